This design comes from an exercise in tuning for small area and a short achievable clock period on the open sky130 flow, not from production work. RTL that was checked went through simulation tests only; none was proved equivalent to the original. Order is by start time. A run may have started before the one above it ended, and the first run may already hold edits. Not every run is shown, and edits may drop behaviour that the tests do not exercise. The RTL of runs 2 to 14, 20, 21, 25, 31 to 33 and 36 was laid out without a check of its function. The clock cells of runs 20 to 39 come from the design's own scripts or RTL, not from TritonCTS. The clock port is modelled as an ideal driver, which makes a skipped or thinned clock tree look cheaper than it is; a real chip needs a root buffer or a tree. Power and IR drop assume default switching activity.

==> design.v <==
module registers (
    input logic rst,
    input logic clk,
    input logic [31:0] reg_addr,
    input logic [31:0] reg_wr_data,
    input logic reg_wr,
    output logic [1:0] op_type
);
    logic [31:0] reg_op_ctrl;
    logic [31:0] reg_op_ctrl_d;
    assign op_type = reg_op_ctrl[1:0];
    assign reg_op_ctrl_d = (reg_addr == 32'd10 & reg_wr) ? reg_wr_data : reg_op_ctrl; 
    always_ff @(posedge clk)
    begin
        if (rst) begin
            reg_op_ctrl <= 0;
        end
        else begin
            reg_op_ctrl <= reg_op_ctrl_d;
        end
    end
endmodule
module calculate (
    input logic rst,
    input logic clk,
    input logic [31:0] a,
    input logic [31:0] b,
    input logic [31:0] c,
    input logic [1:0] op_type,
    output logic [63:0] z
);
    always_ff @(posedge clk)
    begin
        if (rst) begin
            z <= 0;
        end
        else begin
            if (op_type == 2'h1) begin
                z <= a + b - c;
            end
            else if (op_type == 2'h2) begin
                z <= a - b - c;
            end
            else begin
                z <= a + b + c;
            end
        end
    end
endmodule
module operator (
    input logic rst,
    input logic clk,
    input logic [31:0] reg_addr,
    input logic [31:0] reg_wr_data,
    input logic reg_wr,
    input logic [31:0] a,
    input logic [31:0] b,
    input logic [31:0] c,
    output logic [63:0] z
);
    logic [1:0] op_type;
    logic [31:0] reg_addr_d;
    logic [31:0] reg_wr_data_d;
    logic reg_wr_d;
    logic [31:0] a_d;
    logic [31:0] b_d;
    logic [31:0] c_d;
    logic [63:0] z_d;
    always_ff @(posedge clk)
    begin
        if (rst) begin
            a_d <= 0;
            b_d <= 0;
            c_d <= 0;
            reg_addr_d <= 0;
            reg_wr_data_d <= 0;
            reg_wr_d <= 0;
            z <= 0;
        end
        else begin
            a_d <= a;
            b_d <= b;
            c_d <= c;
            reg_addr_d <= reg_addr;
            reg_wr_data_d <= reg_wr_data;
            reg_wr_d <= reg_wr;
            z <= z_d;
        end
    end
    calculate ical(
        .clk(clk),
        .rst(rst),
        .a(a_d),
        .b(b_d),
        .c(c_d),
        .z(z_d),
        .op_type(op_type));
    registers ireg(
        .clk(clk),
        .rst(rst),
        .reg_addr(reg_addr_d),
        .reg_wr_data(reg_wr_data_d),
        .reg_wr(reg_wr_d),
        .op_type(op_type));
endmodule
==> run.sh <==
#!/bin/bash
# synth_recipe.tcl (not shown) runs the flow's synth.tcl, then flattens the netlist and writes it again
# the make line also repeats each setting of config.mk as NAME=value (left out here)
make -C /OpenROAD-flow-scripts/flow DESIGN_CONFIG=/design/flow/config.mk WORK_HOME=/design/flow/orfs CLKGATE_MAP_FILE= SYNTH_SCRIPT=/design/flow/synth_recipe.tcl finish
==> config.mk <==
export PLATFORM = sky130hd
export DESIGN_NAME = operator
export DESIGN_NICKNAME = operator
export VERILOG_FILES = /design/flow/design.v
export SDC_FILE = /design/flow/constraint.sdc
export NUM_CORES = 4
export LEC_CHECK = 0
export CAP_MARGIN = 20
export CORE_MARGIN = 2
export CORE_UTILIZATION = 40
export SLEW_MARGIN = 20
==> constraint.sdc <==
create_clock -name core_clock -period 6.0 [get_ports {clk}]
set_input_delay 1.2000 -clock core_clock [delete_from_list [all_inputs] [get_ports {clk}]]
set_output_delay 1.2000 -clock core_clock [all_outputs]
set_load 0.01 [all_outputs]
==> metrics.cfg, run 1 <==
[drt]
viasPerCell=5.245
drc=0
postRouteAntennaNets=0
vias=13780
drt_iter0_markers=913
wire_per_inst_um=17.03
drtPass1Iterations=6
routed_wirelength_um=44760

[global_route]
grt_pass1_vias=13290
grt_pass1_wl_um=70290
grt_max_degree=129
grt_util_all_layers_pct=20.77
overflow=0
antenna_found_initial=0

[sta]
slew-limit-headroom_pct=45.13
finalSetupViolCount=0
setup_tns_ps=0
finalMaxSlewViolations=0
hold_viol_final=0
period_minus_slack_ps=5621
finalCritPeriodShare_pct=93.69
worst_slew_pin_slew_ps=823.0
fmax_mhz=177.9
rsz0062_at_grt=false
fin_skew_ps=8.771
setup_ws_ps=378.9
hold_ws_ps=431.7

[yosys]
synth_seq_cells=261
ys_seq_area_share_pct=32.05
ys_async_sr_fraction_pct=0
ys_types=99
syn_inst=1922
yosys_warnings=3
synth_top_area_share_pct=32.05
syn_avg_cell_area_um2=8.482
synth_area_leaders=dfxtp_1, ha_1, nor2b_1
ys_dominant_reg_cell=dfxtp_1
synth_edf_count=0
syn_area_um2=16300
synth_most_common_cell=dfxtp_1
synth_commonest_cells=dfxtp_1, nor2b_1, a21oi_1, ha_1, nor2_1
post-synth-top-area-cell=dfxtp_1

[clock_network]
htreeDepth=1
insertion_delay_ps=560
cts_num_sinks=261
cts_max_path_buffers=3
clk_pin_slew_ps=60
cts_buffers=27
cts_hold_buffers=0
cts_tree=done
cts_root_buffer=clkbuf_16

[worst_setup_path]
r2r_start=b_d[0]$_SDFF_PP0_
critPathKind=flip-flop to flip-flop
cp-start-kind=flip-flop
critPathRequiredTime_ps=6410
critPathMaxFanout=15
ff2ff_setup_slack_ps=380
r2r_cells=23
rr_endpoint=ical.z[61]$_SDFF_PP0_
arrival_ps=6030
end_kind=flip-flop
cp-startpoint=b_d[0]$_SDFF_PP0_

[power_and_ir_drop]
peakVddDrop_mv=0.2072
power_w=0.005618
power.leakage_nw=8.066
p_per_area_nw_per_um2=285.8

[hold_path]
whs_path_depth=1
min_path_type=flip-flop to flip-flop
worstHoldEndpoint=z[11]$_SDFF_PP0_
min_from=ical.z[11]$_SDFF_PP0_

[floorplanning]
die_y_um=205.9
die_w_um=205.9
initial_core_util_pct=40.75
rows=73
core_area_um2=40010
num_io_pins=227
die_area_um2=42390

[cells_and_area]
nets=2413
drive_above_1_share_pct=5.991
area_growth_pct=20.57
diodes=0

[placed_design]
gp_congestion=0.9134
place_ws_ps=412.1
hpwl_um=35220
port_buffers=196

[outcome]
outcome=complete, no violations

[job]
drv_cap=0

-- worst max-delay path by stage --
stage / cells past startpoint / endpoint
after floorplan: 23 / ical.z[55]$_SDFF_PP0_
after global placement: 22 / ical.z[59]$_SDFF_PP0_
after detailed placement: 21 / ical.z[32]$_SDFF_PP0_
after CTS: 22 / ical.z[61]$_SDFF_PP0_
after global routing: 22 / ical.z[51]$_SDFF_PP0_
final: 23 / ical.z[61]$_SDFF_PP0_
-- final cells by class --
type | count | area [um^2]
fill | 3890 | 20350
clock inverter | 7 | 71.32
tap | 525 | 656.9
inverter | 148 | 555.5
timing repair buffer | 224 | 2188
clock buffer | 41 | 808.3
sequential | 261 | 5225
multi-input combinational | 1422 | 10150
-- power breakdown --
group          switching, W  leakage (nW)  internal, W  total [W]
Sequential        0.0000407          2.15      0.00185    0.00189
Combinational       0.00119          5.48     0.000890    0.00208
Clock              0.000680         0.436     0.000967    0.00165
-- layout by cell type, fill, tap and decap left out, types with 20 or more instances in the layout --
cell type	n
a21oi_1	167
clkdlybuf4s50_1	195
a211oi_1	33
o21bai_1	22
xor2_1	31
buf_4	27
nand2b_1	34
inv_1	146
xnor2_1	90
clkbuf_16	27
nor2_1	152
dfxtp_1	261
nor3_1	32
nor2b_1	216
nand2_1	62
o21ai_0	58
o211ai_1	23
ha_1	161
o21a_1	20
a31oi_1	20
a21o_1	22
-- sequential cells by signal, indices dropped and copies added, names as in the netlist --
signal,cells
ical.z,64
c_d,32
z,64
ireg.reg_op_ctrl,2
reg_wr_data_d,2
a_d,32
b_d,32
reg_wr_d,1
reg_addr_d,32
-- metrics by stage --
stage	area [um^2]	instances	utilization, %
floorplan	16300	1922	-
global placement	18740	2580	46.85
finish	19660	2628	49.13
CTS	19620	2628	49.05
detailed placement	18740	2580	46.85
global route	19660	2628	49.13
-- critical path, cell delays in order (launching register included) --
cell	delay, ps
dfxtp_1	340
ha_1	180
inv_1	60
fa_1	410
nor2_1	160
o211ai_1	190
a211oi_1	380
buf_4	200
o21ai_0	160
a41oi_1	310
o21ai_0	130
a211oi_1	290
o22ai_1	130
xor2_1	190
ha_1	330
nand4bb_1	210
or4_4	540
o211a_1	230
o21a_2	150
o31ai_4	220
nand2b_2	120
a221oi_4	310
buf_12	180
nor2_1	60
-- kinds of logic after synthesis --
logic type               count (synthesis)  synth area share [%]
AO/OA/AOI/OAI                          509                 21.37
buffers and inverters                  239                 5.902
AND/OR/NAND/NOR                        616                 20.59
flip-flops                             261                 32.05
XOR/XNOR                               121                 6.500
adder cells (fa/ha/maj)                166                 12.97
multiplexers                            10                0.6140
-- metal layers --
| metal | vias to the layer above | part of all wire [%] | GRT usage (%) |
|---|---|---|---|
| li1 | 6990 | - | - |
| met1 | 6308 | 50 | 30.21 |
| met2 | 433 | 41 | 32.08 |
| met3 | 52 | 7.0 | 3.295 |
| met4 | 0 | 1.8 | 4.796 |
| met5 | - | 0 | 0 |
-- what timing repair did --
| action | CTS | global route |
|---|---|---|
| buffers inserted | 0 | 0 |
| setup endpoints to repair | 0 | 22 |
| gates resized for setup | 0 | 5 |
==> inputs of run 2 (changes only) <==
==> design.v (replaced) <==
module registers (
    input logic rst,
    input logic clk,
    input logic [31:0] reg_addr,
    input logic [31:0] reg_wr_data,
    input logic reg_wr,
    output logic neg_b,
    output logic neg_c
);
    logic wr_hit;
    assign wr_hit = reg_wr & (reg_addr == 32'd10);
    always_ff @(posedge clk)
    begin
        if (rst) begin
            neg_b <= 1'b0;
            neg_c <= 1'b0;
        end
        else if (wr_hit) begin
            neg_b <= (reg_wr_data[1:0] == 2'h2);
            neg_c <= (reg_wr_data[1:0] == 2'h1) | (reg_wr_data[1:0] == 2'h2);
        end
    end
endmodule
module calculate (
    input logic rst,
    input logic clk,
    input logic [31:0] a,
    input logic [31:0] b,
    input logic [31:0] c,
    input logic neg_b,
    input logic neg_c,
    output logic [63:0] z
);
    logic [31:0] bx, cx;
    logic [31:0] s1, cy1;
    logic nb1, nc1;
    logic [34:0] sum2;
    logic [34:0] x2;
    logic [34:0] z3;
    logic rst1, rst2;
    assign bx = b ^ {32{neg_b}};
    assign cx = c ^ {32{neg_c}};
    always_ff @(posedge clk)
    begin
        s1  <= a ^ bx ^ cx;
        cy1 <= (a & bx) | (a & cx) | (bx & cx);
        nb1 <= neg_b;
        nc1 <= neg_c;
    end
    assign sum2 = {{3{nb1 ^ nc1}}, s1} + {{2{nb1 & nc1}}, cy1, nc1} + {34'b0, nb1};
    always_ff @(posedge clk)
    begin
        x2 <= sum2;
        rst1 <= rst;
        rst2 <= rst1;
        if (rst | rst1 | rst2)
            z3 <= 35'b0;
        else
            z3 <= x2;
    end
    assign z = {{29{z3[34]}}, z3};
endmodule
module operator (
    input logic rst,
    input logic clk,
    input logic [31:0] reg_addr,
    input logic [31:0] reg_wr_data,
    input logic reg_wr,
    input logic [31:0] a,
    input logic [31:0] b,
    input logic [31:0] c,
    output logic [63:0] z
);
    logic neg_b;
    logic neg_c;
    registers ireg(
        .clk(clk),
        .rst(rst),
        .reg_addr(reg_addr),
        .reg_wr_data(reg_wr_data),
        .reg_wr(reg_wr),
        .neg_b(neg_b),
        .neg_c(neg_c));
    calculate ical(
        .clk(clk),
        .rst(rst),
        .a(a),
        .b(b),
        .c(c),
        .neg_b(neg_b),
        .neg_c(neg_c),
        .z(z));
endmodule
==> run 2 against run 1 <==
Effect of this change:
- clock skew fell by 0.65 ps
- combinational power fell by 66%
- final cell count fell by 62%
- area after synthesis fell by 60%
- wire length fell by 68%
- critical endpoint is now z[54]
==> metrics.cfg, run 2 <==
[yosys]
ys_async_sr_fraction_pct=0  ; unchanged
ys_types=56  ; -43%
syn_avg_cell_area_um2=10.97  ; +29%
synth_edf_count=0  ; unchanged
synth_seq_cells=140  ; -46%
syn_area_um2=6574  ; -60%
synth_top_area_share_pct=42.63  ; +11 points
synth_most_common_cell=dfxtp_1
syn_inst=599  ; -69%
post-synth-top-area-cell=dfxtp_1
ys_dominant_reg_cell=dfxtp_1
yosys_warnings=2  ; -1
ys_seq_area_share_pct=42.63  ; +11 points
synth_commonest_cells=dfxtp_1, xor2_1, and2_1, ha_1, fa_1
synth_area_leaders=dfxtp_1, fa_1, xor2_1

[sta]
setup_tns_ps=0  ; unchanged
finalCritPeriodShare_pct=51.93  ; -42 points
hold_viol_final=0  ; unchanged
worst_slew_pin_slew_ps=1059  ; +236.0 ps
finalMaxSlewViolations=0  ; unchanged
slew-limit-headroom_pct=29.40  ; -16 points
finalSetupViolCount=0  ; unchanged
fin_skew_ps=8.126  ; -0.6457 ps
period_minus_slack_ps=3116  ; -2505 ps
fmax_mhz=320.9  ; +80%
rsz0062_at_grt=false

[worst_setup_path]
cp-startpoint=ical.z3[34]$_SDFF_PP0_
r2r_start=ical.nc1$_DFF_P_
slowest_stage=dfxtp_1
ff2ff_setup_slack_ps=3220  ; +2840 ps
critPathMaxFanout=30  ; +15
end_kind=output port
critPathRequiredTime_ps=4800  ; -1610 ps
critPathMaxStageDelay_ps=820  ; +280 ps
crit_chain=clkdlybuf4s50_1
path_delay_family=flip-flops
path_buf_inv=1  ; -2
arrival_ps=1920  ; -4110 ps
cp-start-kind=flip-flop
critPathKind=flip-flop to output port

[hold_path]
min_path_type=flip-flop to flip-flop
min_from=ical.rst1$_DFF_P_

[floorplanning]
die_w_um=132.2  ; -36%
die_area_um2=17480  ; -59%
num_io_pins=227  ; unchanged
core_area_um2=16000  ; -60%
die_y_um=132.2  ; -36%
initial_core_util_pct=41.09  ; +0.33 points
rows=46  ; -37%

[clock_network]
cts_tree=done
post-cts-setup-buffers=0  ; unchanged
cts_root_buffer=clkbuf_16
cts_hold_buffers=0  ; unchanged
clk_pin_slew_ps=60  ; about the same
insertion_delay_ps=410  ; -150 ps
htreeDepth=4  ; +3
cts_num_sinks=140  ; -46%
post_cts_resized=0  ; unchanged
cts_buffers=17  ; -37%
cts_max_path_buffers=2  ; -1

[global_route]
overflow=0  ; unchanged
grt_pass1_wl_um=23980  ; -66%
grt_util_all_layers_pct=17.25  ; -3.5 points
grt_pass1_vias=4867  ; -63%
grt_max_degree=35  ; -73%
antenna_found_initial=0  ; unchanged

[placed_design]
port_buffers=196  ; unchanged
gp_congestion=0.8244  ; -9.7%
hpwl_um=11400  ; -68%

[cells_and_area]
top_regs=ical.x2 x35, ical.z3 x35
drive_above_1_share_pct=6.186  ; +0.19 points
n_fill_cell=1391  ; -64%
nets=996  ; -59%
regArea_um2=2805  ; -46%
multi_input_area_um2=3383  ; -67%
diodes=0  ; unchanged
final_cell_mix=clkdlybuf4s50_1, dfxtp_1, xor2_1
area_growth_pct=38.54
layout_commonest_cell=clkdlybuf4s50_1

[power_and_ir_drop]
p_clk_share_pct=36.1  ; +6.8 points
power.leakage_nw=3.842  ; -52%
power.switching_w=0.0008043  ; -58%
peakVddDrop_mv=0.2049  ; -1.1%
p_sw_share_pct=27.68  ; -6.4 points
seq_power_share_pct=39.7  ; +6.1 points
intPower_w=0.002101  ; -43%
power_w=0.002906  ; -48%
combPwrFrac_pct=24.2  ; -13 points
p_per_area_nw_per_um2=319.0  ; +12%

[outcome]
outcome=complete, no violations

[drt]
routed_wirelength_um=14420  ; -68%
drt_iter0_markers=196  ; -79%
drtPass1Iterations=6  ; unchanged
drc=0  ; unchanged
viasPerCell=4.775  ; -9.0%
vias=4737  ; -66%
wire_per_inst_um=14.53  ; -15%
postRouteAntennaNets=0  ; unchanged

[job]
drv_cap=0  ; unchanged

-- run 2: cell type report --
type	instances	area share (%)
multi-input cells	392	37.15
flip-flops and latches	140	30.80
repair buffers	198	21.93
clock buffers	17	4.671
well taps	216	2.967
clock inverters	14	1.868
inverters	15	0.6182
-- run 2: cells by family after synthesis --
group	synth area share, %
simple gates	10.47
flops	42.63
fa+ha+maj	17.02
compound gates	11.10
buf+inv	5.976
xor+xnor	12.66
mux	0.1523
-- run 2: metal layers --
| layer | share of wire [%] | track usage (%) | wire, um |
|---|---|---|---|
| met3 | 6.1 | 4.037 | 884 |
| met4 | 2.0 | 7.407 | 282 |
| met2 | 47 | 28.41 | 6823 |
| met5 | 0 | 0 | 0 |
| met1 | 45 | 21.72 | 6428 |
-- run 2: final timing paths --
kind                          to  depth (start not counted)
max                        z[54]                          1
min            ical.rst2$_DFF_P_                          0
max reg2reg  ical.x2[34]$_DFF_P_                         10
min reg2reg    ical.rst2$_DFF_P_                          0
-- run 2: power groups by stage --
stage	clock (W)	sequential [W]	combinational [W]
after detailed placement	0	0.00118	0.000701
after global placement	0	0.00117	0.000697
after floorplan	0	0.00117	0.000445
after CTS	0.00107	0.00116	0.000707
after global routing	0.00112	0.00117	0.000781
final	0.00105	0.00115	0.000704
-- run 2: per-stage QoR --
stage	instance area (um^2)	cells	utilization [%]	hold slack [ps]	worst slack, ps
6_report	9107	992	56.92	363.5	2884
5_1_grt	9107	992	56.92	372.2	2670
4_1_cts	9080	991	56.75	364.2	2808
3_5_place_dp	8484	960	53.03	356.0	2884
3_3_place_gp	8484	960	53.03	353.3	2935
2_1_floorplan	6574	599	-	329.0	3555
==> inputs of run 3 (changes only) <==
--- a/config.mk
+++ b/config.mk
@@ -8,4 +8,5 @@
 export CAP_MARGIN = 20
 export CORE_MARGIN = 2
 export CORE_UTILIZATION = 40
+export SETUP_SLACK_MARGIN = 4.0
 export SLEW_MARGIN = 20
==> run 3 against run 2 <==
Effect of this change:
- sequential share of layout area fell by 3.0 points
- critical path depth rose by 2
- design area rose by 12%
- combinational power rose by 22%
- sequential power barely moved
- sequential cell count did not move
- register-to-register slack improved by 410 ps
- global-route usage rose by 0.83 points
- maximum frequency rose by 30%
==> metrics.cfg, run 3 <==
[outcome]
outcome=complete, no violations

[sta]
fmax_mhz=417.4  ; +30%
period_minus_slack_ps=2396  ; -719.9 ps
finalSetupViolCount=0  ; unchanged
slew-limit-headroom_pct=38.19  ; +8.8 points
finalCritPeriodShare_pct=39.93  ; -12 points
rsz0062_at_grt=true
hold_viol_final=0  ; unchanged
worst_slew_pin_slew_ps=927.2  ; -131.8 ps
setup_tns_ps=0  ; unchanged
fin_skew_ps=4.979  ; -3.147 ps
finalMaxSlewViolations=0  ; unchanged

[yosys]
synth_edf_count=0  ; unchanged
synthAdderAreaFrac_pct=17.02  ; unchanged
synth_area_leaders=dfxtp_1, fa_1, xor2_1
synth_compound_area_share_pct=11.10  ; unchanged
synth_commonest_cells=dfxtp_1, xor2_1, and2_1, ha_1, fa_1
synth_seq_cells=140  ; unchanged
syn_avg_cell_area_um2=10.97  ; unchanged
ys_types=56  ; unchanged
syn_inst=599  ; unchanged
yosys.area_share.simple_pct=10.47  ; unchanged
yosys_warnings=2  ; unchanged
ys_seq_area_share_pct=42.63  ; unchanged
synth_most_common_cell=dfxtp_1
ys_async_sr_fraction_pct=0  ; unchanged
muxShareOfSynthArea_pct=0.1523  ; unchanged
syn_area_um2=6574  ; unchanged
synth_top_family_by_area=adder cells
ys_dominant_reg_cell=dfxtp_1
synth_top_area_share_pct=42.63  ; unchanged
synthXorXnorAreaFrac_pct=12.66  ; unchanged
post-synth-top-area-cell=dfxtp_1

[clock_network]
clk_pin_slew_ps=60  ; about the same
cts_tree=done
cts_root_buffer=clkbuf_16
htreeDepth=4  ; unchanged
cts_max_path_buffers=2  ; unchanged
cts_num_sinks=140  ; unchanged
insertion_delay_ps=410  ; about the same
cts_hold_buffers=0  ; unchanged
cts_buffers=17  ; unchanged

[floorplanning]
die_y_um=132.2  ; unchanged
num_io_pins=227  ; unchanged
core_area_um2=16000  ; unchanged
rows=46  ; unchanged
die_w_um=132.2  ; unchanged
die_area_um2=17480  ; unchanged
initial_core_util_pct=41.09  ; unchanged

[drt]
routed_wirelength_um=16250  ; +13%
vias=4911  ; +3.7%
drtPass1Iterations=4  ; -2
drt_iter0_markers=149  ; -24%
wire_per_inst_um=15.92  ; +9.5%
drc=0  ; unchanged
postRouteAntennaNets=0  ; unchanged
viasPerCell=4.810  ; +0.73%

[cells_and_area]
diodes=0  ; unchanged
final_area_um2=10220  ; +12%
nets=1024  ; +2.8%
final_cell_mix=dfxtp_1, buf_6, clkdlybuf4s50_1
drive_above_1_share_pct=34.66  ; +28 points
area_growth_pct=55.52
layout_commonest_cell=dfxtp_1
top_regs=ical.x2 x35, ical.z3 x35
n_fill_cell=1282  ; -7.8%

[placed_design]
hpwl_um=11340  ; -0.56%
port_buffers=196  ; unchanged
placed_cell_area_um2=8516  ; +0.37%
gp_congestion=0.7916  ; -4.0%

[worst_setup_path]
critPathMaxFanout=6  ; -80%
cp-startpoint=ical.z3[34]$_SDFF_PP0_
slowest_stage=dfxtp_4
critPathMaxStageDelay_ps=380  ; -440 ps
critPathRequiredTime_ps=4800  ; about the same
crit_chain=clkbuf_16 -> buf_12 -> buf_6
end_kind=output port
critPathKind=flip-flop to output port
arrival_ps=1200  ; -720 ps
cp-start-kind=flip-flop
r2r_start=ical.nb1$_DFF_P_

[power_and_ir_drop]
p_per_area_nw_per_um2=302.3  ; -5.2%
power.leakage_nw=4.668  ; +21%
peakVddDrop_mv=0.2118  ; +3.4%

[global_route]
grt_pass1_wl_um=25350  ; +5.7%
grt_util_all_layers_pct=18.08  ; +0.83 points
antenna_found_initial=0  ; unchanged
overflow=0  ; unchanged
grt_pass1_vias=5160  ; +6.0%
grt_max_degree=36  ; +2.9%

[hold_path]
min_from=ical.rst1$_DFF_P_
min_path_type=flip-flop to flip-flop

[job]
drv_cap=0  ; unchanged

run 3: cell counts after synthesis:
No cell type changed its count.
run 3: repair_timing:
item / in CTS / in global routing
setup endpoints to repair: 119 / 148
buffers inserted: 15 / 11
gates cloned: 0 / 3
gates resized for setup: 393 / 195
pin swaps: 54 / 53
run 3: logic make-up after synthesis:
kind of cell	after synthesis
AO/OA/AOI/OAI	102
AND/OR/NAND/NOR	125
XOR/XNOR	95
buffers and inverters	67
adder cells (fa/ha/maj)	69
flip-flops	140
multiplexers	1
run 3: report_power, final:
group / total, W / internal [W] / switching [W]
logic: 0.000862 / 0.000427 / 0.000435
clock network: 0.00106 / 0.000666 / 0.000396
registers: 0.00117 / 0.00111 / 0.0000545
run 3: final timing paths:
check / depth (start not counted) / end / slack (ps)
worst max-delay path: 3 / z[35] / 3600
worst max register to register: 10 / ical.x2[22]$_DFF_P_ / 3630
worst min register to register: 0 / ical.rst2$_DFF_P_ / 380
worst min-delay path: 0 / ical.rst2$_DFF_P_ / 380
run 3: cell type report:
type | count | area (um^2) | share of cell area (%)
clock buffer | 19 | 442.9 | 4.332
clock inverter | 13 | 165.2 | 1.615
inverter | 15 | 56.30 | 0.5507
multi-input combinational | 392 | 4136 | 40.46
sequential | 140 | 2843 | 27.81
tap | 216 | 270.3 | 2.643
timing repair buffer | 226 | 2310 | 22.59
run 3: metal layers:
layer  part of all wire [%]  track usage [%]  up-vias
met4                    1.1            6.511        0
met2                     51            30.90      171
met3                    5.3            4.075       16
li1                       -                -     2369
met5                      0                0        -
met1                     43            22.48     2355
run 3: stage by stage:
step,utilization (%),instances,hold WS (ps),setup WS [ps],total power [W]
after detailed placement,53.22,960,355.4,2879,0.001883
final,63.90,1021,383.2,3604,0.003091
after CTS,59.31,1007,361.5,3632,0.003055
after global routing,63.90,1021,386.4,3560,0.003263
after floorplan,-,599,328.9,3569,0.001620
after global placement,53.22,960,351.1,2906,0.001873
run 3: worst max-delay path, delay by kind of cell, from the launching register on:
| family | cells | cell delay [ps] |
|---|---|---|
| buffers and inverters | 3 | 400 |
| flip-flops | 1 | 380 |
==> inputs of run 4 (changes only) <==
--- a/config.mk
+++ b/config.mk
@@ -5,8 +5,9 @@
 export SDC_FILE = /design/flow/constraint.sdc
 export NUM_CORES = 4
 export LEC_CHECK = 0
+export ABC_CLOCK_PERIOD_IN_PS = 2000
 export CAP_MARGIN = 20
 export CORE_MARGIN = 2
-export CORE_UTILIZATION = 40
-export SETUP_SLACK_MARGIN = 4.0
+export CORE_UTILIZATION = 60
+export SETUP_SLACK_MARGIN = 3.6
 export SLEW_MARGIN = 20
==> run 4 against run 3 <==
Effect of this change:
- still clean on timing, DRC and antenna
- combinational power is 11% lower
- clock-buffer cell count is 1 higher
- worst setup slack worse by 50 ps
- clock power is 4% higher
- largest power group unchanged
- highest routed layer unchanged
==> metrics.cfg, run 4 <==
[cells_and_area]
regArea_um2=2815  ; -0.97%
multi_input_area_um2=3553  ; -14%
drive_above_1_share_pct=15.21  ; -19 points
nets=1008  ; -1.6%
layout_commonest_cell=dfxtp_1
diodes=0  ; unchanged
final_cell_mix=dfxtp_1, clkdlybuf4s50_1, xor2_1
n_fill_cell=538  ; -58%
top_regs=ical.x2 x35, ical.z3 x35
finalNonFillerCells=929  ; -9.0%
area_growth_pct=39.57

[clock_network]
insertion_delay_ps=520  ; +110 ps
cts_buffers=17  ; unchanged
cts_tree=done
clk_pin_slew_ps=60  ; about the same
cts_max_path_buffers=2  ; unchanged
cts_hold_buffers=0  ; unchanged
cts_root_buffer=clkbuf_8
cts_num_sinks=140  ; unchanged
htreeDepth=4  ; unchanged

[global_route]
antenna_found_initial=0  ; unchanged
grt_util_all_layers_pct=31.13  ; +13 points
overflow=0  ; unchanged
grt_pass1_vias=5408  ; +4.8%
grt_max_degree=36  ; unchanged
grt_pass1_wl_um=27480  ; +8.4%

[yosys]
synth_area_leaders=dfxtp_1, fa_1, xor2_1
syn_avg_cell_area_um2=10.97  ; unchanged
post-synth-top-area-cell=dfxtp_1
syn_inst=599  ; unchanged
synth_commonest_cells=dfxtp_1, xor2_1, and2_1, ha_1, fa_1
synth_seq_cells=140  ; unchanged
ys_types=56  ; unchanged
ys_dominant_reg_cell=dfxtp_1
synth_edf_count=0  ; unchanged
ys_seq_area_share_pct=42.63  ; unchanged
synth_top_area_share_pct=42.63  ; unchanged
syn_area_um2=6574  ; unchanged
yosys_warnings=2  ; unchanged
synth_most_common_cell=dfxtp_1
ys_async_sr_fraction_pct=0  ; unchanged

[floorplanning]
core_area_um2=10750  ; -33%
die_y_um=108.7  ; -18%
rows=38  ; -17%
initial_core_util_pct=61.18  ; +20 points
num_io_pins=227  ; unchanged
die_w_um=108.7  ; -18%
die_area_um2=11810  ; -32%

[drt]
drc=0  ; unchanged
wire_per_inst_um=19.18  ; +21%
routed_wirelength_um=17820  ; +9.6%
drt_iter0_markers=276  ; +85%
drtPass1Iterations=5  ; +1
viasPerCell=5.531  ; +15%
postRouteAntennaNets=0  ; unchanged
vias=5138  ; +4.6%

[power_and_ir_drop]
p_per_area_nw_per_um2=329.6  ; +9.0%
power_w=0.003024  ; -2.1%
p_clk_share_pct=36.2  ; +1.8 points
power.leakage_nw=4.210  ; -9.8%
peakVddDrop_mv=0.2239  ; +5.7%
power.switching_w=0.0008742  ; -1.4%
seq_power_share_pct=38.5  ; +0.8 points
combPwrFrac_pct=25.2  ; -2.7 points
p_sw_share_pct=28.90  ; +0.23 points
intPower_w=0.002150  ; -2.5%

[hold_path]
worstHoldEndpoint=ical.rst2$_DFF_P_
whs_path_depth=0  ; unchanged
min_from=ical.rst1$_DFF_P_
min_path_type=flip-flop to flip-flop

[outcome]
outcome=complete, no violations

[placed_design]
gp_congestion=0.8037  ; +1.5%
hpwl_um=11960  ; +5.5%
placed_cells=884  ; -7.9%
port_buffers=196  ; unchanged

[sta]
fin_skew_ps=7.542  ; +2.563 ps
period_minus_slack_ps=2446  ; +49.55 ps
finalSetupViolCount=0  ; unchanged
finalCritPeriodShare_pct=40.76  ; +0.83 points
hold_viol_final=0  ; unchanged
setup_tns_ps=0  ; unchanged
finalMaxSlewViolations=0  ; unchanged
slew-limit-headroom_pct=24.50  ; -14 points
worst_slew_pin_slew_ps=1132  ; +205.3 ps
rsz0062_at_grt=true
fmax_mhz=408.9  ; -2.0%

[worst_setup_path]
ff2ff_setup_slack_ps=3620  ; about the same
r2r_cells=7  ; -3
critPathRequiredTime_ps=4800  ; about the same
r2r_start=ical.cy1[21]$_DFF_P_
cp-start-kind=flip-flop
end_kind=output port
rr_endpoint=ical.x2[29]$_DFF_P_
arrival_ps=1250  ; +50 ps
critPathMaxFanout=4  ; -2
critPathKind=flip-flop to output port

[job]
drv_cap=0  ; unchanged

-- run 4: changes by cell type in the layout (fill, tap and decap cells not counted), sizes merged, moves of 2 or more --
cell	delta
clkdlybuf4s50	+59
buf	-53
dlymetal6s2s	-36
dlygate4sd2	+25
clkbuf	-10
clkinvlp	-2
-- run 4: power by group through the flow --
| stage | logic (W) | clock network [W] | registers (W) |
|---|---|---|---|
| after floorplan | 0.000445 | 0 | 0.00117 |
| after global placement | 0.000670 | 0 | 0.00117 |
| after detailed placement | 0.000697 | 0 | 0.00118 |
| after CTS | 0.000735 | 0.00110 | 0.00116 |
| after global routing | 0.000824 | 0.00115 | 0.00118 |
| final | 0.000764 | 0.00110 | 0.00116 |
-- run 4: cell families (layout without fill, tap and decap cells) --
group / count (synthesis) / count (layout) / synth area share [%]
compound gates: 102 / 102 / 11.10
mux: 1 / 1 / 0.1523
flops: 140 / 140 / 42.63
xor+xnor: 95 / 95 / 12.66
buf+inv: 67 / 257 / 5.976
simple gates: 125 / 125 / 10.47
fa+ha+maj: 69 / 69 / 17.02
-- run 4: stage by stage --
stage	hold slack, ps	setup WS, ps	util [%]	instance area (um^2)
2_1_floorplan	329.0	3568	-	6574
3_3_place_gp	352.9	2442	78.07	8389
3_5_place_dp	371.8	2278	78.07	8389
4_1_cts	381.8	3472	84.30	9059
5_1_grt	395.4	3530	85.39	9175
6_report	386.3	3554	85.39	9175
-- run 4: metal layers --
layer	global-route usage, %	vias up	routed length, um
li1	-	2366	-
met4	12.00	0	480
met5	0	-	0
met2	56.88	290	9375
met1	34.98	2429	6695
met3	7.352	53	1266
-- run 4: cell type report --
class	count	share of cell area [%]
clock buffer	20	4.746
multi-input combinational	392	38.73
clock inverter	12	2.046
tap	140	1.909
sequential	140	30.68
timing repair buffer	210	21.27
inverter	15	0.6137
-- run 4: worst max-delay path by stage --
stage                                   end  depth (start not counted)  slack, ps              startpoint
finish                                z[46]                          3       3550  ical.z3[34]$_SDFF_PP0_
global route                          z[46]                          3       3530  ical.z3[34]$_SDFF_PP0_
CTS                                   z[57]                          2       3470  ical.z3[34]$_SDFF_PP0_
detailed placement  ireg.neg_b$_SDFFE_PP0P_                          7       2280             reg_addr[4]
global placement    ireg.neg_b$_SDFFE_PP0P_                          7       2440             reg_addr[4]
floorplan           ireg.neg_b$_SDFFE_PP0P_                          5       3570             reg_addr[6]
-- run 4: repair_timing --
item / CTS / global route
gates resized for setup: 204 / 38
cloned: 1 / 0
buffers inserted: 12 / 0
pin swaps: 17 / 14
setup endpoints to repair: 76 / 37
-- run 4: worst max-delay path: stages (launching register included) --
cell	delay (ps)
dfxtp_4	370
buf_6	130
buf_12	120
buf_6	110
==> inputs of run 5 (changes only) <==
==> flow/run.sh (new file) <==
#!/bin/bash
# Standard ORFS layout, except that the port buffers are small plain buffers
# (buffer_ports otherwise picks a large delay cell for every port).
set -euo pipefail
W=$(pwd)
bash standard.sh synth > "$W/make_synth.log" 2>&1
export DONT_BUFFER_PORTS=1
export PRE_GLOBAL_PLACE_TCL="$W/flow/port_buffers.tcl"
bash standard.sh > "$W/make_layout.log" 2>&1
==> flow/port_buffers.tcl (new file) <==
# Buffer every input and output port, as the standard flow does, with plain buffers.
puts "Perform port buffering with plain buffers..."
buffer_ports -inputs -buffer_cell sky130_fd_sc_hd__buf_1
buffer_ports -outputs -buffer_cell sky130_fd_sc_hd__buf_2
==> standard.sh (new file) <==
#!/bin/bash
# synth_recipe.tcl (not shown) runs the flow's synth.tcl, then flattens the netlist and writes it again
# the make line also repeats each setting of config.mk as NAME=value (left out here)
make -C /OpenROAD-flow-scripts/flow DESIGN_CONFIG=/design/flow/config.mk WORK_HOME=/design/flow/orfs CLKGATE_MAP_FILE= SYNTH_SCRIPT=/design/flow/synth_recipe.tcl "${@:-finish}"
removed: run.sh
==> run 5 against run 4 <==
Effect of this change:
- sequential power is essentially flat
- utilization shrank 17 points
- clock power is essentially flat
- synthesized cell count is the same
- design area shrank 20%
- worst setup slack lost 230 ps
- clock skew grew 1.6 ps
- sequential cell count is the same
- area after synthesis is the same
- die area is the same
- worst hold slack lost 22 ps
- power shrank 3.3%
==> metrics.cfg, run 5 <==
[cells_and_area]
nets=807  ; -20%
final_cell_mix=dfxtp_1, xor2_1, and2_1
multi_input_area_um2=3563  ; +0.28%
drive_above_1_share_pct=14.63  ; -0.58 points
layout_commonest_cell=dfxtp_1
regArea_um2=2813  ; about the same
n_fill_cell=818  ; +52%
area_growth_pct=11.34
top_regs=ical.x2 x35, ical.z3 x35

[power_and_ir_drop]
power.leakage_nw=3.184  ; -24%
intPower_w=0.002100  ; -2.3%
p_clk_share_pct=38.6  ; +2.4 points
seq_power_share_pct=39.9  ; +1.4 points
combPwrFrac_pct=21.5  ; -3.7 points
p_per_area_nw_per_um2=399.7  ; +21%
power.switching_w=0.0008252  ; -5.6%
peakVddDrop_mv=0.2469  ; +10%
p_sw_share_pct=28.21  ; -0.69 points

[placed_design]
port_buffers=196  ; unchanged
gp_congestion=0.8574  ; +6.7%
hpwl_um=9883  ; -17%

[yosys]
yosys_warnings=2  ; unchanged
ys_seq_area_share_pct=42.63  ; unchanged
synth_edf_count=0  ; unchanged
syn_avg_cell_area_um2=10.97  ; unchanged
synth_top_area_share_pct=42.63  ; unchanged
synth_most_common_cell=dfxtp_1
syn_inst=599  ; unchanged
ys_async_sr_fraction_pct=0  ; unchanged
synth_area_leaders=dfxtp_1, fa_1, xor2_1
ys_dominant_reg_cell=dfxtp_1
syn_area_um2=6574  ; unchanged
post-synth-top-area-cell=dfxtp_1
synth_seq_cells=140  ; unchanged
synth_commonest_cells=dfxtp_1, xor2_1, and2_1, ha_1, fa_1
ys_types=56  ; unchanged

[drt]
wire_per_inst_um=19.01  ; -0.87%
routed_wirelength_um=13880  ; -22%
drtPass1Iterations=4  ; -1
drt_iter0_markers=160  ; -42%
vias=4098  ; -20%
drc=0  ; unchanged
postRouteAntennaNets=0  ; unchanged
viasPerCell=5.614  ; +1.5%

[sta]
fmax_mhz=374.2  ; -8.5%
hold_viol_final=0  ; unchanged
hold_ws_ps=364.3  ; -22.06 ps
finalCritPeriodShare_pct=44.54  ; +3.8 points
worst_slew_pin_slew_ps=1099  ; -33.27 ps
finalMaxSlewViolations=0  ; unchanged
rsz0062_at_grt=true
fin_skew_ps=9.166  ; +1.623 ps
period_minus_slack_ps=2672  ; +226.9 ps
finalSetupViolCount=0  ; unchanged
setup_tns_ps=0  ; unchanged
slew-limit-headroom_pct=26.72  ; +2.2 points

[clock_network]
cts_hold_buffers=0  ; unchanged
cts_max_path_buffers=2  ; unchanged
insertion_delay_ps=530  ; about the same
htreeDepth=4  ; unchanged
cts_tree=done
cts_root_buffer=clkbuf_8
clk_pin_slew_ps=60  ; about the same
cts_buffers=17  ; unchanged
cts_num_sinks=140  ; unchanged

[hold_path]
whs_path_depth=0  ; unchanged
min_from=ical.rst1$_DFF_P_
min_path_type=flip-flop to flip-flop
worstHoldEndpoint=ical.rst2$_DFF_P_

[worst_setup_path]
ff2ff_setup_slack_ps=3610  ; about the same
worst-path-stages=0  ; -3
rr_endpoint=ical.x2[34]$_DFF_P_
critPathMaxFanout=30  ; +26
r2r_cells=10  ; +3
cp-start-kind=flip-flop
critPathKind=flip-flop to output port
critPathRequiredTime_ps=4800  ; about the same
arrival_ps=1470  ; +220 ps
r2r_start=ical.nb1$_DFF_P_
end_kind=output port

[floorplanning]
core_area_um2=10750  ; unchanged
die_area_um2=11810  ; unchanged
die_y_um=108.7  ; unchanged
die_w_um=108.7  ; unchanged
rows=38  ; unchanged
initial_core_util_pct=61.18  ; unchanged
num_io_pins=227  ; unchanged

[global_route]
overflow=0  ; unchanged
grt_util_all_layers_pct=24.25  ; -6.9 points
grt_pass1_wl_um=20960  ; -24%
grt_pass1_vias=4028  ; -26%
grt_max_degree=36  ; unchanged
antenna_found_initial=2  ; +2

[outcome]
outcome=complete, no violations

[job]
drv_cap=0  ; unchanged

-- run 5: cell counts after synthesis --
Identical to the previous run, type by type.
-- run 5: cell type report --
| class | count | area share [%] |
|---|---|---|
| Sequential cell | 140 | 38.43 |
| Timing Repair Buffer | 9 | 0.9744 |
| Inverter | 15 | 0.7692 |
| Tap cell | 140 | 2.393 |
| Clock buffer | 19 | 5.761 |
| Multi-Input combinational cell | 392 | 48.68 |
| Antenna cell | 2 | 0.06838 |
| Clock inverter | 13 | 2.923 |
-- run 5: worst max-delay path by stage --
| stage | startpoint | endpoint |
|---|---|---|
| 5_1_grt | ical.z3[34]$_SDFF_PP0_ | z[49] |
| 6_report | ical.z3[34]$_SDFF_PP0_ | z[54] |
| 2_1_floorplan | reg_addr[6] | ireg.neg_b$_SDFFE_PP0P_ |
| 4_1_cts | ical.z3[34]$_SDFF_PP0_ | z[54] |
| 3_5_place_dp | reg_addr[2] | ireg.neg_b$_SDFFE_PP0P_ |
| 3_3_place_gp | reg_addr[2] | ireg.neg_b$_SDFFE_PP0P_ |
-- run 5: timing repair --
item	4_1_cts	5_1_grt
setup buffers	6	2
resized for setup	12	29
endpoints found under the setup margin	42	44
pin swaps	7	8
-- run 5: power groups by stage --
stage,combinational [W],sequential (W),clock [W]
5_1_grt,0.000696,0.00119,0.00119
4_1_cts,0.000583,0.00117,0.00114
3_3_place_gp,0.000545,0.00118,0
6_report,0.000630,0.00117,0.00113
3_5_place_dp,0.000553,0.00119,0
2_1_floorplan,0.000445,0.00117,0
-- run 5: cells by family (layout without fill, tap and decap cells) --
group           Yosys count  in the layout  synth area share [%]
flops                   140            140                 42.63
simple gates            125            125                 10.47
compound gates          102            102                 11.10
xor+xnor                 95             95                 12.66
fa+ha+maj                69             69                 17.02
buf+inv                  67             56                 5.976
mux                       1              1                0.1523
other cells               0              2                     0
-- run 5: stage by stage --
step | instances | setup WS, ps | power (W) | instance area (um^2) | utilization (%)
after floorplan | 599 | 3568 | 0.001613 | 6574 | -
after detailed placement | 688 | 2924 | 0.001740 | 6431 | 59.85
final | 730 | 3328 | 0.002925 | 7320 | 68.12
after global placement | 688 | 2970 | 0.001726 | 6431 | 59.85
after global routing | 730 | 3195 | 0.003068 | 7320 | 68.12
after CTS | 726 | 3320 | 0.002890 | 7167 | 66.70
-- run 5: per-layer routing --
metal	vias to the layer above	global-route usage (%)	share of wire, %
met5	-	0	0
met4	0	10.99	2.9
met3	26	6.695	6.5
met2	184	39.73	49
met1	1925	29.88	42
li1	1963	-	-
==> inputs of run 6 (changes only) <==
--- a/flow/run.sh
+++ b/flow/run.sh
@@ -4,6 +4,5 @@
 set -euo pipefail
 W=$(pwd)
 bash standard.sh synth > "$W/make_synth.log" 2>&1
-export DONT_BUFFER_PORTS=1
-export PRE_GLOBAL_PLACE_TCL="$W/flow/port_buffers.tcl"
+export BUFFER_PORTS_ARGS="-buffer_cell sky130_fd_sc_hd__buf_1"
 bash standard.sh > "$W/make_layout.log" 2>&1
removed: flow/port_buffers.tcl
==> run 6 against run 5 <==
Effect of this change:
- synthesized cell count unchanged
- sequential power about the same
- maximum frequency increased by 10%
- design area increased by 15%
- register-to-register slack got worse by 20 ps
- largest power group is now clock
- critical path depth increased by 2
- worst setup slack improved by 240 ps
- die area unchanged
- clock-buffer cell count increased by 1
- critical path type unchanged
==> metrics.cfg, run 6 <==
[worst_setup_path]
critPathMaxStageDelay_ps=410
r2r_cells=10  ; unchanged
critPathRequiredTime_ps=4800  ; about the same
critPathMaxFanout=7  ; -77%
r2r_start=ical.nb1$_DFF_P_
rr_endpoint=ical.x2[26]$_DFF_P_
crit_chain=clkbuf_16 -> buf_2
end_kind=output port
ff2ff_setup_slack_ps=3590  ; -20 ps
critPathKind=flip-flop to output port
cp-startpoint=ical.z3[34]$_SDFF_PP0_
slowest_stage=dfxtp_4
crit_path_end=z[39]
cp-start-kind=flip-flop
arrival_ps=1230  ; -240 ps

[cells_and_area]
n_fill_cell=656  ; -20%
diodes=0  ; -2
final_cell_mix=buf_1, dfxtp_1, xor2_1
area_growth_pct=27.90
layout_commonest_cell=buf_1
final_area_um2=8408  ; +15%
nets=1010  ; +25%
final_core_util_pct=78.25  ; +10 points
drive_above_1_share_pct=15.68  ; +1.1 points
top_regs=ical.x2 x35, ical.z3 x35

[drt]
drtPass1Iterations=7  ; +3
viasPerCell=5.411  ; -3.6%
wire_per_inst_um=18.41  ; -3.2%
drc=0  ; unchanged
drt_iter0_markers=302  ; +89%
vias=5038  ; +23%
postRouteAntennaNets=0  ; unchanged
routed_wirelength_um=17140  ; +23%

[clock_network]
htreeDepth=4  ; unchanged
clk_pin_slew_ps=60  ; about the same
insertion_delay_ps=520  ; about the same
cts_hold_buffers=0  ; unchanged
cts_buffers=17  ; unchanged
cts_tree=done
cts_max_path_buffers=2  ; unchanged
cts_root_buffer=clkbuf_8
cts_num_sinks=140  ; unchanged

[sta]
period_minus_slack_ps=2429  ; -243.4 ps
hold_viol_final=0  ; unchanged
worst_slew_pin_slew_ps=1127  ; +28.22 ps
rsz0062_at_grt=true
finalSetupViolCount=0  ; unchanged
fin_skew_ps=6.051  ; -3.114 ps
setup_ws_ps=3571  ; +243.4 ps
fmax_mhz=411.7  ; +10%
hold_ws_ps=374.9  ; +10.61 ps
finalCritPeriodShare_pct=40.48  ; -4.1 points
setup_tns_ps=0  ; unchanged
finalMaxSlewViolations=0  ; unchanged
slew-limit-headroom_pct=24.84  ; -1.9 points

[power_and_ir_drop]
p_per_area_nw_per_um2=367.6  ; -8.0%
peakVddDrop_mv=0.2166  ; -12%
power.leakage_nw=3.642  ; +14%

[yosys]
ys_seq_area_share_pct=42.63  ; unchanged
ys_types=56  ; unchanged
syn_inst=599  ; unchanged
synth_most_common_cell=dfxtp_1
synth_edf_count=0  ; unchanged
synth_seq_cells=140  ; unchanged
yosys_warnings=2  ; unchanged
ys_dominant_reg_cell=dfxtp_1
syn_avg_cell_area_um2=10.97  ; unchanged
post-synth-top-area-cell=dfxtp_1
ys_async_sr_fraction_pct=0  ; unchanged
synth_area_leaders=dfxtp_1, fa_1, xor2_1
syn_area_um2=6574  ; unchanged
synth_top_area_share_pct=42.63  ; unchanged
synth_commonest_cells=dfxtp_1, xor2_1, and2_1, ha_1, fa_1

[outcome]
outcome=complete, no violations

[global_route]
grt_pass1_vias=4724  ; +17%
grt_util_all_layers_pct=26.35  ; +2.1 points
grt_util_met1_pct=32.05  ; +2.2 points
overflow=0  ; unchanged
grt_max_degree=36  ; unchanged
grt_pass1_wl_um=23370  ; +11%
antenna_found_initial=0  ; -2
grt_use_met2_pct=47.86  ; +8.1 points
gr-usage-met3_pct=4.483  ; -2.2 points
grt-busiest-layer=met2

[placed_design]
hpwl_um=10850  ; +9.7%
gp_congestion=0.7993  ; -6.8%
place_ws_ps=2797  ; -127.0 ps
port_buffers=196  ; unchanged
placed_cell_area_um2=7163  ; +11%

[floorplanning]
core_area_um2=10750  ; unchanged
initial_core_util_pct=61.18  ; unchanged
rows=38  ; unchanged
die_area_um2=11810  ; unchanged
die_w_um=108.7  ; unchanged
die_y_um=108.7  ; unchanged
num_io_pins=227  ; unchanged

[hold_path]
min_from=ical.rst1$_DFF_P_
min_path_type=flip-flop to flip-flop

[job]
drv_cap=0  ; unchanged

==> run 6: area by class of cell <==
cell class              instances  area (um^2)  area share, %
clock buffers                  20        435.4          5.179
clock inverters                12        234.0          2.783
inverters                      15        56.30         0.6696
multi-input cells             392         3583          42.62
flip-flops and latches        140         2814          33.47
well taps                     140        175.2          2.083
repair buffers                212         1110          13.20
==> run 6: metal layers <==
metal	vias up	part of all wire (%)	wire length, um
li1	2367	-	-
met4	0	2.2	385
met2	261	52	8866
met1	2371	40	6804
met5	-	0	0
met3	39	6.3	1084
==> run 6: what timing repair did <==
item                                    4_1_cts  5_1_grt
gates cloned                                  0        2
resized for setup                            21      116
buffers inserted                              9        4
pin swaps                                    10        7
endpoints found under the setup margin       41       44
==> run 6: worst min path at each step <==
stage	endpoint	slack, ps	cells after the start
6_report	ical.rst2$_DFF_P_	370	0
3_5_place_dp	ical.rst2$_DFF_P_	350	0
4_1_cts	ical.rst2$_DFF_P_	360	0
3_3_place_gp	ical.rst2$_DFF_P_	350	0
5_1_grt	ical.rst2$_DFF_P_	380	0
2_1_floorplan	ical.nb1$_DFF_P_	330	0
==> run 6: worst max-delay path: cells and delay by family (launching register included) <==
family	cells	cell delay, ps
flops	1	410
buf+inv	2	300
==> run 6: stage by stage <==
stage	std cells	total power [W]
after floorplan	599	0.001613
after global placement	884	0.001769
after detailed placement	884	0.001794
after CTS	925	0.003012
after global routing	931	0.003206
final	931	0.003091
==> run 6: logic make-up (layout without fill, tap and decap cells) <==
group	after synthesis	after routing	synth area share (%)
AO/OA/AOI/OAI	102	102	11.10
XOR/XNOR	95	95	12.66
adder cells (fa/ha/maj)	69	69	17.02
buffers and inverters	67	259	5.976
flip-flops	140	140	42.63
multiplexers	1	1	0.1523
AND/OR/NAND/NOR	125	125	10.47
==> run 6: report_power, final <==
group / leakage [nW] / switching, W / internal, W / total, W
Combinational: 2.15 / 0.000426 / 0.000305 / 0.000731
Clock: 0.322 / 0.000416 / 0.000778 / 0.00119
Sequential: 1.17 / 0.0000560 / 0.00111 / 0.00117
Total: 3.64 / 0.000898 / 0.00219 / 0.00309
==> inputs of run 7 (changes only) <==
--- a/design.v
+++ b/design.v
@@ -31,12 +31,13 @@
     input logic neg_c,
     output logic [63:0] z
 );
+    localparam int W = 38;
     logic [31:0] bx, cx;
     logic [31:0] s1, cy1;
     logic nb1, nc1;
-    logic [34:0] sum2;
-    logic [34:0] x2;
-    logic [34:0] z3;
+    logic [W-1:0] sum2;
+    logic [W-1:0] x2;
+    logic [W-1:0] z3;
     logic rst1, rst2;
     assign bx = b ^ {32{neg_b}};
     assign cx = c ^ {32{neg_c}};
@@ -47,18 +48,25 @@
         nb1 <= neg_b;
         nc1 <= neg_c;
     end
-    assign sum2 = {{3{nb1 ^ nc1}}, s1} + {{2{nb1 & nc1}}, cy1, nc1} + {34'b0, nb1};
+    assign sum2 = {{(W-32){nb1 ^ nc1}}, s1}
+                + {{(W-33){nb1 & nc1}}, cy1, nc1}
+                + {{(W-1){1'b0}}, nb1};
     always_ff @(posedge clk)
     begin
         x2 <= sum2;
         rst1 <= rst;
         rst2 <= rst1;
         if (rst | rst1 | rst2)
-            z3 <= 35'b0;
+            z3 <= '0;
         else
             z3 <= x2;
     end
-    assign z = {{29{z3[34]}}, z3};
+    always_comb
+    begin
+        z[W-1:0] = z3;
+        for (int i = W; i < 64; i++)
+            z[i] = z3[34 + (i % (W-34))];
+    end
 endmodule
 module operator (
     input logic rst,
==> run 7 against run 6 <==
Effect of this change:
- still clean on timing, DRC and antenna
- clock-buffer cell count did not move
- maximum frequency fell by 27%
- power rose by 13%
- sequential cell count rose by 6
- die area rose by 19%
- utilization fell by 2.5 points
- first-iteration DRC count rose by 4.3%
==> metrics.cfg, run 7 <==
[yosys]
synth_edf_count=0  ; unchanged
yosys_warnings=2  ; unchanged
ys_dominant_reg_cell=dfxtp_1
syn_avg_cell_area_um2=9.932  ; -9.5%
ys_types=79  ; +41%
synth_seq_cells=146  ; +4.3%
synth_most_common_cell=dfxtp_1
synth_commonest_cells=dfxtp_1, xor2_1, nand2_1, and2_1
post-synth-top-area-cell=dfxtp_1
ys_seq_area_share_pct=37.20  ; -5.4 points
syn_inst=791  ; +32%
syn_area_um2=7856  ; +20%
synth_top_area_share_pct=37.20  ; -5.4 points
ys_async_sr_fraction_pct=0  ; unchanged
synth_area_leaders=dfxtp_1, xor2_1, fa_1

[floorplanning]
die_area_um2=14030  ; +19%
die_y_um=118.4  ; +9.0%
initial_core_util_pct=61.75  ; +0.57 points
rows=41  ; +7.9%
num_io_pins=227  ; unchanged
core_area_um2=12720  ; +18%
die_w_um=118.4  ; +9.0%

[global_route]
grt_pass1_wl_um=29980  ; +28%
grt_pass1_vias=6225  ; +32%
antenna_found_initial=0  ; unchanged
grt_util_all_layers_pct=26.74  ; +0.39 points
overflow=0  ; unchanged
grt_max_degree=39  ; +8.3%

[worst_setup_path]
arrival_ps=3620  ; +2390 ps
cp-start-kind=flip-flop
critPathMaxFanout=6  ; -1
critPathRequiredTime_ps=6280  ; +1480 ps
critPathKind=flip-flop to flip-flop
r2r_cells=12  ; +2
end_kind=flip-flop

[cells_and_area]
area_growth_pct=22.74
final_core_util_pct=75.80  ; -2.5 points
top_regs=ical.x2 x38, ical.z3 x38
multi_input_area_um2=4886  ; +36%
finalNonFillerCells=1159  ; +24%
n_fill_cell=836  ; +27%
drive_above_1_share_pct=13.27  ; -2.4 points
nets=1208  ; +20%
final_area_um2=9643  ; +15%
diodes=0  ; unchanged
final_cell_mix=buf_1, dfxtp_1, xor2_1
layout_commonest_cell=buf_1
regArea_um2=2929  ; +4.1%

[placed_design]
gp_congestion=0.8636  ; +8.0%
placed_cells=1103  ; +25%
hpwl_um=13700  ; +26%
placed_cell_area_um2=8558  ; +19%
port_buffers=196  ; unchanged

[sta]
worst_slew_pin_slew_ps=1001  ; -126.7 ps
finalSetupViolCount=0  ; unchanged
period_minus_slack_ps=3336  ; +906.8 ps
finalMaxSlewViolations=0  ; unchanged
fmax_mhz=299.8  ; -27%
hold_viol_final=0  ; unchanged
fin_skew_ps=11.53  ; +5.481 ps
finalCritPeriodShare_pct=55.60  ; +15 points
hold_ws_ps=376.4  ; +1.546 ps
rsz0062_at_grt=true
slew-limit-headroom_pct=33.28  ; +8.4 points
setup_tns_ps=0  ; unchanged

[outcome]
outcome=complete, no violations

[clock_network]
cts_max_path_buffers=2  ; unchanged
cts_tree=done
cts_buffers=17  ; unchanged
cts_root_buffer=clkbuf_16
insertion_delay_ps=420  ; -100 ps
cts_num_sinks=146  ; +4.3%
cts_hold_buffers=0  ; unchanged
htreeDepth=4  ; unchanged
clk_pin_slew_ps=70  ; about the same

[drt]
drtPass1Iterations=5  ; -2
wire_per_inst_um=16.46  ; -11%
vias=6459  ; +28%
routed_wirelength_um=19080  ; +11%
drt_iter0_markers=315  ; +4.3%
drc=0  ; unchanged
postRouteAntennaNets=0  ; unchanged
viasPerCell=5.573  ; +3.0%

[power_and_ir_drop]
p_per_area_nw_per_um2=362.5  ; -1.4%
peakVddDrop_mv=0.1903  ; -12%
power.leakage_nw=3.940  ; +8.2%

[job]
drv_cap=0  ; unchanged

[hold_path]
min_path_type=flip-flop to flip-flop
whs_path_depth=0  ; unchanged

[run 7: cell count changes after synthesis, moves of 7 or more]
cell and delta:
a21oi_1 +11, and2_1 +10, xor2_1 +9, xnor2_1 +10, o21ai_1 +8, nor4_1 +7
nor2_1 +23, nand3_1 +8, nor3_1 +8, nand2_1 +27
[run 7: layout make-up]
| type | count | area share (%) |
|---|---|---|
| multi-input combinational | 578 | 50.67 |
| sequential | 146 | 30.37 |
| timing repair buffer | 221 | 9.848 |
| clock buffer | 20 | 4.736 |
| tap | 172 | 2.232 |
| clock inverter | 12 | 1.752 |
| inverter | 10 | 0.3893 |
[run 7: final timing paths]
check,start,to,slack [ps]
worst max register to register,ical.cy1[3]$_DFF_P_,ical.x2[34]$_DFF_P_,2660
worst max-delay path,ical.cy1[3]$_DFF_P_,ical.x2[34]$_DFF_P_,2660
worst min-delay path,ical.rst1$_DFF_P_,ical.rst2$_DFF_P_,380
worst min register to register,ical.rst1$_DFF_P_,ical.rst2$_DFF_P_,380
[run 7: what timing repair did]
action	4_1_cts	5_1_grt
setup buffers	17	7
endpoints found under the setup margin	30	31
resized for setup	37	19
pin swaps	10	11
[run 7: report_power, final]
part	leakage (nW)	switching, W	internal (W)
clock network	0.301	0.000421	0.000687
registers	1.22	0.0000514	0.00114
logic	2.42	0.000710	0.000482
total	3.94	0.00118	0.00231
[run 7: cells by family after synthesis]
logic type	after synthesis	share of synthesized area, %
compound gates	149	13.33
xor+xnor	114	12.71
fa+ha+maj	71	14.46
buf+inv	67	4.635
flops	146	37.20
mux	6	0.8122
simple gates	238	16.85
[run 7: critical path: stages (launching register included)]
cell and delay, ps:
dfxtp_1 310, ha_1 400, o211ai_1 120, buf_4 170
o21ai_2 220, xor2_1 480, nand3_2 230, nor4_4 330
nand2_2 180, nor4_4 270, buf_4 180, nand4_1 140
xor2_1 180
[run 7: stage by stage]
step                      total power [W]  setup slack [ps]
final                            0.003495              2664
after global routing             0.003661              2497
after CTS                        0.003408              2712
after detailed placement         0.002189              2308
after floorplan                  0.001932              2936
after global placement           0.002149              2396
[run 7: routing by layer]
metal | global-route usage (%) | wire length (um) | vias to the layer above
met1 | 34.24 | 8486 | 3027
met5 | 0 | 0 | -
li1 | - | - | 3115
met3 | 4.344 | 1012 | 30
met2 | 45.70 | 9185 | 287
met4 | 9.598 | 398 | 0
==> inputs of run 8 (changes only) <==
--- a/design.v
+++ b/design.v
@@ -31,13 +31,12 @@
     input logic neg_c,
     output logic [63:0] z
 );
-    localparam int W = 38;
     logic [31:0] bx, cx;
     logic [31:0] s1, cy1;
     logic nb1, nc1;
-    logic [W-1:0] sum2;
-    logic [W-1:0] x2;
-    logic [W-1:0] z3;
+    logic [34:0] sum2;
+    logic [34:0] x2;
+    logic [34:0] z3;
     logic rst1, rst2;
     assign bx = b ^ {32{neg_b}};
     assign cx = c ^ {32{neg_c}};
@@ -48,25 +47,18 @@
         nb1 <= neg_b;
         nc1 <= neg_c;
     end
-    assign sum2 = {{(W-32){nb1 ^ nc1}}, s1}
-                + {{(W-33){nb1 & nc1}}, cy1, nc1}
-                + {{(W-1){1'b0}}, nb1};
+    assign sum2 = {{3{nb1 ^ nc1}}, s1} + {{2{nb1 & nc1}}, cy1, nc1} + {34'b0, nb1};
     always_ff @(posedge clk)
     begin
         x2 <= sum2;
         rst1 <= rst;
         rst2 <= rst1;
         if (rst | rst1 | rst2)
-            z3 <= '0;
+            z3 <= 35'b0;
         else
             z3 <= x2;
     end
-    always_comb
-    begin
-        z[W-1:0] = z3;
-        for (int i = W; i < 64; i++)
-            z[i] = z3[34 + (i % (W-34))];
-    end
+    assign z = {{29{z3[34]}}, z3};
 endmodule
 module operator (
     input logic rst,
--- a/config.mk
+++ b/config.mk
@@ -9,5 +9,8 @@
 export CAP_MARGIN = 20
 export CORE_MARGIN = 2
 export CORE_UTILIZATION = 60
+export CTS_BUF_LIST = sky130_fd_sc_hd__clkbuf_4 sky130_fd_sc_hd__clkbuf_8
+export CTS_CLUSTER_DIAMETER = 60
+export CTS_CLUSTER_SIZE = 30
 export SETUP_SLACK_MARGIN = 3.6
 export SLEW_MARGIN = 20
==> run 8 against run 7 <==
Effect of this change:
- non-clock buffer count down 12
- utilization shrank 1.7 points
- area after synthesis decreased by 16%
- largest cell class unchanged
==> metrics.cfg, run 8 <==
[worst_setup_path]
slowest_stage=fa_2
critPathKind=flip-flop to flip-flop
crit_chain=fa_2 -> inv_2 -> fa_2 -> nor2b_4 -> o2111ai_4 -> a21o_1 -> a31oi_4 -> a41o_4 -> a31oi_4 -> xnor2_2
critPathMaxFanout=3  ; -3
cp-start-kind=flip-flop
critPathMaxStageDelay_ps=360  ; -120 ps
path_buf_inv=1  ; -1
critPathRequiredTime_ps=6330  ; +50 ps
path_delay_family=compound AO/OA/AOI/OAI gates
arrival_ps=2710  ; -910 ps
end_kind=flip-flop

[sta]
finalSetupViolCount=0  ; unchanged
rsz0062_at_grt=true
hold_ws_ps=364.2  ; -12.24 ps
fmax_mhz=418.8  ; +40%
slew-limit-headroom_pct=26.74  ; -6.5 points
worst_slew_pin_slew_ps=1099  ; +98.23 ps
period_minus_slack_ps=2388  ; -948.0 ps
finalMaxSlewViolations=0  ; unchanged
finalCritPeriodShare_pct=39.80  ; -16 points
setup_tns_ps=0  ; unchanged
fin_skew_ps=11.53  ; -0.007300 ps
hold_viol_final=0  ; unchanged

[drt]
drtPass1Iterations=4  ; -1
routed_wirelength_um=14840  ; -22%
vias=4852  ; -25%
wire_per_inst_um=15.99  ; -2.9%
drc=0  ; unchanged
viasPerCell=5.228  ; -6.2%
drt_iter0_markers=218  ; -31%
postRouteAntennaNets=0  ; unchanged

[global_route]
overflow=0  ; unchanged
grt-busiest-layer=met2
antenna_found_initial=0  ; unchanged
grt_use_met2_pct=45.18  ; -0.52 points
gr-usage-met3_pct=4.662  ; +0.32 points
grt_pass1_wl_um=22360  ; -25%
grt_pass1_vias=4626  ; -26%
grt_util_all_layers_pct=25.22  ; -1.5 points
grt_util_met1_pct=30.57  ; -3.7 points
grt_max_degree=36  ; -7.7%

[yosys]
synth_top_area_share_pct=42.63  ; +5.4 points
synth_commonest_cells=dfxtp_1, xor2_1, and2_1, ha_1, fa_1
post-synth-top-area-cell=dfxtp_1
ys_seq_area_share_pct=42.63  ; +5.4 points
yosys_warnings=2  ; unchanged
synth_edf_count=0  ; unchanged
syn_area_um2=6574  ; -16%
syn_avg_cell_area_um2=10.97  ; +10%
synth_seq_cells=140  ; -4.1%
synth_most_common_cell=dfxtp_1
syn_inst=599  ; -24%
ys_async_sr_fraction_pct=0  ; unchanged
ys_types=56  ; -29%
synth_area_leaders=dfxtp_1, fa_1, xor2_1
ys_dominant_reg_cell=dfxtp_1

[floorplanning]
num_io_pins=227  ; unchanged
rows=38  ; -7.3%
initial_core_util_pct=61.18  ; -0.57 points
core_area_um2=10750  ; -16%
die_w_um=108.7  ; -8.2%
die_y_um=108.7  ; -8.2%
die_area_um2=11810  ; -16%

[clock_network]
insertion_delay_ps=440  ; +20 ps
cts_num_sinks=140  ; -4.1%
cts_buffers=17  ; unchanged
cts_tree=done
cts_max_path_buffers=2  ; unchanged
htreeDepth=4  ; unchanged
clk_pin_slew_ps=80  ; about the same
cts_root_buffer=clkbuf_8
cts_hold_buffers=0  ; unchanged

[cells_and_area]
nets=1007  ; -17%
area_growth_pct=21.13
drive_above_1_share_pct=11.55  ; -1.7 points
layout_commonest_cell=buf_1
final_cell_mix=buf_1, dfxtp_1, xor2_1
top_regs=ical.x2 x35, ical.z3 x35
diodes=0  ; unchanged

[power_and_ir_drop]
p_per_area_nw_per_um2=349.2  ; -3.7%
power.switching_w=0.0008135  ; -31%
seq_power_share_pct=41.5  ; +7.3 points
combPwrFrac_pct=25.0  ; -9.1 points
power.leakage_nw=3.394  ; -14%
p_clk_share_pct=33.6  ; +1.9 points
peakVddDrop_mv=0.1846  ; -3.0%
p_sw_share_pct=29.26  ; -4.6 points
intPower_w=0.001967  ; -15%

[outcome]
outcome=complete, no violations

[job]
drv_cap=0  ; unchanged

[hold_path]
min_path_type=flip-flop to flip-flop

[placed_design]
gp_congestion=0.7993  ; -7.4%
port_buffers=196  ; unchanged
hpwl_um=10850  ; -21%

## run 8: changes by cell type in the layout (fill, tap and decap cells not counted), sizes merged, moves of 8 or more
| cell | previous run | this run |
|---|---|---|
| nand2 | 48 | 21 |
| nor2 | 38 | 15 |
| buf | 221 | 209 |
| a21oi | 40 | 30 |
| nor4 | 15 | 5 |
| xnor2 | 31 | 21 |
| and2 | 46 | 37 |
| nor3 | 17 | 8 |
| o21ai | 26 | 17 |
| xor2 | 83 | 74 |
| nand3 | 19 | 11 |
## run 8: power by group through the flow
stage          Sequential, W  Clock [W]  Combinational [W]
2_1_floorplan        0.00117          0           0.000445
3_3_place_gp         0.00117          0           0.000601
3_5_place_dp         0.00118          0           0.000618
4_1_cts              0.00116   0.000944           0.000650
5_1_grt              0.00117   0.000981           0.000760
6_report             0.00115   0.000933           0.000694
## run 8: cells by family after synthesis
family	after synthesis	synth area share, %
flops	140	42.63
simple gates	125	10.47
compound gates	102	11.10
xor+xnor	95	12.66
fa+ha+maj	69	17.02
buf+inv	67	5.976
mux	1	0.1523
## run 8: area by class of cell
cell class                 instances  area (um^2)
clock buffer                      20        262.8
timing repair buffer             209        853.3
fill                             753         2783
inverter                          15        56.30
sequential                       140         2813
multi-input combinational        392         3568
tap                              140        175.2
clock inverter                    12        234.0
## run 8: through the flow
stage | util [%] | instance area (um^2) | setup slack (ps) | total power, W | std cells
finish | 74.10 | 7963 | 3612 | 0.002781 | 928
global route | 74.10 | 7963 | 3523 | 0.002910 | 928
CTS | 72.39 | 7779 | 3590 | 0.002750 | 923
floorplan | - | 6574 | 3568 | 0.001613 | 599
global placement | 66.66 | 7163 | 2790 | 0.001769 | 884
detailed placement | 66.66 | 7163 | 2797 | 0.001794 | 884
## run 8: worst register-to-register path, delay by kind of cell (launching register included)
family                     cells  cell delay (ps)
DFF                            1              350
xor gates and xnor gates       1              150
buffers and inverters          1               40
and+or+nand+nor                1              160
AOI/OAI and AO/OA              5              990
adders and majority gates      2              580
## run 8: repair_timing
| item | 4_1_cts | 5_1_grt |
|---|---|---|
| endpoints found under the setup margin | 40 | 45 |
| endpoints found under the hold margin | 0 | 0 |
| resized for setup | 16 | 25 |
| cloned | 0 | 0 |
| pin swaps | 8 | 4 |
| setup buffers | 7 | 5 |
## run 8: layer usage
layer	vias up	share of wire, %	routed length (um)
met1	2276	42	6168
met5	-	0	0
li1	2355	-	-
met3	18	5.4	795
met4	0	1.4	205
met2	203	52	7671
## run 8: final timing paths
path	startpoint	to	slack, ps	cells past startpoint
max	ical.nc1$_DFF_P_	ical.x2[30]$_DFF_P_	3610	10
max reg2reg	ical.nc1$_DFF_P_	ical.x2[30]$_DFF_P_	3610	10
min	ical.rst1$_DFF_P_	ical.rst2$_DFF_P_	360	0
min reg2reg	ical.rst1$_DFF_P_	ical.rst2$_DFF_P_	360	0
==> inputs of run 9 (changes only) <==
--- a/config.mk
+++ b/config.mk
@@ -12,5 +12,5 @@
 export CTS_BUF_LIST = sky130_fd_sc_hd__clkbuf_4 sky130_fd_sc_hd__clkbuf_8
 export CTS_CLUSTER_DIAMETER = 60
 export CTS_CLUSTER_SIZE = 30
-export SETUP_SLACK_MARGIN = 3.6
+export SETUP_SLACK_MARGIN = 4.0
 export SLEW_MARGIN = 20
==> run 9 against run 8 <==
Effect of this change:
- global-route usage is 0.11 points lower
- worst hold slack better by 28 ps
- sequential power hardly changed
- first-iteration DRC count is 46% higher
==> metrics.cfg, run 9 <==
[outcome]
outcome=complete, no violations

[clock_network]
insertion_delay_ps=450  ; about the same
clk_pin_slew_ps=90  ; about the same
htreeDepth=4  ; unchanged
cts_num_sinks=140  ; unchanged
cts_tree=done
cts_buffers=17  ; unchanged
cts_root_buffer=clkbuf_8
cts_max_path_buffers=2  ; unchanged

[sta]
worst_slew_pin_slew_ps=620.6  ; -478.4 ps
setup_tns_ps=0  ; unchanged
rsz0062_at_grt=true
finalMaxSlewViolations=0  ; unchanged
hold_viol_final=0  ; unchanged
finalSetupViolCount=0  ; unchanged
fin_skew_ps=16.05  ; +4.520 ps
slew-limit-headroom_pct=58.63  ; +32 points
finalCritPeriodShare_pct=41.25  ; +1.5 points
fmax_mhz=404.0  ; -3.5%
period_minus_slack_ps=2475  ; +87.24 ps

[worst_setup_path]
critPathRequiredTime_ps=6330  ; about the same
crit_chain=fa_2 -> inv_2 -> fa_2 -> nor2b_4 -> o2111ai_2 -> a21o_1 -> a31oi_4 -> a41o_4 -> a21oi_2 -> a31o_1
cp-startpoint=ical.nb1$_DFF_P_
slowest_stage=fa_2
critPathMaxStageDelay_ps=380  ; +20 ps
end_kind=flip-flop
critPathKind=flip-flop to flip-flop
cp_common_cell=fa_2
path_buf_inv=1  ; unchanged
worst-path-stages=10  ; unchanged
ff2ff_setup_slack_ps=3530  ; -90 ps
crit_path_end=ical.x2[34]$_DFF_P_
r2r_start=ical.nb1$_DFF_P_
rr_endpoint=ical.x2[34]$_DFF_P_
r2r_cells=10  ; unchanged
cp-start-kind=flip-flop
arrival_ps=2800  ; +90 ps
critPathMaxFanout=3  ; unchanged
path_delay_family=compound AO/OA/AOI/OAI gates

[global_route]
grt_use_met2_pct=43.75  ; -1.4 points
gr-usage-met3_pct=5.678  ; +1.0 points
grt_pass1_wl_um=22580  ; +0.98%
overflow=0  ; unchanged
antenna_found_initial=0  ; unchanged
grt-busiest-layer=met2
grt_util_all_layers_pct=25.11  ; -0.11 points
grt_util_met1_pct=30.57  ; about the same
grt_max_degree=36  ; unchanged
grt_pass1_vias=4660  ; +0.73%

[cells_and_area]
final_area_um2=8577  ; +7.7%
diodes=0  ; unchanged
drive_above_1_share_pct=25.16  ; +14 points
area_growth_pct=30.47
nets=1015  ; +0.79%
final_cell_mix=buf_1, dfxtp_1, xor2_1
top_regs=ical.x2 x35, ical.z3 x35
layout_commonest_cell=buf_1

[drt]
viasPerCell=5.474  ; +4.7%
drtPass1Iterations=5  ; +1
postRouteAntennaNets=0  ; unchanged
drc=0  ; unchanged
wire_per_inst_um=18.76  ; +17%
vias=5118  ; +5.5%
drt_iter0_markers=319  ; +46%
routed_wirelength_um=17540  ; +18%

[power_and_ir_drop]
power.leakage_nw=3.746  ; +10%
p_clk_share_pct=30.3  ; -3.3 points
power_w=0.002820  ; +1.4%
power.switching_w=0.0008570  ; +5.3%
combPwrFrac_pct=28.3  ; +3.3 points
p_per_area_nw_per_um2=328.8  ; -5.8%
seq_power_share_pct=41.5  ; about the same
peakVddDrop_mv=0.1881  ; +1.9%
intPower_w=0.001963  ; -0.21%
p_sw_share_pct=30.39  ; +1.1 points

[yosys]
syn_inst=599  ; unchanged
synth_top_area_share_pct=42.63  ; unchanged
syn_area_um2=6574  ; unchanged
synth_seq_cells=140  ; unchanged
yosys_warnings=2  ; unchanged
synth_most_common_cell=dfxtp_1
synth_edf_count=0  ; unchanged
syn_avg_cell_area_um2=10.97  ; unchanged
ys_types=56  ; unchanged
post-synth-top-area-cell=dfxtp_1
synth_commonest_cells=dfxtp_1, xor2_1, and2_1, ha_1, fa_1
ys_async_sr_fraction_pct=0  ; unchanged
ys_dominant_reg_cell=dfxtp_1
ys_seq_area_share_pct=42.63  ; unchanged
synth_area_leaders=dfxtp_1, fa_1, xor2_1

[floorplanning]
rows=38  ; unchanged
core_area_um2=10750  ; unchanged
die_w_um=108.7  ; unchanged
die_y_um=108.7  ; unchanged
die_area_um2=11810  ; unchanged
initial_core_util_pct=61.18  ; unchanged
num_io_pins=227  ; unchanged

[placed_design]
hpwl_um=10390  ; -4.2%
placed_cell_area_um2=7194  ; +0.44%
gp_congestion=0.8460  ; +5.8%
port_buffers=196  ; unchanged

[hold_path]
min_from=ical.rst1$_DFF_P_
min_path_type=flip-flop to flip-flop

[job]
drv_cap=0  ; unchanged

==> run 9: changes by cell type in the layout (fill, tap and decap cells not counted), sizes merged <==
| cell | delta |
|---|---|
| bufinv | -2 |
| clkbuf | +4 |
| clkinvlp | +1 |
| buf | +6 |
| inv | -1 |
| clkinv | -1 |
==> run 9: worst register-to-register path, cell delays in order (launching register included) <==
cell and delay [ps]:
dfxtp_2 350, fa_2 220, inv_2 40, fa_2 380, nor2b_4 170, o2111ai_2 150
a21o_1 260, a31oi_4 240, a41o_4 280, a21oi_2 70, a31o_1 190
==> run 9: repair_timing <==
action	CTS	global route
cloned	0	2
resized for setup	141	64
setup endpoints to repair	91	96
setup buffers	13	5
pin swaps	18	9
hold buffers	0	0
==> run 9: final cells by class <==
type / count / area (um^2)
Multi-Input combinational cell: 392 / 3759
Clock buffer: 22 / 290.3
Inverter: 15 / 56.30
Timing Repair Buffer: 217 / 1305
Fill cell: 637 / 2168
Clock inverter: 9 / 157.7
Tap cell: 140 / 175.2
Sequential cell: 140 / 2834
==> run 9: logic make-up (layout without fill, tap and decap cells) <==
logic type | count (synthesis) | in the layout | share of synthesized area, %
multiplexers | 1 | 1 | 0.1523
buffers and inverters | 67 | 263 | 5.976
flip-flops | 140 | 140 | 42.63
XOR/XNOR | 95 | 95 | 12.66
AND/OR/NAND/NOR | 125 | 125 | 10.47
AO/OA/AOI/OAI | 102 | 102 | 11.10
adder cells (fa/ha/maj) | 69 | 69 | 17.02
==> run 9: power by group through the flow <==
stage,Sequential [W],Combinational [W],Clock [W]
4_1_cts,0.00116,0.000726,0.000852
3_5_place_dp,0.00117,0.000620,0
5_1_grt,0.00118,0.000863,0.000900
3_3_place_gp,0.00117,0.000606,0
6_report,0.00117,0.000797,0.000854
2_1_floorplan,0.00117,0.000452,0
==> run 9: worst min path at each step <==
stage | endpoint | slack, ps | depth (start not counted)
after global routing | ical.rst2$_DFF_P_ | 400 | 0
after detailed placement | ical.rst2$_DFF_P_ | 360 | 0
after floorplan | ical.nb1$_DFF_P_ | 330 | 0
after CTS | ical.rst2$_DFF_P_ | 370 | 0
after global placement | ical.rst2$_DFF_P_ | 350 | 0
final | ical.rst2$_DFF_P_ | 390 | 0
==> run 9: per-layer routing <==
layer  wire [um]  up-vias
met3        1151       59
met1        6762     2444
li1            -     2371
met5           0        -
met2        8858      244
met4         768        0
==> run 9: per-stage QoR <==
step           std cells  utilization (%)  setup slack [ps]  hold slack (ps)
3_5_place_dp         884            66.95              3169            358.2
4_1_cts              928            76.14              3622            368.9
2_1_floorplan        599                -              3569            328.9
5_1_grt              935            79.82              3476            399.8
6_report             935            79.82              3525            391.8
3_3_place_gp         884            66.95              3195            350.4
==> inputs of run 10 (changes only) <==
--- a/design.v
+++ b/design.v
@@ -31,12 +31,14 @@
     input logic neg_c,
     output logic [63:0] z
 );
+    localparam int W = 38;
     logic [31:0] bx, cx;
     logic [31:0] s1, cy1;
     logic nb1, nc1;
-    logic [34:0] sum2;
-    logic [34:0] x2;
-    logic [34:0] z3;
+    logic [W-1:0] opa, opb;
+    logic [W-1:0] sum2;
+    logic [W-1:0] x2n;
+    logic [W-1:0] z3;
     logic rst1, rst2;
     assign bx = b ^ {32{neg_b}};
     assign cx = c ^ {32{neg_c}};
@@ -47,18 +49,54 @@
         nb1 <= neg_b;
         nc1 <= neg_c;
     end
-    assign sum2 = {{3{nb1 ^ nc1}}, s1} + {{2{nb1 & nc1}}, cy1, nc1} + {34'b0, nb1};
+    assign opa = {{(W-32){nb1 ^ nc1}}, s1};
+    assign opb = {{(W-33){nb1 & nc1}}, cy1, nc1};
+    prefix_adder #(.W(W)) iadd(.x(opa), .y(opb), .cin(nb1), .s(sum2));
     always_ff @(posedge clk)
     begin
-        x2 <= sum2;
+        x2n <= ~sum2;
         rst1 <= rst;
         rst2 <= rst1;
         if (rst | rst1 | rst2)
-            z3 <= 35'b0;
+            z3 <= '0;
         else
-            z3 <= x2;
+            z3 <= ~x2n;
     end
-    assign z = {{29{z3[34]}}, z3};
+    always_comb
+    begin
+        z[W-1:0] = z3;
+        for (int i = W; i < 64; i++)
+            z[i] = z3[34 + (i % (W-34))];
+    end
+endmodule
+module prefix_adder #(
+    parameter int W = 38
+) (
+    input logic [W-1:0] x,
+    input logic [W-1:0] y,
+    input logic cin,
+    output logic [W-1:0] s
+);
+    localparam int L = $clog2(W);
+    logic [W-1:0] p;
+    logic [W-1:0] g0;
+    assign p = x ^ y;
+    assign g0 = {x[W-1:1] & y[W-1:1], (x[0] & y[0]) | (x[0] & cin) | (y[0] & cin)};
+    for (genvar l = 0; l <= L; l++) begin : level
+        logic [W-1:0] g;
+        logic [W-1:0] t;
+        if (l == 0) begin : first
+            assign g = g0;
+            assign t = p;
+        end
+        else begin : next
+            localparam int D = 1 << (l - 1);
+            assign g = {level[l-1].g[W-1:D] | (level[l-1].t[W-1:D] & level[l-1].g[W-1-D:0]),
+                        level[l-1].g[D-1:0]};
+            assign t = {level[l-1].t[W-1:D] & level[l-1].t[W-1-D:0], level[l-1].t[D-1:0]};
+        end
+    end
+    assign s = p ^ {level[L].g[W-2:0], cin};
 endmodule
 module operator (
     input logic rst,
--- a/config.mk
+++ b/config.mk
@@ -12,5 +12,5 @@
 export CTS_BUF_LIST = sky130_fd_sc_hd__clkbuf_4 sky130_fd_sc_hd__clkbuf_8
 export CTS_CLUSTER_DIAMETER = 60
 export CTS_CLUSTER_SIZE = 30
-export SETUP_SLACK_MARGIN = 4.0
+export SETUP_SLACK_MARGIN = 3.6
 export SLEW_MARGIN = 20
==> run 10 against run 9 <==
Effect of this change:
- register-to-register slack got worse by 180 ps
- die area decreased by 2.0%
- first-iteration DRC count decreased by 52%
- sequential power increased by 3%
- largest cell class unchanged
- utilization decreased by 3.1 points
- power decreased by 7.5%
- largest power group unchanged
==> metrics.cfg, run 10 <==
[placed_design]
hpwl_um=9557  ; -8.1%
gp_congestion=0.8776  ; +3.7%
port_buffers=196  ; unchanged

[floorplanning]
die_area_um2=11580  ; -2.0%
die_w_um=107.6  ; -0.99%
rows=37  ; -2.6%
initial_core_util_pct=62.09  ; +0.91 points
num_io_pins=227  ; unchanged
core_area_um2=10370  ; -3.5%
die_y_um=107.6  ; -0.99%

[yosys]
synth_area_leaders=dfxtp_1, xor2_1, fa_1
synthAdderAreaFrac_pct=17.37  ; +0.36 points
synth_seq_cells=146  ; +4.3%
synth_top_area_share_pct=45.39  ; +2.8 points
synth_most_common_cell=dfxtp_1
ys_types=57  ; +1.8%
ys_dominant_reg_cell=dfxtp_1
yosys_warnings=2  ; unchanged
ys_async_sr_fraction_pct=0  ; unchanged
synth_commonest_cells=dfxtp_1, xor2_1, nor2_1, a21oi_1, ha_1
synth_compound_area_share_pct=10.71  ; -0.39 points
ys_seq_area_share_pct=45.39  ; +2.8 points
syn_area_um2=6439  ; -2.1%
muxShareOfSynthArea_pct=0.3109  ; +0.16 points
synth_edf_count=0  ; unchanged
post-synth-top-area-cell=dfxtp_1
synth_top_family_by_area=adder cells
synthXorXnorAreaFrac_pct=12.65  ; about the same
yosys.area_share.simple_pct=8.784  ; -1.7 points
syn_inst=586  ; -2.2%
syn_avg_cell_area_um2=10.99  ; +0.12%

[worst_setup_path]
critPathMaxStageDelay_ps=430  ; +50 ps
cp-start-kind=flip-flop
ff2ff_setup_slack_ps=3350  ; -180 ps
end_kind=flip-flop
rr_endpoint=ical.x2n[31]$_DFF_P_
r2r_start=ical.nc1$_DFF_P_
critPathMaxFanout=4  ; +1
path_buf_inv=1  ; unchanged
path_delay_family=compound AO/OA/AOI/OAI gates
crit_chain=fa_2 -> a211oi_2 -> o211ai_1 -> or3b_4 -> a21oi_4 -> a211o_4 -> a41o_4 -> buf_6 -> a41o_1 -> nor2_1
worst-path-stages=10  ; unchanged
r2r_cells=10  ; unchanged
critPathRequiredTime_ps=6370  ; +40 ps
critPathKind=flip-flop to flip-flop
slowest_stage=fa_2
arrival_ps=3020  ; +220 ps

[sta]
hold_viol_final=0  ; unchanged
worst_slew_pin_slew_ps=1082  ; +461.6 ps
finalMaxSlewViolations=0  ; unchanged
setup_tns_ps=0  ; unchanged
fmax_mhz=377.3  ; -6.6%
slew-limit-headroom_pct=27.85  ; -31 points
period_minus_slack_ps=2650  ; +175.3 ps
finalSetupViolCount=0  ; unchanged
finalCritPeriodShare_pct=44.17  ; +2.9 points
fin_skew_ps=7.275  ; -8.771 ps
rsz0062_at_grt=true

[power_and_ir_drop]
p_per_area_nw_per_um2=327.9  ; -0.28%
power.leakage_nw=3.411  ; -8.9%
peakVddDrop_mv=0.1967  ; +4.6%

[hold_path]
min_path_type=flip-flop to flip-flop
whs_path_depth=0  ; unchanged
min_from=ical.rst1$_DFF_P_
worstHoldEndpoint=ical.rst2$_DFF_P_

[cells_and_area]
drive_above_1_share_pct=13.51  ; -12 points
final_cell_mix=buf_1, dfxtp_1, xor2_1
final_core_util_pct=76.76  ; -3.1 points
nets=1013  ; -0.20%
top_regs=ical.x2n x38, ical.z3 x38
diodes=0  ; unchanged
n_fill_cell=711  ; +12%
multi_input_area_um2=3518  ; -6.4%
regArea_um2=2928  ; +3.3%
layout_commonest_cell=buf_1
area_growth_pct=23.63

[clock_network]
cts_num_sinks=146  ; +4.3%
cts_buffers=17  ; unchanged
cts_root_buffer=clkbuf_8
clk_pin_slew_ps=70  ; -20 ps
htreeDepth=4  ; unchanged
insertion_delay_ps=440  ; about the same
cts_hold_buffers=0  ; unchanged
cts_tree=done
cts_max_path_buffers=2  ; unchanged

[global_route]
grt_pass1_vias=4831  ; +3.7%
overflow=0  ; unchanged
grt_pass1_wl_um=21260  ; -5.8%
antenna_found_initial=0  ; unchanged
grt_max_degree=35  ; -2.8%
grt_util_all_layers_pct=24.21  ; -0.89 points

[job]
drv_cap=0  ; unchanged

[drt]
drt_iter0_markers=154  ; -52%
drc=0  ; unchanged
vias=4734  ; -7.5%
drtPass1Iterations=4  ; -1
postRouteAntennaNets=0  ; unchanged
routed_wirelength_um=13440  ; -23%
viasPerCell=5.101  ; -6.8%
wire_per_inst_um=14.49  ; -23%

[outcome]
outcome=complete, no violations

-- run 10: cell count changes after synthesis, sizes merged, moves of 9 or more --
cell | previous run | this run
xnor2 | 21 | 12
nor2 | 15 | 62
buf | 42 | 32
and2 | 37 | 2
-- run 10: timing repair --
action	4_1_cts	5_1_grt
resized for setup	36	15
pin swaps	29	24
setup endpoints to repair	20	23
buffers inserted	13	6
cloned	0	0
-- run 10: worst max-delay path by stage --
stage               slack (ps)          startpoint              endpoint
finish                    3350    ical.nc1$_DFF_P_  ical.x2n[31]$_DFF_P_
global route              3270    ical.nc1$_DFF_P_  ical.x2n[18]$_DFF_P_
CTS                       3340    ical.nb1$_DFF_P_  ical.x2n[31]$_DFF_P_
detailed placement        3210  ical.s1[0]$_DFF_P_  ical.x2n[30]$_DFF_P_
global placement          3220  ical.s1[0]$_DFF_P_  ical.x2n[30]$_DFF_P_
floorplan                 3570  ical.s1[0]$_DFF_P_  ical.x2n[31]$_DFF_P_
-- run 10: stage by stage --
stage               std cells  total power [W]  hold slack [ps]  area [um^2]  setup WS, ps
finish                    928         0.002610            350.1         7960          3350
global route              928         0.002750            359.4         7960          3267
CTS                       921         0.002581            353.6         7833          3341
detailed placement        878         0.001777            339.2         7144          3213
global placement          878         0.001757            330.2         7144          3220
floorplan                 586         0.001620            324.6         6487          3567
-- run 10: per-layer routing --
layer	global-route usage [%]	part of all wire, %	up-vias
met3	5.508	6.7	26
met2	44.79	51	196
met5	0	0	-
li1	-	-	2333
met1	26.19	39	2179
met4	10.62	2.7	0
-- run 10: cells by family after synthesis --
logic type      count (synthesis)
buf+inv                        55
mux                             2
compound gates                100
flops                         146
fa+ha+maj                      69
xor+xnor                       93
simple gates                  121
-- run 10: cell type report --
type	count	share of cell area, %
clock buffer	25	4.165
clock inverter	5	0.6287
inverter	14	0.6602
multi-input combinational	385	44.20
sequential	146	36.78
tap	136	2.138
timing repair buffer	217	11.43
-- run 10: power breakdown --
part | internal, W | switching, W
logic | 0.000318 | 0.000361
registers | 0.00115 | 0.0000590
clock network | 0.000396 | 0.000326
==> inputs of run 11 (changes only) <==
--- a/config.mk
+++ b/config.mk
@@ -5,7 +5,7 @@
 export SDC_FILE = /design/flow/constraint.sdc
 export NUM_CORES = 4
 export LEC_CHECK = 0
-export ABC_CLOCK_PERIOD_IN_PS = 2000
+export ABC_CLOCK_PERIOD_IN_PS = 1000
 export CAP_MARGIN = 20
 export CORE_MARGIN = 2
 export CORE_UTILIZATION = 60
==> run 11 against run 10 <==
Effect of this change:
- still clean
- register-to-register slack about the same
- global-route usage unchanged
- worst setup slack did not move
- clock power hardly changed
- maximum frequency did not move
- critical endpoint unchanged
- highest routed layer unchanged
==> metrics.cfg, run 11 <==
[sta]
fmax_mhz=377.3  ; unchanged
setup_tns_ps=0  ; unchanged
hold_viol_final=0  ; unchanged
finalMaxSlewViolations=0  ; unchanged
period_minus_slack_ps=2650  ; unchanged
slew-limit-headroom_pct=27.85  ; unchanged
finalSetupViolCount=0  ; unchanged
rsz0062_at_grt=true
finalCritPeriodShare_pct=44.17  ; unchanged
worst_slew_pin_slew_ps=1082  ; unchanged
fin_skew_ps=7.275  ; unchanged

[floorplanning]
die_w_um=107.6  ; unchanged
num_io_pins=227  ; unchanged
rows=37  ; unchanged
die_y_um=107.6  ; unchanged
initial_core_util_pct=62.09  ; unchanged
core_area_um2=10370  ; unchanged
die_area_um2=11580  ; unchanged

[drt]
drc=0  ; unchanged
wire_per_inst_um=14.49  ; unchanged
routed_wirelength_um=13440  ; unchanged
viasPerCell=5.101  ; unchanged
vias=4734  ; unchanged
postRouteAntennaNets=0  ; unchanged
drtPass1Iterations=4  ; unchanged
drt_iter0_markers=154  ; unchanged

[worst_setup_path]
arrival_ps=3020  ; about the same
r2r_cells=10  ; unchanged
critPathMaxFanout=4  ; unchanged
end_kind=flip-flop
critPathKind=flip-flop to flip-flop
cp-start-kind=flip-flop
critPathRequiredTime_ps=6370  ; about the same
critPathMaxStageDelay_ps=430  ; about the same
slowest_stage=fa_2
crit_chain=fa_2 -> a211oi_2 -> o211ai_1 -> or3b_4 -> a21oi_4 -> a211o_4 -> a41o_4 -> buf_6 -> a41o_1 -> nor2_1

[clock_network]
htreeDepth=4  ; unchanged
cts_max_path_buffers=2  ; unchanged
cts_root_buffer=clkbuf_8
cts_tree=done
insertion_delay_ps=440  ; about the same
cts_num_sinks=146  ; unchanged
cts_buffers=17  ; unchanged
clk_pin_slew_ps=70  ; about the same

[placed_design]
hpwl_um=9557  ; unchanged
gp_congestion=0.8776  ; unchanged
port_buffers=196  ; unchanged
placed_cells=878  ; unchanged

[cells_and_area]
drive_above_1_share_pct=13.51  ; unchanged
diodes=0  ; unchanged
final_core_util_pct=76.76  ; unchanged
nets=1013  ; unchanged
n_fill_cell=711  ; unchanged
finalNonFillerCells=928  ; unchanged
area_growth_pct=23.63  ; unchanged
final_cell_mix=buf_1, dfxtp_1, xor2_1
top_regs=ical.x2n x38, ical.z3 x38
layout_commonest_cell=buf_1

[power_and_ir_drop]
combPwrFrac_pct=26.0  ; about the same
power.leakage_nw=3.411  ; unchanged
power.switching_w=0.0007463  ; unchanged
p_per_area_nw_per_um2=327.9  ; unchanged
p_sw_share_pct=28.60  ; unchanged
peakVddDrop_mv=0.1967  ; unchanged
seq_power_share_pct=46.3  ; about the same
intPower_w=0.001864  ; unchanged
p_clk_share_pct=27.7  ; about the same

[global_route]
overflow=0  ; unchanged
grt-busiest-layer=met2
grt_pass1_vias=4831  ; unchanged
grt_max_degree=35  ; unchanged
antenna_found_initial=0  ; unchanged
grt_use_met2_pct=44.79  ; unchanged
gr-usage-met3_pct=5.508  ; unchanged
grt_pass1_wl_um=21260  ; unchanged
grt_util_all_layers_pct=24.21  ; unchanged
grt_util_met1_pct=26.19  ; unchanged

[yosys]
synth_top_area_share_pct=45.39  ; unchanged
ys_async_sr_fraction_pct=0  ; unchanged
syn_area_um2=6439  ; unchanged
ys_dominant_reg_cell=dfxtp_1
post-synth-top-area-cell=dfxtp_1
ys_types=57  ; unchanged
ys_seq_area_share_pct=45.39  ; unchanged
synth_seq_cells=146  ; unchanged
synth_commonest_cells=dfxtp_1, xor2_1, nor2_1, a21oi_1, ha_1
yosys_warnings=2  ; unchanged
synth_edf_count=0  ; unchanged
synth_most_common_cell=dfxtp_1
syn_avg_cell_area_um2=10.99  ; unchanged
synth_area_leaders=dfxtp_1, xor2_1, fa_1
syn_inst=586  ; unchanged

[hold_path]
min_path_type=flip-flop to flip-flop
whs_path_depth=0  ; unchanged

[job]
drv_cap=0  ; unchanged

[outcome]
outcome=complete, no violations

run 11: cell counts in the layout (fill, tap and decap cells not counted):
Identical to the previous run, type by type.
run 11: power by group through the flow:
stage | sequential [W] | combinational [W] | clock (W)
2_1_floorplan | 0.00122 | 0.000401 | 0
3_3_place_gp | 0.00122 | 0.000536 | 0
3_5_place_dp | 0.00122 | 0.000553 | 0
4_1_cts | 0.00121 | 0.000639 | 0.000732
5_1_grt | 0.00122 | 0.000753 | 0.000774
6_report | 0.00121 | 0.000679 | 0.000722
run 11: logic make-up after synthesis:
group	share of synthesized area, %
adders and majority gates	17.37
AOI/OAI and AO/OA	10.71
xor gates and xnor gates	12.65
muxes	0.3109
DFF	45.39
buffers and inverters	4.780
and+or+nand+nor	8.784
run 11: critical path, delay by kind of cell (launching register included):
| family | cells | cell delay (ps) |
|---|---|---|
| DFF | 1 | 340 |
| buffers and inverters | 1 | 120 |
| adders and majority gates | 1 | 430 |
| AOI/OAI and AO/OA | 6 | 1270 |
| and+or+nand+nor | 2 | 400 |
run 11: final timing paths:
| kind | slack [ps] | to | startpoint |
|---|---|---|---|
| max | 3350 | ical.x2n[31]$_DFF_P_ | ical.nc1$_DFF_P_ |
| min | 350 | ical.rst2$_DFF_P_ | ical.rst1$_DFF_P_ |
| max reg2reg | 3350 | ical.x2n[31]$_DFF_P_ | ical.nc1$_DFF_P_ |
| min reg2reg | 350 | ical.rst2$_DFF_P_ | ical.rst1$_DFF_P_ |
run 11: cell type report:
cell class                      count  area [um^2]  share of cell area (%)
Clock buffer                       25        331.6                   4.165
Clock inverter                      5        50.05                  0.6287
Multi-Input combinational cell    385         3518                   44.20
Tap cell                          136        170.2                   2.138
Timing Repair Buffer              217        909.6                   11.43
Inverter                           14        52.55                  0.6602
Sequential cell                   146         2928                   36.78
run 11: repair_timing:
action,CTS,global route
gates resized for setup,36,15
setup endpoints to repair,20,23
buffers inserted,13,6
pin swaps,29,24
hold buffers,0,0
run 11: through the flow:
| stage | cell area (um^2) | hold WS, ps | power (W) | worst slack (ps) |
|---|---|---|---|---|
| final | 7960 | 350.1 | 0.002610 | 3350 |
| after global routing | 7960 | 359.4 | 0.002750 | 3267 |
| after floorplan | 6487 | 324.6 | 0.001620 | 3567 |
| after global placement | 7144 | 330.2 | 0.001757 | 3220 |
| after detailed placement | 7144 | 339.2 | 0.001777 | 3213 |
| after CTS | 7833 | 353.6 | 0.002581 | 3341 |
run 11: routing by layer:
metal | vias up | part of all wire [%]
li1 | 2333 | -
met1 | 2179 | 39
met2 | 196 | 51
met3 | 26 | 6.7
met4 | 0 | 2.7
met5 | - | 0
==> inputs of run 12 (changes only) <==
--- a/config.mk
+++ b/config.mk
@@ -12,5 +12,5 @@
 export CTS_BUF_LIST = sky130_fd_sc_hd__clkbuf_4 sky130_fd_sc_hd__clkbuf_8
 export CTS_CLUSTER_DIAMETER = 60
 export CTS_CLUSTER_SIZE = 30
-export SETUP_SLACK_MARGIN = 3.6
+export SETUP_SLACK_MARGIN = 3.8
 export SLEW_MARGIN = 20
==> run 12 against run 11 <==
Effect of this change:
- clock skew grew 3.3 ps
- final cell count grew 0.75%
- combinational power grew 9.3%
- synthesized cell count is the same
- largest power group unchanged
==> metrics.cfg, run 12 <==
[power_and_ir_drop]
power.switching_w=0.0008111  ; +8.7%
power.leakage_nw=3.612  ; +5.9%
power_w=0.002869  ; +9.9%
combPwrFrac_pct=25.9  ; about the same
intPower_w=0.002058  ; +10%
p_sw_share_pct=28.27  ; -0.32 points
p_clk_share_pct=31.9  ; +4.2 points
seq_power_share_pct=42.2  ; -4.1 points
p_per_area_nw_per_um2=347.1  ; +5.9%
peakVddDrop_mv=0.1870  ; -4.9%

[worst_setup_path]
critPathMaxFanout=5  ; +1
end_kind=flip-flop
r2r_cells=9  ; -1
r2r_start=ical.s1[0]$_DFF_P_
cp-startpoint=ical.s1[0]$_DFF_P_
crit_path_end=ical.x2n[31]$_DFF_P_
ff2ff_setup_slack_ps=3340  ; about the same
critPathKind=flip-flop to flip-flop
cp-start-kind=flip-flop
rr_endpoint=ical.x2n[31]$_DFF_P_
critPathRequiredTime_ps=6320  ; -50 ps
arrival_ps=2990  ; -30 ps

[outcome]
outcome=complete, no violations

[drt]
drtPass1Iterations=5  ; +1
viasPerCell=5.099  ; about the same
drc=0  ; unchanged
drt_iter0_markers=141  ; -8.4%
postRouteAntennaNets=0  ; unchanged
wire_per_inst_um=14.85  ; +2.5%
vias=4768  ; +0.72%
routed_wirelength_um=13890  ; +3.3%

[cells_and_area]
nets=1019  ; +0.59%
multi_input_area_um2=3603  ; +2.4%
diodes=0  ; unchanged
area_growth_pct=28.35
regArea_um2=2937  ; +0.30%
n_fill_cell=661  ; -7.0%
finalNonFillerCells=935  ; +0.75%
layout_commonest_cell=buf_1
top_regs=ical.x2n x38, ical.z3 x38
drive_above_1_share_pct=20.40  ; +6.9 points
final_cell_mix=buf_1, dfxtp_1, xor2_1

[clock_network]
cts_max_path_buffers=2  ; unchanged
insertion_delay_ps=440  ; about the same
cts_hold_buffers=0  ; unchanged
cts_buffers=17  ; unchanged
clk_pin_slew_ps=80  ; about the same
cts_tree=done
htreeDepth=4  ; unchanged
cts_root_buffer=clkbuf_8
cts_num_sinks=146  ; unchanged

[floorplanning]
rows=37  ; unchanged
die_y_um=107.6  ; unchanged
num_io_pins=227  ; unchanged
die_w_um=107.6  ; unchanged
die_area_um2=11580  ; unchanged
initial_core_util_pct=62.09  ; unchanged
core_area_um2=10370  ; unchanged

[global_route]
overflow=0  ; unchanged
grt_max_degree=39  ; +11%
antenna_found_initial=0  ; unchanged
grt_pass1_vias=4714  ; -2.4%
grt_util_all_layers_pct=23.72  ; -0.49 points
grt_pass1_wl_um=21190  ; -0.32%

[placed_design]
port_buffers=196  ; unchanged
hpwl_um=9361  ; -2.0%
gp_congestion=0.8837  ; +0.70%
placed_cells=878  ; unchanged

[yosys]
synth_commonest_cells=dfxtp_1, xor2_1, nor2_1, a21oi_1, ha_1
synth_top_area_share_pct=45.39  ; unchanged
ys_seq_area_share_pct=45.39  ; unchanged
yosys_warnings=2  ; unchanged
syn_avg_cell_area_um2=10.99  ; unchanged
post-synth-top-area-cell=dfxtp_1
ys_async_sr_fraction_pct=0  ; unchanged
syn_inst=586  ; unchanged
syn_area_um2=6439  ; unchanged
synth_seq_cells=146  ; unchanged
synth_area_leaders=dfxtp_1, xor2_1, fa_1
synth_most_common_cell=dfxtp_1
synth_edf_count=0  ; unchanged
ys_dominant_reg_cell=dfxtp_1
ys_types=57  ; unchanged

[sta]
finalCritPeriodShare_pct=44.37  ; +0.20 points
hold_viol_final=0  ; unchanged
slew-limit-headroom_pct=27.96  ; +0.10 points
rsz0062_at_grt=true
setup_tns_ps=0  ; unchanged
finalMaxSlewViolations=0  ; unchanged
finalSetupViolCount=0  ; unchanged
fin_skew_ps=10.54  ; +3.267 ps
worst_slew_pin_slew_ps=1081  ; -1.540 ps
period_minus_slack_ps=2662  ; +12.13 ps
hold_ws_ps=359.6  ; +9.451 ps
fmax_mhz=375.6  ; -0.46%

[job]
drv_cap=0  ; unchanged

[hold_path]
min_path_type=flip-flop to flip-flop

-- run 12: cell types whose count changed in the layout (fill, tap and decap cells not counted), sizes merged --
cell | before | now
clkinv | 4 | 3
bufinv | 1 | 6
clkinvlp | 0 | 2
clkbuf | 25 | 51
buf | 217 | 191
inv | 14 | 15
-- run 12: area by class of cell --
cell class | instances | share of cell area, %
clock inverter | 12 | 2.786
tap | 136 | 2.059
multi-input combinational | 385 | 43.60
sequential | 146 | 35.53
inverter | 14 | 0.6359
timing repair buffer | 223 | 12.29
clock buffer | 19 | 3.089
-- run 12: power by group through the flow --
stage          clock network [W]  logic (W)  registers (W)
2_1_floorplan                  0   0.000410        0.00122
3_3_place_gp                   0   0.000546        0.00122
3_5_place_dp                   0   0.000562        0.00122
4_1_cts                 0.000921   0.000670        0.00121
5_1_grt                 0.000966   0.000813        0.00122
6_report                0.000916   0.000742        0.00121
-- run 12: cells by family (layout without fill, tap and decap cells) --
kind of cell / after synthesis / in the layout / share of synthesized area, %
DFF: 146 / 146 / 45.39
muxes: 2 / 2 / 0.3109
buffers and inverters: 55 / 268 / 4.780
xor gates and xnor gates: 93 / 93 / 12.65
and+or+nand+nor: 121 / 121 / 8.784
adders and majority gates: 69 / 69 / 17.37
AOI/OAI and AO/OA: 100 / 100 / 10.71
-- run 12: worst min path at each step --
stage | startpoint | endpoint | slack [ps] | cells after the start
after floorplan | ical.rst1$_DFF_P_ | ical.rst2$_DFF_P_ | 320 | 0
after detailed placement | ical.rst1$_DFF_P_ | ical.rst2$_DFF_P_ | 340 | 0
after global routing | ical.rst1$_DFF_P_ | ical.rst2$_DFF_P_ | 370 | 0
after CTS | ical.rst1$_DFF_P_ | ical.rst2$_DFF_P_ | 360 | 0
after global placement | ical.rst1$_DFF_P_ | ical.rst2$_DFF_P_ | 330 | 0
final | ical.rst1$_DFF_P_ | ical.rst2$_DFF_P_ | 360 | 0
-- run 12: metal layers --
metal / vias to the layer above / track usage, % / wire [um]
met3: 20 / 6.477 / 969
li1: 2341 / - / -
met5: - / 0 / 0
met1: 2220 / 25.84 / 5408
met2: 187 / 44.34 / 7305
met4: 0 / 7.418 / 206
-- run 12: critical path: stages (launching register included) --
cell and delay (ps):
dfxtp_2 330, fa_2 420, a211oi_2 280, o211ai_1 150, or3b_4 280, a21oi_4 60
a211o_4 350, a41o_4 290, a2111oi_4 300, nor2_1 70
-- run 12: per-stage QoR --
step,cell area [um^2],setup slack (ps),utilization [%]
after CTS,8026,3358,77.40
after detailed placement,7179,3237,69.23
after global placement,7179,3218,69.23
after global routing,8264,3275,79.69
after floorplan,6523,3569,-
final,8264,3338,79.69
-- run 12: what timing repair did --
action / CTS / global route
gates resized for setup: 46 / 64
setup buffers: 17 / 9
pin swaps: 30 / 31
gates cloned: 0 / 0
endpoints found under the setup margin: 57 / 62
==> inputs of run 13 (changes only) <==
==> design.v (replaced) <==
module registers (
    input logic rst,
    input logic clk,
    input logic [31:0] reg_addr,
    input logic [31:0] reg_wr_data,
    input logic reg_wr,
    output logic neg_b,
    output logic neg_c
);
    logic wr_hit, wr_nb, wr_nc;
    logic nb_r, nc_r;
    always_ff @(posedge clk)
    begin
        wr_hit <= ~rst & reg_wr & (reg_addr == 32'd10);
        wr_nb <= (reg_wr_data[1:0] == 2'h2);
        wr_nc <= (reg_wr_data[1:0] == 2'h1) | (reg_wr_data[1:0] == 2'h2);
    end
    assign neg_b = wr_hit ? wr_nb : nb_r;
    assign neg_c = wr_hit ? wr_nc : nc_r;
    always_ff @(posedge clk)
    begin
        if (rst) begin
            nb_r <= 1'b0;
            nc_r <= 1'b0;
        end
        else begin
            nb_r <= neg_b;
            nc_r <= neg_c;
        end
    end
endmodule
module calculate (
    input logic rst,
    input logic clk,
    input logic [31:0] a,
    input logic [31:0] b,
    input logic [31:0] c,
    input logic neg_b,
    input logic neg_c,
    output logic [63:0] z
);
    localparam int W = 38;
    logic [31:0] bx, cx;
    logic [31:0] s0, cy0;
    logic [W-1:0] ra, rb;
    logic [W-1:0] p1, g1;
    logic nb1;
    logic [W-1:0] sum2;
    logic [W-1:0] x2n;
    logic [W-1:0] z3;
    logic rst1, rst2;
    assign bx = b ^ {32{neg_b}};
    assign cx = c ^ {32{neg_c}};
    assign s0  = a ^ bx ^ cx;
    assign cy0 = (a & bx) | (a & cx) | (bx & cx);
    assign ra = {{(W-32){neg_b ^ neg_c}}, s0};
    assign rb = {{(W-33){neg_b & neg_c}}, cy0, neg_c};
    always_ff @(posedge clk)
    begin
        p1 <= ra ^ rb;
        g1 <= {ra[W-1:1] & rb[W-1:1], (ra[0] & rb[0]) | (ra[0] & neg_b) | (rb[0] & neg_b)};
        nb1 <= neg_b;
    end
    prefix_carry #(.W(W)) iadd(.p(p1), .g(g1), .cin(nb1), .s(sum2));
    always_ff @(posedge clk)
    begin
        x2n <= ~sum2;
        rst1 <= rst;
        rst2 <= rst1;
        if (rst | rst1 | rst2)
            z3 <= '0;
        else
            z3 <= ~x2n;
    end
    always_comb
    begin
        z[W-1:0] = z3;
        for (int i = W; i < 64; i++)
            z[i] = z3[34 + (i % (W-34))];
    end
endmodule
module prefix_carry #(
    parameter int W = 38
) (
    input logic [W-1:0] p,
    input logic [W-1:0] g,
    input logic cin,
    output logic [W-1:0] s
);
    localparam int L = $clog2(W);
    for (genvar l = 0; l <= L; l++) begin : level
        logic [W-1:0] gg;
        logic [W-1:0] tt;
        if (l == 0) begin : first
            assign gg = g;
            assign tt = p;
        end
        else begin : next
            localparam int D = 1 << (l - 1);
            assign gg = {level[l-1].gg[W-1:D] | (level[l-1].tt[W-1:D] & level[l-1].gg[W-1-D:0]),
                         level[l-1].gg[D-1:0]};
            assign tt = {level[l-1].tt[W-1:D] & level[l-1].tt[W-1-D:0], level[l-1].tt[D-1:0]};
        end
    end
    assign s = p ^ {level[L].gg[W-2:0], cin};
endmodule
module operator (
    input logic rst,
    input logic clk,
    input logic [31:0] reg_addr,
    input logic [31:0] reg_wr_data,
    input logic reg_wr,
    input logic [31:0] a,
    input logic [31:0] b,
    input logic [31:0] c,
    output logic [63:0] z
);
    logic neg_b;
    logic neg_c;
    registers ireg(
        .clk(clk),
        .rst(rst),
        .reg_addr(reg_addr),
        .reg_wr_data(reg_wr_data),
        .reg_wr(reg_wr),
        .neg_b(neg_b),
        .neg_c(neg_c));
    calculate ical(
        .clk(clk),
        .rst(rst),
        .a(a),
        .b(b),
        .c(c),
        .neg_b(neg_b),
        .neg_c(neg_c),
        .z(z));
endmodule
--- a/config.mk
+++ b/config.mk
@@ -12,5 +12,5 @@
 export CTS_BUF_LIST = sky130_fd_sc_hd__clkbuf_4 sky130_fd_sc_hd__clkbuf_8
 export CTS_CLUSTER_DIAMETER = 60
 export CTS_CLUSTER_SIZE = 30
-export SETUP_SLACK_MARGIN = 3.8
+export SETUP_SLACK_MARGIN = 3.6
 export SLEW_MARGIN = 20
==> run 13 against run 12 <==
Effect of this change:
- sequential power increased by 13%
- critical path depth unchanged
- highest routed layer unchanged
- synthesized cell count is 4.6% higher
- wire length decreased by 1.0%
- maximum frequency up 14%
- non-clock buffer count down 20
- worst setup slack improved by 330 ps
- global-route usage grew 0.95 points
- worst hold slack worse by 12 ps
- largest cell class unchanged
- power shrank 9.4%
==> metrics.cfg, run 13 <==
[clock_network]
cts_hold_buffers=0  ; unchanged
cts_buffers=17  ; unchanged
clk_pin_slew_ps=90  ; about the same
cts_tree=done
cts_root_buffer=clkbuf_8
cts_max_path_buffers=2  ; unchanged
insertion_delay_ps=440  ; about the same
cts_num_sinks=152  ; +4.1%
htreeDepth=4  ; unchanged

[power_and_ir_drop]
p_clk_share_pct=28.0  ; -3.9 points
power.leakage_nw=3.168  ; -12%
intPower_w=0.001829  ; -11%
power_w=0.002598  ; -9.4%
p_sw_share_pct=29.59  ; +1.3 points
p_per_area_nw_per_um2=329.9  ; -5.0%
seq_power_share_pct=52.7  ; +10 points
peakVddDrop_mv=0.2258  ; +21%
power.switching_w=0.0007689  ; -5.2%
combPwrFrac_pct=19.3  ; -6.6 points

[worst_setup_path]
end_kind=flip-flop
critPathMaxFanout=5  ; unchanged
arrival_ps=2660  ; -330 ps
critPathKind=flip-flop to flip-flop
cp-start-kind=flip-flop
critPathRequiredTime_ps=6320  ; about the same
r2r_start=ical.p1[1]$_DFF_P_
cp-startpoint=ical.p1[1]$_DFF_P_

[sta]
finalMaxSlewViolations=0  ; unchanged
finalCritPeriodShare_pct=38.94  ; -5.4 points
hold_viol_final=0  ; unchanged
setup_ws_ps=3664  ; +326.3 ps
setup_tns_ps=0  ; unchanged
finalSetupViolCount=0  ; unchanged
worst_slew_pin_slew_ps=521.8  ; -558.9 ps
period_minus_slack_ps=2336  ; -326.3 ps
fin_skew_ps=12.54  ; +1.994 ps
slew-limit-headroom_pct=64.92  ; +37 points
rsz0062_at_grt=true
fmax_mhz=428.1  ; +14%

[drt]
viasPerCell=5.124  ; +0.49%
routed_wirelength_um=13750  ; -1.0%
vias=4827  ; +1.2%
dr_wl_met3_um=814  ; -16%
drc=0  ; unchanged
postRouteAntennaNets=0  ; unchanged
top_layer_used=met4
drt_iter0_markers=157  ; +11%
wire_per_inst_um=14.59  ; -1.8%
drtPass1Iterations=7  ; +2
route.met2.wl_um=6838  ; -6.4%
wl_met1_um=5790  ; +7.1%

[yosys]
syn_inst=613  ; +4.6%
post-synth-top-area-cell=dfxtp_1
synth_commonest_cells=dfxtp_1, xnor2_1, nor2_1, ha_1, a21oi_1
synth_top_area_share_pct=45.20  ; -0.19 points
synth_seq_cells=152  ; +4.1%
yosys_warnings=2  ; unchanged
synth_most_common_cell=dfxtp_1
syn_avg_cell_area_um2=10.98  ; about the same
synth_edf_count=0  ; unchanged
ys_seq_area_share_pct=45.20  ; -0.19 points
ys_dominant_reg_cell=dfxtp_1
ys_types=58  ; +1.8%
syn_area_um2=6731  ; +4.5%
synth_area_leaders=dfxtp_1, xnor2_1, fa_1
ys_async_sr_fraction_pct=0  ; unchanged

[floorplanning]
core_area_um2=10890  ; +5.0%
die_area_um2=12080  ; +4.4%
die_w_um=109.9  ; +2.2%
rows=38  ; +2.7%
num_io_pins=227  ; unchanged
initial_core_util_pct=61.82  ; -0.26 points
die_y_um=109.9  ; +2.2%

[placed_design]
port_buffers=196  ; unchanged
place_ws_ps=3272  ; +35.43 ps
hpwl_um=10770  ; +15%
gp_congestion=0.8356  ; -5.4%

[outcome]
outcome=complete, no violations

[global_route]
grt_max_degree=39  ; unchanged
grt_pass1_wl_um=22160  ; +4.6%
grt_pass1_vias=4698  ; -0.34%
grt_util_all_layers_pct=24.67  ; +0.95 points
overflow=0  ; unchanged
antenna_found_initial=0  ; unchanged

[cells_and_area]
top_regs=ical.x2n x38, ical.z3 x38
nets=1021  ; +0.20%
layout_commonest_cell=buf_1
diodes=0  ; unchanged
drive_above_1_share_pct=7.855  ; -13 points
final_cell_mix=buf_1, dfxtp_1, xnor2_1
area_growth_pct=17.01

[job]
drv_cap=0  ; unchanged

[hold_path]
min_from=ical.rst1$_DFF_P_
min_path_type=flip-flop to flip-flop

## run 13: logic make-up after synthesis
family / Yosys count / share of synthesized area (%)
AOI/OAI and AO/OA: 108 / 11.54
xor gates and xnor gates: 95 / 12.36
adders and majority gates: 69 / 16.39
buffers and inverters: 62 / 5.037
DFF: 152 / 45.20
muxes: 3 / 0.4461
and+or+nand+nor: 124 / 9.015
## run 13: critical path, stage by stage (launching register included)
cell and delay (ps):
dfxtp_2 340, ha_4 160, o211ai_1 280, a21oi_2 140, o31ai_4 330, a211oi_2 140, o211ai_2 360, nor2b_1 260
o21ai_1 100, xnor2_1 130
## run 13: worst paths after layout
check                                       endpoint  slack [ps]  cells after the start
worst min-delay path               ical.rst2$_DFF_P_         350                      0
worst max-delay path            ical.x2n[22]$_DFF_P_        3660                      9
worst max register to register  ical.x2n[22]$_DFF_P_        3660                      9
worst min register to register     ical.rst2$_DFF_P_         350                      0
## run 13: area by class of cell
| cell class | count | area (um^2) |
|---|---|---|
| inverter | 16 | 60.06 |
| fill | 827 | 3012 |
| multi-input combinational | 399 | 3407 |
| clock inverter | 11 | 97.59 |
| clock buffer | 21 | 282.8 |
| sequential | 152 | 3045 |
| timing repair buffer | 203 | 808.3 |
| tap | 140 | 175.2 |
## run 13: per-layer routing
metal	up-vias	global-route usage, %
li1	2407	-
met1	2214	29.24
met2	184	42.77
met3	22	5.631
met4	0	10.49
met5	-	0
## run 13: stage by stage
step                      cell area [um^2]  hold WS, ps  utilization, %  cells
after floorplan                       6733        324.6               -    613
after global placement                7411        329.2           68.06    906
after detailed placement              7411        336.1           68.06    906
after CTS                             7826        349.1           71.88    940
after global routing                  7876        356.9           72.34    942
final                                 7876        348.0           72.34    942
## run 13: what timing repair did
action / 4_1_cts / 5_1_grt
setup endpoints to repair: 55 / 5
pin swaps: 0 / 8
resized for setup: 4 / 8
buffers inserted: 2 / 2
## run 13: power by group through the flow
| stage | clock network (W) | registers, W | logic, W |
|---|---|---|---|
| after global placement | 0 | 0.00138 | 0.000481 |
| after detailed placement | 0 | 0.00139 | 0.000493 |
| after global routing | 0.000790 | 0.00139 | 0.000575 |
| final | 0.000727 | 0.00137 | 0.000502 |
| after floorplan | 0 | 0.00134 | 0.000375 |
| after CTS | 0.000747 | 0.00136 | 0.000500 |
==> inputs of run 14 (changes only) <==
--- a/design.v
+++ b/design.v
@@ -40,13 +40,18 @@
     output logic [63:0] z
 );
     localparam int W = 38;
+    localparam int K = 17;
     logic [31:0] bx, cx;
     logic [31:0] s0, cy0;
     logic [W-1:0] ra, rb;
     logic [W-1:0] p1, g1;
     logic nb1;
-    logic [W-1:0] sum2;
+    logic [K-1:0] lo2;
+    logic lo2_c;
+    logic [W-K-1:0] hi2;
     logic [W-1:0] x2n;
+    logic x2n_c;
+    logic [W-K-1:0] hi3;
     logic [W-1:0] z3;
     logic rst1, rst2;
     assign bx = b ^ {32{neg_b}};
@@ -61,16 +66,22 @@
         g1 <= {ra[W-1:1] & rb[W-1:1], (ra[0] & rb[0]) | (ra[0] & neg_b) | (rb[0] & neg_b)};
         nb1 <= neg_b;
     end
-    prefix_carry #(.W(W)) iadd(.p(p1), .g(g1), .cin(nb1), .s(sum2));
+    prefix_carry #(.W(K)) ilo(.p(p1[K-1:0]), .g(g1[K-1:0]), .cin(nb1), .s(lo2), .cout(lo2_c));
+    prefix_carry #(.W(W-K)) ihi(.p(p1[W-1:K]), .g(g1[W-1:K]), .cin(1'b0), .s(hi2), .cout());
     always_ff @(posedge clk)
     begin
-        x2n <= ~sum2;
+        x2n <= ~{hi2, lo2};
+        x2n_c <= ~lo2_c;
         rst1 <= rst;
         rst2 <= rst1;
+    end
+    incrementer #(.W(W-K)) iinc(.x(~x2n[W-1:K]), .cin(~x2n_c), .s(hi3));
+    always_ff @(posedge clk)
+    begin
         if (rst | rst1 | rst2)
             z3 <= '0;
         else
-            z3 <= ~x2n;
+            z3 <= {hi3, ~x2n[K-1:0]};
     end
     always_comb
     begin
@@ -85,7 +96,8 @@
     input logic [W-1:0] p,
     input logic [W-1:0] g,
     input logic cin,
-    output logic [W-1:0] s
+    output logic [W-1:0] s,
+    output logic cout
 );
     localparam int L = $clog2(W);
     for (genvar l = 0; l <= L; l++) begin : level
@@ -103,6 +115,27 @@
         end
     end
     assign s = p ^ {level[L].gg[W-2:0], cin};
+    assign cout = level[L].gg[W-1];
+endmodule
+module incrementer #(
+    parameter int W = 21
+) (
+    input logic [W-1:0] x,
+    input logic cin,
+    output logic [W-1:0] s
+);
+    localparam int L = $clog2(W);
+    for (genvar l = 0; l <= L; l++) begin : level
+        logic [W-1:0] tt;
+        if (l == 0) begin : first
+            assign tt = x;
+        end
+        else begin : next
+            localparam int D = 1 << (l - 1);
+            assign tt = {level[l-1].tt[W-1:D] & level[l-1].tt[W-1-D:0], level[l-1].tt[D-1:0]};
+        end
+    end
+    assign s = x ^ ({level[L].tt[W-2:0], 1'b1} & {W{cin}});
 endmodule
 module operator (
     input logic rst,
==> run 14 against run 13 <==
Effect of this change:
- utilization increased by 0.12 points
- power rose by 1.1%
- worst hold slack improved by 25 ps
- maximum frequency grew 3.6%
- still clean
- sequential cell count grew 1
- critical endpoint is now ical.g1[0]$_DFF_P_
- clock power rose by 6.5%
- sequential power barely moved
- first-iteration DRC count grew 20%
- combinational power down 5.4%
- non-clock buffer count decreased by 5
- wire length is 13% lower
==> metrics.cfg, run 14 <==
[yosys]
post-synth-top-area-cell=dfxtp_1
ys_seq_area_share_pct=45.19  ; about the same
synth_most_common_cell=dfxtp_1
syn_area_um2=6778  ; +0.69%
synth_top_area_share_pct=45.19  ; about the same
synth_area_leaders=dfxtp_1, xnor2_1, fa_1
yosys_warnings=2  ; unchanged
synth_edf_count=0  ; unchanged
ys_async_sr_fraction_pct=0  ; unchanged
syn_inst=616  ; +0.49%
ys_dominant_reg_cell=dfxtp_1
syn_avg_cell_area_um2=11.00  ; +0.20%
synth_commonest_cells=dfxtp_1, xnor2_1, nor2_1, ha_1, fa_1
synth_seq_cells=153  ; +0.66%
ys_types=54  ; -6.9%

[global_route]
grt_util_all_layers_pct=20.81  ; -3.9 points
gr-usage-met3_pct=4.879  ; -0.75 points
overflow=0  ; unchanged
grt_max_degree=36  ; -7.7%
antenna_found_initial=0  ; unchanged
grt_pass1_vias=4537  ; -3.4%
grt_pass1_wl_um=19550  ; -12%
grt_use_met2_pct=36.59  ; -6.2 points
grt-busiest-layer=met2
grt_util_met1_pct=25.07  ; -4.2 points

[floorplanning]
die_y_um=110.3  ; +0.33%
initial_core_util_pct=61.98  ; +0.15 points
die_area_um2=12160  ; +0.67%
die_w_um=110.3  ; +0.33%
core_area_um2=10940  ; +0.44%
num_io_pins=227  ; unchanged
rows=38  ; unchanged

[drt]
drt_iter0_markers=188  ; +20%
routed_wirelength_um=11980  ; -13%
postRouteAntennaNets=0  ; unchanged
wire_per_inst_um=12.69  ; -13%
drc=0  ; unchanged
drtPass1Iterations=4  ; -3
viasPerCell=5.115  ; -0.17%
vias=4829  ; +0.041%

[cells_and_area]
drive_above_1_share_pct=6.343  ; -1.5 points
final_core_util_pct=72.46  ; +0.12 points
regArea_um2=3063  ; +0.58%
final_cell_mix=buf_1, dfxtp_1, xnor2_1
multi_input_area_um2=3428  ; +0.62%
area_growth_pct=16.91  ; about the same
n_fill_cell=806  ; -2.5%
nets=1025  ; +0.39%
finalNonFillerCells=944  ; +0.21%
layout_commonest_cell=buf_1
diodes=0  ; unchanged
top_regs=ical.x2n x38, ical.z3 x38

[worst_setup_path]
critPathMaxFanout=35  ; +30
cp-start-kind=flip-flop
end_kind=flip-flop
critPathKind=flip-flop to flip-flop
critPathRequiredTime_ps=6320  ; about the same
arrival_ps=2580  ; -80 ps

[sta]
fin_skew_ps=15.13  ; +2.597 ps
worst_slew_pin_slew_ps=630.8  ; +109.0 ps
finalCritPeriodShare_pct=37.59  ; -1.3 points
rsz0062_at_grt=false
finalMaxSlewViolations=0  ; unchanged
hold_viol_final=0  ; unchanged
setup_tns_ps=0  ; unchanged
period_minus_slack_ps=2256  ; -80.48 ps
fmax_mhz=443.3  ; +3.6%
slew-limit-headroom_pct=57.36  ; -7.6 points
finalSetupViolCount=0  ; unchanged

[clock_network]
htreeDepth=4  ; unchanged
insertion_delay_ps=430  ; about the same
clk_pin_slew_ps=100  ; about the same
cts_max_path_buffers=2  ; unchanged
cts_tree=done
cts_root_buffer=clkbuf_8
cts_num_sinks=153  ; +0.66%
post-cts-setup-buffers=0  ; -2
cts_buffers=17  ; unchanged

[placed_design]
placed_cells=912  ; +0.66%
gp_congestion=0.8750  ; +4.7%
port_buffers=196  ; unchanged
hpwl_um=9313  ; -14%

[power_and_ir_drop]
power.leakage_nw=3.205  ; +1.2%
p_per_area_nw_per_um2=331.5  ; +0.48%
peakVddDrop_mv=0.1952  ; -14%

[hold_path]
min_path_type=flip-flop to flip-flop

[outcome]
outcome=complete, no violations

[job]
drv_cap=0  ; unchanged

## run 14: per-layer routing
layer / up-vias / part of all wire, %
met4: 0 / 1.3
met3: 12 / 5.0
met1: 2242 / 42
li1: 2435 / -
met2: 140 / 52
met5: - / 0
## run 14: final cells by class
class	instances	share of cell area, %
clock buffer	17	2.953
clock inverter	15	2.274
inverter	18	0.8527
multi-input combinational	403	43.27
sequential	153	38.65
tap	140	2.211
timing repair buffer	198	9.790
## run 14: path summary, 6_finish.rpt
kind,slack [ps],from,cells after the start,to
max,3740,ireg.wr_hit$_DFF_P_,6,ical.g1[0]$_DFF_P_
min,370,ical.rst1$_DFF_P_,0,ical.rst2$_DFF_P_
max reg2reg,3740,ireg.wr_hit$_DFF_P_,6,ical.g1[0]$_DFF_P_
min reg2reg,370,ical.rst1$_DFF_P_,0,ical.rst2$_DFF_P_
## run 14: logic make-up (layout without fill, tap and decap cells)
family                     after synthesis  count (layout)  synth area share (%)
AOI/OAI and AO/OA                      104             104                 10.02
xor gates and xnor gates                99              99                 12.79
adders and majority gates               71              71                 16.65
buffers and inverters                   60             248                 4.763
DFF                                    153             153                 45.19
muxes                                    2               2                0.2954
and+or+nand+nor                        127             127                 10.28
## run 14: repair_timing
action	4_1_cts	5_1_grt
endpoints found under the hold margin	0	0
setup endpoints to repair	1	5
hold buffers	0	0
resized for setup	3	6
## run 14: stage by stage
stage                     total power, W  setup WS (ps)  area, um^2  hold slack, ps
after floorplan                 0.001712           3610        6783           337.9
after global placement          0.001847           3316        7473           340.4
after detailed placement        0.001874           3280        7473           365.8
after CTS                       0.002649           3615        7899           375.6
after global routing            0.002793           3606        7924           378.8
final                           0.002627           3744        7924           372.5
## run 14: power by group
group          switching (W)  leakage [nW]  internal [W]
sequential          0.000155          1.27       0.00122
combinational       0.000234          1.73      0.000241
clock               0.000419         0.208      0.000355
## run 14: worst max-delay path, stage by stage (launching register included)
cell and delay, ps:
dfxtp_1 460, mux2i_4 300, buf_12 270, xnor2_1 180, fa_1 480, ha_1 200
a211o_1 260
==> inputs of run 15 (changes only) <==
--- a/design.v
+++ b/design.v
@@ -40,18 +40,13 @@
     output logic [63:0] z
 );
     localparam int W = 38;
-    localparam int K = 17;
     logic [31:0] bx, cx;
     logic [31:0] s0, cy0;
     logic [W-1:0] ra, rb;
     logic [W-1:0] p1, g1;
     logic nb1;
-    logic [K-1:0] lo2;
-    logic lo2_c;
-    logic [W-K-1:0] hi2;
+    logic [W-1:0] sum2;
     logic [W-1:0] x2n;
-    logic x2n_c;
-    logic [W-K-1:0] hi3;
     logic [W-1:0] z3;
     logic rst1, rst2;
     assign bx = b ^ {32{neg_b}};
@@ -66,22 +61,16 @@
         g1 <= {ra[W-1:1] & rb[W-1:1], (ra[0] & rb[0]) | (ra[0] & neg_b) | (rb[0] & neg_b)};
         nb1 <= neg_b;
     end
-    prefix_carry #(.W(K)) ilo(.p(p1[K-1:0]), .g(g1[K-1:0]), .cin(nb1), .s(lo2), .cout(lo2_c));
-    prefix_carry #(.W(W-K)) ihi(.p(p1[W-1:K]), .g(g1[W-1:K]), .cin(1'b0), .s(hi2), .cout());
+    prefix_carry #(.W(W)) iadd(.p(p1), .g(g1), .cin(nb1), .s(sum2));
     always_ff @(posedge clk)
     begin
-        x2n <= ~{hi2, lo2};
-        x2n_c <= ~lo2_c;
+        x2n <= ~sum2;
         rst1 <= rst;
         rst2 <= rst1;
-    end
-    incrementer #(.W(W-K)) iinc(.x(~x2n[W-1:K]), .cin(~x2n_c), .s(hi3));
-    always_ff @(posedge clk)
-    begin
         if (rst | rst1 | rst2)
             z3 <= '0;
         else
-            z3 <= {hi3, ~x2n[K-1:0]};
+            z3 <= ~x2n;
     end
     always_comb
     begin
@@ -96,10 +85,9 @@
     input logic [W-1:0] p,
     input logic [W-1:0] g,
     input logic cin,
-    output logic [W-1:0] s,
-    output logic cout
+    output logic [W-1:0] s
 );
-    localparam int L = $clog2(W);
+    localparam int L = (W > 32) ? 6 : (W > 16) ? 5 : (W > 8) ? 4 : (W > 4) ? 3 : (W > 2) ? 2 : 1;
     for (genvar l = 0; l <= L; l++) begin : level
         logic [W-1:0] gg;
         logic [W-1:0] tt;
@@ -115,27 +103,6 @@
         end
     end
     assign s = p ^ {level[L].gg[W-2:0], cin};
-    assign cout = level[L].gg[W-1];
-endmodule
-module incrementer #(
-    parameter int W = 21
-) (
-    input logic [W-1:0] x,
-    input logic cin,
-    output logic [W-1:0] s
-);
-    localparam int L = $clog2(W);
-    for (genvar l = 0; l <= L; l++) begin : level
-        logic [W-1:0] tt;
-        if (l == 0) begin : first
-            assign tt = x;
-        end
-        else begin : next
-            localparam int D = 1 << (l - 1);
-            assign tt = {level[l-1].tt[W-1:D] & level[l-1].tt[W-1-D:0], level[l-1].tt[D-1:0]};
-        end
-    end
-    assign s = x ^ ({level[L].tt[W-2:0], 1'b1} & {W{cin}});
 endmodule
 module operator (
     input logic rst,
==> run 15 against run 14 <==
Effect of this change:
- clock power is 6.1% lower
- sequential share of layout area hardly changed
- critical path type unchanged
- first-iteration DRC count is 16% lower
- clock-buffer cell count is 4 higher
- utilization is 0.12 points lower
- register-to-register slack worse by 80 ps
- design area is 0.60% lower
- largest cell class unchanged
- die area is 0.66% lower
- still clean
- area after synthesis is 0.68% lower
- largest power group unchanged
- synthesized cell count is 0.49% lower
- critical endpoint is now ical.x2n[22]$_DFF_P_
==> metrics.cfg, run 15 <==
[clock_network]
cts_tree=done
insertion_delay_ps=440  ; about the same
cts_buffers=17  ; unchanged
htreeDepth=4  ; unchanged
clk_pin_slew_ps=90  ; about the same
cts_max_path_buffers=2  ; unchanged
cts_num_sinks=152  ; -0.65%
cts_root_buffer=clkbuf_8

[cells_and_area]
top_regs=ical.x2n x38, ical.z3 x38
regArea_um2=3045  ; -0.57%
layout_commonest_cell=buf_1
final_cell_mix=buf_1, dfxtp_1, xnor2_1
area_growth_pct=17.01  ; about the same
finalNonFillerCells=942  ; -0.21%
nets=1021  ; -0.39%
diodes=0  ; unchanged
multi_input_area_um2=3407  ; -0.62%
n_fill_cell=827  ; +2.6%
drive_above_1_share_pct=7.855  ; +1.5 points

[power_and_ir_drop]
combPwrFrac_pct=19.3  ; +1.2 points
power.leakage_nw=3.168  ; -1.2%
intPower_w=0.001829  ; +0.60%
p_sw_share_pct=29.59  ; -1.2 points
p_clk_share_pct=28.0  ; -1.5 points
seq_power_share_pct=52.7  ; +0.3 points
p_per_area_nw_per_um2=329.9  ; -0.48%
peakVddDrop_mv=0.2258  ; +16%
power.switching_w=0.0007689  ; -4.9%

[sta]
finalMaxSlewViolations=0  ; unchanged
worst_slew_pin_slew_ps=521.8  ; -109.0 ps
finalCritPeriodShare_pct=38.94  ; +1.3 points
period_minus_slack_ps=2336  ; +80.48 ps
hold_viol_final=0  ; unchanged
setup_tns_ps=0  ; unchanged
fmax_mhz=428.1  ; -3.4%
finalSetupViolCount=0  ; unchanged
rsz0062_at_grt=true
fin_skew_ps=12.54  ; -2.597 ps
slew-limit-headroom_pct=64.92  ; +7.6 points

[yosys]
syn_inst=613  ; -0.49%
synth_compound_area_share_pct=11.54  ; +1.5 points
synth_commonest_cells=dfxtp_1, xnor2_1, nor2_1, ha_1, a21oi_1
syn_area_um2=6731  ; -0.68%
syn_avg_cell_area_um2=10.98  ; -0.20%
synth_area_leaders=dfxtp_1, xnor2_1, fa_1
ys_seq_area_share_pct=45.20  ; about the same
yosys_warnings=2  ; unchanged
synthXorXnorAreaFrac_pct=12.36  ; -0.43 points
muxShareOfSynthArea_pct=0.4461  ; +0.15 points
ys_dominant_reg_cell=dfxtp_1
yosys.area_share.simple_pct=9.015  ; -1.3 points
synth_top_family_by_area=adder cells
synth_most_common_cell=dfxtp_1
synth_seq_cells=152  ; -0.65%
synthAdderAreaFrac_pct=16.39  ; -0.26 points
synth_edf_count=0  ; unchanged
post-synth-top-area-cell=dfxtp_1
ys_async_sr_fraction_pct=0  ; unchanged
ys_types=58  ; +7.4%
synth_top_area_share_pct=45.20  ; about the same

[job]
drv_cap=0  ; unchanged

[placed_design]
placed_cells=906  ; -0.66%
hpwl_um=10770  ; +16%
port_buffers=196  ; unchanged
gp_congestion=0.8356  ; -4.5%

[floorplanning]
num_io_pins=227  ; unchanged
initial_core_util_pct=61.82  ; -0.15 points
die_area_um2=12080  ; -0.66%
die_w_um=109.9  ; -0.33%
die_y_um=109.9  ; -0.33%
rows=38  ; unchanged
core_area_um2=10890  ; -0.44%

[worst_setup_path]
crit_path_end=ical.x2n[22]$_DFF_P_
rr_endpoint=ical.x2n[22]$_DFF_P_
r2r_start=ical.p1[1]$_DFF_P_
ff2ff_setup_slack_ps=3660  ; -80 ps
arrival_ps=2660  ; +80 ps
critPathRequiredTime_ps=6320  ; about the same
cp-start-kind=flip-flop
end_kind=flip-flop
critPathKind=flip-flop to flip-flop
cp-startpoint=ical.p1[1]$_DFF_P_
critPathMaxFanout=5  ; -86%
r2r_cells=9  ; +3

[drt]
wire_per_inst_um=14.59  ; +15%
drtPass1Iterations=7  ; +3
routed_wirelength_um=13750  ; +15%
viasPerCell=5.124  ; +0.17%
dr_wl_met3_um=814  ; +36%
wl_met1_um=5790  ; +15%
top_layer_used=met4
drt_iter0_markers=157  ; -16%
drc=0  ; unchanged
postRouteAntennaNets=0  ; unchanged
vias=4827  ; -0.041%
route.met2.wl_um=6838  ; +10%

[global_route]
grt_pass1_vias=4698  ; +3.5%
grt_max_degree=39  ; +8.3%
grt_util_all_layers_pct=24.67  ; +3.9 points
grt_pass1_wl_um=22160  ; +13%
antenna_found_initial=0  ; unchanged
overflow=0  ; unchanged

[hold_path]
min_path_type=flip-flop to flip-flop
whs_path_depth=0  ; unchanged

[outcome]
outcome=complete, no violations

[run 15: layer usage]
metal | vias to the layer above | global-route usage [%]
li1 | 2407 | -
met1 | 2214 | 29.24
met2 | 184 | 42.77
met3 | 22 | 5.631
met4 | 0 | 10.49
met5 | - | 0
[run 15: area by class of cell]
class                   instances  area share, %
inverters                      16         0.7625
clock inverters                11          1.239
flip-flops and latches        152          38.67
clock buffers                  21          3.590
well taps                     140          2.224
repair buffers                203          10.26
multi-input cells             399          43.26
[run 15: worst min path at each step]
| stage | start | slack (ps) | end |
|---|---|---|---|
| 2_1_floorplan | ical.rst1$_DFF_P_ | 320 | ical.rst2$_DFF_P_ |
| 5_1_grt | ical.rst1$_DFF_P_ | 360 | ical.rst2$_DFF_P_ |
| 4_1_cts | ical.rst1$_DFF_P_ | 350 | ical.rst2$_DFF_P_ |
| 3_3_place_gp | ical.rst1$_DFF_P_ | 330 | ical.rst2$_DFF_P_ |
| 3_5_place_dp | ical.rst1$_DFF_P_ | 340 | ical.rst2$_DFF_P_ |
| 6_report | ical.rst1$_DFF_P_ | 350 | ical.rst2$_DFF_P_ |
[run 15: what timing repair did]
action,in CTS,in global routing
hold buffers,0,0
setup buffers,2,2
pin swaps,0,8
gates resized for setup,4,8
setup endpoints to repair,55,5
[run 15: worst max-delay path, cell delays in order, from the launching register on]
cell      delay, ps
dfxtp_2         340
ha_4            160
o211ai_1        280
a21oi_2         140
o31ai_4         330
a211oi_2        140
o211ai_2        360
nor2b_1         260
o21ai_1         100
xnor2_1         130
[run 15: logic make-up after synthesis]
| group | after synthesis |
|---|---|
| buffers and inverters | 62 |
| xor gates and xnor gates | 95 |
| adders and majority gates | 69 |
| AOI/OAI and AO/OA | 108 |
| muxes | 3 |
| DFF | 152 |
| and+or+nand+nor | 124 |
[run 15: power by group through the flow]
stage | clock network (W) | logic [W] | registers (W)
3_3_place_gp | 0 | 0.000481 | 0.00138
4_1_cts | 0.000747 | 0.000500 | 0.00136
3_5_place_dp | 0 | 0.000493 | 0.00139
6_report | 0.000727 | 0.000502 | 0.00137
5_1_grt | 0.000790 | 0.000575 | 0.00139
2_1_floorplan | 0 | 0.000375 | 0.00134
[run 15: through the flow]
stage               cell area, um^2  worst slack (ps)  hold slack, ps  power (W)  util [%]
detailed placement             7411              3272           336.1   0.001880     68.06
CTS                            7826              3668           349.1   0.002612     71.88
finish                         7876              3664           348.0   0.002598     72.34
global placement               7411              3310           329.2   0.001862     68.06
floorplan                      6733              3610           324.6   0.001712         -
global route                   7876              3507           356.9   0.002759     72.34
==> inputs of run 16 (changes only) <==
--- a/design.v
+++ b/design.v
@@ -40,13 +40,18 @@
     output logic [63:0] z
 );
     localparam int W = 38;
+    localparam int K = 17;
     logic [31:0] bx, cx;
     logic [31:0] s0, cy0;
     logic [W-1:0] ra, rb;
     logic [W-1:0] p1, g1;
     logic nb1;
-    logic [W-1:0] sum2;
+    logic [K-1:0] lo2;
+    logic lo2_c;
+    logic [W-K-1:0] hi2;
     logic [W-1:0] x2n;
+    logic x2n_c;
+    logic [W-K-1:0] hi3;
     logic [W-1:0] z3;
     logic rst1, rst2;
     assign bx = b ^ {32{neg_b}};
@@ -61,16 +66,22 @@
         g1 <= {ra[W-1:1] & rb[W-1:1], (ra[0] & rb[0]) | (ra[0] & neg_b) | (rb[0] & neg_b)};
         nb1 <= neg_b;
     end
-    prefix_carry #(.W(W)) iadd(.p(p1), .g(g1), .cin(nb1), .s(sum2));
+    prefix_carry #(.W(K)) ilo(.p(p1[K-1:0]), .g(g1[K-1:0]), .cin(nb1), .s(lo2), .cout(lo2_c));
+    prefix_carry #(.W(W-K)) ihi(.p(p1[W-1:K]), .g(g1[W-1:K]), .cin(1'b0), .s(hi2), .cout());
     always_ff @(posedge clk)
     begin
-        x2n <= ~sum2;
+        x2n <= ~{hi2, lo2};
+        x2n_c <= ~lo2_c;
         rst1 <= rst;
         rst2 <= rst1;
+    end
+    incrementer #(.W(W-K)) iinc(.x(~x2n[W-1:K]), .cin(~x2n_c), .s(hi3));
+    always_ff @(posedge clk)
+    begin
         if (rst | rst1 | rst2)
             z3 <= '0;
         else
-            z3 <= ~x2n;
+            z3 <= {hi3, ~x2n[K-1:0]};
     end
     always_comb
     begin
@@ -85,7 +96,8 @@
     input logic [W-1:0] p,
     input logic [W-1:0] g,
     input logic cin,
-    output logic [W-1:0] s
+    output logic [W-1:0] s,
+    output logic cout
 );
     localparam int L = (W > 32) ? 6 : (W > 16) ? 5 : (W > 8) ? 4 : (W > 4) ? 3 : (W > 2) ? 2 : 1;
     for (genvar l = 0; l <= L; l++) begin : level
@@ -103,6 +115,27 @@
         end
     end
     assign s = p ^ {level[L].gg[W-2:0], cin};
+    assign cout = level[L].gg[W-1];
+endmodule
+module incrementer #(
+    parameter int W = 21
+) (
+    input logic [W-1:0] x,
+    input logic cin,
+    output logic [W-1:0] s
+);
+    localparam int L = (W > 32) ? 6 : (W > 16) ? 5 : (W > 8) ? 4 : (W > 4) ? 3 : (W > 2) ? 2 : 1;
+    for (genvar l = 0; l <= L; l++) begin : level
+        logic [W-1:0] tt;
+        if (l == 0) begin : first
+            assign tt = x;
+        end
+        else begin : next
+            localparam int D = 1 << (l - 1);
+            assign tt = {level[l-1].tt[W-1:D] & level[l-1].tt[W-1-D:0], level[l-1].tt[D-1:0]};
+        end
+    end
+    assign s = x ^ ({level[L].tt[W-2:0], 1'b1} & {W{cin}});
 endmodule
 module operator (
     input logic rst,
==> flow/run.sh (replaced) <==
#!/bin/bash
# Standard ORFS layout, except that:
#  - the port buffers are small plain buffers (buffer_ports otherwise picks a
#    large delay cell for every port);
#  - the clock tree uses fewer, larger sink clusters and no dummy loads.
set -euo pipefail
W=$(pwd)
bash standard.sh synth > "$W/make_synth.log" 2>&1
export BUFFER_PORTS_ARGS="-buffer_cell sky130_fd_sc_hd__buf_1"
export CTS_ARGS="-sink_clustering_enable -repair_clock_nets -sink_clustering_size 40 -sink_clustering_max_diameter 100 -buf_list {sky130_fd_sc_hd__clkbuf_8 sky130_fd_sc_hd__clkbuf_16} -dont_use_dummy_load"
bash standard.sh > "$W/make_layout.log" 2>&1
==> run 16 against run 15 <==
Effect of this change:
- still clean
- sequential power hardly changed
- utilization is 0.12 points higher
- synthesized cell count is 0.49% higher
- power is 2.9% higher
- worst hold slack better by 21 ps
- sequential share of layout area hardly changed
- critical path depth is 3 lower
- area after synthesis is 0.69% higher
- clock-buffer cell count is 4 lower
- combinational power is 5.0% lower
- design area is 0.60% higher
- final cell count is 1.4% lower
- largest power group unchanged
- highest routed layer unchanged
==> metrics.cfg, run 16 <==
[outcome]
outcome=complete, no violations

[power_and_ir_drop]
p_per_area_nw_per_um2=337.5  ; +2.3%
power.leakage_nw=3.200  ; +1.0%
peakVddDrop_mv=0.2255  ; -0.13%

[drt]
drc=0  ; unchanged
top_layer_used=met4
vias=4812  ; -0.31%
dr_wl_met3_um=555  ; -32%
drt_iter0_markers=154  ; -1.9%
drtPass1Iterations=4  ; -3
wire_per_inst_um=13.02  ; -11%
route.met2.wl_um=6388  ; -6.6%
postRouteAntennaNets=0  ; unchanged
viasPerCell=5.180  ; +1.1%
routed_wirelength_um=12100  ; -12%
wl_met1_um=5026  ; -13%

[yosys]
synth_commonest_cells=dfxtp_1, xnor2_1, nor2_1, ha_1, fa_1
ys_async_sr_fraction_pct=0  ; unchanged
ys_types=54  ; -6.9%
syn_inst=616  ; +0.49%
syn_avg_cell_area_um2=11.00  ; +0.20%
yosys_warnings=2  ; unchanged
synth_top_area_share_pct=45.19  ; about the same
synth_seq_cells=153  ; +0.66%
syn_area_um2=6778  ; +0.69%
post-synth-top-area-cell=dfxtp_1
ys_dominant_reg_cell=dfxtp_1
synth_edf_count=0  ; unchanged
synth_area_leaders=dfxtp_1, xnor2_1, fa_1
synth_most_common_cell=dfxtp_1
ys_seq_area_share_pct=45.19  ; about the same

[cells_and_area]
drive_above_1_share_pct=4.563  ; -3.3 points
nets=1025  ; +0.39%
layout_commonest_cell=buf_1
final_core_util_pct=72.46  ; +0.12 points
area_growth_pct=16.91  ; about the same
top_regs=ical.x2n x38, ical.z3 x38
final_cell_mix=buf_1, dfxtp_1, xnor2_1
diodes=0  ; unchanged
n_fill_cell=801  ; -3.1%

[placed_design]
port_buffers=196  ; unchanged
place_ws_ps=3280  ; +7.370 ps
hpwl_um=9313  ; -14%
gp_congestion=0.8750  ; +4.7%

[sta]
fin_skew_ps=22.54  ; +10.01 ps
setup_ws_ps=3661  ; -2.510 ps
slew-limit-headroom_pct=56.67  ; -8.3 points
finalCritPeriodShare_pct=38.98  ; +0.042 points
finalSetupViolCount=0  ; unchanged
setup_tns_ps=0  ; unchanged
finalMaxSlewViolations=0  ; unchanged
hold_viol_final=0  ; unchanged
rsz0062_at_grt=true
period_minus_slack_ps=2339  ; +2.510 ps
worst_slew_pin_slew_ps=641.0  ; +119.2 ps
fmax_mhz=427.6  ; -0.11%

[clock_network]
cts_root_buffer=clkbuf_16
post-cts-setup-buffers=0  ; -2
clk_pin_slew_ps=60  ; -30 ps
insertion_delay_ps=410  ; -30 ps
htreeDepth=4  ; unchanged
cts_tree=done
cts_buffers=17  ; unchanged
cts_num_sinks=153  ; +0.66%
cts_hold_buffers=0  ; unchanged
cts_max_path_buffers=2  ; unchanged

[hold_path]
min_path_type=flip-flop to flip-flop

[global_route]
grt_max_degree=36  ; -7.7%
antenna_found_initial=0  ; unchanged
grt_pass1_vias=4534  ; -3.5%
overflow=0  ; unchanged
grt_util_all_layers_pct=21.08  ; -3.6 points
grt_pass1_wl_um=19660  ; -11%

[floorplanning]
rows=38  ; unchanged
initial_core_util_pct=61.98  ; +0.15 points
die_w_um=110.3  ; +0.33%
core_area_um2=10940  ; +0.44%
die_y_um=110.3  ; +0.33%
num_io_pins=227  ; unchanged
die_area_um2=12160  ; +0.67%

[worst_setup_path]
arrival_ps=2630  ; -30 ps
critPathMaxFanout=35  ; +30
end_kind=flip-flop
critPathRequiredTime_ps=6290  ; -30 ps
critPathKind=flip-flop to flip-flop
cp-start-kind=flip-flop

[job]
drv_cap=0  ; unchanged

## run 16: cell count changes after synthesis, moves of 6 or more
cell and change:
xor2_1 +7, nand2_1 -6, buf_2 -7, o21ai_0 +17, o21ai_1 -6, a21oi_1 -8, nor3_1 +8, nor2_1 -10
## run 16: layer usage
layer | track usage, % | vias to the layer above
met5 | 0 | -
met4 | 6.518 | 0
met3 | 5.585 | 13
met2 | 37.55 | 138
met1 | 24.80 | 2242
li1 | - | 2419
## run 16: stage by stage
stage | instances | total power [W] | area (um^2) | hold WS (ps)
after detailed placement | 912 | 0.001874 | 7473 | 365.8
after global routing | 929 | 0.002835 | 7924 | 372.4
final | 929 | 0.002675 | 7924 | 368.6
after global placement | 912 | 0.001847 | 7473 | 340.4
after floorplan | 616 | 0.001712 | 6783 | 337.9
after CTS | 929 | 0.002697 | 7910 | 369.5
## run 16: power breakdown
| part | total (W) | internal [W] | switching [W] |
|---|---|---|---|
| registers | 0.00138 | 0.00123 | 0.000157 |
| clock network | 0.000814 | 0.000489 | 0.000325 |
| logic | 0.000477 | 0.000241 | 0.000236 |
| total | 0.00267 | 0.00196 | 0.000718 |
## run 16: final cells by class
class / instances / area [um^2] / area share (%)
tap: 140 / 175.2 / 2.211
sequential: 153 / 3063 / 38.65
inverter: 18 / 67.56 / 0.8527
timing repair buffer: 198 / 764.5 / 9.648
clock buffer: 17 / 425.4 / 5.369
multi-input combinational: 403 / 3428 / 43.27
## run 16: worst paths after layout
check                       from            endpoint  slack [ps]  cells after the start
max reg2reg  ireg.wr_hit$_DFF_P_  ical.g1[0]$_DFF_P_        3660                      6
min            ical.rst1$_DFF_P_   ical.rst2$_DFF_P_         370                      0
max          ireg.wr_hit$_DFF_P_  ical.g1[0]$_DFF_P_        3660                      6
min reg2reg    ical.rst1$_DFF_P_   ical.rst2$_DFF_P_         370                      0
## run 16: logic make-up after synthesis
kind of cell,share of synthesized area (%)
XOR/XNOR,12.79
AND/OR/NAND/NOR,10.28
AO/OA/AOI/OAI,10.02
multiplexers,0.2954
adder cells (fa/ha/maj),16.65
buffers and inverters,4.763
flip-flops,45.19
## run 16: worst max-delay path, stage by stage (launching register included)
cell	delay, ps
dfxtp_1	450
mux2i_4	260
clkbuf_8	380
xnor2_1	190
fa_1	480
ha_1	200
a211o_1	260
## run 16: timing repair
item / in CTS / in global routing
hold endpoints to repair: 0 / 0
setup endpoints to repair: 3 / 5
cloned: 0 / 0
resized for setup: 3 / 4
==> inputs of run 17 (changes only) <==
==> flow/run.sh (replaced) <==
#!/bin/bash
# Standard ORFS layout, except that the port buffers are small plain buffers
# (buffer_ports otherwise picks a large delay cell for every port).
set -euo pipefail
W=$(pwd)
bash standard.sh synth > "$W/make_synth.log" 2>&1
export BUFFER_PORTS_ARGS="-buffer_cell sky130_fd_sc_hd__buf_1"
bash standard.sh > "$W/make_layout.log" 2>&1
--- a/config.mk
+++ b/config.mk
@@ -12,5 +12,5 @@
 export CTS_BUF_LIST = sky130_fd_sc_hd__clkbuf_4 sky130_fd_sc_hd__clkbuf_8
 export CTS_CLUSTER_DIAMETER = 60
 export CTS_CLUSTER_SIZE = 30
-export SETUP_SLACK_MARGIN = 3.6
+export SETUP_SLACK_MARGIN = 3.95
 export SLEW_MARGIN = 20
==> run 17 against run 16 <==
Effect of this change:
- still clean
- power increased by 7.8%
- die area unchanged
- sequential cell count unchanged
- global-route usage increased by 5.8 points
- critical path depth decreased by 5
- critical path type is now flip-flop to output port
- largest power group unchanged
==> metrics.cfg, run 17 <==
[outcome]
outcome=complete, no violations

[worst_setup_path]
arrival_ps=960  ; -1670 ps
r2r_cells=7  ; +1
end_kind=output port
critPathKind=flip-flop to output port
path_delay_family=flip-flops
critPathMaxFanout=8  ; -77%
r2r_start=ireg.wr_hit$_DFF_P_
cp-start-kind=flip-flop
rr_endpoint=ical.p1[22]$_DFF_P_
slowest_stage=dfxtp_4
critPathRequiredTime_ps=4800  ; -1490 ps
crit_chain=buf_2
path_buf_inv=1  ; unchanged
worst-path-stages=1  ; -5
cp-startpoint=ical.z3[37]$_SDFF_PP0_
ff2ff_setup_slack_ps=3850  ; +190 ps
crit_path_end=z[39]
critPathMaxStageDelay_ps=390  ; -90 ps

[cells_and_area]
drive_above_1_share_pct=30.83  ; +26 points
final_core_util_pct=87.75  ; +15 points
nets=1061  ; +3.5%
n_fill_cell=512  ; -36%
final_cell_mix=buf_1, dfxtp_1, nor2_1
area_growth_pct=41.57
layout_commonest_cell=buf_1
top_regs=ical.x2n x38, ical.z3 x38

[yosys]
synth_top_area_share_pct=45.19  ; unchanged
synth_edf_count=0  ; unchanged
yosys_warnings=2  ; unchanged
synth_most_common_cell=dfxtp_1
syn_avg_cell_area_um2=11.00  ; unchanged
ys_async_sr_fraction_pct=0  ; unchanged
post-synth-top-area-cell=dfxtp_1
ys_types=54  ; unchanged
ys_seq_area_share_pct=45.19  ; unchanged
synth_seq_cells=153  ; unchanged
ys_dominant_reg_cell=dfxtp_1
synth_commonest_cells=dfxtp_1, xnor2_1, nor2_1, ha_1, fa_1
syn_inst=616  ; unchanged
synth_area_leaders=dfxtp_1, xnor2_1, fa_1
syn_area_um2=6778  ; unchanged

[drt]
drtPass1Iterations=5  ; +1
drt_iter0_markers=266  ; +73%
route.met2.wl_um=9646  ; +51%
wire_per_inst_um=18.47  ; +42%
wl_met1_um=6707  ; +33%
drc=0  ; unchanged
top_layer_used=met4
routed_wirelength_um=18120  ; +50%
dr_wl_met3_um=1048  ; +89%
viasPerCell=5.457  ; +5.3%
vias=5353  ; +11%
postRouteAntennaNets=0  ; unchanged

[clock_network]
clk_pin_slew_ps=80  ; +20 ps
cts_num_sinks=153  ; unchanged
cts_max_path_buffers=2  ; unchanged
cts_buffers=17  ; unchanged
htreeDepth=4  ; unchanged
cts_tree=done
cts_hold_buffers=0  ; unchanged
cts_root_buffer=clkbuf_8
insertion_delay_ps=440  ; +30 ps

[floorplanning]
die_area_um2=12160  ; unchanged
core_area_um2=10940  ; unchanged
die_y_um=110.3  ; unchanged
die_w_um=110.3  ; unchanged
rows=38  ; unchanged
initial_core_util_pct=61.98  ; unchanged
num_io_pins=227  ; unchanged

[power_and_ir_drop]
peakVddDrop_mv=0.2213  ; -1.9%
power.leakage_nw=4.189  ; +31%
p_per_area_nw_per_um2=300.5  ; -11%
power_w=0.002883  ; +7.8%

[global_route]
antenna_found_initial=1  ; +1
grt_max_degree=34  ; -5.6%
overflow=0  ; unchanged
grt_pass1_wl_um=24050  ; +22%
grt_util_all_layers_pct=26.90  ; +5.8 points
grt_pass1_vias=5107  ; +13%

[sta]
setup_tns_ps=0  ; unchanged
finalCritPeriodShare_pct=36.00  ; -3.0 points
hold_viol_final=0  ; unchanged
slew-limit-headroom_pct=59.03  ; +2.4 points
worst_slew_pin_slew_ps=606.0  ; -35.03 ps
finalSetupViolCount=0  ; unchanged
rsz0062_at_grt=true
fmax_mhz=462.9  ; +8.3%
period_minus_slack_ps=2160  ; -178.5 ps
fin_skew_ps=17.26  ; -5.281 ps
finalMaxSlewViolations=0  ; unchanged

[job]
drv_cap=0  ; unchanged

[placed_design]
gp_congestion=0.8248  ; -5.7%
hpwl_um=11230  ; +21%
port_buffers=196  ; unchanged

[hold_path]
min_path_type=flip-flop to flip-flop

run 17: per-layer routing:
layer / global-route usage [%] / up-vias
met4: 11.88 / 0
met3: 7.055 / 55
li1: - / 2515
met5: 0 / -
met1: 28.59 / 2505
met2: 49.78 / 278
run 17: worst register-to-register path: stages (launching register included):
cell and delay, ps:
dfxtp_4 390, mux2i_4 290, buf_12 150, buf_12 130
buf_12 140, xnor2_2 80, fa_1 580, ha_2 280
run 17: area by class of cell:
cell class / count / area, um^2 / area share (%)
Clock buffer: 21 / 270.3 / 2.817
Inverter: 18 / 67.56 / 0.7041
Timing Repair Buffer: 234 / 1536 / 16.01
Antenna cell: 1 / 2.502 / 0.02608
Clock inverter: 11 / 193.9 / 2.021
Tap cell: 140 / 175.2 / 1.826
Multi-Input combinational cell: 403 / 4245 / 44.24
Sequential cell: 153 / 3104 / 32.35
run 17: logic make-up after synthesis:
group,count (synthesis),share of synthesized area [%]
buf+inv,60,4.763
xor+xnor,99,12.79
simple gates,127,10.28
compound gates,104,10.02
flops,153,45.19
mux,2,0.2954
fa+ha+maj,71,16.65
run 17: how the worst min path moves through the flow:
stage	from	end	slack [ps]	cells past startpoint
2_1_floorplan	ical.p1[17]$_DFF_P_	ical.x2n[17]$_DFF_P_	340	1
3_3_place_gp	ical.p1[17]$_DFF_P_	ical.x2n[17]$_DFF_P_	340	1
3_5_place_dp	ical.p1[17]$_DFF_P_	ical.x2n[17]$_DFF_P_	350	1
4_1_cts	ical.p1[17]$_DFF_P_	ical.x2n[17]$_DFF_P_	370	1
5_1_grt	ical.x2n[13]$_DFF_P_	ical.z3[13]$_SDFF_PP0_	390	1
6_report	ical.x2n[15]$_DFF_P_	ical.z3[15]$_SDFF_PP0_	380	1
run 17: what timing repair did:
action / 4_1_cts / 5_1_grt
setup buffers: 15 / 18
endpoints found under the setup margin: 152 / 112
pin swaps: 3 / 25
cloned: 2 / 0
resized for setup: 110 / 60
run 17: where the power goes:
part           internal [W]  total (W)  switching [W]
combinational      0.000305   0.000594       0.000289
clock              0.000521   0.000884       0.000362
sequential          0.00122    0.00141       0.000182
run 17: per-stage QoR:
step	instances	hold slack, ps	area (um^2)	setup slack (ps)
2_1_floorplan	616	337.9	7490	3680
3_3_place_gp	913	343.2	8135	2941
3_5_place_dp	913	347.7	8137	2851
4_1_cts	962	367.4	9148	3831
5_1_grt	981	387.0	9595	3769
6_report	981	377.8	9595	3840
==> inputs of run 18 (changes only) <==
==> flow/run.sh (replaced) <==
#!/bin/bash
# Standard ORFS layout, except that:
#  - the port buffers are small plain buffers (buffer_ports otherwise picks a
#    large delay cell for every port);
#  - the clock tree uses fewer, larger sink clusters and no dummy loads.
set -euo pipefail
W=$(pwd)
bash standard.sh synth > "$W/make_synth.log" 2>&1
export BUFFER_PORTS_ARGS="-buffer_cell sky130_fd_sc_hd__buf_1"
export CTS_ARGS="-sink_clustering_enable -repair_clock_nets -sink_clustering_size 80 -sink_clustering_max_diameter 150 -buf_list {sky130_fd_sc_hd__clkbuf_4 sky130_fd_sc_hd__clkbuf_8} -dont_use_dummy_load"
bash standard.sh > "$W/make_layout.log" 2>&1
--- a/config.mk
+++ b/config.mk
@@ -12,5 +12,5 @@
 export CTS_BUF_LIST = sky130_fd_sc_hd__clkbuf_4 sky130_fd_sc_hd__clkbuf_8
 export CTS_CLUSTER_DIAMETER = 60
 export CTS_CLUSTER_SIZE = 30
-export SETUP_SLACK_MARGIN = 3.95
+export SETUP_SLACK_MARGIN = 3.6
 export SLEW_MARGIN = 20
==> run 18 against run 17 <==
Effect of this change:
- area after synthesis stayed put
- synthesized cell count stayed put
- worst hold slack worse by 6.3 ps
- largest power group unchanged
==> metrics.cfg, run 18 <==
[outcome]
outcome=complete, no violations

[power_and_ir_drop]
p_clk_share_pct=22.6  ; -8.0 points
peakVddDrop_mv=0.1838  ; -17%
p_per_area_nw_per_um2=309.3  ; +2.9%
power.switching_w=0.0006784  ; -19%
seq_power_share_pct=57.6  ; +8.9 points
power.leakage_nw=3.117  ; -26%
p_sw_share_pct=28.35  ; -0.55 points
intPower_w=0.001715  ; -16%
combPwrFrac_pct=19.8  ; -0.8 points

[global_route]
grt_max_degree=36  ; +5.9%
overflow=0  ; unchanged
grt_pass1_vias=4530  ; -11%
grt_util_all_layers_pct=20.79  ; -6.1 points
antenna_found_initial=0  ; -1
grt_pass1_wl_um=19440  ; -19%

[placed_design]
hpwl_um=9313  ; -17%
port_buffers=196  ; unchanged
placed_cells=912  ; -0.11%
gp_congestion=0.8750  ; +6.1%
placed_cell_area_um2=7473  ; -8.2%

[clock_network]
htreeDepth=4  ; unchanged
cts_hold_buffers=0  ; unchanged
cts_max_path_buffers=2  ; unchanged
insertion_delay_ps=430  ; about the same
clk_pin_slew_ps=80  ; about the same
post-cts-setup-buffers=0  ; -15
cts_num_sinks=153  ; unchanged
cts_buffers=17  ; unchanged
cts_root_buffer=clkbuf_8
cts_tree=done

[worst_setup_path]
cp-start-kind=flip-flop
critPathMaxFanout=35  ; +27
slowest_stage=fa_1
path_delay_family=adder cells
crit_chain=mux2i_4 -> buf_12 -> xnor2_1 -> fa_1 -> ha_1 -> a211o_1
ff2ff_setup_slack_ps=3760  ; -90 ps
critPathKind=flip-flop to flip-flop
r2r_cells=6  ; -1
critPathRequiredTime_ps=6300  ; +1500 ps
rr_endpoint=ical.g1[0]$_DFF_P_
worst-path-stages=6  ; +5
path_buf_inv=1  ; unchanged
r2r_start=ireg.wr_hit$_DFF_P_
critPathMaxStageDelay_ps=480  ; +90 ps
end_kind=flip-flop
arrival_ps=2540  ; +1580 ps

[yosys]
ys_async_sr_fraction_pct=0  ; unchanged
synth_seq_cells=153  ; unchanged
synth_top_area_share_pct=45.19  ; unchanged
syn_area_um2=6778  ; unchanged
ys_dominant_reg_cell=dfxtp_1
synth_most_common_cell=dfxtp_1
syn_avg_cell_area_um2=11.00  ; unchanged
synth_edf_count=0  ; unchanged
syn_inst=616  ; unchanged
yosys_warnings=2  ; unchanged
ys_seq_area_share_pct=45.19  ; unchanged
synth_area_leaders=dfxtp_1, xnor2_1, fa_1
synth_commonest_cells=dfxtp_1, xnor2_1, nor2_1, ha_1, fa_1
post-synth-top-area-cell=dfxtp_1
ys_types=54  ; unchanged

[drt]
vias=4794  ; -10%
drc=0  ; unchanged
drt_iter0_markers=190  ; -29%
postRouteAntennaNets=0  ; unchanged
wire_per_inst_um=12.80  ; -31%
drtPass1Iterations=4  ; -1
routed_wirelength_um=11890  ; -34%
viasPerCell=5.160  ; -5.4%

[sta]
finalMaxSlewViolations=0  ; unchanged
finalCritPeriodShare_pct=37.40  ; +1.4 points
worst_slew_pin_slew_ps=633.3  ; +27.31 ps
finalSetupViolCount=0  ; unchanged
fin_skew_ps=32.96  ; +15.70 ps
period_minus_slack_ps=2244  ; +83.68 ps
hold_viol_final=0  ; unchanged
slew-limit-headroom_pct=57.19  ; -1.8 points
setup_tns_ps=0  ; unchanged
rsz0062_at_grt=false
fmax_mhz=445.7  ; -3.7%

[cells_and_area]
top_regs=ical.x2n x38, ical.z3 x38
finalNonFillerCells=929  ; -5.3%
final_cell_mix=buf_1, dfxtp_1, xnor2_1
drive_above_1_share_pct=4.436  ; -26 points
n_fill_cell=833  ; +63%
final_area_um2=7737  ; -19%
diodes=0  ; -1
area_growth_pct=14.16
nets=1025  ; -3.4%
layout_commonest_cell=buf_1

[hold_path]
worstHoldEndpoint=ical.rst2$_DFF_P_
min_from=ical.rst1$_DFF_P_
whs_path_depth=0  ; -1
min_path_type=flip-flop to flip-flop

[floorplanning]
die_area_um2=12160  ; unchanged
rows=38  ; unchanged
initial_core_util_pct=61.98  ; unchanged
num_io_pins=227  ; unchanged
die_w_um=110.3  ; unchanged
die_y_um=110.3  ; unchanged
core_area_um2=10940  ; unchanged

[job]
drv_cap=0  ; unchanged

-- run 18: power groups by stage --
stage          clock (W)  sequential (W)  combinational, W
6_report        0.000541         0.00138          0.000474
5_1_grt         0.000599         0.00141          0.000547
4_1_cts         0.000558         0.00138          0.000480
3_5_place_dp           0         0.00140          0.000474
3_3_place_gp           0         0.00139          0.000456
2_1_floorplan          0         0.00137          0.000346
-- run 18: how the worst max path moves through the flow --
stage / startpoint / endpoint / slack [ps]
floorplan: c[0] / ical.g1[0]$_DFF_P_ / 3610
global placement: rst / ical.z3[22]$_SDFF_PP0_ / 3320
detailed placement: rst / ical.z3[36]$_SDFF_PP0_ / 3280
CTS: ireg.wr_hit$_DFF_P_ / ical.g1[0]$_DFF_P_ / 3610
global route: ical.g1[17]$_DFF_P_ / ical.x2n[35]$_DFF_P_ / 3580
finish: ireg.wr_hit$_DFF_P_ / ical.g1[0]$_DFF_P_ / 3760
-- run 18: cell type report --
type / count / area, um^2 / share of cell area [%]
Tap cell: 140 / 175.2 / 2.264
Clock buffer: 17 / 234.0 / 3.024
Sequential cell: 153 / 3063 / 39.59
Multi-Input combinational cell: 403 / 3422 / 44.23
Inverter: 18 / 67.56 / 0.8732
Timing Repair Buffer: 198 / 775.7 / 10.03
-- run 18: metrics by stage --
| stage | worst slack (ps) | total power [W] | util [%] | hold slack, ps |
|---|---|---|---|---|
| after global routing | 3583 | 0.002555 | 70.76 | 376.1 |
| final | 3756 | 0.002393 | 70.76 | 371.5 |
| after floorplan | 3610 | 0.001712 | - | 337.9 |
| after CTS | 3606 | 0.002415 | 70.55 | 372.8 |
| after detailed placement | 3280 | 0.001874 | 68.34 | 365.8 |
| after global placement | 3316 | 0.001847 | 68.34 | 340.4 |
-- run 18: kinds of logic (layout without fill, tap and decap cells) --
kind of cell / after synthesis / after routing / synth area share, %
flops: 153 / 153 / 45.19
simple gates: 127 / 127 / 10.28
compound gates: 104 / 104 / 10.02
xor+xnor: 99 / 99 / 12.79
fa+ha+maj: 71 / 71 / 16.65
buf+inv: 60 / 233 / 4.763
mux: 2 / 2 / 0.2954
-- run 18: layer usage --
layer | global-route usage (%) | part of all wire [%] | up-vias
met5 | 0 | 0 | -
met3 | 5.056 | 4.6 | 10
met4 | 7.500 | 1.2 | 0
li1 | - | - | 2415
met1 | 24.71 | 42 | 2237
met2 | 36.55 | 52 | 132
-- run 18: worst register-to-register path, cell delays in order (launching register included) --
cell and delay, ps:
dfxtp_1 450, mux2i_4 300, buf_12 270, xnor2_1 190, fa_1 480, ha_1 200
a211o_1 260
-- run 18: timing repair --
item / in CTS / in global routing
gates resized for setup: 2 / 7
setup endpoints to repair: 1 / 6
pin swaps: 0 / 1
==> inputs of run 19 (changes only) <==
==> flow/run.sh (replaced) <==
#!/bin/bash
# Standard ORFS layout, except that:
#  - the port buffers are small plain buffers (buffer_ports otherwise picks a
#    large delay cell for every port);
#  - the clock tree uses fewer, larger sink clusters and no dummy loads.
set -euo pipefail
W=$(pwd)
bash standard.sh synth > "$W/make_synth.log" 2>&1
export BUFFER_PORTS_ARGS="-buffer_cell sky130_fd_sc_hd__buf_1"
export CTS_ARGS="-sink_clustering_enable -repair_clock_nets -sink_clustering_size 30 -sink_clustering_max_diameter 60 -buf_list {sky130_fd_sc_hd__clkbuf_4 sky130_fd_sc_hd__clkbuf_8} -dont_use_dummy_load"
bash standard.sh > "$W/make_layout.log" 2>&1
==> run 19 against run 18 <==
Effect of this change:
- clock power is essentially flat
- via count stayed put
- sequential share of layout area stayed put
- final cell count stayed put
==> metrics.cfg, run 19 <==
[outcome]
outcome=complete, no violations

[placed_design]
placed_cell_area_um2=7473  ; unchanged
gp_congestion=0.8750  ; unchanged
port_buffers=196  ; unchanged
place_ws_ps=3280  ; unchanged
hpwl_um=9313  ; unchanged

[worst_setup_path]
arrival_ps=2540  ; about the same
critPathMaxFanout=35  ; unchanged
cp-start-kind=flip-flop
end_kind=flip-flop
critPathKind=flip-flop to flip-flop
critPathRequiredTime_ps=6300  ; about the same

[drt]
routed_wirelength_um=11890  ; unchanged
vias=4794  ; unchanged
wire_per_inst_um=12.80  ; unchanged
viasPerCell=5.160  ; unchanged
top_layer_used=met4
dr_wl_met3_um=545  ; unchanged
drc=0  ; unchanged
postRouteAntennaNets=0  ; unchanged
route.met2.wl_um=6213  ; unchanged
drtPass1Iterations=4  ; unchanged
wl_met1_um=4991  ; unchanged
drt_iter0_markers=190  ; unchanged

[global_route]
grt_max_degree=36  ; unchanged
grt_pass1_wl_um=19440  ; unchanged
antenna_found_initial=0  ; unchanged
overflow=0  ; unchanged
grt_util_all_layers_pct=20.79  ; unchanged
grt_pass1_vias=4530  ; unchanged

[floorplanning]
die_w_um=110.3  ; unchanged
die_area_um2=12160  ; unchanged
rows=38  ; unchanged
core_area_um2=10940  ; unchanged
initial_core_util_pct=61.98  ; unchanged
die_y_um=110.3  ; unchanged
num_io_pins=227  ; unchanged

[clock_network]
cts_root_buffer=clkbuf_8
cts_buffers=17  ; unchanged
cts_num_sinks=153  ; unchanged
cts_tree=done
cts_hold_buffers=0  ; unchanged
post-cts-setup-buffers=0  ; unchanged
clk_pin_slew_ps=80  ; about the same
insertion_delay_ps=430  ; about the same
htreeDepth=4  ; unchanged
cts_max_path_buffers=2  ; unchanged

[sta]
setup_tns_ps=0  ; unchanged
setup_ws_ps=3756  ; unchanged
slew-limit-headroom_pct=57.19  ; unchanged
worst_slew_pin_slew_ps=633.3  ; unchanged
fmax_mhz=445.7  ; unchanged
finalMaxSlewViolations=0  ; unchanged
finalCritPeriodShare_pct=37.40  ; unchanged
hold_viol_final=0  ; unchanged
period_minus_slack_ps=2244  ; unchanged
finalSetupViolCount=0  ; unchanged
fin_skew_ps=32.96  ; unchanged
rsz0062_at_grt=false

[cells_and_area]
diodes=0  ; unchanged
layout_commonest_cell=buf_1
nets=1025  ; unchanged
final_cell_mix=buf_1, dfxtp_1, xnor2_1
area_growth_pct=14.16  ; unchanged
n_fill_cell=833  ; unchanged
drive_above_1_share_pct=4.436  ; unchanged
final_area_um2=7737  ; unchanged
top_regs=ical.x2n x38, ical.z3 x38

[yosys]
ys_async_sr_fraction_pct=0  ; unchanged
synth_area_leaders=dfxtp_1, xnor2_1, fa_1
synth_top_area_share_pct=45.19  ; unchanged
synth_most_common_cell=dfxtp_1
synth_seq_cells=153  ; unchanged
yosys_warnings=2  ; unchanged
synth_commonest_cells=dfxtp_1, xnor2_1, nor2_1, ha_1, fa_1
ys_types=54  ; unchanged
synth_edf_count=0  ; unchanged
ys_seq_area_share_pct=45.19  ; unchanged
syn_inst=616  ; unchanged
ys_dominant_reg_cell=dfxtp_1
syn_area_um2=6778  ; unchanged
post-synth-top-area-cell=dfxtp_1
syn_avg_cell_area_um2=11.00  ; unchanged

[job]
drv_cap=0  ; unchanged

[power_and_ir_drop]
p_per_area_nw_per_um2=309.3  ; unchanged
power.leakage_nw=3.117  ; unchanged
peakVddDrop_mv=0.1838  ; unchanged

[hold_path]
min_path_type=flip-flop to flip-flop

run 19: power breakdown:
group | internal [W] | switching, W | total, W
combinational | 0.000240 | 0.000233 | 0.000474
clock | 0.000250 | 0.000291 | 0.000541
sequential | 0.00122 | 0.000154 | 0.00138
run 19: cells by family after synthesis:
logic type,count (synthesis),share of synthesized area [%]
adder cells (fa/ha/maj),71,16.65
AO/OA/AOI/OAI,104,10.02
XOR/XNOR,99,12.79
AND/OR/NAND/NOR,127,10.28
flip-flops,153,45.19
buffers and inverters,60,4.763
multiplexers,2,0.2954
run 19: layout make-up:
cell class,count,area [um^2],share of cell area [%]
Multi-Input combinational cell,403,3422,44.23
Timing Repair Buffer,198,775.7,10.03
Tap cell,140,175.2,2.264
Sequential cell,153,3063,39.59
Inverter,18,67.56,0.8732
Clock buffer,17,234.0,3.024
run 19: metrics by stage:
| stage | util, % | std cells | power [W] | hold WS [ps] |
|---|---|---|---|---|
| 2_1_floorplan | - | 616 | 0.001712 | 337.9 |
| 5_1_grt | 70.76 | 929 | 0.002555 | 376.1 |
| 6_report | 70.76 | 929 | 0.002393 | 371.5 |
| 3_5_place_dp | 68.34 | 912 | 0.001874 | 365.8 |
| 3_3_place_gp | 68.34 | 912 | 0.001847 | 340.4 |
| 4_1_cts | 70.55 | 929 | 0.002415 | 372.8 |
run 19: worst max-delay path, cell delays in order, from the launching register on:
cell	delay, ps
dfxtp_1	450
mux2i_4	300
buf_12	270
xnor2_1	180
fa_1	480
ha_1	200
a211o_1	260
run 19: repair_timing:
action / 4_1_cts / 5_1_grt
gates resized for setup: 2 / 7
pin swaps: 0 / 1
endpoints found under the setup margin: 1 / 6
run 19: worst paths after layout:
path | from | end | slack [ps] | cells past startpoint
worst max register to register | ireg.wr_hit$_DFF_P_ | ical.g1[0]$_DFF_P_ | 3760 | 6
worst max-delay path | ireg.wr_hit$_DFF_P_ | ical.g1[0]$_DFF_P_ | 3760 | 6
worst min register to register | ical.rst1$_DFF_P_ | ical.rst2$_DFF_P_ | 370 | 0
worst min-delay path | ical.rst1$_DFF_P_ | ical.rst2$_DFF_P_ | 370 | 0
run 19: routing by layer:
layer / up-vias / GRT usage [%]
met4: 0 / 7.500
li1: 2415 / -
met2: 132 / 36.55
met5: - / 0
met3: 10 / 5.056
met1: 2237 / 24.71
==> inputs of run 20 (changes only) <==
--- a/design.v
+++ b/design.v
@@ -53,7 +53,7 @@
     logic x2n_c;
     logic [W-K-1:0] hi3;
     logic [W-1:0] z3;
-    logic rst1, rst2;
+    logic rst1, rst12;
     assign bx = b ^ {32{neg_b}};
     assign cx = c ^ {32{neg_c}};
     assign s0  = a ^ bx ^ cx;
@@ -73,12 +73,12 @@
         x2n <= ~{hi2, lo2};
         x2n_c <= ~lo2_c;
         rst1 <= rst;
-        rst2 <= rst1;
+        rst12 <= rst | rst1;
     end
     incrementer #(.W(W-K)) iinc(.x(~x2n[W-1:K]), .cin(~x2n_c), .s(hi3));
     always_ff @(posedge clk)
     begin
-        if (rst | rst1 | rst2)
+        if (rst | rst12)
             z3 <= '0;
         else
             z3 <= {hi3, ~x2n[K-1:0]};
==> flow/run.sh (replaced) <==
#!/bin/bash
# Standard ORFS layout, except that:
#  - the port buffers are small plain buffers (buffer_ports otherwise picks a
#    large delay cell for every port);
#  - the clock tree is two levels: the clock port drives a root clock
#    buffer, which drives six leaf buffers, each driving the flip-flops of
#    one sixth of the core (manual_cts.tcl).
set -euo pipefail
W=$(pwd)
bash standard.sh synth > "$W/make_synth.log" 2>&1
export BUFFER_PORTS_ARGS="-buffer_cell sky130_fd_sc_hd__buf_1"
export PRE_CTS_TCL="$W/flow/manual_cts.tcl"
bash standard.sh > "$W/make_layout.log" 2>&1
==> flow/manual_cts.tcl (new file) <==
# A two-level clock tree: the clock port drives one root clock buffer, which
# drives one leaf clock buffer per region of the core; each leaf drives the
# flip-flops of its region. The regions split the flip-flops into n_cols
# columns of equal count by x, and each column into n_rows rows by y.
proc manual_clock_tree {n_cols n_rows leaf_master root_master} {
  set block [ord::get_db_block]
  set net [$block findNet clk]
  set leaf_m [[ord::get_db] findMaster $leaf_master]
  set root_m [[ord::get_db] findMaster $root_master]
  set sinks {}
  foreach it [$net getITerms] {
    set bb [[$it getInst] getBBox]
    lappend sinks [list $it [expr {([$bb xMin] + [$bb xMax]) / 2}] [expr {([$bb yMin] + [$bb yMax]) / 2}]]
  }
  set n [llength $sinks]
  set by_x [lsort -integer -index 1 $sinks]
  set groups {}
  for {set c 0} {$c < $n_cols} {incr c} {
    set col [lsort -integer -index 2 [lrange $by_x [expr {$c * $n / $n_cols}] [expr {($c + 1) * $n / $n_cols - 1}]]]
    set m [llength $col]
    for {set r 0} {$r < $n_rows} {incr r} {
      lappend groups [lrange $col [expr {$r * $m / $n_rows}] [expr {($r + 1) * $m / $n_rows - 1}]]
    }
  }
  # the root buffer, between the port net and the leaves' net
  set root [odb::dbInst_create $block $root_m "clkbuf_root"]
  set trunk [odb::dbNet_create $block "clknet_root"]
  $trunk setSigType CLOCK
  [$root findITerm A] connect $net
  [$root findITerm X] connect $trunk
  set k 0
  set rx 0
  set ry 0
  foreach g $groups {
    set sx 0; set sy 0
    foreach s $g { incr sx [lindex $s 1]; incr sy [lindex $s 2] }
    set cx [expr {$sx / [llength $g]}]
    set cy [expr {$sy / [llength $g]}]
    incr rx $cx
    incr ry $cy
    set inst [odb::dbInst_create $block $leaf_m "clkbuf_leaf_$k"]
    $inst setLocation $cx $cy
    $inst setPlacementStatus PLACED
    set leaf [odb::dbNet_create $block "clknet_leaf_$k"]
    $leaf setSigType CLOCK
    foreach s $g {
      set it [lindex $s 0]
      $it disconnect
      $it connect $leaf
    }
    [$inst findITerm A] connect $trunk
    [$inst findITerm X] connect $leaf
    puts "clock leaf $k: [llength $g] sinks at ($cx, $cy)"
    incr k
  }
  $root setLocation [expr {$rx / $k}] [expr {$ry / $k}]
  $root setPlacementStatus PLACED
  $net setSigType CLOCK
}

# Used in place of TritonCTS: cts.tcl calls clock_tree_synthesis, then
# legalises the placement and repairs timing as usual.
rename clock_tree_synthesis tritoncts_clock_tree_synthesis
proc clock_tree_synthesis {args} {
  manual_clock_tree 3 2 sky130_fd_sc_hd__clkbuf_16 sky130_fd_sc_hd__clkbuf_16
  set_propagated_clock [all_clocks]
}
--- a/config.mk
+++ b/config.mk
@@ -8,9 +8,9 @@
 export ABC_CLOCK_PERIOD_IN_PS = 1000
 export CAP_MARGIN = 20
 export CORE_MARGIN = 2
-export CORE_UTILIZATION = 60
+export CORE_UTILIZATION = 70
 export CTS_BUF_LIST = sky130_fd_sc_hd__clkbuf_4 sky130_fd_sc_hd__clkbuf_8
 export CTS_CLUSTER_DIAMETER = 60
 export CTS_CLUSTER_SIZE = 30
-export SETUP_SLACK_MARGIN = 3.6
+export SETUP_SLACK_MARGIN = 3.7
 export SLEW_MARGIN = 20
==> run 20 against run 19 <==
Effect of this change:
- utilization up 9.9 points
- worst setup slack better by 31 ps
- die area shrank 13%
- sequential cell count is the same
- combinational power grew 6.5%
- largest cell class unchanged
- worst hold slack gained 0.74 ps
- maximum frequency is 1.4% higher
- critical path type is now primary input to flip-flop
- first-iteration DRC count down 42%
- synthesized cell count increased by 0.97%
- design area up 0.49%
==> metrics.cfg, run 20 <==
[outcome]
outcome=complete, no violations

[global_route]
grt_pass1_vias=4451  ; -1.7%
grt_max_degree=36  ; unchanged
grt_util_all_layers_pct=22.79  ; +2.0 points
grt_pass1_wl_um=19580  ; +0.75%
overflow=0  ; unchanged
antenna_found_initial=0  ; unchanged

[drt]
postRouteAntennaNets=0  ; unchanged
wire_per_inst_um=13.75  ; +7.4%
drtPass1Iterations=4  ; unchanged
vias=4870  ; +1.6%
routed_wirelength_um=12660  ; +6.5%
drc=0  ; unchanged
viasPerCell=5.288  ; +2.5%
drt_iter0_markers=111  ; -42%

[yosys]
syn_avg_cell_area_um2=11.01  ; about the same
synth_commonest_cells=dfxtp_1, xnor2_1, nor2_1, ha_1, fa_1
synth_top_area_share_pct=44.74  ; -0.45 points
post-synth-top-area-cell=dfxtp_1
ys_dominant_reg_cell=dfxtp_1
synth_area_leaders=dfxtp_1, xnor2_1, fa_1
syn_inst=622  ; +0.97%
synth_most_common_cell=dfxtp_1
synth_compound_area_share_pct=9.558  ; -0.47 points
synthAdderAreaFrac_pct=16.48  ; -0.17 points
synth_top_family_by_area=adder cells
yosys.area_share.simple_pct=11.04  ; +0.76 points
ys_seq_area_share_pct=44.74  ; -0.45 points
yosys_warnings=2  ; unchanged
ys_types=60  ; +11%
synth_edf_count=0  ; unchanged
muxShareOfSynthArea_pct=0.5848  ; +0.29 points
synth_seq_cells=153  ; unchanged
ys_async_sr_fraction_pct=0  ; unchanged
syn_area_um2=6847  ; +1.0%
synthXorXnorAreaFrac_pct=12.92  ; +0.13 points

[power_and_ir_drop]
power.leakage_nw=3.134  ; +0.54%
peakVddDrop_mv=0.2028  ; +10%
p_per_area_nw_per_um2=307.0  ; -0.74%

[sta]
fmax_mhz=452.0  ; +1.4%
hold_viol_final=0  ; unchanged
slew-limit-headroom_pct=54.91  ; -2.3 points
finalMaxSlewViolations=0  ; unchanged
finalCritPeriodShare_pct=36.87  ; -0.52 points
fin_skew_ps=9.196  ; -23.76 ps
worst_slew_pin_slew_ps=676.4  ; +43.12 ps
period_minus_slack_ps=2212  ; -31.49 ps
finalSetupViolCount=0  ; unchanged
rsz0062_at_grt=false
setup_tns_ps=0  ; unchanged
hold_ws_ps=372.2  ; +0.7360 ps

[worst_setup_path]
end_kind=flip-flop
critPathKind=primary input to flip-flop
cp-start-kind=primary input
arrival_ps=2460  ; -80 ps
critPathMaxStageDelay_ps=550  ; +70 ps
path_buf_inv=1  ; unchanged
critPathMaxFanout=2  ; -94%
slowest_stage=fa_1
path_delay_family=adder cells
crit_chain=buf_1 -> xnor2_4 -> fa_1 -> ha_2 -> a211o_1
critPathRequiredTime_ps=6240  ; -60 ps

[cells_and_area]
drive_above_1_share_pct=4.569  ; +0.13 points
area_growth_pct=13.56
top_regs=ical.x2n x38, ical.z3 x38
nets=1024  ; -0.098%
final_cell_mix=buf_1, dfxtp_1, xnor2_1
diodes=0  ; unchanged
layout_commonest_cell=buf_1
n_fill_cell=614  ; -26%

[placed_design]
hpwl_um=9794  ; +5.2%
port_buffers=196  ; unchanged
gp_congestion=0.8666  ; -0.96%

[job]
drv_cap=0  ; unchanged

[hold_path]
min_path_type=flip-flop to flip-flop

[floorplanning]
num_io_pins=227  ; unchanged
rows=36  ; -5.3%
die_w_um=102.9  ; -6.7%
core_area_um2=9639  ; -12%
initial_core_util_pct=71.03  ; +9.0 points
die_y_um=102.9  ; -6.7%
die_area_um2=10590  ; -13%

[clock_network]
insertion_delay_ps=340  ; -90 ps
clk_pin_slew_ps=90  ; about the same

==> run 20: layout make-up <==
type,instances,area (um^2),share of cell area (%)
Buffer,7,175.2,2.253
Inverter,15,56.30,0.7242
Multi-Input combinational cell,412,3510,45.14
Sequential cell,153,3064,39.41
Tap cell,133,166.4,2.140
Timing Repair Buffer,201,803.3,10.33
==> run 20: what timing repair did <==
item,CTS,global route
pin swaps,0,0
resized for setup,3,1
setup endpoints to repair,59,6
cloned,0,1
buffers inserted,2,0
hold buffers,0,0
==> run 20: layer usage <==
metal / vias to the layer above / track usage, % / wire [um]
li1: 2410 / - / -
met1: 2285 / 27.88 / 5364
met2: 155 / 43.51 / 6412
met3: 20 / 2.712 / 682
met4: 0 / 3.846 / 204
met5: - / 0 / 0
==> run 20: cells by family after synthesis <==
group	after synthesis
DFF	153
and+or+nand+nor	140
adders and majority gates	71
buffers and inverters	57
AOI/OAI and AO/OA	96
xor gates and xnor gates	101
muxes	4
==> run 20: worst paths after layout <==
kind / start / to / slack, ps / depth (start not counted)
setup / recovery: c[0] / ical.g1[0]$_DFF_P_ / 3790 / 5
setup reg to reg: ireg.wr_hit$_DFF_P_ / ical.g1[0]$_DFF_P_ / 3820 / 6
hold / removal: ical.p1[17]$_DFF_P_ / ical.x2n[17]$_DFF_P_ / 370 / 1
hold reg to reg: ical.p1[17]$_DFF_P_ / ical.x2n[17]$_DFF_P_ / 370 / 1
==> run 20: metrics by stage <==
step                      instances  setup WS (ps)  utilization, %  total power, W  instance area, um^2
after floorplan                 622           3679               -        0.001738                 6872
after global placement          911           3239           78.28        0.001879                 7546
final                           921           3788           80.66        0.002387                 7775
after CTS                       920           3704           80.39        0.002394                 7749
after global routing            921           3723           80.66        0.002526                 7775
after detailed placement        911           3165           78.28        0.001915                 7546
==> run 20: where the power goes <==
| part | internal [W] | leakage, nW | switching (W) |
|---|---|---|---|
| clock | 0.000211 | 0.0863 | 0.000278 |
| sequential | 0.00122 | 1.27 | 0.000168 |
| combinational | 0.000253 | 1.78 | 0.000252 |
| total | 0.00169 | 3.13 | 0.000698 |
==> inputs of run 21 (changes only) <==
--- a/design.v
+++ b/design.v
@@ -40,48 +40,57 @@
     output logic [63:0] z
 );
     localparam int W = 38;
-    localparam int K = 17;
+    localparam int B1 = 8;
+    localparam int B2 = 22;
     logic [31:0] bx, cx;
-    logic [31:0] s0, cy0;
+    logic [31:0] s1, cy1;
+    logic nb1, nc1;
     logic [W-1:0] ra, rb;
-    logic [W-1:0] p1, g1;
-    logic nb1;
-    logic [K-1:0] lo2;
-    logic lo2_c;
-    logic [W-K-1:0] hi2;
+    logic [W-1:0] p2, g2;
+    logic [B1-1:0] u0;
+    logic [B2-B1-1:0] u1;
+    logic [W-B2-1:0] u2;
+    logic c0, c1;
     logic [W-1:0] x2n;
-    logic x2n_c;
-    logic [W-K-1:0] hi3;
+    logic c0n, c1n;
+    logic [B2-B1-1:0] v1;
+    logic [W-B2-1:0] v2;
+    logic carry2;
     logic [W-1:0] z3;
     logic rst1, rst12;
     assign bx = b ^ {32{neg_b}};
     assign cx = c ^ {32{neg_c}};
-    assign s0  = a ^ bx ^ cx;
-    assign cy0 = (a & bx) | (a & cx) | (bx & cx);
-    assign ra = {{(W-32){neg_b ^ neg_c}}, s0};
-    assign rb = {{(W-33){neg_b & neg_c}}, cy0, neg_c};
     always_ff @(posedge clk)
     begin
-        p1 <= ra ^ rb;
-        g1 <= {ra[W-1:1] & rb[W-1:1], (ra[0] & rb[0]) | (ra[0] & neg_b) | (rb[0] & neg_b)};
+        s1  <= a ^ bx ^ cx;
+        cy1 <= (a & bx) | (a & cx) | (bx & cx);
         nb1 <= neg_b;
+        nc1 <= neg_c;
     end
-    prefix_carry #(.W(K)) ilo(.p(p1[K-1:0]), .g(g1[K-1:0]), .cin(nb1), .s(lo2), .cout(lo2_c));
-    prefix_carry #(.W(W-K)) ihi(.p(p1[W-1:K]), .g(g1[W-1:K]), .cin(1'b0), .s(hi2), .cout());
+    assign ra = {{(W-32){nb1 ^ nc1}}, s1};
+    assign rb = {{(W-33){nb1 & nc1}}, cy1, nc1};
+    assign p2 = ra ^ rb;
+    assign g2 = {ra[W-1:1] & rb[W-1:1], nb1 | (ra[0] & nc1)};
+    prefix_carry #(.W(B1)) iblk0(.p(p2[B1-1:0]), .g(g2[B1-1:0]), .cin(nb1), .s(u0), .cout(c0));
+    prefix_carry #(.W(B2-B1)) iblk1(.p(p2[B2-1:B1]), .g(g2[B2-1:B1]), .cin(1'b0), .s(u1), .cout(c1));
+    prefix_carry #(.W(W-B2)) iblk2(.p(p2[W-1:B2]), .g(g2[W-1:B2]), .cin(1'b0), .s(u2), .cout());
     always_ff @(posedge clk)
     begin
-        x2n <= ~{hi2, lo2};
-        x2n_c <= ~lo2_c;
+        x2n <= ~{u2, u1, u0};
+        c0n <= ~c0;
+        c1n <= ~c1;
         rst1 <= rst;
         rst12 <= rst | rst1;
     end
-    incrementer #(.W(W-K)) iinc(.x(~x2n[W-1:K]), .cin(~x2n_c), .s(hi3));
+    assign carry2 = ~c1n | (~c0n & (&(~x2n[B2-1:B1])));
+    incrementer #(.W(B2-B1)) iinc1(.x(~x2n[B2-1:B1]), .cin(~c0n), .s(v1));
+    incrementer #(.W(W-B2)) iinc2(.x(~x2n[W-1:B2]), .cin(carry2), .s(v2));
     always_ff @(posedge clk)
     begin
         if (rst | rst12)
             z3 <= '0;
         else
-            z3 <= {hi3, ~x2n[K-1:0]};
+            z3 <= {v2, v1, ~x2n[B1-1:0]};
     end
     always_comb
     begin
==> run 21 against run 20 <==
Effect of this change:
- combinational power rose by 13%
- still clean
- global-route usage rose by 3.1 points
- critical endpoint is now ical.z3[36]$_SDFF_PP0_
- highest routed layer unchanged
- via count fell by 3.4%
==> metrics.cfg, run 21 <==
[global_route]
overflow=0  ; unchanged
antenna_found_initial=0  ; unchanged
grt_pass1_vias=4850  ; +9.0%
grt_util_all_layers_pct=25.91  ; +3.1 points
grt_max_degree=35  ; -2.8%
grt_pass1_wl_um=21530  ; +10%

[yosys]
synth_commonest_cells=dfxtp_1, xnor2_1, ha_1, fa_1, nor2_1
ys_seq_area_share_pct=45.25  ; +0.52 points
synth_area_leaders=dfxtp_1, xnor2_1, fa_1
syn_area_um2=6680  ; -2.4%
ys_async_sr_fraction_pct=0  ; unchanged
syn_inst=598  ; -3.9%
synth_most_common_cell=dfxtp_1
post-synth-top-area-cell=dfxtp_1
synth_top_family_by_area=adder cells
yosys_warnings=2  ; unchanged
synthXorXnorAreaFrac_pct=13.37  ; +0.45 points
syn_avg_cell_area_um2=11.17  ; +1.5%
synth_edf_count=0  ; unchanged
ys_types=54  ; -10%
synth_seq_cells=151  ; -1.3%
synth_top_area_share_pct=45.25  ; +0.52 points
muxShareOfSynthArea_pct=0.4495  ; -0.14 points
synth_compound_area_share_pct=7.904  ; -1.7 points
ys_dominant_reg_cell=dfxtp_1
synthAdderAreaFrac_pct=17.61  ; +1.1 points
yosys.area_share.simple_pct=10.53  ; -0.51 points

[outcome]
outcome=complete, no violations

[clock_network]
insertion_delay_ps=340  ; about the same
clk_pin_slew_ps=100  ; about the same
cts_hold_buffers=0  ; unchanged

[sta]
setup_tns_ps=0  ; unchanged
fin_skew_ps=11.55  ; +2.352 ps
finalCritPeriodShare_pct=37.31  ; +0.44 points
rsz0062_at_grt=true
hold_viol_final=0  ; unchanged
slew-limit-headroom_pct=45.52  ; -9.4 points
period_minus_slack_ps=2239  ; +26.19 ps
finalMaxSlewViolations=0  ; unchanged
finalSetupViolCount=0  ; unchanged
worst_slew_pin_slew_ps=814.2  ; +137.8 ps
fmax_mhz=446.7  ; -1.2%

[hold_path]
min_from=ical.x2n[0]$_DFF_P_
worstHoldEndpoint=ical.z3[0]$_SDFF_PP0_
min_path_type=flip-flop to flip-flop
whs_path_depth=1  ; unchanged

[worst_setup_path]
critPathKind=flip-flop to flip-flop
crit_chain=or4_4 -> or3_4 -> nor3_4 -> nand3_4 -> o311a_2
arrival_ps=2470  ; about the same
critPathMaxStageDelay_ps=530  ; -20 ps
cp-start-kind=flip-flop
end_kind=flip-flop
rr_endpoint=ical.z3[36]$_SDFF_PP0_
slowest_stage=or4_4
critPathRequiredTime_ps=6240  ; about the same
r2r_cells=5  ; -1
r2r_start=ical.x2n[22]$_DFF_P_
ff2ff_setup_slack_ps=3760  ; -60 ps
critPathMaxFanout=8  ; +6

[drt]
drtPass1Iterations=4  ; unchanged
vias=4702  ; -3.4%
postRouteAntennaNets=0  ; unchanged
drc=0  ; unchanged
wire_per_inst_um=14.78  ; +7.5%
drt_iter0_markers=95  ; -14%
viasPerCell=5.219  ; -1.3%
routed_wirelength_um=13320  ; +5.2%

[placed_design]
gp_congestion=0.8308  ; -4.1%
placed_cell_area_um2=7381  ; -2.2%
hpwl_um=10370  ; +5.9%
port_buffers=196  ; unchanged

[cells_and_area]
drive_above_1_share_pct=5.440  ; +0.87 points
nets=1010  ; -1.4%
final_area_um2=7696  ; -1.0%
final_cell_mix=buf_1, dfxtp_1, xnor2_1
diodes=0  ; unchanged
area_growth_pct=15.21
top_regs=ical.x2n x38, ical.z3 x38
layout_commonest_cell=buf_1

[floorplanning]
die_w_um=101.7  ; -1.2%
die_area_um2=10340  ; -2.3%
core_area_um2=9240  ; -4.1%
num_io_pins=227  ; unchanged
die_y_um=101.7  ; -1.2%
initial_core_util_pct=72.30  ; +1.3 points
rows=35  ; -2.8%

[job]
drv_cap=0  ; unchanged

[power_and_ir_drop]
seq_power_share_pct=55.0  ; -3.3 points
power.leakage_nw=3.138  ; +0.15%
combPwrFrac_pct=24.2  ; +3.0 points
intPower_w=0.001667  ; -1.3%
power.switching_w=0.0006817  ; -2.4%
p_sw_share_pct=29.03  ; -0.22 points
p_clk_share_pct=20.8  ; +0.3 points
peakVddDrop_mv=0.1785  ; -12%
p_per_area_nw_per_um2=305.1  ; -0.61%

run 21: layout make-up:
type	instances	area, um^2
timing repair buffer	204	799.5
fill	552	1544
buffer	7	175.2
multi-input combinational	386	3447
tap	129	161.4
inverter	24	90.09
sequential	151	3023
run 21: power by group through the flow:
stage | clock [W] | combinational, W | sequential, W
global placement | 0 | 0.000503 | 0.00129
global route | 0.000535 | 0.000644 | 0.00131
finish | 0.000488 | 0.000569 | 0.00129
floorplan | 0 | 0.000379 | 0.00128
CTS | 0.000499 | 0.000551 | 0.00128
detailed placement | 0 | 0.000533 | 0.00130
run 21: layer usage:
layer  share of wire (%)  up-vias  global-route usage, %
li1                    -     2320                      -
met1                  39     2181                  29.26
met2                  53      168                  51.11
met3                 5.3       33                  3.037
met4                 2.7        0                  6.445
met5                   0        -                      0
run 21: timing repair:
item / 4_1_cts / 5_1_grt
setup endpoints to repair: 14 / 13
pin swaps: 1 / 4
gates resized for setup: 5 / 15
buffers inserted: 2 / 4
run 21: stage by stage:
step / power [W] / setup WS, ps / std cells / utilization (%) / hold WS, ps
after detailed placement: 0.001837 / 3485 / 888 / 79.88 / 376.5
final: 0.002348 / 3761 / 901 / 83.29 / 379.2
after global placement: 0.001797 / 3537 / 888 / 79.88 / 372.7
after global routing: 0.002491 / 3696 / 901 / 83.29 / 400.2
after floorplan: 0.001664 / 3716 / 598 / - / 368.2
after CTS: 0.002334 / 3695 / 897 / 82.25 / 386.9
run 21: how the worst max path moves through the flow:
| stage | to | startpoint | slack, ps | cells past startpoint |
|---|---|---|---|---|
| global route | ical.z3[36]$_SDFF_PP0_ | ical.x2n[22]$_DFF_P_ | 3700 | 5 |
| floorplan | ical.z3[36]$_SDFF_PP0_ | ical.x2n[22]$_DFF_P_ | 3720 | 5 |
| global placement | ical.z3[37]$_SDFF_PP0_ | rst | 3540 | 4 |
| finish | ical.z3[36]$_SDFF_PP0_ | ical.x2n[22]$_DFF_P_ | 3760 | 5 |
| CTS | ical.z3[36]$_SDFF_PP0_ | ical.x2n[22]$_DFF_P_ | 3690 | 5 |
| detailed placement | ical.z3[37]$_SDFF_PP0_ | rst | 3490 | 4 |
run 21: cell families after synthesis:
kind of cell,Yosys count
adders and majority gates,73
DFF,151
muxes,3
AOI/OAI and AO/OA,78
and+or+nand+nor,130
buffers and inverters,61
xor gates and xnor gates,102
run 21: critical path, delay by kind of cell (launching register included):
kind | cells | cell delay, ps
DFF | 1 | 330
and+or+nand+nor | 4 | 1370
AOI/OAI and AO/OA | 1 | 420
==> inputs of run 22 (changes only) <==
--- a/design.v
+++ b/design.v
@@ -40,8 +40,8 @@
     output logic [63:0] z
 );
     localparam int W = 38;
-    localparam int B1 = 8;
-    localparam int B2 = 22;
+    localparam int B1 = 16;
+    localparam int B2 = 32;
     logic [31:0] bx, cx;
     logic [31:0] s1, cy1;
     logic nb1, nc1;
@@ -70,7 +70,7 @@
     assign ra = {{(W-32){nb1 ^ nc1}}, s1};
     assign rb = {{(W-33){nb1 & nc1}}, cy1, nc1};
     assign p2 = ra ^ rb;
-    assign g2 = {ra[W-1:1] & rb[W-1:1], nb1 | (ra[0] & nc1)};
+    assign g2 = {ra[W-1:1] & rb[W-1:1], (ra[0] & rb[0]) | (ra[0] & nb1) | (rb[0] & nb1)};
     prefix_carry #(.W(B1)) iblk0(.p(p2[B1-1:0]), .g(g2[B1-1:0]), .cin(nb1), .s(u0), .cout(c0));
     prefix_carry #(.W(B2-B1)) iblk1(.p(p2[B2-1:B1]), .g(g2[B2-1:B1]), .cin(1'b0), .s(u1), .cout(c1));
     prefix_carry #(.W(W-B2)) iblk2(.p(p2[W-1:B2]), .g(g2[W-1:B2]), .cin(1'b0), .s(u2), .cout());
==> run 22 against run 21 <==
Effect of this change:
- first-iteration DRC count grew 130%
- still clean on timing, DRC and antenna
- register-to-register slack is essentially flat
- critical path type unchanged
- sequential share of layout area shrank 0.17 points
- wire length shrank 3.0%
- utilization shrank 0.87 points
- maximum frequency shrank 0.51%
- design area shrank 2.0%
- final cell count shrank 2.8%
- global-route usage shrank 1.1 points
- sequential power shrank 4%
- worst setup slack lost 11 ps
==> metrics.cfg, run 22 <==
[yosys]
synth_edf_count=0  ; unchanged
synth_compound_area_share_pct=9.327  ; +1.4 points
syn_inst=589  ; -1.5%
ys_seq_area_share_pct=44.86  ; -0.39 points
synthAdderAreaFrac_pct=17.47  ; -0.14 points
synth_commonest_cells=dfxtp_1, xnor2_1, nor2_1, fa_1, ha_1
post-synth-top-area-cell=dfxtp_1
ys_async_sr_fraction_pct=0  ; unchanged
synth_top_area_share_pct=44.86  ; -0.39 points
ys_dominant_reg_cell=dfxtp_1
yosys_warnings=2  ; unchanged
synth_top_family_by_area=adder cells
ys_types=56  ; +3.7%
synth_most_common_cell=dfxtp_1
yosys.area_share.simple_pct=10.26  ; -0.27 points
muxShareOfSynthArea_pct=0.3052  ; -0.14 points
syn_area_um2=6560  ; -1.8%
synth_area_leaders=dfxtp_1, fa_1, xnor2_1
synth_seq_cells=147  ; -2.6%
syn_avg_cell_area_um2=11.14  ; -0.30%
synthXorXnorAreaFrac_pct=12.68  ; -0.69 points

[hold_path]
min_path_type=flip-flop to flip-flop
worstHoldEndpoint=ical.z3[7]$_SDFF_PP0_
min_from=ical.x2n[7]$_DFF_P_
whs_path_depth=1  ; unchanged

[cells_and_area]
final_cell_mix=buf_1, dfxtp_1, xnor2_1
top_register=ical.z3
layout_commonest_cell=buf_1
diodes=0  ; unchanged
drive_above_1_share_pct=6.013  ; +0.57 points
area_growth_pct=14.99
nets=1000  ; -0.99%
top_regs=ical.z3 x38, ical.x2n x34
largest_reg_flops=38

[sta]
setup_ws_ps=3750  ; -11.45 ps
worst_slew_pin_slew_ps=634.2  ; -179.9 ps
finalSetupViolCount=0  ; unchanged
fmax_mhz=444.5  ; -0.51%
finalCritPeriodShare_pct=37.50  ; +0.19 points
fin_skew_ps=6.198  ; -5.350 ps
finalMaxSlewViolations=0  ; unchanged
rsz0062_at_grt=true
hold_viol_final=0  ; unchanged
setup_tns_ps=0  ; unchanged
period_minus_slack_ps=2250  ; +11.45 ps
slew-limit-headroom_pct=57.72  ; +12 points

[placed_design]
hpwl_um=10100  ; -2.7%
place_ws_ps=3422  ; -63.21 ps
gp_congestion=0.8653  ; +4.2%
port_buffers=196  ; unchanged

[drt]
drc=0  ; unchanged
postRouteAntennaNets=0  ; unchanged
drt_iter0_markers=222  ; +130%
routed_wirelength_um=12920  ; -3.0%
drtPass1Iterations=6  ; +2
viasPerCell=5.316  ; +1.9%
wire_per_inst_um=14.74  ; -0.28%
vias=4657  ; -0.96%

[floorplanning]
die_w_um=100.8  ; -0.87%
die_y_um=100.8  ; -0.87%
rows=35  ; unchanged
core_area_um2=9153  ; -0.95%
die_area_um2=10160  ; -1.7%
num_io_pins=227  ; unchanged
initial_core_util_pct=71.67  ; -0.62 points

[clock_network]
insertion_delay_ps=350  ; about the same
cts_hold_buffers=0  ; unchanged
clk_pin_slew_ps=90  ; about the same

[worst_setup_path]
ff2ff_setup_slack_ps=3750  ; about the same
critPathKind=flip-flop to flip-flop
critPathMaxFanout=4  ; -4
arrival_ps=2490  ; +20 ps
rr_endpoint=ical.x2n[14]$_DFF_P_
r2r_start=ical.nb1$_DFF_P_
cp-start-kind=flip-flop
critPathRequiredTime_ps=6240  ; about the same
end_kind=flip-flop
r2r_cells=9  ; +4

[power_and_ir_drop]
power.leakage_nw=3.124  ; -0.47%
p_per_area_nw_per_um2=309.8  ; +1.5%
peakVddDrop_mv=0.1842  ; +3.2%

[job]
drv_cap=0  ; unchanged

[global_route]
grt_max_degree=33  ; -5.7%
antenna_found_initial=0  ; unchanged
overflow=0  ; unchanged
grt_pass1_vias=4644  ; -4.2%
grt_util_all_layers_pct=24.83  ; -1.1 points
grt_pass1_wl_um=20470  ; -5.0%

[outcome]
outcome=complete, no violations

==> run 22: cell count changes in the layout (fill, tap and decap cells not counted), sizes merged, moves of 4 or more <==
cell,before,now
nor2,32,42
a21o,11,17
xnor2,82,78
dfxtp,151,147
ha,38,34
and3,12,8
a211oi,2,8
a21oi,17,23
buf,204,210
a21boi,5,0
==> run 22: kinds of logic after synthesis <==
kind of cell | Yosys count
flip-flops | 147
AND/OR/NAND/NOR | 123
XOR/XNOR | 95
AO/OA/AOI/OAI | 89
adder cells (fa/ha/maj) | 70
buffers and inverters | 63
multiplexers | 2
==> run 22: through the flow <==
| stage | total power (W) | util, % | instances | instance area, um^2 | hold slack, ps |
|---|---|---|---|---|---|
| 2_1_floorplan | 0.001662 | - | 589 | 6560 | 368.2 |
| 3_3_place_gp | 0.001807 | 78.92 | 857 | 7223 | 370.2 |
| 3_5_place_dp | 0.001838 | 78.92 | 857 | 7223 | 371.2 |
| 4_1_cts | 0.002324 | 81.57 | 870 | 7466 | 385.1 |
| 5_1_grt | 0.002469 | 82.42 | 876 | 7543 | 388.8 |
| 6_report | 0.002337 | 82.42 | 876 | 7543 | 385.6 |
==> run 22: final cells by class <==
class	instances	area (um^2)
Buffer	7	175.2
Fill cell	550	1609
Inverter	22	82.58
Multi-Input combinational cell	379	3356
Sequential cell	147	2950
Tap cell	111	138.9
Timing Repair Buffer	210	840.8
==> run 22: timing repair <==
action	in CTS	in global routing
hold endpoints to repair	0	0
setup endpoints to repair	48	8
setup buffers	6	6
resized for setup	5	10
pin swaps	5	9
==> run 22: worst max-delay path: stages, from the launching register on <==
cell	delay (ps)
dfxtp_4	360
fa_2	200
inv_1	60
fa_2	390
nor2b_4	160
o31ai_4	100
a21o_1	230
o31ai_4	350
and4b_1	260
nor3_2	50
==> run 22: worst max-delay path by stage <==
stage / from / to / cells past startpoint
after detailed placement: ical.nb1$_DFF_P_ / ical.x2n[14]$_DFF_P_ / 9
after global routing: ical.nb1$_DFF_P_ / ical.x2n[14]$_DFF_P_ / 9
after global placement: ireg.wr_hit$_DFF_P_ / ical.s1[29]$_DFF_P_ / 4
after floorplan: ical.c0n$_DFF_P_ / ical.z3[32]$_SDFF_PP0_ / 6
after CTS: ical.x2n[18]$_DFF_P_ / ical.z3[33]$_SDFF_PP0_ / 7
final: ical.nb1$_DFF_P_ / ical.x2n[14]$_DFF_P_ / 9
==> run 22: power by group <==
part | internal, W | leakage [nW] | switching, W | total, W
clock | 0.000211 | 0.0863 | 0.000274 | 0.000484
sequential | 0.00115 | 1.23 | 0.0000911 | 0.00124
combinational | 0.000289 | 1.81 | 0.000320 | 0.000608
total | 0.00165 | 3.12 | 0.000685 | 0.00234
==> run 22: per-layer routing <==
layer	wire length [um]	track usage (%)	vias up	share of wire (%)
met5	0	0	-	0
met4	223	4.004	0	1.7
li1	-	-	2293	-
met1	5203	29.85	2161	40
met3	686	2.219	24	5.3
met2	6802	48.51	179	53
==> inputs of run 23 (changes only) <==
--- a/flow/run.sh
+++ b/flow/run.sh
@@ -4,7 +4,9 @@
 #    large delay cell for every port);
 #  - the clock tree is two levels: the clock port drives a root clock
 #    buffer, which drives six leaf buffers, each driving the flip-flops of
-#    one sixth of the core (manual_cts.tcl).
+#    one sixth of the core (manual_cts.tcl);
+#  - before the clock tree, the output port buffers and the output registers
+#    are given more drive (manual_cts.tcl).
 set -euo pipefail
 W=$(pwd)
 bash standard.sh synth > "$W/make_synth.log" 2>&1
--- a/flow/manual_cts.tcl
+++ b/flow/manual_cts.tcl
@@ -62,6 +62,26 @@
 # legalises the placement and repairs timing as usual.
 rename clock_tree_synthesis tritoncts_clock_tree_synthesis
 proc clock_tree_synthesis {args} {
+  upsize_output_stage
   manual_clock_tree 3 2 sky130_fd_sc_hd__clkbuf_16 sky130_fd_sc_hd__clkbuf_16
   set_propagated_clock [all_clocks]
 }
+
+# The paths from the output registers to the ports are among the longest:
+# give the output port buffers and the output registers more drive. The
+# registers that drive several ports (copies of the sign) get the most.
+proc upsize_output_stage {} {
+  set master_buf [get_lib_cells sky130_fd_sc_hd__buf_2]
+  foreach inst [get_cells output*] {
+    if {[get_property $inst ref_name] eq "sky130_fd_sc_hd__buf_1"} {
+      replace_cell $inst $master_buf
+    }
+  }
+  foreach inst [get_cells -hier *z3*] {
+    if {[get_property $inst ref_name] eq "sky130_fd_sc_hd__dfxtp_1"} {
+      set q [get_pins -of_objects $inst -filter "direction==output"]
+      set fanout [llength [get_pins -of_objects [get_nets -of_objects $q] -filter "direction==input"]]
+      replace_cell $inst [expr {$fanout > 2 ? "sky130_fd_sc_hd__dfxtp_4" : "sky130_fd_sc_hd__dfxtp_2"}]
+    }
+  }
+}
==> run 23 against run 22 <==
Effect of this change:
- power grew 0.19%
- first-iteration DRC count grew 0.45%
- final cell count is 0.11% higher
- still clean on timing, DRC and antenna
- critical path depth did not move
- critical endpoint unchanged
- worst hold slack worse by 8.2 ps
- synthesized cell count did not move
- sequential cell count did not move
==> metrics.cfg, run 23 <==
[outcome]
outcome=complete, no violations

[sta]
finalMaxSlewViolations=0  ; unchanged
rsz0062_at_grt=true
slew-limit-headroom_pct=56.40  ; -1.3 points
hold_viol_final=0  ; unchanged
finalSetupViolCount=0  ; unchanged
fmax_mhz=445.2  ; +0.18%
setup_tns_ps=0  ; unchanged
setup_ws_ps=3754  ; +4.000 ps
fin_skew_ps=7.249  ; +1.052 ps
period_minus_slack_ps=2246  ; -4.000 ps
worst_slew_pin_slew_ps=654.1  ; +19.83 ps
finalCritPeriodShare_pct=37.43  ; -0.067 points

[job]
drv_cap=0  ; unchanged

[worst_setup_path]
critPathMaxFanout=4  ; unchanged
critPathRequiredTime_ps=6250  ; about the same
cp-start-kind=flip-flop
cp-startpoint=ical.nb1$_DFF_P_
crit_chain=fa_2 -> inv_1 -> fa_2 -> nor2b_4 -> o31ai_4 -> a21o_1 -> o31ai_4 -> and4b_1 -> nor3_2
arrival_ps=2490  ; about the same
r2r_cells=9  ; unchanged
r2r_start=ical.nb1$_DFF_P_
critPathKind=flip-flop to flip-flop
end_kind=flip-flop
crit_path_end=ical.x2n[14]$_DFF_P_
ff2ff_setup_slack_ps=3750  ; about the same
rr_endpoint=ical.x2n[14]$_DFF_P_
critPathMaxStageDelay_ps=380  ; about the same
slowest_stage=fa_2

[clock_network]
cts_hold_buffers=0  ; unchanged
insertion_delay_ps=350  ; about the same
clk_pin_slew_ps=90  ; about the same

[global_route]
grt-busiest-layer=met2
grt_use_met2_pct=49.44  ; +0.92 points
overflow=0  ; unchanged
grt_util_met1_pct=30.70  ; +0.85 points
antenna_found_initial=0  ; unchanged
grt_pass1_wl_um=20730  ; +1.3%
gr-usage-met3_pct=2.080  ; -0.14 points
grt_max_degree=33  ; unchanged
grt_util_all_layers_pct=25.32  ; +0.48 points
grt_pass1_vias=4580  ; -1.4%

[cells_and_area]
nets=1001  ; +0.10%
multi_input_area_um2=3356  ; unchanged
final_area_um2=7691  ; +2.0%
diodes=0  ; unchanged
n_fill_cell=521  ; -5.3%
largest_reg_flops=38  ; unchanged
layout_commonest_cell=buf_1
final_cell_mix=buf_1, dfxtp_1, xnor2_1
top_register=ical.z3
top_regs=ical.z3 x38, ical.x2n x34
regArea_um2=3010  ; +2.0%
area_growth_pct=17.24
finalNonFillerCells=877  ; +0.11%
drive_above_1_share_pct=19.45  ; +13 points

[yosys]
syn_avg_cell_area_um2=11.14  ; unchanged
synth_most_common_cell=dfxtp_1
ys_types=56  ; unchanged
synth_area_leaders=dfxtp_1, fa_1, xnor2_1
synth_commonest_cells=dfxtp_1, xnor2_1, nor2_1, fa_1, ha_1
synth_seq_cells=147  ; unchanged
syn_inst=589  ; unchanged
post-synth-top-area-cell=dfxtp_1
synth_top_area_share_pct=44.86  ; unchanged
ys_dominant_reg_cell=dfxtp_1
ys_async_sr_fraction_pct=0  ; unchanged
ys_seq_area_share_pct=44.86  ; unchanged
syn_area_um2=6560  ; unchanged
yosys_warnings=2  ; unchanged
synth_edf_count=0  ; unchanged

[placed_design]
gp_congestion=0.8653  ; unchanged
place_ws_ps=3422  ; unchanged
placed_cells=857  ; unchanged
hpwl_um=10100  ; unchanged
placed_cell_area_um2=7223  ; unchanged
port_buffers=196  ; unchanged

[power_and_ir_drop]
power.leakage_nw=3.425  ; +9.6%
intPower_w=0.001657  ; +0.24%
seq_power_share_pct=53.3  ; about the same
combPwrFrac_pct=26.1  ; about the same
p_sw_share_pct=29.26  ; -0.034 points
p_clk_share_pct=20.6  ; about the same
power.switching_w=0.0006852  ; about the same
p_per_area_nw_per_um2=304.5  ; -1.7%
peakVddDrop_mv=0.1805  ; -2.0%

[drt]
vias=4690  ; +0.71%
routed_wirelength_um=13340  ; +3.3%
drt_iter0_markers=223  ; +0.45%
wire_per_inst_um=15.21  ; +3.2%
drc=0  ; unchanged
postRouteAntennaNets=0  ; unchanged
viasPerCell=5.348  ; +0.59%
drtPass1Iterations=4  ; -2

[floorplanning]
rows=35  ; unchanged
die_area_um2=10160  ; unchanged
num_io_pins=227  ; unchanged
die_y_um=100.8  ; unchanged
initial_core_util_pct=71.67  ; unchanged
die_w_um=100.8  ; unchanged
core_area_um2=9153  ; unchanged

[hold_path]
min_path_type=flip-flop to flip-flop

run 23: layer usage:
layer  routed length, um  vias up
li1                    -     2296
met1                5277     2204
met2                7100      171
met3                 717       19
met4                 244        0
met5                   0        -
run 23: critical path: cells and delay by family, from the launching register on:
family,cells,cell delay [ps]
buffers and inverters,1,60
flip-flops,1,370
adder cells (fa/ha/maj),2,570
AND/OR/NAND/NOR,3,470
AO/OA/AOI/OAI,3,670
run 23: logic make-up after synthesis:
logic type               share of synthesized area, %
flip-flops                                      44.86
AND/OR/NAND/NOR                                 10.26
XOR/XNOR                                        12.68
AO/OA/AOI/OAI                                   9.327
adder cells (fa/ha/maj)                         17.47
buffers and inverters                           5.092
multiplexers                                   0.3052
run 23: area by class of cell:
class | instances | area share (%)
buffer | 7 | 2.278
inverter | 22 | 1.074
multi-input combinational | 379 | 43.63
sequential | 147 | 39.14
tap | 111 | 1.806
timing repair buffer | 211 | 12.07
run 23: timing repair:
action | in CTS | in global routing
setup endpoints to repair | 50 | 7
gates resized for setup | 4 | 12
setup buffers | 6 | 7
endpoints found under the hold margin | 0 | 0
pin swaps | 5 | 9
run 23: how the worst min path moves through the flow:
stage                         from                     to  slack (ps)  cells past startpoint
2_1_floorplan  ical.x2n[0]$_DFF_P_  ical.z3[0]$_SDFF_PP0_         370                      1
3_3_place_gp   ical.x2n[0]$_DFF_P_  ical.z3[0]$_SDFF_PP0_         370                      1
3_5_place_dp   ical.x2n[3]$_DFF_P_  ical.z3[3]$_SDFF_PP0_         370                      1
4_1_cts        ical.x2n[3]$_DFF_P_  ical.z3[3]$_SDFF_PP0_         380                      1
5_1_grt        ical.x2n[7]$_DFF_P_  ical.z3[7]$_SDFF_PP0_         380                      1
6_report       ical.x2n[4]$_DFF_P_  ical.z3[4]$_SDFF_PP0_         380                      1
run 23: power by group through the flow:
stage          registers (W)  logic, W  clock network (W)
6_report             0.00125  0.000612           0.000483
3_3_place_gp         0.00126  0.000548                  0
5_1_grt              0.00126  0.000681           0.000527
4_1_cts              0.00125  0.000590           0.000490
3_5_place_dp         0.00127  0.000571                  0
2_1_floorplan        0.00125  0.000408                  0
run 23: metrics by stage:
stage / hold WS (ps) / total power (W) / utilization, %
2_1_floorplan: 368.2 / 0.001662 / -
3_3_place_gp: 370.2 / 0.001807 / 78.92
3_5_place_dp: 371.2 / 0.001838 / 78.92
4_1_cts: 377.8 / 0.002329 / 82.98
5_1_grt: 381.7 / 0.002470 / 84.03
6_report: 377.4 / 0.002342 / 84.03
==> inputs of run 24 (changes only) <==
--- a/flow/run.sh
+++ b/flow/run.sh
@@ -4,9 +4,7 @@
 #    large delay cell for every port);
 #  - the clock tree is two levels: the clock port drives a root clock
 #    buffer, which drives six leaf buffers, each driving the flip-flops of
-#    one sixth of the core (manual_cts.tcl);
-#  - before the clock tree, the output port buffers and the output registers
-#    are given more drive (manual_cts.tcl).
+#    one sixth of the core (manual_cts.tcl).
 set -euo pipefail
 W=$(pwd)
 bash standard.sh synth > "$W/make_synth.log" 2>&1
--- a/flow/manual_cts.tcl
+++ b/flow/manual_cts.tcl
@@ -62,26 +62,6 @@
 # legalises the placement and repairs timing as usual.
 rename clock_tree_synthesis tritoncts_clock_tree_synthesis
 proc clock_tree_synthesis {args} {
-  upsize_output_stage
   manual_clock_tree 3 2 sky130_fd_sc_hd__clkbuf_16 sky130_fd_sc_hd__clkbuf_16
   set_propagated_clock [all_clocks]
 }
-
-# The paths from the output registers to the ports are among the longest:
-# give the output port buffers and the output registers more drive. The
-# registers that drive several ports (copies of the sign) get the most.
-proc upsize_output_stage {} {
-  set master_buf [get_lib_cells sky130_fd_sc_hd__buf_2]
-  foreach inst [get_cells output*] {
-    if {[get_property $inst ref_name] eq "sky130_fd_sc_hd__buf_1"} {
-      replace_cell $inst $master_buf
-    }
-  }
-  foreach inst [get_cells -hier *z3*] {
-    if {[get_property $inst ref_name] eq "sky130_fd_sc_hd__dfxtp_1"} {
-      set q [get_pins -of_objects $inst -filter "direction==output"]
-      set fanout [llength [get_pins -of_objects [get_nets -of_objects $q] -filter "direction==input"]]
-      replace_cell $inst [expr {$fanout > 2 ? "sky130_fd_sc_hd__dfxtp_4" : "sky130_fd_sc_hd__dfxtp_2"}]
-    }
-  }
-}
--- a/config.mk
+++ b/config.mk
@@ -8,7 +8,7 @@
 export ABC_CLOCK_PERIOD_IN_PS = 1000
 export CAP_MARGIN = 20
 export CORE_MARGIN = 2
-export CORE_UTILIZATION = 70
+export CORE_UTILIZATION = 80
 export CTS_BUF_LIST = sky130_fd_sc_hd__clkbuf_4 sky130_fd_sc_hd__clkbuf_8
 export CTS_CLUSTER_DIAMETER = 60
 export CTS_CLUSTER_SIZE = 30
==> run 24 against run 23 <==
Effect of this change:
- power grew 7.3%
- worst setup slack worse by 160 ps
- worst hold slack gained 14 ps
- critical path depth stayed put
- register-to-register slack worse by 160 ps
==> metrics.cfg, run 24 <==
[hold_path]
whs_path_depth=1  ; unchanged
min_from=ical.x2n[8]$_DFF_P_
min_path_type=flip-flop to flip-flop
worstHoldEndpoint=ical.z3[8]$_SDFF_PP0_

[drt]
viasPerCell=6.429  ; +20%
routed_wirelength_um=21030  ; +58%
drtPass1Iterations=7  ; +3
wire_per_inst_um=24.12  ; +59%
drc=0  ; unchanged
drt_iter0_markers=526  ; +140%
vias=5606  ; +20%
postRouteAntennaNets=0  ; unchanged

[outcome]
outcome=complete, no violations

[sta]
finalMaxSlewViolations=0  ; unchanged
setup_tns_ps=0  ; unchanged
fin_skew_ps=12.38  ; +5.130 ps
hold_viol_final=0  ; unchanged
worst_slew_pin_slew_ps=765.9  ; +111.9 ps
finalSetupViolCount=0  ; unchanged
rsz0062_at_grt=true
slew-limit-headroom_pct=48.40  ; -8.0 points
period_minus_slack_ps=2404  ; +157.8 ps
setup_ws_ps=3596  ; -157.8 ps
finalCritPeriodShare_pct=40.06  ; +2.6 points
fmax_mhz=416.0  ; -6.6%

[global_route]
antenna_found_initial=0  ; unchanged
grt_pass1_wl_um=27830  ; +34%
grt_util_all_layers_pct=41.01  ; +16 points
grt_max_degree=33  ; unchanged
grt_pass1_vias=5452  ; +19%
overflow=0  ; unchanged

[yosys]
synth_area_leaders=dfxtp_1, fa_1, xnor2_1
ys_seq_area_share_pct=44.86  ; unchanged
synth_commonest_cells=dfxtp_1, xnor2_1, nor2_1, fa_1, ha_1
synth_top_area_share_pct=44.86  ; unchanged
synth_edf_count=0  ; unchanged
syn_area_um2=6560  ; unchanged
syn_inst=589  ; unchanged
ys_dominant_reg_cell=dfxtp_1
post-synth-top-area-cell=dfxtp_1
syn_avg_cell_area_um2=11.14  ; unchanged
synth_seq_cells=147  ; unchanged
yosys_warnings=2  ; unchanged
ys_types=56  ; unchanged
ys_async_sr_fraction_pct=0  ; unchanged
synth_most_common_cell=dfxtp_1

[cells_and_area]
final_cell_mix=buf_1, dfxtp_1, xnor2_1
area_growth_pct=15.33
largest_reg_flops=38  ; unchanged
drive_above_1_share_pct=6.910  ; -13 points
top_register=ical.z3
n_fill_cell=257  ; -51%
top_regs=ical.z3 x38, ical.x2n x34
layout_commonest_cell=buf_1
diodes=0  ; unchanged
nets=1002  ; +0.10%

[worst_setup_path]
end_kind=flip-flop
r2r_cells=9  ; unchanged
arrival_ps=2680  ; +190 ps
r2r_start=ical.nc1$_DFF_P_
ff2ff_setup_slack_ps=3600  ; -160 ps
rr_endpoint=ical.x2n[14]$_DFF_P_
critPathRequiredTime_ps=6280  ; +30 ps
cp-start-kind=flip-flop
critPathKind=flip-flop to flip-flop
critPathMaxFanout=4  ; unchanged

[floorplanning]
num_io_pins=227  ; unchanged
rows=33  ; -5.7%
initial_core_util_pct=81.06  ; +9.4 points
die_area_um2=8941  ; -12%
die_w_um=94.56  ; -6.2%
core_area_um2=8093  ; -12%
die_y_um=94.56  ; -6.2%

[clock_network]
insertion_delay_ps=360  ; about the same
clk_pin_slew_ps=90  ; about the same

[power_and_ir_drop]
power.leakage_nw=3.139  ; -8.3%
peakVddDrop_mv=0.2133  ; +18%
p_per_area_nw_per_um2=332.1  ; +9.1%
power_w=0.002512  ; +7.3%

[placed_design]
port_buffers=196  ; unchanged
gp_congestion=0.8269  ; -4.4%
hpwl_um=11330  ; +12%
place_ws_ps=3359  ; -63.43 ps

[job]
drv_cap=0  ; unchanged

[run 24: area by class of cell]
type                       count  area (um^2)  area share [%]
inverter                      22        82.58           1.091
multi-input combinational    379         3371           44.55
tap                          105        131.4           1.736
timing repair buffer         212        855.8           11.31
sequential                   147         2950           38.99
buffer                         7        175.2           2.315
[run 24: routing by layer]
metal | routed length, um | share of wire (%) | vias to the layer above | global-route usage (%)
met5 | 0 | 0 | - | 0
met4 | 1742 | 8.3 | 0 | 26.69
met3 | 2127 | 10 | 167 | 8.939
met2 | 10440 | 50 | 532 | 73.45
met1 | 6723 | 32 | 2613 | 43.37
li1 | - | - | 2294 | -
[run 24: worst max-delay path by stage]
stage / start / end / cells past startpoint
detailed placement: ical.nb1$_DFF_P_ / ical.x2n[14]$_DFF_P_ / 9
finish: ical.nc1$_DFF_P_ / ical.x2n[14]$_DFF_P_ / 9
floorplan: ical.c0n$_DFF_P_ / ical.z3[32]$_SDFF_PP0_ / 6
CTS: ical.x2n[18]$_DFF_P_ / ical.z3[33]$_SDFF_PP0_ / 7
global placement: ical.nb1$_DFF_P_ / ical.x2n[14]$_DFF_P_ / 9
global route: ical.nc1$_DFF_P_ / ical.x2n[14]$_DFF_P_ / 9
[run 24: per-stage QoR]
stage	area (um^2)	hold slack (ps)	cells	utilization, %
after floorplan	6560	368.2	589	-
after global placement	7216	369.7	851	89.16
after detailed placement	7216	370.4	851	89.16
after CTS	7521	391.1	869	92.93
after global routing	7566	400.3	872	93.49
final	7566	391.7	872	93.49
[run 24: what timing repair did]
item                       CTS  global route
pin swaps                    8            11
hold buffers                 0             0
resized for setup           14             6
buffers inserted            11             3
setup endpoints to repair   46            14
[run 24: critical path, stage by stage, from the launching register on]
cell and delay [ps]:
dfxtp_2 360, fa_2 410, inv_2 130, fa_2 260
nor2b_4 60, o31ai_4 320, a21o_1 260, o31ai_4 100
and4b_1 240, nor3_2 180
[run 24: logic make-up (layout without fill, tap and decap cells)]
logic type,Yosys count,count (layout),share of synthesized area (%)
flip-flops,147,147,44.86
buffers and inverters,63,241,5.092
AO/OA/AOI/OAI,89,89,9.327
multiplexers,2,2,0.3052
AND/OR/NAND/NOR,123,123,10.26
adder cells (fa/ha/maj),70,70,17.47
XOR/XNOR,95,95,12.68
[run 24: power breakdown]
group	switching, W	leakage [nW]	internal [W]
registers	0.000119	1.23	0.00115
logic	0.000434	1.83	0.000304
clock network	0.000290	0.0863	0.000211
==> inputs of run 25 (changes only) <==
--- a/design.v
+++ b/design.v
@@ -40,8 +40,8 @@
     output logic [63:0] z
 );
     localparam int W = 38;
-    localparam int B1 = 16;
-    localparam int B2 = 32;
+    localparam int B1 = 8;
+    localparam int B2 = 22;
     logic [31:0] bx, cx;
     logic [31:0] s1, cy1;
     logic nb1, nc1;
@@ -70,7 +70,7 @@
     assign ra = {{(W-32){nb1 ^ nc1}}, s1};
     assign rb = {{(W-33){nb1 & nc1}}, cy1, nc1};
     assign p2 = ra ^ rb;
-    assign g2 = {ra[W-1:1] & rb[W-1:1], (ra[0] & rb[0]) | (ra[0] & nb1) | (rb[0] & nb1)};
+    assign g2 = {ra[W-1:1] & rb[W-1:1], nb1 | (ra[0] & nc1)};
     prefix_carry #(.W(B1)) iblk0(.p(p2[B1-1:0]), .g(g2[B1-1:0]), .cin(nb1), .s(u0), .cout(c0));
     prefix_carry #(.W(B2-B1)) iblk1(.p(p2[B2-1:B1]), .g(g2[B2-1:B1]), .cin(1'b0), .s(u1), .cout(c1));
     prefix_carry #(.W(W-B2)) iblk2(.p(p2[W-1:B2]), .g(g2[W-1:B2]), .cin(1'b0), .s(u2), .cout());
==> run 25 against run 24 <==
Effect of this change:
- worst hold slack worse by 5.7 ps
- clock skew fell by 3.5 ps
- area after synthesis is 1.8% higher
- synthesized cell count up 1.5%
- design area rose by 1.6%
- utilization is 0.49 points higher
- critical path depth is 2 lower
- sequential share of layout area rose by 0.36 points
- power decreased by 2.6%
==> metrics.cfg, run 25 <==
[yosys]
synth_most_common_cell=dfxtp_1
synth_seq_cells=151  ; +2.7%
ys_seq_area_share_pct=45.25  ; +0.39 points
syn_avg_cell_area_um2=11.17  ; +0.30%
ys_async_sr_fraction_pct=0  ; unchanged
post-synth-top-area-cell=dfxtp_1
synth_edf_count=0  ; unchanged
syn_area_um2=6680  ; +1.8%
ys_dominant_reg_cell=dfxtp_1
synth_area_leaders=dfxtp_1, xnor2_1, fa_1
ys_types=54  ; -3.6%
synth_commonest_cells=dfxtp_1, xnor2_1, ha_1, fa_1, nor2_1
yosys_warnings=2  ; unchanged
synth_top_area_share_pct=45.25  ; +0.39 points
syn_inst=598  ; +1.5%

[cells_and_area]
final_core_util_pct=93.99  ; +0.49 points
n_fill_cell=274  ; +6.6%
nets=1011  ; +0.90%
diodes=0  ; unchanged
multi_input_area_um2=3460  ; +2.6%
layout_commonest_cell=buf_1
final_cell_mix=buf_1, dfxtp_1, xnor2_1
regArea_um2=3024  ; +2.5%
top_regs=ical.x2n x38, ical.z3 x38
area_growth_pct=15.02
drive_above_1_share_pct=6.210  ; -0.70 points

[power_and_ir_drop]
peakVddDrop_mv=0.2264  ; +6.2%
p_per_area_nw_per_um2=318.4  ; -4.1%
power.leakage_nw=3.144  ; +0.17%

[floorplanning]
num_io_pins=227  ; unchanged
core_area_um2=8175  ; +1.0%
initial_core_util_pct=81.71  ; +0.65 points
rows=33  ; unchanged
die_y_um=95.38  ; +0.87%
die_area_um2=9097  ; +1.8%
die_w_um=95.38  ; +0.87%

[worst_setup_path]
critPathMaxFanout=5  ; +1
path_buf_inv=1  ; unchanged
critPathRequiredTime_ps=6300  ; +20 ps
critPathMaxStageDelay_ps=570  ; +160 ps
arrival_ps=2780  ; +100 ps
cp-start-kind=flip-flop
critPathKind=flip-flop to flip-flop
end_kind=flip-flop
crit_chain=or4_4 -> nand2b_4 -> o41ai_4 -> buf_4 -> or2b_2 -> o21ai_0 -> and3_1
path_delay_family=simple AND/OR/NAND/NOR gates
slowest_stage=or4_4

[sta]
period_minus_slack_ps=2487  ; +83.03 ps
setup_tns_ps=0  ; unchanged
fin_skew_ps=8.877  ; -3.502 ps
setup_ws_ps=3513  ; -83.03 ps
finalMaxSlewViolations=0  ; unchanged
rsz0062_at_grt=true
finalCritPeriodShare_pct=41.45  ; +1.4 points
worst_slew_pin_slew_ps=614.4  ; -151.6 ps
fmax_mhz=402.1  ; -3.3%
finalSetupViolCount=0  ; unchanged
slew-limit-headroom_pct=59.04  ; +11 points
hold_viol_final=0  ; unchanged

[drt]
vias=5156  ; -8.0%
drtPass1Iterations=6  ; -1
drc=0  ; unchanged
viasPerCell=5.872  ; -8.7%
postRouteAntennaNets=0  ; unchanged
wire_per_inst_um=19.03  ; -21%
drt_iter0_markers=288  ; -45%
routed_wirelength_um=16700  ; -21%

[clock_network]
clk_pin_slew_ps=100  ; about the same
insertion_delay_ps=350  ; about the same

[placed_design]
port_buffers=196  ; unchanged
place_ws_ps=3338  ; -20.54 ps
gp_congestion=0.8613  ; +4.2%
hpwl_um=11340  ; +0.14%

[hold_path]
min_path_type=flip-flop to flip-flop

[global_route]
grt_pass1_wl_um=24230  ; -13%
antenna_found_initial=0  ; unchanged
grt_max_degree=35  ; +6.1%
grt_pass1_vias=5285  ; -3.1%
grt_util_all_layers_pct=34.51  ; -6.5 points
overflow=0  ; unchanged

[outcome]
outcome=complete, no violations

[job]
drv_cap=0  ; unchanged

[run 25: routing by layer]
metal	wire length, um	global-route usage (%)
met5	0	0
met4	932	16.07
met3	1286	5.217
met2	8881	67.90
met1	5603	35.26
[run 25: area by class of cell]
cell class                      instances  area share [%]
Sequential cell                       151           39.36
Buffer                                  7           2.280
Inverter                               24           1.172
Multi-Input combinational cell        386           45.03
Timing Repair Buffer                  205           10.45
Tap cell                              105           1.710
[run 25: final timing paths]
path	startpoint	endpoint	depth (start not counted)	slack [ps]
hold / removal	ical.x2n[3]$_DFF_P_	ical.z3[3]$_SDFF_PP0_	1	390
setup / recovery	ical.c0n$_DFF_P_	ical.z3[29]$_SDFF_PP0_	7	3510
hold reg to reg	ical.x2n[3]$_DFF_P_	ical.z3[3]$_SDFF_PP0_	1	390
setup reg to reg	ical.c0n$_DFF_P_	ical.z3[29]$_SDFF_PP0_	7	3510
[run 25: where the power goes]
part	internal, W	switching [W]	total, W
clock network	0.000211	0.000288	0.000499
logic	0.000285	0.000347	0.000632
registers	0.00118	0.000133	0.00132
[run 25: repair_timing]
action,in CTS,in global routing
hold buffers,0,0
endpoints found under the hold margin,0,0
gates resized for setup,8,14
pin swaps,3,4
buffers inserted,3,4
endpoints found under the setup margin,11,19
[run 25: through the flow]
step                      power, W  hold slack, ps  std cells  cell area [um^2]
final                     0.002447           386.0        878              7684
after global routing      0.002539           400.5        878              7684
after CTS                 0.002365           386.5        874              7594
after detailed placement  0.001852           372.7        864              7351
after global placement    0.001793           370.5        864              7351
after floorplan           0.001664           368.2        598              6680
[run 25: kinds of logic (layout without fill, tap and decap cells)]
family          Yosys count  count (layout)  share of synthesized area [%]
xor+xnor                102             102                          13.37
mux                       3               3                         0.4495
fa+ha+maj                73              73                          17.61
buf+inv                  61             236                          4.889
compound gates           78              78                          7.904
flops                   151             151                          45.25
simple gates            130             130                          10.53
==> inputs of run 26 (changes only) <==
--- a/design.v
+++ b/design.v
@@ -40,8 +40,8 @@
     output logic [63:0] z
 );
     localparam int W = 38;
-    localparam int B1 = 8;
-    localparam int B2 = 22;
+    localparam int B1 = 16;
+    localparam int B2 = 32;
     logic [31:0] bx, cx;
     logic [31:0] s1, cy1;
     logic nb1, nc1;
@@ -70,7 +70,7 @@
     assign ra = {{(W-32){nb1 ^ nc1}}, s1};
     assign rb = {{(W-33){nb1 & nc1}}, cy1, nc1};
     assign p2 = ra ^ rb;
-    assign g2 = {ra[W-1:1] & rb[W-1:1], nb1 | (ra[0] & nc1)};
+    assign g2 = {ra[W-1:1] & rb[W-1:1], (ra[0] & rb[0]) | (ra[0] & nb1) | (rb[0] & nb1)};
     prefix_carry #(.W(B1)) iblk0(.p(p2[B1-1:0]), .g(g2[B1-1:0]), .cin(nb1), .s(u0), .cout(c0));
     prefix_carry #(.W(B2-B1)) iblk1(.p(p2[B2-1:B1]), .g(g2[B2-1:B1]), .cin(1'b0), .s(u1), .cout(c1));
     prefix_carry #(.W(W-B2)) iblk2(.p(p2[W-1:B2]), .g(g2[W-1:B2]), .cin(1'b0), .s(u2), .cout());
--- a/config.mk
+++ b/config.mk
@@ -8,9 +8,9 @@
 export ABC_CLOCK_PERIOD_IN_PS = 1000
 export CAP_MARGIN = 20
 export CORE_MARGIN = 2
-export CORE_UTILIZATION = 80
+export CORE_UTILIZATION = 70
 export CTS_BUF_LIST = sky130_fd_sc_hd__clkbuf_4 sky130_fd_sc_hd__clkbuf_8
 export CTS_CLUSTER_DIAMETER = 60
 export CTS_CLUSTER_SIZE = 30
-export SETUP_SLACK_MARGIN = 3.7
+export SETUP_SLACK_MARGIN = 3.75
 export SLEW_MARGIN = 20
==> run 26 against run 25 <==
Effect of this change:
- sequential power fell by 6%
- worst setup slack better by 260 ps
- critical endpoint is now ical.z3[33]$_SDFF_PP0_
- via count is 9.9% lower
- maximum frequency is 12% higher
- design area shrank 1.8%
- sequential share of layout area down 0.31 points
- power decreased by 4.4%
==> metrics.cfg, run 26 <==
[yosys]
synth_area_leaders=dfxtp_1, fa_1, xnor2_1
synth_commonest_cells=dfxtp_1, xnor2_1, nor2_1, fa_1, ha_1
ys_seq_area_share_pct=44.86  ; -0.39 points
syn_avg_cell_area_um2=11.14  ; -0.30%
synth_top_area_share_pct=44.86  ; -0.39 points
synth_edf_count=0  ; unchanged
syn_area_um2=6560  ; -1.8%
ys_types=56  ; +3.7%
yosys_warnings=2  ; unchanged
ys_async_sr_fraction_pct=0  ; unchanged
synth_most_common_cell=dfxtp_1
syn_inst=589  ; -1.5%
post-synth-top-area-cell=dfxtp_1
ys_dominant_reg_cell=dfxtp_1
synth_seq_cells=147  ; -2.6%

[cells_and_area]
top_register=ical.z3
largest_reg_flops=38
drive_above_1_share_pct=6.283  ; +0.073 points
final_cell_mix=buf_1, dfxtp_1, xnor2_1
top_regs=ical.z3 x38, ical.x2n x34
layout_commonest_cell=buf_1
final_core_util_pct=82.42  ; -12 points
area_growth_pct=14.99  ; about the same
diodes=0  ; unchanged
nets=999  ; -1.2%

[drt]
drc=0  ; unchanged
wire_per_inst_um=14.79  ; -22%
postRouteAntennaNets=0  ; unchanged
routed_wirelength_um=12940  ; -23%
viasPerCell=5.311  ; -9.6%
vias=4647  ; -9.9%
drt_iter0_markers=201  ; -30%
drtPass1Iterations=4  ; -2

[worst_setup_path]
arrival_ps=2430  ; -350 ps
critPathKind=flip-flop to flip-flop
critPathRequiredTime_ps=6210  ; -90 ps
critPathMaxFanout=2  ; -3
cp-start-kind=flip-flop
end_kind=flip-flop

[sta]
hold_ws_ps=385.5  ; -0.4920 ps
finalSetupViolCount=0  ; unchanged
fin_skew_ps=6.214  ; -2.663 ps
setup_tns_ps=0  ; unchanged
worst_slew_pin_slew_ps=635.6  ; +21.18 ps
period_minus_slack_ps=2222  ; -264.4 ps
setup_ws_ps=3778  ; +264.4 ps
fmax_mhz=450.0  ; +12%
finalMaxSlewViolations=0  ; unchanged
hold_viol_final=0  ; unchanged
rsz0062_at_grt=true
finalCritPeriodShare_pct=37.04  ; -4.4 points
slew-limit-headroom_pct=57.63  ; -1.4 points

[floorplanning]
core_area_um2=9153  ; +12%
die_y_um=100.8  ; +5.7%
die_area_um2=10160  ; +12%
die_w_um=100.8  ; +5.7%
rows=35  ; +6.1%
num_io_pins=227  ; unchanged
initial_core_util_pct=71.67  ; -10 points

[job]
drv_cap=0  ; unchanged

[power_and_ir_drop]
power.leakage_nw=3.120  ; -0.77%
p_per_area_nw_per_um2=310.2  ; -2.6%
peakVddDrop_mv=0.1847  ; -18%

[global_route]
overflow=0  ; unchanged
grt_max_degree=33  ; -5.7%
grt_pass1_wl_um=20490  ; -15%
grt_pass1_vias=4648  ; -12%
antenna_found_initial=0  ; unchanged
grt_util_all_layers_pct=24.86  ; -9.6 points

[placed_design]
port_buffers=196  ; unchanged
hpwl_um=10100  ; -11%
gp_congestion=0.8653  ; +0.46%
place_ws_ps=3422  ; +83.97 ps

[hold_path]
min_path_type=flip-flop to flip-flop

[clock_network]
clk_pin_slew_ps=90  ; about the same
cts_hold_buffers=0  ; unchanged
insertion_delay_ps=350  ; about the same

[outcome]
outcome=complete, no violations

[run 26: through the flow]
stage	total power (W)	instances	cell area [um^2]
2_1_floorplan	0.001662	589	6560
3_3_place_gp	0.001807	857	7223
3_5_place_dp	0.001838	857	7223
4_1_cts	0.002328	871	7477
5_1_grt	0.002474	875	7543
6_report	0.002340	875	7543
[run 26: metal layers]
layer	part of all wire [%]	track usage, %	vias to the layer above
li1	-	-	2293
met1	40	29.94	2154
met2	53	48.51	182
met3	5.3	2.219	18
met4	1.7	4.004	0
met5	0	0	-
[run 26: power by group]
group	switching [W]	total [W]	internal (W)
Combinational	0.000322	0.000613	0.000291
Sequential	0.0000909	0.00124	0.00115
Clock	0.000272	0.000483	0.000211
Total	0.000685	0.00234	0.00165
[run 26: worst paths after layout]
kind / startpoint / end / slack (ps) / cells after the start
worst max register to register: ical.x2n[18]$_DFF_P_ / ical.z3[33]$_SDFF_PP0_ / 3780 / 7
worst min register to register: ical.x2n[7]$_DFF_P_ / ical.z3[7]$_SDFF_PP0_ / 390 / 1
worst min-delay path: ical.x2n[7]$_DFF_P_ / ical.z3[7]$_SDFF_PP0_ / 390 / 1
worst max-delay path: ical.x2n[18]$_DFF_P_ / ical.z3[33]$_SDFF_PP0_ / 3780 / 7
[run 26: area by class of cell]
cell class	instances	area [um^2]
sequential	147	2945
inverter	22	82.58
buffer	7	175.2
fill	551	1609
multi-input combinational	379	3368
timing repair buffer	209	833.3
tap	111	138.9
[run 26: critical path, stage by stage (launching register included)]
cell      delay, ps
dfxtp_1         320
or4_4           550
nor4b_4         360
nand3b_4        130
o41ai_4         270
ha_2            250
xor2_1          150
nor2_1           60
[run 26: logic make-up after synthesis]
logic type	share of synthesized area, %
AOI/OAI and AO/OA	9.327
adders and majority gates	17.47
DFF	44.86
muxes	0.3052
and+or+nand+nor	10.26
xor gates and xnor gates	12.68
buffers and inverters	5.092
[run 26: what timing repair did]
action,in CTS,in global routing
setup endpoints to repair,51,16
gates resized for setup,7,10
pin swaps,6,9
setup buffers,7,4
==> inputs of run 27 (changes only) <==
--- a/config.mk
+++ b/config.mk
@@ -8,9 +8,9 @@
 export ABC_CLOCK_PERIOD_IN_PS = 1000
 export CAP_MARGIN = 20
 export CORE_MARGIN = 2
-export CORE_UTILIZATION = 70
+export CORE_UTILIZATION = 60
 export CTS_BUF_LIST = sky130_fd_sc_hd__clkbuf_4 sky130_fd_sc_hd__clkbuf_8
 export CTS_CLUSTER_DIAMETER = 60
 export CTS_CLUSTER_SIZE = 30
-export SETUP_SLACK_MARGIN = 3.75
+export SETUP_SLACK_MARGIN = 3.7
 export SLEW_MARGIN = 20
==> run 27 against run 26 <==
Effect of this change:
- area after synthesis unchanged
- largest power group unchanged
- via count decreased by 2.6%
- final cell count increased by 2.5%
- sequential share of layout area increased by 0.19 points
- still clean on timing, DRC and antenna
==> metrics.cfg, run 27 <==
[yosys]
ys_types=56  ; unchanged
ys_seq_area_share_pct=44.86  ; unchanged
synth_edf_count=0  ; unchanged
syn_avg_cell_area_um2=11.14  ; unchanged
syn_area_um2=6560  ; unchanged
synth_top_area_share_pct=44.86  ; unchanged
post-synth-top-area-cell=dfxtp_1
synth_area_leaders=dfxtp_1, fa_1, xnor2_1
ys_async_sr_fraction_pct=0  ; unchanged
ys_dominant_reg_cell=dfxtp_1
synth_commonest_cells=dfxtp_1, xnor2_1, nor2_1, fa_1, ha_1
synth_seq_cells=147  ; unchanged
yosys_warnings=2  ; unchanged
syn_inst=589  ; unchanged
synth_most_common_cell=dfxtp_1

[worst_setup_path]
rr_endpoint=ical.z3[32]$_SDFF_PP0_
ff2ff_setup_slack_ps=3780  ; about the same
arrival_ps=2480  ; +50 ps
critPathKind=flip-flop to flip-flop
path_buf_inv=0  ; unchanged
cp-start-kind=flip-flop
crit_chain=or4_4 -> nor4b_4 -> nand3b_4 -> o41ai_4 -> ha_2 -> and2_4
critPathMaxStageDelay_ps=570  ; +20 ps
path_delay_family=simple AND/OR/NAND/NOR gates
critPathMaxFanout=5  ; +3
slowest_stage=or4_4
critPathRequiredTime_ps=6260  ; +50 ps
r2r_start=ical.c0n$_DFF_P_
end_kind=flip-flop
r2r_cells=6  ; -1

[hold_path]
worstHoldEndpoint=ical.z3[9]$_SDFF_PP0_
min_path_type=flip-flop to flip-flop
whs_path_depth=1  ; unchanged
min_from=ical.x2n[9]$_DFF_P_

[floorplanning]
die_area_um2=11790  ; +16%
core_area_um2=10750  ; +17%
die_y_um=108.6  ; +7.7%
die_w_um=108.6  ; +7.7%
num_io_pins=227  ; unchanged
rows=38  ; +8.6%
initial_core_util_pct=61.05  ; -11 points

[drt]
drtPass1Iterations=4  ; unchanged
drc=0  ; unchanged
routed_wirelength_um=12500  ; -3.4%
drt_iter0_markers=178  ; -11%
viasPerCell=5.043  ; -5.0%
wire_per_inst_um=13.93  ; -5.8%
vias=4524  ; -2.6%
postRouteAntennaNets=0  ; unchanged

[placed_design]
hpwl_um=9701  ; -3.9%
gp_congestion=0.9193  ; +6.2%
port_buffers=196  ; unchanged

[cells_and_area]
drive_above_1_share_pct=5.020  ; -1.3 points
layout_commonest_cell=buf_1
diodes=0  ; unchanged
top_regs=ical.z3 x38, ical.x2n x34
n_fill_cell=851  ; +54%
nets=992  ; -0.70%
final_cell_mix=buf_1, dfxtp_1, xnor2_1
top_register=ical.z3
largest_reg_flops=38  ; unchanged
area_growth_pct=14.53

[sta]
setup_tns_ps=0  ; unchanged
finalCritPeriodShare_pct=37.02  ; about the same
period_minus_slack_ps=2221  ; -1.270 ps
finalMaxSlewViolations=0  ; unchanged
finalSetupViolCount=0  ; unchanged
hold_ws_ps=386.6  ; +1.091 ps
fin_skew_ps=7.181  ; +0.9665 ps
slew-limit-headroom_pct=55.60  ; -2.0 points
rsz0062_at_grt=true
worst_slew_pin_slew_ps=666.0  ; +30.44 ps
fmax_mhz=450.2  ; about the same
hold_viol_final=0  ; unchanged

[outcome]
outcome=complete, no violations

[clock_network]
cts_hold_buffers=0  ; unchanged
clk_pin_slew_ps=90  ; about the same
insertion_delay_ps=350  ; about the same

[power_and_ir_drop]
power_w=0.002323  ; -0.74%
peakVddDrop_mv=0.2242  ; +21%
power.leakage_nw=3.088  ; -1.0%
p_per_area_nw_per_um2=309.1  ; -0.35%

[global_route]
antenna_found_initial=0  ; unchanged
grt_pass1_wl_um=19820  ; -3.3%
overflow=0  ; unchanged
grt_util_all_layers_pct=20.96  ; -3.9 points
grt_pass1_vias=4415  ; -5.0%
grt_max_degree=35  ; +6.1%

[job]
drv_cap=0  ; unchanged

## run 27: cell counts after synthesis
No cell type changed its count.
## run 27: cell families after synthesis
family	Yosys count	share of synthesized area (%)
compound gates	89	9.327
xor+xnor	95	12.68
fa+ha+maj	70	17.47
buf+inv	63	5.092
flops	147	44.86
mux	2	0.3052
simple gates	123	10.26
## run 27: what timing repair did
item                                    4_1_cts  5_1_grt
pin swaps                                     5        5
buffers inserted                              3        1
endpoints found under the setup margin        6       11
gates resized for setup                       3       11
## run 27: layout make-up
| class | instances | area, um^2 | area share, % |
|---|---|---|---|
| buffer | 7 | 175.2 | 2.331 |
| inverter | 22 | 82.58 | 1.099 |
| multi-input combinational | 379 | 3352 | 44.61 |
| sequential | 147 | 2948 | 39.23 |
| tap | 140 | 175.2 | 2.331 |
| timing repair buffer | 202 | 780.7 | 10.39 |
## run 27: metrics by stage
stage	cell area [um^2]	instances	worst slack [ps]	utilization [%]
6_report	7513	897	3779	69.92
5_1_grt	7513	897	3651	69.92
4_1_cts	7470	896	3594	69.52
3_5_place_dp	7259	886	3500	67.56
3_3_place_gp	7259	886	3543	67.56
2_1_floorplan	6560	589	3787	-
## run 27: report_power, final
group	leakage [nW]	total [W]	internal, W	switching [W]
clock network	0.0863	0.000487	0.000211	0.000276
registers	1.23	0.00124	0.00115	0.0000892
logic	1.78	0.000593	0.000281	0.000312
## run 27: metal layers
layer / share of wire [%] / vias up / global-route usage, %
li1: - / 2276 / -
met1: 42 / 2071 / 25.74
met2: 51 / 162 / 40.04
met3: 5.2 / 15 / 1.929
met4: 1.7 / 0 / 3.755
met5: 0 / - / 0
## run 27: worst max-delay path by stage
stage               slack, ps                 start  depth (start not counted)                     end
global route             3650  ical.x2n[16]$_DFF_P_                          7  ical.z3[33]$_SDFF_PP0_
finish                   3780      ical.c0n$_DFF_P_                          6  ical.z3[32]$_SDFF_PP0_
global placement         3540      ical.c0n$_DFF_P_                          7  ical.z3[33]$_SDFF_PP0_
CTS                      3590  ical.x2n[18]$_DFF_P_                          6  ical.z3[32]$_SDFF_PP0_
floorplan                3790      ical.c0n$_DFF_P_                          6  ical.z3[32]$_SDFF_PP0_
detailed placement       3500      ical.c0n$_DFF_P_                          7  ical.z3[33]$_SDFF_PP0_
==> inputs of run 28 (changes only) <==
--- a/config.mk
+++ b/config.mk
@@ -8,9 +8,9 @@
 export ABC_CLOCK_PERIOD_IN_PS = 1000
 export CAP_MARGIN = 20
 export CORE_MARGIN = 2
-export CORE_UTILIZATION = 60
+export CORE_UTILIZATION = 65
 export CTS_BUF_LIST = sky130_fd_sc_hd__clkbuf_4 sky130_fd_sc_hd__clkbuf_8
 export CTS_CLUSTER_DIAMETER = 60
 export CTS_CLUSTER_SIZE = 30
-export SETUP_SLACK_MARGIN = 3.7
+export SETUP_SLACK_MARGIN = 3.75
 export SLEW_MARGIN = 20
==> run 28 against run 27 <==
Effect of this change:
- still clean on timing, DRC and antenna
- register-to-register slack barely moved
- clock power fell by 2%
- utilization rose by 7.7 points
- synthesized cell count did not move
- first-iteration DRC count fell by 35%
- power rose by 0.24%
- global-route usage rose by 0.99 points
- via count rose by 2.1%
- worst setup slack improved by 4.9 ps
- clock skew rose by 3.2 ps
- final cell count rose by 0.33%
- critical endpoint is now ical.x2n[14]$_DFF_P_
- largest cell class unchanged
==> metrics.cfg, run 28 <==
[outcome]
outcome=complete, no violations

[worst_setup_path]
critPathMaxStageDelay_ps=390  ; -180 ps
arrival_ps=2460  ; -20 ps
critPathMaxFanout=4  ; -1
critPathRequiredTime_ps=6250  ; about the same
cp-start-kind=flip-flop
r2r_start=ical.nc1$_DFF_P_
slowest_stage=fa_2
rr_endpoint=ical.x2n[14]$_DFF_P_
end_kind=flip-flop
critPathKind=flip-flop to flip-flop
crit_chain=fa_2 -> inv_2 -> fa_2 -> nor2b_4 -> o31ai_4 -> a21o_1 -> o31ai_4 -> and4b_1 -> nor3_1
path_delay_family=compound AO/OA/AOI/OAI gates
ff2ff_setup_slack_ps=3780  ; about the same
r2r_cells=9  ; +3
path_buf_inv=1  ; +1

[cells_and_area]
largest_reg_flops=38  ; unchanged
diodes=0  ; unchanged
final_cell_mix=buf_1, dfxtp_1, xnor2_1
drive_above_1_share_pct=6.519  ; +1.5 points
area_growth_pct=15.60
nets=1002  ; +1.0%
top_regs=ical.z3 x38, ical.x2n x34
layout_commonest_cell=buf_1
top_register=ical.z3

[yosys]
ys_async_sr_fraction_pct=0  ; unchanged
yosys_warnings=2  ; unchanged
synth_seq_cells=147  ; unchanged
syn_area_um2=6560  ; unchanged
syn_avg_cell_area_um2=11.14  ; unchanged
ys_types=56  ; unchanged
synth_area_leaders=dfxtp_1, fa_1, xnor2_1
syn_inst=589  ; unchanged
synth_commonest_cells=dfxtp_1, xnor2_1, nor2_1, fa_1, ha_1
ys_seq_area_share_pct=44.86  ; unchanged
ys_dominant_reg_cell=dfxtp_1
synth_top_area_share_pct=44.86  ; unchanged
post-synth-top-area-cell=dfxtp_1
synth_most_common_cell=dfxtp_1
synth_edf_count=0  ; unchanged

[sta]
slew-limit-headroom_pct=57.79  ; +2.2 points
rsz0062_at_grt=true
worst_slew_pin_slew_ps=633.1  ; -32.85 ps
setup_tns_ps=0  ; unchanged
finalMaxSlewViolations=0  ; unchanged
setup_ws_ps=3784  ; +4.900 ps
fmax_mhz=451.2  ; +0.22%
finalCritPeriodShare_pct=36.94  ; -0.082 points
hold_viol_final=0  ; unchanged
finalSetupViolCount=0  ; unchanged
fin_skew_ps=10.42  ; +3.241 ps
period_minus_slack_ps=2216  ; -4.900 ps

[floorplanning]
rows=36  ; -5.3%
die_w_um=104.5  ; -3.8%
core_area_um2=9774  ; -9.0%
num_io_pins=227  ; unchanged
initial_core_util_pct=67.11  ; +6.1 points
die_area_um2=10910  ; -7.4%
die_y_um=104.5  ; -3.8%

[drt]
wire_per_inst_um=13.64  ; -2.1%
routed_wirelength_um=12280  ; -1.8%
postRouteAntennaNets=0  ; unchanged
viasPerCell=5.132  ; +1.8%
drc=0  ; unchanged
vias=4619  ; +2.1%
drt_iter0_markers=115  ; -35%
drtPass1Iterations=5  ; +1

[job]
drv_cap=0  ; unchanged

[clock_network]
clk_pin_slew_ps=90  ; about the same
insertion_delay_ps=350  ; about the same
cts_hold_buffers=0  ; unchanged

[global_route]
antenna_found_initial=0  ; unchanged
grt_util_all_layers_pct=21.95  ; +0.99 points
grt_max_degree=35  ; unchanged
grt_pass1_vias=4585  ; +3.9%
overflow=0  ; unchanged
grt_pass1_wl_um=20200  ; +2.0%

[hold_path]
min_path_type=flip-flop to flip-flop
min_from=ical.x2n[10]$_DFF_P_
worstHoldEndpoint=ical.z3[10]$_SDFF_PP0_
whs_path_depth=1  ; unchanged

[placed_design]
gp_congestion=0.8786  ; -4.4%
port_buffers=196  ; unchanged
hpwl_um=9469  ; -2.4%
place_ws_ps=3487  ; -12.76 ps

[power_and_ir_drop]
peakVddDrop_mv=0.1954  ; -13%
power_w=0.002328  ; +0.24%
p_per_area_nw_per_um2=307.0  ; -0.68%
power.leakage_nw=3.135  ; +1.5%

run 28: cell counts after synthesis:
No cell type changed its count.
run 28: worst max path at each step:
stage,start,endpoint,slack (ps),cells past startpoint
6_report,ical.nc1$_DFF_P_,ical.x2n[14]$_DFF_P_,3780,9
3_3_place_gp,ical.nb1$_DFF_P_,ical.x2n[14]$_DFF_P_,3550,9
4_1_cts,ical.x2n[18]$_DFF_P_,ical.z3[32]$_SDFF_PP0_,3680,6
3_5_place_dp,ical.nb1$_DFF_P_,ical.x2n[14]$_DFF_P_,3490,9
2_1_floorplan,ical.c0n$_DFF_P_,ical.z3[32]$_SDFF_PP0_,3790,6
5_1_grt,ical.nc1$_DFF_P_,ical.x2n[14]$_DFF_P_,3710,9
run 28: power by group:
group / switching [W] / internal (W)
Combinational: 0.000315 / 0.000291
Clock: 0.000266 / 0.000210
Sequential: 0.0000917 / 0.00115
Total: 0.000673 / 0.00166
run 28: metal layers:
| layer | vias up | track usage (%) | routed length [um] |
|---|---|---|---|
| met3 | 18 | 2.130 | 721 |
| met1 | 2131 | 27.40 | 5264 |
| met5 | - | 0 | 0 |
| met2 | 173 | 41.46 | 6106 |
| li1 | 2297 | - | - |
| met4 | 0 | 3.764 | 185 |
run 28: area by class of cell:
| type | count | area [um^2] |
|---|---|---|
| Inverter | 22 | 82.58 |
| Buffer | 7 | 175.2 |
| Tap cell | 133 | 166.4 |
| Sequential cell | 147 | 2952 |
| Timing Repair Buffer | 212 | 855.8 |
| Fill cell | 671 | 2191 |
| Multi-Input combinational cell | 379 | 3352 |
run 28: stage by stage:
stage	cell area, um^2	instances	util (%)	hold WS, ps
6_report	7584	900	77.59	384.7
5_1_grt	7584	900	77.59	390.5
4_1_cts	7486	891	76.59	385.9
3_5_place_dp	7251	879	74.18	371.0
3_3_place_gp	7251	879	74.18	370.0
2_1_floorplan	6560	589	-	368.2
run 28: what timing repair did:
item | in CTS | in global routing
gates resized for setup | 5 | 12
endpoints found under the setup margin | 6 | 13
pin swaps | 4 | 11
cloned | 0 | 0
setup buffers | 5 | 9
run 28: worst reg2reg max path, cell delays in order, from the launching register on:
cell	delay [ps]
dfxtp_2	360
fa_2	220
inv_2	40
fa_2	390
nor2b_4	150
o31ai_4	90
a21o_1	230
o31ai_4	350
and4b_1	240
nor3_1	50
run 28: logic make-up (layout without fill, tap and decap cells):
group	after synthesis	in the layout	share of synthesized area (%)
DFF	147	147	44.86
and+or+nand+nor	123	123	10.26
xor gates and xnor gates	95	95	12.68
AOI/OAI and AO/OA	89	89	9.327
adders and majority gates	70	70	17.47
buffers and inverters	63	241	5.092
muxes	2	2	0.3052
==> inputs of run 29 (changes only) <==
--- a/config.mk
+++ b/config.mk
@@ -12,5 +12,5 @@
 export CTS_BUF_LIST = sky130_fd_sc_hd__clkbuf_4 sky130_fd_sc_hd__clkbuf_8
 export CTS_CLUSTER_DIAMETER = 60
 export CTS_CLUSTER_SIZE = 30
-export SETUP_SLACK_MARGIN = 3.75
+export SETUP_SLACK_MARGIN = 3.7
 export SLEW_MARGIN = 20
==> run 29 against run 28 <==
Effect of this change:
- critical path depth unchanged
- sequential power about the same
- utilization down 0.70 points
- sequential cell count unchanged
- area after synthesis unchanged
- worst setup slack better by 45 ps
- die area unchanged
- via count down 0.45%
- sequential share of layout area up 0.29 points
- worst hold slack about the same
- synthesized cell count unchanged
- critical endpoint unchanged
- largest power group unchanged
==> metrics.cfg, run 29 <==
[outcome]
outcome=complete, no violations

[yosys]
ys_seq_area_share_pct=44.86  ; unchanged
synthXorXnorAreaFrac_pct=12.68  ; unchanged
synth_top_area_share_pct=44.86  ; unchanged
synth_commonest_cells=dfxtp_1, xnor2_1, nor2_1, fa_1, ha_1
syn_area_um2=6560  ; unchanged
synthAdderAreaFrac_pct=17.47  ; unchanged
syn_inst=589  ; unchanged
yosys.area_share.simple_pct=10.26  ; unchanged
yosys_warnings=2  ; unchanged
synth_compound_area_share_pct=9.327  ; unchanged
ys_dominant_reg_cell=dfxtp_1
synth_most_common_cell=dfxtp_1
synth_seq_cells=147  ; unchanged
post-synth-top-area-cell=dfxtp_1
ys_types=56  ; unchanged
synth_top_family_by_area=adder cells
synth_area_leaders=dfxtp_1, fa_1, xnor2_1
syn_avg_cell_area_um2=11.14  ; unchanged
synth_edf_count=0  ; unchanged
muxShareOfSynthArea_pct=0.3052  ; unchanged
ys_async_sr_fraction_pct=0  ; unchanged

[sta]
slew-limit-headroom_pct=57.71  ; -0.081 points
finalSetupViolCount=0  ; unchanged
rsz0062_at_grt=false
finalCritPeriodShare_pct=36.19  ; -0.75 points
worst_slew_pin_slew_ps=634.4  ; +1.211 ps
fmax_mhz=460.5  ; +2.1%
hold_viol_final=0  ; unchanged
period_minus_slack_ps=2171  ; -44.76 ps
setup_tns_ps=0  ; unchanged
fin_skew_ps=11.06  ; +0.6405 ps
finalMaxSlewViolations=0  ; unchanged

[placed_design]
port_buffers=196  ; unchanged
gp_congestion=0.8786  ; unchanged
hpwl_um=9469  ; unchanged
placed_cell_area_um2=7251  ; unchanged
placed_cells=879  ; unchanged

[power_and_ir_drop]
peakVddDrop_mv=0.1978  ; +1.2%
power_w=0.002320  ; -0.36%
power.leakage_nw=3.096  ; -1.2%
p_per_area_nw_per_um2=308.7  ; +0.56%

[cells_and_area]
top_regs=ical.z3 x38, ical.x2n x34
n_fill_cell=683  ; +1.8%
drive_above_1_share_pct=4.875  ; -1.6 points
diodes=0  ; unchanged
final_area_um2=7515  ; -0.91%
top_register=ical.z3
layout_commonest_cell=buf_1
nets=994  ; -0.80%
regArea_um2=2947  ; -0.17%
finalNonFillerCells=892  ; -0.89%
area_growth_pct=14.55
largest_reg_flops=38  ; unchanged
final_cell_mix=buf_1, dfxtp_1, xnor2_1
multi_input_area_um2=3348  ; -0.11%

[floorplanning]
num_io_pins=227  ; unchanged
core_area_um2=9774  ; unchanged
rows=36  ; unchanged
initial_core_util_pct=67.11  ; unchanged
die_w_um=104.5  ; unchanged
die_area_um2=10910  ; unchanged
die_y_um=104.5  ; unchanged

[drt]
wire_per_inst_um=13.66  ; +0.13%
viasPerCell=5.155  ; +0.44%
drt_iter0_markers=120  ; +4.3%
drc=0  ; unchanged
routed_wirelength_um=12190  ; -0.76%
drtPass1Iterations=4  ; -1
postRouteAntennaNets=0  ; unchanged
vias=4598  ; -0.45%

[worst_setup_path]
critPathMaxFanout=4  ; unchanged
critPathRequiredTime_ps=6280  ; +30 ps
end_kind=flip-flop
critPathKind=flip-flop to flip-flop
cp-start-kind=flip-flop
arrival_ps=2450  ; about the same

[job]
drv_cap=0  ; unchanged

[clock_network]
insertion_delay_ps=350  ; about the same
clk_pin_slew_ps=90  ; about the same
cts_hold_buffers=0  ; unchanged

[global_route]
overflow=0  ; unchanged
grt_util_all_layers_pct=21.95  ; unchanged
antenna_found_initial=0  ; unchanged
grt_max_degree=35  ; unchanged
grt_pass1_vias=4585  ; unchanged
grt_pass1_wl_um=20200  ; unchanged

[hold_path]
min_path_type=flip-flop to flip-flop

## run 29: cell counts after synthesis
Identical to the previous run, type by type.
## run 29: layer usage
layer  up-vias  GRT usage (%)  routed length, um
li1       2281              -                  -
met1      2121          27.40               5249
met2       176          41.46               5995
met3        20          2.130                729
met4         0          3.764                210
met5         -              0                  0
## run 29: layout make-up
type,count,share of cell area (%)
Sequential cell,147,39.21
Tap cell,133,2.214
Multi-Input combinational cell,379,44.56
Inverter,22,1.099
Timing Repair Buffer,204,10.59
Buffer,7,2.331
## run 29: cells by family after synthesis
logic type,Yosys count
buffers and inverters,63
AOI/OAI and AO/OA,89
adders and majority gates,70
DFF,147
muxes,2
and+or+nand+nor,123
xor gates and xnor gates,95
## run 29: worst paths after layout
kind / from / to / slack, ps / depth (start not counted)
max reg2reg: ical.nb1$_DFF_P_ / ical.x2n[14]$_DFF_P_ / 3830 / 9
min: ical.x2n[10]$_DFF_P_ / ical.z3[10]$_SDFF_PP0_ / 390 / 1
min reg2reg: ical.x2n[10]$_DFF_P_ / ical.z3[10]$_SDFF_PP0_ / 390 / 1
max: ical.nb1$_DFF_P_ / ical.x2n[14]$_DFF_P_ / 3830 / 9
## run 29: worst max-delay path, stage by stage, from the launching register on
cell	delay [ps]
dfxtp_2	350
fa_1	430
inv_1	90
fa_2	240
nor2b_4	60
o31ai_4	220
a21o_1	220
o31ai_4	110
and4b_1	230
nor3_1	150
## run 29: metrics by stage
stage / util (%) / worst slack [ps] / hold WS [ps]
after floorplan: - / 3787 / 368.2
after global placement: 74.18 / 3552 / 370.0
after detailed placement: 74.18 / 3487 / 371.0
after CTS: 76.59 / 3684 / 385.9
after global routing: 76.88 / 3709 / 390.5
final: 76.88 / 3829 / 385.0
## run 29: timing repair
item | in CTS | in global routing
cloned | 0 | 0
endpoints found under the setup margin | 6 | 5
setup buffers | 5 | 1
gates resized for setup | 5 | 6
pin swaps | 4 | 3
## run 29: power by group
group          leakage [nW]  internal, W  switching [W]  total [W]
sequential             1.23      0.00115      0.0000914    0.00125
combinational          1.78     0.000284       0.000313   0.000597
clock                0.0863     0.000210       0.000268   0.000478
==> inputs of run 30 (changes only) <==
--- a/flow/run.sh
+++ b/flow/run.sh
@@ -3,8 +3,8 @@
 #  - the port buffers are small plain buffers (buffer_ports otherwise picks a
 #    large delay cell for every port);
 #  - the clock tree is two levels: the clock port drives a root clock
-#    buffer, which drives six leaf buffers, each driving the flip-flops of
-#    one sixth of the core (manual_cts.tcl).
+#    buffer, which drives eight leaf buffers, each driving the flip-flops of
+#    one eighth of the core (manual_cts.tcl).
 set -euo pipefail
 W=$(pwd)
 bash standard.sh synth > "$W/make_synth.log" 2>&1
--- a/flow/manual_cts.tcl
+++ b/flow/manual_cts.tcl
@@ -62,6 +62,6 @@
 # legalises the placement and repairs timing as usual.
 rename clock_tree_synthesis tritoncts_clock_tree_synthesis
 proc clock_tree_synthesis {args} {
-  manual_clock_tree 3 2 sky130_fd_sc_hd__clkbuf_16 sky130_fd_sc_hd__clkbuf_16
+  manual_clock_tree 4 2 sky130_fd_sc_hd__clkbuf_16 sky130_fd_sc_hd__clkbuf_16
   set_propagated_clock [all_clocks]
 }
==> run 30 against run 29 <==
Effect of this change:
- global-route usage rose by 0.26 points
- critical path depth did not move
- largest cell class unchanged
- register-to-register slack got worse by 50 ps
- highest routed layer unchanged
- maximum frequency fell by 2.0%
- utilization rose by 0.50 points
- sequential cell count did not move
- sequential share of layout area fell by 0.25 points
- wire length rose by 1.2%
- clock power rose by 15%
- final cell count rose by 0.22%
- largest power group unchanged
- worst hold slack got worse by 3.2 ps
==> metrics.cfg, run 30 <==
[hold_path]
min_from=ical.x2n[3]$_DFF_P_
min_path_type=flip-flop to flip-flop

[worst_setup_path]
slowest_stage=dfxtp_2
cp-start-kind=flip-flop
critPathRequiredTime_ps=6250  ; -30 ps
end_kind=flip-flop
arrival_ps=2470  ; +20 ps
crit_chain=fa_1 -> inv_1 -> fa_2 -> nor2b_2 -> o31ai_4 -> a21o_1 -> o31ai_4 -> and4b_1 -> nor3_1
cp-startpoint=ical.nb1$_DFF_P_
r2r_start=ical.nb1$_DFF_P_
path_delay_family=compound AO/OA/AOI/OAI gates
critPathKind=flip-flop to flip-flop
critPathMaxStageDelay_ps=360  ; -70 ps
critPathMaxFanout=4  ; unchanged
path_buf_inv=1  ; unchanged
cp_common_cell=o31ai_4

[global_route]
grt_use_met2_pct=42.20  ; +0.75 points
grt_pass1_vias=4648  ; +1.4%
grt-busiest-layer=met2
grt_pass1_wl_um=20430  ; +1.1%
grt_util_met1_pct=27.14  ; -0.26 points
gr-usage-met3_pct=2.506  ; +0.38 points
overflow=0  ; unchanged
grt_max_degree=35  ; unchanged
antenna_found_initial=1  ; +1
grt_util_all_layers_pct=22.22  ; +0.26 points

[yosys]
syn_avg_cell_area_um2=11.14  ; unchanged
ys_seq_area_share_pct=44.86  ; unchanged
yosys_warnings=2  ; unchanged
ys_dominant_reg_cell=dfxtp_1
ys_types=56  ; unchanged
muxShareOfSynthArea_pct=0.3052  ; unchanged
synth_top_family_by_area=adder cells
synthXorXnorAreaFrac_pct=12.68  ; unchanged
synth_seq_cells=147  ; unchanged
synthAdderAreaFrac_pct=17.47  ; unchanged
post-synth-top-area-cell=dfxtp_1
synth_top_area_share_pct=44.86  ; unchanged
synth_compound_area_share_pct=9.327  ; unchanged
synth_area_leaders=dfxtp_1, fa_1, xnor2_1
synth_commonest_cells=dfxtp_1, xnor2_1, nor2_1, fa_1, ha_1
ys_async_sr_fraction_pct=0  ; unchanged
yosys.area_share.simple_pct=10.26  ; unchanged
syn_area_um2=6560  ; unchanged
synth_most_common_cell=dfxtp_1
synth_edf_count=0  ; unchanged
syn_inst=589  ; unchanged

[sta]
rsz0062_at_grt=true
period_minus_slack_ps=2217  ; +45.19 ps
finalMaxSlewViolations=0  ; unchanged
finalSetupViolCount=0  ; unchanged
worst_slew_pin_slew_ps=642.3  ; +7.958 ps
finalCritPeriodShare_pct=36.94  ; +0.75 points
slew-limit-headroom_pct=57.18  ; -0.53 points
fin_skew_ps=11.97  ; +0.9065 ps
hold_viol_final=0  ; unchanged
setup_tns_ps=0  ; unchanged
fmax_mhz=451.1  ; -2.0%

[cells_and_area]
top_regs=ical.z3 x38, ical.x2n x34
final_core_util_pct=77.38  ; +0.50 points
drive_above_1_share_pct=5.256  ; +0.38 points
layout_commonest_cell=buf_1
final_cell_mix=buf_1, dfxtp_1, xnor2_1
diodes=0  ; unchanged
largest_reg_flops=38  ; unchanged
finalNonFillerCells=894  ; +0.22%
final_area_um2=7564  ; +0.65%
nets=996  ; +0.20%
top_register=ical.z3
area_growth_pct=15.30

[job]
drv_cap=0  ; unchanged

[clock_network]
clk_pin_slew_ps=70  ; -20 ps
insertion_delay_ps=360  ; about the same

[drt]
vias=4601  ; +0.065%
viasPerCell=5.147  ; -0.16%
drt_iter0_markers=144  ; +20%
wire_per_inst_um=13.80  ; +0.99%
drc=0  ; unchanged
postRouteAntennaNets=0  ; unchanged
routed_wirelength_um=12330  ; +1.2%
drtPass1Iterations=5  ; +1

[power_and_ir_drop]
power_w=0.002393  ; +3.2%
power.leakage_nw=3.118  ; +0.70%
peakVddDrop_mv=0.2128  ; +7.6%
p_per_area_nw_per_um2=316.4  ; +2.5%

[placed_design]
hpwl_um=9469  ; unchanged
gp_congestion=0.8786  ; unchanged
placed_cells=879  ; unchanged
port_buffers=196  ; unchanged
placed_cell_area_um2=7251  ; unchanged

[outcome]
outcome=complete, no violations

[floorplanning]
num_io_pins=227  ; unchanged
core_area_um2=9774  ; unchanged
die_y_um=104.5  ; unchanged
initial_core_util_pct=67.11  ; unchanged
die_area_um2=10910  ; unchanged
rows=36  ; unchanged
die_w_um=104.5  ; unchanged

[run 30: cell counts after synthesis]
No cell type changed its count.
[run 30: final cells by class]
| type | instances | area, um^2 |
|---|---|---|
| Sequential cell | 147 | 2947 |
| Timing Repair Buffer | 204 | 795.8 |
| Multi-Input combinational cell | 379 | 3347 |
| Inverter | 22 | 82.58 |
| Buffer | 9 | 225.2 |
| Fill cell | 677 | 2211 |
| Tap cell | 133 | 166.4 |
[run 30: worst register-to-register path, cell delays in order, from the launching register on]
cell and delay [ps]:
dfxtp_2 360, fa_1 200, inv_1 60, fa_2 360, nor2b_2 190, o31ai_4 90, a21o_1 210, o31ai_4 350
and4b_1 240, nor3_1 50
[run 30: power by group]
group | leakage [nW] | total, W | internal (W) | switching (W)
sequential | 1.23 | 0.00125 | 0.00115 | 0.0000911
combinational | 1.78 | 0.000600 | 0.000283 | 0.000317
clock | 0.111 | 0.000548 | 0.000267 | 0.000281
total | 3.12 | 0.00239 | 0.00170 | 0.000689
[run 30: metal layers]
| layer | up-vias | share of wire, % |
|---|---|---|
| met5 | - | 0 |
| met4 | 0 | 2.1 |
| met3 | 24 | 6.0 |
| met2 | 177 | 49 |
| met1 | 2117 | 42 |
| li1 | 2283 | - |
[run 30: repair_timing]
item | 4_1_cts | 5_1_grt
buffers inserted | 5 | 1
hold buffers | 0 | 0
endpoints found under the setup margin | 6 | 8
pin swaps | 4 | 3
resized for setup | 5 | 6
[run 30: worst paths after layout]
| check | to | slack, ps | cells past startpoint |
|---|---|---|---|
| worst max-delay path | ical.x2n[14]$_DFF_P_ | 3780 | 9 |
| worst max register to register | ical.x2n[14]$_DFF_P_ | 3780 | 9 |
| worst min register to register | ical.z3[3]$_SDFF_PP0_ | 380 | 1 |
| worst min-delay path | ical.z3[3]$_SDFF_PP0_ | 380 | 1 |
[run 30: stage by stage]
step                worst slack, ps  hold WS (ps)
global route                   3662         387.3
global placement               3552         370.0
floorplan                      3787         368.2
detailed placement             3487         371.0
CTS                            3684         382.5
finish                         3783         381.8
[run 30: kinds of logic after synthesis]
logic type,Yosys count
xor gates and xnor gates,95
muxes,2
and+or+nand+nor,123
adders and majority gates,70
DFF,147
buffers and inverters,63
AOI/OAI and AO/OA,89
==> inputs of run 31 (changes only) <==
--- a/design.v
+++ b/design.v
@@ -39,7 +39,7 @@
     input logic neg_c,
     output logic [63:0] z
 );
-    localparam int W = 38;
+    localparam int W = 36;
     localparam int B1 = 16;
     localparam int B2 = 32;
     logic [31:0] bx, cx;
--- a/flow/run.sh
+++ b/flow/run.sh
@@ -3,8 +3,8 @@
 #  - the port buffers are small plain buffers (buffer_ports otherwise picks a
 #    large delay cell for every port);
 #  - the clock tree is two levels: the clock port drives a root clock
-#    buffer, which drives eight leaf buffers, each driving the flip-flops of
-#    one eighth of the core (manual_cts.tcl).
+#    buffer, which drives six leaf buffers, each driving the flip-flops of
+#    one sixth of the core (manual_cts.tcl).
 set -euo pipefail
 W=$(pwd)
 bash standard.sh synth > "$W/make_synth.log" 2>&1
--- a/flow/manual_cts.tcl
+++ b/flow/manual_cts.tcl
@@ -62,6 +62,6 @@
 # legalises the placement and repairs timing as usual.
 rename clock_tree_synthesis tritoncts_clock_tree_synthesis
 proc clock_tree_synthesis {args} {
-  manual_clock_tree 4 2 sky130_fd_sc_hd__clkbuf_16 sky130_fd_sc_hd__clkbuf_16
+  manual_clock_tree 3 2 sky130_fd_sc_hd__clkbuf_16 sky130_fd_sc_hd__clkbuf_16
   set_propagated_clock [all_clocks]
 }
==> run 31 against run 30 <==
Effect of this change:
- combinational power decreased by 4.0%
- maximum frequency decreased by 6.0%
- worst hold slack improved by 3.6 ps
- clock power decreased by 13%
- first-iteration DRC count decreased by 52%
- register-to-register slack got worse by 140 ps
- wire length decreased by 2.7%
- sequential cell count decreased by 2
- design area decreased by 1.6%
- sequential power about the same
- critical path type unchanged
- highest routed layer unchanged
==> metrics.cfg, run 31 <==
[outcome]
outcome=complete, no violations

[yosys]
post-synth-top-area-cell=dfxtp_1
synth_area_leaders=dfxtp_1, fa_1, xnor2_1
ys_seq_area_share_pct=45.49  ; +0.63 points
synth_commonest_cells=dfxtp_1, xnor2_1, nor2_1, fa_1, ha_1
synth_most_common_cell=dfxtp_1
ys_async_sr_fraction_pct=0  ; unchanged
synth_top_area_share_pct=45.49  ; +0.63 points
syn_avg_cell_area_um2=11.29  ; +1.4%
syn_inst=565  ; -4.1%
ys_dominant_reg_cell=dfxtp_1
synth_edf_count=0  ; unchanged
syn_area_um2=6381  ; -2.7%
ys_types=47  ; -16%
synth_seq_cells=145  ; -1.4%
yosys_warnings=2  ; unchanged

[sta]
finalMaxSlewViolations=0  ; unchanged
finalCritPeriodShare_pct=39.30  ; +2.4 points
setup_tns_ps=0  ; unchanged
worst_slew_pin_slew_ps=629.2  ; -13.10 ps
slew-limit-headroom_pct=58.05  ; +0.87 points
rsz0062_at_grt=true
hold_ws_ps=385.4  ; +3.619 ps
fmax_mhz=424.1  ; -6.0%
setup_ws_ps=3642  ; -141.2 ps
finalSetupViolCount=0  ; unchanged
fin_skew_ps=7.716  ; -4.253 ps
period_minus_slack_ps=2358  ; +141.2 ps
hold_viol_final=0  ; unchanged

[global_route]
grt_pass1_wl_um=18400  ; -10%
overflow=0  ; unchanged
grt_util_all_layers_pct=21.67  ; -0.55 points
grt_pass1_vias=4298  ; -7.5%
grt_max_degree=31  ; -11%
antenna_found_initial=0  ; -1

[power_and_ir_drop]
peakVddDrop_mv=0.1938  ; -8.9%
power_w=0.002286  ; -4.5%
p_clk_share_pct=21.0  ; -1.9 points
p_per_area_nw_per_um2=307.2  ; -2.9%
intPower_w=0.001631  ; -4.3%
power.leakage_nw=3.002  ; -3.7%
seq_power_share_pct=53.9  ; +1.9 points
p_sw_share_pct=28.65  ; -0.14 points
combPwrFrac_pct=25.2  ; about the same
power.switching_w=0.0006549  ; -5.0%

[floorplanning]
die_area_um2=10630  ; -2.6%
core_area_um2=9639  ; -1.4%
initial_core_util_pct=66.20  ; -0.92 points
die_y_um=103.1  ; -1.3%
die_w_um=103.1  ; -1.3%
num_io_pins=227  ; unchanged
rows=36  ; unchanged

[worst_setup_path]
r2r_start=ical.x2n[18]$_DFF_P_
end_kind=flip-flop
critPathMaxFanout=2  ; -2
critPathKind=flip-flop to flip-flop
arrival_ps=2570  ; +100 ps
ff2ff_setup_slack_ps=3640  ; -140 ps
rr_endpoint=ical.z3[33]$_SDFF_PP0_
r2r_cells=8  ; -1
cp-start-kind=flip-flop
critPathRequiredTime_ps=6220  ; -30 ps

[cells_and_area]
final_cell_mix=buf_1, dfxtp_1, xnor2_1
layout_commonest_cell=buf_1
nets=981  ; -1.5%
largest_reg_flops=36  ; -5.3%
top_regs=ical.z3 x36, ical.x2n x34
top_register=ical.z3
finalNonFillerCells=879  ; -1.7%
diodes=0  ; unchanged
area_growth_pct=16.61
drive_above_1_share_pct=6.971  ; +1.7 points

[drt]
routed_wirelength_um=12000  ; -2.7%
drt_iter0_markers=69  ; -52%
postRouteAntennaNets=0  ; unchanged
drc=0  ; unchanged
drtPass1Iterations=4  ; -1
vias=4463  ; -3.0%
wire_per_inst_um=13.65  ; -1.0%
viasPerCell=5.077  ; -1.3%

[hold_path]
worstHoldEndpoint=ical.z3[8]$_SDFF_PP0_
min_from=ical.x2n[8]$_DFF_P_
whs_path_depth=1  ; unchanged
min_path_type=flip-flop to flip-flop

[placed_design]
hpwl_um=9311  ; -1.7%
port_buffers=196  ; unchanged
place_ws_ps=3315  ; -172.6 ps
placed_cells=857  ; -2.5%
gp_congestion=0.8357  ; -4.9%

[clock_network]
insertion_delay_ps=350  ; about the same
clk_pin_slew_ps=90  ; +20 ps

[job]
drv_cap=0  ; unchanged

run 31: through the flow:
step	instance area (um^2)	utilization, %
2_1_floorplan	6381	-
3_3_place_gp	7072	73.36
3_5_place_dp	7072	73.36
4_1_cts	7381	76.57
5_1_grt	7441	77.19
6_report	7441	77.19
run 31: worst max-delay path, stage by stage (launching register included):
cell and delay [ps]:
dfxtp_2 330, or4_4 550, nor4b_4 310, nand2_4 80
or4_4 440, o21ai_4 170, ha_4 150, xor2_1 140
nor2_1 50
run 31: power by group through the flow:
stage / sequential (W) / clock (W) / combinational (W)
floorplan: 0.00124 / 0 / 0.000385
global placement: 0.00124 / 0 / 0.000515
detailed placement: 0.00125 / 0 / 0.000534
CTS: 0.00123 / 0.000491 / 0.000561
global route: 0.00125 / 0.000526 / 0.000650
finish: 0.00123 / 0.000479 / 0.000576
run 31: worst max path at each step:
stage | startpoint | end | slack [ps] | cells past startpoint
2_1_floorplan | ical.c0n$_DFF_P_ | ical.z3[32]$_SDFF_PP0_ | 3630 | 7
3_3_place_gp | rst | ireg.wr_hit$_DFF_P_ | 3430 | 5
3_5_place_dp | rst | ireg.wr_hit$_DFF_P_ | 3310 | 5
4_1_cts | ical.x2n[18]$_DFF_P_ | ical.z3[33]$_SDFF_PP0_ | 3580 | 8
5_1_grt | ical.x2n[18]$_DFF_P_ | ical.z3[33]$_SDFF_PP0_ | 3540 | 8
6_report | ical.x2n[18]$_DFF_P_ | ical.z3[33]$_SDFF_PP0_ | 3640 | 8
run 31: timing repair:
action | 4_1_cts | 5_1_grt
endpoints found under the setup margin | 86 | 11
setup buffers | 10 | 5
pin swaps | 5 | 8
hold buffers | 0 | 0
gates resized for setup | 14 | 8
run 31: layout make-up:
type                       instances  area (um^2)
multi-input combinational        362         3254
sequential                       145         2910
fill                             707         2198
timing repair buffer             213        863.3
buffer                             7        175.2
tap                              133        166.4
inverter                          19        71.32
run 31: kinds of logic after synthesis:
| logic type | Yosys count | share of synthesized area, % |
|---|---|---|
| DFF | 145 | 45.49 |
| xor gates and xnor gates | 98 | 13.45 |
| adders and majority gates | 70 | 17.96 |
| muxes | 2 | 0.3137 |
| and+or+nand+nor | 109 | 9.314 |
| AOI/OAI and AO/OA | 83 | 8.412 |
| buffers and inverters | 58 | 5.059 |
run 31: routing by layer:
metal | track usage (%) | share of wire [%] | vias to the layer above
li1 | - | - | 2223
met1 | 24.53 | 39 | 2082
met2 | 43.96 | 54 | 138
met3 | 2.102 | 5.1 | 20
met4 | 3.644 | 1.8 | 0
met5 | 0 | 0 | -
==> inputs of run 32 (changes only) <==
--- a/design.v
+++ b/design.v
@@ -39,9 +39,9 @@
     input logic neg_c,
     output logic [63:0] z
 );
-    localparam int W = 36;
-    localparam int B1 = 16;
-    localparam int B2 = 32;
+    localparam int W = 38;
+    localparam int B1 = 8;
+    localparam int B2 = 24;
     logic [31:0] bx, cx;
     logic [31:0] s1, cy1;
     logic nb1, nc1;
@@ -50,9 +50,9 @@
     logic [B1-1:0] u0;
     logic [B2-B1-1:0] u1;
     logic [W-B2-1:0] u2;
-    logic c0, c1;
+    logic c0, c1, a1;
     logic [W-1:0] x2n;
-    logic c0n, c1n;
+    logic c0_3, c1_3, a1_3;
     logic [B2-B1-1:0] v1;
     logic [W-B2-1:0] v2;
     logic carry2;
@@ -70,20 +70,21 @@
     assign ra = {{(W-32){nb1 ^ nc1}}, s1};
     assign rb = {{(W-33){nb1 & nc1}}, cy1, nc1};
     assign p2 = ra ^ rb;
-    assign g2 = {ra[W-1:1] & rb[W-1:1], (ra[0] & rb[0]) | (ra[0] & nb1) | (rb[0] & nb1)};
-    prefix_carry #(.W(B1)) iblk0(.p(p2[B1-1:0]), .g(g2[B1-1:0]), .cin(nb1), .s(u0), .cout(c0));
-    prefix_carry #(.W(B2-B1)) iblk1(.p(p2[B2-1:B1]), .g(g2[B2-1:B1]), .cin(1'b0), .s(u1), .cout(c1));
-    prefix_carry #(.W(W-B2)) iblk2(.p(p2[W-1:B2]), .g(g2[W-1:B2]), .cin(1'b0), .s(u2), .cout());
+    assign g2 = {ra[W-1:1] & rb[W-1:1], nb1 | (ra[0] & nc1)};
+    prefix_carry #(.W(B1)) iblk0(.p(p2[B1-1:0]), .g(g2[B1-1:0]), .cin(nb1), .s(u0), .cout(c0), .prop());
+    prefix_carry #(.W(B2-B1)) iblk1(.p(p2[B2-1:B1]), .g(g2[B2-1:B1]), .cin(1'b0), .s(u1), .cout(c1), .prop(a1));
+    prefix_carry #(.W(W-B2)) iblk2(.p(p2[W-1:B2]), .g(g2[W-1:B2]), .cin(1'b0), .s(u2), .cout(), .prop());
     always_ff @(posedge clk)
     begin
         x2n <= ~{u2, u1, u0};
-        c0n <= ~c0;
-        c1n <= ~c1;
+        c0_3 <= c0;
+        c1_3 <= c1;
+        a1_3 <= a1;
         rst1 <= rst;
         rst12 <= rst | rst1;
     end
-    assign carry2 = ~c1n | (~c0n & (&(~x2n[B2-1:B1])));
-    incrementer #(.W(B2-B1)) iinc1(.x(~x2n[B2-1:B1]), .cin(~c0n), .s(v1));
+    assign carry2 = c1_3 | (c0_3 & a1_3);
+    incrementer #(.W(B2-B1)) iinc1(.x(~x2n[B2-1:B1]), .cin(c0_3), .s(v1));
     incrementer #(.W(W-B2)) iinc2(.x(~x2n[W-1:B2]), .cin(carry2), .s(v2));
     always_ff @(posedge clk)
     begin
@@ -106,7 +107,8 @@
     input logic [W-1:0] g,
     input logic cin,
     output logic [W-1:0] s,
-    output logic cout
+    output logic cout,
+    output logic prop
 );
     localparam int L = (W > 32) ? 6 : (W > 16) ? 5 : (W > 8) ? 4 : (W > 4) ? 3 : (W > 2) ? 2 : 1;
     for (genvar l = 0; l <= L; l++) begin : level
@@ -125,6 +127,7 @@
     end
     assign s = p ^ {level[L].gg[W-2:0], cin};
     assign cout = level[L].gg[W-1];
+    assign prop = level[L].tt[W-1];
 endmodule
 module incrementer #(
     parameter int W = 21
==> run 32 against run 31 <==
Effect of this change:
- still clean
- die area is 6.1% higher
- final cell count is 4.8% higher
- clock skew is 1.6 ps higher
- largest power group unchanged
==> metrics.cfg, run 32 <==
[worst_setup_path]
rr_endpoint=ical.x2n[22]$_DFF_P_
crit_chain=ha_1 -> nor2b_2 -> o31a_1 -> o31ai_2 -> nand4b_1 -> buf_4 -> o31ai_2 -> xor2_1
critPathKind=flip-flop to flip-flop
r2r_start=ical.s1[10]$_DFF_P_
worst-path-stages=8  ; unchanged
critPathRequiredTime_ps=6280  ; +60 ps
slowest_stage=ha_1
cp_common_cell=o31ai_2
critPathMaxFanout=5  ; +3
r2r_cells=8  ; unchanged
cp-start-kind=flip-flop
crit_path_end=ical.x2n[22]$_DFF_P_
path_buf_inv=1  ; +1
arrival_ps=2510  ; -60 ps
end_kind=flip-flop
path_delay_family=compound AO/OA/AOI/OAI gates
critPathMaxStageDelay_ps=360  ; -190 ps
cp-startpoint=ical.s1[10]$_DFF_P_
ff2ff_setup_slack_ps=3770  ; +130 ps

[global_route]
overflow=0  ; unchanged
antenna_found_initial=0  ; unchanged
grt_util_all_layers_pct=22.45  ; +0.78 points
grt_max_degree=35  ; +13%
grt_pass1_wl_um=20840  ; +13%
grt_pass1_vias=4586  ; +6.7%

[floorplanning]
core_area_um2=10230  ; +6.1%
num_io_pins=227  ; unchanged
die_w_um=106.2  ; +3.0%
initial_core_util_pct=66.32  ; +0.12 points
die_area_um2=11270  ; +6.1%
die_y_um=106.2  ; +3.0%
rows=37  ; +2.8%

[yosys]
yosys_warnings=2  ; unchanged
synth_top_area_share_pct=44.85  ; -0.64 points
syn_avg_cell_area_um2=11.09  ; -1.8%
ys_async_sr_fraction_pct=0  ; unchanged
post-synth-top-area-cell=dfxtp_1
ys_dominant_reg_cell=dfxtp_1
synth_area_leaders=dfxtp_1, xnor2_1, fa_1
synth_most_common_cell=dfxtp_1
ys_seq_area_share_pct=44.85  ; -0.64 points
synth_seq_cells=152  ; +4.8%
synth_edf_count=0  ; unchanged
ys_types=53  ; +13%
syn_area_um2=6785  ; +6.3%
syn_inst=612  ; +8.3%
synth_commonest_cells=dfxtp_1, xnor2_1, nor2_1, ha_1, fa_1

[drt]
routed_wirelength_um=12710  ; +5.9%
drt_iter0_markers=169  ; +140%
viasPerCell=5.051  ; -0.52%
drc=0  ; unchanged
vias=4652  ; +4.2%
postRouteAntennaNets=0  ; unchanged
wire_per_inst_um=13.80  ; +1.0%
drtPass1Iterations=4  ; unchanged

[power_and_ir_drop]
peakVddDrop_mv=0.2453  ; +27%
p_per_area_nw_per_um2=306.7  ; -0.17%
power.leakage_nw=3.141  ; +4.6%

[clock_network]
insertion_delay_ps=350  ; about the same
cts_hold_buffers=0  ; unchanged
clk_pin_slew_ps=90  ; about the same

[hold_path]
min_path_type=flip-flop to flip-flop

[placed_design]
placed_cells=908  ; +6.0%
place_ws_ps=3306  ; -9.250 ps
hpwl_um=10140  ; +8.9%
placed_cell_area_um2=7491  ; +5.9%
port_buffers=196  ; unchanged
gp_congestion=0.8922  ; +6.8%

[cells_and_area]
top_regs=ical.x2n x38, ical.z3 x38
finalNonFillerCells=921  ; +4.8%
diodes=0  ; unchanged
layout_commonest_cell=buf_1
final_area_um2=7742  ; +4.1%
final_core_util_pct=75.68  ; -1.5 points
final_cell_mix=buf_1, dfxtp_1, xnor2_1
n_fill_cell=725  ; +2.5%
nets=1023  ; +4.3%
drive_above_1_share_pct=4.841  ; -2.1 points
area_growth_pct=14.11

[sta]
finalCritPeriodShare_pct=37.09  ; -2.2 points
hold_viol_final=0  ; unchanged
finalMaxSlewViolations=0  ; unchanged
setup_tns_ps=0  ; unchanged
slew-limit-headroom_pct=54.58  ; -3.5 points
fin_skew_ps=9.307  ; +1.591 ps
period_minus_slack_ps=2226  ; -132.3 ps
finalSetupViolCount=0  ; unchanged
fmax_mhz=449.3  ; +5.9%
setup_ws_ps=3774  ; +132.3 ps
rsz0062_at_grt=false
worst_slew_pin_slew_ps=681.3  ; +52.04 ps

[outcome]
outcome=complete, no violations

[job]
drv_cap=0  ; unchanged

==> run 32: changes by cell type in the layout (fill, tap and decap cells not counted), moves of 6 or more <==
cell,previous run,this run
inv_1,18,26
buf_4,17,8
a21oi_1,24,17
nor3_1,7,16
nor2_1,38,45
nand2_1,8,18
nor3b_1,0,8
a211oi_1,6,0
dfxtp_1,139,152
dfxtp_2,6,0
==> run 32: worst min path at each step <==
stage	slack, ps	end	from	cells after the start
3_3_place_gp	370	ical.z3[0]$_SDFF_PP0_	ical.x2n[0]$_DFF_P_	1
6_report	390	ical.z3[6]$_SDFF_PP0_	ical.x2n[6]$_DFF_P_	1
5_1_grt	400	ical.z3[0]$_SDFF_PP0_	ical.x2n[0]$_DFF_P_	1
4_1_cts	390	ical.z3[6]$_SDFF_PP0_	ical.x2n[6]$_DFF_P_	1
2_1_floorplan	370	ical.z3[0]$_SDFF_PP0_	ical.x2n[0]$_DFF_P_	1
3_5_place_dp	380	ical.z3[4]$_SDFF_PP0_	ical.x2n[4]$_DFF_P_	1
==> run 32: power breakdown <==
group | internal [W] | switching (W)
clock | 0.000211 | 0.000284
sequential | 0.00119 | 0.000104
combinational | 0.000280 | 0.000307
total | 0.00168 | 0.000695
==> run 32: per-layer routing <==
| metal | global-route usage [%] | part of all wire (%) | vias to the layer above |
|---|---|---|---|
| li1 | - | - | 2347 |
| met1 | 31.22 | 46 | 2141 |
| met2 | 38.37 | 47 | 149 |
| met3 | 2.698 | 6.0 | 15 |
| met4 | 3.947 | 1.7 | 0 |
| met5 | 0 | 0 | - |
==> run 32: what timing repair did <==
item / CTS / global route
cloned: 0 / 0
pin swaps: 1 / 5
gates resized for setup: 2 / 6
setup endpoints to repair: 29 / 3
setup buffers: 4 / 2
==> run 32: final cells by class <==
class                           instances  area, um^2  share of cell area (%)
Inverter                               26       97.59                   1.261
Buffer                                  7       175.2                   2.262
Sequential cell                       152        3043                   39.30
Timing Repair Buffer                  204       795.8                   10.28
Multi-Input combinational cell        396        3461                   44.70
Tap cell                              136       170.2                   2.198
==> run 32: per-stage QoR <==
stage               power (W)  hold slack, ps
floorplan            0.001698           368.2
global placement     0.001851           368.8
detailed placement   0.001875           380.3
CTS                  0.002370           391.7
global route         0.002518           403.8
finish               0.002374           390.4
==> run 32: cell families (layout without fill, tap and decap cells) <==
kind of cell	count (synthesis)	count (layout)	synth area share, %
AOI/OAI and AO/OA	68	68	6.638
xor gates and xnor gates	105	105	13.55
adders and majority gates	73	73	17.33
buffers and inverters	64	237	4.979
DFF	152	152	44.85
muxes	2	2	0.2951
and+or+nand+nor	148	148	12.35
==> inputs of run 33 (changes only) <==
--- a/flow/run.sh
+++ b/flow/run.sh
@@ -4,7 +4,9 @@
 #    large delay cell for every port);
 #  - the clock tree is two levels: the clock port drives a root clock
 #    buffer, which drives six leaf buffers, each driving the flip-flops of
-#    one sixth of the core (manual_cts.tcl).
+#    one sixth of the core (manual_cts.tcl);
+#  - before the clock tree, the output port buffers and the output registers
+#    are given more drive (manual_cts.tcl).
 set -euo pipefail
 W=$(pwd)
 bash standard.sh synth > "$W/make_synth.log" 2>&1
--- a/flow/manual_cts.tcl
+++ b/flow/manual_cts.tcl
@@ -62,6 +62,26 @@
 # legalises the placement and repairs timing as usual.
 rename clock_tree_synthesis tritoncts_clock_tree_synthesis
 proc clock_tree_synthesis {args} {
+  upsize_output_stage
   manual_clock_tree 3 2 sky130_fd_sc_hd__clkbuf_16 sky130_fd_sc_hd__clkbuf_16
   set_propagated_clock [all_clocks]
 }
+
+# The paths from the output registers to the ports are among the longest:
+# give the output port buffers and the output registers more drive. The
+# registers that drive several ports (copies of the sign) get the most.
+proc upsize_output_stage {} {
+  set master_buf [get_lib_cells sky130_fd_sc_hd__buf_2]
+  foreach inst [get_cells output*] {
+    if {[get_property $inst ref_name] eq "sky130_fd_sc_hd__buf_1"} {
+      replace_cell $inst $master_buf
+    }
+  }
+  foreach inst [get_cells -hier *z3*] {
+    if {[get_property $inst ref_name] eq "sky130_fd_sc_hd__dfxtp_1"} {
+      set q [get_pins -of_objects $inst -filter "direction==output"]
+      set fanout [llength [get_pins -of_objects [get_nets -of_objects $q] -filter "direction==input"]]
+      replace_cell $inst [expr {$fanout > 2 ? "sky130_fd_sc_hd__dfxtp_4" : "sky130_fd_sc_hd__dfxtp_2"}]
+    }
+  }
+}
==> run 33 against run 32 <==
Effect of this change:
- global-route usage up 0.18 points
- final cell count did not move
- synthesized cell count did not move
- power grew 0.17%
- register-to-register slack about the same
- clock power is essentially flat
- combinational power up 0.9%
- design area up 1.8%
- area after synthesis unchanged
- sequential cell count unchanged
- sequential share of layout area about the same
- highest routed layer unchanged
==> metrics.cfg, run 33 <==
[outcome]
outcome=complete, no violations

[yosys]
syn_area_um2=6785  ; unchanged
synth_commonest_cells=dfxtp_1, xnor2_1, nor2_1, ha_1, fa_1
ys_types=53  ; unchanged
syn_inst=612  ; unchanged
ys_dominant_reg_cell=dfxtp_1
synth_top_area_share_pct=44.85  ; unchanged
syn_avg_cell_area_um2=11.09  ; unchanged
synth_seq_cells=152  ; unchanged
synth_area_leaders=dfxtp_1, xnor2_1, fa_1
synth_most_common_cell=dfxtp_1
yosys_warnings=2  ; unchanged
synth_edf_count=0  ; unchanged
ys_seq_area_share_pct=44.85  ; unchanged
post-synth-top-area-cell=dfxtp_1
ys_async_sr_fraction_pct=0  ; unchanged

[sta]
hold_ws_ps=379.9  ; -10.49 ps
period_minus_slack_ps=2232  ; +6.840 ps
finalSetupViolCount=0  ; unchanged
fin_skew_ps=12.10  ; +2.791 ps
setup_tns_ps=0  ; unchanged
finalCritPeriodShare_pct=37.21  ; +0.11 points
fmax_mhz=448.0  ; -0.31%
hold_viol_final=0  ; unchanged
rsz0062_at_grt=false
setup_ws_ps=3768  ; -6.840 ps
worst_slew_pin_slew_ps=680.3  ; -0.9807 ps
finalMaxSlewViolations=0  ; unchanged
slew-limit-headroom_pct=54.65  ; +0.065 points

[global_route]
grt_pass1_wl_um=21020  ; +0.83%
overflow=0  ; unchanged
grt_pass1_vias=4619  ; +0.72%
antenna_found_initial=0  ; unchanged
grt_max_degree=35  ; unchanged
grt_util_all_layers_pct=22.63  ; +0.18 points

[drt]
wire_per_inst_um=13.95  ; +1.1%
drtPass1Iterations=5  ; +1
vias=4713  ; +1.3%
drc=0  ; unchanged
drt_iter0_markers=173  ; +2.4%
routed_wirelength_um=12850  ; +1.1%
postRouteAntennaNets=0  ; unchanged
viasPerCell=5.117  ; +1.3%

[worst_setup_path]
end_kind=flip-flop
critPathRequiredTime_ps=6250  ; -30 ps
cp-start-kind=flip-flop
critPathKind=flip-flop to flip-flop
critPathMaxFanout=5  ; unchanged
arrival_ps=2480  ; -30 ps

[placed_design]
place_ws_ps=3306  ; unchanged
gp_congestion=0.8922  ; unchanged
port_buffers=196  ; unchanged
placed_cells=908  ; unchanged
hpwl_um=10140  ; unchanged

[floorplanning]
core_area_um2=10230  ; unchanged
num_io_pins=227  ; unchanged
die_w_um=106.2  ; unchanged
die_area_um2=11270  ; unchanged
die_y_um=106.2  ; unchanged
initial_core_util_pct=66.32  ; unchanged
rows=37  ; unchanged

[power_and_ir_drop]
intPower_w=0.001686  ; +0.40%
p_clk_share_pct=20.8  ; about the same
p_per_area_nw_per_um2=301.8  ; -1.6%
peakVddDrop_mv=0.2487  ; +1.4%
power.switching_w=0.0006925  ; -0.37%
seq_power_share_pct=54.3  ; about the same
power.leakage_nw=3.436  ; +9.4%
combPwrFrac_pct=24.9  ; +0.2 points
p_sw_share_pct=29.12  ; -0.16 points

[cells_and_area]
final_cell_mix=buf_1, dfxtp_1, xnor2_1
nets=1023  ; unchanged
regArea_um2=3100  ; +1.9%
final_core_util_pct=77.02  ; +1.3 points
layout_commonest_cell=buf_1
multi_input_area_um2=3461  ; unchanged
finalNonFillerCells=921  ; unchanged
top_regs=ical.x2n x38, ical.z3 x38
n_fill_cell=702  ; -3.2%
diodes=0  ; unchanged
area_growth_pct=16.14
drive_above_1_share_pct=17.83  ; +13 points

[clock_network]
cts_hold_buffers=0  ; unchanged
clk_pin_slew_ps=100  ; about the same
insertion_delay_ps=350  ; about the same

[hold_path]
min_path_type=flip-flop to flip-flop

[job]
drv_cap=0  ; unchanged

==> run 33: critical path: stages, from the launching register on <==
cell	delay, ps
dfxtp_1	320
ha_1	360
nor2b_2	190
o31a_1	320
o31ai_2	210
nand4b_1	200
a221o_1	360
a21o_1	190
==> run 33: layer usage <==
| metal | routed length [um] | vias up | track usage, % |
|---|---|---|---|
| met5 | 0 | - | 0 |
| met4 | 230 | 0 | 3.947 |
| met3 | 843 | 19 | 2.636 |
| met2 | 5978 | 166 | 39.01 |
| met1 | 5798 | 2174 | 31.24 |
| li1 | - | 2354 | - |
==> run 33: logic make-up after synthesis <==
logic type | share of synthesized area, %
adder cells (fa/ha/maj) | 17.33
multiplexers | 0.2951
AO/OA/AOI/OAI | 6.638
XOR/XNOR | 13.55
buffers and inverters | 4.979
AND/OR/NAND/NOR | 12.35
flip-flops | 44.85
==> run 33: area by class of cell <==
| type | count | area share, % |
|---|---|---|
| Sequential cell | 152 | 39.35 |
| Inverter | 26 | 1.238 |
| Buffer | 7 | 2.223 |
| Multi-Input combinational cell | 396 | 43.92 |
| Timing Repair Buffer | 204 | 11.11 |
| Tap cell | 136 | 2.159 |
==> run 33: final timing paths <==
check,start,to,slack [ps],cells past startpoint
max,ical.s1[10]$_DFF_P_,ical.c1_3$_DFF_P_,3770,7
min,ical.x2n[6]$_DFF_P_,ical.z3[6]$_SDFF_PP0_,380,1
max reg2reg,ical.s1[10]$_DFF_P_,ical.c1_3$_DFF_P_,3770,7
min reg2reg,ical.x2n[6]$_DFF_P_,ical.z3[6]$_SDFF_PP0_,380,1
==> run 33: what timing repair did <==
item                                    CTS  global route
gates resized for setup                   2             6
setup buffers                             4             2
pin swaps                                 1             5
endpoints found under the setup margin   29             3
==> run 33: through the flow <==
step                area, um^2  power, W
floorplan                 6785  0.001698
global placement          7491  0.001851
detailed placement        7491  0.001875
CTS                       7846  0.002376
global route              7880  0.002523
finish                    7880  0.002379
==> run 33: power groups by stage <==
stage | Combinational [W] | Sequential [W] | Clock (W)
floorplan | 0.000402 | 0.00130 | 0
global placement | 0.000548 | 0.00130 | 0
detailed placement | 0.000562 | 0.00131 | 0
CTS | 0.000580 | 0.00129 | 0.000504
global route | 0.000664 | 0.00131 | 0.000546
finish | 0.000592 | 0.00129 | 0.000494
==> inputs of run 34 (changes only) <==
==> design.v: back to that of run 22 <==
--- a/flow/run.sh
+++ b/flow/run.sh
@@ -4,9 +4,7 @@
 #    large delay cell for every port);
 #  - the clock tree is two levels: the clock port drives a root clock
 #    buffer, which drives six leaf buffers, each driving the flip-flops of
-#    one sixth of the core (manual_cts.tcl);
-#  - before the clock tree, the output port buffers and the output registers
-#    are given more drive (manual_cts.tcl).
+#    one sixth of the core (manual_cts.tcl).
 set -euo pipefail
 W=$(pwd)
 bash standard.sh synth > "$W/make_synth.log" 2>&1
--- a/flow/manual_cts.tcl
+++ b/flow/manual_cts.tcl
@@ -62,26 +62,6 @@
 # legalises the placement and repairs timing as usual.
 rename clock_tree_synthesis tritoncts_clock_tree_synthesis
 proc clock_tree_synthesis {args} {
-  upsize_output_stage
   manual_clock_tree 3 2 sky130_fd_sc_hd__clkbuf_16 sky130_fd_sc_hd__clkbuf_16
   set_propagated_clock [all_clocks]
 }
-
-# The paths from the output registers to the ports are among the longest:
-# give the output port buffers and the output registers more drive. The
-# registers that drive several ports (copies of the sign) get the most.
-proc upsize_output_stage {} {
-  set master_buf [get_lib_cells sky130_fd_sc_hd__buf_2]
-  foreach inst [get_cells output*] {
-    if {[get_property $inst ref_name] eq "sky130_fd_sc_hd__buf_1"} {
-      replace_cell $inst $master_buf
-    }
-  }
-  foreach inst [get_cells -hier *z3*] {
-    if {[get_property $inst ref_name] eq "sky130_fd_sc_hd__dfxtp_1"} {
-      set q [get_pins -of_objects $inst -filter "direction==output"]
-      set fanout [llength [get_pins -of_objects [get_nets -of_objects $q] -filter "direction==input"]]
-      replace_cell $inst [expr {$fanout > 2 ? "sky130_fd_sc_hd__dfxtp_4" : "sky130_fd_sc_hd__dfxtp_2"}]
-    }
-  }
-}
--- a/config.mk
+++ b/config.mk
@@ -8,7 +8,7 @@
 export ABC_CLOCK_PERIOD_IN_PS = 1000
 export CAP_MARGIN = 20
 export CORE_MARGIN = 2
-export CORE_UTILIZATION = 65
+export CORE_UTILIZATION = 62
 export CTS_BUF_LIST = sky130_fd_sc_hd__clkbuf_4 sky130_fd_sc_hd__clkbuf_8
 export CTS_CLUSTER_DIAMETER = 60
 export CTS_CLUSTER_SIZE = 30
==> run 34 against run 33 <==
Effect of this change:
- combinational power about the same
- global-route usage down 0.52 points
- register-to-register slack better by 40 ps
- critical path depth down 1
- final cell count down 2.7%
- wire length down 0.30%
- maximum frequency up 1.8%
- sequential cell count down 5
- area after synthesis down 3.3%
- sequential share of layout area down 0.20 points
- critical endpoint is now ical.z3[32]$_SDFF_PP0_
- clock skew up 0.69 ps
==> metrics.cfg, run 34 <==
[outcome]
outcome=complete, no violations

[placed_design]
gp_congestion=0.9123  ; +2.3%
port_buffers=196  ; unchanged
hpwl_um=9791  ; -3.4%
place_ws_ps=3507  ; +201.1 ps

[yosys]
syn_avg_cell_area_um2=11.14  ; +0.46%
syn_area_um2=6560  ; -3.3%
synth_commonest_cells=dfxtp_1, xnor2_1, nor2_1, fa_1, ha_1
synth_edf_count=0  ; unchanged
yosys_warnings=2  ; unchanged
synth_top_area_share_pct=44.86  ; about the same
ys_seq_area_share_pct=44.86  ; about the same
syn_inst=589  ; -3.8%
synth_area_leaders=dfxtp_1, fa_1, xnor2_1
synth_most_common_cell=dfxtp_1
ys_async_sr_fraction_pct=0  ; unchanged
ys_types=56  ; +5.7%
synth_seq_cells=147  ; -3.3%
post-synth-top-area-cell=dfxtp_1
ys_dominant_reg_cell=dfxtp_1

[worst_setup_path]
critPathMaxFanout=2  ; -3
critPathKind=flip-flop to flip-flop
cp-start-kind=flip-flop
critPathRequiredTime_ps=6250  ; about the same
end_kind=flip-flop
arrival_ps=2440  ; -40 ps

[cells_and_area]
top_regs=ical.z3 x38, ical.x2n x34
area_growth_pct=14.69
layout_commonest_cell=buf_1
largest_reg_flops=38
top_register=ical.z3
drive_above_1_share_pct=5.526  ; -12 points
diodes=0  ; unchanged
nets=995  ; -2.7%
final_cell_mix=buf_1, dfxtp_1, xnor2_1

[clock_network]
insertion_delay_ps=350  ; about the same
cts_hold_buffers=0  ; unchanged
clk_pin_slew_ps=90  ; about the same

[sta]
setup_tns_ps=0  ; unchanged
worst_slew_pin_slew_ps=676.2  ; -4.086 ps
hold_ws_ps=385.0  ; +5.141 ps
finalCritPeriodShare_pct=36.53  ; -0.68 points
period_minus_slack_ps=2192  ; -40.53 ps
finalMaxSlewViolations=0  ; unchanged
hold_viol_final=0  ; unchanged
fin_skew_ps=12.79  ; +0.6927 ps
slew-limit-headroom_pct=54.92  ; +0.27 points
finalSetupViolCount=0  ; unchanged
rsz0062_at_grt=false
fmax_mhz=456.2  ; +1.8%
setup_ws_ps=3808  ; +40.53 ps

[drt]
wire_per_inst_um=14.30  ; +2.5%
routed_wirelength_um=12810  ; -0.30%
drc=0  ; unchanged
viasPerCell=5.086  ; -0.61%
vias=4557  ; -3.3%
drtPass1Iterations=4  ; -1
postRouteAntennaNets=0  ; unchanged
drt_iter0_markers=141  ; -18%

[global_route]
grt_max_degree=35  ; unchanged
grt_util_all_layers_pct=22.11  ; -0.52 points
grt_util_met1_pct=25.71  ; -5.5 points
grt_pass1_vias=4456  ; -3.5%
gr-usage-met3_pct=2.188  ; -0.45 points
grt-busiest-layer=met2
antenna_found_initial=0  ; unchanged
overflow=0  ; unchanged
grt_use_met2_pct=44.09  ; +5.1 points
grt_pass1_wl_um=20270  ; -3.6%

[job]
drv_cap=0  ; unchanged

[floorplanning]
initial_core_util_pct=63.83  ; -2.5 points
die_y_um=106.9  ; +0.65%
rows=37  ; unchanged
num_io_pins=227  ; unchanged
die_w_um=106.9  ; +0.65%
core_area_um2=10280  ; +0.45%
die_area_um2=11420  ; +1.3%

[power_and_ir_drop]
peakVddDrop_mv=0.2462  ; -1.0%
power.leakage_nw=3.096  ; -9.9%
p_per_area_nw_per_um2=309.5  ; +2.6%
power_w=0.002329  ; -2.1%

[hold_path]
min_path_type=flip-flop to flip-flop

## run 34: what timing repair did
item,CTS,global route
endpoints found under the setup margin,7,10
pin swaps,4,5
gates resized for setup,5,8
buffers inserted,5,2
## run 34: final timing paths
kind                              from                      to  slack [ps]  cells after the start
setup / recovery  ical.x2n[18]$_DFF_P_  ical.z3[32]$_SDFF_PP0_        3810                      6
hold / removal     ical.x2n[7]$_DFF_P_   ical.z3[7]$_SDFF_PP0_         390                      1
setup reg to reg  ical.x2n[18]$_DFF_P_  ical.z3[32]$_SDFF_PP0_        3810                      6
hold reg to reg    ical.x2n[7]$_DFF_P_   ical.z3[7]$_SDFF_PP0_         390                      1
## run 34: per-layer routing
metal | vias up | routed length [um]
met5 | - | 0
met4 | 0 | 180
met3 | 14 | 716
met2 | 156 | 6759
met1 | 2108 | 5155
li1 | 2279 | -
## run 34: cells by family after synthesis
kind of cell	count (synthesis)	synth area share, %
compound gates	89	9.327
fa+ha+maj	70	17.47
simple gates	123	10.26
xor+xnor	95	12.68
buf+inv	63	5.092
flops	147	44.86
mux	2	0.3052
## run 34: layout make-up
type / count / area [um^2]
multi-input combinational: 379 / 3347
sequential: 147 / 2945
fill: 768 / 2754
timing repair buffer: 205 / 803.3
buffer: 7 / 175.2
tap: 136 / 170.2
inverter: 22 / 82.58
## run 34: metrics by stage
step                      util [%]  cells  instance area [um^2]
after floorplan                  -    589                  6560
after global routing         73.20    896                  7523
after CTS                    72.88    894                  7490
final                        73.20    896                  7523
after detailed placement     70.59    882                  7254
after global placement       70.59    882                  7254
## run 34: where the power goes
| part | switching (W) | internal (W) |
|---|---|---|
| Clock | 0.000279 | 0.000211 |
| Combinational | 0.000313 | 0.000282 |
| Sequential | 0.0000912 | 0.00115 |
| Total | 0.000683 | 0.00165 |
## run 34: worst max-delay path, stage by stage, from the launching register on
cell	delay [ps]
dfxtp_1	330
or4_4	560
nor4b_4	320
nand3b_4	130
o41ai_4	280
ha_2	340
and2_1	130
==> inputs of run 35 (changes only) <==
--- a/config.mk
+++ b/config.mk
@@ -8,7 +8,7 @@
 export ABC_CLOCK_PERIOD_IN_PS = 1000
 export CAP_MARGIN = 20
 export CORE_MARGIN = 2
-export CORE_UTILIZATION = 62
+export CORE_UTILIZATION = 67
 export CTS_BUF_LIST = sky130_fd_sc_hd__clkbuf_4 sky130_fd_sc_hd__clkbuf_8
 export CTS_CLUSTER_DIAMETER = 60
 export CTS_CLUSTER_SIZE = 30
==> run 35 against run 34 <==
Effect of this change:
- power hardly changed
- critical endpoint is now ical.x2n[14]$_DFF_P_
- still clean on timing, DRC and antenna
- combinational power is 1% higher
- sequential cell count stayed put
- maximum frequency is 3.1% lower
- highest routed layer unchanged
==> metrics.cfg, run 35 <==
[sta]
finalMaxSlewViolations=0  ; unchanged
hold_viol_final=0  ; unchanged
finalSetupViolCount=0  ; unchanged
fmax_mhz=442.2  ; -3.1%
worst_slew_pin_slew_ps=647.1  ; -29.06 ps
period_minus_slack_ps=2261  ; +69.37 ps
finalCritPeriodShare_pct=37.69  ; +1.2 points
setup_tns_ps=0  ; unchanged
rsz0062_at_grt=true
fin_skew_ps=10.86  ; -1.925 ps
slew-limit-headroom_pct=56.86  ; +1.9 points

[global_route]
antenna_found_initial=0  ; unchanged
grt_max_degree=35  ; unchanged
grt_pass1_wl_um=19840  ; -2.1%
grt_pass1_vias=4448  ; -0.18%
grt_util_all_layers_pct=23.48  ; +1.4 points
overflow=0  ; unchanged

[cells_and_area]
largest_reg_flops=38  ; unchanged
multi_input_area_um2=3356  ; +0.26%
n_fill_cell=664  ; -14%
area_growth_pct=14.65  ; about the same
final_cell_mix=buf_1, dfxtp_1, xnor2_1
finalNonFillerCells=892  ; -0.45%
top_regs=ical.z3 x38, ical.x2n x34
regArea_um2=2945  ; unchanged
diodes=0  ; unchanged
layout_commonest_cell=buf_1
drive_above_1_share_pct=5.007  ; -0.52 points
nets=994  ; -0.10%
top_register=ical.z3

[yosys]
ys_seq_area_share_pct=44.86  ; unchanged
syn_area_um2=6560  ; unchanged
synth_top_area_share_pct=44.86  ; unchanged
synth_edf_count=0  ; unchanged
yosys_warnings=2  ; unchanged
synth_area_leaders=dfxtp_1, fa_1, xnor2_1
syn_inst=589  ; unchanged
post-synth-top-area-cell=dfxtp_1
synth_commonest_cells=dfxtp_1, xnor2_1, nor2_1, fa_1, ha_1
synth_most_common_cell=dfxtp_1
ys_async_sr_fraction_pct=0  ; unchanged
synth_seq_cells=147  ; unchanged
syn_avg_cell_area_um2=11.14  ; unchanged
ys_types=56  ; unchanged
ys_dominant_reg_cell=dfxtp_1

[outcome]
outcome=complete, no violations

[drt]
wire_per_inst_um=14.47  ; +1.2%
drt_iter0_markers=170  ; +21%
routed_wirelength_um=12900  ; +0.73%
viasPerCell=5.168  ; +1.6%
drc=0  ; unchanged
drtPass1Iterations=4  ; unchanged
postRouteAntennaNets=0  ; unchanged
vias=4610  ; +1.2%

[power_and_ir_drop]
p_clk_share_pct=20.8  ; -0.2 points
combPwrFrac_pct=25.7  ; +0.2 points
p_sw_share_pct=29.40  ; +0.086 points
intPower_w=0.001646  ; about the same
peakVddDrop_mv=0.2216  ; -10%
p_per_area_nw_per_um2=309.9  ; +0.13%
power.leakage_nw=3.098  ; about the same
seq_power_share_pct=53.4  ; about the same
power.switching_w=0.0006852  ; +0.39%

[hold_path]
min_path_type=flip-flop to flip-flop

[floorplanning]
die_area_um2=10600  ; -7.2%
die_y_um=103.0  ; -3.7%
die_w_um=103.0  ; -3.7%
rows=36  ; -2.7%
num_io_pins=227  ; unchanged
initial_core_util_pct=68.06  ; +4.2 points
core_area_um2=9639  ; -6.2%

[clock_network]
insertion_delay_ps=350  ; about the same
cts_hold_buffers=0  ; unchanged
clk_pin_slew_ps=100  ; about the same

[worst_setup_path]
arrival_ps=2530  ; +90 ps
critPathRequiredTime_ps=6270  ; +20 ps
end_kind=flip-flop
critPathKind=flip-flop to flip-flop
critPathMaxFanout=4  ; +2
cp-start-kind=flip-flop

[placed_design]
placed_cells=879  ; -0.34%
hpwl_um=9944  ; +1.6%
gp_congestion=0.9313  ; +2.1%
port_buffers=196  ; unchanged

[job]
drv_cap=0  ; unchanged

run 35: stage by stage:
step | power (W) | hold WS, ps | cell area [um^2] | setup slack [ps] | utilization, %
global placement | 0.001806 | 369.2 | 7251 | 3461 | 75.22
detailed placement | 0.001837 | 373.4 | 7251 | 3439 | 75.22
floorplan | 0.001662 | 368.2 | 6560 | 3787 | -
global route | 0.002464 | 391.9 | 7521 | 3657 | 78.02
finish | 0.002331 | 386.3 | 7521 | 3739 | 78.02
CTS | 0.002329 | 386.8 | 7485 | 3655 | 77.65
run 35: area by class of cell:
| class | count | share of cell area, % |
|---|---|---|
| buffer | 7 | 2.329 |
| timing repair buffer | 204 | 10.58 |
| inverter | 22 | 1.098 |
| tap | 133 | 2.213 |
| multi-input combinational | 379 | 44.62 |
| sequential | 147 | 39.16 |
run 35: kinds of logic after synthesis:
family / count (synthesis) / synth area share [%]
compound gates: 89 / 9.327
simple gates: 123 / 10.26
xor+xnor: 95 / 12.68
fa+ha+maj: 70 / 17.47
mux: 2 / 0.3052
buf+inv: 63 / 5.092
flops: 147 / 44.86
run 35: repair_timing:
item	4_1_cts	5_1_grt
endpoints found under the setup margin	44	9
gates resized for setup	4	8
buffers inserted	5	1
pin swaps	4	3
run 35: power groups by stage:
stage	Sequential [W]	Combinational, W	Clock, W
4_1_cts	0.00125	0.000588	0.000495
6_report	0.00125	0.000600	0.000486
5_1_grt	0.00126	0.000674	0.000526
3_5_place_dp	0.00127	0.000569	0
2_1_floorplan	0.00125	0.000408	0
3_3_place_gp	0.00126	0.000546	0
run 35: path summary, 6_finish.rpt:
path / depth (start not counted) / to / from / slack, ps
min reg2reg: 1 / ical.z3[2]$_SDFF_PP0_ / ical.x2n[2]$_DFF_P_ / 390
max: 9 / ical.x2n[14]$_DFF_P_ / ical.nb1$_DFF_P_ / 3740
min: 1 / ical.z3[2]$_SDFF_PP0_ / ical.x2n[2]$_DFF_P_ / 390
max reg2reg: 9 / ical.x2n[14]$_DFF_P_ / ical.nb1$_DFF_P_ / 3740
run 35: worst max-delay path, stage by stage (launching register included):
cell     delay, ps
dfxtp_2        350
fa_1           450
inv_1          100
fa_2           240
nor2b_4         60
o31ai_4        230
a21o_1         230
o31ai_4        120
and4b_1        240
nor3_1         170
run 35: per-layer routing:
metal	share of wire, %	up-vias	GRT usage [%]
li1	-	2281	-
met3	6.0	13	2.441
met1	41	2131	28.64
met2	52	185	45.15
met4	1.2	0	4.049
met5	0	-	0
==> inputs of run 36 (changes only) <==
--- a/design.v
+++ b/design.v
@@ -7,25 +7,17 @@
     output logic neg_b,
     output logic neg_c
 );
-    logic wr_hit, wr_nb, wr_nc;
-    logic nb_r, nc_r;
-    always_ff @(posedge clk)
-    begin
-        wr_hit <= ~rst & reg_wr & (reg_addr == 32'd10);
-        wr_nb <= (reg_wr_data[1:0] == 2'h2);
-        wr_nc <= (reg_wr_data[1:0] == 2'h1) | (reg_wr_data[1:0] == 2'h2);
-    end
-    assign neg_b = wr_hit ? wr_nb : nb_r;
-    assign neg_c = wr_hit ? wr_nc : nc_r;
+    logic wr_hit;
+    assign wr_hit = reg_wr & (reg_addr == 32'd10);
     always_ff @(posedge clk)
     begin
         if (rst) begin
-            nb_r <= 1'b0;
-            nc_r <= 1'b0;
+            neg_b <= 1'b0;
+            neg_c <= 1'b0;
         end
-        else begin
-            nb_r <= neg_b;
-            nc_r <= neg_c;
+        else if (wr_hit) begin
+            neg_b <= (reg_wr_data[1:0] == 2'h2);
+            neg_c <= (reg_wr_data[1:0] == 2'h1) | (reg_wr_data[1:0] == 2'h2);
         end
     end
 endmodule
--- a/config.mk
+++ b/config.mk
@@ -8,7 +8,7 @@
 export ABC_CLOCK_PERIOD_IN_PS = 1000
 export CAP_MARGIN = 20
 export CORE_MARGIN = 2
-export CORE_UTILIZATION = 67
+export CORE_UTILIZATION = 65
 export CTS_BUF_LIST = sky130_fd_sc_hd__clkbuf_4 sky130_fd_sc_hd__clkbuf_8
 export CTS_CLUSTER_DIAMETER = 60
 export CTS_CLUSTER_SIZE = 30
==> run 36 against run 35 <==
Effect of this change:
- still clean on timing, DRC and antenna
- worst setup slack lost 87 ps
- register-to-register slack gained 40 ps
- first-iteration DRC count shrank 18%
- power shrank 1.4%
- utilization shrank 0.66 points
- critical endpoint is now ireg.neg_b$_SDFFE_PP0P_
==> metrics.cfg, run 36 <==
[outcome]
outcome=complete, no violations

[cells_and_area]
drive_above_1_share_pct=6.928  ; +1.9 points
n_fill_cell=731  ; +10%
area_growth_pct=15.63
finalNonFillerCells=898  ; +0.67%
top_regs=ical.z3 x38, ical.x2n x34
diodes=0  ; unchanged
layout_commonest_cell=buf_1
largest_reg_flops=38  ; unchanged
final_area_um2=7527  ; about the same
top_register=ical.z3
final_cell_mix=buf_1, dfxtp_1, xor2_1
nets=1000  ; +0.60%

[drt]
drc=0  ; unchanged
vias=4645  ; +0.76%
routed_wirelength_um=12320  ; -4.5%
drt_iter0_markers=140  ; -18%
viasPerCell=5.173  ; about the same
wire_per_inst_um=13.72  ; -5.1%
postRouteAntennaNets=0  ; unchanged
drtPass1Iterations=4  ; unchanged

[worst_setup_path]
critPathRequiredTime_ps=6230  ; -40 ps
critPathKind=primary input to flip-flop
end_kind=flip-flop
critPathMaxFanout=3  ; -1
arrival_ps=2580  ; +50 ps
cp-start-kind=primary input

[yosys]
synth_edf_count=0  ; unchanged
ys_dominant_reg_cell=dfxtp_1
synth_commonest_cells=dfxtp_1, xor2_1, nor2_1, fa_1, ha_1
post-synth-top-area-cell=dfxtp_1
syn_avg_cell_area_um2=10.98  ; -1.4%
synth_most_common_cell=dfxtp_1
ys_seq_area_share_pct=44.28  ; -0.58 points
synth_area_leaders=dfxtp_1, fa_1, xor2_1
synth_top_area_share_pct=44.28  ; -0.58 points
ys_types=54  ; -3.6%
syn_area_um2=6510  ; -0.76%
synth_seq_cells=144  ; -2.0%
syn_inst=593  ; +0.68%
yosys_warnings=2  ; unchanged
ys_async_sr_fraction_pct=0  ; unchanged

[global_route]
grt_pass1_wl_um=20110  ; +1.4%
grt_util_all_layers_pct=22.22  ; -1.3 points
overflow=0  ; unchanged
antenna_found_initial=0  ; unchanged
grt_pass1_vias=4538  ; +2.0%
grt_max_degree=35  ; unchanged

[floorplanning]
initial_core_util_pct=66.91  ; -1.1 points
rows=36  ; unchanged
core_area_um2=9729  ; +0.93%
die_area_um2=10830  ; +2.2%
die_w_um=104.1  ; +1.1%
num_io_pins=227  ; unchanged
die_y_um=104.1  ; +1.1%

[sta]
slew-limit-headroom_pct=24.97  ; -32 points
finalSetupViolCount=0  ; unchanged
rsz0062_at_grt=true
period_minus_slack_ps=2348  ; +86.70 ps
setup_tns_ps=0  ; unchanged
hold_viol_final=0  ; unchanged
worst_slew_pin_slew_ps=1125  ; +478.4 ps
fmax_mhz=425.9  ; -3.7%
finalCritPeriodShare_pct=39.13  ; +1.4 points
finalMaxSlewViolations=0  ; unchanged
hold_ws_ps=383.8  ; -2.585 ps
fin_skew_ps=6.015  ; -4.850 ps

[power_and_ir_drop]
power.leakage_nw=3.215  ; +3.8%
p_per_area_nw_per_um2=305.3  ; -1.5%
peakVddDrop_mv=0.1826  ; -18%

[placed_design]
hpwl_um=9345  ; -6.0%
port_buffers=196  ; unchanged
placed_cell_area_um2=7148  ; -1.4%
placed_cells=877  ; -0.23%
gp_congestion=0.7925  ; -15%

[job]
drv_cap=0  ; unchanged

[hold_path]
min_path_type=flip-flop to flip-flop

[clock_network]
clk_pin_slew_ps=90  ; about the same
insertion_delay_ps=350  ; about the same

run 36: cell count changes after synthesis, sizes merged, moves of 5 or more:
| cell | delta |
|---|---|
| nand2b | -6 |
| xnor2 | -63 |
| a21o | -8 |
| nand2 | -5 |
| xor2 | +61 |
| nand3 | +6 |
run 36: cells by family (layout without fill, tap and decap cells):
logic type | count (synthesis) | in the layout | synth area share [%]
and+or+nand+nor | 128 | 128 | 10.44
buffers and inverters | 65 | 237 | 5.247
AOI/OAI and AO/OA | 90 | 90 | 9.456
DFF | 144 | 144 | 44.28
muxes | 3 | 3 | 0.4613
adders and majority gates | 70 | 70 | 17.61
xor gates and xnor gates | 93 | 93 | 12.51
run 36: cell type report:
cell class | count | area (um^2) | area share (%)
timing repair buffer | 210 | 840.8 | 11.17
multi-input combinational | 384 | 3381 | 44.91
inverter | 20 | 75.07 | 0.9973
tap | 133 | 166.4 | 2.211
buffer | 7 | 175.2 | 2.327
sequential | 144 | 2889 | 38.38
run 36: timing repair:
item / 4_1_cts / 5_1_grt
endpoints found under the hold margin: 0 / 0
setup buffers: 10 / 4
resized for setup: 15 / 10
hold buffers: 0 / 0
endpoints found under the setup margin: 7 / 13
pin swaps: 10 / 15
run 36: final timing paths:
kind	to	cells after the start	from	slack, ps
worst max-delay path	ireg.neg_b$_SDFFE_PP0P_	6	reg_addr[11]	3650
worst min register to register	ical.z3[9]$_SDFF_PP0_	1	ical.x2n[9]$_DFF_P_	380
worst max register to register	ical.z3[32]$_SDFF_PP0_	6	ical.x2n[16]$_DFF_P_	3780
worst min-delay path	ical.z3[9]$_SDFF_PP0_	1	ical.x2n[9]$_DFF_P_	380
run 36: worst max-delay path: stages:
cell	delay (ps)
buf_1	70
or4_4	550
nor4_4	210
and4_4	260
mux2i_2	220
nor2_1	70
run 36: report_power, final:
part           internal (W)  switching, W
clock              0.000210      0.000267
combinational      0.000285      0.000317
sequential          0.00113     0.0000874
total               0.00163      0.000671
run 36: metrics by stage:
stage	utilization, %	total power, W	worst slack [ps]
floorplan	-	0.001636	3569
global placement	73.47	0.001771	3350
detailed placement	73.47	0.001802	3303
CTS	76.62	0.002299	3640
global route	77.37	0.002442	3631
finish	77.37	0.002298	3652
run 36: per-layer routing:
layer | share of wire (%) | wire length [um] | global-route usage [%] | vias up
li1 | - | - | - | 2313
met1 | 41 | 5072 | 26.61 | 2159
met2 | 51 | 6246 | 42.39 | 143
met3 | 5.4 | 660 | 2.444 | 30
met4 | 2.8 | 345 | 5.405 | 0
met5 | 0 | 0 | 0 | -
==> inputs of run 37 (changes only) <==
--- a/design.v
+++ b/design.v
@@ -7,17 +7,25 @@
     output logic neg_b,
     output logic neg_c
 );
-    logic wr_hit;
-    assign wr_hit = reg_wr & (reg_addr == 32'd10);
+    logic wr_hit, wr_nb, wr_nc;
+    logic nb_r, nc_r;
+    always_ff @(posedge clk)
+    begin
+        wr_hit <= ~rst & reg_wr & (reg_addr == 32'd10);
+        wr_nb <= (reg_wr_data[1:0] == 2'h2);
+        wr_nc <= (reg_wr_data[1:0] == 2'h1) | (reg_wr_data[1:0] == 2'h2);
+    end
+    assign neg_b = wr_hit ? wr_nb : nb_r;
+    assign neg_c = wr_hit ? wr_nc : nc_r;
     always_ff @(posedge clk)
     begin
         if (rst) begin
-            neg_b <= 1'b0;
-            neg_c <= 1'b0;
+            nb_r <= 1'b0;
+            nc_r <= 1'b0;
         end
-        else if (wr_hit) begin
-            neg_b <= (reg_wr_data[1:0] == 2'h2);
-            neg_c <= (reg_wr_data[1:0] == 2'h1) | (reg_wr_data[1:0] == 2'h2);
+        else begin
+            nb_r <= neg_b;
+            nc_r <= neg_c;
         end
     end
 endmodule
--- a/config.mk
+++ b/config.mk
@@ -14,3 +14,4 @@
 export CTS_CLUSTER_SIZE = 30
 export SETUP_SLACK_MARGIN = 3.7
 export SLEW_MARGIN = 20
+export SYNTH_HIERARCHICAL = 1
==> run 37 against run 36 <==
Effect of this change:
- maximum frequency increased by 6.3%
- combinational power increased by 18%
- clock power grew 2%
- utilization is 3.0 points lower
- critical path depth increased by 3
- still clean on timing, DRC and antenna
- area after synthesis is 13% higher
- synthesized cell count rose by 19%
- sequential share of layout area fell by 1.2 points
- power is 6.5% higher
- die area up 12%
- clock skew up 2.4 ps
==> metrics.cfg, run 37 <==
[outcome]
outcome=complete, no violations

[placed_design]
port_buffers=196  ; unchanged
gp_congestion=0.8691  ; +9.7%
hpwl_um=10250  ; +9.7%

[worst_setup_path]
path_buf_inv=1  ; unchanged
critPathKind=flip-flop to flip-flop
rr_endpoint=ical.c0n$_DFF_P_
end_kind=flip-flop
critPathRequiredTime_ps=6300  ; +70 ps
crit_chain=ha_1 -> a211o_1 -> ha_1 -> o211ai_1 -> a21oi_2 -> o21ai_2 -> a41oi_1 -> a31o_2 -> inv_1
cp-startpoint=ical.nc1$_DFF_P_
path_delay_family=compound AO/OA/AOI/OAI gates
cp_common_cell=ha_1
critPathMaxStageDelay_ps=340  ; -210 ps
slowest_stage=dfxtp_1
arrival_ps=2510  ; -70 ps
crit_path_end=ical.c0n$_DFF_P_
r2r_cells=9  ; +3
ff2ff_setup_slack_ps=3790  ; about the same
worst-path-stages=9  ; +3
cp-start-kind=flip-flop
critPathMaxFanout=3  ; unchanged
r2r_start=ical.nc1$_DFF_P_

[global_route]
grt_pass1_wl_um=20130  ; +0.10%
overflow=0  ; unchanged
grt_pass1_vias=4668  ; +2.9%
grt_util_all_layers_pct=20.32  ; -1.9 points
grt_max_degree=35  ; unchanged
antenna_found_initial=0  ; unchanged

[clock_network]
insertion_delay_ps=350  ; about the same
clk_pin_slew_ps=90  ; about the same
cts_hold_buffers=0  ; unchanged

[sta]
finalMaxSlewViolations=0  ; unchanged
finalCritPeriodShare_pct=36.82  ; -2.3 points
rsz0062_at_grt=false
finalSetupViolCount=0  ; unchanged
fin_skew_ps=8.443  ; +2.427 ps
hold_viol_final=0  ; unchanged
slew-limit-headroom_pct=29.44  ; +4.5 points
period_minus_slack_ps=2209  ; -138.6 ps
worst_slew_pin_slew_ps=1058  ; -67.08 ps
setup_tns_ps=0  ; unchanged
fmax_mhz=452.6  ; +6.3%

[power_and_ir_drop]
power_w=0.002448  ; +6.5%
power.leakage_nw=3.712  ; +15%
p_per_area_nw_per_um2=301.0  ; -1.4%
peakVddDrop_mv=0.3064  ; +68%

[drt]
drc=0  ; unchanged
wire_per_inst_um=12.42  ; -9.5%
vias=5110  ; +10%
viasPerCell=5.059  ; -2.2%
drtPass1Iterations=6  ; +2
drt_iter0_markers=211  ; +51%
postRouteAntennaNets=0  ; unchanged
routed_wirelength_um=12550  ; +1.8%

[yosys]
yosys_warnings=8  ; +6
syn_avg_cell_area_um2=10.38  ; -5.5%
syn_area_um2=7336  ; +13%
syn_inst=707  ; +19%

[floorplanning]
core_area_um2=10940  ; +12%
die_y_um=110.2  ; +5.9%
die_area_um2=12150  ; +12%
initial_core_util_pct=67.08  ; +0.17 points
rows=38  ; +5.6%
num_io_pins=227  ; unchanged
die_w_um=110.2  ; +5.9%

[cells_and_area]
multi_input_area_um2=3742  ; +11%
n_fill_cell=802  ; +9.7%
diodes=0  ; unchanged
final_cell_mix=buf_1, dfxtp_1, xor2_1
top_regs=ical.x2n x38, ical.z3 x38
drive_above_1_share_pct=4.828  ; -2.1 points
regArea_um2=3023  ; +4.6%
nets=1108  ; +11%
area_growth_pct=10.86
layout_commonest_cell=buf_1

[job]
drv_cap=0  ; unchanged

[hold_path]
min_path_type=flip-flop to flip-flop

run 37: area by class of cell:
type / instances / area share (%)
Buffer: 7 / 2.154
Inverter: 73 / 3.369
Multi-Input combinational cell: 442 / 46.02
Sequential cell: 151 / 37.17
Tap cell: 140 / 2.154
Timing Repair Buffer: 197 / 9.138
run 37: how the worst min path moves through the flow:
stage                              startpoint               endpoint  slack (ps)  cells past startpoint
after floorplan           ical.x2n[0]$_DFF_P_  ical.z3[0]$_SDFF_PP0_         370                      1
after global placement    ical.x2n[6]$_DFF_P_  ical.z3[6]$_SDFF_PP0_         370                      1
after detailed placement  ical.x2n[8]$_DFF_P_  ical.z3[8]$_SDFF_PP0_         370                      1
after CTS                 ical.x2n[8]$_DFF_P_  ical.z3[8]$_SDFF_PP0_         390                      1
after global routing      ical.x2n[0]$_DFF_P_  ical.z3[0]$_SDFF_PP0_         390                      1
final                     ical.x2n[8]$_DFF_P_  ical.z3[8]$_SDFF_PP0_         380                      1
run 37: worst reg2reg max path, stage by stage (launching register included):
cell	delay, ps
dfxtp_1	340
ha_1	200
a211o_1	300
ha_1	210
o211ai_1	260
a21oi_2	130
o21ai_2	200
a41oi_1	190
a31o_2	300
inv_1	40
run 37: power by group:
group	internal (W)	total [W]	switching [W]	leakage, nW
clock	0.000211	0.000487	0.000276	0.0863
combinational	0.000295	0.000712	0.000418	2.37
sequential	0.00118	0.00125	0.0000673	1.26
total	0.00169	0.00245	0.000761	3.71
run 37: per-layer routing:
metal / GRT usage (%) / part of all wire, % / vias up
met5: 0 / 0 / -
met4: 3.304 / 1.7 / 0
met3: 1.940 / 5.9 / 18
met2: 37.99 / 48 / 179
met1: 25.84 / 44 / 2301
li1: - / - / 2612
run 37: repair_timing:
action | 4_1_cts | 5_1_grt
pin swaps | 0 | 2
buffers inserted | 0 | 1
setup endpoints to repair | 2 | 3
gates resized for setup | 1 | 2
run 37: through the flow:
stage | hold slack [ps] | area, um^2 | util (%) | setup slack (ps) | cells
after floorplan | 368.2 | 7340 | - | 3996 | 708
after global placement | 370.5 | 7939 | 72.60 | 3675 | 1002
after detailed placement | 371.8 | 7939 | 72.60 | 3620 | 1002
after CTS | 385.9 | 8118 | 74.23 | 3731 | 1009
after global routing | 390.4 | 8133 | 74.37 | 3659 | 1010
final | 382.5 | 8133 | 74.37 | 3791 | 1010
==> inputs of run 38 (changes only) <==
--- a/config.mk
+++ b/config.mk
@@ -5,6 +5,7 @@
 export SDC_FILE = /design/flow/constraint.sdc
 export NUM_CORES = 4
 export LEC_CHECK = 0
+export ABC_AREA = 1
 export ABC_CLOCK_PERIOD_IN_PS = 1000
 export CAP_MARGIN = 20
 export CORE_MARGIN = 2
@@ -14,4 +15,3 @@
 export CTS_CLUSTER_SIZE = 30
 export SETUP_SLACK_MARGIN = 3.7
 export SLEW_MARGIN = 20
-export SYNTH_HIERARCHICAL = 1
==> run 38 against run 37 <==
Effect of this change:
- design area decreased by 2.2%
- worst hold slack improved by 3.0 ps
- register-to-register slack improved by 290 ps
- final cell count increased by 12%
- synthesized cell count increased by 16%
- die area decreased by 2.4%
- critical path depth decreased by 8
- utilization decreased by 0.69 points
- clock power increased by 1%
- sequential power about the same
- critical path type is now flip-flop to output port
==> metrics.cfg, run 38 <==
[worst_setup_path]
critPathKind=flip-flop to output port
path_buf_inv=1  ; unchanged
end_kind=output port
critPathRequiredTime_ps=4800  ; -1500 ps
cp-start-kind=flip-flop
arrival_ps=980  ; -1530 ps
cp-startpoint=ical.z3[34]$_SDFF_PP0_
r2r_start=ical.nb1$_DFF_P_
path_delay_family=flip-flops
critPathMaxFanout=7  ; +4
crit_chain=buf_1
ff2ff_setup_slack_ps=4080  ; +290 ps
critPathMaxStageDelay_ps=440  ; +100 ps
slowest_stage=dfxtp_1

[power_and_ir_drop]
peakVddDrop_mv=0.2354  ; -23%
power.leakage_nw=3.692  ; -0.54%
p_per_area_nw_per_um2=300.7  ; about the same

[cells_and_area]
final_cell_mix=nand2_1, buf_1, dfxtp_1
drive_above_1_share_pct=2.427  ; -2.4 points
top_register=ical.z3
diodes=0  ; unchanged
layout_commonest_cell=nand2_1
final_area_um2=7953  ; -2.2%
area_growth_pct=11.18
top_regs=ical.z3 x38, ical.x2n x34
largest_reg_flops=38
nets=1224  ; +10%
n_fill_cell=856  ; +6.7%

[clock_network]
post-cts-setup-buffers=0  ; unchanged
post_cts_resized=0  ; -1
insertion_delay_ps=360  ; about the same
cts_hold_buffers=0  ; unchanged
clk_pin_slew_ps=90  ; about the same

[sta]
slew-limit-headroom_pct=69.53  ; +40 points
fin_skew_ps=10.91  ; +2.470 ps
setup_tns_ps=0  ; unchanged
period_minus_slack_ps=2178  ; -31.52 ps
setup_ws_ps=3822  ; +31.52 ps
fmax_mhz=459.2  ; +1.4%
hold_viol_final=0  ; unchanged
finalMaxSlewViolations=0  ; unchanged
finalCritPeriodShare_pct=36.30  ; -0.53 points
rsz0062_at_grt=false
finalSetupViolCount=0  ; unchanged
worst_slew_pin_slew_ps=456.0  ; -602.4 ps

[drt]
routed_wirelength_um=14810  ; +18%
postRouteAntennaNets=0  ; unchanged
drtPass1Iterations=5  ; -1
viasPerCell=4.926  ; -2.6%
vias=5562  ; +8.8%
wire_per_inst_um=13.12  ; +5.6%
drc=0  ; unchanged
drt_iter0_markers=204  ; -3.3%

[yosys]
synth_most_common_cell=nand2_1
syn_inst=820  ; +16%
syn_avg_cell_area_um2=8.723  ; -16%
ys_dominant_reg_cell=dfxtp_1
synth_area_leaders=dfxtp_1, nand2_1, fa_1
synth_commonest_cells=nand2_1, dfxtp_1, inv_1, xnor2_1, nor2_1
synth_edf_count=0
syn_area_um2=7153  ; -2.5%
post-synth-top-area-cell=dfxtp_1
yosys_warnings=2  ; -6
synth_top_area_share_pct=41.14
ys_seq_area_share_pct=41.14
synth_seq_cells=147
ys_types=31
ys_async_sr_fraction_pct=0

[global_route]
grt_pass1_wl_um=23770  ; +18%
grt_pass1_vias=5356  ; +15%
grt_util_all_layers_pct=25.16  ; +4.8 points
antenna_found_initial=0  ; unchanged
grt_max_degree=35  ; unchanged
overflow=0  ; unchanged

[placed_design]
placed_cell_area_um2=7776  ; -2.0%
port_buffers=196  ; unchanged
place_ws_ps=3705  ; +84.80 ps
gp_congestion=0.9002  ; +3.6%
hpwl_um=12180  ; +19%

[outcome]
outcome=complete, no violations

[hold_path]
min_from=ical.x2n[1]$_DFF_P_
min_path_type=flip-flop to flip-flop

[floorplanning]
initial_core_util_pct=66.28  ; -0.81 points
die_w_um=108.9  ; -1.2%
num_io_pins=227  ; unchanged
rows=38  ; unchanged
die_y_um=108.9  ; -1.2%
die_area_um2=11860  ; -2.4%
core_area_um2=10790  ; -1.3%

[job]
drv_cap=0  ; unchanged

==> run 38: layout make-up <==
cell class	count	area (um^2)	share of cell area [%]
plain buffers	7	175.2	2.203
inverters	113	424.2	5.334
multi-input cells	526	3498	43.99
flip-flops and latches	147	2944	37.02
well taps	140	175.2	2.203
repair buffers	196	735.7	9.251
==> run 38: routing by layer <==
metal	wire length [um]	global-route usage, %	vias to the layer above
li1	-	-	2811
met1	6333	32.63	2495
met2	7259	46.76	235
met3	1046	2.391	21
met4	174	2.839	0
met5	0	0	-
==> run 38: power breakdown <==
part / total (W) / leakage, nW / internal, W / switching (W)
combinational: 0.000667 / 2.38 / 0.000255 / 0.000412
clock: 0.000493 / 0.0863 / 0.000211 / 0.000282
sequential: 0.00123 / 1.23 / 0.00115 / 0.0000865
total: 0.00239 / 3.69 / 0.00161 / 0.000781
==> run 38: final timing paths <==
kind / endpoint / cells after the start
hold / removal: ical.z3[1]$_SDFF_PP0_ / 1
setup / recovery: z[34] / 1
hold reg to reg: ical.z3[1]$_SDFF_PP0_ / 1
setup reg to reg: ical.x2n[8]$_DFF_P_ / 9
==> run 38: worst reg2reg max path: stages, from the launching register on <==
cell,delay [ps]
dfxtp_1,350
fa_1,450
inv_1,80
fa_1,200
inv_1,60
nand3_1,60
nand3_1,160
nand2_1,100
nand3_1,120
xor2_1,240
==> run 38: stage by stage <==
step | util (%) | power [W] | instances | hold WS (ps)
final | 73.68 | 0.002392 | 1129 | 385.5
after global routing | 73.68 | 0.002551 | 1129 | 403.9
after CTS | 73.67 | 0.002400 | 1129 | 387.9
after detailed placement | 72.05 | 0.001912 | 1122 | 376.8
after global placement | 72.05 | 0.001882 | 1122 | 369.1
after floorplan | - | 0.001700 | 820 | 368.2
==> run 38: kinds of logic (layout without fill, tap and decap cells) <==
family                     Yosys count  in the layout  synth area share [%]
buffers and inverters              147            316                 9.953
and+or+nand+nor                    336            336                 20.26
adders and majority gates           70             70                 16.02
DFF                                147            147                 41.14
AOI/OAI and AO/OA                   42             42                 3.078
xor gates and xnor gates            78             78                 9.550
==> inputs of run 39 (changes only) <==
--- a/flow/run.sh
+++ b/flow/run.sh
@@ -3,8 +3,8 @@
 #  - the port buffers are small plain buffers (buffer_ports otherwise picks a
 #    large delay cell for every port);
 #  - the clock tree is two levels: the clock port drives a root clock
-#    buffer, which drives six leaf buffers, each driving the flip-flops of
-#    one sixth of the core (manual_cts.tcl).
+#    buffer, which drives five leaf buffers, each driving the flip-flops of
+#    one fifth of the core (manual_cts.tcl).
 set -euo pipefail
 W=$(pwd)
 bash standard.sh synth > "$W/make_synth.log" 2>&1
--- a/flow/manual_cts.tcl
+++ b/flow/manual_cts.tcl
@@ -62,6 +62,6 @@
 # legalises the placement and repairs timing as usual.
 rename clock_tree_synthesis tritoncts_clock_tree_synthesis
 proc clock_tree_synthesis {args} {
-  manual_clock_tree 3 2 sky130_fd_sc_hd__clkbuf_16 sky130_fd_sc_hd__clkbuf_16
+  manual_clock_tree 5 1 sky130_fd_sc_hd__clkbuf_16 sky130_fd_sc_hd__clkbuf_16
   set_propagated_clock [all_clocks]
 }
--- a/config.mk
+++ b/config.mk
@@ -5,7 +5,6 @@
 export SDC_FILE = /design/flow/constraint.sdc
 export NUM_CORES = 4
 export LEC_CHECK = 0
-export ABC_AREA = 1
 export ABC_CLOCK_PERIOD_IN_PS = 1000
 export CAP_MARGIN = 20
 export CORE_MARGIN = 2
==> run 39 against run 38 <==
Effect of this change:
- clock skew is essentially flat
- largest power group unchanged
- design area decreased by 5.8%
- still clean on timing, DRC and antenna
- first-iteration DRC count is 46% lower
==> metrics.cfg, run 39 <==
[outcome]
outcome=complete, no violations

[sta]
period_minus_slack_ps=2197  ; +18.76 ps
rsz0062_at_grt=false
setup_tns_ps=0  ; unchanged
fin_skew_ps=11.03  ; +0.1174 ps
finalCritPeriodShare_pct=36.61  ; +0.31 points
fmax_mhz=455.3  ; -0.85%
slew-limit-headroom_pct=57.15  ; -12 points
worst_slew_pin_slew_ps=642.8  ; +186.8 ps
finalMaxSlewViolations=0  ; unchanged
hold_viol_final=0  ; unchanged
finalSetupViolCount=0  ; unchanged
hold_ws_ps=386.6  ; +1.071 ps

[power_and_ir_drop]
p_per_area_nw_per_um2=305.1  ; +1.4%
power_w=0.002285  ; -4.4%
power.leakage_nw=3.084  ; -16%
peakVddDrop_mv=0.2506  ; +6.5%

[worst_setup_path]
crit_chain=fa_1 -> inv_1 -> fa_2 -> nor2b_4 -> o31ai_4 -> a21o_1 -> o31ai_4 -> and4b_1 -> nor3_1
rr_endpoint=ical.x2n[14]$_DFF_P_
critPathMaxFanout=4  ; -3
cp_common_cell=o31ai_4
cp-start-kind=flip-flop
slowest_stage=fa_1
cp-startpoint=ical.nb1$_DFF_P_
r2r_cells=9  ; unchanged
critPathKind=flip-flop to flip-flop
ff2ff_setup_slack_ps=3800  ; -280 ps
end_kind=flip-flop
r2r_start=ical.nb1$_DFF_P_
critPathRequiredTime_ps=6260  ; +1460 ps
arrival_ps=2460  ; +1480 ps
critPathMaxStageDelay_ps=430  ; about the same

[cells_and_area]
area_growth_pct=14.19
final_area_um2=7491  ; -5.8%
drive_above_1_share_pct=4.881  ; +2.5 points
top_register=ical.z3
diodes=0  ; unchanged
largest_reg_flops=38  ; unchanged
layout_commonest_cell=buf_1
top_regs=ical.z3 x38, ical.x2n x34
nets=993  ; -19%
final_cell_mix=buf_1, dfxtp_1, xnor2_1

[drt]
drt_iter0_markers=111  ; -46%
drtPass1Iterations=5  ; unchanged
vias=4576  ; -18%
postRouteAntennaNets=0  ; unchanged
viasPerCell=5.136  ; +4.2%
drc=0  ; unchanged
routed_wirelength_um=12160  ; -18%
wire_per_inst_um=13.65  ; +4.0%

[yosys]
synth_most_common_cell=dfxtp_1
ys_async_sr_fraction_pct=0  ; unchanged
syn_avg_cell_area_um2=11.14  ; +28%
synth_commonest_cells=dfxtp_1, xnor2_1, nor2_1, fa_1, ha_1
ys_seq_area_share_pct=44.86  ; +3.7 points
syn_inst=589  ; -28%
synth_seq_cells=147  ; unchanged
yosys_warnings=2  ; unchanged
ys_dominant_reg_cell=dfxtp_1
synth_area_leaders=dfxtp_1, fa_1, xnor2_1
syn_area_um2=6560  ; -8.3%
synth_top_area_share_pct=44.86  ; +3.7 points
ys_types=56  ; +81%
post-synth-top-area-cell=dfxtp_1
synth_edf_count=0  ; unchanged

[global_route]
grt_max_degree=35  ; unchanged
grt_pass1_vias=4590  ; -14%
grt_use_met2_pct=42.72  ; -4.0 points
grt_util_all_layers_pct=22.03  ; -3.1 points
overflow=0  ; unchanged
grt_util_met1_pct=27.01  ; -5.6 points
grt-busiest-layer=met2
gr-usage-met3_pct=1.880  ; -0.51 points
antenna_found_initial=0  ; unchanged
grt_pass1_wl_um=20290  ; -15%

[floorplanning]
initial_core_util_pct=67.11  ; +0.84 points
num_io_pins=227  ; unchanged
core_area_um2=9774  ; -9.4%
die_w_um=104.5  ; -4.1%
die_area_um2=10910  ; -8.0%
die_y_um=104.5  ; -4.1%
rows=36  ; -5.3%

[placed_design]
placed_cell_area_um2=7251  ; -6.8%
gp_congestion=0.8786  ; -2.4%
hpwl_um=9469  ; -22%
port_buffers=196  ; unchanged

[clock_network]
clk_pin_slew_ps=100  ; about the same
insertion_delay_ps=330  ; -30 ps
cts_hold_buffers=0  ; unchanged

[hold_path]
whs_path_depth=1  ; unchanged
min_from=ical.x2n[3]$_DFF_P_
min_path_type=flip-flop to flip-flop
worstHoldEndpoint=ical.z3[3]$_SDFF_PP0_

[job]
drv_cap=0  ; unchanged

-- run 39: cell types whose count changed in the layout (fill, tap and decap cells not counted), moves of 4 or more --
cell	delta
nor2_1	-20
o21ai_0	+11
nand2b_1	+8
and3_1	+7
nand3_1	-31
xor2_1	+13
a211oi_1	+8
a21o_1	+17
a21oi_1	-12
buf_4	+8
inv_1	-88
xnor2_1	+4
nand2_1	-180
nand3b_1	-4
-- run 39: kinds of logic (layout without fill, tap and decap cells) --
family / after synthesis / in the layout / synth area share (%)
AO/OA/AOI/OAI: 89 / 89 / 9.327
XOR/XNOR: 95 / 95 / 12.68
adder cells (fa/ha/maj): 70 / 70 / 17.47
buffers and inverters: 63 / 232 / 5.092
flip-flops: 147 / 147 / 44.86
multiplexers: 2 / 2 / 0.3052
AND/OR/NAND/NOR: 123 / 123 / 10.26
-- run 39: report_power, final --
group / leakage (nW) / internal [W] / switching [W]
combinational: 1.78 / 0.000284 / 0.000313
clock: 0.0739 / 0.000182 / 0.000261
sequential: 1.23 / 0.00115 / 0.0000911
-- run 39: metrics by stage --
stage	setup WS (ps)	std cells	util [%]
floorplan	3787	589	-
global placement	3552	879	74.18
detailed placement	3487	879	74.18
CTS	3680	890	76.33
global route	3702	891	76.64
finish	3803	891	76.64
-- run 39: cell type report --
cell class	count	area [um^2]
Buffer	6	150.1
Fill cell	690	2283
Inverter	22	82.58
Multi-Input combinational cell	379	3349
Sequential cell	147	2947
Tap cell	133	166.4
Timing Repair Buffer	204	795.8
-- run 39: how the worst max path moves through the flow --
stage                                   to  slack (ps)  cells past startpoint
floorplan           ical.z3[32]$_SDFF_PP0_        3790                      6
global placement      ical.x2n[14]$_DFF_P_        3550                      9
detailed placement    ical.x2n[14]$_DFF_P_        3490                      9
CTS                 ical.z3[32]$_SDFF_PP0_        3680                      6
global route        ical.z3[33]$_SDFF_PP0_        3700                      7
finish                ical.x2n[14]$_DFF_P_        3800                      9
-- run 39: worst max-delay path, delay by kind of cell (launching register included) --
family | cells | cell delay, ps
fa+ha+maj | 2 | 680
simple gates | 3 | 440
compound gates | 3 | 560
buf+inv | 1 | 90
flops | 1 | 350
-- run 39: timing repair --
item / CTS / global route
setup endpoints to repair: 6 / 6
buffers inserted: 5 / 1
gates resized for setup: 5 / 7
pin swaps: 4 / 3
-- run 39: layer usage --
| layer | share of wire, % | wire length (um) | vias up |
|---|---|---|---|
| li1 | - | - | 2275 |
| met2 | 51 | 6200 | 175 |
| met3 | 5.7 | 689 | 14 |
| met1 | 42 | 5094 | 2112 |
| met4 | 1.4 | 174 | 0 |
| met5 | 0 | 0 | - |

-- what the ideal ports hide --
The results above use ideal ports. As a check the final layouts listed here were re-extracted and re-timed, cells and wires unchanged. Step 1 (the two cells are an assumption about what drives the block):
set clk [get_ports {clk}]
set_driving_cell -lib_cell sky130_fd_sc_hd__clkbuf_16 $clk
set_driving_cell -lib_cell sky130_fd_sc_hd__buf_2 [delete_from_list [all_inputs] $clk]
Step 2 also shifts input and output timing later by t, the mid clock arrival at the registers, as if the neighbouring blocks saw the same clock. Three values: ideal, step 1, step 2; two values: the first two.
| run | t, ns | setup slack, ns | worst setup path after step 2 | latest minus earliest clock arrival (ns) |
|---|---|---|---|---|
| run 1 | 0.609 | 0.379 / 0.379 / 0.379 | register to register | 0.009 / 0.010 |
| run 2 | 0.446 | 2.884 / 2.847 / 2.895 | input to register | 0.008 / 0.008 |
| run 3 | 0.450 | 3.604 / 3.562 / 3.311 | input to register | 0.005 / 0.004 |
| run 4 | 0.552 | 3.554 / 3.519 / 3.127 | input to register | 0.009 / 0.009 |
| run 5 | 0.565 | 3.328 / 3.293 / 3.184 | input to register | 0.010 / 0.009 |
| run 6 | 0.556 | 3.571 / 3.536 / 3.048 | input to register | 0.006 / 0.006 |
| run 7 | 0.453 | 2.664 / 2.664 / 2.664 | register to register | 0.012 / 0.012 |
| run 8 | 0.468 | 3.612 / 3.612 / 3.188 | input to register | 0.012 / 0.012 |
| run 9 | 0.473 | 3.525 / 3.525 / 3.280 | input to register | 0.016 / 0.016 |
| run 10 | 0.475 | 3.350 / 3.350 / 3.300 | input to register | 0.008 / 0.008 |
| run 11 | 0.475 | 3.350 / 3.350 / 3.300 | input to register | 0.008 / 0.008 |
| run 12 | 0.465 | 3.338 / 3.338 / 3.212 | input to register | 0.012 / 0.011 |
| run 13 | 0.469 | 3.664 / 3.664 / 3.408 | input to register | 0.013 / 0.012 |
| run 14 | 0.457 | 3.744 / 3.721 / 3.432 | input to register | 0.016 / 0.015 |
| run 15 | 0.469 | 3.664 / 3.664 / 3.408 | input to register | 0.013 / 0.012 |
| run 16 | 0.433 | 3.661 / 3.661 / 3.426 | input to register | 0.031 / 0.031 |
| run 17 | 0.465 | 3.840 / 3.806 / 3.365 | input to register | 0.018 / 0.018 |
| run 18 | 0.439 | 3.756 / 3.751 / 3.425 | input to register | 0.042 / 0.042 |
| run 19 | 0.439 | 3.756 / 3.751 / 3.425 | input to register | 0.042 / 0.042 |
| run 20 | 0.377 | 3.788 / 3.797 / 3.421 | input to register | 0.010 / 0.011 |
| run 21 | 0.379 | 3.761 / 3.761 / 3.447 | input to register | 0.012 / 0.013 |
| run 22 | 0.384 | 3.750 / 3.750 / 3.547 | input to register | 0.007 / 0.006 |
| run 23 | 0.384 | 3.754 / 3.754 / 3.499 | input to register | 0.008 / 0.008 |
| run 24 | 0.399 | 3.596 / 3.596 / 3.389 | input to register | 0.013 / 0.013 |
| run 25 | 0.386 | 3.513 / 3.513 / 3.439 | input to register | 0.010 / 0.009 |
| run 26 | 0.384 | 3.778 / 3.778 / 3.544 | input to register | 0.007 / 0.007 |
| run 27 | 0.388 | 3.779 / 3.779 / 3.570 | input to register | 0.009 / 0.009 |
| run 28 | 0.382 | 3.784 / 3.784 / 3.593 | input to register | 0.011 / 0.011 |
| run 29 | 0.382 | 3.829 / 3.800 / 3.592 | input to register | 0.011 / 0.011 |
| run 30 | 0.398 | 3.783 / 3.783 / 3.575 | input to register | 0.012 / 0.012 |
| run 31 | 0.381 | 3.642 / 3.642 / 3.455 | input to register | 0.008 / 0.007 |
| run 32 | 0.387 | 3.774 / 3.774 / 3.490 | input to register | 0.010 / 0.010 |
| run 33 | 0.386 | 3.768 / 3.768 / 3.506 | input to register | 0.012 / 0.012 |
| run 34 | 0.388 | 3.808 / 3.806 / 3.519 | input to register | 0.017 / 0.018 |
| run 35 | 0.384 | 3.739 / 3.739 / 3.577 | input to register | 0.011 / 0.011 |
| run 36 | 0.384 | 3.652 / 3.666 / 3.282 | input to register | 0.006 / 0.006 |
| run 37 | 0.386 | 3.791 / 3.791 / 3.656 | input to register | 0.010 / 0.010 |
| run 38 | 0.394 | 3.822 / 3.780 / 3.665 | input to register | 0.011 / 0.011 |
| run 39 | 0.370 | 3.803 / 3.803 / 3.586 | input to register | 0.012 / 0.012 |
After both steps setup and hold are still met in every run listed. The setup slack of run 6, which loses most, moves by -0.035 ns with the drivers and by -0.523 ns with both steps.
